From an optimization exercise on the open Yosys and OpenROAD flow, aimed at small area and a short achievable clock period; shortcuts taken in it are not production practice. RTL that was checked went through simulation tests only; none was proved equivalent to the original. Runs are listed by start time; runs that overlapped did not see each other's results, and the first one shown may already differ from the original design. Some runs may be left out. An edit can pass the tests and still lose a function that they never use. Only the layout flow was run in runs 2 to 7, 9, 12 to 14, 23, 24 and 27; the RTL was not checked for function there. The clock cells of runs 13 to 34 come from the design's own scripts or RTL, not from TritonCTS. The clock input has no modelled driver; a real chip could not lean on it and would need a root buffer or a full tree. Power figures rest on the tool's default switching activity, not on a simulated workload.

### flow/config.mk
export PLATFORM = sky130hd
export DESIGN_NAME = multiplier
export DESIGN_NICKNAME = multiplier
export VERILOG_FILES = /design/flow/design.v
export SDC_FILE = /design/flow/constraint.sdc
export NUM_CORES = 4
export LEC_CHECK = 0
export CAP_MARGIN = 20
export CORE_MARGIN = 2
export CORE_UTILIZATION = 40
export SLEW_MARGIN = 20
### flow/design.v
`timescale 1ns / 1ps
module multiplier(clk, INPUT_A, INPUT_B, RES);
	input clk;
	input[7:0] INPUT_A, INPUT_B;
	output[15:0] RES;
	reg[15:0] RES;
	reg[15:0] in_a, in_b;
	reg[15:0] pipe;
	wire[15:0] mult_res;
	assign mult_res = in_a * in_b;
	always @(posedge clk)
	begin
		in_a <= INPUT_A;
		in_b <= INPUT_B;
		pipe<= mult_res;
		RES <= pipe;
	end
endmodule
### flow/run.sh
#!/bin/bash
# synth_recipe.tcl (not shown) runs the flow's synth.tcl, then flattens the netlist and writes it again
# the make line also repeats each setting of config.mk as NAME=value (left out here)
make -C /OpenROAD-flow-scripts/flow DESIGN_CONFIG=/design/flow/config.mk WORK_HOME=/design/flow/orfs CLKGATE_MAP_FILE= SYNTH_SCRIPT=/design/flow/synth_recipe.tcl finish
### flow/constraint.sdc
create_clock -name core_clock -period 4.0 [get_ports {clk}]
set_input_delay 0.8000 -clock core_clock [delete_from_list [all_inputs] [get_ports {clk}]]
set_output_delay 0.8000 -clock core_clock [all_outputs]
set_load 0.01 [all_outputs]
==> metrics.yaml, run 1 <==
synth:
  synth-edff-count: 0
  syn_inst: 291
  synth_area_leaders: "dfxtp_1, fa_1, ha_1, and2_1, inv_1"
  yosys_warnings: 1
  synthFlopType: "dfxtp_1"
  syn-cell-area_um2: 3070
  syn-num-nets: 380
  async_flop_share_pct: 0
  synthTopCellsByCount: "inv_1, dfxtp_1, and2_1"
  avgSynthCellArea_um2: 10.5
  yosys_register_bits: 48
  ys_seq_area_share_pct: 31.3
  yosysTopAreaCell: "dfxtp_1"
  synthDistinctLibCells: 29
  yosysMostFrequentCell: "inv_1"
  yosys.area.top_type_share_pct: 31.3
sta:
  finalCritPeriodShare_pct: 96.1
  fmaxAchievable_ghz: 0.260
  fin_tns_setup_ps: 0
  relSlewSlack_pct: 74.0
  hold-worst-slack_ps: 333
  rsz0062_at_grt: "yes"
  worstMarginPinSlew_ps: 386
  setup_slack_ps: 155
  fin_skew_ps: 5.63
  drv_slew: 0
  min_period_ps: 3850
  hold_violations: 0
  setup_viol: 0
layout:
  diodes: 0
  nets: 442
  stdcell_count: 453
  areaGrowthSynthToFinish_pct: 27.0
  final_layout_size_suffix_gt1_share_pct: 17.8
grt:
  first_global_vias: 2095
  grt_use_met3_pct: 2.66
  top_usage_layer: "met2"
  grt_pass1_wl_um: 9230
  grt_max_degree: 18
  grt_usage_pct: 13.6
  grt.met2_usage_pct: 22.0
  use_met1_pct: 18.6
  grt_antenna_before_repair: 0
  overflow: 0
clock_tree:
  clkSinkCount: 48
  cts.root.buffer_cell: "clkbuf_8"
  numCtsBuffers: 5
  cts_buffer_depth: 2
  cts.reportedPaths.clkPinSlew_ps: 90
  postCtsHoldBufs: 0
  cts_max_level: 2
  clock_latency_ps: 300
  tritoncts: "done"
floorplan:
  rows: 31
  dieArea_um2: 8390
  coreArea_um2: 7330
  die_h_um: 91.6
  ios: 33
  die_x_um: 91.6
  start_util_pct: 41.9
route:
  drc: 0
  drtIter0Drc: 92
  wl_um: 5170
  drtPass1Iterations: 4
  vias: 1999
  ant_nets: 0
  drt-wirelength-per-cell_um: 11.4
  vias_per_cell: 4.41
setup_path:
  reg2reg_slack_ps: 150
  required_ps: 4230
  worstRegToRegCells: 13
  crit_top_cell: "fa_1"
  r2r-end: "pipe[15]"
  cp_cell_sequence: "buf_4 -> and2_1 -> fa_1 -> fa_1 -> fa_1 -> inv_1 -> fa_1 -> inv_1 -> ha_4 -> a211o_1 -> o22a_1 -> and3_1 -> a211oi_2"
  crit_type: "flop to flop"
  critPathTopFamily: "adder cells"
  cp_num_buf_inv: 3
  critPathSlowestCell: "fa_1"
  max_stage_delay_ps: 540
  worstReg2RegStart: "in_b[4]"
  critPathMaxFanout: 5
  crit_path_end_kind: "flop"
  critical_path_arrival_ps: 4070
  startpoint_type: "flop"
worst_hold_path:
  holdPathEnd: "RES[10]"
  hold_depth: 0
  hold_path_class: "flop to flop"
  hold_start: "pipe[10]"
status:
  status: "timing/DRC/antenna clean"
place:
  io_buffers: 32
  preCtsSetupSlack_ps: -84.5
  dp_hpwl_um: 4250
  placedCellCount: 439
  finalWeightedCongestion: 0.842
power:
  powerDensity_nw_per_um2: 549
  total_power_mw: 2.14
  p_leak_nw: 1.86
  irDropWorstVdd_uv: 200
flow_run:
  drv_cap: 0
## what timing repair did
item                                    4_1_cts  5_1_grt
hold endpoints to repair                      0        0
pin swaps                                     5       19
endpoints found under the setup margin        6        8
resized for setup                            11       22
buffers inserted                              3        3
## area by class of cell
type,count,area (um2)
inverter,49,184
clock inverter,3,25.0
sequential,48,987
clock buffer,5,68.8
timing repair buffer,55,493
tap,99,124
fill,630,3440
multi-input combinational,194,2010
## routing by layer
metal	routed length, um	vias to the layer above
met2	2380	27
met4	59	0
li1	-	1032
met1	2600	935
met3	126	5
met5	0	-
## worst max-delay path by stage
stage,to,slack [ps],depth (start not counted),from
after floorplan,pipe[11],90,15,in_b[4]
after global placement,pipe[15],-50,15,in_b[4]
after detailed placement,pipe[15],-80,15,in_b[4]
after CTS,pipe[14],10,14,in_b[4]
after global routing,pipe[14],-10,14,in_b[4]
final,pipe[15],150,13,in_b[4]
## logic make-up after synthesis
kind of cell,count (synthesis),share of synthesized area [%]
compound gates,23,5.59
simple gates,88,15.8
flops,48,31.3
fa+ha+maj,72,38.2
xor+xnor,11,3.14
buf+inv,49,6.00
## sequential cells by signal (all words and copies together) (netlist names)
| name | cells |
|---|---|
| RES | 16 |
| in_a | 8 |
| in_b | 8 |
| pipe | 16 |
## stage by stage
| step | util (%) | area (um2) |
|---|---|---|
| 6_report | 53.1 | 3890 |
| 5_1_grt | 53.1 | 3890 |
| 3_5_place_dp | 49.7 | 3640 |
| 3_3_place_gp | 49.7 | 3640 |
| 4_1_cts | 51.8 | 3790 |
| 2_1_floorplan | - | 3070 |
## worst register-to-register path: stages (launching register included)
cell and delay, ps:
dfxtp_4 370, buf_4 140, and2_1 160, fa_1 460, fa_1 500, fa_1 540, inv_1 50, fa_1 530
inv_1 60, ha_4 230, a211o_1 290, o22a_1 160, and3_1 150, a211oi_2 140
## placed cells by master, fill, tap and decap left out, drive strengths merged
| cell | netlist | final |
|---|---|---|
| buf | 0 | 23 |
| xnor2 | 7 | 7 |
| nor4 | 1 | 1 |
| nand2 | 23 | 23 |
| a211o | 3 | 3 |
| o22a | 1 | 1 |
| dfxtp | 48 | 48 |
| fa | 36 | 36 |
| nand3 | 1 | 1 |
| nor3 | 2 | 2 |
| or4 | 1 | 1 |
| a21oi | 5 | 5 |
| a221oi | 1 | 1 |
| ha | 36 | 36 |
| a211oi | 1 | 1 |
| clkbuf | 0 | 5 |
| o21ai | 3 | 3 |
| xor2 | 4 | 4 |
| nor3b | 1 | 1 |
| a21o | 1 | 1 |
| o311ai | 1 | 1 |
| o211ai | 2 | 2 |
| clkdlybuf4s50 | 0 | 32 |
| nor2 | 6 | 6 |
| and3 | 3 | 3 |
| nor2b | 2 | 2 |
| inv | 49 | 51 |
| o21a | 4 | 4 |
| a31oi | 1 | 1 |
| clkinvlp | 0 | 1 |
| and2 | 48 | 48 |
## power breakdown
| part | internal [mW] | switching, mW |
|---|---|---|
| Combinational | 0.634 | 0.539 |
| Sequential | 0.626 | 0.0373 |
| Clock | 0.128 | 0.175 |
| Total | 1.39 | 0.751 |
==> run 2: changes to the inputs <==
==> flow/design.v (replaced) <==
module multiplier(clk, INPUT_A, INPUT_B, RES);
  input clk;
  input [7:0] INPUT_A, INPUT_B;
  output reg [15:0] RES;
  reg [7:0] a_r, b_r;
  reg r2_0_0;
  reg r2_1_0;
  reg r2_1_1;
  reg r2_2_0;
  reg r2_2_1;
  reg r2_2_2;
  reg r2_3_0;
  reg r2_3_1;
  reg r2_3_2;
  reg r2_4_0;
  reg r2_4_1;
  reg r2_4_2;
  reg r2_5_0;
  reg r2_5_1;
  reg r2_5_2;
  reg r2_6_0;
  reg r2_6_1;
  reg r2_6_2;
  reg r2_7_0;
  reg r2_7_1;
  reg r2_7_2;
  reg r2_8_0;
  reg r2_8_1;
  reg r2_8_2;
  reg r2_9_0;
  reg r2_9_1;
  reg r2_9_2;
  reg r2_10_0;
  reg r2_10_1;
  reg r2_10_2;
  reg r2_11_0;
  reg r2_11_1;
  reg r2_11_2;
  reg r2_12_0;
  reg r2_12_1;
  reg r2_12_2;
  reg r2_13_0;
  reg r2_13_1;
  reg r2_13_2;
  reg r2_14_0;
  wire [15:0] prod;
  wire pp1;
  wire pp2;
  wire pp3;
  wire pp4;
  wire pp5;
  wire pp6;
  wire pp7;
  wire pp8;
  wire pp9;
  wire pp10;
  wire pp11;
  wire pp12;
  wire pp13;
  wire pp14;
  wire pp15;
  wire pp16;
  wire pp17;
  wire pp18;
  wire pp19;
  wire pp20;
  wire pp21;
  wire pp22;
  wire pp23;
  wire pp24;
  wire pp25;
  wire pp26;
  wire pp27;
  wire pp28;
  wire pp29;
  wire pp30;
  wire pp31;
  wire pp32;
  wire pp33;
  wire pp34;
  wire pp35;
  wire pp36;
  wire pp37;
  wire pp38;
  wire pp39;
  wire pp40;
  wire pp41;
  wire pp42;
  wire pp43;
  wire pp44;
  wire pp45;
  wire pp46;
  wire pp47;
  wire pp48;
  wire pp49;
  wire pp50;
  wire pp51;
  wire pp52;
  wire pp53;
  wire pp54;
  wire pp55;
  wire pp56;
  wire pp57;
  wire pp58;
  wire pp59;
  wire pp60;
  wire pp61;
  wire pp62;
  wire pp63;
  wire pp64;
  wire s65;
  wire c66;
  wire s67;
  wire c68;
  wire s69;
  wire c70;
  wire s71;
  wire c72;
  wire s73;
  wire c74;
  wire s75;
  wire c76;
  wire s77;
  wire c78;
  wire s79;
  wire c80;
  wire s81;
  wire c82;
  wire s83;
  wire c84;
  wire s85;
  wire c86;
  wire s87;
  wire c88;
  wire s89;
  wire c90;
  wire s91;
  wire c92;
  wire s93;
  wire c94;
  wire s95;
  wire c96;
  wire s97;
  wire c98;
  wire s99;
  wire c100;
  wire s101;
  wire c102;
  wire s103;
  wire c104;
  wire s105;
  wire c106;
  wire s107;
  wire c108;
  wire s109;
  wire c110;
  wire s111;
  wire c112;
  wire s113;
  wire c114;
  wire s115;
  wire c116;
  wire s117;
  wire c118;
  wire s119;
  wire c120;
  wire s121;
  wire c122;
  wire s123;
  wire c124;
  wire s125;
  wire c126;
  wire s127;
  wire c128;
  wire s129;
  wire c130;
  wire s131;
  wire c132;
  wire s133;
  wire c134;
  wire s135;
  wire c136;
  wire s137;
  wire c138;
  wire s139;
  wire c140;
  wire s141;
  wire c142;
  wire s143;
  wire c144;
  wire s145;
  wire c146;
  wire s147;
  wire c148;
  always @(posedge clk) begin
    a_r <= INPUT_A;
    b_r <= INPUT_B;
    r2_0_0 <= pp1;
    r2_1_0 <= pp2;
    r2_1_1 <= pp9;
    r2_2_0 <= pp3;
    r2_2_1 <= pp10;
    r2_2_2 <= pp17;
    r2_3_0 <= pp18;
    r2_3_1 <= pp25;
    r2_3_2 <= s105;
    r2_4_0 <= s77;
    r2_4_1 <= s107;
    r2_4_2 <= c106;
    r2_5_0 <= s79;
    r2_5_1 <= s109;
    r2_5_2 <= c108;
    r2_6_0 <= s85;
    r2_6_1 <= s111;
    r2_6_2 <= c110;
    r2_7_0 <= s89;
    r2_7_1 <= s113;
    r2_7_2 <= c112;
    r2_8_0 <= s93;
    r2_8_1 <= s115;
    r2_8_2 <= c114;
    r2_9_0 <= s97;
    r2_9_1 <= s117;
    r2_9_2 <= c116;
    r2_10_0 <= c98;
    r2_10_1 <= s119;
    r2_10_2 <= c118;
    r2_11_0 <= c102;
    r2_11_1 <= s121;
    r2_11_2 <= c120;
    r2_12_0 <= c104;
    r2_12_1 <= s123;
    r2_12_2 <= c122;
    r2_13_0 <= pp56;
    r2_13_1 <= pp63;
    r2_13_2 <= c124;
    r2_14_0 <= pp64;
    RES <= prod;
  end
  assign pp1 = a_r[0] & b_r[0];
  assign pp2 = a_r[0] & b_r[1];
  assign pp3 = a_r[0] & b_r[2];
  assign pp4 = a_r[0] & b_r[3];
  assign pp5 = a_r[0] & b_r[4];
  assign pp6 = a_r[0] & b_r[5];
  assign pp7 = a_r[0] & b_r[6];
  assign pp8 = a_r[0] & b_r[7];
  assign pp9 = a_r[1] & b_r[0];
  assign pp10 = a_r[1] & b_r[1];
  assign pp11 = a_r[1] & b_r[2];
  assign pp12 = a_r[1] & b_r[3];
  assign pp13 = a_r[1] & b_r[4];
  assign pp14 = a_r[1] & b_r[5];
  assign pp15 = a_r[1] & b_r[6];
  assign pp16 = a_r[1] & b_r[7];
  assign pp17 = a_r[2] & b_r[0];
  assign pp18 = a_r[2] & b_r[1];
  assign pp19 = a_r[2] & b_r[2];
  assign pp20 = a_r[2] & b_r[3];
  assign pp21 = a_r[2] & b_r[4];
  assign pp22 = a_r[2] & b_r[5];
  assign pp23 = a_r[2] & b_r[6];
  assign pp24 = a_r[2] & b_r[7];
  assign pp25 = a_r[3] & b_r[0];
  assign pp26 = a_r[3] & b_r[1];
  assign pp27 = a_r[3] & b_r[2];
  assign pp28 = a_r[3] & b_r[3];
  assign pp29 = a_r[3] & b_r[4];
  assign pp30 = a_r[3] & b_r[5];
  assign pp31 = a_r[3] & b_r[6];
  assign pp32 = a_r[3] & b_r[7];
  assign pp33 = a_r[4] & b_r[0];
  assign pp34 = a_r[4] & b_r[1];
  assign pp35 = a_r[4] & b_r[2];
  assign pp36 = a_r[4] & b_r[3];
  assign pp37 = a_r[4] & b_r[4];
  assign pp38 = a_r[4] & b_r[5];
  assign pp39 = a_r[4] & b_r[6];
  assign pp40 = a_r[4] & b_r[7];
  assign pp41 = a_r[5] & b_r[0];
  assign pp42 = a_r[5] & b_r[1];
  assign pp43 = a_r[5] & b_r[2];
  assign pp44 = a_r[5] & b_r[3];
  assign pp45 = a_r[5] & b_r[4];
  assign pp46 = a_r[5] & b_r[5];
  assign pp47 = a_r[5] & b_r[6];
  assign pp48 = a_r[5] & b_r[7];
  assign pp49 = a_r[6] & b_r[0];
  assign pp50 = a_r[6] & b_r[1];
  assign pp51 = a_r[6] & b_r[2];
  assign pp52 = a_r[6] & b_r[3];
  assign pp53 = a_r[6] & b_r[4];
  assign pp54 = a_r[6] & b_r[5];
  assign pp55 = a_r[6] & b_r[6];
  assign pp56 = a_r[6] & b_r[7];
  assign pp57 = a_r[7] & b_r[0];
  assign pp58 = a_r[7] & b_r[1];
  assign pp59 = a_r[7] & b_r[2];
  assign pp60 = a_r[7] & b_r[3];
  assign pp61 = a_r[7] & b_r[4];
  assign pp62 = a_r[7] & b_r[5];
  assign pp63 = a_r[7] & b_r[6];
  assign pp64 = a_r[7] & b_r[7];
  assign s65 = pp7 ^ pp14;
  assign c66 = pp7 & pp14;
  assign s67 = pp8 ^ pp15 ^ pp22;
  assign c68 = (pp8 & pp15) | (pp8 & pp22) | (pp15 & pp22);
  assign s69 = pp29 ^ pp36;
  assign c70 = pp29 & pp36;
  assign s71 = pp16 ^ pp23 ^ pp30;
  assign c72 = (pp16 & pp23) | (pp16 & pp30) | (pp23 & pp30);
  assign s73 = pp37 ^ pp44;
  assign c74 = pp37 & pp44;
  assign s75 = pp24 ^ pp31 ^ pp38;
  assign c76 = (pp24 & pp31) | (pp24 & pp38) | (pp31 & pp38);
  assign s77 = pp5 ^ pp12;
  assign c78 = pp5 & pp12;
  assign s79 = pp6 ^ pp13 ^ pp20;
  assign c80 = (pp6 & pp13) | (pp6 & pp20) | (pp13 & pp20);
  assign s81 = pp27 ^ pp34;
  assign c82 = pp27 & pp34;
  assign s83 = pp21 ^ pp28 ^ pp35;
  assign c84 = (pp21 & pp28) | (pp21 & pp35) | (pp28 & pp35);
  assign s85 = pp42 ^ pp49 ^ s65;
  assign c86 = (pp42 & pp49) | (pp42 & s65) | (pp49 & s65);
  assign s87 = pp43 ^ pp50 ^ pp57;
  assign c88 = (pp43 & pp50) | (pp43 & pp57) | (pp50 & pp57);
  assign s89 = c66 ^ s69 ^ s67;
  assign c90 = (c66 & s69) | (c66 & s67) | (s69 & s67);
  assign s91 = pp51 ^ pp58 ^ c70;
  assign c92 = (pp51 & pp58) | (pp51 & c70) | (pp58 & c70);
  assign s93 = s73 ^ c68 ^ s71;
  assign c94 = (s73 & c68) | (s73 & s71) | (c68 & s71);
  assign s95 = pp45 ^ pp52 ^ pp59;
  assign c96 = (pp45 & pp52) | (pp45 & pp59) | (pp52 & pp59);
  assign s97 = c74 ^ c72 ^ s75;
  assign c98 = (c74 & c72) | (c74 & s75) | (c72 & s75);
  assign s99 = pp32 ^ pp39 ^ pp46;
  assign c100 = (pp32 & pp39) | (pp32 & pp46) | (pp39 & pp46);
  assign s101 = pp53 ^ pp60 ^ c76;
  assign c102 = (pp53 & pp60) | (pp53 & c76) | (pp60 & c76);
  assign s103 = pp40 ^ pp47 ^ pp54;
  assign c104 = (pp40 & pp47) | (pp40 & pp54) | (pp47 & pp54);
  assign s105 = pp4 ^ pp11;
  assign c106 = pp4 & pp11;
  assign s107 = pp19 ^ pp26 ^ pp33;
  assign c108 = (pp19 & pp26) | (pp19 & pp33) | (pp26 & pp33);
  assign s109 = pp41 ^ c78 ^ s81;
  assign c110 = (pp41 & c78) | (pp41 & s81) | (c78 & s81);
  assign s111 = c82 ^ c80 ^ s83;
  assign c112 = (c82 & c80) | (c82 & s83) | (c80 & s83);
  assign s113 = c84 ^ s87 ^ c86;
  assign c114 = (c84 & s87) | (c84 & c86) | (s87 & c86);
  assign s115 = c88 ^ s91 ^ c90;
  assign c116 = (c88 & s91) | (c88 & c90) | (s91 & c90);
  assign s117 = s95 ^ c92 ^ c94;
  assign c118 = (s95 & c92) | (s95 & c94) | (c92 & c94);
  assign s119 = c96 ^ s99 ^ s101;
  assign c120 = (c96 & s99) | (c96 & s101) | (s99 & s101);
  assign s121 = pp61 ^ c100 ^ s103;
  assign c122 = (pp61 & c100) | (pp61 & s103) | (c100 & s103);
  assign s123 = pp48 ^ pp55 ^ pp62;
  assign c124 = (pp48 & pp55) | (pp48 & pp62) | (pp55 & pp62);
  assign s125 = r2_2_0 ^ r2_2_1;
  assign c126 = r2_2_0 & r2_2_1;
  assign s127 = r2_3_0 ^ r2_3_1 ^ r2_3_2;
  assign c128 = (r2_3_0 & r2_3_1) | (r2_3_0 & r2_3_2) | (r2_3_1 & r2_3_2);
  assign s129 = r2_4_0 ^ r2_4_1 ^ r2_4_2;
  assign c130 = (r2_4_0 & r2_4_1) | (r2_4_0 & r2_4_2) | (r2_4_1 & r2_4_2);
  assign s131 = r2_5_0 ^ r2_5_1 ^ r2_5_2;
  assign c132 = (r2_5_0 & r2_5_1) | (r2_5_0 & r2_5_2) | (r2_5_1 & r2_5_2);
  assign s133 = r2_6_0 ^ r2_6_1 ^ r2_6_2;
  assign c134 = (r2_6_0 & r2_6_1) | (r2_6_0 & r2_6_2) | (r2_6_1 & r2_6_2);
  assign s135 = r2_7_0 ^ r2_7_1 ^ r2_7_2;
  assign c136 = (r2_7_0 & r2_7_1) | (r2_7_0 & r2_7_2) | (r2_7_1 & r2_7_2);
  assign s137 = r2_8_0 ^ r2_8_1 ^ r2_8_2;
  assign c138 = (r2_8_0 & r2_8_1) | (r2_8_0 & r2_8_2) | (r2_8_1 & r2_8_2);
  assign s139 = r2_9_0 ^ r2_9_1 ^ r2_9_2;
  assign c140 = (r2_9_0 & r2_9_1) | (r2_9_0 & r2_9_2) | (r2_9_1 & r2_9_2);
  assign s141 = r2_10_0 ^ r2_10_1 ^ r2_10_2;
  assign c142 = (r2_10_0 & r2_10_1) | (r2_10_0 & r2_10_2) | (r2_10_1 & r2_10_2);
  assign s143 = r2_11_0 ^ r2_11_1 ^ r2_11_2;
  assign c144 = (r2_11_0 & r2_11_1) | (r2_11_0 & r2_11_2) | (r2_11_1 & r2_11_2);
  assign s145 = r2_12_0 ^ r2_12_1 ^ r2_12_2;
  assign c146 = (r2_12_0 & r2_12_1) | (r2_12_0 & r2_12_2) | (r2_12_1 & r2_12_2);
  assign s147 = r2_13_0 ^ r2_13_1 ^ r2_13_2;
  assign c148 = (r2_13_0 & r2_13_1) | (r2_13_0 & r2_13_2) | (r2_13_1 & r2_13_2);
  assign prod = {1'b0, r2_14_0, s147, s145, s143, s141, s139, s137, s135, s133, s131, s129, s127, r2_2_2, r2_1_0, r2_0_0} + {1'b0, c148, c146, c144, c142, c140, c138, c136, c134, c132, c130, c128, c126, s125, r2_1_1, 1'b0};
endmodule
==> run 2 against run 1 <==
Compared with the run above:
- combinational power fell by 31%
- setup slack improved by 1600 ps
- critical path depth decreased by 6
- die area grew 7.3%
- sequential cell count up 24
- fmax grew 71%
- global-route usage barely moved
- via count up 0.20%
- register-to-register slack improved by 1600 ps
- utilization decreased by 4.3 points
- critical path type unchanged
- critical endpoint is now RES[11]
==> metrics.yaml, run 2 <==
route:
  vias_per_cell: 4.51
  wl_um: 5430
  vias: 2003
  drt-wirelength-per-cell_um: 12.2
  drtIter0Drc: 65
  drc: 0
  drtPass1Iterations: 4
  ant_nets: 0
setup_path:
  worstReg2RegStart: "r2_3_0"
  r2r-end: "RES[11]"
  critPathSlowestCell: "fa_1"
  cp_num_buf_inv: 0
  worstRegToRegCells: 7
  critical_path_arrival_ps: 2480
  cp_num_cells: 7
  cp_cell_sequence: "fa_1 -> ha_1 -> a21o_1 -> nand4_1 -> a21oi_1 -> nor2_1 -> xnor2_1"
  max_stage_delay_ps: 490
  critPathTopFamily: "adder cells"
  crit_path_end_kind: "flop"
  crit_type: "flop to flop"
  critPathMaxFanout: 4
  required_ps: 4240
  startpoint_type: "flop"
  reg2reg_slack_ps: 1760
layout:
  stdcell_count: 444
  top_register: "RES"
  multi_input_area_um2: 1750
  diodes: 0
  final_common_cell: "dfxtp_1"
  nets: 408
  reg.largest.list: "RES x16, a_r x8, b_r x8"
  seq_area_um2: 1440
  fillers: 768
  finalInstanceArea_um2: 3960
  final_cell_mix: "dfxtp_1, and2_1, fa_1"
  largest_register_ffs: 16
  fin_util_pct: 48.9
  areaGrowthSynthToFinish_pct: 19.8
  final_layout_size_suffix_gt1_share_pct: 5.90
sta:
  fin_skew_ps: 6.50
  fin_tns_setup_ps: 0
  rsz0062_at_grt: "no"
  fmaxAchievable_ghz: 0.446
  finalCritPeriodShare_pct: 56.1
  drv_slew: 0
  relSlewSlack_pct: 78.5
  min_period_ps: 2240
  worstMarginPinSlew_ps: 323
  setup_viol: 0
  hold_violations: 0
synth:
  yosysMostFrequentCell: "dfxtp_1"
  yosys_warnings: 1
  ys_seq_area_share_pct: 43.7
  synth_top_family_by_area: "adder cells"
  syn_inst: 292
  synthFlopType: "dfxtp_1"
  avgSynthCellArea_um2: 11.3
  synth_area_leaders: "dfxtp_1, fa_1, ha_1, and2_1, nand2_1"
  synth_compound_area_share_pct: 6.56
  synth-xor-area-share_pct: 2.65
  yosys_register_bits: 72
  yosys.area.top_type_share_pct: 43.7
  synth-edff-count: 0
  syn-cell-area_um2: 3300
  synthDistinctLibCells: 30
  synthTopCellsByCount: "dfxtp_1, and2_1, fa_1"
  synth-simple-area-share_pct: 13.9
  async_flop_share_pct: 0
  syn-num-nets: 366
  yosysTopAreaCell: "dfxtp_1"
  synthMuxAreaShare_pct: 0
  synthAdderAreaFrac_pct: 29.8
worst_hold_path:
  hold_path_class: "flop to flop"
  hold_depth: 0
  holdPathEnd: "RES[0]"
  hold_start: "r2_0_0"
grt:
  overflow: 0
  grt_pass1_wl_um: 9400
  grt_usage_pct: 13.6
  grt_max_degree: 13
  first_global_vias: 2061
  grt_antenna_before_repair: 0
clock_tree:
  cts.root.buffer_cell: "clkbuf_8"
  clock_latency_ps: 340
  clkSinkCount: 72
  postCtsSetupBuffers: 0
  postCtsHoldBufs: 0
  tritoncts: "done"
  cts_buffer_depth: 2
  cts_resized: 0
  cts_max_level: 3
  numCtsBuffers: 9
  cts.reportedPaths.clkPinSlew_ps: 80
floorplan:
  start_util_pct: 40.8
  ios: 33
  rows: 33
  die_x_um: 94.8
  coreArea_um2: 8090
  dieArea_um2: 8990
  die_h_um: 94.8
place:
  io_buffers: 32
  placedCellCount: 428
  placed_area_um2: 3750
  dp_hpwl_um: 4220
  finalWeightedCongestion: 0.848
power:
  total_power_mw: 2.31
  irDropWorstVdd_uv: 190
  powerDensity_nw_per_um2: 585
  p_leak_nw: 1.82
flow_run:
  drv_cap: 0
status:
  status: "timing/DRC/antenna clean"
run 2: through the flow:
| stage | setup slack, ps | hold WS [ps] |
|---|---|---|
| 6_report | 1760 | 333 |
| 5_1_grt | 1680 | 339 |
| 4_1_cts | 1790 | 336 |
| 3_5_place_dp | 1800 | 319 |
| 3_3_place_gp | 1820 | 314 |
| 2_1_floorplan | 1940 | 310 |
run 2: layout make-up:
cell class	instances	share of cell area, %
inverters	29	2.75
multi-input cells	190	44.2
clock buffers	11	3.83
clock inverters	5	1.39
well taps	105	3.32
repair buffers	32	8.10
flip-flops and latches	72	36.4
run 2: cell families (layout without fill, tap and decap cells):
logic type                 after synthesis  in the layout
AOI/OAI and AO/OA                       34             34
xor gates and xnor gates                10             10
adders and majority gates               57             57
buffers and inverters                   30             77
DFF                                     72             72
and+or+nand+nor                         89             89
run 2: routing by layer:
layer | track usage (%) | vias to the layer above | wire length, um
met3 | 3.35 | 10 | 247
met5 | 0 | - | 0
met4 | 5.07 | 0 | 97
met2 | 21.9 | 43 | 2420
li1 | - | 1012 | -
met1 | 17.9 | 938 | 2670
run 2: where the power goes:
part	switching [mW]	internal [mW]	total, mW
logic	0.403	0.410	0.813
clock network	0.262	0.320	0.581
registers	0.0618	0.856	0.917
run 2: worst max path at each step:
stage / start / end / slack [ps]
3_5_place_dp: r2_3_0 / RES[11] / 1800
5_1_grt: r2_3_0 / RES[11] / 1680
3_3_place_gp: r2_3_0 / RES[11] / 1820
6_report: r2_3_0 / RES[11] / 1760
4_1_cts: r2_3_0 / RES[11] / 1790
2_1_floorplan: r2_5_0 / RES[9] / 1940
==> run 3: changes to the inputs <==
--- a/flow/design.v
+++ b/flow/design.v
@@ -8,41 +8,30 @@
   reg r2_1_1;
   reg r2_2_0;
   reg r2_2_1;
-  reg r2_2_2;
   reg r2_3_0;
   reg r2_3_1;
-  reg r2_3_2;
   reg r2_4_0;
   reg r2_4_1;
-  reg r2_4_2;
   reg r2_5_0;
   reg r2_5_1;
-  reg r2_5_2;
   reg r2_6_0;
   reg r2_6_1;
-  reg r2_6_2;
   reg r2_7_0;
   reg r2_7_1;
-  reg r2_7_2;
   reg r2_8_0;
   reg r2_8_1;
-  reg r2_8_2;
   reg r2_9_0;
   reg r2_9_1;
-  reg r2_9_2;
   reg r2_10_0;
   reg r2_10_1;
-  reg r2_10_2;
   reg r2_11_0;
   reg r2_11_1;
-  reg r2_11_2;
   reg r2_12_0;
   reg r2_12_1;
-  reg r2_12_2;
   reg r2_13_0;
   reg r2_13_1;
-  reg r2_13_2;
   reg r2_14_0;
+  reg r2_14_1;
   wire [15:0] prod;
   wire pp1;
   wire pp2;
@@ -198,43 +187,32 @@
     r2_0_0 <= pp1;
     r2_1_0 <= pp2;
     r2_1_1 <= pp9;
-    r2_2_0 <= pp3;
-    r2_2_1 <= pp10;
-    r2_2_2 <= pp17;
-    r2_3_0 <= pp18;
-    r2_3_1 <= pp25;
-    r2_3_2 <= s105;
-    r2_4_0 <= s77;
-    r2_4_1 <= s107;
-    r2_4_2 <= c106;
-    r2_5_0 <= s79;
-    r2_5_1 <= s109;
-    r2_5_2 <= c108;
-    r2_6_0 <= s85;
-    r2_6_1 <= s111;
-    r2_6_2 <= c110;
-    r2_7_0 <= s89;
-    r2_7_1 <= s113;
-    r2_7_2 <= c112;
-    r2_8_0 <= s93;
-    r2_8_1 <= s115;
-    r2_8_2 <= c114;
-    r2_9_0 <= s97;
-    r2_9_1 <= s117;
-    r2_9_2 <= c116;
-    r2_10_0 <= c98;
-    r2_10_1 <= s119;
-    r2_10_2 <= c118;
-    r2_11_0 <= c102;
-    r2_11_1 <= s121;
-    r2_11_2 <= c120;
-    r2_12_0 <= c104;
-    r2_12_1 <= s123;
-    r2_12_2 <= c122;
-    r2_13_0 <= pp56;
-    r2_13_1 <= pp63;
-    r2_13_2 <= c124;
+    r2_2_0 <= pp17;
+    r2_2_1 <= s125;
+    r2_3_0 <= s127;
+    r2_3_1 <= c126;
+    r2_4_0 <= s129;
+    r2_4_1 <= c128;
+    r2_5_0 <= s131;
+    r2_5_1 <= c130;
+    r2_6_0 <= s133;
+    r2_6_1 <= c132;
+    r2_7_0 <= s135;
+    r2_7_1 <= c134;
+    r2_8_0 <= s137;
+    r2_8_1 <= c136;
+    r2_9_0 <= s139;
+    r2_9_1 <= c138;
+    r2_10_0 <= s141;
+    r2_10_1 <= c140;
+    r2_11_0 <= s143;
+    r2_11_1 <= c142;
+    r2_12_0 <= s145;
+    r2_12_1 <= c144;
+    r2_13_0 <= s147;
+    r2_13_1 <= c146;
     r2_14_0 <= pp64;
+    r2_14_1 <= c148;
     RES <= prod;
   end
   assign pp1 = a_r[0] & b_r[0];
@@ -361,29 +339,29 @@
   assign c122 = (pp61 & c100) | (pp61 & s103) | (c100 & s103);
   assign s123 = pp48 ^ pp55 ^ pp62;
   assign c124 = (pp48 & pp55) | (pp48 & pp62) | (pp55 & pp62);
-  assign s125 = r2_2_0 ^ r2_2_1;
-  assign c126 = r2_2_0 & r2_2_1;
-  assign s127 = r2_3_0 ^ r2_3_1 ^ r2_3_2;
-  assign c128 = (r2_3_0 & r2_3_1) | (r2_3_0 & r2_3_2) | (r2_3_1 & r2_3_2);
-  assign s129 = r2_4_0 ^ r2_4_1 ^ r2_4_2;
-  assign c130 = (r2_4_0 & r2_4_1) | (r2_4_0 & r2_4_2) | (r2_4_1 & r2_4_2);
-  assign s131 = r2_5_0 ^ r2_5_1 ^ r2_5_2;
-  assign c132 = (r2_5_0 & r2_5_1) | (r2_5_0 & r2_5_2) | (r2_5_1 & r2_5_2);
-  assign s133 = r2_6_0 ^ r2_6_1 ^ r2_6_2;
-  assign c134 = (r2_6_0 & r2_6_1) | (r2_6_0 & r2_6_2) | (r2_6_1 & r2_6_2);
-  assign s135 = r2_7_0 ^ r2_7_1 ^ r2_7_2;
-  assign c136 = (r2_7_0 & r2_7_1) | (r2_7_0 & r2_7_2) | (r2_7_1 & r2_7_2);
-  assign s137 = r2_8_0 ^ r2_8_1 ^ r2_8_2;
-  assign c138 = (r2_8_0 & r2_8_1) | (r2_8_0 & r2_8_2) | (r2_8_1 & r2_8_2);
-  assign s139 = r2_9_0 ^ r2_9_1 ^ r2_9_2;
-  assign c140 = (r2_9_0 & r2_9_1) | (r2_9_0 & r2_9_2) | (r2_9_1 & r2_9_2);
-  assign s141 = r2_10_0 ^ r2_10_1 ^ r2_10_2;
-  assign c142 = (r2_10_0 & r2_10_1) | (r2_10_0 & r2_10_2) | (r2_10_1 & r2_10_2);
-  assign s143 = r2_11_0 ^ r2_11_1 ^ r2_11_2;
-  assign c144 = (r2_11_0 & r2_11_1) | (r2_11_0 & r2_11_2) | (r2_11_1 & r2_11_2);
-  assign s145 = r2_12_0 ^ r2_12_1 ^ r2_12_2;
-  assign c146 = (r2_12_0 & r2_12_1) | (r2_12_0 & r2_12_2) | (r2_12_1 & r2_12_2);
-  assign s147 = r2_13_0 ^ r2_13_1 ^ r2_13_2;
-  assign c148 = (r2_13_0 & r2_13_1) | (r2_13_0 & r2_13_2) | (r2_13_1 & r2_13_2);
-  assign prod = {1'b0, r2_14_0, s147, s145, s143, s141, s139, s137, s135, s133, s131, s129, s127, r2_2_2, r2_1_0, r2_0_0} + {1'b0, c148, c146, c144, c142, c140, c138, c136, c134, c132, c130, c128, c126, s125, r2_1_1, 1'b0};
+  assign s125 = pp3 ^ pp10;
+  assign c126 = pp3 & pp10;
+  assign s127 = pp18 ^ pp25 ^ s105;
+  assign c128 = (pp18 & pp25) | (pp18 & s105) | (pp25 & s105);
+  assign s129 = c106 ^ s77 ^ s107;
+  assign c130 = (c106 & s77) | (c106 & s107) | (s77 & s107);
+  assign s131 = c108 ^ s79 ^ s109;
+  assign c132 = (c108 & s79) | (c108 & s109) | (s79 & s109);
+  assign s133 = c110 ^ s85 ^ s111;
+  assign c134 = (c110 & s85) | (c110 & s111) | (s85 & s111);
+  assign s135 = c112 ^ s89 ^ s113;
+  assign c136 = (c112 & s89) | (c112 & s113) | (s89 & s113);
+  assign s137 = c114 ^ s93 ^ s115;
+  assign c138 = (c114 & s93) | (c114 & s115) | (s93 & s115);
+  assign s139 = s97 ^ c116 ^ s117;
+  assign c140 = (s97 & c116) | (s97 & s117) | (c116 & s117);
+  assign s141 = c98 ^ c118 ^ s119;
+  assign c142 = (c98 & c118) | (c98 & s119) | (c118 & s119);
+  assign s143 = c102 ^ s121 ^ c120;
+  assign c144 = (c102 & s121) | (c102 & c120) | (s121 & c120);
+  assign s145 = c104 ^ s123 ^ c122;
+  assign c146 = (c104 & s123) | (c104 & c122) | (s123 & c122);
+  assign s147 = pp56 ^ pp63 ^ c124;
+  assign c148 = (pp56 & pp63) | (pp56 & c124) | (pp63 & c124);
+  assign prod = {1'b0, r2_14_0, r2_13_0, r2_12_0, r2_11_0, r2_10_0, r2_9_0, r2_8_0, r2_7_0, r2_6_0, r2_5_0, r2_4_0, r2_3_0, r2_2_0, r2_1_0, r2_0_0} + {1'b0, r2_14_1, r2_13_1, r2_12_1, r2_11_1, r2_10_1, r2_9_1, r2_8_1, r2_7_1, r2_6_1, r2_5_1, r2_4_1, r2_3_1, r2_2_1, r2_1_1, 1'b0};
 endmodule
==> run 3 against run 2 <==
Compared with the run above:
- still clean on timing, DRC and antenna
- combinational power is 8.2% higher
- first-iteration DRC count fell by 20%
- synthesized area fell by 3.7%
- critical path depth increased by 1
- synthesized cell count increased by 1.4%
- utilization shrank 0.12 points
- non-clock buffer count unchanged
- critical path type unchanged
==> metrics.yaml, run 3 <==
status:
  status: "timing/DRC/antenna clean"
grt:
  overflow: 0
  grt_max_degree: 10
  grt_antenna_before_repair: 0
  grt_usage_pct: 14.8
  grt_pass1_wl_um: 9840
  first_global_vias: 2157
route:
  drc: 0
  ant_nets: 0
  drtPass1Iterations: 4
  met2WireLength_um: 2500
  met1_length_um: 2750
  drtIter0Drc: 52
  top_layer_used: "met4"
  drt-wirelength-per-cell_um: 12.6
  wl_met3_um: 218
  wl_um: 5580
  vias: 2071
  vias_per_cell: 4.67
layout:
  nets: 412
  top_register: "RES"
  finalInstanceArea_um2: 3770
  fin_util_pct: 48.8
  reg.largest.list: "RES x16, a_r x8, b_r x8"
  areaGrowthSynthToFinish_pct: 18.5
  diodes: 0
  final_common_cell: "dfxtp_1"
  final_layout_size_suffix_gt1_share_pct: 4.99
  largest_register_ffs: 16
  final_cell_mix: "dfxtp_1, and2_1, fa_1"
floorplan:
  ios: 33
  rows: 32
  coreArea_um2: 7730
  die_h_um: 93.1
  die_x_um: 93.1
  start_util_pct: 41.1
  dieArea_um2: 8670
place:
  io_buffers: 32
  finalWeightedCongestion: 0.896
  dp_hpwl_um: 4310
  placed_area_um2: 3620
sta:
  rsz0062_at_grt: "no"
  drv_slew: 0
  relSlewSlack_pct: 61.8
  min_period_ps: 2590
  worstMarginPinSlew_ps: 559
  finalCritPeriodShare_pct: 64.7
  hold-worst-slack_ps: 344
  setup_viol: 0
  fmaxAchievable_ghz: 0.386
  fin_skew_ps: 5.15
  hold_violations: 0
  fin_tns_setup_ps: 0
setup_path:
  critPathMaxFanout: 8
  required_ps: 4210
  crit_type: "flop to flop"
  critical_path_arrival_ps: 2790
  startpoint_type: "flop"
  crit_path_end_kind: "flop"
synth:
  synthFlopType: "dfxtp_1"
  yosysMostFrequentCell: "dfxtp_1"
  avgSynthCellArea_um2: 10.7
  synthTopCellsByCount: "dfxtp_1, and2_1, fa_1"
  async_flop_share_pct: 0
  synth-edff-count: 0
  yosys_warnings: 1
  yosys_register_bits: 61
  synth-simple-area-share_pct: 16.0
  synth-xor-area-share_pct: 2.20
  synth_area_leaders: "dfxtp_1, fa_1, and2_1, ha_1, inv_1"
  yosysTopAreaCell: "dfxtp_1"
  synthAdderAreaFrac_pct: 30.9
  syn-num-nets: 370
  yosys.area.top_type_share_pct: 38.4
  synthDistinctLibCells: 38
  synth_top_family_by_area: "adder cells"
  synthMuxAreaShare_pct: 0
  syn-cell-area_um2: 3180
  ys_seq_area_share_pct: 38.4
  syn_inst: 296
  synth_compound_area_share_pct: 8.15
power:
  irDropWorstVdd_uv: 176
  power_switching_uw: 719
  p_int_mw: 1.40
  powerDensity_nw_per_um2: 564
  p_leak_nw: 1.70
  seqPwrFrac_pct: 38.4
  combPwrFrac_pct: 41.4
  p_sw_share_pct: 33.9
  p_clk_share_pct: 20.2
clock_tree:
  tritoncts: "done"
  clock_latency_ps: 330
  cts.reportedPaths.clkPinSlew_ps: 60
  postCtsSetupBuffers: 0
  cts_max_level: 3
  cts.root.buffer_cell: "clkbuf_8"
  clkSinkCount: 61
  cts_resized: 0
  numCtsBuffers: 9
  postCtsHoldBufs: 0
  cts_buffer_depth: 2
flow_run:
  drv_cap: 0
worst_hold_path:
  hold_path_class: "flop to flop"
==> run 3: worst max-delay path, stage by stage (launching register included) <==
cell     delay (ps)
dfxtp_1         450
nand2_1         130
fa_1            550
inv_1            50
fa_1            350
inv_1            70
fa_1            400
inv_1            70
fa_1            400
==> run 3: final timing paths <==
kind / from / to / slack (ps) / depth (start not counted)
hold / removal: r2_0_0 / RES[0] / 340 / 0
setup / recovery: b_r[7] / r2_8_0 / 1410 / 8
setup reg to reg: b_r[7] / r2_8_0 / 1410 / 8
hold reg to reg: r2_0_0 / RES[0] / 340 / 0
==> run 3: power groups by stage <==
stage | combinational [mW] | sequential (mW) | clock, mW
finish | 0.880 | 0.815 | 0.428
global route | 0.996 | 0.831 | 0.470
CTS | 0.877 | 0.817 | 0.444
detailed placement | 0.872 | 0.830 | 0
global placement | 0.860 | 0.828 | 0
floorplan | 0.573 | 0.853 | 0
==> run 3: cell type report <==
cell class / instances / area [um2]
clock buffers: 11 / 131
repair buffers: 32 / 320
clock inverters: 3 / 15.0
flip-flops and latches: 61 / 1220
multi-input cells: 199 / 1820
fillers: 711 / 3960
well taps: 102 / 128
inverters: 35 / 131
==> run 3: layer usage <==
metal | vias to the layer above | track usage (%)
met4 | 0 | 7.11
met1 | 978 | 18.9
li1 | 1039 | -
met5 | - | 0
met3 | 8 | 4.51
met2 | 46 | 22.8
==> run 3: cells by family (layout without fill, tap and decap cells) <==
| kind of cell | after synthesis | after routing |
|---|---|---|
| XOR/XNOR | 8 | 8 |
| flip-flops | 61 | 61 |
| AND/OR/NAND/NOR | 96 | 96 |
| adder cells (fa/ha/maj) | 57 | 57 |
| AO/OA/AOI/OAI | 38 | 38 |
| buffers and inverters | 36 | 81 |
==> run 3: metrics by stage <==
| step | total power, mW | setup WS (ps) | instances |
|---|---|---|---|
| floorplan | 1.43 | 1570 | 296 |
| global placement | 1.69 | 1470 | 429 |
| detailed placement | 1.70 | 1390 | 429 |
| CTS | 2.14 | 1390 | 443 |
| global route | 2.30 | 1260 | 443 |
| finish | 2.12 | 1410 | 443 |
==> run 4: changes to the inputs <==
==> flow/design.v: back to that of run 2 <==
--- a/flow/config.mk
+++ b/flow/config.mk
@@ -5,6 +5,7 @@
 export SDC_FILE = /design/flow/constraint.sdc
 export NUM_CORES = 4
 export LEC_CHECK = 0
+export ABC_CLOCK_PERIOD_IN_PS = 1500
 export CAP_MARGIN = 20
 export CORE_MARGIN = 2
 export CORE_UTILIZATION = 40
==> run 4 against run 3 <==
Compared with the run above:
- still clean on timing, DRC and antenna
- setup slack better by 340 ps
- hold slack worse by 11 ps
- clock power up 36%
- die area up 3.7%
- sequential cell count up 11
- sequential share of layout area up 4.0 points
- register-to-register slack better by 340 ps
- design area up 5.0%
- sequential power up 13%
- global-route usage down 1.1 points
- fmax up 15%
- highest routed layer unchanged
==> metrics.yaml, run 4 <==
status:
  status: "timing/DRC/antenna clean"
layout:
  reg.largest.list: "RES x16, a_r x8, b_r x8"
  largest_register_ffs: 16
  final_layout_size_suffix_gt1_share_pct: 5.90
  fin_util_pct: 48.9
  nets: 408
  diodes: 0
  final_cell_mix: "dfxtp_1, and2_1, fa_1"
  final_common_cell: "dfxtp_1"
  stdcell_count: 444
  areaGrowthSynthToFinish_pct: 19.8
  top_register: "RES"
floorplan:
  rows: 33
  ios: 33
  dieArea_um2: 8990
  die_x_um: 94.8
  coreArea_um2: 8090
  start_util_pct: 40.8
  die_h_um: 94.8
synth:
  ys_seq_area_share_pct: 43.7
  yosysMostFrequentCell: "dfxtp_1"
  synthTopCellsByCount: "dfxtp_1, and2_1, fa_1"
  syn-num-nets: 366
  yosys_register_bits: 72
  yosys_warnings: 1
  yosysTopAreaCell: "dfxtp_1"
  yosys.area.top_type_share_pct: 43.7
  syn_inst: 292
  synth-edff-count: 0
  synth_area_leaders: "dfxtp_1, fa_1, ha_1, and2_1, nand2_1"
  synthFlopType: "dfxtp_1"
  avgSynthCellArea_um2: 11.3
  synthDistinctLibCells: 30
  syn-cell-area_um2: 3300
  async_flop_share_pct: 0
clock_tree:
  cts_resized: 0
  postCtsSetupBuffers: 0
  numCtsBuffers: 9
  cts.root.buffer_cell: "clkbuf_8"
  postCtsHoldBufs: 0
  clkSinkCount: 72
  cts.reportedPaths.clkPinSlew_ps: 80
  cts_max_level: 3
  cts_buffer_depth: 2
  tritoncts: "done"
  clock_latency_ps: 340
place:
  finalWeightedCongestion: 0.848
  dp_hpwl_um: 4220
  placedCellCount: 428
  io_buffers: 32
power:
  p_leak_nw: 1.82
  p_clk_share_pct: 25.1
  total_power_mw: 2.31
  p_sw_share_pct: 31.4
  powerDensity_nw_per_um2: 585
  p_int_mw: 1.59
  irDropWorstVdd_uv: 190
  power_switching_uw: 727
  seqPwrFrac_pct: 39.7
  combPwrFrac_pct: 35.2
sta:
  rsz0062_at_grt: "no"
  relSlewSlack_pct: 78.5
  fmaxAchievable_ghz: 0.446
  worstMarginPinSlew_ps: 323
  hold-worst-slack_ps: 333
  setup_viol: 0
  drv_slew: 0
  fin_tns_setup_ps: 0
  finalCritPeriodShare_pct: 56.1
  min_period_ps: 2240
  hold_violations: 0
  fin_skew_ps: 6.50
route:
  drtPass1Iterations: 4
  drc: 0
  drtIter0Drc: 65
  vias: 2003
  ant_nets: 0
  drt-wirelength-per-cell_um: 12.2
  vias_per_cell: 4.51
  wl_um: 5430
grt:
  grt_antenna_before_repair: 0
  grt_max_degree: 13
  grt_pass1_wl_um: 9400
  grt_usage_pct: 13.6
  overflow: 0
  first_global_vias: 2061
setup_path:
  critical_path_arrival_ps: 2480
  crit_type: "flop to flop"
  startpoint_type: "flop"
  required_ps: 4240
  critPathMaxFanout: 4
  crit_path_end_kind: "flop"
worst_hold_path:
  hold_path_class: "flop to flop"
flow_run:
  drv_cap: 0
[run 4: changes by cell type in the layout (fill, tap and decap cells not counted), moves of 3 or more]
cell | before | now
dfxtp_1 | 61 | 72
nand3_1 | 5 | 2
o21ai_0 | 7 | 2
inv_1 | 35 | 29
and2_1 | 42 | 38
a21oi_1 | 11 | 14
o21ai_1 | 0 | 4
a21o_1 | 2 | 5
[run 4: per-stage QoR]
step	setup slack (ps)	instance area [um2]
floorplan	1940	3300
global placement	1820	3750
detailed placement	1800	3750
CTS	1790	3960
global route	1680	3960
finish	1760	3960
[run 4: worst paths after layout]
path | from | to | slack [ps] | cells past startpoint
worst min-delay path | r2_0_0 | RES[0] | 330 | 0
worst max-delay path | r2_3_0 | RES[11] | 1760 | 7
worst min register to register | r2_0_0 | RES[0] | 330 | 0
worst max register to register | r2_3_0 | RES[11] | 1760 | 7
[run 4: routing by layer]
| layer | share of wire, % | track usage, % | vias up |
|---|---|---|---|
| met1 | 49 | 17.9 | 938 |
| met5 | 0 | 0 | - |
| met3 | 4.5 | 3.35 | 10 |
| met4 | 1.8 | 5.07 | 0 |
| met2 | 45 | 21.9 | 43 |
| li1 | - | - | 1012 |
[run 4: area by class of cell]
class / instances / area (um2)
Multi-Input combinational cell: 190 / 1750
Clock inverter: 5 / 55.1
Sequential cell: 72 / 1440
Fill cell: 768 / 4140
Tap cell: 105 / 131
Clock buffer: 11 / 151
Inverter: 29 / 109
Timing Repair Buffer: 32 / 320
[run 4: power groups by stage]
stage | sequential, mW | clock, mW | combinational [mW]
final | 0.917 | 0.581 | 0.813
after global routing | 0.934 | 0.627 | 0.932
after CTS | 0.921 | 0.601 | 0.818
after detailed placement | 0.937 | 0 | 0.815
after global placement | 0.933 | 0 | 0.804
after floorplan | 0.959 | 0 | 0.529
[run 4: logic make-up (layout without fill, tap and decap cells)]
group                      after synthesis  count (layout)  share of synthesized area [%]
and+or+nand+nor                         89              89                           13.9
DFF                                     72              72                           43.7
adders and majority gates               57              57                           29.8
AOI/OAI and AO/OA                       34              34                           6.56
buffers and inverters                   30              77                           3.41
xor gates and xnor gates                10              10                           2.65
[run 4: critical path, cell delays in order, from the launching register on]
cell,delay [ps]
dfxtp_1,330
fa_1,490
ha_1,360
a21o_1,160
nand4_1,180
a21oi_1,350
nor2_1,140
xnor2_1,140
==> run 5: changes to the inputs <==
--- a/flow/config.mk
+++ b/flow/config.mk
@@ -5,8 +5,8 @@
 export SDC_FILE = /design/flow/constraint.sdc
 export NUM_CORES = 4
 export LEC_CHECK = 0
-export ABC_CLOCK_PERIOD_IN_PS = 1500
 export CAP_MARGIN = 20
 export CORE_MARGIN = 2
 export CORE_UTILIZATION = 40
+export SETUP_SLACK_MARGIN = 2.0
 export SLEW_MARGIN = 20
==> run 5 against run 4 <==
Compared with the run above:
- first-iteration DRC count fell by 12%
- design area up 8.6%
- combinational power is 27% higher
- register-to-register slack better by 110 ps
- die area unchanged
- clock skew rose by 1.5 ps
==> metrics.yaml, run 5 <==
clock_tree:
  clkSinkCount: 72
  cts.reportedPaths.clkPinSlew_ps: 80
  cts_buffer_depth: 2
  cts.root.buffer_cell: "clkbuf_8"
  postCtsHoldBufs: 0
  tritoncts: "done"
  cts_max_level: 3
  clock_latency_ps: 350
  numCtsBuffers: 9
floorplan:
  die_h_um: 94.8
  dieArea_um2: 8990
  die_x_um: 94.8
  rows: 33
  coreArea_um2: 8090
  ios: 33
  start_util_pct: 40.8
power:
  powerDensity_nw_per_um2: 587
  irDropWorstVdd_uv: 182
  total_power_mw: 2.52
  p_leak_nw: 2.04
synth:
  synth_compound_area_share_pct: 6.56
  synthAdderAreaFrac_pct: 29.8
  syn_inst: 292
  yosys.area.top_type_share_pct: 43.7
  yosysMostFrequentCell: "dfxtp_1"
  ys_seq_area_share_pct: 43.7
  synth-simple-area-share_pct: 13.9
  async_flop_share_pct: 0
  synthFlopType: "dfxtp_1"
  synth-edff-count: 0
  synth-xor-area-share_pct: 2.65
  yosys_register_bits: 72
  avgSynthCellArea_um2: 11.3
  syn-cell-area_um2: 3300
  synthTopCellsByCount: "dfxtp_1, and2_1, fa_1"
  synthMuxAreaShare_pct: 0
  yosysTopAreaCell: "dfxtp_1"
  synthDistinctLibCells: 30
  synth_top_family_by_area: "adder cells"
  synth_area_leaders: "dfxtp_1, fa_1, ha_1, and2_1, nand2_1"
  yosys_warnings: 1
  syn-num-nets: 366
setup_path:
  crit_type: "flop to flop"
  cp_cell_sequence: "fa_1 -> ha_4 -> nand2_4 -> o211ai_1 -> nor3b_4 -> a21o_1 -> xor2_1"
  crit_path_end_kind: "flop"
  critPathMaxFanout: 4
  critPathTopFamily: "adder cells"
  max_stage_delay_ps: 520
  critPathSlowestCell: "fa_1"
  worstReg2RegStart: "r2_4_0"
  critical_path_arrival_ps: 2410
  crit_start: "r2_4_0"
  required_ps: 4280
  cp_num_buf_inv: 0
  startpoint_type: "flop"
sta:
  drv_slew: 0
  fmaxAchievable_ghz: 0.470
  relSlewSlack_pct: 78.2
  rsz0062_at_grt: "yes"
  finalCritPeriodShare_pct: 53.2
  hold_violations: 0
  min_period_ps: 2130
  fin_skew_ps: 7.96
  fin_tns_setup_ps: 0
  setup_viol: 0
  worstMarginPinSlew_ps: 327
layout:
  top_register: "RES"
  diodes: 0
  nets: 425
  largest_register_ffs: 16
  reg.largest.list: "RES x16, a_r x8, b_r x8"
  finalInstanceArea_um2: 4300
  areaGrowthSynthToFinish_pct: 30.1
  final_common_cell: "dfxtp_1"
  final_layout_size_suffix_gt1_share_pct: 21.6
  fillers: 737
  final_cell_mix: "dfxtp_1, and2_1, fa_1"
place:
  dp_hpwl_um: 4310
  finalWeightedCongestion: 0.830
  placed_area_um2: 3760
  io_buffers: 32
worst_hold_path:
  hold_path_class: "flop to flop"
  hold_start: "r2_0_0"
route:
  drtIter0Drc: 57
  drt-wirelength-per-cell_um: 13.5
  wl_um: 6210
  drtPass1Iterations: 4
  vias_per_cell: 4.56
  ant_nets: 0
  drc: 0
  vias: 2102
flow_run:
  drv_cap: 0
grt:
  grt_pass1_wl_um: 10400
  grt_usage_pct: 15.3
  grt_antenna_before_repair: 0
  first_global_vias: 2159
  grt_max_degree: 14
  overflow: 0
status:
  status: "timing/DRC/antenna clean"
run 5: cell count changes in the layout (fill, tap and decap cells not counted), sizes merged:
| cell | before | now |
|---|---|---|
| clkdlybuf4s50 | 32 | 17 |
| dlymetal6s2s | 0 | 10 |
| inv | 29 | 30 |
| dlygate4sd2 | 0 | 5 |
| buf | 0 | 17 |
| clkbuf | 11 | 10 |
run 5: final cells by class:
type                       instances  area [um2]  share of cell area, %
multi-input combinational        190        1910                   44.4
sequential                        72        1480                   34.4
timing repair buffer              49         467                   10.9
clock buffer                      10         138                   3.20
tap                              105         131                   3.06
inverter                          29         109                   2.53
clock inverter                     6        67.6                   1.57
run 5: path summary, 6_finish.rpt:
path	end	slack [ps]	cells after the start
worst min register to register	RES[0]	340	0
worst max register to register	RES[14]	1870	7
worst max-delay path	RES[14]	1870	7
worst min-delay path	RES[0]	340	0
run 5: what timing repair did:
action / CTS / global route
endpoints found under the setup margin: 18 / 23
setup buffers: 10 / 7
resized for setup: 34 / 33
endpoints found under the hold margin: 0 / 0
pin swaps: 12 / 20
run 5: worst reg2reg max path: cells and delay by family (launching register included):
kind,cells,cell delay (ps)
adders and majority gates,2,850
and+or+nand+nor,2,330
DFF,1,330
xor gates and xnor gates,1,140
AOI/OAI and AO/OA,2,410
run 5: logic make-up (layout without fill, tap and decap cells):
group	Yosys count	after routing
buffers and inverters	30	94
AND/OR/NAND/NOR	89	89
adder cells (fa/ha/maj)	57	57
AO/OA/AOI/OAI	34	34
flip-flops	72	72
XOR/XNOR	10	10
run 5: through the flow:
step	util, %	instances	hold slack [ps]	worst slack [ps]
4_1_cts	51.1	454	341	1870
5_1_grt	53.1	461	354	1780
6_report	53.1	461	336	1870
2_1_floorplan	-	292	310	2000
3_5_place_dp	46.5	428	324	1810
3_3_place_gp	46.5	428	316	1820
run 5: layer usage:
layer  share of wire, %  vias up  global-route usage, %
met5                  0        -                      0
met4                1.4        0                   7.00
met3                3.3        8                   3.35
met2                 49       36                   24.9
met1                 46     1007                   19.6
li1                   -     1051                      -
run 5: power by group:
part           switching, mW  leakage, nW  internal (mW)
registers             0.0586        0.607          0.853
logic                  0.496         1.33          0.531
clock network          0.277       0.0989          0.307
==> run 6: changes to the inputs <==
==> flow/design.v (replaced) <==
module fa(input a, input b, input ci, output s, output co);
  assign s = a ^ b ^ ci;
  assign co = (a & b) | (a & ci) | (b & ci);
endmodule
module multiplier(clk, INPUT_A, INPUT_B, RES);
  input clk;
  input [7:0] INPUT_A, INPUT_B;
  output reg [15:0] RES;
  reg [7:0] a_r, b_r;
  reg r2_0_0;
  reg r2_1_0;
  reg r2_1_1;
  reg r2_2_0;
  reg r2_2_1;
  reg r2_2_2;
  reg r2_3_0;
  reg r2_3_1;
  reg r2_3_2;
  reg r2_4_0;
  reg r2_4_1;
  reg r2_4_2;
  reg r2_5_0;
  reg r2_5_1;
  reg r2_5_2;
  reg r2_6_0;
  reg r2_6_1;
  reg r2_6_2;
  reg r2_7_0;
  reg r2_7_1;
  reg r2_7_2;
  reg r2_8_0;
  reg r2_8_1;
  reg r2_8_2;
  reg r2_9_0;
  reg r2_9_1;
  reg r2_9_2;
  reg r2_10_0;
  reg r2_10_1;
  reg r2_10_2;
  reg r2_11_0;
  reg r2_11_1;
  reg r2_11_2;
  reg r2_12_0;
  reg r2_12_1;
  reg r2_12_2;
  reg r2_13_0;
  reg r2_13_1;
  reg r2_13_2;
  reg r2_14_0;
  wire [15:0] prod;
  wire pp1;
  wire pp2;
  wire pp3;
  wire pp4;
  wire pp5;
  wire pp6;
  wire pp7;
  wire pp8;
  wire pp9;
  wire pp10;
  wire pp11;
  wire pp12;
  wire pp13;
  wire pp14;
  wire pp15;
  wire pp16;
  wire pp17;
  wire pp18;
  wire pp19;
  wire pp20;
  wire pp21;
  wire pp22;
  wire pp23;
  wire pp24;
  wire pp25;
  wire pp26;
  wire pp27;
  wire pp28;
  wire pp29;
  wire pp30;
  wire pp31;
  wire pp32;
  wire pp33;
  wire pp34;
  wire pp35;
  wire pp36;
  wire pp37;
  wire pp38;
  wire pp39;
  wire pp40;
  wire pp41;
  wire pp42;
  wire pp43;
  wire pp44;
  wire pp45;
  wire pp46;
  wire pp47;
  wire pp48;
  wire pp49;
  wire pp50;
  wire pp51;
  wire pp52;
  wire pp53;
  wire pp54;
  wire pp55;
  wire pp56;
  wire pp57;
  wire pp58;
  wire pp59;
  wire pp60;
  wire pp61;
  wire pp62;
  wire pp63;
  wire pp64;
  wire s65;
  wire c66;
  wire s67;
  wire c68;
  wire s69;
  wire c70;
  wire s71;
  wire c72;
  wire s73;
  wire c74;
  wire s75;
  wire c76;
  wire s77;
  wire c78;
  wire s79;
  wire c80;
  wire s81;
  wire c82;
  wire s83;
  wire c84;
  wire s85;
  wire c86;
  wire s87;
  wire c88;
  wire s89;
  wire c90;
  wire s91;
  wire c92;
  wire s93;
  wire c94;
  wire s95;
  wire c96;
  wire s97;
  wire c98;
  wire s99;
  wire c100;
  wire s101;
  wire c102;
  wire s103;
  wire c104;
  wire s105;
  wire c106;
  wire s107;
  wire c108;
  wire s109;
  wire c110;
  wire s111;
  wire c112;
  wire s113;
  wire c114;
  wire s115;
  wire c116;
  wire s117;
  wire c118;
  wire s119;
  wire c120;
  wire s121;
  wire c122;
  wire s123;
  wire c124;
  wire s125;
  wire c126;
  wire s127;
  wire c128;
  wire s129;
  wire c130;
  wire s131;
  wire c132;
  wire s133;
  wire c134;
  wire s135;
  wire c136;
  wire s137;
  wire c138;
  wire s139;
  wire c140;
  wire s141;
  wire c142;
  wire s143;
  wire c144;
  wire s145;
  wire c146;
  wire s147;
  wire c148;
  always @(posedge clk) begin
    a_r <= INPUT_A;
    b_r <= INPUT_B;
    r2_0_0 <= pp1;
    r2_1_0 <= pp2;
    r2_1_1 <= pp9;
    r2_2_0 <= pp3;
    r2_2_1 <= pp10;
    r2_2_2 <= pp17;
    r2_3_0 <= pp18;
    r2_3_1 <= pp25;
    r2_3_2 <= s105;
    r2_4_0 <= s77;
    r2_4_1 <= s107;
    r2_4_2 <= c106;
    r2_5_0 <= s79;
    r2_5_1 <= s109;
    r2_5_2 <= c108;
    r2_6_0 <= s85;
    r2_6_1 <= s111;
    r2_6_2 <= c110;
    r2_7_0 <= s89;
    r2_7_1 <= s113;
    r2_7_2 <= c112;
    r2_8_0 <= s93;
    r2_8_1 <= s115;
    r2_8_2 <= c114;
    r2_9_0 <= s97;
    r2_9_1 <= s117;
    r2_9_2 <= c116;
    r2_10_0 <= c98;
    r2_10_1 <= s119;
    r2_10_2 <= c118;
    r2_11_0 <= c102;
    r2_11_1 <= s121;
    r2_11_2 <= c120;
    r2_12_0 <= c104;
    r2_12_1 <= s123;
    r2_12_2 <= c122;
    r2_13_0 <= pp56;
    r2_13_1 <= pp63;
    r2_13_2 <= c124;
    r2_14_0 <= pp64;
    RES <= prod;
  end
  assign pp1 = ~(a_r[0] & b_r[0]);
  assign pp2 = ~(a_r[0] & b_r[1]);
  assign pp3 = ~(a_r[0] & b_r[2]);
  assign pp4 = ~(a_r[0] & b_r[3]);
  assign pp5 = ~(a_r[0] & b_r[4]);
  assign pp6 = ~(a_r[0] & b_r[5]);
  assign pp7 = ~(a_r[0] & b_r[6]);
  assign pp8 = ~(a_r[0] & b_r[7]);
  assign pp9 = ~(a_r[1] & b_r[0]);
  assign pp10 = ~(a_r[1] & b_r[1]);
  assign pp11 = ~(a_r[1] & b_r[2]);
  assign pp12 = ~(a_r[1] & b_r[3]);
  assign pp13 = ~(a_r[1] & b_r[4]);
  assign pp14 = ~(a_r[1] & b_r[5]);
  assign pp15 = ~(a_r[1] & b_r[6]);
  assign pp16 = ~(a_r[1] & b_r[7]);
  assign pp17 = ~(a_r[2] & b_r[0]);
  assign pp18 = ~(a_r[2] & b_r[1]);
  assign pp19 = ~(a_r[2] & b_r[2]);
  assign pp20 = ~(a_r[2] & b_r[3]);
  assign pp21 = ~(a_r[2] & b_r[4]);
  assign pp22 = ~(a_r[2] & b_r[5]);
  assign pp23 = ~(a_r[2] & b_r[6]);
  assign pp24 = ~(a_r[2] & b_r[7]);
  assign pp25 = ~(a_r[3] & b_r[0]);
  assign pp26 = ~(a_r[3] & b_r[1]);
  assign pp27 = ~(a_r[3] & b_r[2]);
  assign pp28 = ~(a_r[3] & b_r[3]);
  assign pp29 = ~(a_r[3] & b_r[4]);
  assign pp30 = ~(a_r[3] & b_r[5]);
  assign pp31 = ~(a_r[3] & b_r[6]);
  assign pp32 = ~(a_r[3] & b_r[7]);
  assign pp33 = ~(a_r[4] & b_r[0]);
  assign pp34 = ~(a_r[4] & b_r[1]);
  assign pp35 = ~(a_r[4] & b_r[2]);
  assign pp36 = ~(a_r[4] & b_r[3]);
  assign pp37 = ~(a_r[4] & b_r[4]);
  assign pp38 = ~(a_r[4] & b_r[5]);
  assign pp39 = ~(a_r[4] & b_r[6]);
  assign pp40 = ~(a_r[4] & b_r[7]);
  assign pp41 = ~(a_r[5] & b_r[0]);
  assign pp42 = ~(a_r[5] & b_r[1]);
  assign pp43 = ~(a_r[5] & b_r[2]);
  assign pp44 = ~(a_r[5] & b_r[3]);
  assign pp45 = ~(a_r[5] & b_r[4]);
  assign pp46 = ~(a_r[5] & b_r[5]);
  assign pp47 = ~(a_r[5] & b_r[6]);
  assign pp48 = ~(a_r[5] & b_r[7]);
  assign pp49 = ~(a_r[6] & b_r[0]);
  assign pp50 = ~(a_r[6] & b_r[1]);
  assign pp51 = ~(a_r[6] & b_r[2]);
  assign pp52 = ~(a_r[6] & b_r[3]);
  assign pp53 = ~(a_r[6] & b_r[4]);
  assign pp54 = ~(a_r[6] & b_r[5]);
  assign pp55 = ~(a_r[6] & b_r[6]);
  assign pp56 = ~(a_r[6] & b_r[7]);
  assign pp57 = ~(a_r[7] & b_r[0]);
  assign pp58 = ~(a_r[7] & b_r[1]);
  assign pp59 = ~(a_r[7] & b_r[2]);
  assign pp60 = ~(a_r[7] & b_r[3]);
  assign pp61 = ~(a_r[7] & b_r[4]);
  assign pp62 = ~(a_r[7] & b_r[5]);
  assign pp63 = ~(a_r[7] & b_r[6]);
  assign pp64 = ~(a_r[7] & b_r[7]);
  assign s65 = ~(pp7 ^ pp14);
  assign c66 = pp7 | pp14;
  fa u_fa1 (.a(pp8), .b(pp15), .ci(pp22), .s(s67), .co(c68));
  assign s69 = ~(pp29 ^ pp36);
  assign c70 = pp29 | pp36;
  fa u_fa2 (.a(pp16), .b(pp23), .ci(pp30), .s(s71), .co(c72));
  assign s73 = ~(pp37 ^ pp44);
  assign c74 = pp37 | pp44;
  fa u_fa3 (.a(pp24), .b(pp31), .ci(pp38), .s(s75), .co(c76));
  assign s77 = ~(pp5 ^ pp12);
  assign c78 = pp5 | pp12;
  fa u_fa4 (.a(pp6), .b(pp13), .ci(pp20), .s(s79), .co(c80));
  assign s81 = ~(pp27 ^ pp34);
  assign c82 = pp27 | pp34;
  fa u_fa5 (.a(pp21), .b(pp28), .ci(pp35), .s(s83), .co(c84));
  fa u_fa6 (.a(pp42), .b(pp49), .ci(s65), .s(s85), .co(c86));
  fa u_fa7 (.a(pp43), .b(pp50), .ci(pp57), .s(s87), .co(c88));
  fa u_fa8 (.a(s69), .b(c66), .ci(s67), .s(s89), .co(c90));
  fa u_fa9 (.a(pp51), .b(pp58), .ci(s73), .s(s91), .co(c92));
  fa u_fa10 (.a(c70), .b(c68), .ci(s71), .s(s93), .co(c94));
  fa u_fa11 (.a(pp45), .b(pp52), .ci(pp59), .s(s95), .co(c96));
  fa u_fa12 (.a(c74), .b(c72), .ci(s75), .s(s97), .co(c98));
  fa u_fa13 (.a(pp32), .b(pp39), .ci(pp46), .s(s99), .co(c100));
  fa u_fa14 (.a(pp53), .b(pp60), .ci(c76), .s(s101), .co(c102));
  fa u_fa15 (.a(pp40), .b(pp47), .ci(pp54), .s(s103), .co(c104));
  assign s105 = ~(pp4 ^ pp11);
  assign c106 = pp4 | pp11;
  fa u_fa16 (.a(pp19), .b(pp26), .ci(pp33), .s(s107), .co(c108));
  fa u_fa17 (.a(pp41), .b(s81), .ci(c78), .s(s109), .co(c110));
  fa u_fa18 (.a(c82), .b(c80), .ci(s83), .s(s111), .co(c112));
  fa u_fa19 (.a(c84), .b(s87), .ci(c86), .s(s113), .co(c114));
  fa u_fa20 (.a(c88), .b(s91), .ci(c90), .s(s115), .co(c116));
  fa u_fa21 (.a(s95), .b(c92), .ci(c94), .s(s117), .co(c118));
  fa u_fa22 (.a(c96), .b(s99), .ci(s101), .s(s119), .co(c120));
  fa u_fa23 (.a(pp61), .b(c100), .ci(s103), .s(s121), .co(c122));
  fa u_fa24 (.a(pp48), .b(pp55), .ci(pp62), .s(s123), .co(c124));
  assign s125 = ~(r2_2_0 ^ r2_2_1);
  assign c126 = r2_2_0 | r2_2_1;
  fa u_fa25 (.a(r2_3_0), .b(r2_3_1), .ci(r2_3_2), .s(s127), .co(c128));
  fa u_fa26 (.a(r2_4_0), .b(r2_4_1), .ci(r2_4_2), .s(s129), .co(c130));
  fa u_fa27 (.a(r2_5_0), .b(r2_5_1), .ci(r2_5_2), .s(s131), .co(c132));
  fa u_fa28 (.a(r2_6_0), .b(r2_6_1), .ci(r2_6_2), .s(s133), .co(c134));
  fa u_fa29 (.a(r2_7_0), .b(r2_7_1), .ci(r2_7_2), .s(s135), .co(c136));
  fa u_fa30 (.a(r2_8_0), .b(r2_8_1), .ci(r2_8_2), .s(s137), .co(c138));
  fa u_fa31 (.a(r2_9_0), .b(r2_9_1), .ci(r2_9_2), .s(s139), .co(c140));
  fa u_fa32 (.a(r2_10_0), .b(r2_10_1), .ci(r2_10_2), .s(s141), .co(c142));
  fa u_fa33 (.a(r2_11_0), .b(r2_11_1), .ci(r2_11_2), .s(s143), .co(c144));
  fa u_fa34 (.a(r2_12_0), .b(r2_12_1), .ci(r2_12_2), .s(s145), .co(c146));
  fa u_fa35 (.a(r2_13_0), .b(r2_13_1), .ci(r2_13_2), .s(s147), .co(c148));
  assign prod = ~({1'b1, r2_14_0, s147, s145, s143, s141, s139, s137, s135, s133, s131, s129, s127, r2_2_2, r2_1_0, r2_0_0} + {1'b1, c148, c146, c144, c142, c140, c138, c136, c134, c132, c130, c128, c126, s125, r2_1_1, 1'b1} + 16'd1);
endmodule
==> flow/flow/run.sh (new file) <==
#!/bin/bash
# Own layout flow: the standard flow (standard.sh), unchanged synthesis, with
# small buffers on the ports and a lighter clock tree. Each step logs to its own file.
set -euo pipefail
here=$(pwd)
extra=()
[[ -f flow/extra.txt ]] && mapfile -t extra < flow/extra.txt
bash standard.sh synth > "$here/synth.log" 2>&1
bash standard.sh "${extra[@]}" floorplan > "$here/floorplan.log" 2>&1
bash standard.sh "${extra[@]}" place > "$here/place.log" 2>&1
bash standard.sh "${extra[@]}" cts > "$here/cts.log" 2>&1
bash standard.sh "${extra[@]}" route > "$here/route.log" 2>&1
bash standard.sh "${extra[@]}" finish > "$here/finish.log" 2>&1
==> flow/flow/extra.txt (new file) <==
BUFFER_PORTS_ARGS=-buffer_cell sky130_fd_sc_hd__buf_1
MATCH_CELL_FOOTPRINT=0
==> flow/standard.sh (new file) <==
#!/bin/bash
# synth_recipe.tcl (not shown) runs the flow's synth.tcl, then flattens the netlist and writes it again
# the make line also repeats each setting of config.mk as NAME=value (left out here)
make -C /OpenROAD-flow-scripts/flow DESIGN_CONFIG=/design/flow/config.mk WORK_HOME=/design/flow/orfs CLKGATE_MAP_FILE= SYNTH_SCRIPT=/design/flow/synth_recipe.tcl "${@:-finish}"
--- a/flow/config.mk
+++ b/flow/config.mk
@@ -8,5 +8,5 @@
 export CAP_MARGIN = 20
 export CORE_MARGIN = 2
 export CORE_UTILIZATION = 40
-export SETUP_SLACK_MARGIN = 2.0
 export SLEW_MARGIN = 20
+export SYNTH_HIERARCHICAL = 1
removed: flow/run.sh
==> run 6 against run 5 <==
Compared with the run above:
- clock skew up 1.0 ps
- hold slack better by 26 ps
- non-clock buffer count down 17
- setup slack worse by 260 ps
- register-to-register slack worse by 260 ps
- critical path type unchanged
- first-iteration DRC count up 46%
- sequential power up 1%
- sequential cell count unchanged
==> metrics.yaml, run 6 <==
sta:
  setup_viol: 0
  min_period_ps: 2390
  finalCritPeriodShare_pct: 59.8
  hold_violations: 0
  drv_slew: 0
  relSlewSlack_pct: 67.6
  fmaxAchievable_ghz: 0.418
  fin_tns_setup_ps: 0
  worstMarginPinSlew_ps: 484
  fin_skew_ps: 8.98
  setup_slack_ps: 1610
  rsz0062_at_grt: "no"
floorplan:
  die_x_um: 94.2
  dieArea_um2: 8870
  start_util_pct: 41.7
  die_h_um: 94.2
  ios: 33
  coreArea_um2: 7810
  rows: 32
grt:
  first_global_vias: 2066
  grt_antenna_before_repair: 0
  grt_max_degree: 15
  grt_pass1_wl_um: 9630
  grt_usage_pct: 14.5
  overflow: 0
place:
  dp_hpwl_um: 4220
  io_buffers: 32
  finalWeightedCongestion: 0.802
  preCtsSetupSlack_ps: 1620
  placedCellCount: 416
route:
  wl_um: 5480
  drtPass1Iterations: 4
  vias_per_cell: 4.59
  drc: 0
  ant_nets: 0
  drt-wirelength-per-cell_um: 12.7
  vias: 1985
  drtIter0Drc: 83
synth:
  yosysTopAreaCell: "dfxtp_1"
  yosysMostFrequentCell: "dfxtp_1"
  ys_seq_area_share_pct: 44.3
  syn-num-nets: 363
  synthTopCellsByCount: "dfxtp_1, nand2_1, fa_1"
  synth_area_leaders: "dfxtp_1, fa_1, ha_1, nand2_1, inv_1"
  synthDistinctLibCells: 32
  yosys_register_bits: 72
  syn_inst: 289
  syn-cell-area_um2: 3250
  async_flop_share_pct: 0
  avgSynthCellArea_um2: 11.3
  synthFlopType: "dfxtp_1"
  yosys.area.top_type_share_pct: 44.3
  synth-edff-count: 0
  yosys_warnings: 7
power:
  p_leak_nw: 1.54
  powerDensity_nw_per_um2: 680
  total_power_mw: 2.53
  irDropWorstVdd_uv: 220
status:
  status: "timing/DRC/antenna clean"
layout:
  stdcell_count: 432
  nets: 399
  multi_input_area_um2: 1690
  final_cell_mix: "dfxtp_1, nand2_1, fa_1"
  fillers: 736
  areaGrowthSynthToFinish_pct: 14.4
  top_register: "RES"
  final_layout_size_suffix_gt1_share_pct: 6.36
  reg.largest.list: "RES x16, a_r x8, b_r x8"
  seq_area_um2: 1440
  fin_util_pct: 47.7
  largest_register_ffs: 16
  diodes: 0
  final_common_cell: "dfxtp_1"
setup_path:
  required_ps: 4240
  crit_path_end_kind: "flop"
  crit_type: "flop to flop"
  critical_path_arrival_ps: 2630
  startpoint_type: "flop"
  critPathMaxFanout: 4
clock_tree:
  tritoncts: "done"
  numCtsBuffers: 9
  clock_latency_ps: 340
  cts.root.buffer_cell: "clkbuf_8"
  postCtsSetupBuffers: 0
  clkSinkCount: 72
  cts.reportedPaths.clkPinSlew_ps: 80
  cts_resized: 0
  cts_max_level: 3
  cts_buffer_depth: 2
  postCtsHoldBufs: 0
worst_hold_path:
  hold_path_class: "flop to flop"
flow_run:
  drv_cap: 0
run 6: cell count changes after synthesis, sizes merged, moves of 3 or more:
cell and change:
nand2 +26, and2 -25, a21oi -6, nor2 -6
clkbuf +5, inv -5, xor2 +3
run 6: cell families (layout without fill, tap and decap cells):
logic type / count (synthesis) / after routing / share of synthesized area, %
flip-flops: 72 / 72 / 44.3
adder cells (fa/ha/maj): 57 / 57 / 30.2
AO/OA/AOI/OAI: 33 / 33 / 7.08
AND/OR/NAND/NOR: 85 / 85 / 11.8
buffers and inverters: 31 / 72 / 3.62
XOR/XNOR: 11 / 11 / 2.96
run 6: stage by stage:
stage,cell area (um2),hold WS (ps)
final,3720,362
after global routing,3720,374
after CTS,3720,368
after detailed placement,3470,348
after global placement,3470,342
after floorplan,3250,338
run 6: final timing paths:
path / to / cells past startpoint / slack [ps] / startpoint
max: RES[9] / 7 / 1610 / r2_5_0
min reg2reg: RES[0] / 1 / 360 / r2_0_0
max reg2reg: RES[9] / 7 / 1610 / r2_5_0
min: RES[0] / 1 / 360 / r2_0_0
run 6: critical path: stages (launching register included):
cell	delay [ps]
dfxtp_1	320
fa_1	470
ha_1	340
and2_4	190
a221oi_2	290
a21boi_1	120
or4_1	390
and3_1	170
run 6: final cells by class:
| cell class | count | area share, % |
|---|---|---|
| Clock buffer | 9 | 3.33 |
| Sequential cell | 72 | 38.7 |
| Tap cell | 102 | 3.43 |
| Timing Repair Buffer | 32 | 3.23 |
| Clock inverter | 7 | 3.36 |
| Multi-Input combinational cell | 186 | 45.5 |
| Inverter | 24 | 2.42 |
run 6: where the power goes:
part	leakage (nW)	switching (mW)	internal, mW	total (mW)
combinational	0.810	0.495	0.405	0.900
clock	0.125	0.287	0.422	0.709
sequential	0.604	0.0623	0.861	0.923
total	1.54	0.844	1.69	2.53
run 6: per-module statistics from Yosys, one instance, submodules excluded:
| module | flops+latches | copies in the design | area [um2] | cells inside |
|---|---|---|---|---|
| multiplier | 72 | 1 | 2550 | 254 |
| fa | 0 | 35 | 20.0 | 1 |
run 6: per-layer routing:
metal | GRT usage (%) | wire length [um] | part of all wire (%)
met1 | 18.8 | 2630 | 48
met4 | 7.00 | 88 | 1.6
met3 | 4.57 | 275 | 5.0
met5 | 0 | 0 | 0
met2 | 21.8 | 2490 | 45
==> run 7: changes to the inputs <==
==> flow/run.sh (new file) <==
#!/bin/bash
# synth_recipe.tcl (not shown) runs the flow's synth.tcl, then flattens the netlist and writes it again
# the make line also repeats each setting of config.mk as NAME=value (left out here)
make -C /OpenROAD-flow-scripts/flow DESIGN_CONFIG=/design/flow/config.mk WORK_HOME=/design/flow/orfs CLKGATE_MAP_FILE= SYNTH_SCRIPT=/design/flow/synth_recipe.tcl finish
removed: flow/flow/run.sh
removed: flow/flow/extra.txt
removed: flow/standard.sh
==> run 7 against run 6 <==
Compared with the run above:
- still clean
- count of clock-buffer cells in the layout rose by 1
- via count increased by 0.20%
- die area stayed put
- power shrank 3.8%
- combinational power up 11%
- cell count unchanged
- utilization rose by 1.6 points
- setup slack got worse by 45 ps
- hold slack improved by 7.2 ps
- synthesized cell count unchanged
- largest power group is now combinational logic
==> metrics.yaml, run 7 <==
synth:
  syn-cell-area_um2: 3250
  async_flop_share_pct: 0
  synth-edff-count: 0
  yosys_warnings: 7
  avgSynthCellArea_um2: 11.3
  ys_seq_area_share_pct: 44.3
  yosys.area.top_type_share_pct: 44.3
  synthTopCellsByCount: "dfxtp_1, nand2_1, fa_1"
  syn-num-nets: 363
  yosysMostFrequentCell: "dfxtp_1"
  synth_area_leaders: "dfxtp_1, fa_1, ha_1, nand2_1, inv_1"
  yosys_register_bits: 72
  synthDistinctLibCells: 32
  syn_inst: 289
  synthFlopType: "dfxtp_1"
  yosysTopAreaCell: "dfxtp_1"
floorplan:
  rows: 32
  die_x_um: 94.2
  dieArea_um2: 8870
  ios: 33
  coreArea_um2: 7810
  die_h_um: 94.2
  start_util_pct: 41.7
setup_path:
  required_ps: 4240
  critPathSlowestCell: "fa_1"
  worstRegToRegCells: 7
  critPathMaxFanout: 4
  r2r-end: "RES[9]"
  crit_path_end_kind: "flop"
  cp_cell_sequence: "fa_1 -> ha_1 -> and2_4 -> a221oi_2 -> a21boi_1 -> or4_1 -> and3_1"
  startpoint_type: "flop"
  reg2reg_slack_ps: 1560
  worstReg2RegStart: "r2_5_0"
  max_stage_delay_ps: 480
  crit_type: "flop to flop"
  critPathTopFamily: "adder cells"
  cp_num_buf_inv: 0
  critical_path_arrival_ps: 2680
route:
  drtPass1Iterations: 4
  wl_um: 5610
  drtIter0Drc: 54
  vias_per_cell: 4.60
  ant_nets: 0
  drc: 0
  drt-wirelength-per-cell_um: 13.0
  vias: 1989
sta:
  finalCritPeriodShare_pct: 60.9
  fin_tns_setup_ps: 0
  fin_skew_ps: 5.86
  hold_violations: 0
  setup_viol: 0
  drv_slew: 0
  relSlewSlack_pct: 66.2
  min_period_ps: 2440
  worstMarginPinSlew_ps: 504
  fmaxAchievable_ghz: 0.411
  rsz0062_at_grt: "no"
layout:
  top_register: "RES"
  final_layout_size_suffix_gt1_share_pct: 6.06
  nets: 399
  largest_register_ffs: 16
  fin_util_pct: 49.2
  fillers: 713
  reg.largest.list: "RES x16, a_r x8, b_r x8"
  diodes: 0
  final_common_cell: "dfxtp_1"
  final_cell_mix: "dfxtp_1, nand2_1, fa_1"
  areaGrowthSynthToFinish_pct: 18.2
  stdcell_count: 432
  finalInstanceArea_um2: 3840
grt:
  first_global_vias: 2061
  overflow: 0
  grt_usage_pct: 14.7
  grt_pass1_wl_um: 9740
  grt_antenna_before_repair: 0
  grt_max_degree: 14
power:
  p_leak_nw: 1.58
  irDropWorstVdd_uv: 196
  powerDensity_nw_per_um2: 634
worst_hold_path:
  holdPathEnd: "RES[0]"
  hold_start: "r2_0_0"
  hold_depth: 1
  hold_path_class: "flop to flop"
clock_tree:
  clock_latency_ps: 350
  cts_max_level: 3
  postCtsHoldBufs: 0
  cts.reportedPaths.clkPinSlew_ps: 80
  cts_resized: 0
  cts.root.buffer_cell: "clkbuf_8"
  postCtsSetupBuffers: 0
  clkSinkCount: 72
  cts_buffer_depth: 2
  numCtsBuffers: 9
  tritoncts: "done"
place:
  placed_area_um2: 3670
  io_buffers: 32
  dp_hpwl_um: 4150
  placedCellCount: 416
  finalWeightedCongestion: 0.814
status:
  status: "timing/DRC/antenna clean"
flow_run:
  drv_cap: 0
run 7: Yosys stat by module (local to each module, per instance):
module	cell area (um2)	cells	copies in the design	flip-flops and latches
fa	20.0	1	35	0
multiplier	2550	254	1	72
run 7: report_power, final:
part           internal, mW  leakage (nW)  switching [mW]  total [mW]
Clock                 0.227        0.0789           0.280       0.507
Sequential            0.861         0.604          0.0639       0.925
Combinational         0.499         0.897           0.505        1.00
run 7: worst max-delay path by stage:
stage          cells past startpoint  startpoint  slack (ps)  endpoint
6_report                           7      r2_5_0        1560    RES[9]
3_3_place_gp                       7      r2_5_0        1650    RES[9]
3_5_place_dp                       7      r2_5_0        1600    RES[9]
4_1_cts                            7      r2_5_0        1560    RES[9]
2_1_floorplan                      7      r2_5_0        1710    RES[9]
5_1_grt                            7      r2_5_0        1470    RES[9]
run 7: final cells by class:
cell class / count / area (um2) / area share, %
clock buffers: 10 / 128 / 3.32
repair buffers: 32 / 320 / 8.33
inverters: 24 / 90.1 / 2.34
clock inverters: 6 / 45.0 / 1.17
multi-input cells: 186 / 1690 / 44.0
well taps: 102 / 128 / 3.32
flip-flops and latches: 72 / 1440 / 37.5
run 7: logic make-up after synthesis:
group / share of synthesized area (%)
simple gates: 11.8
buf+inv: 3.62
compound gates: 7.08
fa+ha+maj: 30.2
flops: 44.3
xor+xnor: 2.96
run 7: stage by stage:
| step | total power [mW] | worst slack, ps | hold WS, ps |
|---|---|---|---|
| after floorplan | 1.64 | 1710 | 338 |
| final | 2.44 | 1560 | 369 |
| after global routing | 2.64 | 1470 | 398 |
| after detailed placement | 1.94 | 1600 | 355 |
| after global placement | 1.92 | 1650 | 345 |
| after CTS | 2.46 | 1560 | 373 |
run 7: layer usage:
layer	global-route usage (%)	wire length (um)	part of all wire, %
met1	19.0	2820	50
met2	22.1	2510	45
met5	0	0	0
met4	7.73	102	1.8
met3	4.33	173	3.1
==> run 8: changes to the inputs <==
==> flow/design.v (replaced) <==
module fa(input a, input b, input ci, output s, output co);
  assign s = a ^ b ^ ci;
  assign co = (a & b) | (a & ci) | (b & ci);
endmodule
module multiplier(clk, INPUT_A, INPUT_B, RES);
  input clk;
  input [7:0] INPUT_A, INPUT_B;
  output reg [15:0] RES;
  reg [7:0] a_r, b_r;
  reg r2_p0;
  reg r2_p1;
  reg r2_p2;
  reg r2_p3;
  reg r2_p4;
  reg r2_cin;
  reg r2_g5;
  reg r2_q5;
  reg r2_g6;
  reg r2_q6;
  reg r2_g7;
  reg r2_q7;
  reg r2_g8;
  reg r2_q8;
  reg r2_g9;
  reg r2_q9;
  reg r2_g10;
  reg r2_q10;
  reg r2_g11;
  reg r2_q11;
  reg r2_g12;
  reg r2_q12;
  reg r2_g13;
  reg r2_q13;
  reg r2_g14;
  reg r2_q14;
  wire [15:0] prod;
  wire pp1;
  wire pp2;
  wire pp3;
  wire pp4;
  wire pp5;
  wire pp6;
  wire pp7;
  wire pp8;
  wire pp9;
  wire pp10;
  wire pp11;
  wire pp12;
  wire pp13;
  wire pp14;
  wire pp15;
  wire pp16;
  wire pp17;
  wire pp18;
  wire pp19;
  wire pp20;
  wire pp21;
  wire pp22;
  wire pp23;
  wire pp24;
  wire pp25;
  wire pp26;
  wire pp27;
  wire pp28;
  wire pp29;
  wire pp30;
  wire pp31;
  wire pp32;
  wire pp33;
  wire pp34;
  wire pp35;
  wire pp36;
  wire pp37;
  wire pp38;
  wire pp39;
  wire pp40;
  wire pp41;
  wire pp42;
  wire pp43;
  wire pp44;
  wire pp45;
  wire pp46;
  wire pp47;
  wire pp48;
  wire pp49;
  wire pp50;
  wire pp51;
  wire pp52;
  wire pp53;
  wire pp54;
  wire pp55;
  wire pp56;
  wire pp57;
  wire pp58;
  wire pp59;
  wire pp60;
  wire pp61;
  wire pp62;
  wire pp63;
  wire pp64;
  wire s65;
  wire c66;
  wire s67;
  wire c68;
  wire s69;
  wire c70;
  wire s71;
  wire c72;
  wire s73;
  wire c74;
  wire s75;
  wire c76;
  wire s77;
  wire c78;
  wire s79;
  wire c80;
  wire s81;
  wire c82;
  wire s83;
  wire c84;
  wire s85;
  wire c86;
  wire s87;
  wire c88;
  wire s89;
  wire c90;
  wire s91;
  wire c92;
  wire s93;
  wire c94;
  wire s95;
  wire c96;
  wire s97;
  wire c98;
  wire s99;
  wire c100;
  wire s101;
  wire c102;
  wire s103;
  wire c104;
  wire s105;
  wire c106;
  wire s107;
  wire c108;
  wire s109;
  wire c110;
  wire s111;
  wire c112;
  wire s113;
  wire c114;
  wire s115;
  wire c116;
  wire s117;
  wire c118;
  wire s119;
  wire c120;
  wire s121;
  wire c122;
  wire s123;
  wire c124;
  wire s125;
  wire c126;
  wire s127;
  wire c128;
  wire s129;
  wire c130;
  wire s131;
  wire c132;
  wire s133;
  wire c134;
  wire s135;
  wire c136;
  wire s137;
  wire c138;
  wire s139;
  wire c140;
  wire s141;
  wire c142;
  wire s143;
  wire c144;
  wire s145;
  wire c146;
  wire s147;
  wire c148;
  wire s149;
  wire c150;
  wire s151;
  wire c152;
  wire s153;
  wire c154;
  wire s155;
  wire c156;
  wire g157;
  wire p158;
  wire g159;
  wire p160;
  wire g161;
  wire p162;
  wire g163;
  wire p164;
  wire g165;
  wire p166;
  wire g167;
  wire p168;
  wire g169;
  wire p170;
  wire g171;
  wire p172;
  wire g173;
  wire p174;
  wire g175;
  wire p176;
  wire g177;
  wire G1_178;
  wire P1_179;
  wire G1_180;
  wire P1_181;
  wire G1_182;
  wire P1_183;
  wire G1_184;
  wire P1_185;
  wire G1_186;
  wire P1_187;
  wire G2_188;
  wire P2_189;
  wire G2_190;
  wire P2_191;
  wire G3_192;
  wire P3_193;
  wire G7_194;
  wire P7_195;
  wire G7_196;
  wire P7_197;
  wire G8_198;
  wire P8_199;
  wire G8_200;
  wire P8_201;
  wire G8_202;
  wire P8_203;
  wire G8_204;
  wire P8_205;
  wire G8_206;
  wire P8_207;
  always @(posedge clk) begin
    a_r <= INPUT_A;
    b_r <= INPUT_B;
    r2_p0 <= pp1;
    r2_p1 <= s149;
    r2_p2 <= s151;
    r2_p3 <= s153;
    r2_p4 <= s155;
    r2_cin <= c156;
    r2_g5 <= g157;
    r2_q5 <= p158;
    r2_g6 <= g159;
    r2_q6 <= p160;
    r2_g7 <= g161;
    r2_q7 <= p162;
    r2_g8 <= g163;
    r2_q8 <= p164;
    r2_g9 <= g165;
    r2_q9 <= p166;
    r2_g10 <= g167;
    r2_q10 <= p168;
    r2_g11 <= g169;
    r2_q11 <= p170;
    r2_g12 <= g171;
    r2_q12 <= p172;
    r2_g13 <= g173;
    r2_q13 <= p174;
    r2_g14 <= g175;
    r2_q14 <= p176;
    RES <= prod;
  end
  assign pp1 = a_r[0] & b_r[0];
  assign pp2 = a_r[0] & b_r[1];
  assign pp3 = a_r[0] & b_r[2];
  assign pp4 = a_r[0] & b_r[3];
  assign pp5 = a_r[0] & b_r[4];
  assign pp6 = a_r[0] & b_r[5];
  assign pp7 = a_r[0] & b_r[6];
  assign pp8 = a_r[0] & b_r[7];
  assign pp9 = a_r[1] & b_r[0];
  assign pp10 = a_r[1] & b_r[1];
  assign pp11 = a_r[1] & b_r[2];
  assign pp12 = a_r[1] & b_r[3];
  assign pp13 = a_r[1] & b_r[4];
  assign pp14 = a_r[1] & b_r[5];
  assign pp15 = a_r[1] & b_r[6];
  assign pp16 = a_r[1] & b_r[7];
  assign pp17 = a_r[2] & b_r[0];
  assign pp18 = a_r[2] & b_r[1];
  assign pp19 = a_r[2] & b_r[2];
  assign pp20 = a_r[2] & b_r[3];
  assign pp21 = a_r[2] & b_r[4];
  assign pp22 = a_r[2] & b_r[5];
  assign pp23 = a_r[2] & b_r[6];
  assign pp24 = a_r[2] & b_r[7];
  assign pp25 = a_r[3] & b_r[0];
  assign pp26 = a_r[3] & b_r[1];
  assign pp27 = a_r[3] & b_r[2];
  assign pp28 = a_r[3] & b_r[3];
  assign pp29 = a_r[3] & b_r[4];
  assign pp30 = a_r[3] & b_r[5];
  assign pp31 = a_r[3] & b_r[6];
  assign pp32 = a_r[3] & b_r[7];
  assign pp33 = a_r[4] & b_r[0];
  assign pp34 = a_r[4] & b_r[1];
  assign pp35 = a_r[4] & b_r[2];
  assign pp36 = a_r[4] & b_r[3];
  assign pp37 = a_r[4] & b_r[4];
  assign pp38 = a_r[4] & b_r[5];
  assign pp39 = a_r[4] & b_r[6];
  assign pp40 = a_r[4] & b_r[7];
  assign pp41 = a_r[5] & b_r[0];
  assign pp42 = a_r[5] & b_r[1];
  assign pp43 = a_r[5] & b_r[2];
  assign pp44 = a_r[5] & b_r[3];
  assign pp45 = a_r[5] & b_r[4];
  assign pp46 = a_r[5] & b_r[5];
  assign pp47 = a_r[5] & b_r[6];
  assign pp48 = a_r[5] & b_r[7];
  assign pp49 = a_r[6] & b_r[0];
  assign pp50 = a_r[6] & b_r[1];
  assign pp51 = a_r[6] & b_r[2];
  assign pp52 = a_r[6] & b_r[3];
  assign pp53 = a_r[6] & b_r[4];
  assign pp54 = a_r[6] & b_r[5];
  assign pp55 = a_r[6] & b_r[6];
  assign pp56 = a_r[6] & b_r[7];
  assign pp57 = a_r[7] & b_r[0];
  assign pp58 = a_r[7] & b_r[1];
  assign pp59 = a_r[7] & b_r[2];
  assign pp60 = a_r[7] & b_r[3];
  assign pp61 = a_r[7] & b_r[4];
  assign pp62 = a_r[7] & b_r[5];
  assign pp63 = a_r[7] & b_r[6];
  assign pp64 = a_r[7] & b_r[7];
  assign s65 = pp7 ^ pp14;
  assign c66 = pp7 & pp14;
  fa u_fa1 (.a(pp8), .b(pp15), .ci(pp22), .s(s67), .co(c68));
  assign s69 = pp29 ^ pp36;
  assign c70 = pp29 & pp36;
  fa u_fa2 (.a(pp16), .b(pp23), .ci(pp30), .s(s71), .co(c72));
  assign s73 = pp37 ^ pp44;
  assign c74 = pp37 & pp44;
  fa u_fa3 (.a(pp24), .b(pp31), .ci(pp38), .s(s75), .co(c76));
  assign s77 = pp5 ^ pp12;
  assign c78 = pp5 & pp12;
  fa u_fa4 (.a(pp6), .b(pp13), .ci(pp20), .s(s79), .co(c80));
  assign s81 = pp27 ^ pp34;
  assign c82 = pp27 & pp34;
  fa u_fa5 (.a(pp21), .b(pp28), .ci(pp35), .s(s83), .co(c84));
  fa u_fa6 (.a(pp42), .b(pp49), .ci(s65), .s(s85), .co(c86));
  fa u_fa7 (.a(pp43), .b(pp50), .ci(pp57), .s(s87), .co(c88));
  fa u_fa8 (.a(c66), .b(s69), .ci(s67), .s(s89), .co(c90));
  fa u_fa9 (.a(pp51), .b(pp58), .ci(c70), .s(s91), .co(c92));
  fa u_fa10 (.a(s73), .b(c68), .ci(s71), .s(s93), .co(c94));
  fa u_fa11 (.a(pp45), .b(pp52), .ci(pp59), .s(s95), .co(c96));
  fa u_fa12 (.a(c74), .b(c72), .ci(s75), .s(s97), .co(c98));
  fa u_fa13 (.a(pp32), .b(pp39), .ci(pp46), .s(s99), .co(c100));
  fa u_fa14 (.a(pp53), .b(pp60), .ci(c76), .s(s101), .co(c102));
  fa u_fa15 (.a(pp40), .b(pp47), .ci(pp54), .s(s103), .co(c104));
  assign s105 = pp4 ^ pp11;
  assign c106 = pp4 & pp11;
  fa u_fa16 (.a(pp19), .b(pp26), .ci(pp33), .s(s107), .co(c108));
  fa u_fa17 (.a(pp41), .b(c78), .ci(s81), .s(s109), .co(c110));
  fa u_fa18 (.a(c82), .b(c80), .ci(s83), .s(s111), .co(c112));
  fa u_fa19 (.a(c84), .b(s87), .ci(c86), .s(s113), .co(c114));
  fa u_fa20 (.a(c88), .b(s91), .ci(c90), .s(s115), .co(c116));
  fa u_fa21 (.a(s95), .b(c92), .ci(c94), .s(s117), .co(c118));
  fa u_fa22 (.a(c96), .b(s99), .ci(s101), .s(s119), .co(c120));
  fa u_fa23 (.a(pp61), .b(c100), .ci(s103), .s(s121), .co(c122));
  fa u_fa24 (.a(pp48), .b(pp55), .ci(pp62), .s(s123), .co(c124));
  assign s125 = pp3 ^ pp10;
  assign c126 = pp3 & pp10;
  fa u_fa25 (.a(pp18), .b(pp25), .ci(s105), .s(s127), .co(c128));
  fa u_fa26 (.a(c106), .b(s77), .ci(s107), .s(s129), .co(c130));
  fa u_fa27 (.a(c108), .b(s79), .ci(s109), .s(s131), .co(c132));
  fa u_fa28 (.a(c110), .b(s85), .ci(s111), .s(s133), .co(c134));
  fa u_fa29 (.a(c112), .b(s89), .ci(s113), .s(s135), .co(c136));
  fa u_fa30 (.a(s93), .b(c114), .ci(s115), .s(s137), .co(c138));
  fa u_fa31 (.a(s97), .b(c116), .ci(s117), .s(s139), .co(c140));
  fa u_fa32 (.a(c98), .b(s119), .ci(c118), .s(s141), .co(c142));
  fa u_fa33 (.a(c102), .b(s121), .ci(c120), .s(s143), .co(c144));
  fa u_fa34 (.a(c104), .b(s123), .ci(c122), .s(s145), .co(c146));
  fa u_fa35 (.a(pp56), .b(pp63), .ci(c124), .s(s147), .co(c148));
  assign s149 = pp2 ^ pp9;
  assign c150 = pp2 & pp9;
  fa u_fa36 (.a(pp17), .b(s125), .ci(c150), .s(s151), .co(c152));
  fa u_fa37 (.a(s127), .b(c126), .ci(c152), .s(s153), .co(c154));
  fa u_fa38 (.a(s129), .b(c128), .ci(c154), .s(s155), .co(c156));
  assign g157 = s131 & c130;
  assign p158 = s131 ^ c130;
  assign g159 = s133 & c132;
  assign p160 = s133 ^ c132;
  assign g161 = s135 & c134;
  assign p162 = s135 ^ c134;
  assign g163 = s137 & c136;
  assign p164 = s137 ^ c136;
  assign g165 = s139 & c138;
  assign p166 = s139 ^ c138;
  assign g167 = s141 & c140;
  assign p168 = s141 ^ c140;
  assign g169 = s143 & c142;
  assign p170 = s143 ^ c142;
  assign g171 = s145 & c144;
  assign p172 = s145 ^ c144;
  assign g173 = s147 & c146;
  assign p174 = s147 ^ c146;
  assign g175 = pp64 & c148;
  assign p176 = pp64 ^ c148;
  assign prod[0] = r2_p0;
  assign prod[1] = r2_p1;
  assign prod[2] = r2_p2;
  assign prod[3] = r2_p3;
  assign prod[4] = r2_p4;
  assign g177 = r2_g5 | (r2_q5 & r2_cin);
  assign G1_178 = r2_g6 | (r2_q6 & g177);
  assign P1_179 = r2_q6 & r2_q5;
  assign G1_180 = r2_g8 | (r2_q8 & r2_g7);
  assign P1_181 = r2_q8 & r2_q7;
  assign G1_182 = r2_g10 | (r2_q10 & r2_g9);
  assign P1_183 = r2_q10 & r2_q9;
  assign G1_184 = r2_g12 | (r2_q12 & r2_g11);
  assign P1_185 = r2_q12 & r2_q11;
  assign G1_186 = r2_g14 | (r2_q14 & r2_g13);
  assign P1_187 = r2_q14 & r2_q13;
  assign G2_188 = G1_180 | (P1_181 & G1_178);
  assign P2_189 = P1_181 & P1_179;
  assign G2_190 = G1_184 | (P1_185 & G1_182);
  assign P2_191 = P1_185 & P1_183;
  assign G3_192 = G2_190 | (P2_191 & G2_188);
  assign P3_193 = P2_191 & P2_189;
  assign G7_194 = G1_182 | (P1_183 & G2_188);
  assign P7_195 = P1_183 & P2_189;
  assign G7_196 = G1_186 | (P1_187 & G3_192);
  assign P7_197 = P1_187 & P3_193;
  assign G8_198 = r2_g7 | (r2_q7 & G1_178);
  assign P8_199 = r2_q7 & P1_179;
  assign G8_200 = r2_g9 | (r2_q9 & G2_188);
  assign P8_201 = r2_q9 & P2_189;
  assign G8_202 = r2_g11 | (r2_q11 & G7_194);
  assign P8_203 = r2_q11 & P7_195;
  assign G8_204 = r2_g13 | (r2_q13 & G3_192);
  assign P8_205 = r2_q13 & P3_193;
  assign G8_206 = 1'b0 | (1'b0 & G7_196);
  assign P8_207 = 1'b0 & P7_197;
  assign prod[5] = r2_q5 ^ r2_cin;
  assign prod[6] = r2_q6 ^ g177;
  assign prod[7] = r2_q7 ^ G1_178;
  assign prod[8] = r2_q8 ^ G8_198;
  assign prod[9] = r2_q9 ^ G2_188;
  assign prod[10] = r2_q10 ^ G8_200;
  assign prod[11] = r2_q11 ^ G7_194;
  assign prod[12] = r2_q12 ^ G8_202;
  assign prod[13] = r2_q13 ^ G3_192;
  assign prod[14] = r2_q14 ^ G8_204;
  assign prod[15] = 1'b0 ^ G7_196;
endmodule
==> flow/flow/run.sh (new file) <==
#!/bin/bash
# Own layout flow: the standard flow (standard.sh) with the standard synthesis
# unchanged, small port buffers, and (flow/skew.tcl, run after clock tree synthesis)
# a separate delayed clock branch for the internal pipeline register.
# Each step writes its full output to its own log file here.
set -euo pipefail
here=$(pwd)
extra=()
while IFS= read -r line; do
  [[ -z "$line" || "$line" == \#* ]] && continue
  extra+=("${line//@HERE@/$here}")
done < flow/extra.txt
bash standard.sh synth > "$here/synth.log" 2>&1
bash standard.sh "${extra[@]}" floorplan > "$here/floorplan.log" 2>&1
bash standard.sh "${extra[@]}" place > "$here/place.log" 2>&1
bash standard.sh "${extra[@]}" cts > "$here/cts.log" 2>&1
bash standard.sh "${extra[@]}" route > "$here/route.log" 2>&1
bash standard.sh "${extra[@]}" finish > "$here/finish.log" 2>&1
==> flow/flow/extra.txt (new file) <==
# make variables for the layout steps (one per line; @HERE@ is the work folder)
BUFFER_PORTS_ARGS=-buffer_cell sky130_fd_sc_hd__buf_1
MATCH_CELL_FOOTPRINT=0
POST_CTS_TCL=@HERE@/flow/skew.tcl
SKEW_PATTERN=r2_*
SKEW_CLOCK_PORT=clk
SKEW_DRIVER=sky130_fd_sc_hd__clkbuf_8
SKEW_CANDIDATES=none sky130_fd_sc_hd__clkbuf_1 sky130_fd_sc_hd__clkdlybuf4s15_1 sky130_fd_sc_hd__clkdlybuf4s25_1 sky130_fd_sc_hd__clkdlybuf4s50_1 sky130_fd_sc_hd__clkdlybuf4s50_1+sky130_fd_sc_hd__clkdlybuf4s15_1 sky130_fd_sc_hd__clkdlybuf4s50_1+sky130_fd_sc_hd__clkdlybuf4s25_1 sky130_fd_sc_hd__clkdlybuf4s50_1+sky130_fd_sc_hd__clkdlybuf4s50_1 sky130_fd_sc_hd__clkdlybuf4s50_1+sky130_fd_sc_hd__clkdlybuf4s50_1+sky130_fd_sc_hd__clkdlybuf4s25_1 sky130_fd_sc_hd__clkdlybuf4s50_1+sky130_fd_sc_hd__clkdlybuf4s50_1+sky130_fd_sc_hd__clkdlybuf4s50_1
SKEW_HOLD_MARGIN=0.05
==> flow/flow/skew.tcl (new file) <==
# POST_CTS hook: give the internal pipeline register (cells matching SKEW_PATTERN)
# its own clock branch, a buffer chain from the clock port whose delay balances
# the register-to-register paths into and out of it. The registers that face
# the ports stay on the standard clock tree. Hold is repaired afterwards.
set pattern $::env(SKEW_PATTERN)
set block [ord::get_db_block]
set db [ord::get_db]
set_propagated_clock [all_clocks]

set flops {}
foreach inst [$block getInsts] {
  if {[string match $pattern [$inst getName]] && [$inst findITerm CLK] ne "NULL"} { lappend flops $inst }
}
puts "SKEW: [llength $flops] registers match $pattern"
set clk_net [[$block findBTerm $::env(SKEW_CLOCK_PORT)] getNet]

# centroid of the skewed registers
set sx 0; set sy 0
foreach f $flops { lassign [$f getLocation] x y; set sx [expr {$sx + $x}]; set sy [expr {$sy + $y}] }
set cx [expr {int($sx / [llength $flops])}]
set cy [expr {int($sy / [llength $flops])}]

# move the registers to a new net
set old_nets {}
set skew_net [odb::dbNet_create $block skew_clk_leaf]
$skew_net setSigType CLOCK
foreach f $flops {
  set it [$f findITerm CLK]
  set n [$it getNet]
  if {$n ne "NULL"} { lappend old_nets $n }
  $it disconnect
  $it connect $skew_net
}

set chain {}
set chain_nets {}
proc build_chain {cells} {
  global block db chain chain_nets clk_net skew_net cx cy
  foreach i $chain { odb::dbInst_destroy $i }
  foreach n $chain_nets { odb::dbNet_destroy $n }
  set chain {}; set chain_nets {}
  set prev $clk_net
  set k 0
  set ncell [llength $cells]
  foreach c $cells {
    incr k
    set inst [odb::dbInst_create $block [$db findMaster $c] skew_clk_buf_$k]
    $inst setLocation [expr {$cx + 2000 * $k}] $cy
    $inst setPlacementStatus PLACED
    [$inst findITerm A] connect $prev
    if {$k == $ncell} {
      set out $skew_net
    } else {
      set out [odb::dbNet_create $block skew_clk_n$k]
      $out setSigType CLOCK
      lappend chain_nets $out
    }
    [$inst findITerm X] connect $out
    lappend chain $inst
    set prev $out
  }
}

# remove clock tree buffers left without loads
proc prune_tree {} {
  global block
  set again 1
  while {$again} {
    set again 0
    foreach inst [$block getInsts] {
      set m [[$inst getMaster] getName]
      if {![string match *clkbuf* $m] && ![string match *clkinv* $m] && ![string match *bufinv* $m] && ![string match *inv_* $m]} { continue }
      if {![string match clk* [$inst getName]]} { continue }
      set out [$inst findITerm X]
      if {$out eq "NULL"} { set out [$inst findITerm Y] }
      if {$out eq "NULL"} { continue }
      set n [$out getNet]
      if {$n eq "NULL" || [llength [$n getITerms]] <= 1 && [llength [$n getBTerms]] == 0} {
        puts "SKEW: removing unloaded clock cell [$inst getName]"
        odb::dbInst_destroy $inst
        if {$n ne "NULL"} { odb::dbNet_destroy $n }
        set again 1
      }
    }
  }
}
prune_tree

set best ""
set best_ws -1e9
set drv $::env(SKEW_DRIVER)
foreach cand $::env(SKEW_CANDIDATES) {
  set cells [concat [split $cand +] $drv]
  if {$cand eq "none"} { set cells $drv }
  build_chain $cells
  estimate_parasitics -placement
  set ws [worst_slack -max]
  puts "SKEW: chain $cells worst setup slack $ws"
  if {$ws > $best_ws + 0.005} { set best_ws $ws; set best $cells }
}
puts "SKEW: chosen chain $best ($best_ws)"
build_chain $best
detailed_placement
estimate_parasitics -placement
puts "SKEW: after placement: setup [worst_slack -max] hold [worst_slack -min]"
repair_timing -hold -hold_margin $::env(SKEW_HOLD_MARGIN) -verbose
detailed_placement
check_placement -verbose
estimate_parasitics -placement
puts "SKEW: final: setup [worst_slack -max] hold [worst_slack -min]"
==> flow/standard.sh (new file) <==
#!/bin/bash
# synth_recipe.tcl (not shown) runs the flow's synth.tcl, then flattens the netlist and writes it again
# the make line also repeats each setting of config.mk as NAME=value (left out here)
make -C /OpenROAD-flow-scripts/flow DESIGN_CONFIG=/design/flow/config.mk WORK_HOME=/design/flow/orfs CLKGATE_MAP_FILE= SYNTH_SCRIPT=/design/flow/synth_recipe.tcl "${@:-finish}"
removed: flow/run.sh
==> run 8 against run 7 <==
Compared with the run above:
- the flow now stops in clock tree synthesis (4_1_cts)
- synthesized area fell by 15%
- synthesized cell count fell by 28%
==> metrics.yaml, run 8 <==
place:
  finalWeightedCongestion: 0.814
  io_buffers: 32
  placedCellCount: 320
  dp_hpwl_um: 3250
status:
  status: "stopped before the end"
  error: "Error: cts.tcl, 90 can't read \"block\": no such variable"
  haltStage: "clock tree synthesis (4_1_cts)"
synth:
  yosys.area.top_type_share_pct: 42.1
  synth_compound_area_share_pct: 1.86
  synthMuxAreaShare_pct: 0
  synthDistinctLibCells: 14
  synthTopCellsByCount: "and2_1, dfxtp_1, fa_1"
  ys_seq_area_share_pct: 42.1
  yosysTopAreaCell: "dfxtp_1"
  yosys_register_bits: 58
  synth-edff-count: 0
  avgSynthCellArea_um2: 13.3
  syn_inst: 208
  synth-simple-area-share_pct: 16.4
  synthFlopType: "dfxtp_1"
  syn-num-nets: 287
  synthAdderAreaFrac_pct: 38.4
  syn-cell-area_um2: 2760
  synth_area_leaders: "dfxtp_1, fa_1, and2_1, ha_1, xnor2_1"
  synth_top_family_by_area: "adder cells"
  yosysMostFrequentCell: "and2_1"
  synth-xor-area-share_pct: 1.27
  async_flop_share_pct: 0
  yosys_warnings: 7
floorplan:
  die_x_um: 87.1
  die_h_um: 87.1
  ios: 33
  start_util_pct: 41.1
  rows: 30
clock_tree:
  clkSinkCount: 58
## run 8: cell count changes after synthesis, sizes merged, moves of 6 or more
cell    previous run  this run
a21oi              9         3
and2              13        64
clkbuf             6         0
dfxtp             72        58
inv               24         0
nand2             58         4
xor2               7         0
## run 8: power groups by stage
stage               logic (mW)  registers [mW]  clock network [mW]
global placement         0.423           0.826                   0
floorplan                0.271           0.847                   0
detailed placement       0.426           0.828                   0
## run 8: worst max path at each step
| stage | start | end | slack, ps | cells past startpoint |
|---|---|---|---|---|
| after floorplan | a_r[2] | r2_q10 | 1310 | 6 |
| after global placement | a_r[2] | r2_q10 | 1240 | 6 |
| after detailed placement | a_r[2] | r2_q10 | 1210 | 6 |
## run 8: kinds of logic after synthesis
kind of cell,Yosys count
and+or+nand+nor,76
xor gates and xnor gates,4
AOI/OAI and AO/OA,8
DFF,58
adders and majority gates,62
## run 8: per-module statistics from Yosys (local to each module, per instance)
| module | flops+latches | cells inside | area (um2) |
|---|---|---|---|
| multiplier | 58 | 170 | 2000 |
| fa | 0 | 1 | 20.0 |
## run 8: metrics by stage
step	hold WS, ps	power [mW]	setup WS (ps)	area, um2
3_3_place_gp	310	1.25	1240	2980
2_1_floorplan	310	1.12	1310	2760
3_5_place_dp	315	1.25	1210	2980
==> run 9: changes to the inputs <==
--- a/flow/design.v
+++ b/flow/design.v
@@ -7,33 +7,8 @@
   input [7:0] INPUT_A, INPUT_B;
   output reg [15:0] RES;
   reg [7:0] a_r, b_r;
-  reg r2_p0;
-  reg r2_p1;
-  reg r2_p2;
-  reg r2_p3;
-  reg r2_p4;
-  reg r2_cin;
-  reg r2_g5;
-  reg r2_q5;
-  reg r2_g6;
-  reg r2_q6;
-  reg r2_g7;
-  reg r2_q7;
-  reg r2_g8;
-  reg r2_q8;
-  reg r2_g9;
-  reg r2_q9;
-  reg r2_g10;
-  reg r2_q10;
-  reg r2_g11;
-  reg r2_q11;
-  reg r2_g12;
-  reg r2_q12;
-  reg r2_g13;
-  reg r2_q13;
-  reg r2_g14;
-  reg r2_q14;
   wire [15:0] prod;
+  reg [15:0] r2_prod;
   wire pp1;
   wire pp2;
   wire pp3;
@@ -182,14 +157,14 @@
   wire c146;
   wire s147;
   wire c148;
-  wire s149;
-  wire c150;
-  wire s151;
-  wire c152;
-  wire s153;
-  wire c154;
-  wire s155;
-  wire c156;
+  wire g149;
+  wire p150;
+  wire g151;
+  wire p152;
+  wire g153;
+  wire p154;
+  wire g155;
+  wire p156;
   wire g157;
   wire p158;
   wire g159;
@@ -210,67 +185,63 @@
   wire p174;
   wire g175;
   wire p176;
-  wire g177;
-  wire G1_178;
-  wire P1_179;
-  wire G1_180;
-  wire P1_181;
-  wire G1_182;
-  wire P1_183;
-  wire G1_184;
-  wire P1_185;
-  wire G1_186;
-  wire P1_187;
-  wire G2_188;
-  wire P2_189;
-  wire G2_190;
-  wire P2_191;
-  wire G3_192;
-  wire P3_193;
-  wire G7_194;
-  wire P7_195;
-  wire G7_196;
-  wire P7_197;
-  wire G8_198;
-  wire P8_199;
-  wire G8_200;
-  wire P8_201;
-  wire G8_202;
-  wire P8_203;
-  wire G8_204;
-  wire P8_205;
-  wire G8_206;
-  wire P8_207;
+  wire G1_177;
+  wire P1_178;
+  wire G1_179;
+  wire P1_180;
+  wire G1_181;
+  wire P1_182;
+  wire G1_183;
+  wire P1_184;
+  wire G1_185;
+  wire P1_186;
+  wire G1_187;
+  wire P1_188;
+  wire G1_189;
+  wire P1_190;
+  wire G1_191;
+  wire P1_192;
+  wire G2_193;
+  wire P2_194;
+  wire G2_195;
+  wire P2_196;
+  wire G2_197;
+  wire P2_198;
+  wire G2_199;
+  wire P2_200;
+  wire G3_201;
+  wire P3_202;
+  wire G3_203;
+  wire P3_204;
+  wire G4_205;
+  wire P4_206;
+  wire G6_207;
+  wire P6_208;
+  wire G7_209;
+  wire P7_210;
+  wire G7_211;
+  wire P7_212;
+  wire G7_213;
+  wire P7_214;
+  wire G8_215;
+  wire P8_216;
+  wire G8_217;
+  wire P8_218;
+  wire G8_219;
+  wire P8_220;
+  wire G8_221;
+  wire P8_222;
+  wire G8_223;
+  wire P8_224;
+  wire G8_225;
+  wire P8_226;
+  wire G8_227;
+  wire P8_228;
   always @(posedge clk) begin
     a_r <= INPUT_A;
     b_r <= INPUT_B;
-    r2_p0 <= pp1;
-    r2_p1 <= s149;
-    r2_p2 <= s151;
-    r2_p3 <= s153;
-    r2_p4 <= s155;
-    r2_cin <= c156;
-    r2_g5 <= g157;
-    r2_q5 <= p158;
-    r2_g6 <= g159;
-    r2_q6 <= p160;
-    r2_g7 <= g161;
-    r2_q7 <= p162;
-    r2_g8 <= g163;
-    r2_q8 <= p164;
-    r2_g9 <= g165;
-    r2_q9 <= p166;
-    r2_g10 <= g167;
-    r2_q10 <= p168;
-    r2_g11 <= g169;
-    r2_q11 <= p170;
-    r2_g12 <= g171;
-    r2_q12 <= p172;
-    r2_g13 <= g173;
-    r2_q13 <= p174;
-    r2_g14 <= g175;
-    r2_q14 <= p176;
-    RES <= prod;
+    r2_prod <= prod;
+    RES <= r2_prod;
   end
   assign pp1 = a_r[0] & b_r[0];
   assign pp2 = a_r[0] & b_r[1];
@@ -385,11 +356,14 @@
   fa u_fa33 (.a(c102), .b(s121), .ci(c120), .s(s143), .co(c144));
   fa u_fa34 (.a(c104), .b(s123), .ci(c122), .s(s145), .co(c146));
   fa u_fa35 (.a(pp56), .b(pp63), .ci(c124), .s(s147), .co(c148));
-  assign s149 = pp2 ^ pp9;
-  assign c150 = pp2 & pp9;
-  fa u_fa36 (.a(pp17), .b(s125), .ci(c150), .s(s151), .co(c152));
-  fa u_fa37 (.a(s127), .b(c126), .ci(c152), .s(s153), .co(c154));
-  fa u_fa38 (.a(s129), .b(c128), .ci(c154), .s(s155), .co(c156));
+  assign g149 = pp2 & pp9;
+  assign p150 = pp2 ^ pp9;
+  assign g151 = pp17 & s125;
+  assign p152 = pp17 ^ s125;
+  assign g153 = s127 & c126;
+  assign p154 = s127 ^ c126;
+  assign g155 = s129 & c128;
+  assign p156 = s129 ^ c128;
   assign g157 = s131 & c130;
   assign p158 = s131 ^ c130;
   assign g159 = s133 & c132;
@@ -410,51 +384,72 @@
   assign p174 = s147 ^ c146;
   assign g175 = pp64 & c148;
   assign p176 = pp64 ^ c148;
-  assign prod[0] = r2_p0;
-  assign prod[1] = r2_p1;
-  assign prod[2] = r2_p2;
-  assign prod[3] = r2_p3;
-  assign prod[4] = r2_p4;
-  assign g177 = r2_g5 | (r2_q5 & r2_cin);
-  assign G1_178 = r2_g6 | (r2_q6 & g177);
-  assign P1_179 = r2_q6 & r2_q5;
-  assign G1_180 = r2_g8 | (r2_q8 & r2_g7);
-  assign P1_181 = r2_q8 & r2_q7;
-  assign G1_182 = r2_g10 | (r2_q10 & r2_g9);
-  assign P1_183 = r2_q10 & r2_q9;
-  assign G1_184 = r2_g12 | (r2_q12 & r2_g11);
-  assign P1_185 = r2_q12 & r2_q11;
-  assign G1_186 = r2_g14 | (r2_q14 & r2_g13);
-  assign P1_187 = r2_q14 & r2_q13;
-  assign G2_188 = G1_180 | (P1_181 & G1_178);
-  assign P2_189 = P1_181 & P1_179;
-  assign G2_190 = G1_184 | (P1_185 & G1_182);
-  assign P2_191 = P1_185 & P1_183;
-  assign G3_192 = G2_190 | (P2_191 & G2_188);
-  assign P3_193 = P2_191 & P2_189;
-  assign G7_194 = G1_182 | (P1_183 & G2_188);
-  assign P7_195 = P1_183 & P2_189;
-  assign G7_196 = G1_186 | (P1_187 & G3_192);
-  assign P7_197 = P1_187 & P3_193;
-  assign G8_198 = r2_g7 | (r2_q7 & G1_178);
-  assign P8_199 = r2_q7 & P1_179;
-  assign G8_200 = r2_g9 | (r2_q9 & G2_188);
-  assign P8_201 = r2_q9 & P2_189;
-  assign G8_202 = r2_g11 | (r2_q11 & G7_194);
-  assign P8_203 = r2_q11 & P7_195;
-  assign G8_204 = r2_g13 | (r2_q13 & G3_192);
-  assign P8_205 = r2_q13 & P3_193;
-  assign G8_206 = 1'b0 | (1'b0 & G7_196);
-  assign P8_207 = 1'b0 & P7_197;
-  assign prod[5] = r2_q5 ^ r2_cin;
-  assign prod[6] = r2_q6 ^ g177;
-  assign prod[7] = r2_q7 ^ G1_178;
-  assign prod[8] = r2_q8 ^ G8_198;
-  assign prod[9] = r2_q9 ^ G2_188;
-  assign prod[10] = r2_q10 ^ G8_200;
-  assign prod[11] = r2_q11 ^ G7_194;
-  assign prod[12] = r2_q12 ^ G8_202;
-  assign prod[13] = r2_q13 ^ G3_192;
-  assign prod[14] = r2_q14 ^ G8_204;
-  assign prod[15] = 1'b0 ^ G7_196;
+  assign G1_177 = g149 | (p150 & 1'b0);
+  assign P1_178 = p150 & pp1;
+  assign G1_179 = g153 | (p154 & g151);
+  assign P1_180 = p154 & p152;
+  assign G1_181 = g157 | (p158 & g155);
+  assign P1_182 = p158 & p156;
+  assign G1_183 = g161 | (p162 & g159);
+  assign P1_184 = p162 & p160;
+  assign G1_185 = g165 | (p166 & g163);
+  assign P1_186 = p166 & p164;
+  assign G1_187 = g169 | (p170 & g167);
+  assign P1_188 = p170 & p168;
+  assign G1_189 = g173 | (p174 & g171);
+  assign P1_190 = p174 & p172;
+  assign G1_191 = 1'b0 | (1'b0 & g175);
+  assign P1_192 = 1'b0 & p176;
+  assign G2_193 = G1_179 | (P1_180 & G1_177);
+  assign P2_194 = P1_180 & P1_178;
+  assign G2_195 = G1_183 | (P1_184 & G1_181);
+  assign P2_196 = P1_184 & P1_182;
+  assign G2_197 = G1_187 | (P1_188 & G1_185);
+  assign P2_198 = P1_188 & P1_186;
+  assign G2_199 = G1_191 | (P1_192 & G1_189);
+  assign P2_200 = P1_192 & P1_190;
+  assign G3_201 = G2_195 | (P2_196 & G2_193);
+  assign P3_202 = P2_196 & P2_194;
+  assign G3_203 = G2_199 | (P2_200 & G2_197);
+  assign P3_204 = P2_200 & P2_198;
+  assign G4_205 = G3_203 | (P3_204 & G3_201);
+  assign P4_206 = P3_204 & P3_202;
+  assign G6_207 = G2_197 | (P2_198 & G3_201);
+  assign P6_208 = P2_198 & P3_202;
+  assign G7_209 = G1_181 | (P1_182 & G2_193);
+  assign P7_210 = P1_182 & P2_194;
+  assign G7_211 = G1_185 | (P1_186 & G3_201);
+  assign P7_212 = P1_186 & P3_202;
+  assign G7_213 = G1_189 | (P1_190 & G6_207);
+  assign P7_214 = P1_190 & P6_208;
+  assign G8_215 = g151 | (p152 & G1_177);
+  assign P8_216 = p152 & P1_178;
+  assign G8_217 = g155 | (p156 & G2_193);
+  assign P8_218 = p156 & P2_194;
+  assign G8_219 = g159 | (p160 & G7_209);
+  assign P8_220 = p160 & P7_210;
+  assign G8_221 = g163 | (p164 & G3_201);
+  assign P8_222 = p164 & P3_202;
+  assign G8_223 = g167 | (p168 & G7_211);
+  assign P8_224 = p168 & P7_212;
+  assign G8_225 = g171 | (p172 & G6_207);
+  assign P8_226 = p172 & P6_208;
+  assign G8_227 = g175 | (p176 & G7_213);
+  assign P8_228 = p176 & P7_214;
+  assign prod[0] = pp1;
+  assign prod[1] = p150 ^ 1'b0;
+  assign prod[2] = p152 ^ G1_177;
+  assign prod[3] = p154 ^ G8_215;
+  assign prod[4] = p156 ^ G2_193;
+  assign prod[5] = p158 ^ G8_217;
+  assign prod[6] = p160 ^ G7_209;
+  assign prod[7] = p162 ^ G8_219;
+  assign prod[8] = p164 ^ G3_201;
+  assign prod[9] = p166 ^ G8_221;
+  assign prod[10] = p168 ^ G7_211;
+  assign prod[11] = p170 ^ G8_223;
+  assign prod[12] = p172 ^ G6_207;
+  assign prod[13] = p174 ^ G8_225;
+  assign prod[14] = p176 ^ G7_213;
+  assign prod[15] = 1'b0 ^ G8_227;
 endmodule
==> flow/flow/extra.txt (replaced) <==
# make variables for the layout steps (one per line; @HERE@ is the work folder)
BUFFER_PORTS_ARGS=-buffer_cell sky130_fd_sc_hd__buf_1
MATCH_CELL_FOOTPRINT=0
POST_CTS_TCL=@HERE@/flow/skew.tcl
SKEW_PATTERN=r2_prod*
SKEW_CLOCK_PORT=clk
SKEW_DRIVER=sky130_fd_sc_hd__clkbuf_8
SKEW_CANDIDATES=sky130_fd_sc_hd__clkdlybuf4s50_1+sky130_fd_sc_hd__clkdlybuf4s50_1 sky130_fd_sc_hd__clkdlybuf4s50_1+sky130_fd_sc_hd__clkdlybuf4s50_1+sky130_fd_sc_hd__clkdlybuf4s25_1 sky130_fd_sc_hd__clkdlybuf4s50_1+sky130_fd_sc_hd__clkdlybuf4s50_1+sky130_fd_sc_hd__clkdlybuf4s50_1 sky130_fd_sc_hd__clkdlybuf4s50_1+sky130_fd_sc_hd__clkdlybuf4s50_1+sky130_fd_sc_hd__clkdlybuf4s50_1+sky130_fd_sc_hd__clkdlybuf4s25_1 sky130_fd_sc_hd__clkdlybuf4s50_1+sky130_fd_sc_hd__clkdlybuf4s50_1+sky130_fd_sc_hd__clkdlybuf4s50_1+sky130_fd_sc_hd__clkdlybuf4s50_1 sky130_fd_sc_hd__clkdlybuf4s50_1+sky130_fd_sc_hd__clkdlybuf4s50_1+sky130_fd_sc_hd__clkdlybuf4s50_1+sky130_fd_sc_hd__clkdlybuf4s50_1+sky130_fd_sc_hd__clkdlybuf4s50_1
SKEW_HOLD_MARGIN=0.05
==> flow/flow/skew.tcl (replaced) <==
# POST_CTS hook: runs flow/skew_body.tcl at global scope (see that file).
uplevel #0 [list source [file join [file dirname [info script]] skew_body.tcl]]
==> flow/flow/skew_body.tcl (new file) <==
# POST_CTS hook: give the internal pipeline register (cells matching SKEW_PATTERN)
# its own clock branch, a buffer chain from the clock port whose delay balances
# the register-to-register paths into and out of it. The registers that face
# the ports stay on the standard clock tree. Hold is repaired afterwards.
set pattern $::env(SKEW_PATTERN)
set block [ord::get_db_block]
set db [ord::get_db]
set_propagated_clock [all_clocks]

set flops {}
foreach inst [$block getInsts] {
  if {[string match $pattern [$inst getName]] && [$inst findITerm CLK] ne "NULL"} { lappend flops $inst }
}
puts "SKEW: [llength $flops] registers match $pattern"
set clk_net [[$block findBTerm $::env(SKEW_CLOCK_PORT)] getNet]

# centroid of the skewed registers
set sx 0; set sy 0
foreach f $flops { lassign [$f getLocation] x y; set sx [expr {$sx + $x}]; set sy [expr {$sy + $y}] }
set cx [expr {int($sx / [llength $flops])}]
set cy [expr {int($sy / [llength $flops])}]

# move the registers to a new net
set old_nets {}
set skew_net [odb::dbNet_create $block skew_clk_leaf]
$skew_net setSigType CLOCK
foreach f $flops {
  set it [$f findITerm CLK]
  set n [$it getNet]
  if {$n ne "NULL"} { lappend old_nets $n }
  $it disconnect
  $it connect $skew_net
}

set chain {}
set chain_nets {}
proc build_chain {cells} {
  global block db chain chain_nets clk_net skew_net cx cy
  foreach i $chain { odb::dbInst_destroy $i }
  foreach n $chain_nets { odb::dbNet_destroy $n }
  set chain {}; set chain_nets {}
  set prev $clk_net
  set k 0
  set ncell [llength $cells]
  foreach c $cells {
    incr k
    set inst [odb::dbInst_create $block [$db findMaster $c] skew_clk_buf_$k]
    $inst setLocation [expr {$cx + 2000 * $k}] $cy
    $inst setPlacementStatus PLACED
    [$inst findITerm A] connect $prev
    if {$k == $ncell} {
      set out $skew_net
    } else {
      set out [odb::dbNet_create $block skew_clk_n$k]
      $out setSigType CLOCK
      lappend chain_nets $out
    }
    [$inst findITerm X] connect $out
    lappend chain $inst
    set prev $out
  }
}

# remove clock tree buffers left without loads
proc prune_tree {} {
  global block
  set again 1
  while {$again} {
    set again 0
    foreach inst [$block getInsts] {
      set m [[$inst getMaster] getName]
      if {![string match *clkbuf* $m] && ![string match *clkinv* $m] && ![string match *bufinv* $m] && ![string match *inv_* $m]} { continue }
      if {![string match clk* [$inst getName]]} { continue }
      set out [$inst findITerm X]
      if {$out eq "NULL"} { set out [$inst findITerm Y] }
      if {$out eq "NULL"} { continue }
      set n [$out getNet]
      if {$n eq "NULL" || [llength [$n getITerms]] <= 1 && [llength [$n getBTerms]] == 0} {
        puts "SKEW: removing unloaded clock cell [$inst getName]"
        odb::dbInst_destroy $inst
        if {$n ne "NULL"} { odb::dbNet_destroy $n }
        set again 1
      }
    }
  }
}
prune_tree

set best ""
set best_ws -1e9
set drv $::env(SKEW_DRIVER)
foreach cand $::env(SKEW_CANDIDATES) {
  set cells [concat [split $cand +] $drv]
  if {$cand eq "none"} { set cells $drv }
  build_chain $cells
  estimate_parasitics -placement
  set ws [worst_slack -max]
  puts "SKEW: chain $cells worst setup slack $ws"
  if {$ws > $best_ws + 0.005} { set best_ws $ws; set best $cells }
}
puts "SKEW: chosen chain $best ($best_ws)"
build_chain $best
detailed_placement
estimate_parasitics -placement
puts "SKEW: after placement: setup [worst_slack -max] hold [worst_slack -min]"
repair_timing -hold -hold_margin $::env(SKEW_HOLD_MARGIN) -verbose
detailed_placement
check_placement -verbose
estimate_parasitics -placement
puts "SKEW: final: setup [worst_slack -max] hold [worst_slack -min]"
==> run 9 against run 8 <==
Compared with the run above:
- the run now finishes clean
- synthesized cell count up 4.8%
- synthesized area down 1.1%
==> metrics.yaml, run 9 <==
sta:
  setup_viol: 0
  worstMarginPinSlew_ps: 294
  fin_tns_setup_ps: 0
  fmaxAchievable_ghz: 0.258
  fin_skew_ps: 1830
  relSlewSlack_pct: 80.4
  finalCritPeriodShare_pct: 96.9
  hold-worst-slack_ps: 54.0
  min_period_ps: 3880
  drv_slew: 0
  rsz0062_at_grt: "no"
  hold_violations: 0
place:
  dp_hpwl_um: 3700
  placed_area_um2: 2960
  finalWeightedCongestion: 0.773
  placedCellCount: 331
  io_buffers: 32
floorplan:
  coreArea_um2: 6680
  ios: 33
  rows: 30
  start_util_pct: 40.9
  die_x_um: 86.6
  dieArea_um2: 7500
  die_h_um: 86.6
grt:
  overflow: 0
  grt_usage_pct: 16.6
  grt.met2_usage_pct: 31.7
  grt_antenna_before_repair: 0
  grt_pass1_wl_um: 9430
  top_usage_layer: "met2"
  grt_use_met3_pct: 3.52
  use_met1_pct: 17.2
  first_global_vias: 2167
  grt_max_degree: 17
worst_hold_path:
  hold_path_class: "flop to flop"
setup_path:
  reg2reg_slack_ps: 120
  critPathTopFamily: "buffers and inverters"
  crit_top_cell: "dlygate4sd3_1"
  crit_type: "flop to flop"
  crit_path_end_kind: "flop"
  cp_num_buf_inv: 5
  critPathMaxFanout: 8
  startpoint_type: "flop"
  critical_path_arrival_ps: 5940
  cp_cell_sequence: "dlygate4sd3_1 -> and2_1 -> dlygate4sd3_1 -> ha_1 -> fa_1 -> fa_1 -> ha_1 -> a21oi_1 -> o211ai_2 -> a31o_4 -> o31ai_4 -> fa_1 -> dlygate4sd3_1 -> inv_1 -> dlygate4sd3_1"
  max_stage_delay_ps: 660
  critPathSlowestCell: "dlygate4sd3_1"
  required_ps: 6060
route:
  drc: 0
  drtIter0Drc: 32
  vias_per_cell: 4.60
  vias: 1854
  ant_nets: 0
  drt-wirelength-per-cell_um: 13.2
  drtPass1Iterations: 4
  wl_um: 5310
clock_tree:
  clkSinkCount: 48
  cts.reportedPaths.clkPinSlew_ps: 110
  tritoncts: "done"
  clock_latency_ps: 2100
power:
  powerDensity_nw_per_um2: 531
  p_leak_nw: 1.65
  irDropWorstVdd_uv: 302
layout:
  diodes: 0
  final_common_cell: "and2_1"
  stdcell_count: 403
  reg.largest.list: "RES x16, r2_prod x16"
  nets: 404
  finalInstanceArea_um2: 3710
  areaGrowthSynthToFinish_pct: 36.1
  final_cell_mix: "and2_1, dlygate4sd3_1, dfxtp_1"
  final_layout_size_suffix_gt1_share_pct: 4.95
  fillers: 596
synth:
  synth-edff-count: 0
  yosysMostFrequentCell: "and2_1"
  yosys_register_bits: 48
  ys_seq_area_share_pct: 35.2
  yosys_warnings: 7
  syn-cell-area_um2: 2730
  yosys.area.top_type_share_pct: 35.2
  syn-num-nets: 297
  yosysTopAreaCell: "dfxtp_1"
  avgSynthCellArea_um2: 12.5
  syn_inst: 218
  synthTopCellsByCount: "and2_1, dfxtp_1, fa_1"
  synthFlopType: "dfxtp_1"
  async_flop_share_pct: 0
  synth_area_leaders: "dfxtp_1, fa_1, and2_1, ha_1, inv_1"
  synthDistinctLibCells: 21
flow_run:
  drv_cap: 0
status:
  status: "timing/DRC/antenna clean"
==> run 9: per-stage QoR <==
step	setup slack, ps	total power, mW	utilization (%)
floorplan	239	1.15	-
finish	123	1.97	55.6
global placement	65.4	1.30	44.3
detailed placement	13.7	1.31	44.3
global route	35.6	2.16	55.6
==> run 9: worst paths after layout <==
path | cells past startpoint | end | startpoint
setup reg to reg | 15 | r2_prod[14] | a_r[0]
setup / recovery | 15 | r2_prod[14] | a_r[0]
hold / removal | 6 | r2_prod[12] | b_r[2]
hold reg to reg | 6 | r2_prod[12] | b_r[2]
==> run 9: power by group <==
part | internal (mW) | switching (mW) | total (mW)
Clock | 0.202 | 0.171 | 0.372
Sequential | 0.625 | 0.0303 | 0.655
Combinational | 0.541 | 0.404 | 0.945
Total | 1.37 | 0.605 | 1.97
==> run 9: final cells by class, clock buffers not listed <==
class | instances | area [um2] | share of cell area [%]
tap | 80 | 100 | 2.69
sequential | 48 | 961 | 25.9
timing repair buffer | 95 | 746 | 20.1
inverter | 14 | 52.6 | 1.41
buffer | 5 | 53.8 | 1.45
multi-input combinational | 156 | 1730 | 46.6
==> run 9: worst reg2reg max path: cells and delay by family, from the launching register on <==
| kind | cells | cell delay (ps) |
|---|---|---|
| compound gates | 4 | 880 |
| simple gates | 1 | 170 |
| buf+inv | 5 | 2360 |
| fa+ha+maj | 5 | 1920 |
| flops | 1 | 310 |
==> run 9: logic make-up (layout without fill, tap and decap cells) <==
group                    count (synthesis)  in the layout  synth area share [%]
adder cells (fa/ha/maj)                 62             62                  40.0
flip-flops                              48             48                  35.2
AO/OA/AOI/OAI                           17             17                  5.27
buffers and inverters                   14            119                  1.92
AND/OR/NAND/NOR                         71             71                  15.7
XOR/XNOR                                 6              6                  1.93
==> run 9: per-module statistics from Yosys, one instance, submodules excluded <==
module / cells / flip-flops and latches
fa: 1 / 0
multiplier: 183 / 48
==> run 9: layer usage <==
metal  up-vias  share of wire (%)
met5         -                  0
met4         0                2.2
li1        895                  -
met2        31                 55
met1       918                 40
met3        10                2.7
==> run 10: changes to the inputs <==
==> flow/design.v: back to that of run 8 <==
==> flow/flow/extra.txt (replaced) <==
# make variables for the layout steps (one per line; @HERE@ is the work folder)
BUFFER_PORTS_ARGS=-buffer_cell sky130_fd_sc_hd__buf_1
MATCH_CELL_FOOTPRINT=0
POST_CTS_TCL=@HERE@/flow/skew.tcl
SKEW_PATTERN=r2_*
SKEW_CLOCK_PORT=clk
SKEW_DRIVER=sky130_fd_sc_hd__clkbuf_16
SKEW_CANDIDATES=none sky130_fd_sc_hd__clkbuf_1 sky130_fd_sc_hd__clkdlybuf4s15_1 sky130_fd_sc_hd__clkdlybuf4s25_1 sky130_fd_sc_hd__clkdlybuf4s50_1 sky130_fd_sc_hd__clkdlybuf4s50_1+sky130_fd_sc_hd__clkdlybuf4s15_1 sky130_fd_sc_hd__clkdlybuf4s50_1+sky130_fd_sc_hd__clkdlybuf4s25_1 sky130_fd_sc_hd__clkdlybuf4s50_1+sky130_fd_sc_hd__clkdlybuf4s50_1 sky130_fd_sc_hd__clkdlybuf4s50_1+sky130_fd_sc_hd__clkdlybuf4s50_1+sky130_fd_sc_hd__clkdlybuf4s25_1 sky130_fd_sc_hd__clkdlybuf4s50_1+sky130_fd_sc_hd__clkdlybuf4s50_1+sky130_fd_sc_hd__clkdlybuf4s50_1
SKEW_HOLD_MARGIN=0.05
--- a/flow/config.mk
+++ b/flow/config.mk
@@ -8,5 +8,7 @@
 export CAP_MARGIN = 20
 export CORE_MARGIN = 2
 export CORE_UTILIZATION = 40
+export CTS_CLUSTER_DIAMETER = 100
+export CTS_CLUSTER_SIZE = 30
 export SLEW_MARGIN = 20
 export SYNTH_HIERARCHICAL = 1
==> run 10 against run 9 <==
Compared with the run above:
- global-route usage decreased by 3.0 points
- synthesized area increased by 1.1%
- critical path type unchanged
- design area decreased by 15%
- cell count decreased by 18%
- critical endpoint is now r2_q10
- still clean on timing, DRC and antenna
==> metrics.yaml, run 10 <==
grt:
  first_global_vias: 1728
  grt_usage_pct: 13.5
  overflow: 0
  grt_pass1_wl_um: 7540
  grt_antenna_before_repair: 0
  grt_max_degree: 27
route:
  vias: 1552
  vias_per_cell: 4.69
  wl_um: 4170
  drt-wirelength-per-cell_um: 12.6
  ant_nets: 0
  drc: 0
  drtPass1Iterations: 4
  drtIter0Drc: 50
synth:
  syn_inst: 208
  async_flop_share_pct: 0
  yosysMostFrequentCell: "and2_1"
  synthTopCellsByCount: "and2_1, dfxtp_1, fa_1"
  syn-num-nets: 287
  syn-cell-area_um2: 2760
  yosys_warnings: 7
  yosys.area.top_type_share_pct: 42.1
  synthDistinctLibCells: 14
  avgSynthCellArea_um2: 13.3
  synth-edff-count: 0
  synth_area_leaders: "dfxtp_1, fa_1, and2_1, ha_1, xnor2_1"
  ys_seq_area_share_pct: 42.1
  synthFlopType: "dfxtp_1"
  yosys_register_bits: 58
  yosysTopAreaCell: "dfxtp_1"
clock_tree:
  clock_latency_ps: 690
  tritoncts: "done"
  clkSinkCount: 58
  cts.reportedPaths.clkPinSlew_ps: 90
layout:
  fillers: 617
  top_register: "RES"
  finalInstanceArea_um2: 3140
  final_common_cell: "and2_1"
  stdcell_count: 331
  final_layout_size_suffix_gt1_share_pct: 3.98
  diodes: 0
  areaGrowthSynthToFinish_pct: 13.7
  reg.largest.list: "RES x16, a_r x8, b_r x8"
  final_cell_mix: "and2_1, dfxtp_1, fa_1"
  largest_register_ffs: 16
  nets: 332
power:
  total_power_mw: 1.68
  irDropWorstVdd_uv: 270
  powerDensity_nw_per_um2: 535
  p_leak_nw: 1.41
sta:
  hold_violations: 0
  fmaxAchievable_ghz: 0.418
  relSlewSlack_pct: 81.3
  fin_skew_ps: 397
  worstMarginPinSlew_ps: 280
  finalCritPeriodShare_pct: 59.8
  drv_slew: 0
  min_period_ps: 2390
  fin_tns_setup_ps: 0
  rsz0062_at_grt: "no"
  setup_viol: 0
place:
  placed_area_um2: 2980
  placedCellCount: 320
  finalWeightedCongestion: 0.814
  io_buffers: 32
  dp_hpwl_um: 3250
floorplan:
  coreArea_um2: 6720
  dieArea_um2: 7580
  start_util_pct: 41.1
  die_h_um: 87.1
  ios: 33
  rows: 30
  die_x_um: 87.1
flow_run:
  drv_cap: 0
setup_path:
  worstRegToRegCells: 6
  required_ps: 4590
  crit_path_end_kind: "flop"
  critPathMaxFanout: 8
  startpoint_type: "flop"
  crit_type: "flop to flop"
  critical_path_arrival_ps: 2980
worst_hold_path:
  hold_depth: 1
  hold_path_class: "flop to flop"
status:
  status: "timing/DRC/antenna clean"
-- run 10: area by class of cell, clock buffers not listed --
cell class                 instances  area, um2  share of cell area [%]
buffer                             2       35.0                    1.12
sequential                        58       1160                    37.0
multi-input combinational        150       1600                    50.9
tap                               80        100                    3.19
timing repair buffer              32        120                    3.83
-- run 10: cells by family after synthesis --
family	count (synthesis)	share of synthesized area, %
DFF	58	42.1
AOI/OAI and AO/OA	8	1.86
and+or+nand+nor	76	16.4
adders and majority gates	62	38.4
xor gates and xnor gates	4	1.27
-- run 10: critical path, stage by stage, from the launching register on --
cell and delay, ps:
dfxtp_1 350, and2_1 200, fa_1 440, fa_1 510, fa_1 430, fa_1 460, ha_1 270
-- run 10: worst paths after layout --
kind	slack, ps	endpoint	start
setup / recovery	1610	r2_q10	a_r[2]
hold / removal	180	r2_p0	b_r[0]
setup reg to reg	1610	r2_q10	a_r[2]
hold reg to reg	180	r2_p0	b_r[0]
-- run 10: power breakdown --
part           total [mW]  internal (mW)  switching, mW
registers           0.814          0.743         0.0714
clock network       0.454          0.257          0.198
logic               0.411          0.195          0.216
-- run 10: per-stage QoR --
| step | util [%] | worst slack, ps | hold WS (ps) |
|---|---|---|---|
| floorplan | - | 1310 | 310 |
| global placement | 44.4 | 1240 | 310 |
| detailed placement | 44.4 | 1210 | 315 |
| global route | 46.7 | 1460 | 211 |
| finish | 46.7 | 1610 | 184 |
-- run 10: per-layer routing --
layer / vias up / wire length (um) / GRT usage [%]
li1: 747 / - / -
met1: 766 / 1940 / 16.0
met2: 35 / 1980 / 21.9
met3: 4 / 220 / 5.50
met4: 0 / 24 / 5.68
met5: - / 0 / 0
-- run 10: modules after synthesis (local to each module, per instance) --
module      flip-flops and latches  times used
fa                               0          38
multiplier                      58           1
==> run 11: changes to the inputs <==
--- a/flow/config.mk
+++ b/flow/config.mk
@@ -8,7 +8,5 @@
 export CAP_MARGIN = 20
 export CORE_MARGIN = 2
 export CORE_UTILIZATION = 40
-export CTS_CLUSTER_DIAMETER = 100
-export CTS_CLUSTER_SIZE = 30
 export SLEW_MARGIN = 20
 export SYNTH_HIERARCHICAL = 1
==> run 11 against run 10 <==
Compared with the run above:
- clock skew stayed put
- design area unchanged
- combinational power about the same
- utilization unchanged
- setup slack stayed put
- power stayed put
- synthesized area unchanged
- sequential share of layout area unchanged
- sequential power barely moved
- clock power about the same
- cell count stayed put
- largest power group unchanged
==> metrics.yaml, run 11 <==
status:
  status: "timing/DRC/antenna clean"
synth:
  synth_area_leaders: "dfxtp_1, fa_1, and2_1, ha_1, xnor2_1"
  syn-cell-area_um2: 2760
  synth-edff-count: 0
  yosysTopAreaCell: "dfxtp_1"
  synthDistinctLibCells: 14
  synthFlopType: "dfxtp_1"
  yosys_warnings: 7
  yosys_register_bits: 58
  synthTopCellsByCount: "and2_1, dfxtp_1, fa_1"
  syn-num-nets: 287
  syn_inst: 208
  avgSynthCellArea_um2: 13.3
  ys_seq_area_share_pct: 42.1
  yosys.area.top_type_share_pct: 42.1
  async_flop_share_pct: 0
  yosysMostFrequentCell: "and2_1"
grt:
  top_usage_layer: "met2"
  grt.met2_usage_pct: 21.9
  first_global_vias: 1728
  grt_use_met3_pct: 5.50
  grt_antenna_before_repair: 0
  use_met1_pct: 16.0
  grt_max_degree: 27
  overflow: 0
  grt_pass1_wl_um: 7540
  grt_usage_pct: 13.5
worst_hold_path:
  hold_depth: 1
  holdPathEnd: "r2_p0"
  hold_start: "b_r[0]"
  hold_path_class: "flop to flop"
layout:
  largest_register_ffs: 16
  nets: 332
  final_cell_mix: "and2_1, dfxtp_1, fa_1"
  final_common_cell: "and2_1"
  areaGrowthSynthToFinish_pct: 13.7
  top_register: "RES"
  reg.largest.list: "RES x16, a_r x8, b_r x8"
  diodes: 0
  final_layout_size_suffix_gt1_share_pct: 3.98
place:
  io_buffers: 32
  dp_hpwl_um: 3250
  preCtsSetupSlack_ps: 1210
  finalWeightedCongestion: 0.814
sta:
  rsz0062_at_grt: "no"
  setup_viol: 0
  fmaxAchievable_ghz: 0.418
  fin_skew_ps: 397
  drv_slew: 0
  relSlewSlack_pct: 81.3
  hold_violations: 0
  min_period_ps: 2390
  setup_slack_ps: 1610
  worstMarginPinSlew_ps: 280
  finalCritPeriodShare_pct: 59.8
  fin_tns_setup_ps: 0
floorplan:
  ios: 33
  start_util_pct: 41.1
  coreArea_um2: 6720
  die_h_um: 87.1
  dieArea_um2: 7580
  rows: 30
  die_x_um: 87.1
setup_path:
  r2r-end: "r2_q10"
  startpoint_type: "flop"
  critPathMaxFanout: 8
  required_ps: 4590
  crit_type: "flop to flop"
  worstReg2RegStart: "a_r[2]"
  crit_path_end_kind: "flop"
  critical_path_arrival_ps: 2980
  worstRegToRegCells: 6
  reg2reg_slack_ps: 1610
power:
  combPwrFrac_pct: 24.5
  p_clk_share_pct: 27.1
  seqPwrFrac_pct: 48.5
  power_switching_uw: 485
  powerDensity_nw_per_um2: 535
  p_sw_share_pct: 28.9
  p_int_mw: 1.19
  p_leak_nw: 1.41
  irDropWorstVdd_uv: 270
route:
  vias: 1552
  drtIter0Drc: 50
  drt-wirelength-per-cell_um: 12.6
  wl_um: 4170
  vias_per_cell: 4.69
  drc: 0
  drtPass1Iterations: 4
  ant_nets: 0
clock_tree:
  tritoncts: "done"
  clock_latency_ps: 690
  cts.reportedPaths.clkPinSlew_ps: 90
  clkSinkCount: 58
flow_run:
  drv_cap: 0
run 11: cell counts in the layout (fill, tap and decap cells not counted):
No cell type changed its count.
run 11: kinds of logic (layout without fill, tap and decap cells):
kind of cell,after synthesis,count (layout),share of synthesized area (%)
and+or+nand+nor,76,76,16.4
xor gates and xnor gates,4,4,1.27
AOI/OAI and AO/OA,8,8,1.86
DFF,58,58,42.1
adders and majority gates,62,62,38.4
buffers and inverters,0,43,0
run 11: through the flow:
stage / hold slack, ps / std cells / cell area [um2] / total power [mW] / utilization, %
finish: 184 / 331 / 3140 / 1.68 / 46.7
global route: 211 / 331 / 3140 / 1.84 / 46.7
detailed placement: 315 / 320 / 2980 / 1.25 / 44.4
floorplan: 310 / 208 / 2760 / 1.12 / -
global placement: 310 / 320 / 2980 / 1.25 / 44.4
run 11: layer usage:
metal	vias to the layer above	share of wire [%]
li1	747	-
met1	766	47
met2	35	48
met3	4	5.3
met4	0	0.58
met5	-	0
run 11: layout make-up, clock buffers not listed:
cell class	instances	area [um2]
fillers	617	3580
well taps	80	100
repair buffers	32	120
flip-flops and latches	58	1160
multi-input cells	150	1600
plain buffers	2	35.0
run 11: Yosys stat by module, one instance, submodules excluded:
module / area, um2 / flip-flops and latches / cells / times used
multiplier: 2000 / 58 / 170 / 1
fa: 20.0 / 0 / 1 / 38
run 11: power groups by stage:
stage	clock network, mW	logic, mW	registers, mW
after floorplan	0	0.271	0.847
after detailed placement	0	0.426	0.828
final	0.454	0.411	0.814
after global routing	0.505	0.501	0.832
after global placement	0	0.423	0.826
run 11: worst max-delay path by stage:
stage	end	slack [ps]	startpoint
2_1_floorplan	r2_q10	1310	a_r[2]
3_3_place_gp	r2_q10	1240	a_r[2]
3_5_place_dp	r2_q10	1210	a_r[2]
5_1_grt	r2_q10	1460	b_r[7]
6_report	r2_q10	1610	a_r[2]
run 11: critical path: stages (launching register included):
cell	delay, ps
dfxtp_1	350
and2_1	200
fa_1	440
fa_1	510
fa_1	430
fa_1	460
ha_1	270
==> run 12: changes to the inputs <==
==> flow/design.v (replaced) <==
module fa(input a, input b, input ci, output s, output co);
  assign s = a ^ b ^ ci;
  assign co = (a & b) | (a & ci) | (b & ci);
endmodule
module or2m(input a, input b, output y);
  assign y = a | b;
endmodule
module nor2m(input a, input b, output y);
  assign y = ~(a | b);
endmodule
module multiplier(clk, INPUT_A, INPUT_B, RES);
  input clk;
  input [7:0] INPUT_A, INPUT_B;
  output reg [15:0] RES;
  reg [7:0] a_r, b_r;
  reg r2_p0;
  reg r2_p1;
  reg r2_p2;
  reg r2_p3;
  reg r2_p4;
  reg r2_cin;
  reg r2_g5;
  reg r2_q5;
  reg r2_g6;
  reg r2_q6;
  reg r2_g7;
  reg r2_q7;
  reg r2_g8;
  reg r2_q8;
  reg r2_g9;
  reg r2_q9;
  reg r2_g10;
  reg r2_q10;
  reg r2_g11;
  reg r2_q11;
  reg r2_g12;
  reg r2_q12;
  reg r2_g13;
  reg r2_q13;
  reg r2_g14;
  reg r2_q14;
  wire [15:0] prod;
  wire pp1;
  wire pp2;
  wire pp3;
  wire pp4;
  wire pp5;
  wire pp6;
  wire pp7;
  wire pp8;
  wire pp9;
  wire pp10;
  wire pp11;
  wire pp12;
  wire pp13;
  wire pp14;
  wire pp15;
  wire pp16;
  wire pp17;
  wire pp18;
  wire pp19;
  wire pp20;
  wire pp21;
  wire pp22;
  wire pp23;
  wire pp24;
  wire pp25;
  wire pp26;
  wire pp27;
  wire pp28;
  wire pp29;
  wire pp30;
  wire pp31;
  wire pp32;
  wire pp33;
  wire pp34;
  wire pp35;
  wire pp36;
  wire pp37;
  wire pp38;
  wire pp39;
  wire pp40;
  wire pp41;
  wire pp42;
  wire pp43;
  wire pp44;
  wire pp45;
  wire pp46;
  wire pp47;
  wire pp48;
  wire pp49;
  wire pp50;
  wire pp51;
  wire pp52;
  wire pp53;
  wire pp54;
  wire pp55;
  wire pp56;
  wire pp57;
  wire pp58;
  wire pp59;
  wire pp60;
  wire pp61;
  wire pp62;
  wire pp63;
  wire pp64;
  wire s65;
  wire c66;
  wire s67;
  wire c68;
  wire s69;
  wire c70;
  wire s71;
  wire c72;
  wire s73;
  wire c74;
  wire s75;
  wire c76;
  wire s77;
  wire c78;
  wire s79;
  wire c80;
  wire s81;
  wire c82;
  wire s83;
  wire c84;
  wire s85;
  wire c86;
  wire s87;
  wire c88;
  wire s89;
  wire c90;
  wire s91;
  wire c92;
  wire s93;
  wire c94;
  wire s95;
  wire c96;
  wire s97;
  wire c98;
  wire s99;
  wire c100;
  wire s101;
  wire c102;
  wire s103;
  wire c104;
  wire s105;
  wire c106;
  wire s107;
  wire c108;
  wire s109;
  wire c110;
  wire s111;
  wire c112;
  wire s113;
  wire c114;
  wire s115;
  wire c116;
  wire s117;
  wire c118;
  wire s119;
  wire c120;
  wire s121;
  wire c122;
  wire s123;
  wire c124;
  wire s125;
  wire c126;
  wire s127;
  wire c128;
  wire s129;
  wire c130;
  wire s131;
  wire c132;
  wire s133;
  wire c134;
  wire s135;
  wire c136;
  wire s137;
  wire c138;
  wire s139;
  wire c140;
  wire s141;
  wire c142;
  wire s143;
  wire c144;
  wire s145;
  wire c146;
  wire s147;
  wire c148;
  wire s149;
  wire c150;
  wire s151;
  wire c152;
  wire s153;
  wire c154;
  wire s155;
  wire c156;
  wire g157;
  wire p158;
  wire g159;
  wire p160;
  wire g161;
  wire p162;
  wire g163;
  wire p164;
  wire g165;
  wire p166;
  wire g167;
  wire p168;
  wire g169;
  wire p170;
  wire g171;
  wire p172;
  wire g173;
  wire p174;
  wire g175;
  wire p176;
  wire g177;
  wire G1_178;
  wire P1_179;
  wire G1_180;
  wire P1_181;
  wire G1_182;
  wire P1_183;
  wire G1_184;
  wire P1_185;
  wire G1_186;
  wire P1_187;
  wire G2_188;
  wire P2_189;
  wire G2_190;
  wire P2_191;
  wire G2_192;
  wire P2_193;
  wire G2_194;
  wire P2_195;
  wire G2_196;
  wire P2_197;
  wire G3_198;
  wire P3_199;
  wire G3_200;
  wire P3_201;
  wire G3_202;
  wire P3_203;
  wire G3_204;
  wire P3_205;
  wire G4_206;
  wire P4_207;
  wire G4_208;
  wire P4_209;
  wire G4_210;
  wire P4_211;
  always @(posedge clk) begin
    a_r <= INPUT_A;
    b_r <= INPUT_B;
    r2_p0 <= ~pp1;
    r2_p1 <= s149;
    r2_p2 <= s151;
    r2_p3 <= s153;
    r2_p4 <= s155;
    r2_cin <= c156;
    r2_g5 <= g157;
    r2_q5 <= p158;
    r2_g6 <= g159;
    r2_q6 <= p160;
    r2_g7 <= g161;
    r2_q7 <= p162;
    r2_g8 <= g163;
    r2_q8 <= p164;
    r2_g9 <= g165;
    r2_q9 <= p166;
    r2_g10 <= g167;
    r2_q10 <= p168;
    r2_g11 <= g169;
    r2_q11 <= p170;
    r2_g12 <= g171;
    r2_q12 <= p172;
    r2_g13 <= g173;
    r2_q13 <= p174;
    r2_g14 <= g175;
    r2_q14 <= p176;
    RES <= prod;
  end
  assign pp1 = ~(a_r[0] & b_r[0]);
  assign pp2 = ~(a_r[0] & b_r[1]);
  assign pp3 = ~(a_r[0] & b_r[2]);
  assign pp4 = ~(a_r[0] & b_r[3]);
  assign pp5 = ~(a_r[0] & b_r[4]);
  assign pp6 = ~(a_r[0] & b_r[5]);
  assign pp7 = ~(a_r[0] & b_r[6]);
  assign pp8 = ~(a_r[0] & b_r[7]);
  assign pp9 = ~(a_r[1] & b_r[0]);
  assign pp10 = ~(a_r[1] & b_r[1]);
  assign pp11 = ~(a_r[1] & b_r[2]);
  assign pp12 = ~(a_r[1] & b_r[3]);
  assign pp13 = ~(a_r[1] & b_r[4]);
  assign pp14 = ~(a_r[1] & b_r[5]);
  assign pp15 = ~(a_r[1] & b_r[6]);
  assign pp16 = ~(a_r[1] & b_r[7]);
  assign pp17 = ~(a_r[2] & b_r[0]);
  assign pp18 = ~(a_r[2] & b_r[1]);
  assign pp19 = ~(a_r[2] & b_r[2]);
  assign pp20 = ~(a_r[2] & b_r[3]);
  assign pp21 = ~(a_r[2] & b_r[4]);
  assign pp22 = ~(a_r[2] & b_r[5]);
  assign pp23 = ~(a_r[2] & b_r[6]);
  assign pp24 = ~(a_r[2] & b_r[7]);
  assign pp25 = ~(a_r[3] & b_r[0]);
  assign pp26 = ~(a_r[3] & b_r[1]);
  assign pp27 = ~(a_r[3] & b_r[2]);
  assign pp28 = ~(a_r[3] & b_r[3]);
  assign pp29 = ~(a_r[3] & b_r[4]);
  assign pp30 = ~(a_r[3] & b_r[5]);
  assign pp31 = ~(a_r[3] & b_r[6]);
  assign pp32 = ~(a_r[3] & b_r[7]);
  assign pp33 = ~(a_r[4] & b_r[0]);
  assign pp34 = ~(a_r[4] & b_r[1]);
  assign pp35 = ~(a_r[4] & b_r[2]);
  assign pp36 = ~(a_r[4] & b_r[3]);
  assign pp37 = ~(a_r[4] & b_r[4]);
  assign pp38 = ~(a_r[4] & b_r[5]);
  assign pp39 = ~(a_r[4] & b_r[6]);
  assign pp40 = ~(a_r[4] & b_r[7]);
  assign pp41 = ~(a_r[5] & b_r[0]);
  assign pp42 = ~(a_r[5] & b_r[1]);
  assign pp43 = ~(a_r[5] & b_r[2]);
  assign pp44 = ~(a_r[5] & b_r[3]);
  assign pp45 = ~(a_r[5] & b_r[4]);
  assign pp46 = ~(a_r[5] & b_r[5]);
  assign pp47 = ~(a_r[5] & b_r[6]);
  assign pp48 = ~(a_r[5] & b_r[7]);
  assign pp49 = ~(a_r[6] & b_r[0]);
  assign pp50 = ~(a_r[6] & b_r[1]);
  assign pp51 = ~(a_r[6] & b_r[2]);
  assign pp52 = ~(a_r[6] & b_r[3]);
  assign pp53 = ~(a_r[6] & b_r[4]);
  assign pp54 = ~(a_r[6] & b_r[5]);
  assign pp55 = ~(a_r[6] & b_r[6]);
  assign pp56 = ~(a_r[6] & b_r[7]);
  assign pp57 = ~(a_r[7] & b_r[0]);
  assign pp58 = ~(a_r[7] & b_r[1]);
  assign pp59 = ~(a_r[7] & b_r[2]);
  assign pp60 = ~(a_r[7] & b_r[3]);
  assign pp61 = ~(a_r[7] & b_r[4]);
  assign pp62 = ~(a_r[7] & b_r[5]);
  assign pp63 = ~(a_r[7] & b_r[6]);
  assign pp64 = ~(a_r[7] & b_r[7]);
  assign s65 = ~(pp7 ^ pp14);
  or2m u_orc66 (.a(pp7), .b(pp14), .y(c66));
  fa u_fa1 (.a(pp8), .b(pp15), .ci(pp22), .s(s67), .co(c68));
  assign s69 = ~(pp29 ^ pp36);
  or2m u_orc70 (.a(pp29), .b(pp36), .y(c70));
  fa u_fa2 (.a(pp16), .b(pp23), .ci(pp30), .s(s71), .co(c72));
  assign s73 = ~(pp37 ^ pp44);
  or2m u_orc74 (.a(pp37), .b(pp44), .y(c74));
  fa u_fa3 (.a(pp24), .b(pp31), .ci(pp38), .s(s75), .co(c76));
  assign s77 = ~(pp5 ^ pp12);
  or2m u_orc78 (.a(pp5), .b(pp12), .y(c78));
  fa u_fa4 (.a(pp6), .b(pp13), .ci(pp20), .s(s79), .co(c80));
  assign s81 = ~(pp27 ^ pp34);
  or2m u_orc82 (.a(pp27), .b(pp34), .y(c82));
  fa u_fa5 (.a(pp21), .b(pp28), .ci(pp35), .s(s83), .co(c84));
  fa u_fa6 (.a(pp42), .b(pp49), .ci(s65), .s(s85), .co(c86));
  fa u_fa7 (.a(pp43), .b(pp50), .ci(pp57), .s(s87), .co(c88));
  fa u_fa8 (.a(c66), .b(s69), .ci(s67), .s(s89), .co(c90));
  fa u_fa9 (.a(pp51), .b(pp58), .ci(c70), .s(s91), .co(c92));
  fa u_fa10 (.a(s73), .b(c68), .ci(s71), .s(s93), .co(c94));
  fa u_fa11 (.a(pp45), .b(pp52), .ci(pp59), .s(s95), .co(c96));
  fa u_fa12 (.a(c74), .b(c72), .ci(s75), .s(s97), .co(c98));
  fa u_fa13 (.a(pp32), .b(pp39), .ci(pp46), .s(s99), .co(c100));
  fa u_fa14 (.a(pp53), .b(pp60), .ci(c76), .s(s101), .co(c102));
  fa u_fa15 (.a(pp40), .b(pp47), .ci(pp54), .s(s103), .co(c104));
  assign s105 = ~(pp4 ^ pp11);
  or2m u_orc106 (.a(pp4), .b(pp11), .y(c106));
  fa u_fa16 (.a(pp19), .b(pp26), .ci(pp33), .s(s107), .co(c108));
  fa u_fa17 (.a(pp41), .b(c78), .ci(s81), .s(s109), .co(c110));
  fa u_fa18 (.a(c82), .b(c80), .ci(s83), .s(s111), .co(c112));
  fa u_fa19 (.a(c84), .b(s87), .ci(c86), .s(s113), .co(c114));
  fa u_fa20 (.a(c88), .b(s91), .ci(c90), .s(s115), .co(c116));
  fa u_fa21 (.a(s95), .b(c92), .ci(c94), .s(s117), .co(c118));
  fa u_fa22 (.a(c96), .b(s99), .ci(s101), .s(s119), .co(c120));
  fa u_fa23 (.a(pp61), .b(c100), .ci(s103), .s(s121), .co(c122));
  fa u_fa24 (.a(pp48), .b(pp55), .ci(pp62), .s(s123), .co(c124));
  assign s125 = ~(pp3 ^ pp10);
  or2m u_orc126 (.a(pp3), .b(pp10), .y(c126));
  fa u_fa25 (.a(pp18), .b(pp25), .ci(s105), .s(s127), .co(c128));
  fa u_fa26 (.a(c106), .b(s77), .ci(s107), .s(s129), .co(c130));
  fa u_fa27 (.a(c108), .b(s79), .ci(s109), .s(s131), .co(c132));
  fa u_fa28 (.a(c110), .b(s85), .ci(s111), .s(s133), .co(c134));
  fa u_fa29 (.a(c112), .b(s89), .ci(s113), .s(s135), .co(c136));
  fa u_fa30 (.a(s93), .b(c114), .ci(s115), .s(s137), .co(c138));
  fa u_fa31 (.a(s97), .b(c116), .ci(s117), .s(s139), .co(c140));
  fa u_fa32 (.a(c98), .b(s119), .ci(c118), .s(s141), .co(c142));
  fa u_fa33 (.a(c102), .b(s121), .ci(c120), .s(s143), .co(c144));
  fa u_fa34 (.a(c104), .b(s123), .ci(c122), .s(s145), .co(c146));
  fa u_fa35 (.a(pp56), .b(pp63), .ci(c124), .s(s147), .co(c148));
  assign s149 = ~pp2 ^ ~pp9;
  assign c150 = ~pp2 & ~pp9;
  assign s151 = ~pp17 ^ ~s125 ^ c150;
  assign c152 = (~pp17 & ~s125) | (~pp17 & c150) | (~s125 & c150);
  assign s153 = ~s127 ^ ~c126 ^ c152;
  assign c154 = (~s127 & ~c126) | (~s127 & c152) | (~c126 & c152);
  assign s155 = ~s129 ^ ~c128 ^ c154;
  assign c156 = (~s129 & ~c128) | (~s129 & c154) | (~c128 & c154);
  nor2m u_norg157 (.a(s131), .b(c130), .y(g157));
  assign p158 = s131 ^ c130;
  nor2m u_norg159 (.a(s133), .b(c132), .y(g159));
  assign p160 = s133 ^ c132;
  nor2m u_norg161 (.a(s135), .b(c134), .y(g161));
  assign p162 = s135 ^ c134;
  nor2m u_norg163 (.a(s137), .b(c136), .y(g163));
  assign p164 = s137 ^ c136;
  nor2m u_norg165 (.a(s139), .b(c138), .y(g165));
  assign p166 = s139 ^ c138;
  nor2m u_norg167 (.a(s141), .b(c140), .y(g167));
  assign p168 = s141 ^ c140;
  nor2m u_norg169 (.a(s143), .b(c142), .y(g169));
  assign p170 = s143 ^ c142;
  nor2m u_norg171 (.a(s145), .b(c144), .y(g171));
  assign p172 = s145 ^ c144;
  nor2m u_norg173 (.a(s147), .b(c146), .y(g173));
  assign p174 = s147 ^ c146;
  nor2m u_norg175 (.a(pp64), .b(c148), .y(g175));
  assign p176 = pp64 ^ c148;
  assign prod[0] = r2_p0;
  assign prod[1] = r2_p1;
  assign prod[2] = r2_p2;
  assign prod[3] = r2_p3;
  assign prod[4] = r2_p4;
  assign g177 = r2_g5 | (r2_q5 & r2_cin);
  assign G1_178 = r2_g6 | (r2_q6 & g177);
  assign P1_179 = r2_q6 & r2_q5;
  assign G1_180 = r2_g8 | (r2_q8 & r2_g7);
  assign P1_181 = r2_q8 & r2_q7;
  assign G1_182 = r2_g10 | (r2_q10 & r2_g9);
  assign P1_183 = r2_q10 & r2_q9;
  assign G1_184 = r2_g12 | (r2_q12 & r2_g11);
  assign P1_185 = r2_q12 & r2_q11;
  assign G1_186 = r2_g14 | (r2_q14 & r2_g13);
  assign P1_187 = r2_q14 & r2_q13;
  assign G2_188 = r2_g7 | (r2_q7 & G1_178);
  assign P2_189 = r2_q7 & P1_179;
  assign G2_190 = G1_180 | (P1_181 & G1_178);
  assign P2_191 = P1_181 & P1_179;
  assign G2_192 = r2_g11 | (r2_q11 & G1_182);
  assign P2_193 = r2_q11 & P1_183;
  assign G2_194 = G1_184 | (P1_185 & G1_182);
  assign P2_195 = P1_185 & P1_183;
  assign G2_196 = 1'b0 | (1'b0 & G1_186);
  assign P2_197 = 1'b0 & P1_187;
  assign G3_198 = r2_g9 | (r2_q9 & G2_190);
  assign P3_199 = r2_q9 & P2_191;
  assign G3_200 = G1_182 | (P1_183 & G2_190);
  assign P3_201 = P1_183 & P2_191;
  assign G3_202 = G2_192 | (P2_193 & G2_190);
  assign P3_203 = P2_193 & P2_191;
  assign G3_204 = G2_194 | (P2_195 & G2_190);
  assign P3_205 = P2_195 & P2_191;
  assign G4_206 = r2_g13 | (r2_q13 & G3_204);
  assign P4_207 = r2_q13 & P3_205;
  assign G4_208 = G1_186 | (P1_187 & G3_204);
  assign P4_209 = P1_187 & P3_205;
  assign G4_210 = G2_196 | (P2_197 & G3_204);
  assign P4_211 = P2_197 & P3_205;
  assign prod[5] = r2_q5 ^ r2_cin;
  assign prod[6] = r2_q6 ^ g177;
  assign prod[7] = r2_q7 ^ G1_178;
  assign prod[8] = r2_q8 ^ G2_188;
  assign prod[9] = r2_q9 ^ G2_190;
  assign prod[10] = r2_q10 ^ G3_198;
  assign prod[11] = r2_q11 ^ G3_200;
  assign prod[12] = r2_q12 ^ G3_202;
  assign prod[13] = r2_q13 ^ G3_204;
  assign prod[14] = r2_q14 ^ G4_206;
  assign prod[15] = 1'b0 ^ G4_208;
endmodule
--- a/flow/flow/extra.txt
+++ b/flow/flow/extra.txt
@@ -7,3 +7,4 @@
 SKEW_DRIVER=sky130_fd_sc_hd__clkbuf_16
 SKEW_CANDIDATES=none sky130_fd_sc_hd__clkbuf_1 sky130_fd_sc_hd__clkdlybuf4s15_1 sky130_fd_sc_hd__clkdlybuf4s25_1 sky130_fd_sc_hd__clkdlybuf4s50_1 sky130_fd_sc_hd__clkdlybuf4s50_1+sky130_fd_sc_hd__clkdlybuf4s15_1 sky130_fd_sc_hd__clkdlybuf4s50_1+sky130_fd_sc_hd__clkdlybuf4s25_1 sky130_fd_sc_hd__clkdlybuf4s50_1+sky130_fd_sc_hd__clkdlybuf4s50_1 sky130_fd_sc_hd__clkdlybuf4s50_1+sky130_fd_sc_hd__clkdlybuf4s50_1+sky130_fd_sc_hd__clkdlybuf4s25_1 sky130_fd_sc_hd__clkdlybuf4s50_1+sky130_fd_sc_hd__clkdlybuf4s50_1+sky130_fd_sc_hd__clkdlybuf4s50_1
 SKEW_HOLD_MARGIN=0.05
+SKEW_MAIN_DRIVER=sky130_fd_sc_hd__clkbuf_16
--- a/flow/flow/skew_body.tcl
+++ b/flow/flow/skew_body.tcl
@@ -84,6 +84,33 @@
     }
   }
 }
+# optionally replace the rest of the tree by one buffer from the port (small designs)
+if {[info exists ::env(SKEW_MAIN_DRIVER)] && $::env(SKEW_MAIN_DRIVER) ne ""} {
+  set main {}
+  foreach inst [$block getInsts] {
+    if {[lsearch -exact $flops $inst] >= 0} { continue }
+    set it [$inst findITerm CLK]
+    if {$it eq "NULL" || ![[$inst getMaster] isSequential]} { continue }
+    lappend main $inst
+  }
+  set mx 0; set my 0
+  foreach f $main { lassign [$f getLocation] x y; set mx [expr {$mx + $x}]; set my [expr {$my + $y}] }
+  set mx [expr {int($mx / [llength $main])}]
+  set my [expr {int($my / [llength $main])}]
+  set main_net [odb::dbNet_create $block main_clk_leaf]
+  $main_net setSigType CLOCK
+  foreach f $main {
+    set it [$f findITerm CLK]
+    $it disconnect
+    $it connect $main_net
+  }
+  set mb [odb::dbInst_create $block [$db findMaster $::env(SKEW_MAIN_DRIVER)] main_clk_buf]
+  $mb setLocation $mx $my
+  $mb setPlacementStatus PLACED
+  [$mb findITerm A] connect $clk_net
+  [$mb findITerm X] connect $main_net
+  puts "SKEW: [llength $main] other registers on one [$::env(SKEW_MAIN_DRIVER)]"
+}
 prune_tree
 
 set best ""
==> run 12 against run 11 <==
Compared with the run above:
- synthesized cell count up 20%
- the run now fails in clock tree synthesis (4_1_cts)
- synthesized area shrank 0.86%
==> metrics.yaml, run 12 <==
clock_tree:
  clkSinkCount: 58
place:
  finalWeightedCongestion: 0.846
  placed_area_um2: 2900
  io_buffers: 32
  dp_hpwl_um: 3350
  preCtsSetupSlack_ps: 1260
synth:
  avgSynthCellArea_um2: 11.0
  synthDistinctLibCells: 23
  ys_seq_area_share_pct: 42.4
  async_flop_share_pct: 0
  yosysTopAreaCell: "dfxtp_1"
  syn_inst: 249
  synth-edff-count: 0
  synthTopCellsByCount: "nand2_1, dfxtp_1, fa_1"
  yosys_register_bits: 58
  syn-cell-area_um2: 2740
  syn-num-nets: 310
  yosys_warnings: 7
  synthFlopType: "dfxtp_1"
  synth_area_leaders: "dfxtp_1, fa_1, nand2_1, xor2_1, xnor2_1"
  yosysMostFrequentCell: "nand2_1"
  yosys.area.top_type_share_pct: 42.4
floorplan:
  start_util_pct: 40.7
  ios: 33
  rows: 30
  die_h_um: 86.7
  die_x_um: 86.7
status:
  haltStage: "clock tree synthesis (4_1_cts)"
  error: "Error: cts.tcl, 90 invalid command name \"sky130_fd_sc_hd__clkbuf_16\""
  status: "stopped before the end"
## run 12: cell count changes after synthesis, moves of 10 or more
| cell | change |
|---|---|
| and2_1 | -60 |
| ha_1 | -18 |
| xor2_1 | +11 |
| nor2_1 | +10 |
| buf_2 | +10 |
| nand2_1 | +61 |
## run 12: worst max-delay path by stage
stage | cells after the start | startpoint | slack [ps] | to
floorplan | 7 | b_r[7] | 1380 | r2_q10
global placement | 6 | b_r[7] | 1300 | r2_q10
detailed placement | 6 | a_r[2] | 1260 | r2_q10
## run 12: cell families after synthesis
kind of cell,after synthesis,share of synthesized area [%]
compound gates,11,2.47
mux,1,0.366
simple gates,96,14.5
fa+ha+maj,44,30.5
flops,58,42.4
xor+xnor,21,6.72
buf+inv,18,2.93
## run 12: modules after synthesis, one instance, submodules excluded
module	cells	area [um2]	times used	flops+latches
fa	1	20.0	35	0
nor2m	1	3.75	10	0
or2m	1	6.26	7	0
multiplier	197	1950	1	58
## run 12: per-stage QoR
stage               cells  total power, mW  utilization (%)
global placement      350             1.33             43.2
floorplan             249             1.21                -
detailed placement    350             1.35             43.2
## run 12: power by group through the flow
stage               clock [mW]  sequential (mW)  combinational, mW
floorplan                    0            0.846              0.363
global placement             0            0.834              0.495
detailed placement           0            0.837              0.509
==> run 13: changes to the inputs <==
--- a/flow/design.v
+++ b/flow/design.v
@@ -8,6 +8,12 @@
 module nor2m(input a, input b, output y);
   assign y = ~(a | b);
 endmodule
+module gcell(input gh, input ph, input gl, output g);
+  assign g = gh | (ph & gl);
+endmodule
+module pcell(input ph, input pl, output p);
+  assign p = ph & pl;
+endmodule
 module multiplier(clk, INPUT_A, INPUT_B, RES);
   input clk;
   input [7:0] INPUT_A, INPUT_B;
@@ -218,7 +224,6 @@
   wire p176;
   wire g177;
   wire G1_178;
-  wire P1_179;
   wire G1_180;
   wire P1_181;
   wire G1_182;
@@ -228,29 +233,15 @@
   wire G1_186;
   wire P1_187;
   wire G2_188;
-  wire P2_189;
   wire G2_190;
   wire P2_191;
-  wire G2_192;
-  wire P2_193;
-  wire G2_194;
-  wire P2_195;
-  wire G2_196;
-  wire P2_197;
-  wire G3_198;
-  wire P3_199;
-  wire G3_200;
-  wire P3_201;
-  wire G3_202;
-  wire P3_203;
-  wire G3_204;
-  wire P3_205;
-  wire G4_206;
-  wire P4_207;
-  wire G4_208;
-  wire P4_209;
-  wire G4_210;
-  wire P4_211;
+  wire G3_192;
+  wire G7_194;
+  wire G7_196;
+  wire G8_198;
+  wire G8_200;
+  wire G8_202;
+  wire G8_204;
   always @(posedge clk) begin
     a_r <= INPUT_A;
     b_r <= INPUT_B;
@@ -429,49 +420,34 @@
   assign prod[3] = r2_p3;
   assign prod[4] = r2_p4;
   assign g177 = r2_g5 | (r2_q5 & r2_cin);
-  assign G1_178 = r2_g6 | (r2_q6 & g177);
-  assign P1_179 = r2_q6 & r2_q5;
-  assign G1_180 = r2_g8 | (r2_q8 & r2_g7);
-  assign P1_181 = r2_q8 & r2_q7;
-  assign G1_182 = r2_g10 | (r2_q10 & r2_g9);
-  assign P1_183 = r2_q10 & r2_q9;
-  assign G1_184 = r2_g12 | (r2_q12 & r2_g11);
-  assign P1_185 = r2_q12 & r2_q11;
-  assign G1_186 = r2_g14 | (r2_q14 & r2_g13);
-  assign P1_187 = r2_q14 & r2_q13;
-  assign G2_188 = r2_g7 | (r2_q7 & G1_178);
-  assign P2_189 = r2_q7 & P1_179;
-  assign G2_190 = G1_180 | (P1_181 & G1_178);
-  assign P2_191 = P1_181 & P1_179;
-  assign G2_192 = r2_g11 | (r2_q11 & G1_182);
-  assign P2_193 = r2_q11 & P1_183;
-  assign G2_194 = G1_184 | (P1_185 & G1_182);
-  assign P2_195 = P1_185 & P1_183;
-  assign G2_196 = 1'b0 | (1'b0 & G1_186);
-  assign P2_197 = 1'b0 & P1_187;
-  assign G3_198 = r2_g9 | (r2_q9 & G2_190);
-  assign P3_199 = r2_q9 & P2_191;
-  assign G3_200 = G1_182 | (P1_183 & G2_190);
-  assign P3_201 = P1_183 & P2_191;
-  assign G3_202 = G2_192 | (P2_193 & G2_190);
-  assign P3_203 = P2_193 & P2_191;
-  assign G3_204 = G2_194 | (P2_195 & G2_190);
-  assign P3_205 = P2_195 & P2_191;
-  assign G4_206 = r2_g13 | (r2_q13 & G3_204);
-  assign P4_207 = r2_q13 & P3_205;
-  assign G4_208 = G1_186 | (P1_187 & G3_204);
-  assign P4_209 = P1_187 & P3_205;
-  assign G4_210 = G2_196 | (P2_197 & G3_204);
-  assign P4_211 = P2_197 & P3_205;
+  gcell u_G1_178 (.gh(r2_g6), .ph(r2_q6), .gl(g177), .g(G1_178));
+  gcell u_G1_180 (.gh(r2_g8), .ph(r2_q8), .gl(r2_g7), .g(G1_180));
+  pcell u_P1_181 (.ph(r2_q8), .pl(r2_q7), .p(P1_181));
+  gcell u_G1_182 (.gh(r2_g10), .ph(r2_q10), .gl(r2_g9), .g(G1_182));
+  pcell u_P1_183 (.ph(r2_q10), .pl(r2_q9), .p(P1_183));
+  gcell u_G1_184 (.gh(r2_g12), .ph(r2_q12), .gl(r2_g11), .g(G1_184));
+  pcell u_P1_185 (.ph(r2_q12), .pl(r2_q11), .p(P1_185));
+  gcell u_G1_186 (.gh(r2_g14), .ph(r2_q14), .gl(r2_g13), .g(G1_186));
+  pcell u_P1_187 (.ph(r2_q14), .pl(r2_q13), .p(P1_187));
+  gcell u_G2_188 (.gh(G1_180), .ph(P1_181), .gl(G1_178), .g(G2_188));
+  gcell u_G2_190 (.gh(G1_184), .ph(P1_185), .gl(G1_182), .g(G2_190));
+  pcell u_P2_191 (.ph(P1_185), .pl(P1_183), .p(P2_191));
+  gcell u_G3_192 (.gh(G2_190), .ph(P2_191), .gl(G2_188), .g(G3_192));
+  gcell u_G7_194 (.gh(G1_182), .ph(P1_183), .gl(G2_188), .g(G7_194));
+  gcell u_G7_196 (.gh(G1_186), .ph(P1_187), .gl(G3_192), .g(G7_196));
+  gcell u_G8_198 (.gh(r2_g7), .ph(r2_q7), .gl(G1_178), .g(G8_198));
+  gcell u_G8_200 (.gh(r2_g9), .ph(r2_q9), .gl(G2_188), .g(G8_200));
+  gcell u_G8_202 (.gh(r2_g11), .ph(r2_q11), .gl(G7_194), .g(G8_202));
+  gcell u_G8_204 (.gh(r2_g13), .ph(r2_q13), .gl(G3_192), .g(G8_204));
   assign prod[5] = r2_q5 ^ r2_cin;
   assign prod[6] = r2_q6 ^ g177;
   assign prod[7] = r2_q7 ^ G1_178;
-  assign prod[8] = r2_q8 ^ G2_188;
-  assign prod[9] = r2_q9 ^ G2_190;
-  assign prod[10] = r2_q10 ^ G3_198;
-  assign prod[11] = r2_q11 ^ G3_200;
-  assign prod[12] = r2_q12 ^ G3_202;
-  assign prod[13] = r2_q13 ^ G3_204;
-  assign prod[14] = r2_q14 ^ G4_206;
-  assign prod[15] = 1'b0 ^ G4_208;
+  assign prod[8] = r2_q8 ^ G8_198;
+  assign prod[9] = r2_q9 ^ G2_188;
+  assign prod[10] = r2_q10 ^ G8_200;
+  assign prod[11] = r2_q11 ^ G7_194;
+  assign prod[12] = r2_q12 ^ G8_202;
+  assign prod[13] = r2_q13 ^ G3_192;
+  assign prod[14] = r2_q14 ^ G8_204;
+  assign prod[15] = 1'b0 ^ G7_196;
 endmodule
--- a/flow/flow/skew_body.tcl
+++ b/flow/flow/skew_body.tcl
@@ -109,7 +109,7 @@
   $mb setPlacementStatus PLACED
   [$mb findITerm A] connect $clk_net
   [$mb findITerm X] connect $main_net
-  puts "SKEW: [llength $main] other registers on one [$::env(SKEW_MAIN_DRIVER)]"
+  puts "SKEW: [llength $main] other registers on one $::env(SKEW_MAIN_DRIVER)"
 }
 prune_tree
 
==> run 13 against run 12 <==
Compared with the run above:
- now clean on timing, DRC and antenna
- synthesized area is essentially flat
- synthesized cell count decreased by 3.2%
==> metrics.yaml, run 13 <==
layout:
  nets: 324
  reg.largest.list: "RES x16, a_r x8, b_r x8"
  stdcell_count: 345
  fillers: 645
  finalInstanceArea_um2: 2960
  top_register: "RES"
  final_layout_size_suffix_gt1_share_pct: 3.40
  largest_register_ffs: 16
  multi_input_area_um2: 1500
  seq_area_um2: 1160
  final_cell_mix: "dfxtp_1, nand2_1, fa_1"
  areaGrowthSynthToFinish_pct: 8.28
  final_common_cell: "dfxtp_1"
  diodes: 0
sta:
  finalCritPeriodShare_pct: 59.3
  fmaxAchievable_ghz: 0.421
  setup_slack_ps: 1630
  fin_tns_setup_ps: 0
  drv_slew: 0
  hold_violations: 0
  setup_viol: 0
  rsz0062_at_grt: "no"
  relSlewSlack_pct: 76.8
  worstMarginPinSlew_ps: 347
  min_period_ps: 2370
  fin_skew_ps: 526
synth:
  avgSynthCellArea_um2: 11.3
  synth_top_family_by_area: "adder cells"
  yosys_register_bits: 58
  synthFlopType: "dfxtp_1"
  synth-simple-area-share_pct: 14.0
  yosysTopAreaCell: "dfxtp_1"
  synth-xor-area-share_pct: 8.33
  syn-num-nets: 298
  synthDistinctLibCells: 16
  async_flop_share_pct: 0
  synthMuxAreaShare_pct: 0
  ys_seq_area_share_pct: 42.5
  yosys.area.top_type_share_pct: 42.5
  synthAdderAreaFrac_pct: 28.7
  syn-cell-area_um2: 2730
  synth_area_leaders: "dfxtp_1, fa_1, nand2_1, xor2_1, a21o_1"
  yosysMostFrequentCell: "dfxtp_1"
  synth-edff-count: 0
  syn_inst: 241
  synthTopCellsByCount: "dfxtp_1, nand2_1, fa_1"
  yosys_warnings: 7
  synth_compound_area_share_pct: 3.84
place:
  dp_hpwl_um: 3260
  placedCellCount: 342
  placed_area_um2: 2900
  preCtsSetupSlack_ps: 1190
  finalWeightedCongestion: 0.871
  io_buffers: 32
floorplan:
  die_h_um: 86.7
  ios: 33
  dieArea_um2: 7510
  die_x_um: 86.7
  coreArea_um2: 6720
  start_util_pct: 40.7
  rows: 30
route:
  drc: 0
  vias_per_cell: 4.65
  drt-wirelength-per-cell_um: 11.7
  drtPass1Iterations: 5
  ant_nets: 0
  drtIter0Drc: 47
  vias: 1604
  wl_um: 4020
power:
  p_leak_nw: 1.23
  total_power_mw: 1.56
  irDropWorstVdd_uv: 229
  powerDensity_nw_per_um2: 527
clock_tree:
  clock_latency_ps: 700
  clkSinkCount: 58
  cts.reportedPaths.clkPinSlew_ps: 120
setup_path:
  critPathSlowestCell: "dfxtp_1"
  crit_path_end_kind: "flop"
  r2r-end: "RES[14]"
  worstRegToRegCells: 7
  cp_num_buf_inv: 0
  crit_path_end: "RES[14]"
  cp_num_cells: 7
  critPathMaxFanout: 4
  required_ps: 4080
  startpoint_type: "flop"
  max_stage_delay_ps: 320
  critical_path_arrival_ps: 2450
  crit_type: "flop to flop"
  critPathTopFamily: "compound AO/OA/AOI/OAI gates"
  crit_start: "r2_cin"
  cp_cell_sequence: "ha_1 -> or2_2 -> a21o_1 -> a21o_1 -> a21o_1 -> a21o_1 -> xor2_1"
  crit_top_cell: "a21o_1"
  worstReg2RegStart: "r2_cin"
  reg2reg_slack_ps: 1630
grt:
  first_global_vias: 1716
  grt_max_degree: 33
  grt_antenna_before_repair: 0
  grt_usage_pct: 12.4
  overflow: 0
  grt_pass1_wl_um: 7310
status:
  status: "timing/DRC/antenna clean"
flow_run:
  drv_cap: 0
worst_hold_path:
  hold_path_class: "flop to flop"
run 13: cell types whose count changed after synthesis, sizes merged, moves of 5 or more:
cell / delta
a21o: +13
and2: +5
nand2: -5
nor2: -5
xor2: +9
a21oi: -6
run 13: cell type report:
cell class,count,area share (%)
Multi-Input combinational cell,167,50.7
Timing Repair Buffer,32,4.06
Buffer,3,2.03
Inverter,5,0.634
Tap cell,80,3.38
Sequential cell,58,39.2
run 13: cell families (layout without fill, tap and decap cells):
group / count (synthesis) / in the layout
AOI/OAI and AO/OA: 14 / 14
DFF: 58 / 58
adders and majority gates: 40 / 40
buffers and inverters: 16 / 40
and+or+nand+nor: 87 / 87
xor gates and xnor gates: 26 / 26
run 13: metal layers:
layer / wire length, um / global-route usage, % / vias up / share of wire, %
met4: 59 / 4.55 / 0 / 1.5
met3: 140 / 1.90 / 5 / 3.5
met1: 1740 / 14.0 / 792 / 43
met5: 0 / 0 / - / 0
met2: 2080 / 23.5 / 33 / 52
li1: - / - / 774 / -
run 13: how the worst min path moves through the flow:
stage            from  endpoint  slack (ps)  depth (start not counted)
5_1_grt        b_r[0]     r2_p0         150                          1
3_3_place_gp    r2_p1    RES[1]         310                          0
6_report       b_r[7]    r2_g14         100                          2
2_1_floorplan   r2_p0    RES[0]         310                          0
3_5_place_dp    r2_p0    RES[0]         310                          0
run 13: worst min-delay path: cells and delay by family (launching register included):
kind | cells | cell delay, ps
AND/OR/NAND/NOR | 2 | 180
flip-flops | 1 | 400
run 13: per-module statistics from Yosys, one instance, submodules excluded:
module      area, um2  flip-flops and latches  cells inside  copies in the design
fa               20.0                       0             1                    35
gcell            7.51                       0             1                    14
or2m             6.26                       0             1                     7
pcell            6.26                       0             1                     5
multiplier       1820                      58           170                     1
nor2m            3.75                       0             1                    10
run 13: through the flow:
stage          hold WS (ps)  utilization [%]
2_1_floorplan           310                -
3_3_place_gp            311             43.2
3_5_place_dp            312             43.2
5_1_grt                 152             44.1
6_report                102             44.1
run 13: report_power, final:
group / leakage, nW / internal [mW] / switching (mW) / total (mW)
Clock: 0.0286 / 0.109 / 0.151 / 0.260
Combinational: 0.717 / 0.237 / 0.247 / 0.483
Sequential: 0.486 / 0.741 / 0.0753 / 0.816
Total: 1.23 / 1.09 / 0.473 / 1.56
==> run 14: changes to the inputs <==
--- a/flow/design.v
+++ b/flow/design.v
@@ -232,16 +232,38 @@
   wire P1_185;
   wire G1_186;
   wire P1_187;
-  wire G2_188;
-  wire G2_190;
-  wire P2_191;
-  wire G3_192;
-  wire G7_194;
-  wire G7_196;
-  wire G8_198;
-  wire G8_200;
-  wire G8_202;
-  wire G8_204;
+  wire G1_188;
+  wire P1_189;
+  wire G1_190;
+  wire P1_191;
+  wire G1_192;
+  wire P1_193;
+  wire G1_194;
+  wire P1_195;
+  wire G2_198;
+  wire G2_200;
+  wire G2_202;
+  wire P2_203;
+  wire G2_204;
+  wire P2_205;
+  wire G2_206;
+  wire P2_207;
+  wire G2_208;
+  wire P2_209;
+  wire G2_210;
+  wire P2_211;
+  wire G2_212;
+  wire P2_213;
+  wire G3_216;
+  wire G3_218;
+  wire G3_220;
+  wire G3_222;
+  wire G3_224;
+  wire P3_225;
+  wire G3_226;
+  wire P3_227;
+  wire G4_230;
+  wire G4_232;
   always @(posedge clk) begin
     a_r <= INPUT_A;
     b_r <= INPUT_B;
@@ -421,33 +443,55 @@
   assign prod[4] = r2_p4;
   assign g177 = r2_g5 | (r2_q5 & r2_cin);
   gcell u_G1_178 (.gh(r2_g6), .ph(r2_q6), .gl(g177), .g(G1_178));
-  gcell u_G1_180 (.gh(r2_g8), .ph(r2_q8), .gl(r2_g7), .g(G1_180));
-  pcell u_P1_181 (.ph(r2_q8), .pl(r2_q7), .p(P1_181));
-  gcell u_G1_182 (.gh(r2_g10), .ph(r2_q10), .gl(r2_g9), .g(G1_182));
-  pcell u_P1_183 (.ph(r2_q10), .pl(r2_q9), .p(P1_183));
-  gcell u_G1_184 (.gh(r2_g12), .ph(r2_q12), .gl(r2_g11), .g(G1_184));
-  pcell u_P1_185 (.ph(r2_q12), .pl(r2_q11), .p(P1_185));
-  gcell u_G1_186 (.gh(r2_g14), .ph(r2_q14), .gl(r2_g13), .g(G1_186));
-  pcell u_P1_187 (.ph(r2_q14), .pl(r2_q13), .p(P1_187));
-  gcell u_G2_188 (.gh(G1_180), .ph(P1_181), .gl(G1_178), .g(G2_188));
-  gcell u_G2_190 (.gh(G1_184), .ph(P1_185), .gl(G1_182), .g(G2_190));
-  pcell u_P2_191 (.ph(P1_185), .pl(P1_183), .p(P2_191));
-  gcell u_G3_192 (.gh(G2_190), .ph(P2_191), .gl(G2_188), .g(G3_192));
-  gcell u_G7_194 (.gh(G1_182), .ph(P1_183), .gl(G2_188), .g(G7_194));
-  gcell u_G7_196 (.gh(G1_186), .ph(P1_187), .gl(G3_192), .g(G7_196));
-  gcell u_G8_198 (.gh(r2_g7), .ph(r2_q7), .gl(G1_178), .g(G8_198));
-  gcell u_G8_200 (.gh(r2_g9), .ph(r2_q9), .gl(G2_188), .g(G8_200));
-  gcell u_G8_202 (.gh(r2_g11), .ph(r2_q11), .gl(G7_194), .g(G8_202));
-  gcell u_G8_204 (.gh(r2_g13), .ph(r2_q13), .gl(G3_192), .g(G8_204));
+  gcell u_G1_180 (.gh(r2_g7), .ph(r2_q7), .gl(r2_g6), .g(G1_180));
+  pcell u_P1_181 (.ph(r2_q7), .pl(r2_q6), .p(P1_181));
+  gcell u_G1_182 (.gh(r2_g8), .ph(r2_q8), .gl(r2_g7), .g(G1_182));
+  pcell u_P1_183 (.ph(r2_q8), .pl(r2_q7), .p(P1_183));
+  gcell u_G1_184 (.gh(r2_g9), .ph(r2_q9), .gl(r2_g8), .g(G1_184));
+  pcell u_P1_185 (.ph(r2_q9), .pl(r2_q8), .p(P1_185));
+  gcell u_G1_186 (.gh(r2_g10), .ph(r2_q10), .gl(r2_g9), .g(G1_186));
+  pcell u_P1_187 (.ph(r2_q10), .pl(r2_q9), .p(P1_187));
+  gcell u_G1_188 (.gh(r2_g11), .ph(r2_q11), .gl(r2_g10), .g(G1_188));
+  pcell u_P1_189 (.ph(r2_q11), .pl(r2_q10), .p(P1_189));
+  gcell u_G1_190 (.gh(r2_g12), .ph(r2_q12), .gl(r2_g11), .g(G1_190));
+  pcell u_P1_191 (.ph(r2_q12), .pl(r2_q11), .p(P1_191));
+  gcell u_G1_192 (.gh(r2_g13), .ph(r2_q13), .gl(r2_g12), .g(G1_192));
+  pcell u_P1_193 (.ph(r2_q13), .pl(r2_q12), .p(P1_193));
+  gcell u_G1_194 (.gh(r2_g14), .ph(r2_q14), .gl(r2_g13), .g(G1_194));
+  pcell u_P1_195 (.ph(r2_q14), .pl(r2_q13), .p(P1_195));
+  gcell u_G2_198 (.gh(G1_180), .ph(P1_181), .gl(g177), .g(G2_198));
+  gcell u_G2_200 (.gh(G1_182), .ph(P1_183), .gl(G1_178), .g(G2_200));
+  gcell u_G2_202 (.gh(G1_184), .ph(P1_185), .gl(G1_180), .g(G2_202));
+  pcell u_P2_203 (.ph(P1_185), .pl(P1_181), .p(P2_203));
+  gcell u_G2_204 (.gh(G1_186), .ph(P1_187), .gl(G1_182), .g(G2_204));
+  pcell u_P2_205 (.ph(P1_187), .pl(P1_183), .p(P2_205));
+  gcell u_G2_206 (.gh(G1_188), .ph(P1_189), .gl(G1_184), .g(G2_206));
+  pcell u_P2_207 (.ph(P1_189), .pl(P1_185), .p(P2_207));
+  gcell u_G2_208 (.gh(G1_190), .ph(P1_191), .gl(G1_186), .g(G2_208));
+  pcell u_P2_209 (.ph(P1_191), .pl(P1_187), .p(P2_209));
+  gcell u_G2_210 (.gh(G1_192), .ph(P1_193), .gl(G1_188), .g(G2_210));
+  pcell u_P2_211 (.ph(P1_193), .pl(P1_189), .p(P2_211));
+  gcell u_G2_212 (.gh(G1_194), .ph(P1_195), .gl(G1_190), .g(G2_212));
+  pcell u_P2_213 (.ph(P1_195), .pl(P1_191), .p(P2_213));
+  gcell u_G3_216 (.gh(G2_202), .ph(P2_203), .gl(g177), .g(G3_216));
+  gcell u_G3_218 (.gh(G2_204), .ph(P2_205), .gl(G1_178), .g(G3_218));
+  gcell u_G3_220 (.gh(G2_206), .ph(P2_207), .gl(G2_198), .g(G3_220));
+  gcell u_G3_222 (.gh(G2_208), .ph(P2_209), .gl(G2_200), .g(G3_222));
+  gcell u_G3_224 (.gh(G2_210), .ph(P2_211), .gl(G2_202), .g(G3_224));
+  pcell u_P3_225 (.ph(P2_211), .pl(P2_203), .p(P3_225));
+  gcell u_G3_226 (.gh(G2_212), .ph(P2_213), .gl(G2_204), .g(G3_226));
+  pcell u_P3_227 (.ph(P2_213), .pl(P2_205), .p(P3_227));
+  gcell u_G4_230 (.gh(G3_224), .ph(P3_225), .gl(g177), .g(G4_230));
+  gcell u_G4_232 (.gh(G3_226), .ph(P3_227), .gl(G1_178), .g(G4_232));
   assign prod[5] = r2_q5 ^ r2_cin;
   assign prod[6] = r2_q6 ^ g177;
   assign prod[7] = r2_q7 ^ G1_178;
-  assign prod[8] = r2_q8 ^ G8_198;
-  assign prod[9] = r2_q9 ^ G2_188;
-  assign prod[10] = r2_q10 ^ G8_200;
-  assign prod[11] = r2_q11 ^ G7_194;
-  assign prod[12] = r2_q12 ^ G8_202;
-  assign prod[13] = r2_q13 ^ G3_192;
-  assign prod[14] = r2_q14 ^ G8_204;
-  assign prod[15] = 1'b0 ^ G7_196;
+  assign prod[8] = r2_q8 ^ G2_198;
+  assign prod[9] = r2_q9 ^ G2_200;
+  assign prod[10] = r2_q10 ^ G3_216;
+  assign prod[11] = r2_q11 ^ G3_218;
+  assign prod[12] = r2_q12 ^ G3_220;
+  assign prod[13] = r2_q13 ^ G3_222;
+  assign prod[14] = r2_q14 ^ G4_230;
+  assign prod[15] = 1'b0 ^ G4_232;
 endmodule
==> run 14 against run 13 <==
Compared with the run above:
- critical path depth is 1 lower
- clock power is essentially flat
- first-iteration DRC count up 81%
- sequential cell count did not move
- critical endpoint is now r2_q8
- largest cell class unchanged
- highest routed layer unchanged
==> metrics.yaml, run 14 <==
flow_run:
  drv_cap: 0
synth:
  synthTopCellsByCount: "dfxtp_1, nand2_1, fa_1"
  synth-edff-count: 0
  ys_seq_area_share_pct: 40.2
  synthDistinctLibCells: 16
  syn-num-nets: 320
  yosysTopAreaCell: "dfxtp_1"
  yosys_warnings: 7
  yosys_register_bits: 58
  syn_inst: 263
  syn-cell-area_um2: 2890
  synthFlopType: "dfxtp_1"
  async_flop_share_pct: 0
  synth_area_leaders: "dfxtp_1, fa_1, nand2_1, a21o_1, xor2_1"
  avgSynthCellArea_um2: 11.0
  yosysMostFrequentCell: "dfxtp_1"
  yosys.area.top_type_share_pct: 40.2
setup_path:
  crit_type: "flop to flop"
  critical_path_arrival_ps: 2870
  required_ps: 4580
  critPathMaxFanout: 8
  crit_path_end_kind: "flop"
  startpoint_type: "flop"
place:
  dp_hpwl_um: 3800
  placed_area_um2: 3070
  finalWeightedCongestion: 0.817
  io_buffers: 32
layout:
  final_cell_mix: "dfxtp_1, nand2_1, fa_1"
  reg.largest.list: "RES x16, a_r x8, b_r x8"
  top_register: "RES"
  nets: 346
  final_common_cell: "dfxtp_1"
  finalInstanceArea_um2: 3130
  areaGrowthSynthToFinish_pct: 8.54
  diodes: 0
  largest_register_ffs: 16
  final_layout_size_suffix_gt1_share_pct: 3.14
sta:
  fin_skew_ps: 521
  hold_violations: 0
  worstMarginPinSlew_ps: 344
  rsz0062_at_grt: "no"
  relSlewSlack_pct: 77.1
  drv_slew: 0
  min_period_ps: 2290
  setup_viol: 0
  fmaxAchievable_ghz: 0.437
  finalCritPeriodShare_pct: 57.2
  fin_tns_setup_ps: 0
grt:
  grt_pass1_wl_um: 8320
  grt_max_degree: 33
  grt_antenna_before_repair: 0
  grt_usage_pct: 13.7
  first_global_vias: 1776
  overflow: 0
power:
  p_sw_share_pct: 32.2
  irDropWorstVdd_uv: 222
  p_leak_nw: 1.37
  power_switching_uw: 535
  powerDensity_nw_per_um2: 531
  p_clk_share_pct: 15.6
  p_int_mw: 1.13
  seqPwrFrac_pct: 50.1
  combPwrFrac_pct: 34.3
route:
  drc: 0
  vias: 1730
  drtPass1Iterations: 4
  vias_per_cell: 4.52
  drtIter0Drc: 85
  wl_um: 4640
  drt-wirelength-per-cell_um: 12.1
  ant_nets: 0
worst_hold_path:
  hold_path_class: "flop to flop"
floorplan:
  start_util_pct: 42.0
  die_x_um: 88.9
  ios: 33
  coreArea_um2: 6870
  die_h_um: 88.9
  rows: 30
  dieArea_um2: 7910
clock_tree:
  clock_latency_ps: 690
  cts.reportedPaths.clkPinSlew_ps: 110
  clkSinkCount: 58
status:
  status: "timing/DRC/antenna clean"
run 14: changes by cell type after synthesis, sizes merged:
cell | before | now
and2 | 9 | 20
a21o | 14 | 25
run 14: critical path, cell delays in order, from the launching register on:
cell,delay [ps]
dfxtp_1,530
nand2_1,140
fa_1,500
fa_1,410
fa_1,520
fa_1,440
xor2_1,160
run 14: final timing paths:
kind	startpoint	end	slack [ps]	depth (start not counted)
setup / recovery	a_r[0]	r2_q8	1710	6
hold / removal	b_r[7]	r2_g14	110	2
setup reg to reg	a_r[0]	r2_q8	1710	6
hold reg to reg	b_r[7]	r2_g14	110	2
run 14: kinds of logic (layout without fill, tap and decap cells):
logic type / Yosys count / count (layout) / synth area share, %
simple gates: 98 / 98 / 15.6
flops: 58 / 58 / 40.2
fa+ha+maj: 40 / 40 / 27.2
xor+xnor: 26 / 26 / 7.89
compound gates: 25 / 25 / 6.50
buf+inv: 16 / 40 / 2.52
run 14: Yosys stat by module, one instance, submodules excluded:
module | flip-flops and latches | cell area, um2
or2m | 0 | 6.26
multiplier | 58 | 1820
nor2m | 0 | 3.75
pcell | 0 | 6.26
gcell | 0 | 7.51
fa | 0 | 20.0
run 14: area by class of cell:
cell class              instances  area (um2)
fillers                       661        3740
multi-input cells             189        1650
flip-flops and latches         58        1160
repair buffers                 32         120
well taps                      96         120
plain buffers                   3        60.1
inverters                       5        18.8
run 14: power by group through the flow:
stage          clock network [mW]  logic (mW)  registers [mW]
2_1_floorplan                   0       0.429           0.853
3_3_place_gp                    0       0.573           0.847
3_5_place_dp                    0       0.582           0.850
5_1_grt                     0.302       0.656           0.860
6_report                    0.260       0.571           0.833
run 14: layer usage:
metal / up-vias / share of wire, % / track usage (%)
met2: 29 / 50 / 23.5
met1: 843 / 46 / 18.1
li1: 853 / - / -
met4: 0 / 1.6 / 4.21
met5: - / 0 / 0
met3: 5 / 3.2 / 2.03
run 14: stage by stage:
step	hold slack (ps)	util [%]	cells	setup slack [ps]	power, mW
final	108	45.6	383	1710	1.66
after global routing	156	45.6	383	1590	1.82
after detailed placement	314	44.7	380	1210	1.43
after global placement	310	44.7	380	1280	1.42
after floorplan	310	-	263	1380	1.28
==> run 15: changes to the inputs <==
--- a/flow/design.v
+++ b/flow/design.v
@@ -24,9 +24,8 @@
   reg r2_p2;
   reg r2_p3;
   reg r2_p4;
+  reg r2_p5;
   reg r2_cin;
-  reg r2_g5;
-  reg r2_q5;
   reg r2_g6;
   reg r2_q6;
   reg r2_g7;
@@ -202,8 +201,8 @@
   wire c154;
   wire s155;
   wire c156;
-  wire g157;
-  wire p158;
+  wire s157;
+  wire c158;
   wire g159;
   wire p160;
   wire g161;
@@ -222,48 +221,25 @@
   wire p174;
   wire g175;
   wire p176;
-  wire g177;
-  wire G1_178;
-  wire G1_180;
-  wire P1_181;
-  wire G1_182;
-  wire P1_183;
-  wire G1_184;
-  wire P1_185;
-  wire G1_186;
-  wire P1_187;
-  wire G1_188;
-  wire P1_189;
-  wire G1_190;
-  wire P1_191;
-  wire G1_192;
-  wire P1_193;
-  wire G1_194;
-  wire P1_195;
-  wire G2_198;
-  wire G2_200;
-  wire G2_202;
-  wire P2_203;
-  wire G2_204;
-  wire P2_205;
-  wire G2_206;
-  wire P2_207;
-  wire G2_208;
-  wire P2_209;
-  wire G2_210;
-  wire P2_211;
-  wire G2_212;
-  wire P2_213;
-  wire G3_216;
-  wire G3_218;
-  wire G3_220;
-  wire G3_222;
-  wire G3_224;
-  wire P3_225;
-  wire G3_226;
-  wire P3_227;
-  wire G4_230;
-  wire G4_232;
+  wire G1_177;
+  wire G1_179;
+  wire P1_180;
+  wire G1_181;
+  wire P1_182;
+  wire G1_183;
+  wire P1_184;
+  wire G1_185;
+  wire P1_186;
+  wire G2_187;
+  wire G2_189;
+  wire P2_190;
+  wire G3_191;
+  wire G7_193;
+  wire G7_195;
+  wire G8_197;
+  wire G8_199;
+  wire G8_201;
+  wire G8_203;
   always @(posedge clk) begin
     a_r <= INPUT_A;
     b_r <= INPUT_B;
@@ -272,9 +248,8 @@
     r2_p2 <= s151;
     r2_p3 <= s153;
     r2_p4 <= s155;
-    r2_cin <= c156;
-    r2_g5 <= g157;
-    r2_q5 <= p158;
+    r2_p5 <= s157;
+    r2_cin <= c158;
     r2_g6 <= g159;
     r2_q6 <= p160;
     r2_g7 <= g161;
@@ -416,8 +391,8 @@
   assign c154 = (~s127 & ~c126) | (~s127 & c152) | (~c126 & c152);
   assign s155 = ~s129 ^ ~c128 ^ c154;
   assign c156 = (~s129 & ~c128) | (~s129 & c154) | (~c128 & c154);
-  nor2m u_norg157 (.a(s131), .b(c130), .y(g157));
-  assign p158 = s131 ^ c130;
+  assign s157 = ~s131 ^ ~c130 ^ c156;
+  assign c158 = (~s131 & ~c130) | (~s131 & c156) | (~c130 & c156);
   nor2m u_norg159 (.a(s133), .b(c132), .y(g159));
   assign p160 = s133 ^ c132;
   nor2m u_norg161 (.a(s135), .b(c134), .y(g161));
@@ -441,57 +416,34 @@
   assign prod[2] = r2_p2;
   assign prod[3] = r2_p3;
   assign prod[4] = r2_p4;
-  assign g177 = r2_g5 | (r2_q5 & r2_cin);
-  gcell u_G1_178 (.gh(r2_g6), .ph(r2_q6), .gl(g177), .g(G1_178));
-  gcell u_G1_180 (.gh(r2_g7), .ph(r2_q7), .gl(r2_g6), .g(G1_180));
-  pcell u_P1_181 (.ph(r2_q7), .pl(r2_q6), .p(P1_181));
-  gcell u_G1_182 (.gh(r2_g8), .ph(r2_q8), .gl(r2_g7), .g(G1_182));
-  pcell u_P1_183 (.ph(r2_q8), .pl(r2_q7), .p(P1_183));
-  gcell u_G1_184 (.gh(r2_g9), .ph(r2_q9), .gl(r2_g8), .g(G1_184));
-  pcell u_P1_185 (.ph(r2_q9), .pl(r2_q8), .p(P1_185));
-  gcell u_G1_186 (.gh(r2_g10), .ph(r2_q10), .gl(r2_g9), .g(G1_186));
-  pcell u_P1_187 (.ph(r2_q10), .pl(r2_q9), .p(P1_187));
-  gcell u_G1_188 (.gh(r2_g11), .ph(r2_q11), .gl(r2_g10), .g(G1_188));
-  pcell u_P1_189 (.ph(r2_q11), .pl(r2_q10), .p(P1_189));
-  gcell u_G1_190 (.gh(r2_g12), .ph(r2_q12), .gl(r2_g11), .g(G1_190));
-  pcell u_P1_191 (.ph(r2_q12), .pl(r2_q11), .p(P1_191));
-  gcell u_G1_192 (.gh(r2_g13), .ph(r2_q13), .gl(r2_g12), .g(G1_192));
-  pcell u_P1_193 (.ph(r2_q13), .pl(r2_q12), .p(P1_193));
-  gcell u_G1_194 (.gh(r2_g14), .ph(r2_q14), .gl(r2_g13), .g(G1_194));
-  pcell u_P1_195 (.ph(r2_q14), .pl(r2_q13), .p(P1_195));
-  gcell u_G2_198 (.gh(G1_180), .ph(P1_181), .gl(g177), .g(G2_198));
-  gcell u_G2_200 (.gh(G1_182), .ph(P1_183), .gl(G1_178), .g(G2_200));
-  gcell u_G2_202 (.gh(G1_184), .ph(P1_185), .gl(G1_180), .g(G2_202));
-  pcell u_P2_203 (.ph(P1_185), .pl(P1_181), .p(P2_203));
-  gcell u_G2_204 (.gh(G1_186), .ph(P1_187), .gl(G1_182), .g(G2_204));
-  pcell u_P2_205 (.ph(P1_187), .pl(P1_183), .p(P2_205));
-  gcell u_G2_206 (.gh(G1_188), .ph(P1_189), .gl(G1_184), .g(G2_206));
-  pcell u_P2_207 (.ph(P1_189), .pl(P1_185), .p(P2_207));
-  gcell u_G2_208 (.gh(G1_190), .ph(P1_191), .gl(G1_186), .g(G2_208));
-  pcell u_P2_209 (.ph(P1_191), .pl(P1_187), .p(P2_209));
-  gcell u_G2_210 (.gh(G1_192), .ph(P1_193), .gl(G1_188), .g(G2_210));
-  pcell u_P2_211 (.ph(P1_193), .pl(P1_189), .p(P2_211));
-  gcell u_G2_212 (.gh(G1_194), .ph(P1_195), .gl(G1_190), .g(G2_212));
-  pcell u_P2_213 (.ph(P1_195), .pl(P1_191), .p(P2_213));
-  gcell u_G3_216 (.gh(G2_202), .ph(P2_203), .gl(g177), .g(G3_216));
-  gcell u_G3_218 (.gh(G2_204), .ph(P2_205), .gl(G1_178), .g(G3_218));
-  gcell u_G3_220 (.gh(G2_206), .ph(P2_207), .gl(G2_198), .g(G3_220));
-  gcell u_G3_222 (.gh(G2_208), .ph(P2_209), .gl(G2_200), .g(G3_222));
-  gcell u_G3_224 (.gh(G2_210), .ph(P2_211), .gl(G2_202), .g(G3_224));
-  pcell u_P3_225 (.ph(P2_211), .pl(P2_203), .p(P3_225));
-  gcell u_G3_226 (.gh(G2_212), .ph(P2_213), .gl(G2_204), .g(G3_226));
-  pcell u_P3_227 (.ph(P2_213), .pl(P2_205), .p(P3_227));
-  gcell u_G4_230 (.gh(G3_224), .ph(P3_225), .gl(g177), .g(G4_230));
-  gcell u_G4_232 (.gh(G3_226), .ph(P3_227), .gl(G1_178), .g(G4_232));
-  assign prod[5] = r2_q5 ^ r2_cin;
-  assign prod[6] = r2_q6 ^ g177;
-  assign prod[7] = r2_q7 ^ G1_178;
-  assign prod[8] = r2_q8 ^ G2_198;
-  assign prod[9] = r2_q9 ^ G2_200;
-  assign prod[10] = r2_q10 ^ G3_216;
-  assign prod[11] = r2_q11 ^ G3_218;
-  assign prod[12] = r2_q12 ^ G3_220;
-  assign prod[13] = r2_q13 ^ G3_222;
-  assign prod[14] = r2_q14 ^ G4_230;
-  assign prod[15] = 1'b0 ^ G4_232;
+  assign prod[5] = r2_p5;
+  gcell u_G1_177 (.gh(r2_g6), .ph(r2_q6), .gl(r2_cin), .g(G1_177));
+  gcell u_G1_179 (.gh(r2_g8), .ph(r2_q8), .gl(r2_g7), .g(G1_179));
+  pcell u_P1_180 (.ph(r2_q8), .pl(r2_q7), .p(P1_180));
+  gcell u_G1_181 (.gh(r2_g10), .ph(r2_q10), .gl(r2_g9), .g(G1_181));
+  pcell u_P1_182 (.ph(r2_q10), .pl(r2_q9), .p(P1_182));
+  gcell u_G1_183 (.gh(r2_g12), .ph(r2_q12), .gl(r2_g11), .g(G1_183));
+  pcell u_P1_184 (.ph(r2_q12), .pl(r2_q11), .p(P1_184));
+  gcell u_G1_185 (.gh(r2_g14), .ph(r2_q14), .gl(r2_g13), .g(G1_185));
+  pcell u_P1_186 (.ph(r2_q14), .pl(r2_q13), .p(P1_186));
+  gcell u_G2_187 (.gh(G1_179), .ph(P1_180), .gl(G1_177), .g(G2_187));
+  gcell u_G2_189 (.gh(G1_183), .ph(P1_184), .gl(G1_181), .g(G2_189));
+  pcell u_P2_190 (.ph(P1_184), .pl(P1_182), .p(P2_190));
+  gcell u_G3_191 (.gh(G2_189), .ph(P2_190), .gl(G2_187), .g(G3_191));
+  gcell u_G7_193 (.gh(G1_181), .ph(P1_182), .gl(G2_187), .g(G7_193));
+  gcell u_G7_195 (.gh(G1_185), .ph(P1_186), .gl(G3_191), .g(G7_195));
+  gcell u_G8_197 (.gh(r2_g7), .ph(r2_q7), .gl(G1_177), .g(G8_197));
+  gcell u_G8_199 (.gh(r2_g9), .ph(r2_q9), .gl(G2_187), .g(G8_199));
+  gcell u_G8_201 (.gh(r2_g11), .ph(r2_q11), .gl(G7_193), .g(G8_201));
+  gcell u_G8_203 (.gh(r2_g13), .ph(r2_q13), .gl(G3_191), .g(G8_203));
+  assign prod[6] = r2_q6 ^ r2_cin;
+  assign prod[7] = r2_q7 ^ G1_177;
+  assign prod[8] = r2_q8 ^ G8_197;
+  assign prod[9] = r2_q9 ^ G2_187;
+  assign prod[10] = r2_q10 ^ G8_199;
+  assign prod[11] = r2_q11 ^ G7_193;
+  assign prod[12] = r2_q12 ^ G8_201;
+  assign prod[13] = r2_q13 ^ G3_191;
+  assign prod[14] = r2_q14 ^ G8_203;
+  assign prod[15] = 1'b0 ^ G7_195;
 endmodule
==> flow/flow/extra.txt (replaced) <==
# make variables for the layout steps (one per line; @HERE@ is the work folder)
BUFFER_PORTS_ARGS=-buffer_cell sky130_fd_sc_hd__buf_1
MATCH_CELL_FOOTPRINT=0
POST_CTS_TCL=@HERE@/flow/skew.tcl
SKEW_PATTERN=r2_*
SKEW_CLOCK_PORT=clk
SKEW_DRIVER=sky130_fd_sc_hd__clkbuf_16
SKEW_CANDIDATES=none sky130_fd_sc_hd__clkbuf_1 sky130_fd_sc_hd__clkbuf_2 sky130_fd_sc_hd__clkdlybuf4s15_1 sky130_fd_sc_hd__clkdlybuf4s18_1 sky130_fd_sc_hd__clkdlybuf4s25_1 sky130_fd_sc_hd__clkdlybuf4s50_1 sky130_fd_sc_hd__clkdlybuf4s50_1+sky130_fd_sc_hd__clkbuf_1 sky130_fd_sc_hd__clkdlybuf4s50_1+sky130_fd_sc_hd__clkbuf_2 sky130_fd_sc_hd__clkdlybuf4s50_1+sky130_fd_sc_hd__clkdlybuf4s15_1 sky130_fd_sc_hd__clkdlybuf4s50_1+sky130_fd_sc_hd__clkdlybuf4s18_1 sky130_fd_sc_hd__clkdlybuf4s50_1+sky130_fd_sc_hd__clkdlybuf4s25_1 sky130_fd_sc_hd__clkdlybuf4s50_1+sky130_fd_sc_hd__clkdlybuf4s50_1
SKEW_HOLD_MARGIN=0.05
SKEW_MAIN_DRIVER=sky130_fd_sc_hd__clkbuf_16
--- a/flow/flow/skew_body.tcl
+++ b/flow/flow/skew_body.tcl
@@ -113,6 +113,19 @@
 }
 prune_tree
 
+# optional drive-strength changes, "pattern=master" pairs in SKEW_RESIZE
+if {[info exists ::env(SKEW_RESIZE)]} {
+  foreach pair $::env(SKEW_RESIZE) {
+    lassign [split $pair =] pat master
+    foreach inst [$block getInsts] {
+      if {[string match $pat [$inst getName]]} {
+        $inst swapMaster [$db findMaster $master]
+      }
+    }
+    puts "SKEW: resized $pat to $master"
+  }
+}
+
 set best ""
 set best_ws -1e9
 set drv $::env(SKEW_DRIVER)
==> run 15 against run 14 <==
Compared with the run above:
- clock power grew 6%
- clock skew grew 170 ps
- wire length shrank 9.8%
- hold slack is essentially flat
- register-to-register slack gained 200 ps
- largest cell class unchanged
- critical path type unchanged
- setup slack gained 200 ps
- first-iteration DRC count shrank 49%
==> metrics.yaml, run 15 <==
place:
  dp_hpwl_um: 3270
  placedCellCount: 337
  finalWeightedCongestion: 0.889
  io_buffers: 32
  placed_area_um2: 2860
floorplan:
  coreArea_um2: 6460
  start_util_pct: 41.8
  ios: 33
  dieArea_um2: 7430
  die_x_um: 86.2
  die_h_um: 86.2
  rows: 29
layout:
  final_common_cell: "nand2_1"
  reg.largest.list: "RES x16, a_r x8, b_r x8"
  finalInstanceArea_um2: 2970
  final_cell_mix: "nand2_1, dfxtp_1, fa_1"
  diodes: 0
  fin_util_pct: 46.0
  areaGrowthSynthToFinish_pct: 9.91
  nets: 327
  largest_register_ffs: 16
  fillers: 632
  top_register: "RES"
  final_layout_size_suffix_gt1_share_pct: 0.746
  stdcell_count: 345
synth:
  synth_area_leaders: "dfxtp_1, fa_1, nand2_1, xor2_1, a21o_1"
  yosys_warnings: 7
  syn-cell-area_um2: 2700
  synthDistinctLibCells: 13
  synthFlopType: "dfxtp_1"
  yosys.area.top_type_share_pct: 42.2
  ys_seq_area_share_pct: 42.2
  syn_inst: 240
  syn-num-nets: 297
  avgSynthCellArea_um2: 11.3
  yosysMostFrequentCell: "nand2_1"
  yosysTopAreaCell: "dfxtp_1"
  async_flop_share_pct: 0
  synth-edff-count: 0
  yosys_register_bits: 57
  synthTopCellsByCount: "nand2_1, dfxtp_1, fa_1"
power:
  p_leak_nw: 1.25
  powerDensity_nw_per_um2: 526
  irDropWorstVdd_uv: 229
  total_power_mw: 1.56
sta:
  relSlewSlack_pct: 78.7
  setup_viol: 0
  finalCritPeriodShare_pct: 52.1
  min_period_ps: 2080
  fin_tns_setup_ps: 0
  fmaxAchievable_ghz: 0.480
  drv_slew: 0
  rsz0062_at_grt: "no"
  worstMarginPinSlew_ps: 319
  hold_violations: 0
  fin_skew_ps: 693
setup_path:
  worstReg2RegStart: "r2_q6"
  startpoint_type: "flop"
  reg2reg_slack_ps: 1920
  critPathSlowestCell: "dfxtp_1"
  crit_start: "r2_q6"
  cp_num_cells: 5
  critPathTopFamily: "compound AO/OA/AOI/OAI gates"
  crit_top_cell: "a21o_1"
  crit_type: "flop to flop"
  critPathMaxFanout: 4
  cp_num_buf_inv: 0
  worstRegToRegCells: 5
  crit_path_end: "RES[14]"
  max_stage_delay_ps: 330
  r2r-end: "RES[14]"
  crit_path_end_kind: "flop"
  cp_cell_sequence: "a21o_1 -> a21o_1 -> a21o_1 -> a21o_1 -> xor2_1"
  required_ps: 4080
  critical_path_arrival_ps: 2160
worst_hold_path:
  hold_start: "a_r[1]"
  hold_path_class: "flop to flop"
route:
  ant_nets: 0
  drtIter0Drc: 43
  vias_per_cell: 4.67
  vias: 1611
  wl_um: 4180
  drt-wirelength-per-cell_um: 12.1
  drtPass1Iterations: 4
  drc: 0
grt:
  grt_usage_pct: 12.9
  first_global_vias: 1750
  grt_max_degree: 33
  overflow: 0
  grt_pass1_wl_um: 7630
  grt_antenna_before_repair: 0
status:
  status: "timing/DRC/antenna clean"
flow_run:
  drv_cap: 0
clock_tree:
  clock_latency_ps: 860
  clkSinkCount: 57
  cts.reportedPaths.clkPinSlew_ps: 120
-- run 15: worst min-delay path by stage --
stage | slack (ps) | to | cells after the start
floorplan | 310 | RES[0] | 0
global placement | 310 | RES[3] | 0
detailed placement | 310 | RES[3] | 0
global route | 160 | r2_p1 | 2
finish | 110 | r2_p1 | 2
-- run 15: layout make-up --
class | instances | area [um2] | area share (%)
buffer | 4 | 70.1 | 2.36
inverter | 7 | 26.3 | 0.885
multi-input combinational | 164 | 1480 | 49.7
sequential | 57 | 1140 | 38.4
tap | 77 | 96.3 | 3.24
timing repair buffer | 36 | 160 | 5.39
-- run 15: tightest hold or removal path: stages, from the launching register on --
cell     delay [ps]
dfxtp_1         490
and2_1          170
ha_1            110
-- run 15: per-stage QoR --
step	hold slack (ps)	worst slack, ps
finish	109	1920
detailed placement	312	1260
global route	165	1830
global placement	310	1300
floorplan	310	1380
-- run 15: cells by family (layout without fill, tap and decap cells) --
| logic type | after synthesis | count (layout) | synth area share, % |
|---|---|---|---|
| flip-flops | 57 | 57 | 42.2 |
| adder cells (fa/ha/maj) | 40 | 40 | 29.4 |
| AND/OR/NAND/NOR | 85 | 85 | 13.3 |
| AO/OA/AOI/OAI | 14 | 14 | 3.89 |
| buffers and inverters | 19 | 47 | 3.15 |
| XOR/XNOR | 25 | 25 | 8.10 |
-- run 15: layer usage --
metal  up-vias  track usage (%)  share of wire, %
li1        775                -                 -
met1       799             15.9                42
met2        34             24.0                53
met3         3             1.71               3.7
met4         0             2.98              0.81
met5         -                0                 0
-- run 15: modules after synthesis (local to each module, per instance) --
module,flip-flops and latches,cells
multiplier,57,170
fa,0,1
gcell,0,1
or2m,0,1
pcell,0,1
nor2m,0,1
-- run 15: power by group --
group	switching, mW	internal (mW)	leakage [nW]
Clock	0.154	0.121	0.0331
Sequential	0.0758	0.731	0.478
Combinational	0.247	0.236	0.736
==> run 16: changes to the inputs <==
--- a/flow/flow/extra.txt
+++ b/flow/flow/extra.txt
@@ -8,3 +8,4 @@
 SKEW_CANDIDATES=none sky130_fd_sc_hd__clkbuf_1 sky130_fd_sc_hd__clkbuf_2 sky130_fd_sc_hd__clkdlybuf4s15_1 sky130_fd_sc_hd__clkdlybuf4s18_1 sky130_fd_sc_hd__clkdlybuf4s25_1 sky130_fd_sc_hd__clkdlybuf4s50_1 sky130_fd_sc_hd__clkdlybuf4s50_1+sky130_fd_sc_hd__clkbuf_1 sky130_fd_sc_hd__clkdlybuf4s50_1+sky130_fd_sc_hd__clkbuf_2 sky130_fd_sc_hd__clkdlybuf4s50_1+sky130_fd_sc_hd__clkdlybuf4s15_1 sky130_fd_sc_hd__clkdlybuf4s50_1+sky130_fd_sc_hd__clkdlybuf4s18_1 sky130_fd_sc_hd__clkdlybuf4s50_1+sky130_fd_sc_hd__clkdlybuf4s25_1 sky130_fd_sc_hd__clkdlybuf4s50_1+sky130_fd_sc_hd__clkdlybuf4s50_1
 SKEW_HOLD_MARGIN=0.05
 SKEW_MAIN_DRIVER=sky130_fd_sc_hd__clkbuf_16
+SKEW_RESIZE=a_r*=sky130_fd_sc_hd__dfxtp_2 b_r*=sky130_fd_sc_hd__dfxtp_2
==> run 16 against run 15 <==
Compared with the run above:
- setup slack improved by 37 ps
- wire length barely moved
- cell count did not move
- power fell by 0.31%
- highest routed layer unchanged
- clock power fell by 3%
==> metrics.yaml, run 16 <==
status:
  status: "timing/DRC/antenna clean"
floorplan:
  ios: 33
  die_h_um: 86.2
  rows: 29
  dieArea_um2: 7430
  die_x_um: 86.2
  coreArea_um2: 6460
  start_util_pct: 41.8
setup_path:
  crit_path_end_kind: "flop"
  critPathTopFamily: "adder cells"
  required_ps: 4680
  max_stage_delay_ps: 510
  cp_num_buf_inv: 0
  cp_cell_sequence: "nand2_1 -> fa_1 -> fa_1 -> fa_1 -> fa_1 -> xor2_1"
  critical_path_arrival_ps: 2730
  crit_type: "flop to flop"
  startpoint_type: "flop"
  critPathMaxFanout: 8
  crit_top_cell: "fa_1"
  critPathSlowestCell: "fa_1"
synth:
  yosysMostFrequentCell: "nand2_1"
  ys_seq_area_share_pct: 42.2
  syn-cell-area_um2: 2700
  synthDistinctLibCells: 13
  yosys.area.top_type_share_pct: 42.2
  syn-num-nets: 297
  synthFlopType: "dfxtp_1"
  synth-edff-count: 0
  yosys_register_bits: 57
  avgSynthCellArea_um2: 11.3
  synth_area_leaders: "dfxtp_1, fa_1, nand2_1, xor2_1, a21o_1"
  yosysTopAreaCell: "dfxtp_1"
  synthTopCellsByCount: "nand2_1, dfxtp_1, fa_1"
  yosys_warnings: 7
  syn_inst: 240
  async_flop_share_pct: 0
grt:
  grt_antenna_before_repair: 0
  grt_pass1_wl_um: 7620
  grt_max_degree: 33
  grt_usage_pct: 12.9
  first_global_vias: 1738
  overflow: 0
route:
  top_layer_used: "met4"
  met2WireLength_um: 2230
  wl_um: 4180
  drc: 0
  vias: 1614
  wl_met3_um: 138
  ant_nets: 0
  met1_length_um: 1770
  drtPass1Iterations: 4
  drtIter0Drc: 39
  vias_per_cell: 4.68
  drt-wirelength-per-cell_um: 12.1
sta:
  min_period_ps: 2050
  fin_tns_setup_ps: 0
  drv_slew: 0
  finalCritPeriodShare_pct: 51.1
  fin_skew_ps: 610
  fmaxAchievable_ghz: 0.489
  worstMarginPinSlew_ps: 211
  hold_violations: 0
  relSlewSlack_pct: 85.9
  setup_viol: 0
  rsz0062_at_grt: "no"
  setup_slack_ps: 1950
place:
  io_buffers: 32
  preCtsSetupSlack_ps: 1260
  finalWeightedCongestion: 0.889
  dp_hpwl_um: 3270
layout:
  areaGrowthSynthToFinish_pct: 10.4
  nets: 327
  top_register: "RES"
  fillers: 622
  largest_register_ffs: 16
  reg.largest.list: "RES x16, a_r x8, b_r x8"
  final_cell_mix: "nand2_1, dfxtp_1, fa_1"
  final_layout_size_suffix_gt1_share_pct: 6.72
  diodes: 0
  final_common_cell: "nand2_1"
clock_tree:
  clock_latency_ps: 780
  clkSinkCount: 57
  cts.reportedPaths.clkPinSlew_ps: 120
power:
  p_leak_nw: 1.24
  powerDensity_nw_per_um2: 522
  total_power_mw: 1.56
  irDropWorstVdd_uv: 231
worst_hold_path:
  hold_path_class: "flop to flop"
flow_run:
  drv_cap: 0
run 16: worst paths after layout:
kind         startpoint  slack [ps]     end  cells after the start
max reg2reg      b_r[7]        1950  r2_q10                      6
max              b_r[7]        1950  r2_q10                      6
min              a_r[1]          90   r2_p1                      2
min reg2reg      a_r[1]          90   r2_p1                      2
run 16: worst register-to-register path, stage by stage (launching register included):
cell and delay (ps):
dfxtp_2 420, nand2_1 100, fa_1 450, fa_1 510, fa_1 430, fa_1 500
xor2_1 150
run 16: power by group:
part	switching (mW)	internal [mW]	leakage, nW
Combinational	0.247	0.236	0.736
Clock	0.154	0.113	0.0297
Sequential	0.0759	0.732	0.478
run 16: final cells by class:
class | count | area (um2) | share of cell area (%)
multi-input combinational | 164 | 1480 | 49.5
sequential | 57 | 1160 | 38.9
inverter | 7 | 26.3 | 0.881
buffer | 4 | 63.8 | 2.14
tap | 77 | 96.3 | 3.23
timing repair buffer | 36 | 160 | 5.37
run 16: per-layer routing:
layer / GRT usage (%) / vias to the layer above
li1: - / 775
met1: 15.9 / 806
met2: 24.0 / 30
met3: 1.71 / 3
met4: 2.84 / 0
met5: 0 / -
run 16: cell families after synthesis:
group	count (synthesis)	share of synthesized area, %
fa+ha+maj	40	29.4
buf+inv	19	3.15
xor+xnor	25	8.10
compound gates	14	3.89
flops	57	42.2
simple gates	85	13.3
run 16: modules after synthesis, one instance, submodules excluded:
module      cells inside  times used  flip-flops and latches  area [um2]
fa                     1          35                       0        20.0
nor2m                  1           9                       0        3.75
multiplier           170           1                      57        1790
or2m                   1           7                       0        6.26
pcell                  1           5                       0        6.26
gcell                  1          14                       0        7.51
run 16: through the flow:
stage          cell area (um2)  cells  hold slack, ps  utilization [%]
2_1_floorplan             2700    240             310                -
3_3_place_gp              2860    337             310             44.3
3_5_place_dp              2860    337             312             44.3
5_1_grt                   2980    345             152             46.2
6_report                  2980    345            94.5             46.2
==> run 17: changes to the inputs <==
--- a/flow/flow/skew_body.tcl
+++ b/flow/flow/skew_body.tcl
@@ -126,20 +126,55 @@
   }
 }
 
-set best ""
-set best_ws -1e9
+proc choose_chain {} {
+  global best best_ws drv
+  set best ""
+  set best_ws -1e9
+  foreach cand $::env(SKEW_CANDIDATES) {
+    set cells [concat [split $cand +] $drv]
+    if {$cand eq "none"} { set cells $drv }
+    build_chain $cells
+    estimate_parasitics -placement
+    set ws [worst_slack -max]
+    puts "SKEW: chain $cells worst setup slack $ws"
+    if {$ws > $best_ws + 0.005} { set best_ws $ws; set best $cells }
+  }
+  puts "SKEW: chosen chain $best ($best_ws)"
+  build_chain $best
+  estimate_parasitics -placement
+}
 set drv $::env(SKEW_DRIVER)
-foreach cand $::env(SKEW_CANDIDATES) {
-  set cells [concat [split $cand +] $drv]
-  if {$cand eq "none"} { set cells $drv }
-  build_chain $cells
+choose_chain
+if {[info exists ::env(SKEW_SETUP_PUSH)] && $::env(SKEW_SETUP_PUSH) > 0} {
+  set ws [worst_slack -max]
+  repair_timing -setup -setup_margin [expr {$ws + $::env(SKEW_SETUP_PUSH)}] -skip_pin_swap -skip_gate_cloning -skip_buffering -verbose
   estimate_parasitics -placement
-  set ws [worst_slack -max]
-  puts "SKEW: chain $cells worst setup slack $ws"
-  if {$ws > $best_ws + 0.005} { set best_ws $ws; set best $cells }
+  puts "SKEW: after setup push: [worst_slack -max]"
+  choose_chain
 }
-puts "SKEW: chosen chain $best ($best_ws)"
 build_chain $best
+estimate_parasitics -placement
+# registers of the skewed group whose own paths do not need the delay, but whose
+# hold it would break, go back to the main branch
+if {[info exists main_net]} {
+  foreach f $flops {
+    set pin [get_pins "[$f getName]/D"]
+    set hp [find_timing_paths -to $pin -path_delay min]
+    if {[llength $hp] == 0} { continue }
+    set hs [get_property [lindex $hp 0] slack]
+    if {$hs >= 0.05} { continue }
+    set it [$f findITerm CLK]
+    $it disconnect; $it connect $main_net
+    estimate_parasitics -placement
+    set ws [worst_slack -max]
+    if {$ws < $best_ws - 0.01} {
+      $it disconnect; $it connect $skew_net
+      estimate_parasitics -placement
+    } else {
+      puts "SKEW: [$f getName] (hold slack $hs) back on the main branch, setup $ws"
+    }
+  }
+}
 detailed_placement
 estimate_parasitics -placement
 puts "SKEW: after placement: setup [worst_slack -max] hold [worst_slack -min]"
==> run 17 against run 16 <==
Compared with the run above:
- sequential power about the same
- power about the same
- cell count unchanged
==> metrics.yaml, run 17 <==
sta:
  fin_tns_setup_ps: 0
  worstMarginPinSlew_ps: 211
  hold_violations: 0
  fmaxAchievable_ghz: 0.488
  relSlewSlack_pct: 85.9
  setup_slack_ps: 1950
  finalCritPeriodShare_pct: 51.2
  min_period_ps: 2050
  fin_skew_ps: 608
  setup_viol: 0
  rsz0062_at_grt: "no"
  drv_slew: 0
floorplan:
  rows: 29
  die_x_um: 86.2
  start_util_pct: 41.8
  ios: 33
  coreArea_um2: 6460
  dieArea_um2: 7430
  die_h_um: 86.2
layout:
  nets: 327
  multi_input_area_um2: 1480
  final_common_cell: "nand2_1"
  diodes: 0
  seq_area_um2: 1160
  largest_register_ffs: 16
  fillers: 624
  areaGrowthSynthToFinish_pct: 10.4
  final_cell_mix: "nand2_1, dfxtp_1, fa_1"
  final_layout_size_suffix_gt1_share_pct: 6.72
  top_register: "RES"
  finalInstanceArea_um2: 2980
  reg.largest.list: "RES x16, a_r x8, b_r x8"
power:
  irDropWorstVdd_uv: 233
  powerDensity_nw_per_um2: 522
  p_leak_nw: 1.24
synth:
  yosys_register_bits: 57
  synth-edff-count: 0
  synthTopCellsByCount: "nand2_1, dfxtp_1, fa_1"
  yosys_warnings: 7
  async_flop_share_pct: 0
  avgSynthCellArea_um2: 11.3
  synthFlopType: "dfxtp_1"
  yosys.area.top_type_share_pct: 42.2
  ys_seq_area_share_pct: 42.2
  yosysMostFrequentCell: "nand2_1"
  syn-cell-area_um2: 2700
  syn-num-nets: 297
  yosysTopAreaCell: "dfxtp_1"
  synthDistinctLibCells: 13
  syn_inst: 240
  synth_area_leaders: "dfxtp_1, fa_1, nand2_1, xor2_1, a21o_1"
grt:
  first_global_vias: 1723
  grt_antenna_before_repair: 0
  grt_usage_pct: 12.9
  overflow: 0
  grt_max_degree: 34
  grt_pass1_wl_um: 7640
route:
  ant_nets: 0
  vias_per_cell: 4.68
  drtIter0Drc: 37
  drt-wirelength-per-cell_um: 12.1
  drtPass1Iterations: 4
  vias: 1615
  drc: 0
  wl_um: 4190
worst_hold_path:
  hold_path_class: "flop to flop"
flow_run:
  drv_cap: 0
setup_path:
  required_ps: 4680
  critPathMaxFanout: 8
  crit_type: "flop to flop"
  critical_path_arrival_ps: 2730
  cp_cell_sequence: "nand2_1 -> fa_1 -> fa_1 -> fa_1 -> fa_1 -> xor2_1"
  critPathSlowestCell: "fa_1"
  crit_top_cell: "fa_1"
  max_stage_delay_ps: 510
  crit_path_end_kind: "flop"
  startpoint_type: "flop"
clock_tree:
  clkSinkCount: 57
  cts.reportedPaths.clkPinSlew_ps: 120
  clock_latency_ps: 780
place:
  io_buffers: 32
  placed_area_um2: 2860
  preCtsSetupSlack_ps: 1260
  finalWeightedCongestion: 0.889
  dp_hpwl_um: 3270
status:
  status: "timing/DRC/antenna clean"
==> run 17: cell counts after synthesis <==
Identical to the previous run, type by type.
==> run 17: through the flow <==
step                power [mW]  instances  util [%]  hold WS (ps)
floorplan                 1.19        240         -           310
global placement          1.30        337      44.3           310
detailed placement        1.32        337      44.3           312
global route              1.69        345      46.2           155
finish                    1.56        345      46.2          97.7
==> run 17: path summary, 6_finish.rpt <==
check	startpoint	endpoint	slack (ps)	cells past startpoint
worst max-delay path	b_r[7]	r2_q10	1950	6
worst min register to register	a_r[1]	r2_p1	100	2
worst max register to register	b_r[7]	r2_q10	1950	6
worst min-delay path	a_r[1]	r2_p1	100	2
==> run 17: logic make-up after synthesis <==
logic type / count (synthesis) / synth area share [%]
simple gates: 85 / 13.3
xor+xnor: 25 / 8.10
fa+ha+maj: 40 / 29.4
flops: 57 / 42.2
buf+inv: 19 / 3.15
compound gates: 14 / 3.89
==> run 17: power breakdown <==
| group | switching, mW | internal (mW) |
|---|---|---|
| sequential | 0.0759 | 0.733 |
| combinational | 0.247 | 0.236 |
| clock | 0.153 | 0.113 |
| total | 0.476 | 1.08 |
==> run 17: worst max-delay path: cells and delay by family, from the launching register on <==
kind,cells,cell delay [ps]
XOR/XNOR,1,150
AND/OR/NAND/NOR,1,100
adder cells (fa/ha/maj),4,1890
flip-flops,1,420
==> run 17: final cells by class <==
type	instances	area share (%)
multi-input cells	164	49.5
well taps	77	3.23
flip-flops and latches	57	38.9
repair buffers	36	5.37
inverters	7	0.881
plain buffers	4	2.14
==> run 17: per-layer routing <==
metal	GRT usage, %	up-vias	part of all wire [%]
met4	2.84	0	0.81
met1	16.0	807	43
li1	-	775	-
met5	0	-	0
met3	1.71	3	3.3
met2	23.9	30	53
==> run 17: Yosys stat by module, one instance, submodules excluded <==
module	flip-flops and latches	area (um2)	cells
fa	0	20.0	1
or2m	0	6.26	1
nor2m	0	3.75	1
multiplier	57	1790	170
pcell	0	6.26	1
gcell	0	7.51	1
==> run 18: changes to the inputs <==
--- a/flow/flow/extra.txt
+++ b/flow/flow/extra.txt
@@ -9,3 +9,4 @@
 SKEW_HOLD_MARGIN=0.05
 SKEW_MAIN_DRIVER=sky130_fd_sc_hd__clkbuf_16
 SKEW_RESIZE=a_r*=sky130_fd_sc_hd__dfxtp_2 b_r*=sky130_fd_sc_hd__dfxtp_2
+SKEW_SETUP_PUSH=0.3
==> run 18 against run 17 <==
Compared with the run above:
- register-to-register slack improved by 50 ps
- critical path type unchanged
- wire length down 0.67%
- sequential power about the same
- sequential share of layout area rose by 0.33 points
- cell count decreased by 0.58%
- first-iteration DRC count is 27% lower
- sequential cell count stayed put
- critical path depth is the same
- still clean
- design area grew 0.55%
- largest power group unchanged
==> metrics.yaml, run 18 <==
status:
  status: "timing/DRC/antenna clean"
layout:
  final_cell_mix: "nand2_1, dfxtp_1, fa_1"
  final_layout_size_suffix_gt1_share_pct: 10.2
  reg.largest.list: "RES x16, a_r x8, b_r x8"
  top_register: "RES"
  areaGrowthSynthToFinish_pct: 11.0
  fillers: 616
  nets: 325
  final_common_cell: "nand2_1"
  diodes: 0
  largest_register_ffs: 16
floorplan:
  die_h_um: 86.2
  coreArea_um2: 6460
  ios: 33
  rows: 29
  start_util_pct: 41.8
  die_x_um: 86.2
  dieArea_um2: 7430
route:
  drc: 0
  vias: 1612
  drtPass1Iterations: 4
  vias_per_cell: 4.70
  ant_nets: 0
  drt-wirelength-per-cell_um: 12.1
  drtIter0Drc: 27
  wl_um: 4160
clock_tree:
  clock_latency_ps: 780
  clkSinkCount: 57
  cts.reportedPaths.clkPinSlew_ps: 120
setup_path:
  max_stage_delay_ps: 560
  critical_path_arrival_ps: 2710
  critPathSlowestCell: "fa_2"
  startpoint_type: "flop"
  crit_start: "a_r[3]"
  crit_type: "flop to flop"
  critPathMaxFanout: 8
  crit_path_end_kind: "flop"
  critPathTopFamily: "adder cells"
  worstReg2RegStart: "a_r[3]"
  required_ps: 4720
  cp_num_buf_inv: 0
  cp_cell_sequence: "nand2_1 -> fa_2 -> fa_1 -> fa_1 -> fa_2 -> xor2_1"
synth:
  yosys_warnings: 7
  synthTopCellsByCount: "nand2_1, dfxtp_1, fa_1"
  async_flop_share_pct: 0
  ys_seq_area_share_pct: 42.2
  yosysTopAreaCell: "dfxtp_1"
  avgSynthCellArea_um2: 11.3
  yosysMostFrequentCell: "nand2_1"
  syn-cell-area_um2: 2700
  synthFlopType: "dfxtp_1"
  yosys.area.top_type_share_pct: 42.2
  synthDistinctLibCells: 13
  yosys_register_bits: 57
  syn-num-nets: 297
  synth-edff-count: 0
  synth_area_leaders: "dfxtp_1, fa_1, nand2_1, xor2_1, a21o_1"
  syn_inst: 240
grt:
  first_global_vias: 1704
  grt_antenna_before_repair: 0
  grt_max_degree: 35
  grt_usage_pct: 12.7
  grt_pass1_wl_um: 7540
  overflow: 0
power:
  powerDensity_nw_per_um2: 519
  irDropWorstVdd_uv: 234
  p_leak_nw: 1.24
worst_hold_path:
  hold_path_class: "flop to flop"
  hold_start: "a_r[1]"
sta:
  fmaxAchievable_ghz: 0.501
  hold-worst-slack_ps: 78.7
  drv_slew: 0
  min_period_ps: 2000
  relSlewSlack_pct: 84.2
  rsz0062_at_grt: "no"
  finalCritPeriodShare_pct: 49.9
  fin_tns_setup_ps: 0
  fin_skew_ps: 604
  setup_viol: 0
  hold_violations: 0
  worstMarginPinSlew_ps: 235
flow_run:
  drv_cap: 0
place:
  io_buffers: 32
  dp_hpwl_um: 3270
  finalWeightedCongestion: 0.889
## run 18: logic make-up (layout without fill, tap and decap cells)
group	Yosys count	after routing	synth area share [%]
compound gates	14	14	3.89
xor+xnor	25	25	8.10
fa+ha+maj	40	40	29.4
buf+inv	19	45	3.15
flops	57	57	42.2
simple gates	85	85	13.3
## run 18: per-module statistics from Yosys, one instance, submodules excluded
module      copies in the design  flops+latches
or2m                           7              0
pcell                          5              0
nor2m                          9              0
gcell                         14              0
fa                            35              0
multiplier                     1             57
## run 18: final cells by class
type                       count  area (um2)  share of cell area (%)
multi-input combinational    164        1500                    49.9
tap                           77        96.3                    3.21
buffer                         4        63.8                    2.13
sequential                    57        1180                    39.2
inverter                       7        26.3                   0.876
timing repair buffer          34         140                    4.67
## run 18: layer usage
layer | GRT usage [%] | up-vias | part of all wire [%]
li1 | - | 774 | -
met1 | 15.8 | 802 | 43
met3 | 1.71 | 2 | 3.3
met5 | 0 | - | 0
met2 | 23.7 | 34 | 53
met4 | 2.70 | 0 | 0.70
## run 18: final timing paths
| check | slack [ps] | end | cells past startpoint |
|---|---|---|---|
| setup / recovery | 2000 | r2_q10 | 6 |
| hold / removal | 80 | r2_p1 | 2 |
| setup reg to reg | 2000 | r2_q10 | 6 |
| hold reg to reg | 80 | r2_p1 | 2 |
## run 18: worst reg2reg max path: stages (launching register included)
cell	delay, ps
dfxtp_2	430
nand2_1	100
fa_2	370
fa_1	500
fa_1	440
fa_2	560
xor2_1	130
## run 18: where the power goes
part           total, mW  switching (mW)  internal (mW)
Sequential         0.808          0.0770          0.731
Combinational      0.485           0.247          0.237
Clock              0.264           0.151          0.113
## run 18: per-stage QoR
step	util (%)	power, mW	setup WS, ps	std cells	area, um2
6_report	46.5	1.56	2000	343	3000
5_1_grt	46.5	1.69	1930	343	3000
3_5_place_dp	44.3	1.32	1260	337	2860
3_3_place_gp	44.3	1.30	1300	337	2860
2_1_floorplan	-	1.19	1380	240	2700
==> run 19: changes to the inputs <==
--- a/flow/flow/extra.txt
+++ b/flow/flow/extra.txt
@@ -9,4 +9,4 @@
 SKEW_HOLD_MARGIN=0.05
 SKEW_MAIN_DRIVER=sky130_fd_sc_hd__clkbuf_16
 SKEW_RESIZE=a_r*=sky130_fd_sc_hd__dfxtp_2 b_r*=sky130_fd_sc_hd__dfxtp_2
-SKEW_SETUP_PUSH=0.3
+SKEW_SETUP_PUSH=0.6
==> run 19 against run 18 <==
Compared with the run above:
- still clean
- combinational power hardly changed
- sequential cell count stayed put
- die area stayed put
- critical path depth stayed put
- utilization hardly changed
- critical endpoint unchanged
==> metrics.yaml, run 19 <==
synth:
  async_flop_share_pct: 0
  syn_inst: 240
  synth-xor-area-share_pct: 8.10
  ys_seq_area_share_pct: 42.2
  synthAdderAreaFrac_pct: 29.4
  yosys_register_bits: 57
  synthMuxAreaShare_pct: 0
  synthFlopType: "dfxtp_1"
  synth_area_leaders: "dfxtp_1, fa_1, nand2_1, xor2_1, a21o_1"
  yosysMostFrequentCell: "nand2_1"
  syn-cell-area_um2: 2700
  synth_compound_area_share_pct: 3.89
  synth_top_family_by_area: "adder cells"
  synthTopCellsByCount: "nand2_1, dfxtp_1, fa_1"
  synth-simple-area-share_pct: 13.3
  yosysTopAreaCell: "dfxtp_1"
  avgSynthCellArea_um2: 11.3
  synthDistinctLibCells: 13
  syn-num-nets: 297
  yosys.area.top_type_share_pct: 42.2
  yosys_warnings: 7
  synth-edff-count: 0
floorplan:
  die_h_um: 86.2
  coreArea_um2: 6460
  dieArea_um2: 7430
  ios: 33
  rows: 29
  die_x_um: 86.2
  start_util_pct: 41.8
layout:
  final_common_cell: "nand2_1"
  final_layout_size_suffix_gt1_share_pct: 10.5
  areaGrowthSynthToFinish_pct: 11.1
  final_cell_mix: "nand2_1, dfxtp_1, fa_1"
  reg.largest.list: "RES x16, a_r x8, b_r x8"
  top_register: "RES"
  diodes: 0
  fillers: 616
  largest_register_ffs: 16
  nets: 325
sta:
  hold_violations: 0
  hold-worst-slack_ps: 78.7
  fmaxAchievable_ghz: 0.501
  setup_viol: 0
  drv_slew: 0
  worstMarginPinSlew_ps: 235
  relSlewSlack_pct: 84.2
  fin_skew_ps: 604
  rsz0062_at_grt: "no"
  fin_tns_setup_ps: 0
  finalCritPeriodShare_pct: 49.9
  min_period_ps: 2000
grt:
  use_met1_pct: 15.8
  grt_usage_pct: 12.7
  grt_max_degree: 35
  first_global_vias: 1704
  grt_antenna_before_repair: 0
  top_usage_layer: "met2"
  grt_use_met3_pct: 1.71
  overflow: 0
  grt.met2_usage_pct: 23.7
  grt_pass1_wl_um: 7540
power:
  p_clk_share_pct: 17.0
  power_switching_uw: 476
  powerDensity_nw_per_um2: 519
  p_leak_nw: 1.24
  irDropWorstVdd_uv: 234
  seqPwrFrac_pct: 51.9
  p_int_mw: 1.08
  p_sw_share_pct: 30.5
  combPwrFrac_pct: 31.2
setup_path:
  worstReg2RegStart: "a_r[3]"
  worstRegToRegCells: 6
  max_stage_delay_ps: 560
  critPathSlowestCell: "fa_2"
  critPathMaxFanout: 8
  reg2reg_slack_ps: 2000
  startpoint_type: "flop"
  required_ps: 4720
  critical_path_arrival_ps: 2710
  crit_type: "flop to flop"
  r2r-end: "r2_q10"
  crit_path_end_kind: "flop"
  cp_cell_sequence: "nand2_1 -> fa_2 -> fa_1 -> fa_1 -> fa_2 -> xor2_1"
place:
  dp_hpwl_um: 3270
  io_buffers: 32
  finalWeightedCongestion: 0.889
clock_tree:
  cts.reportedPaths.clkPinSlew_ps: 120
  clkSinkCount: 57
  clock_latency_ps: 780
route:
  drt-wirelength-per-cell_um: 12.1
  drtPass1Iterations: 4
  vias: 1612
  wl_um: 4160
  ant_nets: 0
  vias_per_cell: 4.70
  drtIter0Drc: 27
  drc: 0
worst_hold_path:
  hold_path_class: "flop to flop"
  holdPathEnd: "r2_p1"
  hold_start: "a_r[1]"
  hold_depth: 2
status:
  status: "timing/DRC/antenna clean"
flow_run:
  drv_cap: 0
[run 19: logic make-up (layout without fill, tap and decap cells)]
group | Yosys count | after routing
simple gates | 85 | 85
flops | 57 | 57
fa+ha+maj | 40 | 40
xor+xnor | 25 | 25
buf+inv | 19 | 45
compound gates | 14 | 14
[run 19: worst max-delay path by stage]
stage / depth (start not counted) / to / startpoint
2_1_floorplan: 7 / r2_q10 / b_r[7]
3_3_place_gp: 6 / r2_q10 / a_r[3]
3_5_place_dp: 6 / r2_q10 / b_r[7]
5_1_grt: 6 / r2_q10 / a_r[3]
6_report: 6 / r2_q10 / a_r[3]
[run 19: through the flow]
stage	std cells	utilization (%)	setup WS (ps)	total power, mW	cell area (um2)
final	343	46.5	2000	1.56	3000
after detailed placement	337	44.3	1260	1.32	2860
after floorplan	240	-	1380	1.19	2700
after global routing	343	46.5	1930	1.70	3000
after global placement	337	44.3	1300	1.30	2860
[run 19: per-module statistics from Yosys, one instance, submodules excluded]
module,area [um2],times used,flops+latches
gcell,7.51,14,0
fa,20.0,35,0
pcell,6.26,5,0
multiplier,1790,1,57
nor2m,3.75,9,0
or2m,6.26,7,0
[run 19: layout make-up]
class / count / area [um2] / area share, %
inverters: 7 / 26.3 / 0.875
flip-flops and latches: 57 / 1180 / 39.2
well taps: 77 / 96.3 / 3.21
plain buffers: 4 / 63.8 / 2.13
multi-input cells: 164 / 1500 / 49.9
repair buffers: 34 / 141 / 4.71
[run 19: worst max-delay path: cells and delay by family, from the launching register on]
family / cells / cell delay [ps]
adder cells (fa/ha/maj): 4 / 1870
flip-flops: 1 / 430
XOR/XNOR: 1 / 130
AND/OR/NAND/NOR: 1 / 100
[run 19: power groups by stage]
stage                     combinational, mW  clock (mW)  sequential (mW)
final                                 0.486       0.264            0.808
after global routing                  0.564       0.303            0.830
after detailed placement              0.492           0            0.823
after global placement                0.484           0            0.821
after floorplan                       0.359           0            0.834
[run 19: metal layers]
metal | wire, um | vias to the layer above
li1 | - | 774
met3 | 139 | 2
met5 | 0 | -
met4 | 29 | 0
met2 | 2200 | 34
met1 | 1800 | 802
==> run 20: changes to the inputs <==
--- a/flow/flow/extra.txt
+++ b/flow/flow/extra.txt
@@ -9,4 +9,6 @@
 SKEW_HOLD_MARGIN=0.05
 SKEW_MAIN_DRIVER=sky130_fd_sc_hd__clkbuf_16
 SKEW_RESIZE=a_r*=sky130_fd_sc_hd__dfxtp_2 b_r*=sky130_fd_sc_hd__dfxtp_2
-SKEW_SETUP_PUSH=0.6
+SKEW_SETUP_PUSH=0.3
+SKEW_GROUP2=0.06
+SKEW_CANDIDATES2=sky130_fd_sc_hd__clkbuf_8 sky130_fd_sc_hd__clkbuf_1+sky130_fd_sc_hd__clkbuf_8 sky130_fd_sc_hd__clkdlybuf4s15_1+sky130_fd_sc_hd__clkbuf_8 sky130_fd_sc_hd__clkdlybuf4s25_1+sky130_fd_sc_hd__clkbuf_8 sky130_fd_sc_hd__clkdlybuf4s50_1+sky130_fd_sc_hd__clkbuf_8 sky130_fd_sc_hd__clkdlybuf4s50_1+sky130_fd_sc_hd__clkbuf_1+sky130_fd_sc_hd__clkbuf_8 sky130_fd_sc_hd__clkdlybuf4s50_1+sky130_fd_sc_hd__clkdlybuf4s15_1+sky130_fd_sc_hd__clkbuf_8 sky130_fd_sc_hd__clkdlybuf4s50_1+sky130_fd_sc_hd__clkdlybuf4s25_1+sky130_fd_sc_hd__clkbuf_8 sky130_fd_sc_hd__clkdlybuf4s50_1+sky130_fd_sc_hd__clkdlybuf4s50_1+sky130_fd_sc_hd__clkbuf_8
--- a/flow/flow/skew_body.tcl
+++ b/flow/flow/skew_body.tcl
@@ -154,6 +154,74 @@
 }
 build_chain $best
 estimate_parasitics -placement
+# optional second skewed group: the registers whose own paths want a later clock
+proc pin_slack {args} {
+  set v [with_output_to_variable x {eval report_checks $args -format end}]
+  if {[regexp {([-0-9.]+) \((MET|VIOLATED)\)} $x -> sl]} { return $sl }
+  return 9
+}
+proc build_chain2 {cells} {
+  global block db chain2 chain2_nets clk_net skew2_net cx2 cy2
+  foreach i $chain2 { odb::dbInst_destroy $i }
+  foreach n $chain2_nets { odb::dbNet_destroy $n }
+  set chain2 {}; set chain2_nets {}
+  set prev $clk_net
+  set k 0
+  set ncell [llength $cells]
+  foreach c $cells {
+    incr k
+    set inst [odb::dbInst_create $block [$db findMaster $c] skew2_clk_buf_$k]
+    $inst setLocation [expr {$cx2 + 2000 * $k}] $cy2
+    $inst setPlacementStatus PLACED
+    [$inst findITerm A] connect $prev
+    if {$k == $ncell} {
+      set out $skew2_net
+    } else {
+      set out [odb::dbNet_create $block skew2_clk_n$k]
+      $out setSigType CLOCK
+      lappend chain2_nets $out
+    }
+    [$inst findITerm X] connect $out
+    lappend chain2 $inst
+    set prev $out
+  }
+}
+if {[info exists ::env(SKEW_GROUP2)] && $::env(SKEW_GROUP2) > 0} {
+  set late {}
+  foreach f $flops {
+    set n [$f getName]
+    set si [pin_slack -to [get_pins "$n/D"]]
+    set so [pin_slack -from [get_pins "$n/CLK"]]
+    if {$so - $si > $::env(SKEW_GROUP2)} { lappend late $f }
+    puts "SKEW: $n in $si out $so"
+  }
+  if {[llength $late] > 0 && [llength $late] < [llength $flops]} {
+    set chain2 {}; set chain2_nets {}
+    set skew2_net [odb::dbNet_create $block skew2_clk_leaf]
+    $skew2_net setSigType CLOCK
+    set sx 0; set sy 0
+    foreach f $late { lassign [$f getLocation] x y; set sx [expr {$sx + $x}]; set sy [expr {$sy + $y}] }
+    set cx2 [expr {int($sx / [llength $late])}]
+    set cy2 [expr {int($sy / [llength $late]) + 2720}]
+    foreach f $late { set it [$f findITerm CLK]; $it disconnect; $it connect $skew2_net }
+    set base $best
+    foreach round {1 2} {
+      set b2 ""; set b2ws -1e9
+      foreach cand $::env(SKEW_CANDIDATES2) {
+        set cells [split $cand +]
+        build_chain2 $cells
+        estimate_parasitics -placement
+        set ws [worst_slack -max]
+        puts "SKEW: group2 chain $cells worst setup slack $ws"
+        if {$ws > $b2ws + 0.005} { set b2ws $ws; set b2 $cells }
+      }
+      build_chain2 $b2
+      puts "SKEW: group2 ([llength $late] registers) chain $b2 ($b2ws)"
+      choose_chain
+    }
+  }
+}
+
 # registers of the skewed group whose own paths do not need the delay, but whose
 # hold it would break, go back to the main branch
 if {[info exists main_net]} {
@@ -164,11 +232,12 @@
     set hs [get_property [lindex $hp 0] slack]
     if {$hs >= 0.05} { continue }
     set it [$f findITerm CLK]
+    set orig [$it getNet]
     $it disconnect; $it connect $main_net
     estimate_parasitics -placement
     set ws [worst_slack -max]
     if {$ws < $best_ws - 0.01} {
-      $it disconnect; $it connect $skew_net
+      $it disconnect; $it connect $orig
       estimate_parasitics -placement
     } else {
       puts "SKEW: [$f getName] (hold slack $hs) back on the main branch, setup $ws"
==> run 20 against run 19 <==
Compared with the run above:
- clock power about the same
- fmax about the same
- critical path type unchanged
- critical endpoint unchanged
- highest routed layer unchanged
- sequential power about the same
- setup slack about the same
- design area about the same
- cell count unchanged
- sequential share of layout area about the same
- critical path depth unchanged
- utilization about the same
- die area unchanged
- combinational power about the same
==> metrics.yaml, run 20 <==
power:
  seqPwrFrac_pct: 51.9
  p_sw_share_pct: 30.6
  p_leak_nw: 1.24
  irDropWorstVdd_uv: 234
  combPwrFrac_pct: 31.1
  power_switching_uw: 476
  p_clk_share_pct: 17.0
  powerDensity_nw_per_um2: 519
  p_int_mw: 1.08
sta:
  worstMarginPinSlew_ps: 235
  min_period_ps: 2000
  fmaxAchievable_ghz: 0.501
  hold-worst-slack_ps: 78.7
  fin_skew_ps: 604
  drv_slew: 0
  hold_violations: 0
  relSlewSlack_pct: 84.2
  rsz0062_at_grt: "no"
  fin_tns_setup_ps: 0
  setup_viol: 0
  finalCritPeriodShare_pct: 49.9
synth:
  syn_inst: 240
  synthFlopType: "dfxtp_1"
  yosys_warnings: 7
  synth-edff-count: 0
  ys_seq_area_share_pct: 42.2
  yosys_register_bits: 57
  async_flop_share_pct: 0
  yosys.area.top_type_share_pct: 42.2
  syn-num-nets: 297
  yosysMostFrequentCell: "nand2_1"
  synth_area_leaders: "dfxtp_1, fa_1, nand2_1, xor2_1, a21o_1"
  avgSynthCellArea_um2: 11.3
  synthDistinctLibCells: 13
  yosysTopAreaCell: "dfxtp_1"
  synthTopCellsByCount: "nand2_1, dfxtp_1, fa_1"
  syn-cell-area_um2: 2700
floorplan:
  dieArea_um2: 7430
  start_util_pct: 41.8
  ios: 33
  die_h_um: 86.2
  rows: 29
  coreArea_um2: 6460
  die_x_um: 86.2
grt:
  overflow: 0
  grt_max_degree: 35
  first_global_vias: 1704
  grt_pass1_wl_um: 7540
  grt_antenna_before_repair: 0
  grt_usage_pct: 12.7
layout:
  stdcell_count: 343
  largest_register_ffs: 16
  final_common_cell: "nand2_1"
  nets: 325
  top_register: "RES"
  reg.largest.list: "RES x16, a_r x8, b_r x8"
  diodes: 0
  fin_util_pct: 46.5
  areaGrowthSynthToFinish_pct: 11.0
  final_layout_size_suffix_gt1_share_pct: 10.2
  final_cell_mix: "nand2_1, dfxtp_1, fa_1"
place:
  io_buffers: 32
  finalWeightedCongestion: 0.889
  dp_hpwl_um: 3270
  placedCellCount: 337
route:
  drt-wirelength-per-cell_um: 12.1
  drc: 0
  vias_per_cell: 4.70
  drtIter0Drc: 27
  vias: 1612
  drtPass1Iterations: 4
  wl_um: 4160
  ant_nets: 0
setup_path:
  startpoint_type: "flop"
  critical_path_arrival_ps: 2710
  critPathSlowestCell: "fa_2"
  cp_num_buf_inv: 0
  crit_path_end_kind: "flop"
  critPathMaxFanout: 8
  required_ps: 4720
  max_stage_delay_ps: 560
  crit_type: "flop to flop"
  cp_cell_sequence: "nand2_1 -> fa_2 -> fa_1 -> fa_1 -> fa_2 -> xor2_1"
  critPathTopFamily: "adder cells"
  reg2reg_slack_ps: 2000
worst_hold_path:
  hold_path_class: "flop to flop"
clock_tree:
  cts.reportedPaths.clkPinSlew_ps: 120
  clkSinkCount: 57
  clock_latency_ps: 780
status:
  status: "timing/DRC/antenna clean"
flow_run:
  drv_cap: 0
[run 20: per-module statistics from Yosys, one instance, submodules excluded]
module      copies in the design  flip-flops and latches
multiplier                     1                      57
fa                            35                       0
gcell                         14                       0
or2m                           7                       0
pcell                          5                       0
nor2m                          9                       0
[run 20: layout make-up]
type                       instances  area, um2
sequential                        57       1180
buffer                             4       63.8
tap                               77       96.3
fill                             616       3460
inverter                           7       26.3
multi-input combinational        164       1500
timing repair buffer              34        140
[run 20: path summary, 6_finish.rpt]
check	endpoint	cells past startpoint	start
hold reg to reg	r2_p1	2	a_r[1]
setup / recovery	r2_q10	6	a_r[3]
setup reg to reg	r2_q10	6	a_r[3]
hold / removal	r2_p1	2	a_r[1]
[run 20: worst min-delay path, cell delays in order, from the launching register on]
cell     delay, ps
dfxtp_4        410
and2_1         130
ha_1           110
[run 20: per-layer routing]
layer,share of wire [%],global-route usage [%],vias to the layer above
li1,-,-,774
met1,43,15.8,802
met2,53,23.7,34
met3,3.3,1.71,2
met4,0.70,2.70,0
met5,0,0,-
[run 20: kinds of logic after synthesis]
family	count (synthesis)	share of synthesized area, %
xor+xnor	25	8.10
simple gates	85	13.3
compound gates	14	3.89
fa+ha+maj	40	29.4
flops	57	42.2
buf+inv	19	3.15
[run 20: through the flow]
step / cell area (um2) / setup slack, ps / power [mW]
after global routing: 3000 / 1930 / 1.69
after floorplan: 2700 / 1380 / 1.19
after detailed placement: 2860 / 1260 / 1.32
final: 3000 / 2000 / 1.56
after global placement: 2860 / 1300 / 1.30
[run 20: power groups by stage]
stage	clock (mW)	combinational (mW)	sequential (mW)
6_report	0.264	0.485	0.808
2_1_floorplan	0	0.359	0.834
3_5_place_dp	0	0.492	0.823
5_1_grt	0.303	0.562	0.830
3_3_place_gp	0	0.484	0.821
==> run 21: changes to the inputs <==
--- a/flow/flow/skew_body.tcl
+++ b/flow/flow/skew_body.tcl
@@ -156,7 +156,8 @@
 estimate_parasitics -placement
 # optional second skewed group: the registers whose own paths want a later clock
 proc pin_slack {args} {
-  set v [with_output_to_variable x {eval report_checks $args -format end}]
+  set cmd [concat report_checks $args -format end]
+  set v [with_output_to_variable x $cmd]
   if {[regexp {([-0-9.]+) \((MET|VIOLATED)\)} $x -> sl]} { return $sl }
   return 9
 }
==> run 21 against run 20 <==
Compared with the run above:
- still clean on timing, DRC and antenna
- clock power rose by 28%
- sequential cell count is the same
- synthesized area did not move
- critical endpoint is now r2_q8
==> metrics.yaml, run 21 <==
floorplan:
  ios: 33
  coreArea_um2: 6460
  die_h_um: 86.2
  dieArea_um2: 7430
  rows: 29
  start_util_pct: 41.8
  die_x_um: 86.2
layout:
  areaGrowthSynthToFinish_pct: 11.5
  final_cell_mix: "nand2_1, dfxtp_1, fa_1"
  stdcell_count: 344
  largest_register_ffs: 16
  final_common_cell: "nand2_1"
  top_register: "RES"
  finalInstanceArea_um2: 3010
  final_layout_size_suffix_gt1_share_pct: 10.5
  diodes: 0
  nets: 326
  reg.largest.list: "RES x16, a_r x8, b_r x8"
setup_path:
  reg2reg_slack_ps: 2010
  critPathMaxFanout: 8
  crit_type: "flop to flop"
  critical_path_arrival_ps: 2640
  startpoint_type: "flop"
  crit_start: "b_r[6]"
  crit_path_end_kind: "flop"
  worstReg2RegStart: "b_r[6]"
  required_ps: 4650
  worstRegToRegCells: 6
  r2r-end: "r2_q8"
synth:
  yosys.area.top_type_share_pct: 42.2
  syn-cell-area_um2: 2700
  ys_seq_area_share_pct: 42.2
  synth-edff-count: 0
  avgSynthCellArea_um2: 11.3
  synthDistinctLibCells: 13
  yosysTopAreaCell: "dfxtp_1"
  async_flop_share_pct: 0
  synth_area_leaders: "dfxtp_1, fa_1, nand2_1, xor2_1, a21o_1"
  syn_inst: 240
  yosys_warnings: 7
  syn-num-nets: 297
  synthTopCellsByCount: "nand2_1, dfxtp_1, fa_1"
  yosys_register_bits: 57
  synthFlopType: "dfxtp_1"
  yosysMostFrequentCell: "nand2_1"
grt:
  overflow: 0
  grt_usage_pct: 13.3
  grt_antenna_before_repair: 0
  first_global_vias: 1764
  grt_pass1_wl_um: 7770
  grt_max_degree: 35
sta:
  setup_viol: 0
  hold-worst-slack_ps: 52.7
  hold_violations: 0
  worstMarginPinSlew_ps: 247
  rsz0062_at_grt: "no"
  fin_tns_setup_ps: 0
  min_period_ps: 1990
  finalCritPeriodShare_pct: 49.8
  fmaxAchievable_ghz: 0.502
  relSlewSlack_pct: 83.4
  drv_slew: 0
  fin_skew_ps: 633
power:
  powerDensity_nw_per_um2: 541
  p_leak_nw: 1.24
  irDropWorstVdd_uv: 243
worst_hold_path:
  holdPathEnd: "r2_q14"
  hold_depth: 2
  hold_start: "a_r[7]"
  hold_path_class: "flop to flop"
place:
  placed_area_um2: 2860
  io_buffers: 32
  placedCellCount: 337
  finalWeightedCongestion: 0.889
  dp_hpwl_um: 3270
route:
  drc: 0
  vias: 1634
  drtPass1Iterations: 4
  vias_per_cell: 4.75
  drt-wirelength-per-cell_um: 12.5
  ant_nets: 0
  wl_um: 4300
  drtIter0Drc: 37
flow_run:
  drv_cap: 0
status:
  status: "timing/DRC/antenna clean"
clock_tree:
  cts.reportedPaths.clkPinSlew_ps: 120
  clkSinkCount: 57
  clock_latency_ps: 810
-- run 21: cell types whose count changed in the layout (fill, tap and decap cells not counted), sizes merged --
cell and change:
clkbuf +1, clkdlybuf4s15 +1, clkdlybuf4s50 +1, dlygate4sd3 -2
-- run 21: report_power, final --
part	switching, mW	total, mW	internal [mW]
clock	0.174	0.337	0.163
sequential	0.0764	0.808	0.732
combinational	0.249	0.485	0.236
-- run 21: worst max-delay path by stage --
stage / cells after the start / slack (ps) / endpoint
3_3_place_gp: 6 / 1300 / r2_q10
3_5_place_dp: 6 / 1260 / r2_q10
6_report: 6 / 2010 / r2_q8
2_1_floorplan: 7 / 1380 / r2_q10
5_1_grt: 6 / 1940 / r2_q8
-- run 21: final cells by class --
type,instances,area [um2]
fill,615,3440
multi-input combinational,164,1500
sequential,57,1180
timing repair buffer,32,120
buffer,7,97.6
tap,77,96.3
inverter,7,26.3
-- run 21: modules after synthesis (local to each module, per instance) --
module / cells inside / flops+latches / copies in the design
fa: 1 / 0 / 35
gcell: 1 / 0 / 14
multiplier: 170 / 57 / 1
nor2m: 1 / 0 / 9
or2m: 1 / 0 / 7
pcell: 1 / 0 / 5
-- run 21: routing by layer --
| metal | vias up | track usage (%) | part of all wire [%] |
|---|---|---|---|
| met2 | 31 | 24.6 | 53 |
| met4 | 0 | 3.13 | 0.93 |
| li1 | 775 | - | - |
| met3 | 4 | 2.19 | 3.0 |
| met5 | - | 0 | 0 |
| met1 | 824 | 16.1 | 43 |
-- run 21: worst max-delay path: stages, from the launching register on --
cell and delay [ps]:
dfxtp_2 430, nand2_1 100, fa_1 480, fa_2 360, fa_1 500, fa_1 440
xor2_1 150
-- run 21: per-stage QoR --
stage	total power, mW	worst slack [ps]	util [%]
after floorplan	1.19	1380	-
after global placement	1.30	1300	44.3
after detailed placement	1.32	1260	44.3
after global routing	1.77	1940	46.7
final	1.63	2010	46.7
-- run 21: logic make-up (layout without fill, tap and decap cells) --
group | count (synthesis) | after routing | share of synthesized area, %
flip-flops | 57 | 57 | 42.2
AO/OA/AOI/OAI | 14 | 14 | 3.89
adder cells (fa/ha/maj) | 40 | 40 | 29.4
XOR/XNOR | 25 | 25 | 8.10
AND/OR/NAND/NOR | 85 | 85 | 13.3
buffers and inverters | 19 | 46 | 3.15
==> run 22: changes to the inputs <==
--- a/flow/flow/extra.txt
+++ b/flow/flow/extra.txt
@@ -10,5 +10,3 @@
 SKEW_MAIN_DRIVER=sky130_fd_sc_hd__clkbuf_16
 SKEW_RESIZE=a_r*=sky130_fd_sc_hd__dfxtp_2 b_r*=sky130_fd_sc_hd__dfxtp_2
 SKEW_SETUP_PUSH=0.3
-SKEW_GROUP2=0.06
-SKEW_CANDIDATES2=sky130_fd_sc_hd__clkbuf_8 sky130_fd_sc_hd__clkbuf_1+sky130_fd_sc_hd__clkbuf_8 sky130_fd_sc_hd__clkdlybuf4s15_1+sky130_fd_sc_hd__clkbuf_8 sky130_fd_sc_hd__clkdlybuf4s25_1+sky130_fd_sc_hd__clkbuf_8 sky130_fd_sc_hd__clkdlybuf4s50_1+sky130_fd_sc_hd__clkbuf_8 sky130_fd_sc_hd__clkdlybuf4s50_1+sky130_fd_sc_hd__clkbuf_1+sky130_fd_sc_hd__clkbuf_8 sky130_fd_sc_hd__clkdlybuf4s50_1+sky130_fd_sc_hd__clkdlybuf4s15_1+sky130_fd_sc_hd__clkbuf_8 sky130_fd_sc_hd__clkdlybuf4s50_1+sky130_fd_sc_hd__clkdlybuf4s25_1+sky130_fd_sc_hd__clkbuf_8 sky130_fd_sc_hd__clkdlybuf4s50_1+sky130_fd_sc_hd__clkdlybuf4s50_1+sky130_fd_sc_hd__clkbuf_8
==> flow/flow/skew_body.tcl: back to that of run 17 <==
--- a/flow/config.mk
+++ b/flow/config.mk
@@ -7,6 +7,7 @@
 export LEC_CHECK = 0
 export CAP_MARGIN = 20
 export CORE_MARGIN = 2
-export CORE_UTILIZATION = 40
+export CORE_UTILIZATION = 65
+export PLACE_DENSITY = 0.8
 export SLEW_MARGIN = 20
 export SYNTH_HIERARCHICAL = 1
==> run 22 against run 21 <==
Compared with the run above:
- design area is 3.2% lower
- synthesized area stayed put
- sequential cell count stayed put
- fmax shrank 4.2%
- critical path depth shrank 1
- sequential share of layout area increased by 0.77 points
- wire length grew 2.0%
- synthesized cell count unchanged
==> metrics.yaml, run 22 <==
status:
  status: "timing/DRC/antenna clean"
grt:
  grt_antenna_before_repair: 0
  grt_usage_pct: 22.0
  grt_pass1_wl_um: 7510
  overflow: 0
  first_global_vias: 1775
  grt_max_degree: 37
synth:
  avgSynthCellArea_um2: 11.3
  yosys.area.top_type_share_pct: 42.2
  yosysTopAreaCell: "dfxtp_1"
  async_flop_share_pct: 0
  synth-edff-count: 0
  synth-simple-area-share_pct: 13.3
  synthDistinctLibCells: 13
  syn-num-nets: 297
  syn-cell-area_um2: 2700
  syn_inst: 240
  synth_compound_area_share_pct: 3.89
  synthTopCellsByCount: "nand2_1, dfxtp_1, fa_1"
  synthAdderAreaFrac_pct: 29.4
  ys_seq_area_share_pct: 42.2
  yosysMostFrequentCell: "nand2_1"
  synth_top_family_by_area: "adder cells"
  synthFlopType: "dfxtp_1"
  synthMuxAreaShare_pct: 0
  yosys_warnings: 7
  yosys_register_bits: 57
  synth-xor-area-share_pct: 8.10
  synth_area_leaders: "dfxtp_1, fa_1, nand2_1, xor2_1, a21o_1"
power:
  p_leak_nw: 1.23
  p_int_mw: 1.09
  irDropWorstVdd_uv: 289
  combPwrFrac_pct: 31.6
  seqPwrFrac_pct: 51.3
  total_power_mw: 1.58
  p_clk_share_pct: 17.1
  p_sw_share_pct: 31.1
  powerDensity_nw_per_um2: 543
  power_switching_uw: 493
route:
  drt-wirelength-per-cell_um: 14.0
  drtIter0Drc: 29
  drtPass1Iterations: 4
  vias_per_cell: 5.21
  wl_um: 4390
  drc: 0
  ant_nets: 0
  vias: 1635
place:
  dp_hpwl_um: 3260
  preCtsSetupSlack_ps: 1220
  io_buffers: 32
  placedCellCount: 310
  finalWeightedCongestion: 0.949
  placed_area_um2: 2830
setup_path:
  required_ps: 4090
  startpoint_type: "flop"
  worstReg2RegStart: "r2_q6"
  crit_type: "flop to flop"
  reg2reg_slack_ps: 1920
  crit_path_end_kind: "flop"
  worstRegToRegCells: 5
  critPathMaxFanout: 4
  r2r-end: "RES[14]"
  critical_path_arrival_ps: 2170
sta:
  setup_viol: 0
  setup_slack_ps: 1920
  finalCritPeriodShare_pct: 52.0
  worstMarginPinSlew_ps: 258
  relSlewSlack_pct: 82.7
  min_period_ps: 2080
  fin_skew_ps: 679
  fmaxAchievable_ghz: 0.481
  drv_slew: 0
  hold_violations: 0
  fin_tns_setup_ps: 0
  rsz0062_at_grt: "no"
clock_tree:
  cts.reportedPaths.clkPinSlew_ps: 130
  clock_latency_ps: 860
  clkSinkCount: 57
floorplan:
  start_util_pct: 67.6
  rows: 23
  die_x_um: 68.5
  ios: 33
  coreArea_um2: 4000
  die_h_um: 68.5
  dieArea_um2: 4690
layout:
  stdcell_count: 314
  reg.largest.list: "RES x16, a_r x8, b_r x8"
  final_cell_mix: "nand2_1, dfxtp_1, fa_1"
  diodes: 0
  finalInstanceArea_um2: 2920
  largest_register_ffs: 16
  fillers: 264
  final_common_cell: "nand2_1"
  nets: 323
  top_register: "RES"
  areaGrowthSynthToFinish_pct: 7.96
  final_layout_size_suffix_gt1_share_pct: 7.20
worst_hold_path:
  holdPathEnd: "r2_g13"
  hold_depth: 3
  hold_start: "b_r[6]"
  hold_path_class: "flop to flop"
flow_run:
  drv_cap: 0
## run 22: per-module statistics from Yosys, one instance, submodules excluded
module,area (um2),times used
multiplier,1790,1
fa,20.0,35
gcell,7.51,14
or2m,6.26,7
pcell,6.26,5
nor2m,3.75,9
## run 22: routing by layer
metal | global-route usage, % | part of all wire (%) | routed length [um] | vias up
met3 | 2.96 | 5.0 | 220 | 9
met4 | 8.00 | 2.0 | 89 | 0
li1 | - | - | - | 770
met1 | 25.7 | 40 | 1760 | 801
met2 | 40.7 | 53 | 2320 | 55
met5 | 0 | 0 | 0 | -
## run 22: cell families after synthesis
family,after synthesis
adders and majority gates,40
DFF,57
and+or+nand+nor,85
xor gates and xnor gates,25
AOI/OAI and AO/OA,14
buffers and inverters,19
## run 22: worst max-delay path, stage by stage, from the launching register on
cell,delay (ps)
dfxtp_2,330
a21o_1,210
a21o_1,210
a21o_1,230
a21o_1,180
xor2_1,150
## run 22: how the worst max path moves through the flow
stage	start	endpoint	slack, ps	cells past startpoint
floorplan	b_r[7]	r2_q10	1380	7
global placement	b_r[6]	r2_q10	1300	6
detailed placement	a_r[2]	r2_q10	1220	6
global route	r2_q6	RES[14]	1830	5
finish	r2_q6	RES[14]	1920	5
## run 22: layout make-up
type                            count  area (um2)  area share, %
Sequential cell                    57        1160           39.8
Tap cell                           50        62.6           2.14
Multi-Input combinational cell    164        1480           50.6
Inverter                            7        26.3          0.901
Timing Repair Buffer               32         120           4.12
Buffer                              4        70.1           2.40
## run 22: power by group through the flow
stage	clock [mW]	combinational (mW)	sequential, mW
final	0.271	0.500	0.812
after global routing	0.302	0.573	0.839
after detailed placement	0	0.501	0.824
after global placement	0	0.473	0.818
after floorplan	0	0.359	0.834
## run 22: per-stage QoR
stage / hold WS [ps] / util (%)
3_3_place_gp: 310 / 70.7
3_5_place_dp: 312 / 70.7
2_1_floorplan: 310 / -
6_report: 101 / 72.9
5_1_grt: 114 / 72.9
==> run 23: changes to the inputs <==
--- a/flow/design.v
+++ b/flow/design.v
@@ -24,8 +24,9 @@
   reg r2_p2;
   reg r2_p3;
   reg r2_p4;
-  reg r2_p5;
   reg r2_cin;
+  reg r2_g5;
+  reg r2_q5;
   reg r2_g6;
   reg r2_q6;
   reg r2_g7;
@@ -201,8 +202,8 @@
   wire c154;
   wire s155;
   wire c156;
-  wire s157;
-  wire c158;
+  wire g157;
+  wire p158;
   wire g159;
   wire p160;
   wire g161;
@@ -230,16 +231,17 @@
   wire P1_184;
   wire G1_185;
   wire P1_186;
-  wire G2_187;
   wire G2_189;
-  wire P2_190;
-  wire G3_191;
-  wire G7_193;
-  wire G7_195;
-  wire G8_197;
-  wire G8_199;
-  wire G8_201;
+  wire G2_191;
+  wire P2_192;
+  wire G3_195;
+  wire G7_199;
+  wire G7_201;
   wire G8_203;
+  wire G8_205;
+  wire G8_207;
+  wire G8_209;
+  wire G8_211;
   always @(posedge clk) begin
     a_r <= INPUT_A;
     b_r <= INPUT_B;
@@ -248,8 +250,9 @@
     r2_p2 <= s151;
     r2_p3 <= s153;
     r2_p4 <= s155;
-    r2_p5 <= s157;
-    r2_cin <= c158;
+    r2_cin <= c156;
+    r2_g5 <= g157;
+    r2_q5 <= p158;
     r2_g6 <= g159;
     r2_q6 <= p160;
     r2_g7 <= g161;
@@ -391,8 +394,8 @@
   assign c154 = (~s127 & ~c126) | (~s127 & c152) | (~c126 & c152);
   assign s155 = ~s129 ^ ~c128 ^ c154;
   assign c156 = (~s129 & ~c128) | (~s129 & c154) | (~c128 & c154);
-  assign s157 = ~s131 ^ ~c130 ^ c156;
-  assign c158 = (~s131 & ~c130) | (~s131 & c156) | (~c130 & c156);
+  nor2m u_norg157 (.a(s131), .b(c130), .y(g157));
+  assign p158 = s131 ^ c130;
   nor2m u_norg159 (.a(s133), .b(c132), .y(g159));
   assign p160 = s133 ^ c132;
   nor2m u_norg161 (.a(s135), .b(c134), .y(g161));
@@ -416,34 +419,35 @@
   assign prod[2] = r2_p2;
   assign prod[3] = r2_p3;
   assign prod[4] = r2_p4;
-  assign prod[5] = r2_p5;
-  gcell u_G1_177 (.gh(r2_g6), .ph(r2_q6), .gl(r2_cin), .g(G1_177));
-  gcell u_G1_179 (.gh(r2_g8), .ph(r2_q8), .gl(r2_g7), .g(G1_179));
-  pcell u_P1_180 (.ph(r2_q8), .pl(r2_q7), .p(P1_180));
-  gcell u_G1_181 (.gh(r2_g10), .ph(r2_q10), .gl(r2_g9), .g(G1_181));
-  pcell u_P1_182 (.ph(r2_q10), .pl(r2_q9), .p(P1_182));
-  gcell u_G1_183 (.gh(r2_g12), .ph(r2_q12), .gl(r2_g11), .g(G1_183));
-  pcell u_P1_184 (.ph(r2_q12), .pl(r2_q11), .p(P1_184));
-  gcell u_G1_185 (.gh(r2_g14), .ph(r2_q14), .gl(r2_g13), .g(G1_185));
-  pcell u_P1_186 (.ph(r2_q14), .pl(r2_q13), .p(P1_186));
-  gcell u_G2_187 (.gh(G1_179), .ph(P1_180), .gl(G1_177), .g(G2_187));
-  gcell u_G2_189 (.gh(G1_183), .ph(P1_184), .gl(G1_181), .g(G2_189));
-  pcell u_P2_190 (.ph(P1_184), .pl(P1_182), .p(P2_190));
-  gcell u_G3_191 (.gh(G2_189), .ph(P2_190), .gl(G2_187), .g(G3_191));
-  gcell u_G7_193 (.gh(G1_181), .ph(P1_182), .gl(G2_187), .g(G7_193));
-  gcell u_G7_195 (.gh(G1_185), .ph(P1_186), .gl(G3_191), .g(G7_195));
-  gcell u_G8_197 (.gh(r2_g7), .ph(r2_q7), .gl(G1_177), .g(G8_197));
-  gcell u_G8_199 (.gh(r2_g9), .ph(r2_q9), .gl(G2_187), .g(G8_199));
-  gcell u_G8_201 (.gh(r2_g11), .ph(r2_q11), .gl(G7_193), .g(G8_201));
-  gcell u_G8_203 (.gh(r2_g13), .ph(r2_q13), .gl(G3_191), .g(G8_203));
-  assign prod[6] = r2_q6 ^ r2_cin;
-  assign prod[7] = r2_q7 ^ G1_177;
-  assign prod[8] = r2_q8 ^ G8_197;
-  assign prod[9] = r2_q9 ^ G2_187;
-  assign prod[10] = r2_q10 ^ G8_199;
-  assign prod[11] = r2_q11 ^ G7_193;
-  assign prod[12] = r2_q12 ^ G8_201;
-  assign prod[13] = r2_q13 ^ G3_191;
-  assign prod[14] = r2_q14 ^ G8_203;
-  assign prod[15] = 1'b0 ^ G7_195;
+  gcell u_G1_177 (.gh(r2_g5), .ph(r2_q5), .gl(r2_cin), .g(G1_177));
+  gcell u_G1_179 (.gh(r2_g7), .ph(r2_q7), .gl(r2_g6), .g(G1_179));
+  pcell u_P1_180 (.ph(r2_q7), .pl(r2_q6), .p(P1_180));
+  gcell u_G1_181 (.gh(r2_g9), .ph(r2_q9), .gl(r2_g8), .g(G1_181));
+  pcell u_P1_182 (.ph(r2_q9), .pl(r2_q8), .p(P1_182));
+  gcell u_G1_183 (.gh(r2_g11), .ph(r2_q11), .gl(r2_g10), .g(G1_183));
+  pcell u_P1_184 (.ph(r2_q11), .pl(r2_q10), .p(P1_184));
+  gcell u_G1_185 (.gh(r2_g13), .ph(r2_q13), .gl(r2_g12), .g(G1_185));
+  pcell u_P1_186 (.ph(r2_q13), .pl(r2_q12), .p(P1_186));
+  gcell u_G2_189 (.gh(G1_179), .ph(P1_180), .gl(G1_177), .g(G2_189));
+  gcell u_G2_191 (.gh(G1_183), .ph(P1_184), .gl(G1_181), .g(G2_191));
+  pcell u_P2_192 (.ph(P1_184), .pl(P1_182), .p(P2_192));
+  gcell u_G3_195 (.gh(G2_191), .ph(P2_192), .gl(G2_189), .g(G3_195));
+  gcell u_G7_199 (.gh(G1_181), .ph(P1_182), .gl(G2_189), .g(G7_199));
+  gcell u_G7_201 (.gh(G1_185), .ph(P1_186), .gl(G3_195), .g(G7_201));
+  gcell u_G8_203 (.gh(r2_g6), .ph(r2_q6), .gl(G1_177), .g(G8_203));
+  gcell u_G8_205 (.gh(r2_g8), .ph(r2_q8), .gl(G2_189), .g(G8_205));
+  gcell u_G8_207 (.gh(r2_g10), .ph(r2_q10), .gl(G7_199), .g(G8_207));
+  gcell u_G8_209 (.gh(r2_g12), .ph(r2_q12), .gl(G3_195), .g(G8_209));
+  gcell u_G8_211 (.gh(r2_g14), .ph(r2_q14), .gl(G7_201), .g(G8_211));
+  assign prod[5] = r2_q5 ^ r2_cin;
+  assign prod[6] = r2_q6 ^ G1_177;
+  assign prod[7] = r2_q7 ^ G8_203;
+  assign prod[8] = r2_q8 ^ G2_189;
+  assign prod[9] = r2_q9 ^ G8_205;
+  assign prod[10] = r2_q10 ^ G7_199;
+  assign prod[11] = r2_q11 ^ G8_207;
+  assign prod[12] = r2_q12 ^ G3_195;
+  assign prod[13] = r2_q13 ^ G8_209;
+  assign prod[14] = r2_q14 ^ G7_201;
+  assign prod[15] = 1'b0 ^ G8_211;
 endmodule
==> flow/flow/skew_body.tcl: back to that of run 21 <==
--- a/flow/config.mk
+++ b/flow/config.mk
@@ -7,7 +7,6 @@
 export LEC_CHECK = 0
 export CAP_MARGIN = 20
 export CORE_MARGIN = 2
-export CORE_UTILIZATION = 65
-export PLACE_DENSITY = 0.8
+export CORE_UTILIZATION = 40
 export SLEW_MARGIN = 20
 export SYNTH_HIERARCHICAL = 1
==> run 23 against run 22 <==
Compared with the run above:
- clock skew decreased by 88 ps
- fmax rose by 3.8%
- critical path depth grew 1
- first-iteration DRC count rose by 100%
- critical path type unchanged
==> metrics.yaml, run 23 <==
sta:
  finalCritPeriodShare_pct: 50.1
  fin_tns_setup_ps: 0
  worstMarginPinSlew_ps: 248
  fmaxAchievable_ghz: 0.499
  min_period_ps: 2010
  fin_skew_ps: 591
  hold_violations: 0
  rsz0062_at_grt: "no"
  drv_slew: 0
  setup_viol: 0
  hold-worst-slack_ps: 94.3
  relSlewSlack_pct: 83.3
synth:
  yosys_warnings: 7
  async_flop_share_pct: 0
  ys_seq_area_share_pct: 42.5
  yosys.area.top_type_share_pct: 42.5
  syn-cell-area_um2: 2730
  synth_top_family_by_area: "adder cells"
  syn-num-nets: 297
  synthMuxAreaShare_pct: 0
  synth-xor-area-share_pct: 8.66
  yosysMostFrequentCell: "dfxtp_1"
  syn_inst: 241
  synthAdderAreaFrac_pct: 28.3
  synth-simple-area-share_pct: 13.7
  synth-edff-count: 0
  yosys_register_bits: 58
  synthTopCellsByCount: "dfxtp_1, nand2_1, fa_1"
  synth_compound_area_share_pct: 4.12
  synthDistinctLibCells: 15
  yosysTopAreaCell: "dfxtp_1"
  synthFlopType: "dfxtp_1"
  synth_area_leaders: "dfxtp_1, fa_1, nand2_1, xor2_1, a21o_1"
  avgSynthCellArea_um2: 11.3
floorplan:
  die_x_um: 86.6
  start_util_pct: 40.9
  dieArea_um2: 7510
  rows: 30
  die_h_um: 86.6
  ios: 33
  coreArea_um2: 6680
setup_path:
  worstRegToRegCells: 6
  critical_path_arrival_ps: 2710
  worstReg2RegStart: "b_r[7]"
  critPathMaxFanout: 8
  reg2reg_slack_ps: 1990
  crit_type: "flop to flop"
  startpoint_type: "flop"
  crit_path_end: "r2_q10"
  r2r-end: "r2_q10"
  required_ps: 4710
  crit_start: "b_r[7]"
  crit_path_end_kind: "flop"
route:
  wl_um: 4130
  drc: 0
  drtPass1Iterations: 4
  ant_nets: 0
  vias: 1603
  vias_per_cell: 4.61
  drt-wirelength-per-cell_um: 11.9
  drtIter0Drc: 59
power:
  p_sw_share_pct: 30.8
  seqPwrFrac_pct: 51.7
  p_clk_share_pct: 16.9
  p_leak_nw: 1.24
  powerDensity_nw_per_um2: 523
  irDropWorstVdd_uv: 233
  combPwrFrac_pct: 31.4
  power_switching_uw: 491
  p_int_mw: 1.10
grt:
  grt_pass1_wl_um: 7200
  grt_antenna_before_repair: 0
  overflow: 0
  first_global_vias: 1664
  grt_usage_pct: 12.1
  grt_max_degree: 35
layout:
  largest_register_ffs: 16
  final_cell_mix: "nand2_1, dfxtp_1, fa_1, buf_1, xor2_1"
  fin_util_pct: 45.5
  top_register: "RES"
  final_common_cell: "nand2_1"
  final_layout_size_suffix_gt1_share_pct: 12.7
  areaGrowthSynthToFinish_pct: 11.3
  stdcell_count: 348
  diodes: 0
  nets: 326
  finalInstanceArea_um2: 3040
  reg.largest.list: "RES x16, a_r x8, b_r x8"
place:
  dp_hpwl_um: 3280
  finalWeightedCongestion: 0.875
  io_buffers: 32
  placedCellCount: 342
  placed_area_um2: 2900
clock_tree:
  clkSinkCount: 58
  cts.reportedPaths.clkPinSlew_ps: 120
  clock_latency_ps: 770
status:
  status: "timing/DRC/antenna clean"
worst_hold_path:
  hold_path_class: "flop to flop"
flow_run:
  drv_cap: 0
==> run 23: cell types whose count changed after synthesis, sizes merged <==
cell,delta
fa,-1
a21o,+1
nor2,+1
xor2,+2
buf,-1
dfxtp,+1
inv,-2
==> run 23: cells by family after synthesis <==
| logic type | after synthesis |
|---|---|
| compound gates | 15 |
| flops | 58 |
| buf+inv | 16 |
| simple gates | 86 |
| xor+xnor | 27 |
| fa+ha+maj | 39 |
==> run 23: worst min path at each step <==
stage | slack [ps] | from | endpoint | cells after the start
detailed placement | 310 | r2_p2 | RES[2] | 0
floorplan | 310 | r2_p0 | RES[0] | 0
global placement | 310 | r2_p0 | RES[0] | 0
global route | 150 | a_r[1] | r2_p1 | 2
finish | 90 | a_r[1] | r2_p1 | 2
==> run 23: critical path: stages, from the launching register on <==
cell and delay (ps):
dfxtp_4 420, nand2_2 70, fa_2 390, fa_1 500, fa_2 450, fa_2 560
xor2_1 130
==> run 23: layer usage <==
metal	share of wire, %	wire length, um	up-vias	track usage [%]
li1	-	-	785	-
met4	0.70	29	0	2.70
met3	2.9	121	3	1.62
met1	44	1800	789	14.2
met5	0	0	-	0
met2	53	2180	26	23.1
==> run 23: final cells by class <==
class / instances / area (um2)
sequential: 58 / 1200
timing repair buffer: 34 / 140
inverter: 5 / 18.8
multi-input combinational: 167 / 1520
tap: 80 / 100
buffer: 4 / 63.8
fill: 626 / 3640
==> run 23: modules after synthesis, one instance, submodules excluded <==
| module | cells inside | cell area (um2) | flip-flops and latches |
|---|---|---|---|
| fa | 1 | 20.0 | 0 |
| gcell | 1 | 7.51 | 0 |
| multiplier | 169 | 1810 | 58 |
| nor2m | 1 | 3.75 | 0 |
| or2m | 1 | 6.26 | 0 |
| pcell | 1 | 6.26 | 0 |
==> run 23: metrics by stage <==
step           worst slack, ps  power, mW
2_1_floorplan             1380       1.22
3_3_place_gp              1280       1.33
3_5_place_dp              1260       1.34
5_1_grt                   1910       1.73
6_report                  1990       1.59
==> run 23: power groups by stage <==
stage	Clock [mW]	Sequential (mW)	Combinational [mW]
6_report	0.269	0.823	0.500
5_1_grt	0.310	0.846	0.574
3_5_place_dp	0	0.838	0.504
3_3_place_gp	0	0.837	0.492
2_1_floorplan	0	0.849	0.368
==> run 24: changes to the inputs <==
--- a/flow/design.v
+++ b/flow/design.v
@@ -24,11 +24,9 @@
   reg r2_p2;
   reg r2_p3;
   reg r2_p4;
+  reg r2_p5;
+  reg r2_p6;
   reg r2_cin;
-  reg r2_g5;
-  reg r2_q5;
-  reg r2_g6;
-  reg r2_q6;
   reg r2_g7;
   reg r2_q7;
   reg r2_g8;
@@ -202,10 +200,10 @@
   wire c154;
   wire s155;
   wire c156;
-  wire g157;
-  wire p158;
-  wire g159;
-  wire p160;
+  wire s157;
+  wire c158;
+  wire s159;
+  wire c160;
   wire g161;
   wire p162;
   wire g163;
@@ -229,19 +227,15 @@
   wire P1_182;
   wire G1_183;
   wire P1_184;
-  wire G1_185;
-  wire P1_186;
+  wire G2_187;
   wire G2_189;
-  wire G2_191;
-  wire P2_192;
-  wire G3_195;
-  wire G7_199;
-  wire G7_201;
+  wire P2_190;
+  wire G3_191;
+  wire G7_193;
+  wire G8_197;
+  wire G8_199;
+  wire G8_201;
   wire G8_203;
-  wire G8_205;
-  wire G8_207;
-  wire G8_209;
-  wire G8_211;
   always @(posedge clk) begin
     a_r <= INPUT_A;
     b_r <= INPUT_B;
@@ -250,11 +244,9 @@
     r2_p2 <= s151;
     r2_p3 <= s153;
     r2_p4 <= s155;
-    r2_cin <= c156;
-    r2_g5 <= g157;
-    r2_q5 <= p158;
-    r2_g6 <= g159;
-    r2_q6 <= p160;
+    r2_p5 <= s157;
+    r2_p6 <= s159;
+    r2_cin <= c160;
     r2_g7 <= g161;
     r2_q7 <= p162;
     r2_g8 <= g163;
@@ -394,10 +386,10 @@
   assign c154 = (~s127 & ~c126) | (~s127 & c152) | (~c126 & c152);
   assign s155 = ~s129 ^ ~c128 ^ c154;
   assign c156 = (~s129 & ~c128) | (~s129 & c154) | (~c128 & c154);
-  nor2m u_norg157 (.a(s131), .b(c130), .y(g157));
-  assign p158 = s131 ^ c130;
-  nor2m u_norg159 (.a(s133), .b(c132), .y(g159));
-  assign p160 = s133 ^ c132;
+  assign s157 = ~s131 ^ ~c130 ^ c156;
+  assign c158 = (~s131 & ~c130) | (~s131 & c156) | (~c130 & c156);
+  assign s159 = ~s133 ^ ~c132 ^ c158;
+  assign c160 = (~s133 & ~c132) | (~s133 & c158) | (~c132 & c158);
   nor2m u_norg161 (.a(s135), .b(c134), .y(g161));
   assign p162 = s135 ^ c134;
   nor2m u_norg163 (.a(s137), .b(c136), .y(g163));
@@ -419,35 +411,31 @@
   assign prod[2] = r2_p2;
   assign prod[3] = r2_p3;
   assign prod[4] = r2_p4;
-  gcell u_G1_177 (.gh(r2_g5), .ph(r2_q5), .gl(r2_cin), .g(G1_177));
-  gcell u_G1_179 (.gh(r2_g7), .ph(r2_q7), .gl(r2_g6), .g(G1_179));
-  pcell u_P1_180 (.ph(r2_q7), .pl(r2_q6), .p(P1_180));
-  gcell u_G1_181 (.gh(r2_g9), .ph(r2_q9), .gl(r2_g8), .g(G1_181));
-  pcell u_P1_182 (.ph(r2_q9), .pl(r2_q8), .p(P1_182));
-  gcell u_G1_183 (.gh(r2_g11), .ph(r2_q11), .gl(r2_g10), .g(G1_183));
-  pcell u_P1_184 (.ph(r2_q11), .pl(r2_q10), .p(P1_184));
-  gcell u_G1_185 (.gh(r2_g13), .ph(r2_q13), .gl(r2_g12), .g(G1_185));
-  pcell u_P1_186 (.ph(r2_q13), .pl(r2_q12), .p(P1_186));
-  gcell u_G2_189 (.gh(G1_179), .ph(P1_180), .gl(G1_177), .g(G2_189));
-  gcell u_G2_191 (.gh(G1_183), .ph(P1_184), .gl(G1_181), .g(G2_191));
-  pcell u_P2_192 (.ph(P1_184), .pl(P1_182), .p(P2_192));
-  gcell u_G3_195 (.gh(G2_191), .ph(P2_192), .gl(G2_189), .g(G3_195));
-  gcell u_G7_199 (.gh(G1_181), .ph(P1_182), .gl(G2_189), .g(G7_199));
-  gcell u_G7_201 (.gh(G1_185), .ph(P1_186), .gl(G3_195), .g(G7_201));
-  gcell u_G8_203 (.gh(r2_g6), .ph(r2_q6), .gl(G1_177), .g(G8_203));
-  gcell u_G8_205 (.gh(r2_g8), .ph(r2_q8), .gl(G2_189), .g(G8_205));
-  gcell u_G8_207 (.gh(r2_g10), .ph(r2_q10), .gl(G7_199), .g(G8_207));
-  gcell u_G8_209 (.gh(r2_g12), .ph(r2_q12), .gl(G3_195), .g(G8_209));
-  gcell u_G8_211 (.gh(r2_g14), .ph(r2_q14), .gl(G7_201), .g(G8_211));
-  assign prod[5] = r2_q5 ^ r2_cin;
-  assign prod[6] = r2_q6 ^ G1_177;
-  assign prod[7] = r2_q7 ^ G8_203;
-  assign prod[8] = r2_q8 ^ G2_189;
-  assign prod[9] = r2_q9 ^ G8_205;
-  assign prod[10] = r2_q10 ^ G7_199;
-  assign prod[11] = r2_q11 ^ G8_207;
-  assign prod[12] = r2_q12 ^ G3_195;
-  assign prod[13] = r2_q13 ^ G8_209;
-  assign prod[14] = r2_q14 ^ G7_201;
-  assign prod[15] = 1'b0 ^ G8_211;
+  assign prod[5] = r2_p5;
+  assign prod[6] = r2_p6;
+  gcell u_G1_177 (.gh(r2_g7), .ph(r2_q7), .gl(r2_cin), .g(G1_177));
+  gcell u_G1_179 (.gh(r2_g9), .ph(r2_q9), .gl(r2_g8), .g(G1_179));
+  pcell u_P1_180 (.ph(r2_q9), .pl(r2_q8), .p(P1_180));
+  gcell u_G1_181 (.gh(r2_g11), .ph(r2_q11), .gl(r2_g10), .g(G1_181));
+  pcell u_P1_182 (.ph(r2_q11), .pl(r2_q10), .p(P1_182));
+  gcell u_G1_183 (.gh(r2_g13), .ph(r2_q13), .gl(r2_g12), .g(G1_183));
+  pcell u_P1_184 (.ph(r2_q13), .pl(r2_q12), .p(P1_184));
+  gcell u_G2_187 (.gh(G1_179), .ph(P1_180), .gl(G1_177), .g(G2_187));
+  gcell u_G2_189 (.gh(G1_183), .ph(P1_184), .gl(G1_181), .g(G2_189));
+  pcell u_P2_190 (.ph(P1_184), .pl(P1_182), .p(P2_190));
+  gcell u_G3_191 (.gh(G2_189), .ph(P2_190), .gl(G2_187), .g(G3_191));
+  gcell u_G7_193 (.gh(G1_181), .ph(P1_182), .gl(G2_187), .g(G7_193));
+  gcell u_G8_197 (.gh(r2_g8), .ph(r2_q8), .gl(G1_177), .g(G8_197));
+  gcell u_G8_199 (.gh(r2_g10), .ph(r2_q10), .gl(G2_187), .g(G8_199));
+  gcell u_G8_201 (.gh(r2_g12), .ph(r2_q12), .gl(G7_193), .g(G8_201));
+  gcell u_G8_203 (.gh(r2_g14), .ph(r2_q14), .gl(G3_191), .g(G8_203));
+  assign prod[7] = r2_q7 ^ r2_cin;
+  assign prod[8] = r2_q8 ^ G1_177;
+  assign prod[9] = r2_q9 ^ G8_197;
+  assign prod[10] = r2_q10 ^ G2_187;
+  assign prod[11] = r2_q11 ^ G8_199;
+  assign prod[12] = r2_q12 ^ G7_193;
+  assign prod[13] = r2_q13 ^ G8_201;
+  assign prod[14] = r2_q14 ^ G3_191;
+  assign prod[15] = 1'b0 ^ G8_203;
 endmodule
==> run 24 against run 23 <==
Compared with the run above:
- still clean on timing, DRC and antenna
- synthesized area decreased by 2.0%
- die area decreased by 1.9%
- combinational power decreased by 5.0%
- hold slack got worse by 42 ps
- power decreased by 3.4%
- critical path type unchanged
- largest cell class unchanged
==> metrics.yaml, run 24 <==
sta:
  fmaxAchievable_ghz: 0.410
  fin_tns_setup_ps: 0
  drv_slew: 0
  min_period_ps: 2440
  finalCritPeriodShare_pct: 60.9
  rsz0062_at_grt: "no"
  relSlewSlack_pct: 83.6
  hold-worst-slack_ps: 52.2
  worstMarginPinSlew_ps: 244
  hold_violations: 0
  setup_slack_ps: 1560
  setup_viol: 0
  fin_skew_ps: 749
setup_path:
  crit_top_cell: "fa_1"
  worstRegToRegCells: 9
  critPathSlowestCell: "dlygate4sd3_1"
  startpoint_type: "flop"
  required_ps: 4880
  cp_cell_sequence: "dlygate4sd3_1 -> and2_1 -> fa_1 -> fa_2 -> fa_2 -> fa_1 -> inv_1 -> fa_1 -> inv_1"
  crit_path_end_kind: "flop"
  critPathMaxFanout: 8
  critical_path_arrival_ps: 3310
  crit_type: "flop to flop"
  max_stage_delay_ps: 540
grt:
  first_global_vias: 1664
  grt_max_degree: 35
  grt_usage_pct: 12.8
  overflow: 0
  grt_pass1_wl_um: 7330
  grt_antenna_before_repair: 0
layout:
  reg.largest.list: "RES x16, a_r x8, b_r x8"
  finalInstanceArea_um2: 3000
  stdcell_count: 343
  areaGrowthSynthToFinish_pct: 12.1
  largest_register_ffs: 16
  fin_util_pct: 46.7
  nets: 326
  final_cell_mix: "nand2_1, dfxtp_1, fa_1"
  final_common_cell: "nand2_1"
  top_register: "RES"
  final_layout_size_suffix_gt1_share_pct: 9.02
  diodes: 0
place:
  placed_area_um2: 2830
  placedCellCount: 333
  finalWeightedCongestion: 0.856
  preCtsSetupSlack_ps: 958
  io_buffers: 32
  dp_hpwl_um: 3200
route:
  drtPass1Iterations: 6
  drc: 0
  ant_nets: 0
  drtIter0Drc: 56
  wl_um: 3990
  vias: 1556
  vias_per_cell: 4.54
  drt-wirelength-per-cell_um: 11.6
synth:
  yosys_warnings: 7
  synth-edff-count: 0
  synthFlopType: "dfxtp_1"
  synthTopCellsByCount: "nand2_1, dfxtp_1, fa_1"
  avgSynthCellArea_um2: 11.3
  yosysMostFrequentCell: "nand2_1"
  yosys_register_bits: 56
  syn_inst: 236
  ys_seq_area_share_pct: 41.9
  synthDistinctLibCells: 15
  yosys.area.top_type_share_pct: 41.9
  syn-num-nets: 294
  syn-cell-area_um2: 2680
  synth_area_leaders: "dfxtp_1, fa_1, nand2_1, xor2_1, a21o_1"
  yosysTopAreaCell: "dfxtp_1"
  async_flop_share_pct: 0
clock_tree:
  clkSinkCount: 56
  clock_latency_ps: 920
  cts.reportedPaths.clkPinSlew_ps: 120
floorplan:
  die_x_um: 85.8
  die_h_um: 85.8
  start_util_pct: 41.7
  rows: 29
  dieArea_um2: 7360
  ios: 33
  coreArea_um2: 6420
status:
  status: "timing/DRC/antenna clean"
worst_hold_path:
  hold_path_class: "flop to flop"
  hold_depth: 3
power:
  powerDensity_nw_per_um2: 512
  total_power_mw: 1.54
  irDropWorstVdd_uv: 213
  p_leak_nw: 1.24
flow_run:
  drv_cap: 0
run 24: cell count changes after synthesis, moves of 3 or more:
cell,previous run,this run
buf_4,0,3
nand2_2,4,0
a21o_1,15,12
nand2_1,56,60
xor2_1,21,17
inv_1,5,9
run 24: per-layer routing:
metal	wire length [um]	global-route usage [%]
met1	1700	15.4
met3	120	1.83
met4	68	3.75
met2	2100	23.5
met5	0	0
run 24: layout make-up:
cell class / count / area (um2)
fill: 608 / 3420
multi-input combinational: 159 / 1460
sequential: 56 / 1160
timing repair buffer: 38 / 180
tap: 77 / 96.3
buffer: 4 / 70.1
inverter: 9 / 33.8
run 24: final timing paths:
check | from | endpoint | slack, ps
max | a_r[2] | r2_p6 | 1560
min | b_r[6] | r2_q14 | 50
max reg2reg | a_r[2] | r2_p6 | 1560
min reg2reg | b_r[6] | r2_q14 | 50
run 24: power breakdown:
group	switching (mW)	leakage, nW	internal (mW)
Combinational	0.246	0.735	0.230
Sequential	0.0718	0.472	0.720
Clock	0.147	0.0323	0.122
run 24: worst max-delay path, delay by kind of cell (launching register included):
family | cells | cell delay, ps
adders and majority gates | 5 | 1910
buffers and inverters | 3 | 660
DFF | 1 | 390
and+or+nand+nor | 1 | 170
run 24: per-module statistics from Yosys (local to each module, per instance):
module      flops+latches  cells inside  copies in the design
gcell                   0             1                    12
multiplier             56           170                     1
pcell                   0             1                     4
nor2m                   0             1                     8
fa                      0             1                    35
or2m                    0             1                     7
run 24: cells by family (layout without fill, tap and decap cells):
kind of cell	count (synthesis)	after routing	share of synthesized area, %
AO/OA/AOI/OAI	12	12	3.36
XOR/XNOR	23	23	7.52
adder cells (fa/ha/maj)	41	41	30.4
buffers and inverters	21	51	3.74
flip-flops	56	56	41.9
AND/OR/NAND/NOR	83	83	13.1
==> run 25: changes to the inputs <==
==> flow/design.v: back to that of run 15 <==
--- a/flow/flow/extra.txt
+++ b/flow/flow/extra.txt
@@ -10,3 +10,4 @@
 SKEW_MAIN_DRIVER=sky130_fd_sc_hd__clkbuf_16
 SKEW_RESIZE=a_r*=sky130_fd_sc_hd__dfxtp_2 b_r*=sky130_fd_sc_hd__dfxtp_2
 SKEW_SETUP_PUSH=0.3
+SKEW_PUSH_ARGS=-skip_gate_cloning
--- a/flow/flow/skew_body.tcl
+++ b/flow/flow/skew_body.tcl
@@ -147,7 +147,9 @@
 choose_chain
 if {[info exists ::env(SKEW_SETUP_PUSH)] && $::env(SKEW_SETUP_PUSH) > 0} {
   set ws [worst_slack -max]
-  repair_timing -setup -setup_margin [expr {$ws + $::env(SKEW_SETUP_PUSH)}] -skip_pin_swap -skip_gate_cloning -skip_buffering -verbose
+  set pargs {-skip_pin_swap -skip_gate_cloning -skip_buffering}
+  if {[info exists ::env(SKEW_PUSH_ARGS)]} { set pargs $::env(SKEW_PUSH_ARGS) }
+  repair_timing -setup -setup_margin [expr {$ws + $::env(SKEW_SETUP_PUSH)}] {*}$pargs -verbose
   estimate_parasitics -placement
   puts "SKEW: after setup push: [worst_slack -max]"
   choose_chain
==> run 25 against run 24 <==
Compared with the run above:
- clock skew fell by 160 ps
- utilization up 0.98 points
- sequential cell count increased by 1
- sequential power grew 2%
- synthesized area is 0.93% higher
- power rose by 4.4%
- highest routed layer unchanged
==> metrics.yaml, run 25 <==
status:
  status: "timing/DRC/antenna clean"
clock_tree:
  cts.reportedPaths.clkPinSlew_ps: 120
  clock_latency_ps: 770
  clkSinkCount: 57
sta:
  relSlewSlack_pct: 84.0
  fin_tns_setup_ps: 0
  drv_slew: 0
  min_period_ps: 1960
  finalCritPeriodShare_pct: 49.0
  fmaxAchievable_ghz: 0.511
  hold_violations: 0
  worstMarginPinSlew_ps: 239
  rsz0062_at_grt: "no"
  setup_slack_ps: 2040
  fin_skew_ps: 593
  setup_viol: 0
layout:
  reg.largest.list: "RES x16, a_r x8, b_r x8"
  nets: 335
  top_register: "RES"
  areaGrowthSynthToFinish_pct: 14.0
  diodes: 0
  final_cell_mix: "nand2_1, dfxtp_1, fa_1"
  final_layout_size_suffix_gt1_share_pct: 13.8
  largest_register_ffs: 16
  final_common_cell: "nand2_1"
  stdcell_count: 353
floorplan:
  rows: 29
  die_h_um: 86.2
  ios: 33
  start_util_pct: 41.8
  dieArea_um2: 7430
  coreArea_um2: 6460
  die_x_um: 86.2
place:
  io_buffers: 32
  placedCellCount: 337
  preCtsSetupSlack_ps: 1260
  finalWeightedCongestion: 0.889
  dp_hpwl_um: 3270
synth:
  yosys_warnings: 7
  syn-cell-area_um2: 2700
  ys_seq_area_share_pct: 42.2
  yosys_register_bits: 57
  syn-num-nets: 297
  async_flop_share_pct: 0
  synth_area_leaders: "dfxtp_1, fa_1, nand2_1, xor2_1, a21o_1"
  avgSynthCellArea_um2: 11.3
  synth-edff-count: 0
  yosysMostFrequentCell: "nand2_1"
  yosys.area.top_type_share_pct: 42.2
  synthFlopType: "dfxtp_1"
  synthDistinctLibCells: 13
  synthTopCellsByCount: "nand2_1, dfxtp_1, fa_1"
  yosysTopAreaCell: "dfxtp_1"
  syn_inst: 240
setup_path:
  startpoint_type: "flop"
  critPathSlowestCell: "fa_2"
  crit_type: "flop to flop"
  critical_path_arrival_ps: 2670
  max_stage_delay_ps: 550
  crit_path_end_kind: "flop"
  critPathMaxFanout: 4
  cp_cell_sequence: "nand2_1 -> fa_2 -> fa_1 -> fa_1 -> fa_2 -> xor2_1"
  required_ps: 4710
grt:
  grt_pass1_wl_um: 7870
  grt_antenna_before_repair: 0
  overflow: 0
  first_global_vias: 1761
  grt_usage_pct: 13.2
  grt_max_degree: 35
route:
  drtIter0Drc: 38
  vias: 1653
  ant_nets: 0
  drtPass1Iterations: 5
  wl_um: 4230
  drt-wirelength-per-cell_um: 12.0
  drc: 0
  vias_per_cell: 4.68
power:
  powerDensity_nw_per_um2: 520
  p_leak_nw: 1.29
  irDropWorstVdd_uv: 264
worst_hold_path:
  hold_path_class: "flop to flop"
flow_run:
  drv_cap: 0
-- run 25: changes by cell type in the layout (fill, tap and decap cells not counted), moves of 2 or more --
cell and change:
a21o_1 +2, and2_1 +3, and2_2 -2, buf_4 +10, dfxtp_2 -2, dfxtp_4 +2
dlygate4sd3_1 -5, fa_1 -5, fa_2 +4, inv_1 -2, xor2_1 +2
-- run 25: per-stage QoR --
step | power [mW] | hold WS [ps] | utilization [%] | cell area (um2)
2_1_floorplan | 1.19 | 310 | - | 2700
3_3_place_gp | 1.30 | 310 | 44.3 | 2860
3_5_place_dp | 1.32 | 312 | 44.3 | 2860
5_1_grt | 1.75 | 134 | 47.7 | 3080
6_report | 1.60 | 88.8 | 47.7 | 3080
-- run 25: critical path: cells and delay by family (launching register included) --
kind / cells / cell delay (ps)
adders and majority gates: 4 / 1880
xor gates and xnor gates: 1 / 130
DFF: 1 / 390
and+or+nand+nor: 1 / 80
-- run 25: report_power, final --
group / leakage, nW / switching, mW / internal [mW]
logic: 0.777 / 0.259 / 0.275
registers: 0.481 / 0.0737 / 0.730
clock network: 0.0297 / 0.153 / 0.113
-- run 25: logic make-up after synthesis --
| group | Yosys count | synth area share (%) |
|---|---|---|
| compound gates | 14 | 3.89 |
| simple gates | 85 | 13.3 |
| xor+xnor | 25 | 8.10 |
| buf+inv | 19 | 3.15 |
| fa+ha+maj | 40 | 29.4 |
| flops | 57 | 42.2 |
-- run 25: cell type report --
cell class,count,area (um2)
flip-flops and latches,57,1180
fillers,608,3380
inverters,7,26.3
repair buffers,44,216
multi-input cells,164,1500
well taps,77,96.3
plain buffers,4,63.8
-- run 25: worst paths after layout --
kind                             start     end  slack [ps]  cells after the start
worst max register to register  b_r[7]  r2_q10        2040                      6
worst max-delay path            b_r[7]  r2_q10        2040                      6
worst min register to register  a_r[0]   r2_p1          90                      2
worst min-delay path            a_r[0]   r2_p1          90                      2
-- run 25: layer usage --
layer | vias to the layer above | global-route usage (%) | routed length, um
met3 | 4 | 1.81 | 110
met5 | - | 0 | 0
met1 | 826 | 16.3 | 1830
li1 | 796 | - | -
met4 | 0 | 2.70 | 54
met2 | 27 | 24.7 | 2240
-- run 25: Yosys stat by module (local to each module, per instance) --
| module | cells inside | cell area (um2) |
|---|---|---|
| multiplier | 170 | 1790 |
| fa | 1 | 20.0 |
| gcell | 1 | 7.51 |
| or2m | 1 | 6.26 |
| pcell | 1 | 6.26 |
| nor2m | 1 | 3.75 |
==> run 26: changes to the inputs <==
--- a/flow/flow/extra.txt
+++ b/flow/flow/extra.txt
@@ -6,8 +6,7 @@
 SKEW_CLOCK_PORT=clk
 SKEW_DRIVER=sky130_fd_sc_hd__clkbuf_16
 SKEW_CANDIDATES=none sky130_fd_sc_hd__clkbuf_1 sky130_fd_sc_hd__clkbuf_2 sky130_fd_sc_hd__clkdlybuf4s15_1 sky130_fd_sc_hd__clkdlybuf4s18_1 sky130_fd_sc_hd__clkdlybuf4s25_1 sky130_fd_sc_hd__clkdlybuf4s50_1 sky130_fd_sc_hd__clkdlybuf4s50_1+sky130_fd_sc_hd__clkbuf_1 sky130_fd_sc_hd__clkdlybuf4s50_1+sky130_fd_sc_hd__clkbuf_2 sky130_fd_sc_hd__clkdlybuf4s50_1+sky130_fd_sc_hd__clkdlybuf4s15_1 sky130_fd_sc_hd__clkdlybuf4s50_1+sky130_fd_sc_hd__clkdlybuf4s18_1 sky130_fd_sc_hd__clkdlybuf4s50_1+sky130_fd_sc_hd__clkdlybuf4s25_1 sky130_fd_sc_hd__clkdlybuf4s50_1+sky130_fd_sc_hd__clkdlybuf4s50_1
-SKEW_HOLD_MARGIN=0.05
+SKEW_HOLD_MARGIN=0.02
 SKEW_MAIN_DRIVER=sky130_fd_sc_hd__clkbuf_16
 SKEW_RESIZE=a_r*=sky130_fd_sc_hd__dfxtp_2 b_r*=sky130_fd_sc_hd__dfxtp_2
 SKEW_SETUP_PUSH=0.3
-SKEW_PUSH_ARGS=-skip_gate_cloning
==> run 26 against run 25 <==
Compared with the run above:
- setup slack worse by 39 ps
- clock skew increased by 11 ps
- critical path depth did not move
- combinational power fell by 9.2%
- utilization fell by 1.3 points
- largest power group unchanged
==> metrics.yaml, run 26 <==
synth:
  synthFlopType: "dfxtp_1"
  yosys_register_bits: 57
  synthDistinctLibCells: 13
  synthTopCellsByCount: "nand2_1, dfxtp_1, fa_1"
  synth_area_leaders: "dfxtp_1, fa_1, nand2_1, xor2_1, a21o_1"
  syn_inst: 240
  async_flop_share_pct: 0
  syn-num-nets: 297
  syn-cell-area_um2: 2700
  synth-edff-count: 0
  avgSynthCellArea_um2: 11.3
  yosys_warnings: 7
  yosys.area.top_type_share_pct: 42.2
  ys_seq_area_share_pct: 42.2
  yosysMostFrequentCell: "nand2_1"
  yosysTopAreaCell: "dfxtp_1"
worst_hold_path:
  hold_start: "a_r[1]"
  hold_depth: 2
  holdPathEnd: "r2_p1"
  hold_path_class: "flop to flop"
route:
  drt-wirelength-per-cell_um: 12.1
  met1_length_um: 1800
  drc: 0
  met2WireLength_um: 2200
  drtIter0Drc: 27
  wl_met3_um: 139
  drtPass1Iterations: 4
  ant_nets: 0
  vias: 1612
  wl_um: 4160
  vias_per_cell: 4.70
  top_layer_used: "met4"
flow_run:
  drv_cap: 0
floorplan:
  ios: 33
  die_h_um: 86.2
  coreArea_um2: 6460
  start_util_pct: 41.8
  dieArea_um2: 7430
  rows: 29
  die_x_um: 86.2
setup_path:
  startpoint_type: "flop"
  crit_type: "flop to flop"
  required_ps: 4720
  crit_path_end_kind: "flop"
  critPathMaxFanout: 8
  worstRegToRegCells: 6
  cp_cell_sequence: "nand2_1 -> fa_2 -> fa_1 -> fa_1 -> fa_2 -> xor2_1"
  r2r-end: "r2_q10"
  reg2reg_slack_ps: 2000
  max_stage_delay_ps: 560
  worstReg2RegStart: "a_r[3]"
  critical_path_arrival_ps: 2710
  critPathSlowestCell: "fa_2"
layout:
  diodes: 0
  final_layout_size_suffix_gt1_share_pct: 10.2
  top_register: "RES"
  fillers: 616
  final_cell_mix: "nand2_1, dfxtp_1, fa_1"
  areaGrowthSynthToFinish_pct: 11.0
  nets: 325
  final_common_cell: "nand2_1"
  stdcell_count: 343
  largest_register_ffs: 16
  reg.largest.list: "RES x16, a_r x8, b_r x8"
grt:
  overflow: 0
  grt_pass1_wl_um: 7540
  first_global_vias: 1704
  grt_antenna_before_repair: 0
  grt_usage_pct: 12.7
  grt_max_degree: 35
power:
  p_leak_nw: 1.24
  irDropWorstVdd_uv: 234
  powerDensity_nw_per_um2: 519
sta:
  fin_skew_ps: 604
  hold-worst-slack_ps: 78.7
  min_period_ps: 2000
  rsz0062_at_grt: "no"
  drv_slew: 0
  fin_tns_setup_ps: 0
  finalCritPeriodShare_pct: 49.9
  worstMarginPinSlew_ps: 235
  relSlewSlack_pct: 84.2
  setup_slack_ps: 2000
  hold_violations: 0
  fmaxAchievable_ghz: 0.501
  setup_viol: 0
place:
  finalWeightedCongestion: 0.889
  io_buffers: 32
  preCtsSetupSlack_ps: 1260
  placedCellCount: 337
  dp_hpwl_um: 3270
status:
  status: "timing/DRC/antenna clean"
clock_tree:
  clkSinkCount: 57
  clock_latency_ps: 780
  cts.reportedPaths.clkPinSlew_ps: 120
-- run 26: cell counts after synthesis --
Identical to the previous run, type by type.
-- run 26: cell type report --
| type | count | area [um2] | share of cell area [%] |
|---|---|---|---|
| Inverter | 7 | 26.3 | 0.876 |
| Buffer | 4 | 63.8 | 2.13 |
| Multi-Input combinational cell | 164 | 1500 | 49.9 |
| Sequential cell | 57 | 1180 | 39.2 |
| Timing Repair Buffer | 34 | 140 | 4.67 |
| Tap cell | 77 | 96.3 | 3.21 |
-- run 26: routing by layer --
layer,GRT usage (%),vias to the layer above
met5,0,-
met4,2.70,0
met3,1.71,2
met2,23.7,34
met1,15.8,802
li1,-,774
-- run 26: logic make-up after synthesis --
| family | Yosys count | synth area share, % |
|---|---|---|
| xor gates and xnor gates | 25 | 8.10 |
| AOI/OAI and AO/OA | 14 | 3.89 |
| and+or+nand+nor | 85 | 13.3 |
| DFF | 57 | 42.2 |
| adders and majority gates | 40 | 29.4 |
| buffers and inverters | 19 | 3.15 |
-- run 26: Yosys stat by module, one instance, submodules excluded --
module | cells | copies in the design | flip-flops and latches | area [um2]
or2m | 1 | 7 | 0 | 6.26
fa | 1 | 35 | 0 | 20.0
pcell | 1 | 5 | 0 | 6.26
gcell | 1 | 14 | 0 | 7.51
multiplier | 170 | 1 | 57 | 1790
nor2m | 1 | 9 | 0 | 3.75
-- run 26: worst max path at each step --
| stage | slack [ps] | depth (start not counted) | endpoint | startpoint |
|---|---|---|---|---|
| detailed placement | 1260 | 6 | r2_q10 | b_r[7] |
| global placement | 1300 | 6 | r2_q10 | a_r[3] |
| global route | 1930 | 6 | r2_q10 | a_r[3] |
| floorplan | 1380 | 7 | r2_q10 | b_r[7] |
| finish | 2000 | 6 | r2_q10 | a_r[3] |
-- run 26: metrics by stage --
step	area, um2	power (mW)	util (%)
6_report	3000	1.56	46.5
2_1_floorplan	2700	1.19	-
3_5_place_dp	2860	1.32	44.3
5_1_grt	3000	1.69	46.5
3_3_place_gp	2860	1.30	44.3
-- run 26: critical path, delay by kind of cell (launching register included) --
| family | cells | cell delay, ps |
|---|---|---|
| adders and majority gates | 4 | 1870 |
| DFF | 1 | 430 |
| xor gates and xnor gates | 1 | 130 |
| and+or+nand+nor | 1 | 100 |
-- run 26: where the power goes --
group / internal [mW] / switching, mW / total, mW
logic: 0.237 / 0.247 / 0.485
clock network: 0.113 / 0.151 / 0.264
registers: 0.731 / 0.0770 / 0.808
total: 1.08 / 0.476 / 1.56
==> run 27: changes to the inputs <==
--- a/flow/design.v
+++ b/flow/design.v
@@ -230,16 +230,38 @@
   wire P1_184;
   wire G1_185;
   wire P1_186;
-  wire G2_187;
-  wire G2_189;
-  wire P2_190;
-  wire G3_191;
-  wire G7_193;
-  wire G7_195;
-  wire G8_197;
-  wire G8_199;
-  wire G8_201;
-  wire G8_203;
+  wire G1_187;
+  wire P1_188;
+  wire G1_189;
+  wire P1_190;
+  wire G1_191;
+  wire P1_192;
+  wire G1_193;
+  wire P1_194;
+  wire G2_197;
+  wire G2_199;
+  wire G2_201;
+  wire P2_202;
+  wire G2_203;
+  wire P2_204;
+  wire G2_205;
+  wire P2_206;
+  wire G2_207;
+  wire P2_208;
+  wire G2_209;
+  wire P2_210;
+  wire G2_211;
+  wire P2_212;
+  wire G3_215;
+  wire G3_217;
+  wire G3_219;
+  wire G3_221;
+  wire G3_223;
+  wire P3_224;
+  wire G3_225;
+  wire P3_226;
+  wire G4_229;
+  wire G4_231;
   always @(posedge clk) begin
     a_r <= INPUT_A;
     b_r <= INPUT_B;
@@ -418,32 +440,54 @@
   assign prod[4] = r2_p4;
   assign prod[5] = r2_p5;
   gcell u_G1_177 (.gh(r2_g6), .ph(r2_q6), .gl(r2_cin), .g(G1_177));
-  gcell u_G1_179 (.gh(r2_g8), .ph(r2_q8), .gl(r2_g7), .g(G1_179));
-  pcell u_P1_180 (.ph(r2_q8), .pl(r2_q7), .p(P1_180));
-  gcell u_G1_181 (.gh(r2_g10), .ph(r2_q10), .gl(r2_g9), .g(G1_181));
-  pcell u_P1_182 (.ph(r2_q10), .pl(r2_q9), .p(P1_182));
-  gcell u_G1_183 (.gh(r2_g12), .ph(r2_q12), .gl(r2_g11), .g(G1_183));
-  pcell u_P1_184 (.ph(r2_q12), .pl(r2_q11), .p(P1_184));
-  gcell u_G1_185 (.gh(r2_g14), .ph(r2_q14), .gl(r2_g13), .g(G1_185));
-  pcell u_P1_186 (.ph(r2_q14), .pl(r2_q13), .p(P1_186));
-  gcell u_G2_187 (.gh(G1_179), .ph(P1_180), .gl(G1_177), .g(G2_187));
-  gcell u_G2_189 (.gh(G1_183), .ph(P1_184), .gl(G1_181), .g(G2_189));
-  pcell u_P2_190 (.ph(P1_184), .pl(P1_182), .p(P2_190));
-  gcell u_G3_191 (.gh(G2_189), .ph(P2_190), .gl(G2_187), .g(G3_191));
-  gcell u_G7_193 (.gh(G1_181), .ph(P1_182), .gl(G2_187), .g(G7_193));
-  gcell u_G7_195 (.gh(G1_185), .ph(P1_186), .gl(G3_191), .g(G7_195));
-  gcell u_G8_197 (.gh(r2_g7), .ph(r2_q7), .gl(G1_177), .g(G8_197));
-  gcell u_G8_199 (.gh(r2_g9), .ph(r2_q9), .gl(G2_187), .g(G8_199));
-  gcell u_G8_201 (.gh(r2_g11), .ph(r2_q11), .gl(G7_193), .g(G8_201));
-  gcell u_G8_203 (.gh(r2_g13), .ph(r2_q13), .gl(G3_191), .g(G8_203));
+  gcell u_G1_179 (.gh(r2_g7), .ph(r2_q7), .gl(r2_g6), .g(G1_179));
+  pcell u_P1_180 (.ph(r2_q7), .pl(r2_q6), .p(P1_180));
+  gcell u_G1_181 (.gh(r2_g8), .ph(r2_q8), .gl(r2_g7), .g(G1_181));
+  pcell u_P1_182 (.ph(r2_q8), .pl(r2_q7), .p(P1_182));
+  gcell u_G1_183 (.gh(r2_g9), .ph(r2_q9), .gl(r2_g8), .g(G1_183));
+  pcell u_P1_184 (.ph(r2_q9), .pl(r2_q8), .p(P1_184));
+  gcell u_G1_185 (.gh(r2_g10), .ph(r2_q10), .gl(r2_g9), .g(G1_185));
+  pcell u_P1_186 (.ph(r2_q10), .pl(r2_q9), .p(P1_186));
+  gcell u_G1_187 (.gh(r2_g11), .ph(r2_q11), .gl(r2_g10), .g(G1_187));
+  pcell u_P1_188 (.ph(r2_q11), .pl(r2_q10), .p(P1_188));
+  gcell u_G1_189 (.gh(r2_g12), .ph(r2_q12), .gl(r2_g11), .g(G1_189));
+  pcell u_P1_190 (.ph(r2_q12), .pl(r2_q11), .p(P1_190));
+  gcell u_G1_191 (.gh(r2_g13), .ph(r2_q13), .gl(r2_g12), .g(G1_191));
+  pcell u_P1_192 (.ph(r2_q13), .pl(r2_q12), .p(P1_192));
+  gcell u_G1_193 (.gh(r2_g14), .ph(r2_q14), .gl(r2_g13), .g(G1_193));
+  pcell u_P1_194 (.ph(r2_q14), .pl(r2_q13), .p(P1_194));
+  gcell u_G2_197 (.gh(G1_179), .ph(P1_180), .gl(r2_cin), .g(G2_197));
+  gcell u_G2_199 (.gh(G1_181), .ph(P1_182), .gl(G1_177), .g(G2_199));
+  gcell u_G2_201 (.gh(G1_183), .ph(P1_184), .gl(G1_179), .g(G2_201));
+  pcell u_P2_202 (.ph(P1_184), .pl(P1_180), .p(P2_202));
+  gcell u_G2_203 (.gh(G1_185), .ph(P1_186), .gl(G1_181), .g(G2_203));
+  pcell u_P2_204 (.ph(P1_186), .pl(P1_182), .p(P2_204));
+  gcell u_G2_205 (.gh(G1_187), .ph(P1_188), .gl(G1_183), .g(G2_205));
+  pcell u_P2_206 (.ph(P1_188), .pl(P1_184), .p(P2_206));
+  gcell u_G2_207 (.gh(G1_189), .ph(P1_190), .gl(G1_185), .g(G2_207));
+  pcell u_P2_208 (.ph(P1_190), .pl(P1_186), .p(P2_208));
+  gcell u_G2_209 (.gh(G1_191), .ph(P1_192), .gl(G1_187), .g(G2_209));
+  pcell u_P2_210 (.ph(P1_192), .pl(P1_188), .p(P2_210));
+  gcell u_G2_211 (.gh(G1_193), .ph(P1_194), .gl(G1_189), .g(G2_211));
+  pcell u_P2_212 (.ph(P1_194), .pl(P1_190), .p(P2_212));
+  gcell u_G3_215 (.gh(G2_201), .ph(P2_202), .gl(r2_cin), .g(G3_215));
+  gcell u_G3_217 (.gh(G2_203), .ph(P2_204), .gl(G1_177), .g(G3_217));
+  gcell u_G3_219 (.gh(G2_205), .ph(P2_206), .gl(G2_197), .g(G3_219));
+  gcell u_G3_221 (.gh(G2_207), .ph(P2_208), .gl(G2_199), .g(G3_221));
+  gcell u_G3_223 (.gh(G2_209), .ph(P2_210), .gl(G2_201), .g(G3_223));
+  pcell u_P3_224 (.ph(P2_210), .pl(P2_202), .p(P3_224));
+  gcell u_G3_225 (.gh(G2_211), .ph(P2_212), .gl(G2_203), .g(G3_225));
+  pcell u_P3_226 (.ph(P2_212), .pl(P2_204), .p(P3_226));
+  gcell u_G4_229 (.gh(G3_223), .ph(P3_224), .gl(r2_cin), .g(G4_229));
+  gcell u_G4_231 (.gh(G3_225), .ph(P3_226), .gl(G1_177), .g(G4_231));
   assign prod[6] = r2_q6 ^ r2_cin;
   assign prod[7] = r2_q7 ^ G1_177;
-  assign prod[8] = r2_q8 ^ G8_197;
-  assign prod[9] = r2_q9 ^ G2_187;
-  assign prod[10] = r2_q10 ^ G8_199;
-  assign prod[11] = r2_q11 ^ G7_193;
-  assign prod[12] = r2_q12 ^ G8_201;
-  assign prod[13] = r2_q13 ^ G3_191;
-  assign prod[14] = r2_q14 ^ G8_203;
-  assign prod[15] = 1'b0 ^ G7_195;
+  assign prod[8] = r2_q8 ^ G2_197;
+  assign prod[9] = r2_q9 ^ G2_199;
+  assign prod[10] = r2_q10 ^ G3_215;
+  assign prod[11] = r2_q11 ^ G3_217;
+  assign prod[12] = r2_q12 ^ G3_219;
+  assign prod[13] = r2_q13 ^ G3_221;
+  assign prod[14] = r2_q14 ^ G4_229;
+  assign prod[15] = 1'b0 ^ G4_231;
 endmodule
--- a/flow/flow/extra.txt
+++ b/flow/flow/extra.txt
@@ -6,7 +6,7 @@
 SKEW_CLOCK_PORT=clk
 SKEW_DRIVER=sky130_fd_sc_hd__clkbuf_16
 SKEW_CANDIDATES=none sky130_fd_sc_hd__clkbuf_1 sky130_fd_sc_hd__clkbuf_2 sky130_fd_sc_hd__clkdlybuf4s15_1 sky130_fd_sc_hd__clkdlybuf4s18_1 sky130_fd_sc_hd__clkdlybuf4s25_1 sky130_fd_sc_hd__clkdlybuf4s50_1 sky130_fd_sc_hd__clkdlybuf4s50_1+sky130_fd_sc_hd__clkbuf_1 sky130_fd_sc_hd__clkdlybuf4s50_1+sky130_fd_sc_hd__clkbuf_2 sky130_fd_sc_hd__clkdlybuf4s50_1+sky130_fd_sc_hd__clkdlybuf4s15_1 sky130_fd_sc_hd__clkdlybuf4s50_1+sky130_fd_sc_hd__clkdlybuf4s18_1 sky130_fd_sc_hd__clkdlybuf4s50_1+sky130_fd_sc_hd__clkdlybuf4s25_1 sky130_fd_sc_hd__clkdlybuf4s50_1+sky130_fd_sc_hd__clkdlybuf4s50_1
-SKEW_HOLD_MARGIN=0.02
+SKEW_HOLD_MARGIN=0.05
 SKEW_MAIN_DRIVER=sky130_fd_sc_hd__clkbuf_16
 SKEW_RESIZE=a_r*=sky130_fd_sc_hd__dfxtp_2 b_r*=sky130_fd_sc_hd__dfxtp_2
 SKEW_SETUP_PUSH=0.3
==> flow/flow/skew_body.tcl: back to that of run 17 <==
==> run 27 against run 26 <==
Compared with the run above:
- cell count rose by 13%
- die area rose by 5.3%
- wire length rose by 12%
- critical path type unchanged
==> metrics.yaml, run 27 <==
status:
  status: "timing/DRC/antenna clean"
grt:
  overflow: 0
  first_global_vias: 1833
  grt_usage_pct: 13.6
  grt_pass1_wl_um: 8250
  grt_antenna_before_repair: 0
  grt_max_degree: 34
setup_path:
  critical_path_arrival_ps: 3160
  critPathMaxFanout: 7
  crit_start: "b_r[0]"
  required_ps: 4800
  crit_path_end_kind: "flop"
  crit_top_cell: "fa_1"
  startpoint_type: "flop"
  worstReg2RegStart: "b_r[0]"
  critPathSlowestCell: "dlygate4sd3_1"
  crit_type: "flop to flop"
  cp_cell_sequence: "dlygate4sd3_1 -> and2_1 -> ha_1 -> fa_1 -> fa_1 -> fa_1 -> inv_1 -> fa_1 -> inv_1"
  max_stage_delay_ps: 590
power:
  seqPwrFrac_pct: 49.4
  irDropWorstVdd_uv: 231
  p_int_mw: 1.15
  p_leak_nw: 1.40
  p_sw_share_pct: 31.9
  power_switching_uw: 540
  combPwrFrac_pct: 34.2
  p_clk_share_pct: 16.4
  powerDensity_nw_per_um2: 525
layout:
  nets: 351
  reg.largest.list: "RES x16, a_r x8, b_r x8"
  fillers: 685
  final_layout_size_suffix_gt1_share_pct: 10.3
  stdcell_count: 388
  fin_util_pct: 47.2
  seq_area_um2: 1180
  final_common_cell: "nand2_1"
  areaGrowthSynthToFinish_pct: 12.9
  final_cell_mix: "nand2_1, fa_1, dfxtp_1"
  multi_input_area_um2: 1650
  largest_register_ffs: 16
  finalInstanceArea_um2: 3220
  top_register: "RES"
  diodes: 0
sta:
  fin_tns_setup_ps: 0
  fmaxAchievable_ghz: 0.424
  setup_viol: 0
  hold_violations: 0
  relSlewSlack_pct: 84.7
  min_period_ps: 2360
  fin_skew_ps: 675
  drv_slew: 0
  finalCritPeriodShare_pct: 58.9
  worstMarginPinSlew_ps: 228
  rsz0062_at_grt: "no"
floorplan:
  coreArea_um2: 6830
  die_x_um: 88.5
  rows: 30
  ios: 33
  start_util_pct: 41.8
  dieArea_um2: 7830
  die_h_um: 88.5
route:
  ant_nets: 0
  drtIter0Drc: 68
  drc: 0
  drtPass1Iterations: 4
  vias: 1760
  drt-wirelength-per-cell_um: 12.0
  wl_um: 4650
  vias_per_cell: 4.54
synth:
  async_flop_share_pct: 0
  yosys_warnings: 7
  ys_seq_area_share_pct: 40.0
  synthTopCellsByCount: "nand2_1, dfxtp_1, fa_1"
  synthFlopType: "dfxtp_1"
  yosysMostFrequentCell: "nand2_1"
  syn_inst: 262
  syn-num-nets: 319
  syn-cell-area_um2: 2850
  yosys.area.top_type_share_pct: 40.0
  synth-edff-count: 0
  yosys_register_bits: 57
  avgSynthCellArea_um2: 10.9
  synth_area_leaders: "dfxtp_1, fa_1, nand2_1, a21o_1, xor2_1"
  synthDistinctLibCells: 13
  yosysTopAreaCell: "dfxtp_1"
clock_tree:
  cts.reportedPaths.clkPinSlew_ps: 120
  clkSinkCount: 57
  clock_latency_ps: 850
worst_hold_path:
  hold_start: "a_r[2]"
  hold_path_class: "flop to flop"
place:
  dp_hpwl_um: 3640
  io_buffers: 32
  finalWeightedCongestion: 0.835
  placed_area_um2: 3040
  placedCellCount: 378
flow_run:
  drv_cap: 0
[run 27: cell count changes after synthesis]
cell / change
a21o_1: +11
and2_1: +11
[run 27: final cells by class]
type	instances	share of cell area, %
Multi-Input combinational cell	186	51.1
Sequential cell	57	36.6
Timing Repair Buffer	38	5.59
Tap cell	96	3.73
Buffer	4	2.17
Inverter	7	0.816
[run 27: metrics by stage]
stage	power (mW)	hold slack (ps)	setup slack, ps
finish	1.69	96.2	1640
global route	1.85	122	1530
detailed placement	1.41	313	1250
global placement	1.40	310	1290
floorplan	1.27	310	1380
[run 27: worst paths after layout]
path	cells past startpoint	slack, ps	to
hold reg to reg	2	100	r2_p2
setup / recovery	9	1640	r2_p5
hold / removal	2	100	r2_p2
setup reg to reg	9	1640	r2_p5
[run 27: cell families (layout without fill, tap and decap cells)]
kind of cell,Yosys count,count (layout),share of synthesized area (%)
and+or+nand+nor,96,96,15.0
buffers and inverters,19,49,2.98
AOI/OAI and AO/OA,25,25,6.58
adders and majority gates,40,40,27.8
DFF,57,57,40.0
xor gates and xnor gates,25,25,7.67
[run 27: critical path: cells and delay by family, from the launching register on]
kind                       cells  cell delay [ps]
adders and majority gates      5             1740
buffers and inverters          3              730
DFF                            1              380
and+or+nand+nor                1              150
[run 27: metal layers]
| metal | routed length [um] | global-route usage, % | share of wire [%] | up-vias |
|---|---|---|---|---|
| li1 | - | - | - | 861 |
| met1 | 2100 | 17.7 | 45 | 870 |
| met2 | 2350 | 24.3 | 50 | 26 |
| met3 | 154 | 1.77 | 3.3 | 3 |
| met4 | 45 | 2.89 | 0.97 | 0 |
| met5 | 0 | 0 | 0 | - |
[run 27: per-module statistics from Yosys (local to each module, per instance)]
| module | times used | cells inside |
|---|---|---|
| nor2m | 9 | 1 |
| or2m | 7 | 1 |
| multiplier | 1 | 170 |
| pcell | 16 | 1 |
| gcell | 25 | 1 |
| fa | 35 | 1 |
[run 27: power by group through the flow]
stage / clock network, mW / registers [mW] / logic [mW]
finish: 0.277 / 0.837 / 0.579
global route: 0.314 / 0.863 / 0.677
detailed placement: 0 / 0.840 / 0.572
global placement: 0 / 0.839 / 0.565
floorplan: 0 / 0.843 / 0.424
==> run 28: changes to the inputs <==
==> flow/design.v: back to that of run 15 <==
--- a/flow/flow/extra.txt
+++ b/flow/flow/extra.txt
@@ -10,3 +10,4 @@
 SKEW_MAIN_DRIVER=sky130_fd_sc_hd__clkbuf_16
 SKEW_RESIZE=a_r*=sky130_fd_sc_hd__dfxtp_2 b_r*=sky130_fd_sc_hd__dfxtp_2
 SKEW_SETUP_PUSH=0.3
+SKEW_PUSH_ARGS=-skip_gate_cloning -skip_buffering
==> flow/flow/skew_body.tcl: back to that of run 25 <==
==> run 28 against run 27 <==
Compared with the run above:
- cell count down 12%
- fmax rose by 18%
- register-to-register slack better by 350 ps
- utilization shrank 0.67 points
- clock skew down 82 ps
- critical endpoint is now r2_q10
- sequential power shrank 3.5%
- global-route usage is 0.79 points lower
==> metrics.yaml, run 28 <==
sta:
  setup_slack_ps: 1990
  fin_tns_setup_ps: 0
  finalCritPeriodShare_pct: 50.1
  setup_viol: 0
  min_period_ps: 2010
  relSlewSlack_pct: 84.3
  rsz0062_at_grt: "no"
  drv_slew: 0
  fin_skew_ps: 592
  worstMarginPinSlew_ps: 233
  hold_violations: 0
  fmaxAchievable_ghz: 0.499
synth:
  yosys_register_bits: 57
  yosysTopAreaCell: "dfxtp_1"
  syn-num-nets: 297
  yosysMostFrequentCell: "nand2_1"
  synthFlopType: "dfxtp_1"
  synth_area_leaders: "dfxtp_1, fa_1, nand2_1, xor2_1, a21o_1"
  async_flop_share_pct: 0
  yosys_warnings: 7
  synthDistinctLibCells: 13
  syn-cell-area_um2: 2700
  yosys.area.top_type_share_pct: 42.2
  syn_inst: 240
  ys_seq_area_share_pct: 42.2
  synth-edff-count: 0
  avgSynthCellArea_um2: 11.3
  synthTopCellsByCount: "nand2_1, dfxtp_1, fa_1"
layout:
  fillers: 618
  stdcell_count: 343
  nets: 325
  areaGrowthSynthToFinish_pct: 11.1
  final_common_cell: "nand2_1"
  finalInstanceArea_um2: 3000
  final_cell_mix: "nand2_1, dfxtp_1, fa_1"
  final_layout_size_suffix_gt1_share_pct: 10.5
  top_register: "RES"
  largest_register_ffs: 16
  reg.largest.list: "RES x16, a_r x8, b_r x8"
  diodes: 0
  fin_util_pct: 46.5
clock_tree:
  clock_latency_ps: 770
  cts.reportedPaths.clkPinSlew_ps: 120
  clkSinkCount: 57
setup_path:
  worstRegToRegCells: 6
  critPathSlowestCell: "fa_2"
  crit_top_cell: "fa_2"
  required_ps: 4710
  critPathTopFamily: "adder cells"
  r2r-end: "r2_q10"
  critPathMaxFanout: 8
  reg2reg_slack_ps: 1990
  crit_type: "flop to flop"
  crit_path_end: "r2_q10"
  cp_cell_sequence: "nand2_1 -> fa_2 -> fa_1 -> fa_2 -> fa_2 -> xor2_1"
  startpoint_type: "flop"
  cp_num_buf_inv: 0
  crit_path_end_kind: "flop"
  critical_path_arrival_ps: 2710
  crit_start: "a_r[3]"
  worstReg2RegStart: "a_r[3]"
  cp_num_cells: 6
  max_stage_delay_ps: 550
floorplan:
  coreArea_um2: 6460
  die_h_um: 86.2
  start_util_pct: 41.8
  dieArea_um2: 7430
  rows: 29
  die_x_um: 86.2
  ios: 33
grt:
  overflow: 0
  top_usage_layer: "met2"
  grt_pass1_wl_um: 7580
  first_global_vias: 1706
  grt_usage_pct: 12.8
  grt.met2_usage_pct: 23.7
  use_met1_pct: 15.9
  grt_use_met3_pct: 1.71
  grt_antenna_before_repair: 0
  grt_max_degree: 35
place:
  io_buffers: 32
  dp_hpwl_um: 3270
  placed_area_um2: 2860
  placedCellCount: 337
  finalWeightedCongestion: 0.889
  preCtsSetupSlack_ps: 1260
route:
  drc: 0
  drtPass1Iterations: 4
  drtIter0Drc: 25
  ant_nets: 0
  vias_per_cell: 4.75
  wl_um: 4180
  drt-wirelength-per-cell_um: 12.2
  vias: 1628
power:
  powerDensity_nw_per_um2: 519
  p_leak_nw: 1.23
  irDropWorstVdd_uv: 248
flow_run:
  drv_cap: 0
worst_hold_path:
  hold_path_class: "flop to flop"
status:
  status: "timing/DRC/antenna clean"
==> run 28: cell types whose count changed after synthesis, sizes merged <==
cell / change
a21o: -11
and2: -11
==> run 28: Yosys stat by module, one instance, submodules excluded <==
| module | cells inside | times used | area [um2] |
|---|---|---|---|
| pcell | 1 | 5 | 6.26 |
| gcell | 1 | 14 | 7.51 |
| nor2m | 1 | 9 | 3.75 |
| fa | 1 | 35 | 20.0 |
| multiplier | 170 | 1 | 1790 |
| or2m | 1 | 7 | 6.26 |
==> run 28: worst min-delay path by stage <==
stage	slack, ps	depth (start not counted)	endpoint	start
after floorplan	310	0	RES[0]	r2_p0
after global placement	310	0	RES[3]	r2_p3
after detailed placement	310	0	RES[3]	r2_p3
after global routing	140	2	r2_p1	a_r[1]
final	100	2	r2_p1	a_r[1]
==> run 28: kinds of logic (layout without fill, tap and decap cells) <==
family | count (synthesis) | in the layout | share of synthesized area [%]
simple gates | 85 | 85 | 13.3
flops | 57 | 57 | 42.2
fa+ha+maj | 40 | 40 | 29.4
xor+xnor | 25 | 25 | 8.10
buf+inv | 19 | 45 | 3.15
compound gates | 14 | 14 | 3.89
==> run 28: worst reg2reg max path: cells and delay by family (launching register included) <==
family / cells / cell delay [ps]
AND/OR/NAND/NOR: 1 / 100
flip-flops: 1 / 430
adder cells (fa/ha/maj): 4 / 1860
XOR/XNOR: 1 / 130
==> run 28: layer usage <==
metal / vias up / routed length, um
met5: - / 0
met3: 2 / 195
met4: 0 / 29
li1: 775 / -
met2: 41 / 2180
met1: 810 / 1770
==> run 28: area by class of cell <==
class | instances | area (um2) | share of cell area, %
multi-input combinational | 164 | 1500 | 49.9
sequential | 57 | 1180 | 39.2
timing repair buffer | 34 | 140 | 4.67
tap | 77 | 96.3 | 3.21
buffer | 4 | 63.8 | 2.13
inverter | 7 | 26.3 | 0.875
==> run 28: power by group <==
group	switching [mW]	internal (mW)	total, mW
sequential	0.0766	0.731	0.808
clock	0.153	0.113	0.266
combinational	0.247	0.238	0.484
==> run 28: stage by stage <==
| stage | power (mW) | hold WS [ps] |
|---|---|---|
| global route | 1.70 | 142 |
| finish | 1.56 | 99.7 |
| floorplan | 1.19 | 310 |
| detailed placement | 1.32 | 312 |
| global placement | 1.30 | 310 |
==> run 29: changes to the inputs <==
--- a/flow/flow/extra.txt
+++ b/flow/flow/extra.txt
@@ -9,5 +9,5 @@
 SKEW_HOLD_MARGIN=0.05
 SKEW_MAIN_DRIVER=sky130_fd_sc_hd__clkbuf_16
 SKEW_RESIZE=a_r*=sky130_fd_sc_hd__dfxtp_2 b_r*=sky130_fd_sc_hd__dfxtp_2
-SKEW_SETUP_PUSH=0.3
+SKEW_SETUP_PUSH=0.6
 SKEW_PUSH_ARGS=-skip_gate_cloning -skip_buffering
==> run 29 against run 28 <==
Compared with the run above:
- still clean on timing, DRC and antenna
- critical path depth did not move
- global-route usage did not move
- power rose by 0.15%
- critical path type unchanged
- highest routed layer unchanged
==> metrics.yaml, run 29 <==
worst_hold_path:
  hold_path_class: "flop to flop"
  hold_start: "a_r[1]"
  hold_depth: 2
  holdPathEnd: "r2_p1"
route:
  ant_nets: 0
  vias_per_cell: 4.77
  vias: 1637
  drtIter0Drc: 38
  drc: 0
  drt-wirelength-per-cell_um: 12.2
  wl_um: 4170
  drtPass1Iterations: 4
grt:
  overflow: 0
  grt_antenna_before_repair: 0
  grt_max_degree: 35
  grt_usage_pct: 12.8
  first_global_vias: 1710
  grt_pass1_wl_um: 7590
synth:
  synthTopCellsByCount: "nand2_1, dfxtp_1, fa_1"
  yosysMostFrequentCell: "nand2_1"
  avgSynthCellArea_um2: 11.3
  yosysTopAreaCell: "dfxtp_1"
  synthDistinctLibCells: 13
  synth-edff-count: 0
  ys_seq_area_share_pct: 42.2
  synth_area_leaders: "dfxtp_1, fa_1, nand2_1, xor2_1, a21o_1"
  syn-num-nets: 297
  syn-cell-area_um2: 2700
  async_flop_share_pct: 0
  yosys_register_bits: 57
  yosys_warnings: 7
  syn_inst: 240
  yosys.area.top_type_share_pct: 42.2
  synthFlopType: "dfxtp_1"
layout:
  reg.largest.list: "RES x16, a_r x8, b_r x8"
  fillers: 618
  final_common_cell: "nand2_1"
  stdcell_count: 343
  final_cell_mix: "nand2_1, dfxtp_1, fa_1"
  top_register: "RES"
  diodes: 0
  largest_register_ffs: 16
  seq_area_um2: 1180
  multi_input_area_um2: 1500
  final_layout_size_suffix_gt1_share_pct: 10.9
  areaGrowthSynthToFinish_pct: 11.2
  fin_util_pct: 46.5
  finalInstanceArea_um2: 3000
  nets: 325
clock_tree:
  clock_latency_ps: 770
  cts.reportedPaths.clkPinSlew_ps: 120
  clkSinkCount: 57
setup_path:
  crit_type: "flop to flop"
  startpoint_type: "flop"
  critPathMaxFanout: 8
  r2r-end: "r2_q10"
  reg2reg_slack_ps: 1990
  required_ps: 4710
  worstRegToRegCells: 6
  crit_path_end_kind: "flop"
  worstReg2RegStart: "a_r[3]"
  critical_path_arrival_ps: 2710
floorplan:
  die_x_um: 86.2
  coreArea_um2: 6460
  rows: 29
  start_util_pct: 41.8
  dieArea_um2: 7430
  die_h_um: 86.2
  ios: 33
place:
  finalWeightedCongestion: 0.889
  io_buffers: 32
  dp_hpwl_um: 3270
  placed_area_um2: 2860
  placedCellCount: 337
flow_run:
  drv_cap: 0
sta:
  fmaxAchievable_ghz: 0.498
  drv_slew: 0
  rsz0062_at_grt: "no"
  hold_violations: 0
  worstMarginPinSlew_ps: 234
  setup_viol: 0
  fin_skew_ps: 590
  relSlewSlack_pct: 84.3
  min_period_ps: 2010
  fin_tns_setup_ps: 0
  finalCritPeriodShare_pct: 50.2
power:
  powerDensity_nw_per_um2: 519
  irDropWorstVdd_uv: 248
  p_leak_nw: 1.24
status:
  status: "timing/DRC/antenna clean"
run 29: cell counts after synthesis:
Identical to the previous run, type by type.
run 29: where the power goes:
group / leakage, nW / internal (mW) / switching [mW] / total [mW]
Clock: 0.0297 / 0.113 / 0.153 / 0.266
Sequential: 0.480 / 0.731 / 0.0771 / 0.809
Combinational: 0.725 / 0.239 / 0.247 / 0.486
Total: 1.24 / 1.08 / 0.477 / 1.56
run 29: logic make-up (layout without fill, tap and decap cells):
| group | count (synthesis) | in the layout | synth area share (%) |
|---|---|---|---|
| simple gates | 85 | 85 | 13.3 |
| flops | 57 | 57 | 42.2 |
| fa+ha+maj | 40 | 40 | 29.4 |
| xor+xnor | 25 | 25 | 8.10 |
| buf+inv | 19 | 45 | 3.15 |
| compound gates | 14 | 14 | 3.89 |
run 29: per-stage QoR:
step | total power, mW | hold WS, ps | worst slack (ps)
2_1_floorplan | 1.19 | 310 | 1380
3_3_place_gp | 1.30 | 310 | 1300
3_5_place_dp | 1.32 | 312 | 1260
5_1_grt | 1.70 | 145 | 1930
6_report | 1.56 | 97.7 | 1990
run 29: how the worst max path moves through the flow:
stage	startpoint	to	slack, ps	cells after the start
after floorplan	b_r[7]	r2_q10	1380	7
after global placement	a_r[3]	r2_q10	1300	6
after global routing	b_r[1]	r2_p5	1930	8
final	a_r[3]	r2_q10	1990	6
after detailed placement	b_r[7]	r2_q10	1260	6
run 29: final cells by class:
| cell class | count | area share [%] |
|---|---|---|
| Tap cell | 77 | 3.21 |
| Multi-Input combinational cell | 164 | 49.9 |
| Timing Repair Buffer | 34 | 4.71 |
| Buffer | 4 | 2.12 |
| Sequential cell | 57 | 39.2 |
| Inverter | 7 | 0.875 |
run 29: worst max-delay path: stages, from the launching register on:
cell	delay (ps)
dfxtp_2	430
nand2_1	100
fa_2	370
fa_1	500
fa_2	440
fa_2	550
xor2_1	130
run 29: metal layers:
layer  routed length (um)  GRT usage (%)  vias up
li1                     -              -      777
met1                 1780           15.9      814
met2                 2190           23.8       44
met3                  173           1.71        2
met4                   29           2.70        0
met5                    0              0        -
run 29: Yosys stat by module, one instance, submodules excluded:
module | area (um2) | times used | flops+latches | cells inside
fa | 20.0 | 35 | 0 | 1
gcell | 7.51 | 14 | 0 | 1
or2m | 6.26 | 7 | 0 | 1
multiplier | 1790 | 1 | 57 | 170
nor2m | 3.75 | 9 | 0 | 1
pcell | 6.26 | 5 | 0 | 1
==> run 30: changes to the inputs <==
--- a/flow/flow/extra.txt
+++ b/flow/flow/extra.txt
@@ -9,5 +9,4 @@
 SKEW_HOLD_MARGIN=0.05
 SKEW_MAIN_DRIVER=sky130_fd_sc_hd__clkbuf_16
 SKEW_RESIZE=a_r*=sky130_fd_sc_hd__dfxtp_2 b_r*=sky130_fd_sc_hd__dfxtp_2
-SKEW_SETUP_PUSH=0.6
-SKEW_PUSH_ARGS=-skip_gate_cloning -skip_buffering
+SKEW_SETUP_PUSH=0.3
==> flow/flow/skew_body.tcl: back to that of run 17 <==
--- a/flow/config.mk
+++ b/flow/config.mk
@@ -8,5 +8,6 @@
 export CAP_MARGIN = 20
 export CORE_MARGIN = 2
 export CORE_UTILIZATION = 40
+export PLACE_DENSITY = 0.45
 export SLEW_MARGIN = 20
 export SYNTH_HIERARCHICAL = 1
==> run 30 against run 29 <==
Compared with the run above:
- sequential share of layout area shrank 0.10 points
- synthesized area unchanged
- wire length is 1.7% higher
- utilization down 0.52 points
- cell count stayed put
- die area is the same
- clock power is 4% higher
- design area fell by 1.1%
- largest power group unchanged
==> metrics.yaml, run 30 <==
synth:
  synth_area_leaders: "dfxtp_1, fa_1, nand2_1, xor2_1, a21o_1"
  synth_top_family_by_area: "adder cells"
  synthTopCellsByCount: "nand2_1, dfxtp_1, fa_1"
  yosysTopAreaCell: "dfxtp_1"
  synth-edff-count: 0
  yosys.area.top_type_share_pct: 42.2
  syn-cell-area_um2: 2700
  synthAdderAreaFrac_pct: 29.4
  yosysMostFrequentCell: "nand2_1"
  yosys_warnings: 7
  synth_compound_area_share_pct: 3.89
  synth-simple-area-share_pct: 13.3
  synth-xor-area-share_pct: 8.10
  synthMuxAreaShare_pct: 0
  synthFlopType: "dfxtp_1"
  ys_seq_area_share_pct: 42.2
  synthDistinctLibCells: 13
  yosys_register_bits: 57
  syn_inst: 240
  avgSynthCellArea_um2: 11.3
  async_flop_share_pct: 0
  syn-num-nets: 297
route:
  drtPass1Iterations: 4
  ant_nets: 0
  drt-wirelength-per-cell_um: 12.4
  vias: 1548
  vias_per_cell: 4.51
  drtIter0Drc: 49
  wl_um: 4240
  drc: 0
floorplan:
  start_util_pct: 41.8
  coreArea_um2: 6460
  die_h_um: 86.2
  rows: 29
  die_x_um: 86.2
  ios: 33
  dieArea_um2: 7430
setup_path:
  startpoint_type: "flop"
  cp_cell_sequence: "dlygate4sd3_1 -> and2_1 -> ha_1 -> fa_1 -> fa_1 -> fa_1 -> inv_1 -> fa_1 -> inv_1"
  worstRegToRegCells: 9
  critPathTopFamily: "adder cells"
  reg2reg_slack_ps: 1620
  crit_start: "a_r[0]"
  critPathSlowestCell: "dlygate4sd3_1"
  worstReg2RegStart: "a_r[0]"
  required_ps: 4810
  cp_num_buf_inv: 3
  max_stage_delay_ps: 550
  cp_num_cells: 9
  crit_type: "flop to flop"
  critPathMaxFanout: 8
  critical_path_arrival_ps: 3190
  crit_top_cell: "fa_1"
  crit_path_end_kind: "flop"
grt:
  grt_pass1_wl_um: 7740
  grt_max_degree: 36
  grt_antenna_before_repair: 0
  grt_usage_pct: 13.2
  first_global_vias: 1656
  overflow: 0
place:
  dp_hpwl_um: 3290
  finalWeightedCongestion: 0.809
  io_buffers: 32
sta:
  drv_slew: 0
  fin_tns_setup_ps: 0
  hold-worst-slack_ps: 96.0
  hold_violations: 0
  fin_skew_ps: 679
  relSlewSlack_pct: 86.3
  min_period_ps: 2380
  setup_viol: 0
  finalCritPeriodShare_pct: 59.6
  worstMarginPinSlew_ps: 204
  fmaxAchievable_ghz: 0.420
  rsz0062_at_grt: "no"
layout:
  nets: 325
  final_cell_mix: "nand2_1, dfxtp_1, fa_1"
  fillers: 635
  diodes: 0
  areaGrowthSynthToFinish_pct: 9.91
  final_common_cell: "nand2_1"
  multi_input_area_um2: 1480
  reg.largest.list: "RES x16, a_r x8, b_r x8"
  final_layout_size_suffix_gt1_share_pct: 6.77
  fin_util_pct: 46.0
  top_register: "RES"
  seq_area_um2: 1160
  largest_register_ffs: 16
worst_hold_path:
  hold_start: "a_r[7]"
  hold_path_class: "flop to flop"
  hold_depth: 3
power:
  combPwrFrac_pct: 30.8
  seqPwrFrac_pct: 51.6
  p_sw_share_pct: 30.7
  p_leak_nw: 1.24
  powerDensity_nw_per_um2: 529
  total_power_mw: 1.57
  power_switching_uw: 482
  irDropWorstVdd_uv: 211
  p_int_mw: 1.09
  p_clk_share_pct: 17.6
clock_tree:
  clkSinkCount: 57
  clock_latency_ps: 860
  cts.reportedPaths.clkPinSlew_ps: 120
flow_run:
  drv_cap: 0
status:
  status: "timing/DRC/antenna clean"
==> run 30: cell types whose count changed in the layout (fill, tap and decap cells not counted), sizes merged <==
cell           previous run  this run
clkbuf                    4         2
buf                      31        32
clkdlybuf4s15             0         1
==> run 30: logic make-up (layout without fill, tap and decap cells) <==
logic type / count (synthesis) / in the layout
buffers and inverters: 19 / 45
AND/OR/NAND/NOR: 85 / 85
adder cells (fa/ha/maj): 40 / 40
XOR/XNOR: 25 / 25
flip-flops: 57 / 57
AO/OA/AOI/OAI: 14 / 14
==> run 30: layout make-up <==
class | count | area share (%)
flip-flops and latches | 57 | 39.1
inverters | 7 | 0.885
multi-input cells | 164 | 49.7
well taps | 77 | 3.24
repair buffers | 34 | 4.72
plain buffers | 4 | 2.36
==> run 30: per-module statistics from Yosys, one instance, submodules excluded <==
module	cells	copies in the design	area, um2	flops+latches
gcell	1	14	7.51	0
or2m	1	7	6.26	0
multiplier	170	1	1790	57
pcell	1	5	6.26	0
fa	1	35	20.0	0
nor2m	1	9	3.75	0
==> run 30: power groups by stage <==
stage	combinational, mW	sequential, mW	clock [mW]
2_1_floorplan	0.359	0.834	0
6_report	0.483	0.811	0.276
3_3_place_gp	0.492	0.827	0
3_5_place_dp	0.493	0.826	0
5_1_grt	0.564	0.834	0.318
==> run 30: final timing paths <==
path | to
worst min register to register | r2_g13
worst max-delay path | r2_p5
worst max register to register | r2_p5
worst min-delay path | r2_g13
==> run 30: worst register-to-register path: stages (launching register included) <==
cell	delay, ps
dfxtp_2	380
dlygate4sd3_1	550
and2_1	160
ha_1	210
fa_1	400
fa_1	410
fa_1	370
inv_1	70
fa_1	400
inv_1	60
==> run 30: routing by layer <==
layer  GRT usage, %  routed length [um]
met5              0                   0
met2           23.0                2050
met3           1.71                 107
met1           17.7                2050
met4           2.84                  38
==> run 30: through the flow <==
step	area (um2)	cells	setup slack [ps]
floorplan	2700	240	1380
global placement	2860	337	1190
detailed placement	2860	337	1180
global route	2970	343	1480
finish	2970	343	1620
==> run 31: changes to the inputs <==
==> flow/flow/extra.txt (replaced) <==
# make variables for the layout steps (one per line; @HERE@ is the work folder)
BUFFER_PORTS_ARGS=-buffer_cell sky130_fd_sc_hd__buf_1
MATCH_CELL_FOOTPRINT=0
POST_CTS_TCL=@HERE@/flow/skew.tcl
SKEW_PATTERN=r2_*
SKEW_CLOCK_PORT=clk
SKEW_DRIVER=sky130_fd_sc_hd__clkbuf_16
SKEW_CANDIDATES=none sky130_fd_sc_hd__clkbuf_1 sky130_fd_sc_hd__clkbuf_2 sky130_fd_sc_hd__clkdlybuf4s15_1 sky130_fd_sc_hd__clkdlybuf4s18_1 sky130_fd_sc_hd__clkdlybuf4s25_1 sky130_fd_sc_hd__clkdlybuf4s50_1 sky130_fd_sc_hd__dlygate4sd1_1 sky130_fd_sc_hd__dlygate4sd2_1 sky130_fd_sc_hd__dlygate4sd3_1 sky130_fd_sc_hd__clkdlybuf4s50_1+sky130_fd_sc_hd__clkbuf_1 sky130_fd_sc_hd__clkdlybuf4s50_1+sky130_fd_sc_hd__clkbuf_2 sky130_fd_sc_hd__clkdlybuf4s50_1+sky130_fd_sc_hd__clkbuf_4 sky130_fd_sc_hd__clkdlybuf4s50_1+sky130_fd_sc_hd__clkdlybuf4s15_1 sky130_fd_sc_hd__clkdlybuf4s50_1+sky130_fd_sc_hd__clkdlybuf4s18_1 sky130_fd_sc_hd__clkdlybuf4s50_1+sky130_fd_sc_hd__clkdlybuf4s25_1 sky130_fd_sc_hd__clkdlybuf4s50_1+sky130_fd_sc_hd__clkdlybuf4s50_1 sky130_fd_sc_hd__clkdlybuf4s50_1+sky130_fd_sc_hd__dlygate4sd1_1 sky130_fd_sc_hd__clkdlybuf4s25_1+sky130_fd_sc_hd__clkbuf_1 sky130_fd_sc_hd__dlygate4sd3_1+sky130_fd_sc_hd__clkbuf_1 sky130_fd_sc_hd__clkdlybuf4s25_1+sky130_fd_sc_hd__clkbuf_2 sky130_fd_sc_hd__dlygate4sd3_1+sky130_fd_sc_hd__clkbuf_2 sky130_fd_sc_hd__clkdlybuf4s25_1+sky130_fd_sc_hd__clkdlybuf4s15_1 sky130_fd_sc_hd__dlygate4sd3_1+sky130_fd_sc_hd__clkdlybuf4s15_1 sky130_fd_sc_hd__clkdlybuf4s25_1+sky130_fd_sc_hd__clkdlybuf4s25_1 sky130_fd_sc_hd__dlygate4sd3_1+sky130_fd_sc_hd__clkdlybuf4s25_1 sky130_fd_sc_hd__clkdlybuf4s50_1+sky130_fd_sc_hd__clkbuf_1+sky130_fd_sc_hd__clkbuf_1 sky130_fd_sc_hd__clkdlybuf4s50_1+sky130_fd_sc_hd__clkbuf_2+sky130_fd_sc_hd__clkbuf_2
SKEW_HOLD_MARGIN=0.05
SKEW_MAIN_DRIVER=sky130_fd_sc_hd__clkbuf_16
SKEW_RESIZE=a_r*=sky130_fd_sc_hd__dfxtp_2 b_r*=sky130_fd_sc_hd__dfxtp_2
SKEW_SETUP_PUSH=0.3
==> flow/flow/skew_body.tcl: back to that of run 25 <==
--- a/flow/config.mk
+++ b/flow/config.mk
@@ -8,6 +8,6 @@
 export CAP_MARGIN = 20
 export CORE_MARGIN = 2
 export CORE_UTILIZATION = 40
-export PLACE_DENSITY = 0.45
+export PLACE_DENSITY = 0.7
 export SLEW_MARGIN = 20
 export SYNTH_HIERARCHICAL = 1
==> run 31 against run 30 <==
Compared with the run above:
- sequential power is essentially flat
- sequential share of layout area about the same
- clock skew is 19 ps lower
- critical endpoint is now RES[14]
==> metrics.yaml, run 31 <==
power:
  total_power_mw: 1.58
  irDropWorstVdd_uv: 251
  powerDensity_nw_per_um2: 531
  p_leak_nw: 1.24
synth:
  synthFlopType: "dfxtp_1"
  async_flop_share_pct: 0
  yosys_warnings: 7
  yosysMostFrequentCell: "nand2_1"
  synthMuxAreaShare_pct: 0
  synth-xor-area-share_pct: 8.10
  synth_compound_area_share_pct: 3.89
  synth_top_family_by_area: "adder cells"
  synth_area_leaders: "dfxtp_1, fa_1, nand2_1, xor2_1, a21o_1"
  ys_seq_area_share_pct: 42.2
  synthTopCellsByCount: "nand2_1, dfxtp_1, fa_1"
  synth-simple-area-share_pct: 13.3
  yosysTopAreaCell: "dfxtp_1"
  avgSynthCellArea_um2: 11.3
  synth-edff-count: 0
  syn_inst: 240
  yosys.area.top_type_share_pct: 42.2
  synthAdderAreaFrac_pct: 29.4
  synthDistinctLibCells: 13
  yosys_register_bits: 57
  syn-num-nets: 297
  syn-cell-area_um2: 2700
place:
  dp_hpwl_um: 3350
  io_buffers: 32
  preCtsSetupSlack_ps: 1250
  finalWeightedCongestion: 0.945
  placedCellCount: 337
layout:
  final_cell_mix: "nand2_1, dfxtp_1, fa_1"
  nets: 326
  final_common_cell: "nand2_1"
  largest_register_ffs: 16
  final_layout_size_suffix_gt1_share_pct: 7.87
  reg.largest.list: "RES x16, a_r x8, b_r x8"
  top_register: "RES"
  seq_area_um2: 1160
  stdcell_count: 344
  areaGrowthSynthToFinish_pct: 9.95
  fillers: 611
  diodes: 0
  multi_input_area_um2: 1480
setup_path:
  startpoint_type: "flop"
  crit_path_end_kind: "flop"
  worstReg2RegStart: "r2_q6"
  r2r-end: "RES[14]"
  critPathSlowestCell: "dfxtp_2"
  reg2reg_slack_ps: 1950
  cp_num_buf_inv: 0
  worstRegToRegCells: 5
  crit_type: "flop to flop"
  critical_path_arrival_ps: 2130
  critPathTopFamily: "compound AO/OA/AOI/OAI gates"
  required_ps: 4080
  cp_cell_sequence: "a21o_1 -> a21o_1 -> a21o_1 -> a21o_1 -> xor2_1"
  max_stage_delay_ps: 330
  critPathMaxFanout: 4
  crit_top_cell: "a21o_1"
clock_tree:
  clkSinkCount: 57
  clock_latency_ps: 830
  cts.reportedPaths.clkPinSlew_ps: 120
floorplan:
  start_util_pct: 41.8
  ios: 33
  die_x_um: 86.2
  dieArea_um2: 7430
  rows: 29
  die_h_um: 86.2
  coreArea_um2: 6460
grt:
  grt_pass1_wl_um: 7670
  first_global_vias: 1755
  grt_antenna_before_repair: 0
  grt_max_degree: 34
  grt_usage_pct: 13.0
  overflow: 0
route:
  drtIter0Drc: 38
  wl_um: 4360
  vias_per_cell: 4.70
  vias: 1617
  drtPass1Iterations: 4
  drc: 0
  ant_nets: 0
  drt-wirelength-per-cell_um: 12.7
sta:
  drv_slew: 0
  worstMarginPinSlew_ps: 247
  fin_skew_ps: 660
  finalCritPeriodShare_pct: 51.1
  setup_slack_ps: 1950
  fin_tns_setup_ps: 0
  setup_viol: 0
  min_period_ps: 2050
  hold-worst-slack_ps: 65.0
  relSlewSlack_pct: 83.4
  hold_violations: 0
  rsz0062_at_grt: "no"
  fmaxAchievable_ghz: 0.489
flow_run:
  drv_cap: 0
worst_hold_path:
  hold_path_class: "flop to flop"
  hold_start: "b_r[0]"
  holdPathEnd: "r2_p1"
  hold_depth: 2
status:
  status: "timing/DRC/antenna clean"
## run 31: changes by cell type in the layout (fill, tap and decap cells not counted), sizes merged
cell,delta
clkbuf,+2
clkdlybuf4s15,-1
## run 31: modules after synthesis (local to each module, per instance)
module | area [um2] | flip-flops and latches | times used
multiplier | 1790 | 57 | 1
pcell | 6.26 | 0 | 5
nor2m | 3.75 | 0 | 9
fa | 20.0 | 0 | 35
or2m | 6.26 | 0 | 7
gcell | 7.51 | 0 | 14
## run 31: cells by family after synthesis
logic type	Yosys count
simple gates	85
flops	57
fa+ha+maj	40
xor+xnor	25
buf+inv	19
compound gates	14
## run 31: report_power, final
group          internal (mW)  total (mW)  switching, mW
clock network          0.122       0.277          0.154
logic                  0.238       0.490          0.252
registers              0.734       0.811         0.0777
total                   1.09        1.58          0.484
## run 31: how the worst max path moves through the flow
stage | startpoint | to | cells after the start
detailed placement | a_r[1] | r2_q9 | 6
finish | r2_q6 | RES[14] | 5
global route | b_r[2] | r2_p5 | 9
global placement | b_r[7] | r2_q10 | 6
floorplan | b_r[7] | r2_q10 | 7
## run 31: worst reg2reg max path: cells and delay by family, from the launching register on
family / cells / cell delay (ps)
xor gates and xnor gates: 1 / 150
AOI/OAI and AO/OA: 4 / 810
DFF: 1 / 330
## run 31: routing by layer
layer  wire length, um  vias to the layer above  global-route usage, %
met1              1840                      798                   15.8
met5                 0                        -                      0
met3               174                        5                   1.43
met4                52                        0                   3.27
met2              2290                       41                   24.5
li1                  -                      773                      -
## run 31: per-stage QoR
stage                     utilization (%)  cell area, um2
after floorplan                         -            2700
after global placement               44.3            2860
after detailed placement             44.3            2860
after global routing                 46.0            2970
final                                46.0            2970
## run 31: layout make-up
| class | instances | share of cell area, % |
|---|---|---|
| buffer | 5 | 2.36 |
| inverter | 7 | 0.884 |
| multi-input combinational | 164 | 49.7 |
| sequential | 57 | 39.1 |
| tap | 77 | 3.24 |
| timing repair buffer | 34 | 4.72 |
==> run 32: changes to the inputs <==
--- a/flow/config.mk
+++ b/flow/config.mk
@@ -8,6 +8,5 @@
 export CAP_MARGIN = 20
 export CORE_MARGIN = 2
 export CORE_UTILIZATION = 40
-export PLACE_DENSITY = 0.7
 export SLEW_MARGIN = 20
 export SYNTH_HIERARCHICAL = 1
==> run 32 against run 31 <==
Compared with the run above:
- fmax up 0.65%
- power shrank 1.6%
- design area fell by 0.17%
- register-to-register slack hardly changed
- clock power is 5% lower
- synthesized area is the same
- synthesized cell count is the same
- cell count fell by 0.29%
- utilization down 0.077 points
- setup slack better by 13 ps
- first-iteration DRC count is 16% lower
- via count up 0.19%
- highest routed layer unchanged
==> metrics.yaml, run 32 <==
floorplan:
  die_h_um: 86.2
  rows: 29
  coreArea_um2: 6460
  die_x_um: 86.2
  dieArea_um2: 7430
  start_util_pct: 41.8
  ios: 33
sta:
  fmaxAchievable_ghz: 0.492
  rsz0062_at_grt: "no"
  hold-worst-slack_ps: 71.4
  relSlewSlack_pct: 85.7
  finalCritPeriodShare_pct: 50.8
  worstMarginPinSlew_ps: 213
  setup_viol: 0
  fin_tns_setup_ps: 0
  min_period_ps: 2030
  fin_skew_ps: 639
  hold_violations: 0
  drv_slew: 0
place:
  dp_hpwl_um: 3270
  io_buffers: 32
  finalWeightedCongestion: 0.889
setup_path:
  startpoint_type: "flop"
  crit_path_end_kind: "flop"
  crit_top_cell: "a21o_1"
  critPathSlowestCell: "dfxtp_2"
  crit_type: "flop to flop"
  max_stage_delay_ps: 330
  critPathTopFamily: "compound AO/OA/AOI/OAI gates"
  critical_path_arrival_ps: 2110
  critPathMaxFanout: 4
  required_ps: 4080
  cp_cell_sequence: "a21o_1 -> a21o_1 -> a21o_1 -> a21o_1 -> xor2_1"
  cp_num_buf_inv: 0
synth:
  yosysTopAreaCell: "dfxtp_1"
  avgSynthCellArea_um2: 11.3
  yosysMostFrequentCell: "nand2_1"
  synth-edff-count: 0
  syn-num-nets: 297
  synth_area_leaders: "dfxtp_1, fa_1, nand2_1, xor2_1, a21o_1"
  yosys_warnings: 7
  ys_seq_area_share_pct: 42.2
  syn_inst: 240
  syn-cell-area_um2: 2700
  yosys_register_bits: 57
  synthDistinctLibCells: 13
  async_flop_share_pct: 0
  yosys.area.top_type_share_pct: 42.2
  synthTopCellsByCount: "nand2_1, dfxtp_1, fa_1"
  synthFlopType: "dfxtp_1"
layout:
  fin_util_pct: 45.9
  multi_input_area_um2: 1480
  fillers: 627
  final_common_cell: "nand2_1"
  nets: 325
  top_register: "RES"
  largest_register_ffs: 16
  final_cell_mix: "nand2_1, dfxtp_1, fa_1"
  final_layout_size_suffix_gt1_share_pct: 7.52
  diodes: 0
  reg.largest.list: "RES x16, a_r x8, b_r x8"
  areaGrowthSynthToFinish_pct: 9.77
  seq_area_um2: 1160
route:
  drt-wirelength-per-cell_um: 12.1
  drtIter0Drc: 32
  wl_um: 4150
  vias: 1620
  drtPass1Iterations: 4
  vias_per_cell: 4.72
  drc: 0
  ant_nets: 0
status:
  status: "timing/DRC/antenna clean"
worst_hold_path:
  hold_path_class: "flop to flop"
clock_tree:
  cts.reportedPaths.clkPinSlew_ps: 120
  clock_latency_ps: 810
  clkSinkCount: 57
grt:
  grt_pass1_wl_um: 7610
  overflow: 0
  grt_max_degree: 35
  grt_antenna_before_repair: 0
  first_global_vias: 1735
  grt_usage_pct: 12.9
power:
  p_leak_nw: 1.24
  powerDensity_nw_per_um2: 523
  total_power_mw: 1.55
  irDropWorstVdd_uv: 236
flow_run:
  drv_cap: 0
run 32: cell counts after synthesis:
Identical to the previous run, type by type.
run 32: final timing paths:
| check | start | end | slack (ps) | depth (start not counted) |
|---|---|---|---|---|
| setup / recovery | r2_q6 | RES[14] | 1970 | 5 |
| hold reg to reg | a_r[1] | r2_p1 | 70 | 2 |
| hold / removal | a_r[1] | r2_p1 | 70 | 2 |
| setup reg to reg | r2_q6 | RES[14] | 1970 | 5 |
run 32: cell families after synthesis:
logic type	Yosys count	share of synthesized area, %
XOR/XNOR	25	8.10
buffers and inverters	19	3.15
adder cells (fa/ha/maj)	40	29.4
AO/OA/AOI/OAI	14	3.89
flip-flops	57	42.2
AND/OR/NAND/NOR	85	13.3
run 32: Yosys stat by module, one instance, submodules excluded:
module,area [um2],flip-flops and latches,times used
pcell,6.26,0,5
gcell,7.51,0,14
fa,20.0,0,35
or2m,6.26,0,7
multiplier,1790,57,1
nor2m,3.75,0,9
run 32: layout make-up:
class / instances / area share [%]
Multi-Input combinational cell: 164 / 49.8
Sequential cell: 57 / 39.2
Timing Repair Buffer: 34 / 4.72
Tap cell: 77 / 3.25
Buffer: 4 / 2.19
Inverter: 7 / 0.886
run 32: worst min-delay path, cell delays in order, from the launching register on:
cell and delay (ps):
dfxtp_2 430, and2_1 150, ha_1 110
run 32: power breakdown:
group	switching (mW)	internal (mW)	total [mW]	leakage, nW
logic	0.246	0.234	0.481	0.726
clock network	0.150	0.112	0.262	0.0330
registers	0.0762	0.734	0.810	0.478
run 32: metal layers:
layer  up-vias  GRT usage (%)  wire length, um
met2        38           23.9             2200
met5         -              0                0
met1       806           15.9             1750
met4         0           2.98               33
li1        773              -                -
met3         3           1.71              160
run 32: through the flow:
stage	setup slack, ps	std cells	cell area, um2
5_1_grt	1880	343	2970
6_report	1970	343	2970
2_1_floorplan	1380	240	2700
3_3_place_gp	1300	337	2860
3_5_place_dp	1260	337	2860
==> run 33: changes to the inputs <==
==> flow/flow/extra.txt (replaced) <==
# make variables for the layout steps (one per line; @HERE@ is the work folder)
BUFFER_PORTS_ARGS=-buffer_cell sky130_fd_sc_hd__buf_1
MATCH_CELL_FOOTPRINT=0
POST_CTS_TCL=@HERE@/flow/skew.tcl
SKEW_PATTERN=r2_*
SKEW_CLOCK_PORT=clk
SKEW_DRIVER=sky130_fd_sc_hd__clkbuf_16
SKEW_CANDIDATES=none sky130_fd_sc_hd__clkbuf_1 sky130_fd_sc_hd__clkbuf_2 sky130_fd_sc_hd__clkdlybuf4s15_1 sky130_fd_sc_hd__clkdlybuf4s18_1 sky130_fd_sc_hd__clkdlybuf4s25_1 sky130_fd_sc_hd__clkdlybuf4s50_1 sky130_fd_sc_hd__clkdlybuf4s50_1+sky130_fd_sc_hd__clkbuf_1 sky130_fd_sc_hd__clkdlybuf4s50_1+sky130_fd_sc_hd__clkbuf_2 sky130_fd_sc_hd__clkdlybuf4s50_1+sky130_fd_sc_hd__clkdlybuf4s15_1 sky130_fd_sc_hd__clkdlybuf4s50_1+sky130_fd_sc_hd__clkdlybuf4s18_1 sky130_fd_sc_hd__clkdlybuf4s50_1+sky130_fd_sc_hd__clkdlybuf4s25_1 sky130_fd_sc_hd__clkdlybuf4s50_1+sky130_fd_sc_hd__clkdlybuf4s50_1
SKEW_HOLD_MARGIN=0.05
SKEW_MAIN_DRIVER=sky130_fd_sc_hd__clkbuf_16
SKEW_SETUP_PUSH=0.3
==> flow/flow/skew_body.tcl: back to that of run 17 <==
==> run 33 against run 32 <==
Compared with the run above:
- largest power group unchanged
- synthesized area is the same
- combinational power about the same
- first-iteration DRC count rose by 6.3%
- sequential share of layout area shrank 0.22 points
- still clean on timing, DRC and antenna
- cell count increased by 0.29%
- sequential power about the same
- critical endpoint is now r2_q10
- hold slack got worse by 8.6 ps
==> metrics.yaml, run 33 <==
grt:
  grt_pass1_wl_um: 7610
  overflow: 0
  grt_antenna_before_repair: 0
  first_global_vias: 1724
  grt_usage_pct: 12.9
  grt_max_degree: 34
sta:
  hold_violations: 0
  worstMarginPinSlew_ps: 321
  fin_skew_ps: 608
  rsz0062_at_grt: "no"
  finalCritPeriodShare_pct: 51.3
  relSlewSlack_pct: 78.6
  min_period_ps: 2050
  fin_tns_setup_ps: 0
  fmaxAchievable_ghz: 0.487
  hold-worst-slack_ps: 62.8
  setup_viol: 0
  drv_slew: 0
synth:
  yosys_warnings: 7
  synthDistinctLibCells: 13
  synth_area_leaders: "dfxtp_1, fa_1, nand2_1, xor2_1, a21o_1"
  yosys_register_bits: 57
  synthFlopType: "dfxtp_1"
  synth-edff-count: 0
  syn-cell-area_um2: 2700
  syn_inst: 240
  yosysTopAreaCell: "dfxtp_1"
  async_flop_share_pct: 0
  syn-num-nets: 297
  avgSynthCellArea_um2: 11.3
  synthTopCellsByCount: "nand2_1, dfxtp_1, fa_1"
  yosys.area.top_type_share_pct: 42.2
  yosysMostFrequentCell: "nand2_1"
  ys_seq_area_share_pct: 42.2
power:
  irDropWorstVdd_uv: 232
  total_power_mw: 1.56
  p_leak_nw: 1.24
  powerDensity_nw_per_um2: 524
route:
  vias: 1601
  wl_um: 4150
  ant_nets: 0
  drtIter0Drc: 34
  drtPass1Iterations: 4
  vias_per_cell: 4.65
  drc: 0
  drt-wirelength-per-cell_um: 12.1
setup_path:
  crit_type: "flop to flop"
  critical_path_arrival_ps: 2730
  required_ps: 4680
  worstRegToRegCells: 6
  reg2reg_slack_ps: 1950
  critPathMaxFanout: 8
  crit_path_end: "r2_q10"
  crit_start: "b_r[7]"
  r2r-end: "r2_q10"
  startpoint_type: "flop"
  crit_path_end_kind: "flop"
  worstReg2RegStart: "b_r[7]"
worst_hold_path:
  hold_path_class: "flop to flop"
floorplan:
  start_util_pct: 41.8
  die_x_um: 86.2
  dieArea_um2: 7430
  ios: 33
  rows: 29
  coreArea_um2: 6460
  die_h_um: 86.2
layout:
  nets: 326
  top_register: "RES"
  reg.largest.list: "RES x16, a_r x8, b_r x8"
  final_common_cell: "nand2_1"
  diodes: 0
  largest_register_ffs: 16
  final_cell_mix: "nand2_1, dfxtp_1, fa_1"
  final_layout_size_suffix_gt1_share_pct: 5.62
  areaGrowthSynthToFinish_pct: 9.91
flow_run:
  drv_cap: 0
clock_tree:
  cts.reportedPaths.clkPinSlew_ps: 120
  clkSinkCount: 57
  clock_latency_ps: 780
status:
  status: "timing/DRC/antenna clean"
place:
  dp_hpwl_um: 3270
  io_buffers: 32
  finalWeightedCongestion: 0.889
-- run 33: cell counts after synthesis --
Identical to the previous run, type by type.
-- run 33: Yosys stat by module (local to each module, per instance) --
module      cells  flip-flops and latches  area (um2)  times used
fa              1                       0        20.0          35
gcell           1                       0        7.51          14
multiplier    170                      57        1790           1
nor2m           1                       0        3.75           9
or2m            1                       0        6.26           7
pcell           1                       0        6.26           5
-- run 33: how the worst min path moves through the flow --
stage                     cells after the start  slack, ps  startpoint      to
final                                         2         60      a_r[7]  r2_q14
after global routing                          2        130      a_r[7]  r2_q14
after detailed placement                      0        310       r2_p3  RES[3]
after global placement                        0        310       r2_p3  RES[3]
after floorplan                               0        310       r2_p0  RES[0]
-- run 33: critical path, stage by stage, from the launching register on --
cell,delay [ps]
dfxtp_2,420
nand2_1,100
fa_1,450
fa_1,510
fa_1,430
fa_1,500
xor2_1,150
-- run 33: kinds of logic after synthesis --
family	count (synthesis)	synth area share (%)
AOI/OAI and AO/OA	14	3.89
xor gates and xnor gates	25	8.10
adders and majority gates	40	29.4
buffers and inverters	19	3.15
DFF	57	42.2
and+or+nand+nor	85	13.3
-- run 33: stage by stage --
| stage | std cells | instance area (um2) | setup slack, ps | utilization [%] |
|---|---|---|---|---|
| 6_report | 344 | 2970 | 1950 | 46.0 |
| 3_3_place_gp | 337 | 2860 | 1300 | 44.3 |
| 3_5_place_dp | 337 | 2860 | 1260 | 44.3 |
| 5_1_grt | 344 | 2970 | 1850 | 46.0 |
| 2_1_floorplan | 240 | 2700 | 1380 | - |
-- run 33: layout make-up --
cell class | instances | area, um2
well taps | 77 | 96.3
fillers | 626 | 3490
multi-input cells | 164 | 1480
inverters | 7 | 26.3
repair buffers | 35 | 150
plain buffers | 4 | 63.8
flip-flops and latches | 57 | 1160
-- run 33: power by group --
part	leakage, nW	internal [mW]	switching [mW]
clock	0.0297	0.113	0.153
sequential	0.478	0.733	0.0759
combinational	0.733	0.235	0.247
total	1.24	1.08	0.475
-- run 33: metal layers --
layer / routed length, um / up-vias / global-route usage, %
met5: 0 / - / 0
met4: 34 / 0 / 2.84
met3: 140 / 3 / 1.71
met2: 2220 / 32 / 23.9
met1: 1760 / 793 / 16.0
li1: - / 773 / -
==> run 34: changes to the inputs <==
--- a/flow/flow/extra.txt
+++ b/flow/flow/extra.txt
@@ -8,4 +8,5 @@
 SKEW_CANDIDATES=none sky130_fd_sc_hd__clkbuf_1 sky130_fd_sc_hd__clkbuf_2 sky130_fd_sc_hd__clkdlybuf4s15_1 sky130_fd_sc_hd__clkdlybuf4s18_1 sky130_fd_sc_hd__clkdlybuf4s25_1 sky130_fd_sc_hd__clkdlybuf4s50_1 sky130_fd_sc_hd__clkdlybuf4s50_1+sky130_fd_sc_hd__clkbuf_1 sky130_fd_sc_hd__clkdlybuf4s50_1+sky130_fd_sc_hd__clkbuf_2 sky130_fd_sc_hd__clkdlybuf4s50_1+sky130_fd_sc_hd__clkdlybuf4s15_1 sky130_fd_sc_hd__clkdlybuf4s50_1+sky130_fd_sc_hd__clkdlybuf4s18_1 sky130_fd_sc_hd__clkdlybuf4s50_1+sky130_fd_sc_hd__clkdlybuf4s25_1 sky130_fd_sc_hd__clkdlybuf4s50_1+sky130_fd_sc_hd__clkdlybuf4s50_1
 SKEW_HOLD_MARGIN=0.05
 SKEW_MAIN_DRIVER=sky130_fd_sc_hd__clkbuf_16
+SKEW_RESIZE=a_r*=sky130_fd_sc_hd__dfxtp_4 b_r*=sky130_fd_sc_hd__dfxtp_4
 SKEW_SETUP_PUSH=0.3
==> run 34 against run 33 <==
Compared with the run above:
- setup slack gained 50 ps
- clock skew shrank 11 ps
- still clean on timing, DRC and antenna
- critical endpoint unchanged
- critical path depth is the same
- clock power is essentially flat
==> metrics.yaml, run 34 <==
status:
  status: "timing/DRC/antenna clean"
grt:
  grt_antenna_before_repair: 0
  grt.met2_usage_pct: 24.1
  use_met1_pct: 15.8
  grt_use_met3_pct: 1.71
  grt_pass1_wl_um: 7620
  grt_max_degree: 35
  overflow: 0
  top_usage_layer: "met2"
  first_global_vias: 1721
  grt_usage_pct: 12.9
synth:
  syn_inst: 240
  syn-cell-area_um2: 2700
  yosysMostFrequentCell: "nand2_1"
  async_flop_share_pct: 0
  synthTopCellsByCount: "nand2_1, dfxtp_1, fa_1"
  syn-num-nets: 297
  yosys.area.top_type_share_pct: 42.2
  synth-edff-count: 0
  yosys_warnings: 7
  synth_area_leaders: "dfxtp_1, fa_1, nand2_1, xor2_1, a21o_1"
  ys_seq_area_share_pct: 42.2
  synthFlopType: "dfxtp_1"
  yosysTopAreaCell: "dfxtp_1"
  avgSynthCellArea_um2: 11.3
  yosys_register_bits: 57
  synthDistinctLibCells: 13
place:
  io_buffers: 32
  placed_area_um2: 2860
  dp_hpwl_um: 3270
  placedCellCount: 337
  preCtsSetupSlack_ps: 1260
  finalWeightedCongestion: 0.889
setup_path:
  startpoint_type: "flop"
  worstReg2RegStart: "b_r[7]"
  critPathSlowestCell: "fa_2"
  required_ps: 4710
  r2r-end: "r2_q10"
  critPathMaxFanout: 8
  crit_path_end_kind: "flop"
  crit_top_cell: "fa_2"
  cp_num_buf_inv: 0
  crit_start: "b_r[7]"
  worstRegToRegCells: 6
  cp_cell_sequence: "nand2_2 -> fa_2 -> fa_1 -> fa_2 -> fa_2 -> xor2_1"
  critPathTopFamily: "adder cells"
  critical_path_arrival_ps: 2710
  crit_type: "flop to flop"
  reg2reg_slack_ps: 2000
  max_stage_delay_ps: 560
layout:
  fin_util_pct: 47.1
  largest_register_ffs: 16
  final_cell_mix: "nand2_1, dfxtp_1, buf_1"
  final_common_cell: "nand2_1"
  finalInstanceArea_um2: 3040
  nets: 325
  stdcell_count: 343
  top_register: "RES"
  final_layout_size_suffix_gt1_share_pct: 13.2
  reg.largest.list: "RES x16, a_r x8, b_r x8"
  diodes: 0
  areaGrowthSynthToFinish_pct: 12.5
sta:
  rsz0062_at_grt: "no"
  fin_tns_setup_ps: 0
  hold_violations: 0
  drv_slew: 0
  finalCritPeriodShare_pct: 50.1
  min_period_ps: 2000
  fin_skew_ps: 597
  setup_slack_ps: 2000
  setup_viol: 0
  relSlewSlack_pct: 84.3
  worstMarginPinSlew_ps: 234
  fmaxAchievable_ghz: 0.499
power:
  power_switching_uw: 480
  combPwrFrac_pct: 31.6
  seqPwrFrac_pct: 51.5
  irDropWorstVdd_uv: 236
  powerDensity_nw_per_um2: 514
  p_sw_share_pct: 30.7
  p_int_mw: 1.08
  p_clk_share_pct: 16.9
  p_leak_nw: 1.24
route:
  drtIter0Drc: 43
  vias: 1637
  drc: 0
  ant_nets: 0
  wl_um: 4190
  drt-wirelength-per-cell_um: 12.2
  vias_per_cell: 4.77
  drtPass1Iterations: 4
worst_hold_path:
  hold_depth: 2
  hold_start: "b_r[0]"
  holdPathEnd: "r2_p1"
  hold_path_class: "flop to flop"
floorplan:
  dieArea_um2: 7430
  die_x_um: 86.2
  start_util_pct: 41.8
  ios: 33
  rows: 29
  die_h_um: 86.2
  coreArea_um2: 6460
flow_run:
  drv_cap: 0
clock_tree:
  clock_latency_ps: 770
  clkSinkCount: 57
  cts.reportedPaths.clkPinSlew_ps: 120
run 34: cell count changes in the layout (fill, tap and decap cells not counted), sizes merged:
cell         before  now
dlygate4sd3       3    2
run 34: logic make-up after synthesis:
logic type / Yosys count / synth area share (%)
compound gates: 14 / 3.89
xor+xnor: 25 / 8.10
fa+ha+maj: 40 / 29.4
buf+inv: 19 / 3.15
flops: 57 / 42.2
simple gates: 85 / 13.3
run 34: how the worst max path moves through the flow:
stage,endpoint,cells past startpoint
after global routing,RES[14],5
after floorplan,r2_q10,7
after global placement,r2_q10,6
after detailed placement,r2_q10,6
final,r2_q10,6
run 34: worst register-to-register path, delay by kind of cell (launching register included):
family,cells,cell delay (ps)
flip-flops,1,420
XOR/XNOR,1,130
AND/OR/NAND/NOR,1,80
adder cells (fa/ha/maj),4,1900
run 34: metal layers:
metal  share of wire, %  vias up
met5                  0        -
met4               0.69        0
met3                2.7        2
met2                 53       34
met1                 44      827
li1                   -      774
run 34: area by class of cell:
cell class,instances,area (um2)
Sequential cell,57,1200
Fill cell,615,3420
Timing Repair Buffer,34,140
Inverter,7,26.3
Multi-Input combinational cell,164,1510
Tap cell,77,96.3
Buffer,4,63.8
run 34: per-stage QoR:
step           total power, mW  hold WS, ps
2_1_floorplan             1.19          310
3_3_place_gp              1.30          310
3_5_place_dp              1.32          312
5_1_grt                   1.70          133
6_report                  1.56         85.0
run 34: power by group through the flow:
stage	Sequential, mW	Clock (mW)	Combinational (mW)
finish	0.805	0.264	0.493
global route	0.826	0.303	0.570
detailed placement	0.823	0	0.492
global placement	0.821	0	0.484
floorplan	0.834	0	0.359
run 34: per-module statistics from Yosys, one instance, submodules excluded:
module,flops+latches,times used,cell area [um2],cells
nor2m,0,9,3.75,1
or2m,0,7,6.26,1
fa,0,35,20.0,1
pcell,0,5,6.26,1
multiplier,57,1,1790,170
gcell,0,14,7.51,1

## port drivers added, routing unchanged
How much do the figures lean on ideal ports? The routed layouts below were timed once more, with nothing changed but the port constraints. Step 1 sets driving cells, clkbuf_16 on the clock port and buf_2 on the other inputs (assumed; they add their load-dependent delay and slew). Step 2, shift: input delay + t, output delay - t, t = (earliest + latest rising clock arrival at the registers) / 2. This alone moves slack from input paths to output paths. a / b / c = ideal ports / drivers / drivers and shift; a / b = the first two.
| run | t, ns | setup WS [ns] | latest minus earliest clock arrival (ns) | slew at the worst register clock pin (ns) |
|---|---|---|---|---|
| run 1 | 0.325 | 0.155 / 0.155 / 0.155 | 0.007 / 0.007 | 0.10 / 0.10 |
| run 2 | 0.366 | 1.757 / 1.757 / 1.757 | 0.006 / 0.006 | 0.08 / 0.08 |
| run 3 | 0.354 | 1.413 / 1.413 / 1.413 | 0.006 / 0.005 | 0.06 / 0.06 |
| run 4 | 0.366 | 1.757 / 1.757 / 1.757 | 0.006 / 0.006 | 0.08 / 0.08 |
| run 5 | 0.374 | 1.870 / 1.870 / 1.870 | 0.008 / 0.008 | 0.08 / 0.08 |
| run 6 | 0.370 | 1.610 / 1.610 / 1.610 | 0.009 / 0.009 | 0.08 / 0.08 |
| run 7 | 0.373 | 1.564 / 1.564 / 1.564 | 0.007 / 0.007 | 0.08 / 0.08 |
| run 9 | 1.222 | 0.123 / 0.123 / 0.123 | 1.835 / 1.834 | 0.11 / 0.11 |
| run 10 | 0.523 | 1.607 / 1.606 / 1.606 | 0.397 / 0.397 | 0.09 / 0.09 |
| run 11 | 0.523 | 1.607 / 1.606 / 1.606 | 0.397 / 0.397 | 0.09 / 0.09 |
| run 13 | 0.477 | 1.627 / 1.627 / 1.627 | 0.527 / 0.526 | 0.12 / 0.12 |
| run 14 | 0.469 | 1.713 / 1.712 / 1.712 | 0.521 / 0.520 | 0.11 / 0.11 |
| run 15 | 0.556 | 1.917 / 1.918 / 1.918 | 0.694 / 0.693 | 0.12 / 0.12 |
| run 16 | 0.514 | 1.954 / 1.954 / 1.954 | 0.611 / 0.610 | 0.12 / 0.12 |
| run 17 | 0.513 | 1.951 / 1.950 / 1.950 | 0.609 / 0.607 | 0.12 / 0.12 |
| run 18 | 0.511 | 2.003 / 2.002 / 2.002 | 0.604 / 0.603 | 0.12 / 0.12 |
| run 19 | 0.511 | 2.003 / 2.002 / 2.002 | 0.604 / 0.603 | 0.12 / 0.12 |
| run 20 | 0.511 | 2.003 / 2.002 / 2.002 | 0.604 / 0.603 | 0.12 / 0.12 |
| run 21 | 0.538 | 2.007 / 2.006 / 2.006 | 0.634 / 0.634 | 0.12 / 0.12 |
| run 22 | 0.556 | 1.919 / 1.920 / 1.920 | 0.680 / 0.678 | 0.13 / 0.13 |
| run 23 | 0.511 | 1.995 / 1.994 / 1.994 | 0.591 / 0.591 | 0.12 / 0.12 |
| run 24 | 0.591 | 1.563 / 1.562 / 1.562 | 0.749 / 0.749 | 0.12 / 0.12 |
| run 25 | 0.510 | 2.042 / 2.041 / 2.041 | 0.593 / 0.593 | 0.12 / 0.12 |
| run 26 | 0.511 | 2.003 / 2.002 / 2.002 | 0.604 / 0.603 | 0.12 / 0.12 |
| run 27 | 0.549 | 1.642 / 1.642 / 1.642 | 0.677 / 0.676 | 0.12 / 0.12 |
| run 28 | 0.510 | 1.994 / 1.994 / 1.994 | 0.593 / 0.593 | 0.12 / 0.12 |
| run 29 | 0.509 | 1.991 / 1.991 / 1.991 | 0.591 / 0.591 | 0.12 / 0.12 |
| run 30 | 0.555 | 1.618 / 1.617 / 1.617 | 0.679 / 0.679 | 0.13 / 0.13 |
| run 31 | 0.544 | 1.954 / 1.955 / 1.955 | 0.660 / 0.660 | 0.12 / 0.12 |
| run 32 | 0.530 | 1.967 / 1.968 / 1.968 | 0.640 / 0.639 | 0.12 / 0.12 |
| run 33 | 0.514 | 1.948 / 1.947 / 1.947 | 0.608 / 0.608 | 0.12 / 0.12 |
| run 34 | 0.510 | 1.998 / 1.997 / 1.997 | 0.597 / 0.597 | 0.12 / 0.12 |
Clock arrivals are far apart in 25 of these runs, so t is only a midpoint there and step 2 fits no single register.
